From an optimization exercise on the open Yosys and OpenROAD flow, aimed at a short achievable clock period and few clock cycles per item; shortcuts taken in it are not production practice.
Where RTL was checked, it was by simulation tests only, not by an equivalence proof against the original.
Runs are listed by start time; runs that overlapped did not see each other's results, and the first one shown may already differ from the original design.
Not every run is shown, and edits may drop behaviour that the tests do not exercise.
For runs 1 and 2, only the layout was checked, not whether the RTL still works.
Power is estimated from default activity; no workload was simulated.

--- flow/run.sh ---
#!/bin/bash
# synth_recipe.tcl (not shown) runs the flow's synth.tcl, then flattens the netlist and writes it again
# the make line also repeats each setting of config.mk as NAME=value (left out here)
make -C /OpenROAD-flow-scripts/flow DESIGN_CONFIG=/design/flow/config.mk WORK_HOME=/design/flow/orfs CLKGATE_MAP_FILE= SYNTH_SCRIPT=/design/flow/synth_recipe.tcl finish
--- flow/config.mk ---
export PLATFORM = sky130hd
export DESIGN_NAME = rv32_pipe_cpu
export DESIGN_NICKNAME = rv32_pipe_cpu
export VERILOG_FILES = /design/flow/design.v
export SDC_FILE = /design/flow/constraint.sdc
export NUM_CORES = 8
export LEC_CHECK = 0
export ABC_CLOCK_PERIOD_IN_PS = 2500
export CAP_MARGIN = 20
export CORE_MARGIN = 2
export CORE_UTILIZATION = 40
export GPL_TIMING_DRIVEN = 1
export SETUP_SLACK_MARGIN = 5
export SLEW_MARGIN = 20
--- flow/constraint.sdc ---
create_clock -name core_clock -period 10.0 [get_ports {clk}]
set_input_delay 2.0000 -clock core_clock [delete_from_list [all_inputs] [get_ports {clk}]]
set_output_delay 2.0000 -clock core_clock [all_outputs]
set_load 0.01 [all_outputs]
--- flow/design.v ---
module rv32_pipe_cpu(
    input clk,
    input rst_n,
    output [31:0] imem_addr,
    input  [31:0] imem_rdata,
    output [31:0] dmem_addr,
    output [31:0] dmem_wdata,
    output        dmem_we,
    input  [31:0] dmem_rdata,
    output        debug_wb_have_inst,
    output [31:0] debug_wb_pc,
    output        debug_wb_ena,
    output [4:0]  debug_wb_reg,
    output [31:0] debug_wb_value
);
    localparam OP_R    = 7'b0110011;
    localparam OP_I    = 7'b0010011;
    localparam OP_LW   = 7'b0000011;
    localparam OP_SW   = 7'b0100011;
    localparam OP_BR   = 7'b1100011;
    localparam OP_JAL  = 7'b1101111;
    localparam OP_JALR = 7'b1100111;
    localparam OP_LUI  = 7'b0110111;
    reg  [31:0] pc;
    reg         id_valid;
    reg  [31:0] id_pc;
    reg  [31:0] id_inst;
    reg         id_btb_hit;
    reg  [1:0]  id_btb_ctr;
    reg         ex_valid;
    reg  [31:0] ex_pc;
    reg  [31:0] ex_pc4;
    reg  [4:0]  ex_rd;
    reg         ex_rf_we;
    reg         ex_is_load;
    reg         ex_is_store;
    reg         ex_is_branch;
    reg         ex_is_jal;
    reg         ex_is_jalr;
    reg         ex_jal_far;          
    reg  [2:0]  ex_funct3;
    reg         ex_sub;
    reg         ex_sra;
    reg  [7:0]  ex_rsel;             
    reg  [31:0] ex_a;                
    reg  [31:0] ex_b;                
    reg  [31:0] ex_sd;               
    reg         ex_fa_mem, ex_fa_wb;
    reg         ex_fb_mem, ex_fb_wb;
    reg         ex_fs_mem, ex_fs_wb;
    reg  [31:0] ex_target;           
    reg         ex_p_seq;            
    reg         ex_p_tgt;            
    reg  [31:0] ex_jalr_cmp;         
    reg         ex_btb_hit;
    reg  [1:0]  ex_btb_ctr;
    reg         mem_valid;
    reg  [31:0] mem_pc;
    reg  [4:0]  mem_rd;
    reg         mem_rf_we;
    reg         mem_is_load;
    reg         mem_is_store;
    reg  [31:0] mem_alu;
    reg  [31:0] mem_sd;
    reg         mem_btb_upd;         
    reg         mem_btb_ins;         
    reg         mem_is_branch;
    reg  [31:0] mem_npc;
    reg         mem_btb_hit;
    reg  [1:0]  mem_btb_ctr;
    reg         wb_valid;
    reg  [31:0] wb_pc;
    reg  [4:0]  wb_rd;
    reg         wb_rf_we;
    reg  [31:0] wb_val;
    reg  [31:0] rf [1:31];
    reg         btb_v   [0:31];
    reg  [4:0]  btb_tag [0:31];
    reg  [29:0] btb_tgt [0:31];
    reg  [1:0]  btb_ctr [0:31];
    wire [4:0]  f_idx     = pc[6:2];
    wire        f_hit     = btb_v[f_idx] && (btb_tag[f_idx] == pc[11:7]);
    wire [1:0]  f_ctr     = btb_ctr[f_idx];
    wire        f_pred    = f_hit && f_ctr[1];
    wire [31:0] f_pc4     = pc + 32'd4;
    wire [31:0] f_npc     = f_pred ? {btb_tgt[f_idx], 2'b00} : f_pc4;
    assign imem_addr = pc;
    wire [6:0]  d_op  = id_inst[6:0];
    wire [4:0]  d_rd  = id_inst[11:7];
    wire [2:0]  d_f3  = id_inst[14:12];
    wire [4:0]  d_rs1 = id_inst[19:15];
    wire [4:0]  d_rs2 = id_inst[24:20];
    wire d_r    = (d_op == OP_R);
    wire d_i    = (d_op == OP_I);
    wire d_lw   = (d_op == OP_LW);
    wire d_sw   = (d_op == OP_SW);
    wire d_br   = (d_op == OP_BR);
    wire d_jal  = (d_op == OP_JAL);
    wire d_jalr = (d_op == OP_JALR);
    wire d_lui  = (d_op == OP_LUI);
    wire d_use1 = d_r | d_i | d_lw | d_sw | d_br | d_jalr;
    wire d_use2 = d_r | d_sw | d_br;
    wire d_wr   = (d_r | d_i | d_lw | d_jal | d_jalr | d_lui) && (d_rd != 5'd0);
    wire [31:0] d_immI = {{20{id_inst[31]}}, id_inst[31:20]};
    wire [31:0] d_immS = {{20{id_inst[31]}}, id_inst[31:25], id_inst[11:7]};
    wire [31:0] d_immB = {{20{id_inst[31]}}, id_inst[7], id_inst[30:25], id_inst[11:8], 1'b0};
    wire [31:0] d_immJ = {{12{id_inst[31]}}, id_inst[19:12], id_inst[20], id_inst[30:21], 1'b0};
    wire [31:0] d_immU = {id_inst[31:12], 12'h000};
    wire [31:0] d_imm = d_sw  ? d_immS :
                        d_lui ? d_immU : d_immI;
    wire [31:0] d_pc4    = id_pc + 32'd4;
    wire [31:0] d_target = id_pc + (d_jal ? d_immJ : d_immB);
    wire        d_jal_far = d_jal && (d_immJ != 32'd4);
    wire [31:0] d_rf1 = (d_rs1 == 5'd0) ? 32'd0 : rf[d_rs1];
    wire [31:0] d_rf2 = (d_rs2 == 5'd0) ? 32'd0 : rf[d_rs2];
    wire        d_wt1 = wb_valid && wb_rf_we && (wb_rd == d_rs1);
    wire        d_wt2 = wb_valid && wb_rf_we && (wb_rd == d_rs2);
    wire [31:0] d_v1  = d_wt1 ? wb_val : d_rf1;
    wire [31:0] d_v2  = d_wt2 ? wb_val : d_rf2;
    wire d_m1 = ex_valid && ex_rf_we && (ex_rd == d_rs1);
    wire d_m2 = ex_valid && ex_rf_we && (ex_rd == d_rs2);
    wire d_w1 = mem_valid && mem_rf_we && (mem_rd == d_rs1);
    wire d_w2 = mem_valid && mem_rf_we && (mem_rd == d_rs2);
    wire d_stall = id_valid && ex_valid && ex_is_load &&
                   ((d_use1 && d_m1) || (d_use2 && d_m2));
    wire d_pred     = id_btb_hit && id_btb_ctr[1];
    wire d_redirect = id_valid && !d_stall && !d_pred &&
                      (d_jal_far || (d_br && id_inst[31]));
    wire d_alu  = d_r | d_i;
    wire d_add  = (d_alu && d_f3 == 3'b000) | d_lw | d_sw;
    wire d_sub  = d_r && d_f3 == 3'b000 && id_inst[30];
    wire [7:0] d_rsel = {
        d_jal | d_jalr,                       
        d_lui,                                
        d_alu && d_f3 == 3'b101,              
        d_alu && d_f3 == 3'b001,              
        d_alu && d_f3 == 3'b100,              
        d_alu && d_f3 == 3'b110,              
        d_alu && d_f3 == 3'b111,              
        d_add                                 
    };
    wire d_use_imm = d_i | d_lw | d_sw | d_jalr | d_lui;
    wire d_p_seq = !d_redirect && (pc == d_pc4);
    wire d_p_tgt =  d_redirect || (pc == d_target);
    wire [31:0] wb_fwd = wb_val;
    wire [31:0] x_a  = ex_fa_mem ? mem_alu : ex_fa_wb ? wb_fwd : ex_a;
    wire [31:0] x_b  = ex_fb_mem ? mem_alu : ex_fb_wb ? wb_fwd : ex_b;
    wire [31:0] x_sd = ex_fs_mem ? mem_alu : ex_fs_wb ? wb_fwd : ex_sd;
    wire [31:0] x_sum = x_a + (ex_sub ? ~x_b : x_b) + {31'd0, ex_sub};
    wire [31:0] x_sll = x_a << x_b[4:0];
    wire [31:0] x_sr  = $signed({ex_sra & x_a[31], x_a}) >>> x_b[4:0];
    wire [31:0] x_res = ({32{ex_rsel[0]}} & x_sum)
                      | ({32{ex_rsel[1]}} & (x_a & x_b))
                      | ({32{ex_rsel[2]}} & (x_a | x_b))
                      | ({32{ex_rsel[3]}} & (x_a ^ x_b))
                      | ({32{ex_rsel[4]}} & x_sll)
                      | ({32{ex_rsel[5]}} & x_sr)
                      | ({32{ex_rsel[6]}} & ex_b)
                      | ({32{ex_rsel[7]}} & ex_pc4);
    wire x_eq = (x_a == x_b);
    wire x_lt = ($signed(x_a) < $signed(x_b));
    reg  x_cond;
    always @(*) begin
        case (ex_funct3)
            3'b000:  x_cond = x_eq;
            3'b001:  x_cond = !x_eq;
            3'b100:  x_cond = x_lt;
            3'b101:  x_cond = !x_lt;
            default: x_cond = 1'b0;
        endcase
    end
    wire x_taken = (ex_is_branch && x_cond) || ex_is_jal;
    wire x_jalr_ok = (x_a == ex_jalr_cmp);
    wire x_ok = ex_is_jalr ? x_jalr_ok :
                x_taken    ? ex_p_tgt  : ex_p_seq;
    wire x_mispredict = ex_valid && !x_ok;
    wire [31:0] x_npc = ex_is_jalr ? x_sum :
                        x_taken    ? ex_target : ex_pc4;
    assign dmem_addr  = mem_alu;
    assign dmem_wdata = mem_sd;
    assign dmem_we    = mem_valid && mem_is_store;
    wire [31:0] m_val = mem_is_load ? dmem_rdata : mem_alu;
    assign debug_wb_have_inst = wb_valid;
    assign debug_wb_pc        = wb_pc;
    assign debug_wb_ena       = wb_rf_we;
    assign debug_wb_reg       = wb_rd;
    assign debug_wb_value     = wb_val;
    always @(posedge clk or negedge rst_n) begin
        if (!rst_n)              pc <= 32'hffff_fffc;
        else if (x_mispredict)   pc <= x_npc;
        else if (d_stall)        pc <= pc;
        else if (d_redirect)     pc <= d_target;
        else                     pc <= f_npc;
    end
    always @(posedge clk or negedge rst_n) begin
        if (!rst_n)                           id_valid <= 1'b0;
        else if (x_mispredict || d_redirect)  id_valid <= 1'b0;
        else if (!d_stall)                    id_valid <= 1'b1;
    end
    always @(posedge clk) begin
        if (!d_stall) begin
            id_pc      <= pc;
            id_inst    <= imem_rdata;
            id_btb_hit <= f_hit;
            id_btb_ctr <= f_ctr;
        end
    end
    always @(posedge clk or negedge rst_n) begin
        if (!rst_n)                          ex_valid <= 1'b0;
        else if (x_mispredict || d_stall)    ex_valid <= 1'b0;
        else                                 ex_valid <= id_valid;
    end
    always @(posedge clk) begin
        ex_pc        <= id_pc;
        ex_pc4       <= d_pc4;
        ex_rd        <= d_rd;
        ex_rf_we     <= d_wr;
        ex_is_load   <= d_lw;
        ex_is_store  <= d_sw;
        ex_is_branch <= d_br;
        ex_is_jal    <= d_jal;
        ex_is_jalr   <= d_jalr;
        ex_jal_far   <= d_jal_far;
        ex_funct3    <= d_f3;
        ex_sub       <= d_sub;
        ex_sra       <= id_inst[30];
        ex_rsel      <= d_rsel;
        ex_a         <= d_v1;
        ex_b         <= d_use_imm ? d_imm : d_v2;
        ex_sd        <= d_v2;
        ex_fa_mem    <= d_m1 && (d_rs1 != 5'd0);
        ex_fa_wb     <= d_w1 && (d_rs1 != 5'd0);
        ex_fb_mem    <= d_m2 && (d_rs2 != 5'd0) && !d_use_imm;
        ex_fb_wb     <= d_w2 && (d_rs2 != 5'd0) && !d_use_imm;
        ex_fs_mem    <= d_m2 && (d_rs2 != 5'd0);
        ex_fs_wb     <= d_w2 && (d_rs2 != 5'd0);
        ex_target    <= d_target;
        ex_p_seq     <= d_p_seq;
        ex_p_tgt     <= d_p_tgt;
        ex_jalr_cmp  <= pc - d_immI;
        ex_btb_hit   <= id_btb_hit;
        ex_btb_ctr   <= id_btb_ctr;
    end
    always @(posedge clk or negedge rst_n) begin
        if (!rst_n)  mem_valid <= 1'b0;
        else         mem_valid <= ex_valid;
    end
    always @(posedge clk) begin
        mem_pc        <= ex_pc;
        mem_rd        <= ex_rd;
        mem_rf_we     <= ex_rf_we;
        mem_is_load   <= ex_is_load;
        mem_is_store  <= ex_is_store;
        mem_alu       <= x_res;
        mem_sd        <= x_sd;
        mem_btb_upd   <= ex_is_branch | ex_is_jal | ex_is_jalr;
        mem_btb_ins   <= (ex_is_branch && x_cond) || ex_jal_far || ex_is_jalr;
        mem_is_branch <= ex_is_branch;
        mem_npc       <= x_npc;
        mem_btb_hit   <= ex_btb_hit;
        mem_btb_ctr   <= ex_btb_ctr;
    end
    always @(posedge clk or negedge rst_n) begin
        if (!rst_n)  wb_valid <= 1'b0;
        else         wb_valid <= mem_valid;
    end
    always @(posedge clk) begin
        wb_pc    <= mem_pc;
        wb_rd    <= mem_rd;
        wb_rf_we <= mem_rf_we;
        wb_val   <= m_val;
    end
    genvar gi;
    generate
        for (gi = 1; gi < 32; gi = gi + 1) begin : g_rf
            always @(posedge clk or negedge rst_n) begin
                if (!rst_n)
                    rf[gi] <= 32'd0;
                else if (wb_valid && wb_rf_we && (wb_rd == gi))
                    rf[gi] <= wb_val;
            end
        end
    endgenerate
    wire [4:0] m_idx = mem_pc[6:2];
    wire [1:0] m_inc = (mem_btb_ctr == 2'b11) ? 2'b11 : mem_btb_ctr + 2'd1;
    wire [1:0] m_dec = (mem_btb_ctr == 2'b00) ? 2'b00 : mem_btb_ctr - 2'd1;
    wire m_btb_ins = mem_valid && mem_btb_upd && mem_btb_ins;
    wire m_btb_dec = mem_valid && mem_btb_upd && !mem_btb_ins && mem_is_branch && mem_btb_hit;
    generate
        for (gi = 0; gi < 32; gi = gi + 1) begin : g_btb
            always @(posedge clk or negedge rst_n) begin
                if (!rst_n)
                    btb_v[gi] <= 1'b0;
                else if (m_btb_ins && m_idx == gi)
                    btb_v[gi] <= 1'b1;
            end
            always @(posedge clk) begin
                if (m_btb_ins && m_idx == gi) begin
                    btb_tag[gi] <= mem_pc[11:7];
                    btb_tgt[gi] <= mem_npc[31:2];
                    btb_ctr[gi] <= mem_btb_hit ? m_inc : 2'b11;
                end else if (m_btb_dec && m_idx == gi) begin
                    btb_ctr[gi] <= m_dec;
                end
            end
        end
    endgenerate
endmodule
==> flow_metrics.py, run 1 <==
metrics = {
    "worst_setup_path": {
        "crit_arrival_ps": 5900,
        "crit_start": "id_inst[19]",
        "required_ps": 10710,
        "critPathMaxFanout": 20,
        "start_kind": "register",
        "cp-end-kind": "register",
        "worstSetupPathType": "reg -> reg",
        "crit-reg2reg-launch": "id_inst[19]",
    },
    "outcome": {
        "status": "finished clean",
    },
    "drt": {
        "postRouteAntennaNets": 0,
        "post_drt_wl_per_cell_um": 40.8,
        "drt_iter0_drc": 18204,
        "dr.pass1.iters": 10,
        "drt-total-wl_mm": 592,
        "routed_via_density": 6.93,
        "drcViolationCount": 0,
        "vias": 100653,
    },
    "logic_synthesis": {
        "seq_area_frac_synth": 0.586,
        "syn-cell-area_um2": 125000,
        "synthFlopType": "edfxtp_1",
        "syn_inst": 10000,
        "syn_nets": 10264,
        "synth_seq_cells": 2778,
        "avgSynthCellArea_um2": 12.5,
        "ys_types": 96,
        "yosysWarnings": 38,
        "async_reset_ff_frac": 0.382,
        "synth_edf_count": 1251,
    },
    "timing": {
        "max-slew-margin-rel": 0.118,
        "finalHoldViolCount": 0,
        "setup_tns_ps": 0,
        "skew_ps": 101,
        "slew_violations": 0,
        "setup_viol": 0,
        "worst_slack_ps": 4820,
        "max_freq_mhz": 193,
        "hold_slack_ps": 298,
        "tightest_slew_ps": 1310,
        "rsz0062_at_grt": "true",
        "post-route-min-period_ps": 5180,
        "post-route-period-util": 0.518,
    },
    "floorplanning": {
        "core_um2": 312000,
        "initial_core_util": 0.402,
        "row_count": 205,
        "fp.dieW_um": 564,
        "die_y_um": 564,
        "die_area_um2": 318000,
        "ios": 234,
    },
    "power_and_ir_drop": {
        "p_leak_nw": 57.3,
        "ir_drop_uv": 151,
        "p_per_area_nw_per_um2": 224,
    },
    "cts": {
        "cts-buffers-inserted": 306,
        "cts_tree": "built",
        "htreeDepth": 5,
        "ctsLongestPathBuffers": 4,
        "cts.sink_count": 2778,
        "root_buffer": "clkbuf_16",
        "postCtsHoldBufs": 0,
        "clkTransAtPathRegs_ps": 60,
        "clk-insertion-delay-late_ps": 960,
    },
    "finish": {
        "fillCellCount": 27848,
        "largest_reg_flops": 992,
        "layout_commonest_cell": "edfxtp_1",
        "final_cell_mix": "edfxtp_1, mux2_2, dfrtp_1",
        "syn2layout_area_growth_pct": 15.5,
        "reg_top3": "rf: 992 flops, btb_tgt: 960 flops, btb_tag: 160 flops",
        "drive_gt1_frac": 0.226,
        "largest-register": "rf",
        "nets": 10354,
    },
    "placement": {
        "pre_cts_slack_ps": 3890,
        "place.gp.congestion": 1.01,
        "portBuffers": 233,
        "hpwl_mm": 362,
    },
    "grt": {
        "grt_pass1_vias": 95649,
        "grt_use_total": 0.360,
        "grt_max_degree": 175,
        "antenna_found_initial": 57,
        "grt_overflow": 0,
        "grt_pass1_wl_mm": 799,
    },
    "hold_path": {
        "hp-start": "mem_pc[31]",
        "hp-class": "reg -> reg",
    },
    "flow_run": {
        "drv_cap": 0,
    },
}
## synthesized netlist by cell type (15+ instances only)
cell type	instances	area (um2)
nor4_1	37	231
or2_2	21	131
a22oi_1	725	5440
inv_1	182	683
o21ai_1	15	75.1
xor2_1	85	744
nor3_1	113	566
a22o_1	306	2680
dfstp_2	30	788
clkbuf_1	674	2530
a222oi_1	127	1270
a221o_1	20	200
a31oi_1	29	181
a21o_1	43	323
a221oi_1	310	2720
nor2_1	417	1570
and2_1	21	131
or4_1	53	398
mux2i_1	265	2650
edfxtp_1	1251	37600
o21ai_0	269	1350
o211ai_1	37	278
nand2_1	401	1510
buf_2	21	105
o2111ai_1	56	490
xnor2_1	207	1810
dfxtp_1	467	9350
nor2b_1	41	257
nand3_1	299	1500
ha_1	195	2440
nand4_1	205	1280
or3_1	15	93.8
mux2_2	1121	12600
and3_1	36	225
buf_1	123	462
a32oi_1	15	131
a211oi_1	39	293
o31ai_1	20	150
a21oi_1	366	1830
o21a_1	39	293
nand2b_1	58	363
dfrtp_1	1030	25800
## per-layer routing
| layer | part of all wire | routed length [um] | GRT usage |
|---|---|---|---|
| met1 | 0.37 | 218000 | 0.463 |
| met2 | 0.42 | 246000 | 0.518 |
| met3 | 0.14 | 80000 | 0.120 |
| met4 | 0.079 | 47000 | 0.233 |
| met5 | 0.00050 | 296 | 0.00104 |
## where the power goes
| group | switching [mW] | internal (mW) | leakage (nW) |
|---|---|---|---|
| clock | 4.92 | 6.63 | 4.95 |
| sequential | 1.07 | 13.0 | 30.1 |
| combinational | 4.58 | 2.16 | 22.2 |
## path summary, 6_finish.rpt
check | end | slack, ps | cells after the start
min in group asynchronous | rf[5][20] | 1050 | 1
worst min register to register | wb_pc[31] | 300 | 0
worst min-delay path | wb_pc[31] | 300 | 0
max in group asynchronous | rf[27][9] | 6660 | 3
worst max-delay path | ex_a[0] | 4820 | 9
worst max register to register | ex_a[0] | 4820 | 9
## layout make-up
| type | instances | area (um2) | share of cell area |
|---|---|---|---|
| Antenna cell | 49 | 123 | 0.000846 |
| Clock buffer | 412 | 8600 | 0.0593 |
| Clock inverter | 140 | 1490 | 0.0103 |
| Inverter | 190 | 737 | 0.00509 |
| Multi-Input combinational cell | 6197 | 49600 | 0.342 |
| Sequential cell | 2778 | 73500 | 0.508 |
| Tap cell | 4140 | 5180 | 0.0358 |
| Timing Repair Buffer | 617 | 5590 | 0.0386 |
## cell families (layout without fill, tap and decap cells)
family | count (synthesis) | after routing | share of synthesized area
flops | 2778 | 2778 | 0.586
mux | 1389 | 1389 | 0.122
compound gates | 2541 | 2541 | 0.150
buf+inv | 1025 | 1359 | 0.0317
fa+ha+maj | 198 | 198 | 0.0199
other cells | 0 | 49 | 0
simple gates | 1777 | 1777 | 0.0701
xor+xnor | 292 | 292 | 0.0204
## critical path, stage by stage (launching register included)
cell and delay [ps]:
edfxtp_1 1170, nand2b_1 770, nor2_4 940, buf_4 710, a22o_1 240, a221oi_1 50, nand3_1 120, or4_1 390
o2111ai_1 200, o21ai_0 320
## through the flow
stage / total power, mW / util / instance area (um2) / instances
after floorplan: 17.0 / - / 125000 / 10000
after global placement: 20.5 / 0.428 / 133000 / 13871
after detailed placement: 20.5 / 0.428 / 133000 / 13874
after CTS: 32.0 / 0.461 / 144000 / 14447
after global routing: 33.1 / 0.464 / 145000 / 14495
final: 32.4 / 0.464 / 145000 / 14523
## repair_timing
item | CTS | global route
gates resized for setup | 66 | 108
buffers inserted | 21 | 22
endpoints found under the setup margin | 85 | 53
cloned | 0 | 4
pin swaps | 11 | 26
==> run 2, diff against run 1 <==
==> flow/flow/run.sh (new file) <==
#!/bin/bash
set -euo pipefail
export SETUP_SLACK_MARGIN=7
bash standard.sh > standard.log 2>&1
==> flow/standard.sh (new file) <==
#!/bin/bash
# synth_recipe.tcl (not shown) runs the flow's synth.tcl, then flattens the netlist and writes it again
# the make line also repeats each setting of config.mk as NAME=value (left out here)
make -C /OpenROAD-flow-scripts/flow DESIGN_CONFIG=/design/flow/config.mk WORK_HOME=/design/flow/orfs CLKGATE_MAP_FILE= SYNTH_SCRIPT=/design/flow/synth_recipe.tcl "${@:-finish}"
--- a/flow/config.mk
+++ b/flow/config.mk
@@ -12,3 +12,2 @@
 export GPL_TIMING_DRIVEN = 1
-export SETUP_SLACK_MARGIN = 5
 export SLEW_MARGIN = 20
removed: flow/run.sh
==> flow_metrics.py, run 2 <==
metrics = {
    "cts": {
        "cts-buffers-inserted": 307,
        "postCtsHoldBufs": 0,
        "cts_tree": "built",
        "clkTransAtPathRegs_ps": 60,
        "cts.sink_count": 2778,
        "htreeDepth": 5,
        "clk-insertion-delay-late_ps": 990,
        "ctsLongestPathBuffers": 4,
        "root_buffer": "clkbuf_16",
    },
    "worst_setup_path": {
        "critPathMaxStageDelay_ps": 460,
        "path_buf_inv": 6,
        "required_ps": 10830,
        "cp_slowest_cell": "dfxtp_4",
        "cp-end-kind": "register",
        "worstSetupPathType": "reg -> reg",
        "path_common_cell": "buf_12",
        "crit_arrival_ps": 5510,
        "start_kind": "register",
        "path_cells": "clkbuf_16 -> buf_12 -> mux2i_1 -> o21a_1 -> inv_1 -> ha_1 -> o21bai_1 -> a21oi_2 -> o21ai_0 -> o211ai_1 -> mux2i_1 -> or3_4 -> a31o_4 -> buf_12 -> mux2i_4 -> o211a_4 -> buf_12 -> buf_16 -> mux2_4",
        "critPathMaxFanout": 14,
        "cp_top_family": "compound AO/OA/AOI/OAI gates",
    },
    "drt": {
        "drt-total-wl_mm": 681,
        "vias": 110935,
        "postRouteAntennaNets": 0,
        "dr.pass1.iters": 17,
        "drcViolationCount": 0,
        "post_drt_wl_per_cell_um": 43.7,
        "routed_via_density": 7.12,
        "drt_iter0_drc": 21716,
    },
    "timing": {
        "post-route-min-period_ps": 4680,
        "rsz0062_at_grt": "true",
        "hold_slack_ps": 308,
        "tightest_slew_ps": 1290,
        "skew_ps": 117,
        "setup_viol": 0,
        "max_freq_mhz": 214,
        "post-route-period-util": 0.468,
        "max-slew-margin-rel": 0.133,
        "setup_tns_ps": 0,
        "finalHoldViolCount": 0,
        "slew_violations": 0,
    },
    "floorplanning": {
        "row_count": 205,
        "die_y_um": 564,
        "die_area_um2": 318000,
        "ios": 234,
        "fp.dieW_um": 564,
        "initial_core_util": 0.402,
        "core_um2": 312000,
    },
    "logic_synthesis": {
        "synth_edf_count": 1251,
        "yosysWarnings": 38,
        "yosysTopAreaCell": "edfxtp_1",
        "async_reset_ff_frac": 0.382,
        "syn_inst": 10000,
        "ys_types": 96,
        "synth_common_cells": "edfxtp_1, mux2_2, dfrtp_1",
        "syn-cell-area_um2": 125000,
        "yosysMostFrequentCell": "edfxtp_1",
        "synth_top_area_frac": 0.299,
        "ys_top_cells_by_area": "edfxtp_1, dfrtp_1, mux2_2",
        "syn_nets": 10264,
        "synth_seq_cells": 2778,
        "avgSynthCellArea_um2": 12.5,
        "synthFlopType": "edfxtp_1",
        "seq_area_frac_synth": 0.586,
    },
    "finish": {
        "layout_commonest_cell": "edfxtp_1",
        "largest_reg_flops": 992,
        "fillCellCount": 25395,
        "largest-register": "rf",
        "final-seq-area_um2": 73900,
        "multiInputGateArea_um2": 55200,
        "syn2layout_area_growth_pct": 32.4,
        "nets": 11406,
        "drive_gt1_frac": 0.388,
        "reg_top3": "rf: 992 flops, btb_tgt: 960 flops, btb_tag: 160 flops",
        "final_cell_mix": "edfxtp_1, mux2_2, dfrtp_1",
    },
    "grt": {
        "grt_pass1_wl_mm": 888,
        "antenna_found_initial": 66,
        "busiest_layer": "met2",
        "grt_overflow": 0,
        "grt_max_degree": 188,
        "use_met1": 0.490,
        "grt_pass1_vias": 103115,
        "grt_util_met2": 0.560,
        "grt_use_met3": 0.191,
        "grt_use_total": 0.406,
    },
    "power_and_ir_drop": {
        "p_per_area_nw_per_um2": 207,
        "p_leak_nw": 66.8,
        "ir_drop_uv": 188,
    },
    "hold_path": {
        "hp-class": "reg -> reg",
    },
    "outcome": {
        "status": "finished clean",
    },
    "placement": {
        "hpwl_mm": 363,
        "portBuffers": 233,
        "place.gp.congestion": 1.02,
    },
    "flow_run": {
        "drv_cap": 0,
    },
}
[run 2: cell counts after synthesis]
Identical to the previous run, type by type.
[run 2: worst reg2reg max path, stage by stage (launching register included)]
cell	delay, ps
dfxtp_4	460
clkbuf_16	260
buf_12	140
mux2i_1	200
o21a_1	180
inv_1	190
ha_1	250
o21bai_1	240
a21oi_2	140
o21ai_0	360
o211ai_1	190
mux2i_1	180
or3_4	410
a31o_4	240
buf_12	130
mux2i_4	180
o211a_4	280
buf_12	150
buf_16	170
mux2_4	300
[run 2: timing repair]
action,CTS,global route
resized for setup,2615,649
pin swaps,342,352
setup endpoints to repair,2086,1283
buffers inserted,683,309
gates cloned,81,27
[run 2: stage by stage]
| step | util | setup slack [ps] | cell area (um2) | cells | total power, mW |
|---|---|---|---|---|---|
| 5_1_grt | 0.532 | 5270 | 166000 | 15549 | 34.9 |
| 3_3_place_gp | 0.429 | 3840 | 134000 | 13872 | 20.3 |
| 3_5_place_dp | 0.429 | 3740 | 134000 | 13873 | 20.4 |
| 4_1_cts | 0.512 | 5300 | 160000 | 15196 | 33.3 |
| 2_1_floorplan | - | 5720 | 126000 | 10000 | 17.1 |
| 6_report | 0.533 | 5320 | 166000 | 15579 | 34.4 |
[run 2: cell type report]
class                      instances  area share
clock buffer                     415      0.0517
clock inverter                   144     0.00911
timing repair buffer            1663       0.124
timing repair inverter             4    0.000218
sequential                      2778       0.445
tap                             4140      0.0312
antenna                           47    0.000708
inverter                         190     0.00493
multi-input combinational       6198       0.333
[run 2: path summary, 6_finish.rpt]
path | from | endpoint | slack (ps) | cells past startpoint
setup / recovery | ex_fa_wb | pc[16] | 5320 | 19
hold / removal | mem_pc[18] | wb_pc[18] | 310 | 0
setup reg to reg | ex_fa_wb | pc[16] | 5320 | 19
hold reg to reg | mem_pc[18] | wb_pc[18] | 310 | 0
max in group asynchronous | rst_n | pc[31] | 7140 | 3
min in group asynchronous | rst_n | rf[17][19] | 1000 | 1
[run 2: routing by layer]
metal / share of wire / up-vias
li1: - / 41103
met1: 0.34 / 54987
met2: 0.40 / 11278
met3: 0.17 / 3513
met4: 0.10 / 54
met5: 0.0020 / -
[run 2: logic make-up (layout without fill, tap and decap cells)]
group | after synthesis | count (layout) | synth area share
flip-flops | 2778 | 2778 | 0.586
AO/OA/AOI/OAI | 2541 | 2542 | 0.150
AND/OR/NAND/NOR | 1777 | 1777 | 0.0701
multiplexers | 1389 | 1389 | 0.122
buffers and inverters | 1025 | 2416 | 0.0317
XOR/XNOR | 292 | 292 | 0.0204
adder cells (fa/ha/maj) | 198 | 198 | 0.0199
other | 0 | 47 | 0
[run 2: where the power goes]
| group | total (mW) | switching [mW] | internal, mW | leakage [nW] |
|---|---|---|---|---|
| Combinational | 8.74 | 5.40 | 3.34 | 31.6 |
| Sequential | 14.0 | 0.966 | 13.1 | 30.2 |
| Clock | 11.6 | 5.00 | 6.64 | 4.96 |
| Total | 34.4 | 11.4 | 23.0 | 66.8 |
==> run 3, diff against run 2 <==
--- a/flow/design.v
+++ b/flow/design.v
@@ -24,2 +24,3 @@
     reg  [31:0] pc;
+    reg  [31:0] fetch_addr;          
     reg         id_valid;
@@ -27,4 +28,5 @@
     reg  [31:0] id_inst;
-    reg         id_btb_hit;
-    reg  [1:0]  id_btb_ctr;
+    reg  [31:0] id_rs1_oh;           
+    reg  [31:0] id_rs2_oh;
+    reg         id_pred;             
     reg         ex_valid;
@@ -47,5 +49,2 @@
     reg  [31:0] ex_sd;               
-    reg         ex_fa_mem, ex_fa_wb;
-    reg         ex_fb_mem, ex_fb_wb;
-    reg         ex_fs_mem, ex_fs_wb;
     reg  [31:0] ex_target;           
@@ -53,5 +52,3 @@
     reg         ex_p_tgt;            
-    reg  [31:0] ex_jalr_cmp;         
-    reg         ex_btb_hit;
-    reg  [1:0]  ex_btb_ctr;
+    reg  [31:0] ex_pnpc;             
     reg         mem_valid;
@@ -67,5 +64,5 @@
     reg         mem_is_branch;
-    reg  [31:0] mem_npc;
-    reg         mem_btb_hit;
-    reg  [1:0]  mem_btb_ctr;
+    reg  [31:0] mem_npc;             
+    reg         mem_jr_redirect;     
+    reg         mem_we;
     reg         wb_valid;
@@ -76,13 +73,63 @@
     reg  [31:0] rf [1:31];
-    reg         btb_v   [0:31];
-    reg  [4:0]  btb_tag [0:31];
-    reg  [29:0] btb_tgt [0:31];
-    reg  [1:0]  btb_ctr [0:31];
-    wire [4:0]  f_idx     = pc[6:2];
-    wire        f_hit     = btb_v[f_idx] && (btb_tag[f_idx] == pc[11:7]);
-    wire [1:0]  f_ctr     = btb_ctr[f_idx];
-    wire        f_pred    = f_hit && f_ctr[1];
-    wire [31:0] f_pc4     = pc + 32'd4;
-    wire [31:0] f_npc     = f_pred ? {btb_tgt[f_idx], 2'b00} : f_pc4;
-    assign imem_addr = pc;
+    reg  [7:0]  btb_v;
+    reg  [9:0]  btb_tag [0:7];
+    reg  [9:0]  btb_tgt [0:7];
+    reg  [1:0]  btb_ctr [0:7];
+    reg  [2:0]  btb_ptr;             
+    function [31:0] ks_add;
+        input [31:0] a;
+        input [31:0] b;
+        input        cin;
+        reg   [31:0] g, p, gn, pn;
+        integer      i, d;
+        begin
+            g = a & b;
+            p = a ^ b;
+            g[0] = g[0] | (p[0] & cin);
+            for (d = 1; d < 32; d = d * 2) begin
+                gn = g;
+                pn = p;
+                for (i = d; i < 32; i = i + 1) begin
+                    gn[i] = g[i] | (p[i] & g[i-d]);
+                    pn[i] = p[i] & p[i-d];
+                end
+                g = gn;
+                p = pn;
+            end
+            ks_add = (a ^ b) ^ {g[30:0], cin};
+        end
+    endfunction
+    function [31:0] inc4;
+        input [31:0] x;
+        reg   [31:0] c, cn;
+        integer      i, d;
+        begin
+            c = x;
+            for (d = 1; d < 32; d = d * 2) begin
+                cn = c;
+                for (i = 2 + d; i < 32; i = i + 1)
+                    cn[i] = c[i] & c[i-d];
+                c = cn;
+            end
+            inc4 = {x[31:3] ^ c[30:2], ~x[2], x[1:0]};
+        end
+    endfunction
+    reg         f_pred;
+    reg  [9:0]  f_tgt;
+    integer j;
+    always @(*) begin
+        f_pred = 1'b0;
+        f_tgt  = 10'd0;
+        for (j = 0; j < 8; j = j + 1) begin
+            if (btb_v[j] && btb_tag[j] == pc[11:2] && btb_ctr[j][1]) begin
+                f_pred = 1'b1;
+                f_tgt  = f_tgt | btb_tgt[j];
+            end
+        end
+    end
+    wire [31:0] f_pc4     = inc4(pc);
+    wire [31:0] f_npc     = f_pred ? {pc[31:12], f_tgt, 2'b00} : f_pc4;
+    assign imem_addr = fetch_addr;
+    wire [31:0] f_rs1_oh = 32'd1 << imem_rdata[19:15];
+    wire [31:0] f_rs2_oh = 32'd1 << imem_rdata[24:20];
     wire [6:0]  d_op  = id_inst[6:0];
@@ -110,19 +157,26 @@
                         d_lui ? d_immU : d_immI;
-    wire [31:0] d_pc4    = id_pc + 32'd4;
-    wire [31:0] d_target = id_pc + (d_jal ? d_immJ : d_immB);
+    wire [31:0] d_pc4    = inc4(id_pc);
+    wire [31:0] d_tgt_j  = ks_add(id_pc, d_immJ, 1'b0);
+    wire [31:0] d_tgt_b  = ks_add(id_pc, d_immB, 1'b0);
+    wire [31:0] d_target = d_jal ? d_tgt_j : d_tgt_b;
     wire        d_jal_far = d_jal && (d_immJ != 32'd4);
-    wire [31:0] d_rf1 = (d_rs1 == 5'd0) ? 32'd0 : rf[d_rs1];
-    wire [31:0] d_rf2 = (d_rs2 == 5'd0) ? 32'd0 : rf[d_rs2];
-    wire        d_wt1 = wb_valid && wb_rf_we && (wb_rd == d_rs1);
-    wire        d_wt2 = wb_valid && wb_rf_we && (wb_rd == d_rs2);
-    wire [31:0] d_v1  = d_wt1 ? wb_val : d_rf1;
-    wire [31:0] d_v2  = d_wt2 ? wb_val : d_rf2;
-    wire d_m1 = ex_valid && ex_rf_we && (ex_rd == d_rs1);
-    wire d_m2 = ex_valid && ex_rf_we && (ex_rd == d_rs2);
-    wire d_w1 = mem_valid && mem_rf_we && (mem_rd == d_rs1);
-    wire d_w2 = mem_valid && mem_rf_we && (mem_rd == d_rs2);
+    reg  [31:0] d_rf1, d_rf2;
+    integer k;
+    always @(*) begin
+        d_rf1 = 32'd0;
+        d_rf2 = 32'd0;
+        for (k = 1; k < 32; k = k + 1) begin
+            d_rf1 = d_rf1 | ({32{id_rs1_oh[k]}} & rf[k]);
+            d_rf2 = d_rf2 | ({32{id_rs2_oh[k]}} & rf[k]);
+        end
+    end
+    wire d_e1 = ex_valid  && ex_rf_we  && (ex_rd  == d_rs1);
+    wire d_e2 = ex_valid  && ex_rf_we  && (ex_rd  == d_rs2);
+    wire d_m1 = mem_valid && mem_rf_we && (mem_rd == d_rs1);
+    wire d_m2 = mem_valid && mem_rf_we && (mem_rd == d_rs2);
+    wire d_w1 = wb_valid  && wb_rf_we  && (wb_rd  == d_rs1);
+    wire d_w2 = wb_valid  && wb_rf_we  && (wb_rd  == d_rs2);
     wire d_stall = id_valid && ex_valid && ex_is_load &&
-                   ((d_use1 && d_m1) || (d_use2 && d_m2));
-    wire d_pred     = id_btb_hit && id_btb_ctr[1];
-    wire d_redirect = id_valid && !d_stall && !d_pred &&
+                   ((d_use1 && d_e1) || (d_use2 && d_e2));
+    wire d_redirect = id_valid && !d_stall && !id_pred &&
                       (d_jal_far || (d_br && id_inst[31]));
@@ -142,9 +196,11 @@
     wire d_use_imm = d_i | d_lw | d_sw | d_jalr | d_lui;
-    wire d_p_seq = !d_redirect && (pc == d_pc4);
-    wire d_p_tgt =  d_redirect || (pc == d_target);
-    wire [31:0] wb_fwd = wb_val;
-    wire [31:0] x_a  = ex_fa_mem ? mem_alu : ex_fa_wb ? wb_fwd : ex_a;
-    wire [31:0] x_b  = ex_fb_mem ? mem_alu : ex_fb_wb ? wb_fwd : ex_b;
-    wire [31:0] x_sd = ex_fs_mem ? mem_alu : ex_fs_wb ? wb_fwd : ex_sd;
-    wire [31:0] x_sum = x_a + (ex_sub ? ~x_b : x_b) + {31'd0, ex_sub};
+    wire [31:0] d_timm  = d_jal ? d_immJ : d_immB;
+    wire [31:0] d_cs_x  = id_pc ^ d_timm ^ pc;
+    wire [31:0] d_cs_c  = (id_pc & d_timm) | ((id_pc | d_timm) & ~pc);
+    wire        d_pc_is_tgt = (d_cs_x == {d_cs_c[30:0], 1'b0});
+    wire d_p_seq = !d_redirect && !id_pred;
+    wire d_p_tgt =  d_redirect || d_pc_is_tgt;
+    wire [31:0] x_a = ex_a;
+    wire [31:0] x_b = ex_b;
+    wire [31:0] x_sum = ks_add(x_a, x_b, ex_sub);
     wire [31:0] x_sll = x_a << x_b[4:0];
@@ -157,3 +213,3 @@
                       | ({32{ex_rsel[5]}} & x_sr)
-                      | ({32{ex_rsel[6]}} & ex_b)
+                      | ({32{ex_rsel[6]}} & x_b)
                       | ({32{ex_rsel[7]}} & ex_pc4);
@@ -172,12 +228,15 @@
     wire x_taken = (ex_is_branch && x_cond) || ex_is_jal;
-    wire x_jalr_ok = (x_a == ex_jalr_cmp);
-    wire x_ok = ex_is_jalr ? x_jalr_ok :
-                x_taken    ? ex_p_tgt  : ex_p_seq;
-    wire x_mispredict = ex_valid && !x_ok;
-    wire [31:0] x_npc = ex_is_jalr ? x_sum :
-                        x_taken    ? ex_target : ex_pc4;
+    wire [31:0] x_cs_x = x_a ^ x_b ^ ex_pnpc;
+    wire [31:0] x_cs_c = (x_a & x_b) | ((x_a | x_b) & ~ex_pnpc);
+    wire x_jalr_ok = (x_cs_x == {x_cs_c[30:0], 1'b0});
+    wire x_ok = x_taken ? ex_p_tgt : ex_p_seq;
+    wire x_mispredict = ex_valid && !ex_is_jalr && !x_ok;
+    wire x_jr_wrong   = ex_valid &&  ex_is_jalr && !x_jalr_ok;
+    wire [31:0] x_npc = x_taken ? ex_target : ex_pc4;
     assign dmem_addr  = mem_alu;
     assign dmem_wdata = mem_sd;
-    assign dmem_we    = mem_valid && mem_is_store;
+    assign dmem_we    = mem_we;
     wire [31:0] m_val = mem_is_load ? dmem_rdata : mem_alu;
+    wire [31:0] d_v1 = d_e1 ? x_res : d_m1 ? m_val : d_w1 ? wb_val : d_rf1;
+    wire [31:0] d_v2 = d_e2 ? x_res : d_m2 ? m_val : d_w2 ? wb_val : d_rf2;
     assign debug_wb_have_inst = wb_valid;
@@ -187,8 +246,12 @@
     assign debug_wb_value     = wb_val;
+    wire [31:0] pc_id = d_stall    ? pc :
+                        d_redirect ? d_target : f_npc;
+    wire [31:0] pc_n = mem_jr_redirect ? mem_npc :
+                       x_mispredict    ? x_npc   : pc_id;
     always @(posedge clk or negedge rst_n) begin
-        if (!rst_n)              pc <= 32'hffff_fffc;
-        else if (x_mispredict)   pc <= x_npc;
-        else if (d_stall)        pc <= pc;
-        else if (d_redirect)     pc <= d_target;
-        else                     pc <= f_npc;
+        if (!rst_n)  pc <= 32'hffff_fffc;
+        else         pc <= pc_n;
+    end
+    always @(posedge clk) begin
+        fetch_addr <= rst_n ? pc_n : 32'hffff_fffc;
     end
@@ -196,3 +259,4 @@
         if (!rst_n)                           id_valid <= 1'b0;
-        else if (x_mispredict || d_redirect)  id_valid <= 1'b0;
+        else if (mem_jr_redirect || x_mispredict || x_jr_wrong || d_redirect)
+                                              id_valid <= 1'b0;
         else if (!d_stall)                    id_valid <= 1'b1;
@@ -203,4 +267,5 @@
             id_inst    <= imem_rdata;
-            id_btb_hit <= f_hit;
-            id_btb_ctr <= f_ctr;
+            id_rs1_oh  <= f_rs1_oh;
+            id_rs2_oh  <= f_rs2_oh;
+            id_pred    <= f_pred;
         end
@@ -209,3 +274,4 @@
         if (!rst_n)                          ex_valid <= 1'b0;
-        else if (x_mispredict || d_stall)    ex_valid <= 1'b0;
+        else if (x_mispredict || x_jr_wrong || d_stall)
+                                             ex_valid <= 1'b0;
         else                                 ex_valid <= id_valid;
@@ -228,10 +294,4 @@
         ex_a         <= d_v1;
-        ex_b         <= d_use_imm ? d_imm : d_v2;
+        ex_b         <= d_use_imm ? d_imm : d_sub ? ~d_v2 : d_v2;
         ex_sd        <= d_v2;
-        ex_fa_mem    <= d_m1 && (d_rs1 != 5'd0);
-        ex_fa_wb     <= d_w1 && (d_rs1 != 5'd0);
-        ex_fb_mem    <= d_m2 && (d_rs2 != 5'd0) && !d_use_imm;
-        ex_fb_wb     <= d_w2 && (d_rs2 != 5'd0) && !d_use_imm;
-        ex_fs_mem    <= d_m2 && (d_rs2 != 5'd0);
-        ex_fs_wb     <= d_w2 && (d_rs2 != 5'd0);
         ex_target    <= d_target;
@@ -239,9 +299,14 @@
         ex_p_tgt     <= d_p_tgt;
-        ex_jalr_cmp  <= pc - d_immI;
-        ex_btb_hit   <= id_btb_hit;
-        ex_btb_ctr   <= id_btb_ctr;
+        ex_pnpc      <= pc;
     end
     always @(posedge clk or negedge rst_n) begin
-        if (!rst_n)  mem_valid <= 1'b0;
-        else         mem_valid <= ex_valid;
+        if (!rst_n) begin
+            mem_valid       <= 1'b0;
+            mem_we          <= 1'b0;
+            mem_jr_redirect <= 1'b0;
+        end else begin
+            mem_valid       <= ex_valid;
+            mem_we          <= ex_valid && ex_is_store;
+            mem_jr_redirect <= x_jr_wrong;
+        end
     end
@@ -254,3 +319,3 @@
         mem_alu       <= x_res;
-        mem_sd        <= x_sd;
+        mem_sd        <= ex_sd;
         mem_btb_upd   <= ex_is_branch | ex_is_jal | ex_is_jalr;
@@ -258,5 +323,3 @@
         mem_is_branch <= ex_is_branch;
-        mem_npc       <= x_npc;
-        mem_btb_hit   <= ex_btb_hit;
-        mem_btb_ctr   <= ex_btb_ctr;
+        mem_npc       <= ex_is_jalr ? x_sum : x_npc;
     end
@@ -283,9 +346,27 @@
     endgenerate
-    wire [4:0] m_idx = mem_pc[6:2];
-    wire [1:0] m_inc = (mem_btb_ctr == 2'b11) ? 2'b11 : mem_btb_ctr + 2'd1;
-    wire [1:0] m_dec = (mem_btb_ctr == 2'b00) ? 2'b00 : mem_btb_ctr - 2'd1;
+    reg        m_hit;
+    reg  [2:0] m_hidx;
+    integer    q;
+    always @(*) begin
+        m_hit  = 1'b0;
+        m_hidx = 3'd0;
+        for (q = 0; q < 8; q = q + 1) begin
+            if (btb_v[q] && btb_tag[q] == mem_pc[11:2]) begin
+                m_hit  = 1'b1;
+                m_hidx = q;
+            end
+        end
+    end
+    wire [1:0] m_ctr = btb_ctr[m_hidx];
+    wire [1:0] m_inc = (m_ctr == 2'b11) ? 2'b11 : m_ctr + 2'd1;
+    wire [1:0] m_dec = (m_ctr == 2'b00) ? 2'b00 : m_ctr - 2'd1;
     wire m_btb_ins = mem_valid && mem_btb_upd && mem_btb_ins;
-    wire m_btb_dec = mem_valid && mem_btb_upd && !mem_btb_ins && mem_is_branch && mem_btb_hit;
+    wire m_btb_dec = mem_valid && mem_btb_upd && !mem_btb_ins && mem_is_branch && m_hit;
+    wire [2:0] m_widx = m_hit ? m_hidx : btb_ptr;
+    always @(posedge clk or negedge rst_n) begin
+        if (!rst_n)                      btb_ptr <= 3'd0;
+        else if (m_btb_ins && !m_hit)    btb_ptr <= btb_ptr + 3'd1;
+    end
     generate
-        for (gi = 0; gi < 32; gi = gi + 1) begin : g_btb
+        for (gi = 0; gi < 8; gi = gi + 1) begin : g_btb
             always @(posedge clk or negedge rst_n) begin
@@ -293,3 +374,3 @@
                     btb_v[gi] <= 1'b0;
-                else if (m_btb_ins && m_idx == gi)
+                else if (m_btb_ins && m_widx == gi)
                     btb_v[gi] <= 1'b1;
@@ -297,7 +378,7 @@
             always @(posedge clk) begin
-                if (m_btb_ins && m_idx == gi) begin
-                    btb_tag[gi] <= mem_pc[11:7];
-                    btb_tgt[gi] <= mem_npc[31:2];
-                    btb_ctr[gi] <= mem_btb_hit ? m_inc : 2'b11;
-                end else if (m_btb_dec && m_idx == gi) begin
+                if (m_btb_ins && m_widx == gi) begin
+                    btb_tag[gi] <= mem_pc[11:2];
+                    btb_tgt[gi] <= mem_npc[11:2];
+                    btb_ctr[gi] <= m_hit ? m_inc : 2'b11;
+                end else if (m_btb_dec && m_widx == gi) begin
                     btb_ctr[gi] <= m_dec;
==> flow/flow/run.sh (replaced) <==
#!/bin/bash
# The standard layout (standard.sh) with the settings in env.sh:
# environment variables, and make variables in MAKE_ARGS.
set -euo pipefail
MAKE_ARGS=()
source flow/env.sh
bash standard.sh "${MAKE_ARGS[@]}" finish > standard.log 2>&1
==> flow/flow/env.sh (new file) <==
export SETUP_SLACK_MARGIN=7
# Port buffers: a strong buffer instead of the smallest one.
export BUFFER_PORTS_ARGS="-buffer_cell sky130_fd_sc_hd__buf_8"
export ADDER_MAP_FILE=
MAKE_ARGS=("DONT_USE_CELLS= sky130_fd_sc_hd__probe_p_8 sky130_fd_sc_hd__probec_p_8 sky130_fd_sc_hd__lpflow_bleeder_1 sky130_fd_sc_hd__lpflow_clkbufkapwr_1 sky130_fd_sc_hd__lpflow_clkbufkapwr_16 sky130_fd_sc_hd__lpflow_clkbufkapwr_2 sky130_fd_sc_hd__lpflow_clkbufkapwr_4 sky130_fd_sc_hd__lpflow_clkbufkapwr_8 sky130_fd_sc_hd__lpflow_clkinvkapwr_1 sky130_fd_sc_hd__lpflow_clkinvkapwr_16 sky130_fd_sc_hd__lpflow_clkinvkapwr_2 sky130_fd_sc_hd__lpflow_clkinvkapwr_4 sky130_fd_sc_hd__lpflow_clkinvkapwr_8 sky130_fd_sc_hd__lpflow_decapkapwr_12 sky130_fd_sc_hd__lpflow_decapkapwr_3 sky130_fd_sc_hd__lpflow_decapkapwr_4 sky130_fd_sc_hd__lpflow_decapkapwr_6 sky130_fd_sc_hd__lpflow_decapkapwr_8 sky130_fd_sc_hd__lpflow_inputiso0n_1 sky130_fd_sc_hd__lpflow_inputiso0p_1 sky130_fd_sc_hd__lpflow_inputiso1n_1 sky130_fd_sc_hd__lpflow_inputiso1p_1 sky130_fd_sc_hd__lpflow_inputisolatch_1 sky130_fd_sc_hd__lpflow_isobufsrc_1 sky130_fd_sc_hd__lpflow_isobufsrc_16 sky130_fd_sc_hd__lpflow_isobufsrc_2 sky130_fd_sc_hd__lpflow_isobufsrc_4 sky130_fd_sc_hd__lpflow_isobufsrc_8 sky130_fd_sc_hd__lpflow_isobufsrckapwr_16 sky130_fd_sc_hd__lpflow_lsbuf_lh_hl_isowell_tap_1 sky130_fd_sc_hd__lpflow_lsbuf_lh_hl_isowell_tap_2 sky130_fd_sc_hd__lpflow_lsbuf_lh_hl_isowell_tap_4 sky130_fd_sc_hd__lpflow_lsbuf_lh_isowell_4 sky130_fd_sc_hd__lpflow_lsbuf_lh_isowell_tap_1 sky130_fd_sc_hd__lpflow_lsbuf_lh_isowell_tap_2 sky130_fd_sc_hd__lpflow_lsbuf_lh_isowell_tap_4  sky130_fd_sc_hd__or3_* sky130_fd_sc_hd__or3b_* sky130_fd_sc_hd__or4_* sky130_fd_sc_hd__or4b_* sky130_fd_sc_hd__or4bb_* sky130_fd_sc_hd__nor3_* sky130_fd_sc_hd__nor3b_* sky130_fd_sc_hd__nor4_* sky130_fd_sc_hd__nor4b_* sky130_fd_sc_hd__nor4bb_* sky130_fd_sc_hd__o41a_* sky130_fd_sc_hd__o41ai_* sky130_fd_sc_hd__o311a_* sky130_fd_sc_hd__o311ai_* sky130_fd_sc_hd__a2111o_* sky130_fd_sc_hd__a2111oi_* sky130_fd_sc_hd__o32a_* sky130_fd_sc_hd__o32ai_* sky130_fd_sc_hd__maj3_* sky130_fd_sc_hd__fa_* sky130_fd_sc_hd__ha_* sky130_fd_sc_hd__xnor3_* sky130_fd_sc_hd__xor3_* sky130_fd_sc_hd__mux4_* sky130_fd_sc_hd__a211o_* sky130_fd_sc_hd__a211oi_* sky130_fd_sc_hd__o211a_* sky130_fd_sc_hd__o211ai_* sky130_fd_sc_hd__a311o_* sky130_fd_sc_hd__a311oi_* sky130_fd_sc_hd__o31a_* sky130_fd_sc_hd__o31ai_* sky130_fd_sc_hd__a31o_* sky130_fd_sc_hd__a31oi_* sky130_fd_sc_hd__a41o_* sky130_fd_sc_hd__a41oi_* sky130_fd_sc_hd__a32o_* sky130_fd_sc_hd__a32oi_* sky130_fd_sc_hd__o2111a_* sky130_fd_sc_hd__o2111ai_* sky130_fd_sc_hd__a222oi_*")
--- a/flow/config.mk
+++ b/flow/config.mk
@@ -10,3 +10,5 @@
 export CORE_MARGIN = 2
-export CORE_UTILIZATION = 40
+export CORE_UTILIZATION = 55
+export CTS_CLUSTER_DIAMETER = 80
+export CTS_CLUSTER_SIZE = 20
 export GPL_TIMING_DRIVEN = 1
==> flow_metrics.py, run 3 <==
metrics = {
    "grt": {
        "grt_pass1_wl_mm": 633,
        "antenna_found_initial": 30,
        "grt_use_total": 0.513,
        "grt_overflow": 0,
        "grt_pass1_vias": 82518,
        "grt_max_degree": 149,
    },
    "worst_setup_path": {
        "required_ps": 8000,
        "critPathMaxStageDelay_ps": 370,
        "worstSetupPathType": "reg -> out",
        "crit-reg2reg-launch": "id_pc[3]",
        "crit_arrival_ps": 1480,
        "cp_slowest_cell": "dfxtp_4",
        "critPathMaxFanout": 2,
        "cp-end-kind": "output port",
        "path_cells": "buf_12 -> buf_8",
        "r2r_end": "pc[12]",
        "cp.depth": 2,
        "path_buf_inv": 2,
        "r2r.worst_path.cells": 12,
        "cp_top_family": "flip-flops",
        "reg2reg_slack_ps": 6540,
        "start_kind": "register",
    },
    "cts": {
        "cts-buffers-inserted": 115,
        "postCtsHoldBufs": 0,
        "clk-insertion-delay-late_ps": 850,
        "root_buffer": "clkbuf_16",
        "clkTransAtPathRegs_ps": 90,
        "cts_tree": "built",
        "ctsLongestPathBuffers": 3,
        "cts.sink_count": 1832,
        "htreeDepth": 3,
    },
    "drt": {
        "drcViolationCount": 0,
        "drt-total-wl_mm": 467,
        "routed_via_density": 7.48,
        "postRouteAntennaNets": 0,
        "vias": 88413,
        "dr.pass1.iters": 17,
        "post_drt_wl_per_cell_um": 39.5,
        "drt_iter0_drc": 15829,
    },
    "placement": {
        "portBuffers": 233,
        "dpl-instance-area_um2": 99300,
        "dp.cells": 10924,
        "hpwl_mm": 272,
        "place.gp.congestion": 1.01,
    },
    "logic_synthesis": {
        "synth_common_cells": "mux2_2, dfrtp_1, a22oi_1",
        "yosysWarnings": 5,
        "synth-simple-area-share": 0.121,
        "synthMuxAreaShare": 0.158,
        "ys_types": 81,
        "synth_compound_area_frac": 0.157,
        "yosysTopAreaCell": "dfrtp_1",
        "yosysMostFrequentCell": "mux2_2",
        "synth_top_family_by_area": "multiplexers",
        "avgSynthCellArea_um2": 10.5,
        "synth-xor-area-share": 0.0467,
        "synth_edf_count": 303,
        "synth_seq_cells": 1832,
        "synth_fa_ha_area_frac": 0,
        "syn-cell-area_um2": 93800,
        "syn_nets": 9016,
        "synthFlopType": "dfrtp_1",
        "synth_top_area_frac": 0.270,
        "ys_top_cells_by_area": "dfrtp_1, mux2_2, dfxtp_1",
        "syn_inst": 8950,
        "seq_area_frac_synth": 0.479,
        "async_reset_ff_frac": 0.568,
    },
    "floorplanning": {
        "core_um2": 169000,
        "ios": 234,
        "initial_core_util": 0.554,
        "row_count": 151,
        "die_area_um2": 174000,
        "fp.dieW_um": 417,
        "die_y_um": 417,
    },
    "hold_path": {
        "hold_end": "wb_pc[24]",
        "hp-class": "reg -> reg",
        "hold_path_depth": 0,
        "hp-start": "mem_pc[24]",
    },
    "finish": {
        "layout_commonest_cell": "mux2_2",
        "reg_top3": "rf: 992 flops, btb_tag: 80 flops, btb_tgt: 80 flops",
        "largest-register": "rf",
        "syn2layout_area_growth_pct": 23.5,
        "fin_cells": 11823,
        "final_cell_mix": "mux2_2, dfrtp_1, a22oi_1",
        "largest_reg_flops": 992,
        "nets": 9554,
        "fin_area_um2": 116000,
        "drive_gt1_frac": 0.348,
        "utilization": 0.684,
    },
    "timing": {
        "skew_ps": 44.7,
        "finalHoldViolCount": 0,
        "hold_slack_ps": 319,
        "setup_tns_ps": 0,
        "rsz0062_at_grt": "true",
        "tightest_slew_ps": 1200,
        "max_freq_mhz": 287,
        "post-route-min-period_ps": 3480,
        "post-route-period-util": 0.348,
        "max-slew-margin-rel": 0.202,
        "slew_violations": 0,
        "setup_viol": 0,
    },
    "power_and_ir_drop": {
        "p_per_area_nw_per_um2": 174,
        "ir_drop_uv": 174,
        "p_leak_nw": 49.9,
    },
    "outcome": {
        "status": "finished clean",
    },
    "flow_run": {
        "drv_cap": 0,
    },
}
[run 3: cell types whose count changed after synthesis, sizes merged, moves of 97 or more]
cell / change
o21ai: +112
a221oi: -239
xnor2: +186
a22oi: +278
buf: +97
ha: -195
edfxtp: -948
a222oi: -127
clkbuf: -186
nand2: +133
nand4: +147
a22o: -283
nor2: +262
nor3: -113
[run 3: how the worst max path moves through the flow]
| stage | start | to | slack, ps |
|---|---|---|---|
| floorplan | mem_pc[11] | btb_ctr[6][1] | 6680 |
| global placement | id_inst[20] | fetch_addr[11] | 5310 |
| detailed placement | id_inst[20] | fetch_addr[11] | 5260 |
| CTS | wb_val[0] | debug_wb_value[0] | 6510 |
| global route | id_pc[3] | pc[12] | 6490 |
| finish | wb_val[0] | debug_wb_value[0] | 6520 |
[run 3: where the power goes]
group / switching (mW) / internal, mW
Combinational: 3.17 / 2.47
Sequential: 0.995 / 8.37
Clock: 2.85 / 2.36
[run 3: kinds of logic after synthesis]
family / count (synthesis)
AND/OR/NAND/NOR: 2273
multiplexers: 1342
XOR/XNOR: 479
AO/OA/AOI/OAI: 2138
flip-flops: 1832
buffers and inverters: 886
[run 3: routing by layer]
layer	up-vias	GRT usage	routed length (um)
met3	3131	0.205	66100
met4	34	0.460	56800
met5	-	0.00972	422
met1	42898	0.588	152000
li1	34129	-	-
met2	8221	0.736	192000
[run 3: cell type report]
type                            count  area, um2
Fill cell                       12729      53600
Multi-Input combinational cell   6237      49400
Sequential cell                  1832      45500
Timing Repair Buffer             1159      13800
Clock buffer                      178       3260
Tap cell                         2218       2780
Inverter                          140        584
Clock inverter                     33        420
Antenna cell                       23       57.6
Timing Repair inverter              3       25.0
[run 3: through the flow]
step                      total power, mW  setup WS (ps)
after CTS                            19.2           6510
after detailed placement             13.4           5260
after floorplan                      11.3           6680
after global placement               13.3           5310
after global routing                 20.6           6490
final                                20.2           6520
[run 3: repair_timing]
item,in CTS,in global routing
pin swaps,121,247
setup buffers,429,170
cloned,50,16
setup endpoints to repair,1128,1185
gates resized for setup,1034,512
Testbench counts for the RTL of run 3, summed over its fixed seeds: cycles 29,289, instrs 26,430.
==> run 4, diff against run 3 <==
--- a/flow/design.v
+++ b/flow/design.v
@@ -40,2 +40,3 @@
     reg         ex_is_jal;
+    reg         ex_is_addi;
     reg         ex_is_jalr;
@@ -66,3 +67,4 @@
     reg         mem_jr_redirect;     
-    reg         mem_we;
+    reg         mem_we;              
+    reg  [31:0] mem_addr_q;          
     reg         wb_valid;
@@ -72,2 +74,6 @@
     reg  [31:0] wb_val;
+    reg         dbg_have;
+    reg         dbg_ena;
+    reg  [4:0]  dbg_reg;
+    reg  [31:0] dbg_val;
     reg  [31:0] rf [1:31];
@@ -180,4 +186,10 @@
                    ((d_use1 && d_e1) || (d_use2 && d_e2));
-    wire d_redirect = id_valid && !d_stall && !id_pred &&
-                      (d_jal_far || (d_br && id_inst[31]));
+    wire x_addi_zero = ((ex_a ^ ex_b) == {ex_a[30:0] | ex_b[30:0], 1'b0});
+    wire d_fused     = d_br && (d_f3[2:1] == 2'b00) && (d_rs2 == 5'd0) &&
+                       ex_valid && ex_is_addi && ex_rf_we && (ex_rd == d_rs1);
+    wire d_fz_taken  = d_f3[0] ^ x_addi_zero;
+    wire d_redir_seq = d_fused && !d_fz_taken;       
+    wire d_br_redirect = id_valid && !d_stall &&
+                       (d_fused ? (d_fz_taken != id_pred)
+                                : (!id_pred && (d_jal_far || (d_br && id_inst[31]))));
     wire d_alu  = d_r | d_i;
@@ -200,4 +212,8 @@
     wire        d_pc_is_tgt = (d_cs_x == {d_cs_c[30:0], 1'b0});
-    wire d_p_seq = !d_redirect && !id_pred;
-    wire d_p_tgt =  d_redirect || d_pc_is_tgt;
+    wire        d_jr_fuse = d_jalr && ex_valid && ex_is_jal && ex_rf_we && (ex_rd == d_rs1);
+    wire [31:0] d_jr_tgt  = ks_add(ex_pc4, d_immI, 1'b0);
+    wire        d_jr_redirect = id_valid && d_jr_fuse && !id_pred;
+    wire        d_redirect    = d_br_redirect || d_jr_redirect;
+    wire d_p_seq = d_redirect ?  d_redir_seq : !id_pred;
+    wire d_p_tgt = d_redirect ? !d_redir_seq : d_pc_is_tgt;
     wire [31:0] x_a = ex_a;
@@ -235,3 +251,3 @@
     wire [31:0] x_npc = x_taken ? ex_target : ex_pc4;
-    assign dmem_addr  = mem_alu;
+    assign dmem_addr  = mem_addr_q;
     assign dmem_wdata = mem_sd;
@@ -241,9 +257,10 @@
     wire [31:0] d_v2 = d_e2 ? x_res : d_m2 ? m_val : d_w2 ? wb_val : d_rf2;
-    assign debug_wb_have_inst = wb_valid;
+    assign debug_wb_have_inst = dbg_have;
     assign debug_wb_pc        = wb_pc;
-    assign debug_wb_ena       = wb_rf_we;
-    assign debug_wb_reg       = wb_rd;
-    assign debug_wb_value     = wb_val;
+    assign debug_wb_ena       = dbg_ena;
+    assign debug_wb_reg       = dbg_reg;
+    assign debug_wb_value     = dbg_val;
     wire [31:0] pc_id = d_stall    ? pc :
-                        d_redirect ? d_target : f_npc;
+                        d_jr_redirect ? d_jr_tgt :
+                        d_br_redirect ? (d_redir_seq ? d_pc4 : d_target) : f_npc;
     wire [31:0] pc_n = mem_jr_redirect ? mem_npc :
@@ -287,2 +304,3 @@
         ex_is_jal    <= d_jal;
+        ex_is_addi   <= d_i && (d_f3 == 3'b000);
         ex_is_jalr   <= d_jalr;
@@ -299,3 +317,3 @@
         ex_p_tgt     <= d_p_tgt;
-        ex_pnpc      <= pc;
+        ex_pnpc      <= d_jr_redirect ? d_jr_tgt : pc;
     end
@@ -304,8 +322,8 @@
             mem_valid       <= 1'b0;
-            mem_we          <= 1'b0;
             mem_jr_redirect <= 1'b0;
+            mem_alu         <= 32'd0;
         end else begin
             mem_valid       <= ex_valid;
-            mem_we          <= ex_valid && ex_is_store;
             mem_jr_redirect <= x_jr_wrong;
+            mem_alu         <= x_res;
         end
@@ -313,2 +331,6 @@
     always @(posedge clk) begin
+        mem_we     <= rst_n && ex_valid && ex_is_store;
+        mem_addr_q <= x_res;
+    end
+    always @(posedge clk) begin
         mem_pc        <= ex_pc;
@@ -318,3 +340,2 @@
         mem_is_store  <= ex_is_store;
-        mem_alu       <= x_res;
         mem_sd        <= ex_sd;
@@ -326,4 +347,13 @@
     always @(posedge clk or negedge rst_n) begin
-        if (!rst_n)  wb_valid <= 1'b0;
-        else         wb_valid <= mem_valid;
+        if (!rst_n) begin
+            wb_valid <= 1'b0;
+            wb_rd    <= 5'd0;
+            wb_rf_we <= 1'b0;
+            wb_val   <= 32'd0;
+        end else begin
+            wb_valid <= mem_valid;
+            wb_rd    <= mem_rd;
+            wb_rf_we <= mem_rf_we;
+            wb_val   <= m_val;
+        end
     end
@@ -331,5 +361,6 @@
         wb_pc    <= mem_pc;
-        wb_rd    <= mem_rd;
-        wb_rf_we <= mem_rf_we;
-        wb_val   <= m_val;
+        dbg_have <= rst_n && mem_valid;
+        dbg_ena  <= mem_rf_we;
+        dbg_reg  <= mem_rd;
+        dbg_val  <= m_val;
     end
==> flow/flow/env.sh (replaced) <==
export SETUP_SLACK_MARGIN=7
# Port buffers: a strong buffer instead of the smallest one.
export BUFFER_PORTS_ARGS="-buffer_cell sky130_fd_sc_hd__buf_8"
# Leave adders to ABC (no fixed full/half-adder cells in the carry paths).
export ADDER_MAP_FILE=
# Make variables: the platform's don't-use cells plus slow cells ABC tends to
# chain (high-stack OR/NOR, majority, adder and 3-input XOR cells).
MAKE_ARGS=("DONT_USE_CELLS= sky130_fd_sc_hd__probe_p_8 sky130_fd_sc_hd__probec_p_8 sky130_fd_sc_hd__lpflow_bleeder_1 sky130_fd_sc_hd__lpflow_clkbufkapwr_1 sky130_fd_sc_hd__lpflow_clkbufkapwr_16 sky130_fd_sc_hd__lpflow_clkbufkapwr_2 sky130_fd_sc_hd__lpflow_clkbufkapwr_4 sky130_fd_sc_hd__lpflow_clkbufkapwr_8 sky130_fd_sc_hd__lpflow_clkinvkapwr_1 sky130_fd_sc_hd__lpflow_clkinvkapwr_16 sky130_fd_sc_hd__lpflow_clkinvkapwr_2 sky130_fd_sc_hd__lpflow_clkinvkapwr_4 sky130_fd_sc_hd__lpflow_clkinvkapwr_8 sky130_fd_sc_hd__lpflow_decapkapwr_12 sky130_fd_sc_hd__lpflow_decapkapwr_3 sky130_fd_sc_hd__lpflow_decapkapwr_4 sky130_fd_sc_hd__lpflow_decapkapwr_6 sky130_fd_sc_hd__lpflow_decapkapwr_8 sky130_fd_sc_hd__lpflow_inputiso0n_1 sky130_fd_sc_hd__lpflow_inputiso0p_1 sky130_fd_sc_hd__lpflow_inputiso1n_1 sky130_fd_sc_hd__lpflow_inputiso1p_1 sky130_fd_sc_hd__lpflow_inputisolatch_1 sky130_fd_sc_hd__lpflow_isobufsrc_1 sky130_fd_sc_hd__lpflow_isobufsrc_16 sky130_fd_sc_hd__lpflow_isobufsrc_2 sky130_fd_sc_hd__lpflow_isobufsrc_4 sky130_fd_sc_hd__lpflow_isobufsrc_8 sky130_fd_sc_hd__lpflow_isobufsrckapwr_16 sky130_fd_sc_hd__lpflow_lsbuf_lh_hl_isowell_tap_1 sky130_fd_sc_hd__lpflow_lsbuf_lh_hl_isowell_tap_2 sky130_fd_sc_hd__lpflow_lsbuf_lh_hl_isowell_tap_4 sky130_fd_sc_hd__lpflow_lsbuf_lh_isowell_4 sky130_fd_sc_hd__lpflow_lsbuf_lh_isowell_tap_1 sky130_fd_sc_hd__lpflow_lsbuf_lh_isowell_tap_2 sky130_fd_sc_hd__lpflow_lsbuf_lh_isowell_tap_4  sky130_fd_sc_hd__or3_* sky130_fd_sc_hd__or3b_* sky130_fd_sc_hd__or4_* sky130_fd_sc_hd__or4b_* sky130_fd_sc_hd__or4bb_* sky130_fd_sc_hd__nor3_* sky130_fd_sc_hd__nor3b_* sky130_fd_sc_hd__nor4_* sky130_fd_sc_hd__nor4b_* sky130_fd_sc_hd__nor4bb_* sky130_fd_sc_hd__o41a_* sky130_fd_sc_hd__o41ai_* sky130_fd_sc_hd__o311a_* sky130_fd_sc_hd__o311ai_* sky130_fd_sc_hd__a2111o_* sky130_fd_sc_hd__a2111oi_* sky130_fd_sc_hd__o32a_* sky130_fd_sc_hd__o32ai_* sky130_fd_sc_hd__maj3_* sky130_fd_sc_hd__fa_* sky130_fd_sc_hd__ha_* sky130_fd_sc_hd__xnor3_* sky130_fd_sc_hd__xor3_* sky130_fd_sc_hd__mux4_*")
==> flow_metrics.py, run 4 <==
metrics = {
    "logic_synthesis": {
        "seq_area_frac_synth": 0.483,
        "avgSynthCellArea_um2": 10.6,
        "synth_top_area_frac": 0.279,
        "syn-cell-area_um2": 96700,
        "async_reset_ff_frac": 0.583,
        "synthFlopType": "dfrtp_1",
        "synth_common_cells": "dfrtp_1, mux2_2, nand2_1",
        "yosysTopAreaCell": "dfrtp_1",
        "synth_edf_count": 303,
        "syn_nets": 9152,
        "yosysMostFrequentCell": "dfrtp_1",
        "ys_top_cells_by_area": "dfrtp_1, mux2_2, dfxtp_1",
        "synth_seq_cells": 1904,
        "yosysWarnings": 5,
        "syn_inst": 9086,
        "ys_types": 86,
    },
    "drt": {
        "dr.pass1.iters": 13,
        "drt_iter0_drc": 17858,
        "drt-total-wl_mm": 500,
        "drcViolationCount": 0,
        "postRouteAntennaNets": 0,
        "post_drt_wl_per_cell_um": 41.1,
        "vias": 93181,
        "routed_via_density": 7.67,
    },
    "timing": {
        "max_freq_mhz": 279,
        "worst_slack_ps": 6410,
        "max-slew-margin-rel": 0.105,
        "setup_tns_ps": 0,
        "slew_violations": 0,
        "post-route-min-period_ps": 3590,
        "setup_viol": 0,
        "tightest_slew_ps": 1330,
        "post-route-period-util": 0.359,
        "skew_ps": 55.2,
        "rsz0062_at_grt": "true",
        "finalHoldViolCount": 0,
    },
    "floorplanning": {
        "die_y_um": 423,
        "row_count": 153,
        "core_um2": 174000,
        "ios": 234,
        "initial_core_util": 0.555,
        "fp.dieW_um": 423,
        "die_area_um2": 179000,
    },
    "placement": {
        "portBuffers": 233,
        "pre_cts_slack_ps": 4620,
        "place.gp.congestion": 1.05,
        "hpwl_mm": 290,
        "dp.cells": 11039,
    },
    "worst_setup_path": {
        "start_kind": "register",
        "crit_arrival_ps": 4310,
        "critPathMaxStageDelay_ps": 410,
        "cp_slowest_cell": "dfxtp_4",
        "critPathMaxFanout": 9,
        "required_ps": 10720,
        "worstSetupPathType": "reg -> reg",
        "cp-end-kind": "register",
        "path_cells": "buf_4 -> xnor2_4 -> nand3_1 -> o221a_2 -> a211oi_4 -> nand3_4 -> o21ai_4 -> buf_6 -> nand3_4 -> a211oi_4 -> buf_12 -> buf_12 -> nand2_2 -> and3_4 -> a221o_1 -> a32oi_1",
    },
    "power_and_ir_drop": {
        "internal-power_mw": 13.8,
        "combPwrFrac": 0.286,
        "p_total_mw": 21.4,
        "seqPwrFrac": 0.458,
        "swShare": 0.356,
        "clkPwrFrac": 0.256,
        "p_leak_nw": 52.1,
        "netSwitchingPower_mw": 7.62,
        "ir_drop_uv": 213,
        "p_per_area_nw_per_um2": 175,
    },
    "finish": {
        "fin_cells": 12155,
        "largest_reg_flops": 992,
        "final_cell_mix": "dfrtp_1, mux2_2, buf_4",
        "layout_commonest_cell": "dfrtp_1",
        "utilization": 0.701,
        "nets": 9764,
        "reg_top3": "rf: 992 flops, btb_tag: 80 flops, btb_tgt: 80 flops",
        "syn2layout_area_growth_pct": 26.3,
        "drive_gt1_frac": 0.386,
        "largest-register": "rf",
    },
    "cts": {
        "ctsLongestPathBuffers": 3,
        "htreeDepth": 3,
        "root_buffer": "clkbuf_16",
        "cts.sink_count": 1904,
        "clk-insertion-delay-late_ps": 850,
        "clkTransAtPathRegs_ps": 90,
        "cts_tree": "built",
        "cts-buffers-inserted": 120,
        "postCtsHoldBufs": 0,
    },
    "grt": {
        "grt_use_total": 0.531,
        "antenna_found_initial": 32,
        "grt_max_degree": 161,
        "grt_pass1_vias": 86545,
        "grt_overflow": 0,
        "grt_pass1_wl_mm": 674,
    },
    "hold_path": {
        "hp-class": "reg -> reg",
    },
    "outcome": {
        "status": "finished clean",
    },
    "flow_run": {
        "drv_cap": 0,
    },
}
==> run 4: cell count changes after synthesis, sizes merged, moves of 61 or more <==
cell / previous run / this run
a22oi: 1003 / 157
a22o: 23 / 409
a221oi: 72 / 442
nand4: 352 / 217
nor2: 680 / 556
mux2i: 269 / 180
a31oi: 0 / 74
a211oi: 0 / 71
dfrtp: 1011 / 1080
a222oi: 0 / 67
nand3: 231 / 168
clkbuf: 489 / 550
==> run 4: repair_timing <==
action	CTS	global route
setup buffers	577	228
endpoints found under the setup margin	1188	893
pin swaps	225	294
gates cloned	49	8
resized for setup	1318	687
==> run 4: cells by family (layout without fill, tap and decap cells) <==
group | Yosys count | count (layout) | share of synthesized area
other | 0 | 26 | 0
flip-flops | 1904 | 1904 | 0.483
AND/OR/NAND/NOR | 1981 | 1983 | 0.100
buffers and inverters | 974 | 1690 | 0.0393
multiplexers | 1232 | 1232 | 0.141
AO/OA/AOI/OAI | 2425 | 2425 | 0.184
XOR/XNOR | 570 | 570 | 0.0520
==> run 4: worst max-delay path: cells and delay by family (launching register included) <==
| family | cells | cell delay (ps) |
|---|---|---|
| simple gates | 5 | 570 |
| compound gates | 6 | 1530 |
| xor+xnor | 1 | 260 |
| flops | 1 | 410 |
| buf+inv | 4 | 680 |
==> run 4: through the flow <==
step	hold WS, ps	instance area (um2)
2_1_floorplan	309	97300
3_3_place_gp	310	102000
3_5_place_dp	312	102000
4_1_cts	315	117000
5_1_grt	315	122000
6_report	308	122000
==> run 4: routing by layer <==
layer | routed length [um] | GRT usage | vias to the layer above
met3 | 75800 | 0.211 | 3457
li1 | - | - | 35334
met2 | 203000 | 0.754 | 9217
met1 | 160000 | 0.618 | 45137
met5 | 475 | 0.00753 | -
met4 | 60500 | 0.474 | 36
==> run 4: power groups by stage <==
stage	clock network [mW]	logic, mW	registers [mW]
floorplan	0	2.93	9.11
global placement	0	3.79	10.2
detailed placement	0	3.83	10.2
CTS	5.42	5.36	9.70
global route	5.71	6.27	9.80
finish	5.47	6.13	9.80
==> run 4: area by class of cell <==
| cell class | count | area (um2) |
|---|---|---|
| antenna | 26 | 65.1 |
| clock buffer | 193 | 3430 |
| clock inverter | 35 | 478 |
| fill | 12620 | 52200 |
| inverter | 175 | 796 |
| multi-input combinational | 6210 | 52800 |
| sequential | 1904 | 47300 |
| tap | 2325 | 2910 |
| timing repair buffer | 1276 | 14300 |
| timing repair inverter | 11 | 81.3 |
==> run 4: worst paths after layout <==
path                           from              to  slack [ps]  depth (start not counted)
max                        ex_b[15]  fetch_addr[30]        6410                         16
min                        ex_pc[8]       mem_pc[8]         310                          0
max reg2reg                ex_b[15]  fetch_addr[30]        6410                         16
min reg2reg                ex_pc[8]       mem_pc[8]         310                          0
max in group asynchronous     rst_n     mem_alu[10]        7280                          3
min in group asynchronous     rst_n      rf[19][28]        1100                          1
Testbench counts for the RTL of run 4, summed over its fixed seeds: cycles 28,528, instrs 26,430.
==> run 5, diff against run 4 <==
--- a/flow/design.v
+++ b/flow/design.v
@@ -43,3 +43,7 @@
     reg         ex_jal_far;          
-    reg  [2:0]  ex_funct3;
+    reg         ex_br_lt;            
+    reg         ex_br_inv;           
+    reg         ex_m_always;         
+    reg         ex_m_true;           
+    reg         ex_m_false;          
     reg         ex_sub;
@@ -122,2 +126,22 @@
     endfunction
+    function lt32;
+        input [31:0] a;
+        input [31:0] b;
+        reg   [31:0] l, e;
+        reg   [31:0] a2, b2;
+        integer      i, w;
+        begin
+            a2 = {~a[31], a[30:0]};      
+            b2 = {~b[31], b[30:0]};
+            l = ~a2 & b2;
+            e = ~(a2 ^ b2);
+            for (w = 1; w < 32; w = w * 2) begin
+                for (i = 0; i < 32; i = i + 2 * w) begin
+                    l[i] = l[i + w] | (e[i + w] & l[i]);
+                    e[i] = e[i + w] & e[i];
+                end
+            end
+            lt32 = l[0];
+        end
+    endfunction
     reg         f_pred;
@@ -136,3 +160,10 @@
     wire [31:0] f_pc4     = inc4(pc);
-    wire [31:0] f_npc     = f_pred ? {pc[31:12], f_tgt, 2'b00} : f_pc4;
+    wire [11:0] f_immB    = {imem_rdata[7], imem_rdata[30:25], imem_rdata[11:8], 1'b0};
+    wire [11:0] f_immJ    = {imem_rdata[20], imem_rdata[30:21], 1'b0};
+    wire        f_static  = imem_rdata[6] && (imem_rdata[3] || (!imem_rdata[2] && imem_rdata[31]));
+    wire [31:0] f_lo_b    = ks_add({20'd0, pc[11:0]}, {20'd0, f_immB}, 1'b0);
+    wire [31:0] f_lo_j    = ks_add({20'd0, pc[11:0]}, {20'd0, f_immJ}, 1'b0);
+    wire [31:0] f_tgt_b   = {pc[31:12], f_lo_b[11:0]};
+    wire [31:0] f_tgt_j   = {pc[31:12], f_lo_j[11:0]};
+    wire [31:0] f_tgt_s   = imem_rdata[3] ? f_tgt_j : f_tgt_b;
     assign imem_addr = fetch_addr;
@@ -191,5 +222,3 @@
     wire d_redir_seq = d_fused && !d_fz_taken;       
-    wire d_br_redirect = id_valid && !d_stall &&
-                       (d_fused ? (d_fz_taken != id_pred)
-                                : (!id_pred && (d_jal_far || (d_br && id_inst[31]))));
+    wire d_br_redirect = id_valid && d_fused && (d_fz_taken != id_pred);
     wire d_alu  = d_r | d_i;
@@ -232,14 +261,6 @@
     wire x_eq = (x_a == x_b);
-    wire x_lt = ($signed(x_a) < $signed(x_b));
-    reg  x_cond;
-    always @(*) begin
-        case (ex_funct3)
-            3'b000:  x_cond = x_eq;
-            3'b001:  x_cond = !x_eq;
-            3'b100:  x_cond = x_lt;
-            3'b101:  x_cond = !x_lt;
-            default: x_cond = 1'b0;
-        endcase
-    end
+    wire x_lt = lt32(x_a, x_b);
+    wire x_cond = (ex_br_lt ? x_lt : x_eq) ^ ex_br_inv;
     wire x_taken = (ex_is_branch && x_cond) || ex_is_jal;
+    wire x_mispredict = ex_valid && (ex_m_always || (x_cond ? ex_m_true : ex_m_false));
     wire [31:0] x_cs_x = x_a ^ x_b ^ ex_pnpc;
@@ -247,4 +268,2 @@
     wire x_jalr_ok = (x_cs_x == {x_cs_c[30:0], 1'b0});
-    wire x_ok = x_taken ? ex_p_tgt : ex_p_seq;
-    wire x_mispredict = ex_valid && !ex_is_jalr && !x_ok;
     wire x_jr_wrong   = ex_valid &&  ex_is_jalr && !x_jalr_ok;
@@ -262,7 +281,10 @@
     assign debug_wb_value     = dbg_val;
-    wire [31:0] pc_id = d_stall    ? pc :
-                        d_jr_redirect ? d_jr_tgt :
-                        d_br_redirect ? (d_redir_seq ? d_pc4 : d_target) : f_npc;
-    wire [31:0] pc_n = mem_jr_redirect ? mem_npc :
-                       x_mispredict    ? x_npc   : pc_id;
+    wire [31:0] pc_d = mem_jr_redirect ? mem_npc :
+                       d_stall         ? pc :
+                       d_jr_redirect   ? d_jr_tgt :
+                       f_pred          ? {pc[31:12], f_tgt, 2'b00} : f_pc4;
+    wire        use_static = f_static && !(mem_jr_redirect || d_stall || d_jr_redirect || f_pred);
+    wire [31:0] pc_c = use_static ? f_tgt_s : pc_d;
+    wire [31:0] pc_b = d_br_redirect ? (d_redir_seq ? d_pc4 : d_target) : pc_c;
+    wire [31:0] pc_n = x_mispredict ? x_npc : pc_b;
     always @(posedge clk or negedge rst_n) begin
@@ -286,3 +308,3 @@
             id_rs2_oh  <= f_rs2_oh;
-            id_pred    <= f_pred;
+            id_pred    <= f_pred || f_static;
         end
@@ -307,3 +329,7 @@
         ex_jal_far   <= d_jal_far;
-        ex_funct3    <= d_f3;
+        ex_br_lt     <= d_f3[2];
+        ex_br_inv    <= d_f3[0];
+        ex_m_always  <= !d_br && !d_jalr && (d_jal ? !d_p_tgt : !d_p_seq);
+        ex_m_true    <= d_br && !d_p_tgt;
+        ex_m_false   <= d_br && !d_p_seq;
         ex_sub       <= d_sub;
==> flow/flow/env.sh (replaced) <==
export SETUP_SLACK_MARGIN=7
# Port buffers: a strong buffer instead of the smallest one.
export BUFFER_PORTS_ARGS="-buffer_cell sky130_fd_sc_hd__buf_8"
# Leave adders to ABC (no fixed full/half-adder cells in the carry paths).
export ADDER_MAP_FILE=
# Make variables: the platform's don't-use cells plus slow cells ABC tends to
# chain (high-stack OR/NOR and complex AOI/OAI, majority, adder, 3-input XOR).
MAKE_ARGS=("DONT_USE_CELLS= sky130_fd_sc_hd__probe_p_8 sky130_fd_sc_hd__probec_p_8 sky130_fd_sc_hd__lpflow_bleeder_1 sky130_fd_sc_hd__lpflow_clkbufkapwr_1 sky130_fd_sc_hd__lpflow_clkbufkapwr_16 sky130_fd_sc_hd__lpflow_clkbufkapwr_2 sky130_fd_sc_hd__lpflow_clkbufkapwr_4 sky130_fd_sc_hd__lpflow_clkbufkapwr_8 sky130_fd_sc_hd__lpflow_clkinvkapwr_1 sky130_fd_sc_hd__lpflow_clkinvkapwr_16 sky130_fd_sc_hd__lpflow_clkinvkapwr_2 sky130_fd_sc_hd__lpflow_clkinvkapwr_4 sky130_fd_sc_hd__lpflow_clkinvkapwr_8 sky130_fd_sc_hd__lpflow_decapkapwr_12 sky130_fd_sc_hd__lpflow_decapkapwr_3 sky130_fd_sc_hd__lpflow_decapkapwr_4 sky130_fd_sc_hd__lpflow_decapkapwr_6 sky130_fd_sc_hd__lpflow_decapkapwr_8 sky130_fd_sc_hd__lpflow_inputiso0n_1 sky130_fd_sc_hd__lpflow_inputiso0p_1 sky130_fd_sc_hd__lpflow_inputiso1n_1 sky130_fd_sc_hd__lpflow_inputiso1p_1 sky130_fd_sc_hd__lpflow_inputisolatch_1 sky130_fd_sc_hd__lpflow_isobufsrc_1 sky130_fd_sc_hd__lpflow_isobufsrc_16 sky130_fd_sc_hd__lpflow_isobufsrc_2 sky130_fd_sc_hd__lpflow_isobufsrc_4 sky130_fd_sc_hd__lpflow_isobufsrc_8 sky130_fd_sc_hd__lpflow_isobufsrckapwr_16 sky130_fd_sc_hd__lpflow_lsbuf_lh_hl_isowell_tap_1 sky130_fd_sc_hd__lpflow_lsbuf_lh_hl_isowell_tap_2 sky130_fd_sc_hd__lpflow_lsbuf_lh_hl_isowell_tap_4 sky130_fd_sc_hd__lpflow_lsbuf_lh_isowell_4 sky130_fd_sc_hd__lpflow_lsbuf_lh_isowell_tap_1 sky130_fd_sc_hd__lpflow_lsbuf_lh_isowell_tap_2 sky130_fd_sc_hd__lpflow_lsbuf_lh_isowell_tap_4  sky130_fd_sc_hd__or3_* sky130_fd_sc_hd__or3b_* sky130_fd_sc_hd__or4_* sky130_fd_sc_hd__or4b_* sky130_fd_sc_hd__or4bb_* sky130_fd_sc_hd__nor3_* sky130_fd_sc_hd__nor3b_* sky130_fd_sc_hd__nor4_* sky130_fd_sc_hd__nor4b_* sky130_fd_sc_hd__nor4bb_* sky130_fd_sc_hd__o41a_* sky130_fd_sc_hd__o41ai_* sky130_fd_sc_hd__o311a_* sky130_fd_sc_hd__o311ai_* sky130_fd_sc_hd__a2111o_* sky130_fd_sc_hd__a2111oi_* sky130_fd_sc_hd__o32a_* sky130_fd_sc_hd__o32ai_* sky130_fd_sc_hd__maj3_* sky130_fd_sc_hd__fa_* sky130_fd_sc_hd__ha_* sky130_fd_sc_hd__xnor3_* sky130_fd_sc_hd__xor3_* sky130_fd_sc_hd__mux4_* sky130_fd_sc_hd__a211o_* sky130_fd_sc_hd__a211oi_* sky130_fd_sc_hd__o211a_* sky130_fd_sc_hd__o211ai_* sky130_fd_sc_hd__a311o_* sky130_fd_sc_hd__a311oi_* sky130_fd_sc_hd__o31a_* sky130_fd_sc_hd__o31ai_* sky130_fd_sc_hd__a31o_* sky130_fd_sc_hd__a31oi_* sky130_fd_sc_hd__a41o_* sky130_fd_sc_hd__a41oi_* sky130_fd_sc_hd__a32o_* sky130_fd_sc_hd__a32oi_* sky130_fd_sc_hd__o2111a_* sky130_fd_sc_hd__o2111ai_* sky130_fd_sc_hd__a222oi_*")
--- a/flow/config.mk
+++ b/flow/config.mk
@@ -10,3 +10,3 @@
 export CORE_MARGIN = 2
-export CORE_UTILIZATION = 55
+export CORE_UTILIZATION = 65
 export CTS_CLUSTER_DIAMETER = 80
==> flow_metrics.py, run 5 <==
metrics = {
    "drt": {
        "dr.pass1.iters": 12,
        "drcViolationCount": 0,
        "drt-total-wl_mm": 476,
        "routed_via_density": 7.99,
        "post_drt_wl_per_cell_um": 39.4,
        "postRouteAntennaNets": 0,
        "vias": 96465,
        "drt_iter0_drc": 19974,
    },
    "timing": {
        "skew_ps": 75.6,
        "max-slew-margin-rel": 0.177,
        "slew_violations": 0,
        "setup_viol": 0,
        "finalHoldViolCount": 0,
        "setup_tns_ps": 0,
        "max_freq_mhz": 264,
        "tightest_slew_ps": 1230,
        "post-route-period-util": 0.379,
        "post-route-min-period_ps": 3790,
        "rsz0062_at_grt": "true",
    },
    "hold_path": {
        "hold_path_depth": 0,
        "hp-class": "reg -> reg",
    },
    "finish": {
        "largest-register": "rf",
        "largest_reg_flops": 992,
        "final_cell_mix": "dfrtp_1, mux2_2, a22oi_1",
        "drive_gt1_frac": 0.355,
        "nets": 9991,
        "syn2layout_area_growth_pct": 22.6,
        "fin_cells": 12074,
        "layout_commonest_cell": "dfrtp_1",
        "reg_top3": "rf: 992 flops, btb_tag: 80 flops, btb_tgt: 80 flops",
    },
    "worst_setup_path": {
        "cp.depth": 14,
        "worstSetupPathType": "reg -> reg",
        "required_ps": 10740,
        "cp-end-kind": "register",
        "start_kind": "register",
        "critPathMaxFanout": 8,
        "path_buf_inv": 4,
        "critPathMaxStageDelay_ps": 790,
        "cp_top_family": "simple AND/OR/NAND/NOR gates",
        "path_cells": "buf_12 -> xnor2_2 -> and4_1 -> nand4_1 -> nand4_1 -> and4b_4 -> buf_6 -> nor2_4 -> nor2_4 -> buf_12 -> buf_6 -> a221oi_2 -> a221oi_2 -> nand3b_1",
        "r2r.worst_path.cells": 14,
        "cp_slowest_cell": "dfstp_4",
        "crit_arrival_ps": 4530,
    },
    "floorplanning": {
        "die_area_um2": 154000,
        "fp.dieW_um": 392,
        "core_um2": 150000,
        "initial_core_util": 0.654,
        "ios": 234,
        "die_y_um": 392,
        "row_count": 142,
    },
    "cts": {
        "root_buffer": "clkbuf_16",
        "cts.sink_count": 1904,
        "clk-insertion-delay-late_ps": 850,
        "clkTransAtPathRegs_ps": 90,
        "htreeDepth": 3,
        "postCtsHoldBufs": 0,
        "cts-buffers-inserted": 115,
        "ctsLongestPathBuffers": 3,
        "cts_tree": "built",
    },
    "power_and_ir_drop": {
        "ir_drop_uv": 252,
        "p_per_area_nw_per_um2": 175,
        "p_leak_nw": 51.3,
    },
    "grt": {
        "grt_pass1_wl_mm": 645,
        "antenna_found_initial": 51,
        "grt_overflow": 0,
        "grt_pass1_vias": 89169,
        "grt_max_degree": 167,
        "grt_use_total": 0.591,
    },
    "logic_synthesis": {
        "synthFlopType": "dfrtp_1",
        "synth_common_cells": "dfrtp_1, mux2_2, a22oi_1",
        "yosysMostFrequentCell": "dfrtp_1",
        "synth_top_area_frac": 0.276,
        "ys_types": 67,
        "syn_nets": 9536,
        "avgSynthCellArea_um2": 10.3,
        "yosysWarnings": 5,
        "yosysTopAreaCell": "dfrtp_1",
        "synth_seq_cells": 1904,
        "syn_inst": 9470,
        "synth_edf_count": 303,
        "ys_top_cells_by_area": "dfrtp_1, mux2_2, dfxtp_1",
        "seq_area_frac_synth": 0.477,
        "async_reset_ff_frac": 0.583,
        "syn-cell-area_um2": 97900,
    },
    "placement": {
        "place.gp.congestion": 1.12,
        "portBuffers": 233,
        "dp.cells": 11131,
        "hpwl_mm": 275,
    },
    "outcome": {
        "status": "finished clean",
    },
    "flow_run": {
        "drv_cap": 0,
    },
}
[run 5: path summary, 6_finish.rpt]
check                           from              to  slack (ps)
max                            pc[3]  fetch_addr[20]        6210
min                        ex_pc[10]      mem_pc[10]         310
max reg2reg                    pc[3]  fetch_addr[20]        6210
min reg2reg                ex_pc[10]      mem_pc[10]         310
max in group asynchronous      rst_n       rf[22][3]        7060
min in group asynchronous      rst_n       rf[5][19]        1100
[run 5: stage by stage]
| step | hold WS, ps | power (mW) | setup WS, ps | area [um2] | util |
|---|---|---|---|---|---|
| final | 311 | 21.0 | 6210 | 120000 | 0.801 |
| after CTS | 304 | 19.8 | 6590 | 115000 | 0.770 |
| after floorplan | 310 | 11.9 | 5920 | 98300 | - |
| after detailed placement | 312 | 13.8 | 4890 | 103000 | 0.686 |
| after global placement | 310 | 13.8 | 4830 | 103000 | 0.686 |
| after global routing | 329 | 21.3 | 6280 | 120000 | 0.801 |
[run 5: what timing repair did]
action / in CTS / in global routing
endpoints found under the setup margin: 1283 / 1122
endpoints found under the hold margin: 0 / 0
buffers inserted: 468 / 182
cloned: 32 / 9
gates resized for setup: 1240 / 666
pin swaps: 247 / 268
[run 5: area by class of cell]
cell class	instances	area [um2]
well taps	2016	2520
fillers	8871	29800
inverters	170	718
diodes	30	75.1
multi-input cells	6594	53200
clock buffers	195	3350
clock inverters	25	344
flip-flops and latches	1904	47200
repair inverters	16	116
repair buffers	1124	12400
[run 5: cell families after synthesis]
| logic type | share of synthesized area |
|---|---|
| AND/OR/NAND/NOR | 0.123 |
| XOR/XNOR | 0.0527 |
| flip-flops | 0.477 |
| AO/OA/AOI/OAI | 0.158 |
| multiplexers | 0.149 |
| buffers and inverters | 0.0395 |
[run 5: power breakdown]
part / internal, mW / switching, mW / total (mW) / leakage (nW)
sequential: 8.62 / 1.23 / 9.85 / 22.5
clock: 2.34 / 2.86 / 5.20 / 1.76
combinational: 2.60 / 3.37 / 5.97 / 27.0
total: 13.6 / 7.46 / 21.0 / 51.3
[run 5: worst register-to-register path: cells and delay by family (launching register included)]
family          cells  cell delay, ps
flops               1             790
compound gates      2             370
xor+xnor            1              90
buf+inv             4             570
simple gates        7            1920
[run 5: layer usage]
layer  wire (um)  GRT usage  part of all wire
met1      153000      0.726              0.32
met3      102000      0.383              0.21
met2      172000      0.734              0.36
met4       48200      0.409              0.10
met5        1580     0.0293            0.0033
Testbench counts for the RTL of run 5, summed over its fixed seeds: cycles 28,122, instrs 26,430.
==> run 6, diff against run 5 <==
--- a/flow/design.v
+++ b/flow/design.v
@@ -24,3 +24,3 @@
     reg  [31:0] pc;
-    reg  [31:0] fetch_addr;          
+    reg  [11:2] pc_tag;              
     reg         id_valid;
@@ -28,4 +28,6 @@
     reg  [31:0] id_inst;
-    reg  [31:0] id_rs1_oh;           
-    reg  [31:0] id_rs2_oh;
+    reg  [31:0] id_rv1;              
+    reg  [31:0] id_rv2;
+    reg         id_fe1, id_fe2;      
+    reg         id_fw1, id_fw2;      
     reg         id_pred;             
@@ -39,2 +41,4 @@
     reg         ex_is_branch;
+    reg         ex_lp, ex_ne;        
+    reg  [4:0]  ex_rs;
     reg         ex_is_jal;
@@ -58,17 +62,4 @@
     reg  [31:0] ex_pnpc;             
-    reg         mem_valid;
-    reg  [31:0] mem_pc;
-    reg  [4:0]  mem_rd;
-    reg         mem_rf_we;
-    reg         mem_is_load;
-    reg         mem_is_store;
-    reg  [31:0] mem_alu;
-    reg  [31:0] mem_sd;
-    reg         mem_btb_upd;         
-    reg         mem_btb_ins;         
-    reg         mem_is_branch;
-    reg  [31:0] mem_npc;             
-    reg         mem_jr_redirect;     
-    reg         mem_we;              
-    reg  [31:0] mem_addr_q;          
+    reg  [31:0] ex_addr;             
+    reg         ex_we;               
     reg         wb_valid;
@@ -78,2 +69,10 @@
     reg  [31:0] wb_val;
+    reg  [31:0] rf_wd;               
+    reg         wb_btb_upd;          
+    reg         wb_btb_ins;          
+    reg         wb_is_branch;
+    reg         wb_lp, wb_ne;        
+    reg  [4:0]  wb_rs;
+    reg  [31:0] wb_npc;              
+    reg         wb_jr_redirect;      
     reg         dbg_have;
@@ -87,2 +86,5 @@
     reg  [1:0]  btb_ctr [0:7];
+    reg  [7:0]  btb_lp;              
+    reg  [7:0]  btb_ne;              
+    reg  [4:0]  btb_rs  [0:7];       
     reg  [2:0]  btb_ptr;             
@@ -148,2 +150,4 @@
     reg  [9:0]  f_tgt;
+    reg         f_lp, f_ne;
+    reg  [4:0]  f_rs;
     integer j;
@@ -152,6 +156,12 @@
         f_tgt  = 10'd0;
+        f_lp   = 1'b0;
+        f_ne   = 1'b0;
+        f_rs   = 5'd0;
         for (j = 0; j < 8; j = j + 1) begin
-            if (btb_v[j] && btb_tag[j] == pc[11:2] && btb_ctr[j][1]) begin
+            if (btb_v[j] && btb_tag[j] == pc_tag && btb_ctr[j][1]) begin
                 f_pred = 1'b1;
                 f_tgt  = f_tgt | btb_tgt[j];
+                f_lp   = f_lp | btb_lp[j];
+                f_ne   = f_ne | btb_ne[j];
+                f_rs   = f_rs | btb_rs[j];
             end
@@ -163,10 +173,26 @@
     wire        f_static  = imem_rdata[6] && (imem_rdata[3] || (!imem_rdata[2] && imem_rdata[31]));
-    wire [31:0] f_lo_b    = ks_add({20'd0, pc[11:0]}, {20'd0, f_immB}, 1'b0);
-    wire [31:0] f_lo_j    = ks_add({20'd0, pc[11:0]}, {20'd0, f_immJ}, 1'b0);
-    wire [31:0] f_tgt_b   = {pc[31:12], f_lo_b[11:0]};
-    wire [31:0] f_tgt_j   = {pc[31:12], f_lo_j[11:0]};
+    wire [31:0] f_lo_b    = ks_add({22'd0, pc[11:2]}, {22'd0, f_immB[11:2]}, 1'b0);
+    wire [31:0] f_lo_j    = ks_add({22'd0, pc[11:2]}, {22'd0, f_immJ[11:2]}, 1'b0);
+    wire [31:0] f_tgt_b   = {pc[31:12], f_lo_b[9:0], pc[1:0]};
+    wire [31:0] f_tgt_j   = {pc[31:12], f_lo_j[9:0], pc[1:0]};
     wire [31:0] f_tgt_s   = imem_rdata[3] ? f_tgt_j : f_tgt_b;
-    assign imem_addr = fetch_addr;
-    wire [31:0] f_rs1_oh = 32'd1 << imem_rdata[19:15];
-    wire [31:0] f_rs2_oh = 32'd1 << imem_rdata[24:20];
+    assign imem_addr = pc;
+    wire [4:0]  f_rs1    = imem_rdata[19:15];
+    wire [4:0]  f_rs2    = imem_rdata[24:20];
+    wire [31:0] f_rs1_oh = 32'd1 << f_rs1;
+    wire [31:0] f_rs2_oh = 32'd1 << f_rs2;
+    reg  [31:0] f_rf1, f_rf2;
+    integer k;
+    always @(*) begin
+        f_rf1 = 32'd0;
+        f_rf2 = 32'd0;
+        for (k = 1; k < 32; k = k + 1) begin
+            f_rf1 = f_rf1 | ({32{f_rs1_oh[k]}} & rf[k]);
+            f_rf2 = f_rf2 | ({32{f_rs2_oh[k]}} & rf[k]);
+        end
+    end
+    wire        f_wt1 = wb_valid && wb_rf_we && (wb_rd == f_rs1);
+    wire        f_wt2 = wb_valid && wb_rf_we && (wb_rd == f_rs2);
+    wire [31:0] f_rv1 = f_wt1 ? wb_val : f_rf1;
+    wire [31:0] f_rv2 = f_wt2 ? wb_val : f_rf2;
     wire [6:0]  d_op  = id_inst[6:0];
@@ -199,20 +225,14 @@
     wire        d_jal_far = d_jal && (d_immJ != 32'd4);
-    reg  [31:0] d_rf1, d_rf2;
-    integer k;
-    always @(*) begin
-        d_rf1 = 32'd0;
-        d_rf2 = 32'd0;
-        for (k = 1; k < 32; k = k + 1) begin
-            d_rf1 = d_rf1 | ({32{id_rs1_oh[k]}} & rf[k]);
-            d_rf2 = d_rf2 | ({32{id_rs2_oh[k]}} & rf[k]);
-        end
-    end
-    wire d_e1 = ex_valid  && ex_rf_we  && (ex_rd  == d_rs1);
-    wire d_e2 = ex_valid  && ex_rf_we  && (ex_rd  == d_rs2);
-    wire d_m1 = mem_valid && mem_rf_we && (mem_rd == d_rs1);
-    wire d_m2 = mem_valid && mem_rf_we && (mem_rd == d_rs2);
-    wire d_w1 = wb_valid  && wb_rf_we  && (wb_rd  == d_rs1);
-    wire d_w2 = wb_valid  && wb_rf_we  && (wb_rd  == d_rs2);
-    wire d_stall = id_valid && ex_valid && ex_is_load &&
-                   ((d_use1 && d_e1) || (d_use2 && d_e2));
+    wire d_e1 = id_fe1;
+    wire d_e2 = id_fe2;
+    wire d_w1 = id_fw1;
+    wire d_w2 = id_fw2;
+    wire [31:0] d_rf1 = d_w1 ? wb_val : id_rv1;
+    wire [31:0] d_rf2 = d_w2 ? wb_val : id_rv2;
+    wire d_stall = id_valid && (d_lw || d_sw) && d_e1 && !ex_is_load;
+    wire [31:0] f_ai_x    = id_rv1 ^ d_immI;
+    wire        f_ai_zero = (f_ai_x == {id_rv1[30:0] | d_immI[30:0], 1'b0});
+    wire        f_ai_ok   = id_valid && d_i && (d_f3 == 3'b000) && d_wr && !id_fe1 && !id_fw1;
+    wire        f_exit    = f_lp && f_ai_ok && (f_rs == d_rd) && (f_ne == f_ai_zero);
+    wire        f_take    = f_pred && !f_exit;
     wire x_addi_zero = ((ex_a ^ ex_b) == {ex_a[30:0] | ex_b[30:0], 1'b0});
@@ -221,4 +241,8 @@
     wire d_fz_taken  = d_f3[0] ^ x_addi_zero;
-    wire d_redir_seq = d_fused && !d_fz_taken;       
-    wire d_br_redirect = id_valid && d_fused && (d_fz_taken != id_pred);
+    wire d_early     = d_br && !d_e1 && !d_e2 && !d_w1 && !d_w2;
+    wire d_early_taken = (d_f3[2] ? lt32(id_rv1, id_rv2) : (id_rv1 == id_rv2)) ^ d_f3[0];
+    wire d_resolved  = d_fused || d_early;
+    wire d_res_taken = d_fused ? d_fz_taken : d_early_taken;
+    wire d_redir_seq = d_resolved && !d_res_taken;   
+    wire d_br_redirect = id_valid && d_resolved && (d_res_taken != id_pred);
     wire d_alu  = d_r | d_i;
@@ -270,8 +294,10 @@
     wire [31:0] x_npc = x_taken ? ex_target : ex_pc4;
-    assign dmem_addr  = mem_addr_q;
-    assign dmem_wdata = mem_sd;
-    assign dmem_we    = mem_we;
-    wire [31:0] m_val = mem_is_load ? dmem_rdata : mem_alu;
-    wire [31:0] d_v1 = d_e1 ? x_res : d_m1 ? m_val : d_w1 ? wb_val : d_rf1;
-    wire [31:0] d_v2 = d_e2 ? x_res : d_m2 ? m_val : d_w2 ? wb_val : d_rf2;
+    assign dmem_addr  = ex_addr;
+    assign dmem_wdata = ex_sd;
+    assign dmem_we    = ex_we;
+    wire [31:0] x_val = ex_is_load ? dmem_rdata : x_res;
+    wire [31:0] d_v1 = d_e1 ? x_val : d_rf1;
+    wire [31:0] d_v2 = d_e2 ? x_val : d_rf2;
+    wire [31:0] d_base = d_e1 ? dmem_rdata : d_rf1;
+    wire [31:0] d_addr = ks_add(d_base, d_sw ? d_immS : d_immI, 1'b0);
     assign debug_wb_have_inst = dbg_have;
@@ -281,20 +307,18 @@
     assign debug_wb_value     = dbg_val;
-    wire [31:0] pc_d = mem_jr_redirect ? mem_npc :
+    wire [31:0] pc_d = wb_jr_redirect  ? wb_npc  :
                        d_stall         ? pc :
                        d_jr_redirect   ? d_jr_tgt :
-                       f_pred          ? {pc[31:12], f_tgt, 2'b00} : f_pc4;
-    wire        use_static = f_static && !(mem_jr_redirect || d_stall || d_jr_redirect || f_pred);
-    wire [31:0] pc_c = use_static ? f_tgt_s : pc_d;
-    wire [31:0] pc_b = d_br_redirect ? (d_redir_seq ? d_pc4 : d_target) : pc_c;
-    wire [31:0] pc_n = x_mispredict ? x_npc : pc_b;
-    always @(posedge clk or negedge rst_n) begin
-        if (!rst_n)  pc <= 32'hffff_fffc;
-        else         pc <= pc_n;
-    end
+                       f_take          ? {pc[31:12], f_tgt, 2'b00} : f_pc4;
+    wire [31:0] pc_b = d_br_redirect ? (d_redir_seq ? d_pc4 : d_target) : pc_d;
+    wire [31:0] pc_a = x_mispredict ? x_npc : pc_b;
+    wire        use_static = f_static && !(wb_jr_redirect || d_stall || d_jr_redirect || f_pred ||
+                                           d_br_redirect || x_mispredict);
+    wire [31:0] pc_n = use_static ? f_tgt_s : pc_a;
     always @(posedge clk) begin
-        fetch_addr <= rst_n ? pc_n : 32'hffff_fffc;
+        pc     <= rst_n ? pc_n : 32'hffff_fffc;
+        pc_tag <= pc_n[11:2];
     end
-    always @(posedge clk or negedge rst_n) begin
+    always @(posedge clk) begin
         if (!rst_n)                           id_valid <= 1'b0;
-        else if (mem_jr_redirect || x_mispredict || x_jr_wrong || d_redirect)
+        else if (wb_jr_redirect || x_mispredict || x_jr_wrong || d_redirect)
                                               id_valid <= 1'b0;
@@ -302,3 +326,17 @@
     end
+    wire f_fe1 = id_valid && d_wr && (d_rd == f_rs1);
+    wire f_fe2 = id_valid && d_wr && (d_rd == f_rs2);
+    wire f_fw1 = ex_valid && ex_rf_we && (ex_rd == f_rs1);
+    wire f_fw2 = ex_valid && ex_rf_we && (ex_rd == f_rs2);
+    always @(posedge clk) begin
+        id_fe1 <= d_stall ? 1'b0 : f_fe1;
+        id_fe2 <= d_stall ? 1'b0 : f_fe2;
+        id_fw1 <= d_stall ? d_e1 : f_fw1;
+        id_fw2 <= d_stall ? d_e2 : f_fw2;
+    end
     always @(posedge clk) begin
+        if (d_stall) begin
+            id_rv1     <= d_rf1;
+            id_rv2     <= d_rf2;
+        end
         if (!d_stall) begin
@@ -306,8 +344,8 @@
             id_inst    <= imem_rdata;
-            id_rs1_oh  <= f_rs1_oh;
-            id_rs2_oh  <= f_rs2_oh;
-            id_pred    <= f_pred || f_static;
+            id_rv1     <= f_rv1;
+            id_rv2     <= f_rv2;
+            id_pred    <= f_pred ? !f_exit : f_static;
         end
     end
-    always @(posedge clk or negedge rst_n) begin
+    always @(posedge clk) begin
         if (!rst_n)                          ex_valid <= 1'b0;
@@ -325,2 +363,5 @@
         ex_is_branch <= d_br;
+        ex_lp        <= (d_f3[2:1] == 2'b00) && (d_rs2 == 5'd0);
+        ex_ne        <= d_f3[0];
+        ex_rs        <= d_rs1;
         ex_is_jal    <= d_jal;
@@ -344,29 +385,7 @@
         ex_pnpc      <= d_jr_redirect ? d_jr_tgt : pc;
-    end
-    always @(posedge clk or negedge rst_n) begin
-        if (!rst_n) begin
-            mem_valid       <= 1'b0;
-            mem_jr_redirect <= 1'b0;
-            mem_alu         <= 32'd0;
-        end else begin
-            mem_valid       <= ex_valid;
-            mem_jr_redirect <= x_jr_wrong;
-            mem_alu         <= x_res;
-        end
-    end
-    always @(posedge clk) begin
-        mem_we     <= rst_n && ex_valid && ex_is_store;
-        mem_addr_q <= x_res;
+        ex_addr      <= d_addr;
     end
     always @(posedge clk) begin
-        mem_pc        <= ex_pc;
-        mem_rd        <= ex_rd;
-        mem_rf_we     <= ex_rf_we;
-        mem_is_load   <= ex_is_load;
-        mem_is_store  <= ex_is_store;
-        mem_sd        <= ex_sd;
-        mem_btb_upd   <= ex_is_branch | ex_is_jal | ex_is_jalr;
-        mem_btb_ins   <= (ex_is_branch && x_cond) || ex_jal_far || ex_is_jalr;
-        mem_is_branch <= ex_is_branch;
-        mem_npc       <= ex_is_jalr ? x_sum : x_npc;
+        ex_we        <= rst_n && id_valid && d_sw &&
+                        !(x_mispredict || x_jr_wrong || d_stall);
     end
@@ -374,11 +393,13 @@
         if (!rst_n) begin
-            wb_valid <= 1'b0;
-            wb_rd    <= 5'd0;
-            wb_rf_we <= 1'b0;
-            wb_val   <= 32'd0;
+            wb_valid       <= 1'b0;
+            wb_jr_redirect <= 1'b0;
+            wb_rd          <= 5'd0;
+            wb_rf_we       <= 1'b0;
+            wb_val         <= 32'd0;
         end else begin
-            wb_valid <= mem_valid;
-            wb_rd    <= mem_rd;
-            wb_rf_we <= mem_rf_we;
-            wb_val   <= m_val;
+            wb_valid       <= ex_valid;
+            wb_jr_redirect <= x_jr_wrong;
+            wb_rd          <= ex_rd;
+            wb_rf_we       <= ex_rf_we;
+            wb_val         <= x_val;
         end
@@ -386,7 +407,16 @@
     always @(posedge clk) begin
-        wb_pc    <= mem_pc;
-        dbg_have <= rst_n && mem_valid;
-        dbg_ena  <= mem_rf_we;
-        dbg_reg  <= mem_rd;
-        dbg_val  <= m_val;
+        wb_pc        <= ex_pc;
+        wb_btb_upd   <= ex_is_branch | ex_is_jal | ex_is_jalr;
+        wb_btb_ins   <= (ex_is_branch && x_cond) || ex_jal_far || ex_is_jalr;
+        wb_is_branch <= ex_is_branch;
+        wb_lp        <= ex_is_branch && ex_lp;
+        wb_ne        <= ex_ne;
+        wb_rs        <= ex_rs;
+        wb_npc       <= ex_is_jalr ? x_sum : x_npc;
+        dbg_have     <= rst_n && ex_valid;
+        dbg_ena      <= ex_rf_we;
+        dbg_reg      <= ex_rd;
+        dbg_val      <= x_val;
+        if (ex_valid && ex_rf_we)
+            rf_wd    <= x_val;
     end
@@ -399,3 +429,3 @@
                 else if (wb_valid && wb_rf_we && (wb_rd == gi))
-                    rf[gi] <= wb_val;
+                    rf[gi] <= rf_wd;
             end
@@ -410,3 +440,3 @@
         for (q = 0; q < 8; q = q + 1) begin
-            if (btb_v[q] && btb_tag[q] == mem_pc[11:2]) begin
+            if (btb_v[q] && btb_tag[q] == wb_pc[11:2]) begin
                 m_hit  = 1'b1;
@@ -416,7 +446,4 @@
     end
-    wire [1:0] m_ctr = btb_ctr[m_hidx];
-    wire [1:0] m_inc = (m_ctr == 2'b11) ? 2'b11 : m_ctr + 2'd1;
-    wire [1:0] m_dec = (m_ctr == 2'b00) ? 2'b00 : m_ctr - 2'd1;
-    wire m_btb_ins = mem_valid && mem_btb_upd && mem_btb_ins;
-    wire m_btb_dec = mem_valid && mem_btb_upd && !mem_btb_ins && mem_is_branch && m_hit;
+    wire m_btb_ins = wb_valid && wb_btb_upd && wb_btb_ins;
+    wire m_btb_dec = wb_valid && wb_btb_upd && !wb_btb_ins && wb_is_branch && m_hit;
     wire [2:0] m_widx = m_hit ? m_hidx : btb_ptr;
@@ -436,7 +463,10 @@
                 if (m_btb_ins && m_widx == gi) begin
-                    btb_tag[gi] <= mem_pc[11:2];
-                    btb_tgt[gi] <= mem_npc[11:2];
-                    btb_ctr[gi] <= m_hit ? m_inc : 2'b11;
+                    btb_tag[gi] <= wb_pc[11:2];
+                    btb_lp[gi]  <= wb_lp;
+                    btb_ne[gi]  <= wb_ne;
+                    btb_rs[gi]  <= wb_rs;
+                    btb_tgt[gi] <= wb_npc[11:2];
+                    btb_ctr[gi] <= (m_hit && btb_ctr[gi] != 2'b11) ? btb_ctr[gi] + 2'd1 : 2'b11;
                 end else if (m_btb_dec && m_widx == gi) begin
-                    btb_ctr[gi] <= m_dec;
+                    btb_ctr[gi] <= (btb_ctr[gi] == 2'b00) ? 2'b00 : btb_ctr[gi] - 2'd1;
                 end
--- a/flow/config.mk
+++ b/flow/config.mk
@@ -10,3 +10,3 @@
 export CORE_MARGIN = 2
-export CORE_UTILIZATION = 65
+export CORE_UTILIZATION = 55
 export CTS_CLUSTER_DIAMETER = 80
==> flow_metrics.py, run 6 <==
metrics = {
    "outcome": {
        "status": "finished clean",
    },
    "timing": {
        "finalHoldViolCount": 0,
        "max_freq_mhz": 259,
        "max-slew-margin-rel": 0.135,
        "post-route-min-period_ps": 3870,
        "post-route-period-util": 0.387,
        "setup_tns_ps": 0,
        "rsz0062_at_grt": "true",
        "hold_slack_ps": 325,
        "setup_viol": 0,
        "tightest_slew_ps": 1300,
        "skew_ps": 57.8,
        "slew_violations": 0,
    },
    "floorplanning": {
        "initial_core_util": 0.553,
        "ios": 234,
        "row_count": 157,
        "fp.dieW_um": 433,
        "core_um2": 183000,
        "die_area_um2": 187000,
        "die_y_um": 433,
    },
    "logic_synthesis": {
        "synthFlopType": "dfrtp_1",
        "synth_common_cells": "mux2_2, dfrtp_1, nor2_1",
        "syn_nets": 9931,
        "seq_area_frac_synth": 0.457,
        "yosysWarnings": 6,
        "async_reset_ff_frac": 0.554,
        "synth_top_area_frac": 0.258,
        "ys_types": 75,
        "synth_seq_cells": 1884,
        "avgSynthCellArea_um2": 10.3,
        "synth_edf_count": 329,
        "syn-cell-area_um2": 101000,
        "ys_top_cells_by_area": "dfrtp_1, mux2_2, dfxtp_1",
        "yosysTopAreaCell": "dfrtp_1",
        "syn_inst": 9865,
        "yosysMostFrequentCell": "mux2_2",
    },
    "finish": {
        "nets": 10848,
        "fin_area_um2": 137000,
        "final_cell_mix": "mux2_2, dfrtp_1, buf_4",
        "syn2layout_area_growth_pct": 35.1,
        "fin_cells": 13389,
        "reg_top3": "rf: 992 flops, btb_tag: 80 flops, btb_tgt: 80 flops",
        "largest-register": "rf",
        "fillCellCount": 11971,
        "drive_gt1_frac": 0.436,
        "largest_reg_flops": 992,
        "layout_commonest_cell": "mux2_2",
    },
    "power_and_ir_drop": {
        "p_per_area_nw_per_um2": 139,
        "p_leak_nw": 57.9,
        "ir_drop_uv": 184,
    },
    "placement": {
        "place.gp.congestion": 1.05,
        "dp.cells": 11961,
        "portBuffers": 233,
        "hpwl_mm": 314,
        "dpl-instance-area_um2": 108000,
    },
    "drt": {
        "drt_iter0_drc": 20297,
        "dr.pass1.iters": 17,
        "drcViolationCount": 0,
        "vias": 104772,
        "post_drt_wl_per_cell_um": 42.2,
        "routed_via_density": 7.83,
        "drt-total-wl_mm": 565,
        "postRouteAntennaNets": 0,
    },
    "worst_setup_path": {
        "required_ps": 10770,
        "r2r_end": "pc[26]",
        "cp-end-kind": "register",
        "critPathMaxFanout": 6,
        "crit-reg2reg-launch": "pc[2]",
        "path_cells": "buf_12 -> buf_4 -> and4_1 -> and3_1 -> and4_1 -> and3_1 -> nand2_1 -> xnor2_2 -> nand4_1 -> nand2_1 -> o21ai_0 -> and4_1 -> o21ai_1",
        "start_kind": "register",
        "worstSetupPathType": "reg -> reg",
        "reg2reg_slack_ps": 6130,
        "critPathMaxStageDelay_ps": 610,
        "crit_arrival_ps": 4640,
        "cp_slowest_cell": "xnor2_2",
        "r2r.worst_path.cells": 13,
        "path_common_cell": "and4_1",
    },
    "cts": {
        "cts.sink_count": 1884,
        "ctsLongestPathBuffers": 3,
        "cts-buffers-inserted": 118,
        "clkTransAtPathRegs_ps": 90,
        "cts_tree": "built",
        "clk-insertion-delay-late_ps": 870,
        "postCtsHoldBufs": 0,
        "htreeDepth": 3,
        "root_buffer": "clkbuf_16",
    },
    "flow_run": {
        "drv_cap": 0,
    },
    "grt": {
        "grt_overflow": 0,
        "grt_pass1_wl_mm": 739,
        "antenna_found_initial": 55,
        "grt_use_total": 0.563,
        "grt_max_degree": 157,
        "grt_pass1_vias": 94100,
    },
    "hold_path": {
        "hold_path_depth": 0,
        "hp-class": "reg -> reg",
        "hold_end": "wb_pc[8]",
        "hp-start": "ex_pc[8]",
    },
}
==> run 6: metal layers <==
layer | vias up | global-route usage | wire (um)
li1 | 38559 | - | -
met1 | 50125 | 0.626 | 176000
met2 | 11305 | 0.775 | 220000
met3 | 4714 | 0.268 | 91200
met4 | 69 | 0.548 | 77200
met5 | - | 0.0406 | 1670
==> run 6: layout make-up <==
| type | count | area (um2) | area share |
|---|---|---|---|
| Sequential cell | 1884 | 46800 | 0.342 |
| Antenna cell | 51 | 128 | 0.000933 |
| Timing Repair Buffer | 1609 | 20200 | 0.148 |
| Timing Repair inverter | 1 | 8.76 | 0.0000641 |
| Tap cell | 2464 | 3080 | 0.0225 |
| Clock inverter | 32 | 429 | 0.00314 |
| Inverter | 216 | 1000 | 0.00735 |
| Multi-Input combinational cell | 6952 | 61800 | 0.452 |
| Clock buffer | 180 | 3330 | 0.0244 |
==> run 6: timing repair <==
| item | 4_1_cts | 5_1_grt |
|---|---|---|
| gates cloned | 69 | 32 |
| endpoints found under the setup margin | 1196 | 1369 |
| pin swaps | 491 | 581 |
| setup buffers | 690 | 374 |
| gates resized for setup | 1915 | 1001 |
==> run 6: how the worst max path moves through the flow <==
stage	depth (start not counted)	slack [ps]	startpoint	to
detailed placement	14	4840	ex_b[1]	pc[10]
global placement	13	4850	ex_b[3]	pc[10]
floorplan	12	5970	imem_rdata[9]	pc[10]
global route	16	6220	id_inst[21]	pc[3]
CTS	14	6450	ex_a[27]	pc[20]
finish	13	6130	pc[2]	pc[26]
==> run 6: logic make-up (layout without fill, tap and decap cells) <==
| group | count (synthesis) | after routing | synth area share |
|---|---|---|---|
| multiplexers | 1334 | 1334 | 0.145 |
| XOR/XNOR | 667 | 667 | 0.0588 |
| AND/OR/NAND/NOR | 2385 | 2398 | 0.115 |
| buffers and inverters | 1044 | 2038 | 0.0417 |
| flip-flops | 1884 | 1884 | 0.457 |
| AO/OA/AOI/OAI | 2551 | 2553 | 0.182 |
| other | 0 | 51 | 0 |
==> run 6: per-stage QoR <==
step            util  total power, mW  setup WS [ps]
6_report       0.748             19.0           6130
5_1_grt        0.747             19.2           6220
4_1_cts        0.699             18.1           6450
3_5_place_dp   0.592             12.1           4840
3_3_place_gp   0.592             12.1           4850
2_1_floorplan      -             10.7           5970
==> run 6: power breakdown <==
part	switching [mW]	internal, mW
logic	2.65	2.02
registers	0.728	8.22
clock network	2.98	2.38
total	6.35	12.6
==> run 6: critical path, delay by kind of cell, from the launching register on <==
kind	cells	cell delay (ps)
buf+inv	2	220
flops	1	360
xor+xnor	1	610
simple gates	8	2390
compound gates	2	210
Testbench counts for the RTL of run 6, summed over its fixed seeds: cycles 27,131, instrs 26,430.
==> run 7, diff against run 6 <==
--- a/flow/config.mk
+++ b/flow/config.mk
@@ -10,3 +10,3 @@
 export CORE_MARGIN = 2
-export CORE_UTILIZATION = 55
+export CORE_UTILIZATION = 45
 export CTS_CLUSTER_DIAMETER = 80
==> flow_metrics.py, run 7 <==
metrics = {
    "timing": {
        "post-route-min-period_ps": 3840,
        "rsz0062_at_grt": "true",
        "skew_ps": 65.7,
        "finalHoldViolCount": 0,
        "hold_slack_ps": 327,
        "max_freq_mhz": 260,
        "setup_tns_ps": 0,
        "tightest_slew_ps": 1290,
        "setup_viol": 0,
        "post-route-period-util": 0.384,
        "slew_violations": 0,
        "max-slew-margin-rel": 0.143,
    },
    "finish": {
        "fin_area_um2": 137000,
        "final_cell_mix": "mux2_2, dfrtp_1, buf_4",
        "fin_cells": 13958,
        "syn2layout_area_growth_pct": 35.5,
        "layout_commonest_cell": "mux2_2",
        "largest-register": "rf",
        "reg_top3": "rf: 992 flops, btb_tag: 80 flops, btb_tgt: 80 flops",
        "largest_reg_flops": 992,
        "nets": 10885,
        "drive_gt1_frac": 0.425,
    },
    "logic_synthesis": {
        "yosysMostFrequentCell": "mux2_2",
        "syn_inst": 9865,
        "seq_area_frac_synth": 0.457,
        "syn-cell-area_um2": 101000,
        "synth_top_area_frac": 0.258,
        "avgSynthCellArea_um2": 10.3,
        "yosysTopAreaCell": "dfrtp_1",
        "synth_common_cells": "mux2_2, dfrtp_1, nor2_1",
        "ys_types": 75,
        "syn_nets": 9931,
        "synth_edf_count": 329,
        "async_reset_ff_frac": 0.554,
        "yosysWarnings": 6,
        "ys_top_cells_by_area": "dfrtp_1, mux2_2, dfxtp_1",
        "synth_seq_cells": 1884,
        "synthFlopType": "dfrtp_1",
    },
    "worst_setup_path": {
        "crit_arrival_ps": 4560,
        "cp_slowest_cell": "dfxtp_2",
        "critPathMaxStageDelay_ps": 500,
        "reg2reg_slack_ps": 6160,
        "critPathMaxFanout": 8,
        "cp_top_family": "simple AND/OR/NAND/NOR gates",
        "start_kind": "register",
        "cp-end-kind": "register",
        "required_ps": 10720,
        "worstSetupPathType": "reg -> reg",
        "path_buf_inv": 3,
        "path_cells": "nand2_1 -> nor2_1 -> and2_4 -> nand4_1 -> a221oi_4 -> o22a_4 -> nand4_1 -> and3_4 -> buf_12 -> a221oi_4 -> buf_4 -> buf_6 -> nand2b_4 -> and4_1 -> o21ai_1",
    },
    "power_and_ir_drop": {
        "ir_drop_uv": 147,
        "netSwitchingPower_mw": 6.20,
        "p_per_area_nw_per_um2": 140,
        "clkPwrFrac": 0.310,
        "combPwrFrac": 0.226,
        "seqPwrFrac": 0.465,
        "internal-power_mw": 12.9,
        "swShare": 0.324,
        "p_leak_nw": 58.2,
    },
    "grt": {
        "antenna_found_initial": 35,
        "grt_max_degree": 170,
        "grt_pass1_wl_mm": 749,
        "grt_pass1_vias": 93061,
        "grt_overflow": 0,
        "grt_use_total": 0.464,
    },
    "drt": {
        "routed_via_density": 7.19,
        "postRouteAntennaNets": 0,
        "vias": 100322,
        "drt-total-wl_mm": 564,
        "drcViolationCount": 0,
        "post_drt_wl_per_cell_um": 40.4,
        "drt_iter0_drc": 16659,
        "dr.pass1.iters": 17,
    },
    "hold_path": {
        "hp-class": "reg -> reg",
    },
    "placement": {
        "place.gp.congestion": 1.04,
        "dp.cells": 12521,
        "dpl-instance-area_um2": 109000,
        "portBuffers": 233,
        "hpwl_mm": 320,
    },
    "cts": {
        "ctsLongestPathBuffers": 3,
        "root_buffer": "clkbuf_16",
        "postCtsHoldBufs": 0,
        "clk-insertion-delay-late_ps": 860,
        "cts.sink_count": 1884,
        "htreeDepth": 4,
        "cts_tree": "built",
        "clkTransAtPathRegs_ps": 90,
        "cts-buffers-inserted": 132,
    },
    "floorplanning": {
        "ios": 234,
        "die_y_um": 478,
        "row_count": 174,
        "core_um2": 224000,
        "initial_core_util": 0.451,
        "fp.dieW_um": 478,
        "die_area_um2": 229000,
    },
    "outcome": {
        "status": "finished clean",
    },
    "flow_run": {
        "drv_cap": 0,
    },
}
-- run 7: cell types whose count changed in the layout (fill, tap and decap cells not counted), moves of 12 or more --
| cell | before | now |
|---|---|---|
| buf_6 | 266 | 253 |
| a221oi_2 | 321 | 286 |
| nand3_4 | 25 | 13 |
| a221oi_1 | 164 | 196 |
| nor2_1 | 534 | 557 |
| buf_16 | 60 | 72 |
| nand2_1 | 511 | 525 |
| a21oi_4 | 54 | 38 |
| nand2_2 | 71 | 54 |
| buf_4 | 728 | 758 |
| diode_2 | 51 | 39 |
| nor2_4 | 163 | 148 |
| a21oi_1 | 333 | 357 |
-- run 7: area by class of cell --
cell class                      instances  area, um2
Fill cell                           17883      87100
Clock buffer                          191       3690
Inverter                              216        957
Sequential cell                      1884      46800
Tap cell                             2992       3740
Antenna cell                           39       97.6
Clock inverter                         51        666
Timing Repair Buffer                 1639      20600
Multi-Input combinational cell       6946      60600
-- run 7: stage by stage --
| stage | power [mW] | utilization | setup slack (ps) |
|---|---|---|---|
| 2_1_floorplan | 10.7 | - | 5970 |
| 3_3_place_gp | 12.0 | 0.486 | 4710 |
| 3_5_place_dp | 12.0 | 0.487 | 4620 |
| 4_1_cts | 18.6 | 0.578 | 6340 |
| 5_1_grt | 19.6 | 0.611 | 6090 |
| 6_report | 19.1 | 0.611 | 6160 |
-- run 7: path summary, 6_finish.rpt --
| kind | startpoint | end | cells after the start |
|---|---|---|---|
| max | ex_valid | pc[26] | 15 |
| min | ex_pc[4] | wb_pc[4] | 0 |
| max reg2reg | ex_valid | pc[26] | 15 |
| min reg2reg | ex_pc[4] | wb_pc[4] | 0 |
| max in group asynchronous | rst_n | btb_v[2] | 3 |
| min in group asynchronous | rst_n | rf[8][14] | 1 |
-- run 7: kinds of logic (layout without fill, tap and decap cells) --
logic type,after synthesis,after routing,share of synthesized area
other cells,0,39,0
xor+xnor,667,667,0.0588
mux,1334,1334,0.145
flops,1884,1884,0.457
buf+inv,1044,2097,0.0417
simple gates,2385,2394,0.115
compound gates,2551,2551,0.182
-- run 7: power by group through the flow --
| stage | Combinational, mW | Sequential [mW] | Clock [mW] |
|---|---|---|---|
| 6_report | 4.32 | 8.90 | 5.93 |
| 5_1_grt | 4.48 | 8.91 | 6.19 |
| 4_1_cts | 3.83 | 8.85 | 5.90 |
| 3_5_place_dp | 2.93 | 9.12 | 0 |
| 3_3_place_gp | 2.92 | 9.12 | 0 |
| 2_1_floorplan | 2.12 | 8.58 | 0 |
-- run 7: routing by layer --
layer | share of wire | global-route usage
met2 | 0.41 | 0.666
met5 | 0.0037 | 0.0382
met3 | 0.14 | 0.194
met4 | 0.11 | 0.384
met1 | 0.34 | 0.534
-- run 7: repair_timing --
action,in CTS,in global routing
buffers inserted,729,338
setup endpoints to repair,1380,1244
pin swaps,457,488
cloned,66,21
gates resized for setup,1951,809
==> run 8, diff against run 7 <==
--- a/flow/flow/env.sh
+++ b/flow/flow/env.sh
@@ -1,2 +1,2 @@
-export SETUP_SLACK_MARGIN=7
+export SETUP_SLACK_MARGIN=6.5
 # Port buffers: a strong buffer instead of the smallest one.
--- a/flow/config.mk
+++ b/flow/config.mk
@@ -10,3 +10,3 @@
 export CORE_MARGIN = 2
-export CORE_UTILIZATION = 45
+export CORE_UTILIZATION = 55
 export CTS_CLUSTER_DIAMETER = 80
==> flow_metrics.py, run 8 <==
metrics = {
    "placement": {
        "portBuffers": 233,
        "hpwl_mm": 303,
        "place.gp.congestion": 1.07,
    },
    "timing": {
        "hold_slack_ps": 326,
        "post-route-period-util": 0.383,
        "max-slew-margin-rel": 0.186,
        "setup_tns_ps": 0,
        "rsz0062_at_grt": "true",
        "max_freq_mhz": 261,
        "skew_ps": 63.4,
        "setup_viol": 0,
        "tightest_slew_ps": 1220,
        "finalHoldViolCount": 0,
        "slew_violations": 0,
        "post-route-min-period_ps": 3830,
    },
    "grt": {
        "grt_max_degree": 195,
        "grt_pass1_vias": 89489,
        "grt_use_total": 0.519,
        "grt_pass1_wl_mm": 688,
        "grt_overflow": 0,
        "antenna_found_initial": 44,
    },
    "logic_synthesis": {
        "synth_top_area_frac": 0.258,
        "syn_inst": 9865,
        "yosysTopAreaCell": "dfrtp_1",
        "ys_top_cells_by_area": "dfrtp_1, mux2_2, dfxtp_1",
        "async_reset_ff_frac": 0.554,
        "synth_edf_count": 329,
        "ys_types": 75,
        "avgSynthCellArea_um2": 10.3,
        "synthFlopType": "dfrtp_1",
        "synth_seq_cells": 1884,
        "synth_common_cells": "mux2_2, dfrtp_1, nor2_1",
        "syn-cell-area_um2": 101000,
        "yosysMostFrequentCell": "mux2_2",
        "seq_area_frac_synth": 0.457,
        "syn_nets": 9931,
        "yosysWarnings": 6,
    },
    "drt": {
        "drt_iter0_drc": 16400,
        "dr.pass1.iters": 13,
        "vias": 95743,
        "post_drt_wl_per_cell_um": 39.7,
        "postRouteAntennaNets": 0,
        "routed_via_density": 7.53,
        "drt-total-wl_mm": 504,
        "drcViolationCount": 0,
    },
    "worst_setup_path": {
        "reg2reg_slack_ps": 6170,
        "critPathMaxFanout": 7,
        "r2r.worst_path.cells": 16,
        "cp_top_family": "simple AND/OR/NAND/NOR gates",
        "start_kind": "register",
        "cp.depth": 16,
        "critPathMaxStageDelay_ps": 530,
        "crit_arrival_ps": 4520,
        "worstSetupPathType": "reg -> reg",
        "path_buf_inv": 4,
        "path_cells": "buf_6 -> nor2_4 -> and3_4 -> and2_4 -> nand4_1 -> a221oi_2 -> o22a_2 -> nand4_1 -> and3_4 -> buf_12 -> a221oi_4 -> buf_12 -> nand2b_4 -> buf_6 -> and4_1 -> o21ai_1",
        "cp_slowest_cell": "edfxtp_1",
        "cp-end-kind": "register",
        "required_ps": 10690,
    },
    "floorplanning": {
        "fp.dieW_um": 433,
        "row_count": 157,
        "die_y_um": 433,
        "core_um2": 183000,
        "ios": 234,
        "initial_core_util": 0.553,
        "die_area_um2": 187000,
    },
    "finish": {
        "largest_reg_flops": 992,
        "drive_gt1_frac": 0.303,
        "syn2layout_area_growth_pct": 19.1,
        "reg_top3": "rf: 992 flops, btb_tag: 80 flops, btb_tgt: 80 flops",
        "final_cell_mix": "mux2_2, dfrtp_1, nor2_1",
        "layout_commonest_cell": "mux2_2",
        "largest-register": "rf",
        "nets": 10198,
    },
    "cts": {
        "clk-insertion-delay-late_ps": 880,
        "cts.sink_count": 1884,
        "htreeDepth": 3,
        "ctsLongestPathBuffers": 3,
        "cts-buffers-inserted": 117,
        "clkTransAtPathRegs_ps": 90,
        "cts_tree": "built",
        "root_buffer": "clkbuf_16",
    },
    "hold_path": {
        "hold_path_depth": 0,
        "hp-class": "reg -> reg",
    },
    "power_and_ir_drop": {
        "ir_drop_uv": 180,
        "p_leak_nw": 51.6,
        "p_per_area_nw_per_um2": 150,
    },
    "outcome": {
        "status": "finished clean",
    },
    "flow_run": {
        "drv_cap": 0,
    },
}
run 8: cell count changes in the layout (fill, tap and decap cells not counted), moves of 81 or more:
cell | previous run | this run
a221oi_1 | 196 | 466
a221oi_2 | 286 | 37
buf_4 | 758 | 518
buf_6 | 253 | 88
buf_12 | 238 | 86
dfxtp_1 | 264 | 381
a21oi_1 | 357 | 445
o21ai_0 | 239 | 320
run 8: area by class of cell:
cell class                      instances  area [um2]
Fill cell                           14310       62300
Clock inverter                         35         455
Antenna cell                           29        72.6
Clock buffer                          178        3300
Inverter                              216         905
Timing Repair Buffer                  968       11000
Sequential cell                      1884       46600
Tap cell                             2464        3080
Multi-Input combinational cell       6944       55100
Timing Repair inverter                  1        8.76
run 8: metal layers:
| layer | vias up | share of wire | global-route usage | routed length [um] |
|---|---|---|---|---|
| met5 | - | 0.0013 | 0.0234 | 648 |
| met4 | 47 | 0.12 | 0.461 | 61100 |
| li1 | 37167 | - | - | - |
| met1 | 46270 | 0.33 | 0.595 | 165000 |
| met3 | 3350 | 0.14 | 0.210 | 72100 |
| met2 | 8909 | 0.41 | 0.745 | 205000 |
run 8: where the power goes:
group	internal (mW)	leakage [nW]	switching [mW]
combinational	1.69	28.0	2.25
clock	2.40	1.82	2.91
sequential	8.20	21.8	0.659
run 8: repair_timing:
action                                  CTS  global route
buffers inserted                        282           208
pin swaps                               130           160
resized for setup                       751           427
endpoints found under the setup margin  974           767
hold buffers                              0             0
cloned                                   18             9
run 8: through the flow:
step | std cells | utilization | setup slack (ps) | total power, mW | area (um2)
final | 12719 | 0.659 | 6170 | 18.1 | 121000
after global routing | 12694 | 0.659 | 6160 | 18.5 | 121000
after floorplan | 9865 | - | 5970 | 10.6 | 102000
after CTS | 12470 | 0.639 | 6290 | 17.6 | 117000
after detailed placement | 11957 | 0.585 | 4390 | 12.0 | 107000
after global placement | 11956 | 0.585 | 4430 | 12.0 | 107000
run 8: logic make-up after synthesis:
group	synth area share
XOR/XNOR	0.0588
flip-flops	0.457
AO/OA/AOI/OAI	0.182
AND/OR/NAND/NOR	0.115
multiplexers	0.145
buffers and inverters	0.0417
run 8: final timing paths:
check                            start    endpoint
min in group asynchronous        rst_n   rf[17][8]
setup reg to reg           id_inst[23]      pc[26]
hold / removal               ex_pc[26]   wb_pc[26]
max in group asynchronous        rst_n  rf[29][19]
setup / recovery           id_inst[23]      pc[26]
hold reg to reg              ex_pc[26]   wb_pc[26]
run 8: worst reg2reg max path: stages, from the launching register on:
cell and delay [ps]:
edfxtp_1 530, buf_6 200, nor2_4 70, and3_4 180
and2_4 150, nand4_1 200, a221oi_2 390, o22a_2 310
nand4_1 210, and3_4 240, buf_12 140, a221oi_4 280
buf_12 190, nand2b_4 230, buf_6 120, and4_1 160
o21ai_1 50
==> run 9, diff against run 8 <==
--- a/flow/design.v
+++ b/flow/design.v
@@ -52,2 +52,3 @@
     reg         ex_m_false;          
+    reg         ex_jr_chk;           
     reg         ex_sub;
@@ -170,10 +171,2 @@
     wire [31:0] f_pc4     = inc4(pc);
-    wire [11:0] f_immB    = {imem_rdata[7], imem_rdata[30:25], imem_rdata[11:8], 1'b0};
-    wire [11:0] f_immJ    = {imem_rdata[20], imem_rdata[30:21], 1'b0};
-    wire        f_static  = imem_rdata[6] && (imem_rdata[3] || (!imem_rdata[2] && imem_rdata[31]));
-    wire [31:0] f_lo_b    = ks_add({22'd0, pc[11:2]}, {22'd0, f_immB[11:2]}, 1'b0);
-    wire [31:0] f_lo_j    = ks_add({22'd0, pc[11:2]}, {22'd0, f_immJ[11:2]}, 1'b0);
-    wire [31:0] f_tgt_b   = {pc[31:12], f_lo_b[9:0], pc[1:0]};
-    wire [31:0] f_tgt_j   = {pc[31:12], f_lo_j[9:0], pc[1:0]};
-    wire [31:0] f_tgt_s   = imem_rdata[3] ? f_tgt_j : f_tgt_b;
     assign imem_addr = pc;
@@ -246,3 +239,5 @@
     wire d_redir_seq = d_resolved && !d_res_taken;   
-    wire d_br_redirect = id_valid && d_resolved && (d_res_taken != id_pred);
+    wire d_br_redirect = id_valid &&
+                         (d_resolved ? (d_res_taken != id_pred)
+                                     : (!id_pred && (d_jal_far || (d_br && id_inst[31]))));
     wire d_alu  = d_r | d_i;
@@ -288,3 +283,3 @@
     wire x_taken = (ex_is_branch && x_cond) || ex_is_jal;
-    wire x_mispredict = ex_valid && (ex_m_always || (x_cond ? ex_m_true : ex_m_false));
+    wire x_mispredict = ex_m_always || (x_cond ? ex_m_true : ex_m_false);
     wire [31:0] x_cs_x = x_a ^ x_b ^ ex_pnpc;
@@ -292,3 +287,3 @@
     wire x_jalr_ok = (x_cs_x == {x_cs_c[30:0], 1'b0});
-    wire x_jr_wrong   = ex_valid &&  ex_is_jalr && !x_jalr_ok;
+    wire x_jr_wrong   = ex_jr_chk && !x_jalr_ok;
     wire [31:0] x_npc = x_taken ? ex_target : ex_pc4;
@@ -312,6 +307,3 @@
     wire [31:0] pc_b = d_br_redirect ? (d_redir_seq ? d_pc4 : d_target) : pc_d;
-    wire [31:0] pc_a = x_mispredict ? x_npc : pc_b;
-    wire        use_static = f_static && !(wb_jr_redirect || d_stall || d_jr_redirect || f_pred ||
-                                           d_br_redirect || x_mispredict);
-    wire [31:0] pc_n = use_static ? f_tgt_s : pc_a;
+    wire [31:0] pc_n = x_mispredict ? x_npc : pc_b;
     always @(posedge clk) begin
@@ -346,10 +338,12 @@
             id_rv2     <= f_rv2;
-            id_pred    <= f_pred ? !f_exit : f_static;
+            id_pred    <= f_take;
         end
     end
+    wire d_to_ex = rst_n && id_valid && !(x_mispredict || x_jr_wrong || d_stall);
     always @(posedge clk) begin
-        if (!rst_n)                          ex_valid <= 1'b0;
-        else if (x_mispredict || x_jr_wrong || d_stall)
-                                             ex_valid <= 1'b0;
-        else                                 ex_valid <= id_valid;
+        ex_valid     <= d_to_ex;
+        ex_m_always  <= d_to_ex && !d_br && !d_jalr && (d_jal ? !d_p_tgt : !d_p_seq);
+        ex_m_true    <= d_to_ex && d_br && !d_p_tgt;
+        ex_m_false   <= d_to_ex && d_br && !d_p_seq;
+        ex_jr_chk    <= d_to_ex && d_jalr;
     end
@@ -372,5 +366,2 @@
         ex_br_inv    <= d_f3[0];
-        ex_m_always  <= !d_br && !d_jalr && (d_jal ? !d_p_tgt : !d_p_seq);
-        ex_m_true    <= d_br && !d_p_tgt;
-        ex_m_false   <= d_br && !d_p_seq;
         ex_sub       <= d_sub;
==> flow_metrics.py, run 9 <==
metrics = {
    "outcome": {
        "status": "finished clean",
    },
    "drt": {
        "drt_iter0_drc": 15706,
        "routed_via_density": 7.52,
        "post_drt_wl_per_cell_um": 39.6,
        "drcViolationCount": 0,
        "drt-total-wl_mm": 493,
        "postRouteAntennaNets": 0,
        "vias": 93439,
        "dr.pass1.iters": 12,
    },
    "floorplanning": {
        "ios": 234,
        "fp.dieW_um": 431,
        "die_area_um2": 186000,
        "core_um2": 181000,
        "row_count": 156,
        "die_y_um": 431,
        "initial_core_util": 0.554,
    },
    "worst_setup_path": {
        "cp_slowest_cell": "o21ai_0",
        "path_common_cell": "o21ai_4",
        "crit_arrival_ps": 4510,
        "path_buf_inv": 3,
        "critPathMaxStageDelay_ps": 680,
        "required_ps": 10660,
        "path_cells": "buf_8 -> inv_1 -> nand2_1 -> o21ai_0 -> a21oi_1 -> a21oi_2 -> o21ai_4 -> buf_12 -> a221oi_4 -> o21ai_4 -> mux2i_1 -> xor2_1",
        "start_kind": "primary input",
        "worstSetupPathType": "in -> reg",
        "cp-end-kind": "register",
        "critPathMaxFanout": 3,
        "cp_top_family": "compound AO/OA/AOI/OAI gates",
    },
    "timing": {
        "slew_violations": 0,
        "max_freq_mhz": 260,
        "rsz0062_at_grt": "true",
        "setup_tns_ps": 0,
        "setup_viol": 0,
        "finalHoldViolCount": 0,
        "max-slew-margin-rel": 0.140,
        "post-route-period-util": 0.384,
        "tightest_slew_ps": 1290,
        "post-route-min-period_ps": 3840,
        "skew_ps": 115,
    },
    "logic_synthesis": {
        "async_reset_ff_frac": 0.553,
        "syn_nets": 9846,
        "avgSynthCellArea_um2": 10.3,
        "synthFlopType": "dfrtp_1",
        "ys_types": 77,
        "seq_area_frac_synth": 0.460,
        "synth_common_cells": "mux2_2, dfrtp_1, nor2_1",
        "syn-cell-area_um2": 100000,
        "syn_inst": 9780,
        "synth_seq_cells": 1885,
        "yosysTopAreaCell": "dfrtp_1",
        "ys_top_cells_by_area": "dfrtp_1, mux2_2, dfxtp_1",
        "yosysMostFrequentCell": "mux2_2",
        "yosysWarnings": 6,
        "synth_top_area_frac": 0.260,
        "synth_edf_count": 329,
    },
    "finish": {
        "final_cell_mix": "mux2_2, dfrtp_1, nor2_1",
        "multiInputGateArea_um2": 53500,
        "largest_reg_flops": 992,
        "reg_top3": "rf: 992 flops, btb_tag: 80 flops, btb_tgt: 80 flops",
        "layout_commonest_cell": "mux2_2",
        "final-seq-area_um2": 46600,
        "fillCellCount": 14461,
        "syn2layout_area_growth_pct": 17.1,
        "largest-register": "rf",
        "nets": 9994,
        "drive_gt1_frac": 0.284,
    },
    "grt": {
        "grt_max_degree": 175,
        "grt_overflow": 0,
        "grt_pass1_vias": 87893,
        "antenna_found_initial": 25,
        "grt_pass1_wl_mm": 675,
        "grt_use_total": 0.511,
    },
    "cts": {
        "postCtsHoldBufs": 0,
        "cts-buffers-inserted": 117,
        "cts.sink_count": 1885,
        "ctsLongestPathBuffers": 3,
        "cts_tree": "built",
        "clkTransAtPathRegs_ps": 80,
        "htreeDepth": 3,
        "clk-insertion-delay-late_ps": 890,
        "root_buffer": "clkbuf_16",
    },
    "placement": {
        "place.gp.congestion": 1.02,
        "hpwl_mm": 292,
        "portBuffers": 233,
    },
    "power_and_ir_drop": {
        "p_total_mw": 19.6,
        "ir_drop_uv": 165,
        "p_per_area_nw_per_um2": 167,
        "p_leak_nw": 49.8,
    },
    "flow_run": {
        "drv_cap": 0,
    },
    "hold_path": {
        "hp-class": "reg -> reg",
    },
}
## run 9: kinds of logic (layout without fill, tap and decap cells)
logic type,Yosys count,in the layout,share of synthesized area
simple gates,2458,2464,0.121
compound gates,2439,2441,0.172
flops,1885,1885,0.460
mux,1366,1366,0.150
buf+inv,981,1224,0.0389
xor+xnor,651,651,0.0577
other cells,0,28,0
## run 9: cell type report
cell class	instances	area share
Antenna cell	28	0.000596
Clock buffer	185	0.0280
Clock inverter	37	0.00434
Inverter	166	0.00579
Multi-Input combinational cell	6922	0.455
Sequential cell	1885	0.396
Tap cell	2370	0.0252
Timing Repair Buffer	836	0.0846
## run 9: path summary, 6_finish.rpt
path / cells past startpoint / from / end / slack (ps)
min in group asynchronous: 2 / rst_n / rf[2][6] / 1250
hold / removal: 0 / ex_rs[2] / wb_rs[2] / 320
hold reg to reg: 0 / ex_rs[2] / wb_rs[2] / 320
max in group asynchronous: 4 / rst_n / rf[18][19] / 6780
setup reg to reg: 17 / id_inst[31] / pc[24] / 6220
setup / recovery: 12 / dmem_rdata[14] / ex_addr[31] / 6160
## run 9: worst register-to-register path: stages (launching register included)
cell      delay, ps
edfxtp_1        450
buf_6           170
nor2b_4         150
nand2_2          90
o22ai_4         360
and4_1          260
nand4_1         280
xor2_2          280
nand4_1         110
buf_6           130
o21ai_4          70
buf_12          150
buf_16          150
and2_4          200
buf_6           140
a221oi_2        200
o21ai_1         130
a221o_1         330
## run 9: per-layer routing
| layer | track usage | routed length [um] |
|---|---|---|
| met1 | 0.589 | 163000 |
| met2 | 0.732 | 202000 |
| met3 | 0.207 | 70200 |
| met4 | 0.441 | 56400 |
| met5 | 0.0229 | 209 |
## run 9: repair_timing
action,4_1_cts,5_1_grt
resized for setup,599,329
cloned,26,14
setup buffers,210,120
endpoints found under the setup margin,1085,720
pin swaps,96,117
## run 9: metrics by stage
| stage | setup slack, ps | instances | area (um2) | util | hold WS (ps) |
|---|---|---|---|---|---|
| finish | 6160 | 12429 | 118000 | 0.649 | 324 |
| global placement | 4990 | 11806 | 106000 | 0.587 | 310 |
| CTS | 6270 | 12266 | 115000 | 0.634 | 325 |
| floorplan | 5920 | 9780 | 101000 | - | 310 |
| global route | 6180 | 12406 | 118000 | 0.649 | 324 |
| detailed placement | 5030 | 11808 | 106000 | 0.587 | 312 |
## run 9: power breakdown
part	leakage (nW)	total [mW]	switching [mW]	internal, mW
registers	21.8	9.34	0.954	8.39
clock network	1.83	5.37	2.97	2.40
logic	26.1	4.90	2.70	2.19
Testbench counts for the RTL of run 9, summed over its fixed seeds: cycles 27,534, instrs 26,430.
==> run 10, diff against run 9 <==
==> flow/design.v (replaced) <==
module rv32_pipe_cpu(
    input clk,
    input rst_n,
    output [31:0] imem_addr,
    input  [31:0] imem_rdata,
    output [31:0] dmem_addr,
    output [31:0] dmem_wdata,
    output        dmem_we,
    input  [31:0] dmem_rdata,
    output        debug_wb_have_inst,
    output [31:0] debug_wb_pc,
    output        debug_wb_ena,
    output [4:0]  debug_wb_reg,
    output [31:0] debug_wb_value
);
    localparam OP_R    = 7'b0110011;
    localparam OP_I    = 7'b0010011;
    localparam OP_LW   = 7'b0000011;
    localparam OP_SW   = 7'b0100011;
    localparam OP_BR   = 7'b1100011;
    localparam OP_JAL  = 7'b1101111;
    localparam OP_JALR = 7'b1100111;
    localparam OP_LUI  = 7'b0110111;
    reg  [31:0] pc;
    reg  [31:0] fetch_addr;          
    reg         id_valid;
    reg  [31:0] id_pc;
    reg  [31:0] id_inst;
    reg  [31:0] id_rs1_oh;           
    reg  [31:0] id_rs2_oh;
    reg         id_pred;             
    reg         ex_valid;
    reg  [31:0] ex_pc;
    reg  [31:0] ex_pc4;
    reg  [4:0]  ex_rd;
    reg         ex_rf_we;
    reg         ex_is_load;
    reg         ex_is_store;
    reg         ex_is_branch;
    reg         ex_is_jal;
    reg         ex_is_addi;
    reg         ex_is_jalr;
    reg         ex_jal_far;          
    reg  [2:0]  ex_funct3;
    reg         ex_sub;
    reg         ex_sra;
    reg  [7:0]  ex_rsel;             
    reg  [31:0] ex_a;                
    reg  [31:0] ex_b;                
    reg  [31:0] ex_sd;               
    reg  [31:0] ex_target;           
    reg         ex_p_seq;            
    reg         ex_p_tgt;            
    reg  [31:0] ex_pnpc;             
    reg         mem_valid;
    reg  [31:0] mem_pc;
    reg  [4:0]  mem_rd;
    reg         mem_rf_we;
    reg         mem_is_load;
    reg         mem_is_store;
    reg  [31:0] mem_alu;
    reg  [31:0] mem_sd;
    reg         mem_btb_upd;         
    reg         mem_btb_ins;         
    reg         mem_is_branch;
    reg  [31:0] mem_npc;             
    reg         mem_jr_redirect;     
    reg         mem_we;              
    reg  [31:0] mem_addr_q;          
    reg         wb_valid;
    reg  [31:0] wb_pc;
    reg  [4:0]  wb_rd;
    reg         wb_rf_we;
    reg  [31:0] wb_val;
    reg         dbg_have;
    reg         dbg_ena;
    reg  [4:0]  dbg_reg;
    reg  [31:0] dbg_val;
    reg  [31:0] rf [1:31];
    reg  [7:0]  btb_v;
    reg  [9:0]  btb_tag [0:7];
    reg  [9:0]  btb_tgt [0:7];
    reg  [1:0]  btb_ctr [0:7];
    reg  [2:0]  btb_ptr;             
    function [31:0] ks_add;
        input [31:0] a;
        input [31:0] b;
        input        cin;
        reg   [31:0] g, p, gn, pn;
        integer      i, d;
        begin
            g = a & b;
            p = a ^ b;
            g[0] = g[0] | (p[0] & cin);
            for (d = 1; d < 32; d = d * 2) begin
                gn = g;
                pn = p;
                for (i = d; i < 32; i = i + 1) begin
                    gn[i] = g[i] | (p[i] & g[i-d]);
                    pn[i] = p[i] & p[i-d];
                end
                g = gn;
                p = pn;
            end
            ks_add = (a ^ b) ^ {g[30:0], cin};
        end
    endfunction
    function [31:0] inc4;
        input [31:0] x;
        reg   [31:0] c, cn;
        integer      i, d;
        begin
            c = x;
            for (d = 1; d < 32; d = d * 2) begin
                cn = c;
                for (i = 2 + d; i < 32; i = i + 1)
                    cn[i] = c[i] & c[i-d];
                c = cn;
            end
            inc4 = {x[31:3] ^ c[30:2], ~x[2], x[1:0]};
        end
    endfunction
    function lt32;
        input [31:0] a;
        input [31:0] b;
        reg   [31:0] l, e;
        reg   [31:0] a2, b2;
        integer      i, w;
        begin
            a2 = {~a[31], a[30:0]};      
            b2 = {~b[31], b[30:0]};
            l = ~a2 & b2;
            e = ~(a2 ^ b2);
            for (w = 1; w < 32; w = w * 2) begin
                for (i = 0; i < 32; i = i + 2 * w) begin
                    l[i] = l[i + w] | (e[i + w] & l[i]);
                    e[i] = e[i + w] & e[i];
                end
            end
            lt32 = l[0];
        end
    endfunction
    reg         f_pred;
    reg  [9:0]  f_tgt;
    integer j;
    always @(*) begin
        f_pred = 1'b0;
        f_tgt  = 10'd0;
        for (j = 0; j < 8; j = j + 1) begin
            if (btb_v[j] && btb_tag[j] == pc[11:2] && btb_ctr[j][1]) begin
                f_pred = 1'b1;
                f_tgt  = f_tgt | btb_tgt[j];
            end
        end
    end
    wire [31:0] f_pc4     = inc4(pc);
    wire [31:0] f_npc     = f_pred ? {pc[31:12], f_tgt, 2'b00} : f_pc4;
    assign imem_addr = fetch_addr;
    wire [31:0] f_rs1_oh = 32'd1 << imem_rdata[19:15];
    wire [31:0] f_rs2_oh = 32'd1 << imem_rdata[24:20];
    wire [6:0]  d_op  = id_inst[6:0];
    wire [4:0]  d_rd  = id_inst[11:7];
    wire [2:0]  d_f3  = id_inst[14:12];
    wire [4:0]  d_rs1 = id_inst[19:15];
    wire [4:0]  d_rs2 = id_inst[24:20];
    wire d_r    = (d_op == OP_R);
    wire d_i    = (d_op == OP_I);
    wire d_lw   = (d_op == OP_LW);
    wire d_sw   = (d_op == OP_SW);
    wire d_br   = (d_op == OP_BR);
    wire d_jal  = (d_op == OP_JAL);
    wire d_jalr = (d_op == OP_JALR);
    wire d_lui  = (d_op == OP_LUI);
    wire d_use1 = d_r | d_i | d_lw | d_sw | d_br | d_jalr;
    wire d_use2 = d_r | d_sw | d_br;
    wire d_wr   = (d_r | d_i | d_lw | d_jal | d_jalr | d_lui) && (d_rd != 5'd0);
    wire [31:0] d_immI = {{20{id_inst[31]}}, id_inst[31:20]};
    wire [31:0] d_immS = {{20{id_inst[31]}}, id_inst[31:25], id_inst[11:7]};
    wire [31:0] d_immB = {{20{id_inst[31]}}, id_inst[7], id_inst[30:25], id_inst[11:8], 1'b0};
    wire [31:0] d_immJ = {{12{id_inst[31]}}, id_inst[19:12], id_inst[20], id_inst[30:21], 1'b0};
    wire [31:0] d_immU = {id_inst[31:12], 12'h000};
    wire [31:0] d_imm = d_sw  ? d_immS :
                        d_lui ? d_immU : d_immI;
    wire [31:0] d_pc4    = inc4(id_pc);
    wire [31:0] d_tgt_j  = ks_add(id_pc, d_immJ, 1'b0);
    wire [31:0] d_tgt_b  = ks_add(id_pc, d_immB, 1'b0);
    wire [31:0] d_target = d_jal ? d_tgt_j : d_tgt_b;
    wire        d_jal_far = d_jal && (d_immJ != 32'd4);
    reg  [31:0] d_rf1, d_rf2;
    integer k;
    always @(*) begin
        d_rf1 = 32'd0;
        d_rf2 = 32'd0;
        for (k = 1; k < 32; k = k + 1) begin
            d_rf1 = d_rf1 | ({32{id_rs1_oh[k]}} & rf[k]);
            d_rf2 = d_rf2 | ({32{id_rs2_oh[k]}} & rf[k]);
        end
    end
    wire d_e1 = ex_valid  && ex_rf_we  && (ex_rd  == d_rs1);
    wire d_e2 = ex_valid  && ex_rf_we  && (ex_rd  == d_rs2);
    wire d_m1 = mem_valid && mem_rf_we && (mem_rd == d_rs1);
    wire d_m2 = mem_valid && mem_rf_we && (mem_rd == d_rs2);
    wire d_w1 = wb_valid  && wb_rf_we  && (wb_rd  == d_rs1);
    wire d_w2 = wb_valid  && wb_rf_we  && (wb_rd  == d_rs2);
    wire d_stall = id_valid && ex_valid && ex_is_load &&
                   ((d_use1 && d_e1) || (d_use2 && d_e2));
    wire x_addi_zero = ((ex_a ^ ex_b) == {ex_a[30:0] | ex_b[30:0], 1'b0});
    wire d_fused     = d_br && (d_f3[2:1] == 2'b00) && (d_rs2 == 5'd0) &&
                       ex_valid && ex_is_addi && ex_rf_we && (ex_rd == d_rs1);
    wire d_fz_taken  = d_f3[0] ^ x_addi_zero;
    wire d_redir_seq = d_fused && !d_fz_taken;       
    wire d_redirect  = id_valid && !d_stall &&
                       (d_fused ? (d_fz_taken != id_pred)
                                : (!id_pred && (d_jal_far || (d_br && id_inst[31]))));
    wire d_alu  = d_r | d_i;
    wire d_add  = (d_alu && d_f3 == 3'b000) | d_lw | d_sw;
    wire d_sub  = d_r && d_f3 == 3'b000 && id_inst[30];
    wire [7:0] d_rsel = {
        d_jal | d_jalr,                       
        d_lui,                                
        d_alu && d_f3 == 3'b101,              
        d_alu && d_f3 == 3'b001,              
        d_alu && d_f3 == 3'b100,              
        d_alu && d_f3 == 3'b110,              
        d_alu && d_f3 == 3'b111,              
        d_add                                 
    };
    wire d_use_imm = d_i | d_lw | d_sw | d_jalr | d_lui;
    wire [31:0] d_timm  = d_jal ? d_immJ : d_immB;
    wire [31:0] d_cs_x  = id_pc ^ d_timm ^ pc;
    wire [31:0] d_cs_c  = (id_pc & d_timm) | ((id_pc | d_timm) & ~pc);
    wire        d_pc_is_tgt = (d_cs_x == {d_cs_c[30:0], 1'b0});
    wire d_p_seq = d_redirect ?  d_redir_seq : !id_pred;
    wire d_p_tgt = d_redirect ? !d_redir_seq : d_pc_is_tgt;
    wire [31:0] x_a = ex_a;
    wire [31:0] x_b = ex_b;
    wire [31:0] x_sum = ks_add(x_a, x_b, ex_sub);
    wire [31:0] x_sll = x_a << x_b[4:0];
    wire [31:0] x_sr  = $signed({ex_sra & x_a[31], x_a}) >>> x_b[4:0];
    wire [31:0] x_res = ({32{ex_rsel[0]}} & x_sum)
                      | ({32{ex_rsel[1]}} & (x_a & x_b))
                      | ({32{ex_rsel[2]}} & (x_a | x_b))
                      | ({32{ex_rsel[3]}} & (x_a ^ x_b))
                      | ({32{ex_rsel[4]}} & x_sll)
                      | ({32{ex_rsel[5]}} & x_sr)
                      | ({32{ex_rsel[6]}} & x_b)
                      | ({32{ex_rsel[7]}} & ex_pc4);
    wire x_eq = (x_a == x_b);
    wire x_lt = lt32(x_a, x_b);
    reg  x_cond;
    always @(*) begin
        case (ex_funct3)
            3'b000:  x_cond = x_eq;
            3'b001:  x_cond = !x_eq;
            3'b100:  x_cond = x_lt;
            3'b101:  x_cond = !x_lt;
            default: x_cond = 1'b0;
        endcase
    end
    wire x_taken = (ex_is_branch && x_cond) || ex_is_jal;
    wire [31:0] x_cs_x = x_a ^ x_b ^ ex_pnpc;
    wire [31:0] x_cs_c = (x_a & x_b) | ((x_a | x_b) & ~ex_pnpc);
    wire x_jalr_ok = (x_cs_x == {x_cs_c[30:0], 1'b0});
    wire x_ok = x_taken ? ex_p_tgt : ex_p_seq;
    wire x_mispredict = ex_valid && !ex_is_jalr && !x_ok;
    wire x_jr_wrong   = ex_valid &&  ex_is_jalr && !x_jalr_ok;
    wire [31:0] x_npc = x_taken ? ex_target : ex_pc4;
    assign dmem_addr  = mem_addr_q;
    assign dmem_wdata = mem_sd;
    assign dmem_we    = mem_we;
    wire [31:0] m_val = mem_is_load ? dmem_rdata : mem_alu;
    wire [31:0] d_v1 = d_e1 ? x_res : d_m1 ? m_val : d_w1 ? wb_val : d_rf1;
    wire [31:0] d_v2 = d_e2 ? x_res : d_m2 ? m_val : d_w2 ? wb_val : d_rf2;
    assign debug_wb_have_inst = dbg_have;
    assign debug_wb_pc        = wb_pc;
    assign debug_wb_ena       = dbg_ena;
    assign debug_wb_reg       = dbg_reg;
    assign debug_wb_value     = dbg_val;
    wire [31:0] pc_id = d_stall    ? pc :
                        d_redirect ? (d_redir_seq ? d_pc4 : d_target) : f_npc;
    wire [31:0] pc_n = mem_jr_redirect ? mem_npc :
                       x_mispredict    ? x_npc   : pc_id;
    always @(posedge clk or negedge rst_n) begin
        if (!rst_n)  pc <= 32'hffff_fffc;
        else         pc <= pc_n;
    end
    always @(posedge clk) begin
        fetch_addr <= rst_n ? pc_n : 32'hffff_fffc;
    end
    always @(posedge clk or negedge rst_n) begin
        if (!rst_n)                           id_valid <= 1'b0;
        else if (mem_jr_redirect || x_mispredict || x_jr_wrong || d_redirect)
                                              id_valid <= 1'b0;
        else if (!d_stall)                    id_valid <= 1'b1;
    end
    always @(posedge clk) begin
        if (!d_stall) begin
            id_pc      <= pc;
            id_inst    <= imem_rdata;
            id_rs1_oh  <= f_rs1_oh;
            id_rs2_oh  <= f_rs2_oh;
            id_pred    <= f_pred;
        end
    end
    always @(posedge clk or negedge rst_n) begin
        if (!rst_n)                          ex_valid <= 1'b0;
        else if (x_mispredict || x_jr_wrong || d_stall)
                                             ex_valid <= 1'b0;
        else                                 ex_valid <= id_valid;
    end
    always @(posedge clk) begin
        ex_pc        <= id_pc;
        ex_pc4       <= d_pc4;
        ex_rd        <= d_rd;
        ex_rf_we     <= d_wr;
        ex_is_load   <= d_lw;
        ex_is_store  <= d_sw;
        ex_is_branch <= d_br;
        ex_is_jal    <= d_jal;
        ex_is_addi   <= d_i && (d_f3 == 3'b000);
        ex_is_jalr   <= d_jalr;
        ex_jal_far   <= d_jal_far;
        ex_funct3    <= d_f3;
        ex_sub       <= d_sub;
        ex_sra       <= id_inst[30];
        ex_rsel      <= d_rsel;
        ex_a         <= d_v1;
        ex_b         <= d_use_imm ? d_imm : d_sub ? ~d_v2 : d_v2;
        ex_sd        <= d_v2;
        ex_target    <= d_target;
        ex_p_seq     <= d_p_seq;
        ex_p_tgt     <= d_p_tgt;
        ex_pnpc      <= pc;
    end
    always @(posedge clk or negedge rst_n) begin
        if (!rst_n) begin
            mem_valid       <= 1'b0;
            mem_jr_redirect <= 1'b0;
            mem_alu         <= 32'd0;
        end else begin
            mem_valid       <= ex_valid;
            mem_jr_redirect <= x_jr_wrong;
            mem_alu         <= x_res;
        end
    end
    always @(posedge clk) begin
        mem_we     <= rst_n && ex_valid && ex_is_store;
        mem_addr_q <= x_res;
    end
    always @(posedge clk) begin
        mem_pc        <= ex_pc;
        mem_rd        <= ex_rd;
        mem_rf_we     <= ex_rf_we;
        mem_is_load   <= ex_is_load;
        mem_is_store  <= ex_is_store;
        mem_sd        <= ex_sd;
        mem_btb_upd   <= ex_is_branch | ex_is_jal | ex_is_jalr;
        mem_btb_ins   <= (ex_is_branch && x_cond) || ex_jal_far || ex_is_jalr;
        mem_is_branch <= ex_is_branch;
        mem_npc       <= ex_is_jalr ? x_sum : x_npc;
    end
    always @(posedge clk or negedge rst_n) begin
        if (!rst_n) begin
            wb_valid <= 1'b0;
            wb_rd    <= 5'd0;
            wb_rf_we <= 1'b0;
            wb_val   <= 32'd0;
        end else begin
            wb_valid <= mem_valid;
            wb_rd    <= mem_rd;
            wb_rf_we <= mem_rf_we;
            wb_val   <= m_val;
        end
    end
    always @(posedge clk) begin
        wb_pc    <= mem_pc;
        dbg_have <= rst_n && mem_valid;
        dbg_ena  <= mem_rf_we;
        dbg_reg  <= mem_rd;
        dbg_val  <= m_val;
    end
    genvar gi;
    generate
        for (gi = 1; gi < 32; gi = gi + 1) begin : g_rf
            always @(posedge clk or negedge rst_n) begin
                if (!rst_n)
                    rf[gi] <= 32'd0;
                else if (wb_valid && wb_rf_we && (wb_rd == gi))
                    rf[gi] <= wb_val;
            end
        end
    endgenerate
    reg        m_hit;
    reg  [2:0] m_hidx;
    integer    q;
    always @(*) begin
        m_hit  = 1'b0;
        m_hidx = 3'd0;
        for (q = 0; q < 8; q = q + 1) begin
            if (btb_v[q] && btb_tag[q] == mem_pc[11:2]) begin
                m_hit  = 1'b1;
                m_hidx = q;
            end
        end
    end
    wire [1:0] m_ctr = btb_ctr[m_hidx];
    wire [1:0] m_inc = (m_ctr == 2'b11) ? 2'b11 : m_ctr + 2'd1;
    wire [1:0] m_dec = (m_ctr == 2'b00) ? 2'b00 : m_ctr - 2'd1;
    wire m_btb_ins = mem_valid && mem_btb_upd && mem_btb_ins;
    wire m_btb_dec = mem_valid && mem_btb_upd && !mem_btb_ins && mem_is_branch && m_hit;
    wire [2:0] m_widx = m_hit ? m_hidx : btb_ptr;
    always @(posedge clk or negedge rst_n) begin
        if (!rst_n)                      btb_ptr <= 3'd0;
        else if (m_btb_ins && !m_hit)    btb_ptr <= btb_ptr + 3'd1;
    end
    generate
        for (gi = 0; gi < 8; gi = gi + 1) begin : g_btb
            always @(posedge clk or negedge rst_n) begin
                if (!rst_n)
                    btb_v[gi] <= 1'b0;
                else if (m_btb_ins && m_widx == gi)
                    btb_v[gi] <= 1'b1;
            end
            always @(posedge clk) begin
                if (m_btb_ins && m_widx == gi) begin
                    btb_tag[gi] <= mem_pc[11:2];
                    btb_tgt[gi] <= mem_npc[11:2];
                    btb_ctr[gi] <= m_hit ? m_inc : 2'b11;
                end else if (m_btb_dec && m_widx == gi) begin
                    btb_ctr[gi] <= m_dec;
                end
            end
        end
    endgenerate
endmodule
--- a/flow/flow/env.sh
+++ b/flow/flow/env.sh
@@ -1,2 +1,2 @@
-export SETUP_SLACK_MARGIN=6.5
+export SETUP_SLACK_MARGIN=7
 # Port buffers: a strong buffer instead of the smallest one.
==> flow_metrics.py, run 10 <==
metrics = {
    "floorplanning": {
        "ios": 234,
        "initial_core_util": 0.553,
        "row_count": 153,
        "core_um2": 174000,
        "die_area_um2": 178000,
        "die_y_um": 422,
        "fp.dieW_um": 422,
    },
    "power_and_ir_drop": {
        "combPwrFrac": 0.246,
        "clkPwrFrac": 0.265,
        "netSwitchingPower_mw": 6.71,
        "swShare": 0.338,
        "seqPwrFrac": 0.489,
        "ir_drop_uv": 166,
        "p_per_area_nw_per_um2": 173,
        "internal-power_mw": 13.1,
        "p_leak_nw": 49.1,
        "p_total_mw": 19.8,
    },
    "drt": {
        "dr.pass1.iters": 9,
        "drcViolationCount": 0,
        "drt-total-wl_mm": 471,
        "drt_iter0_drc": 15998,
        "routed_via_density": 7.39,
        "post_drt_wl_per_cell_um": 39.4,
        "postRouteAntennaNets": 0,
        "vias": 88201,
    },
    "timing": {
        "hold_slack_ps": 328,
        "max-slew-margin-rel": 0.116,
        "tightest_slew_ps": 1320,
        "post-route-period-util": 0.350,
        "rsz0062_at_grt": "true",
        "setup_tns_ps": 0,
        "max_freq_mhz": 286,
        "skew_ps": 69.4,
        "finalHoldViolCount": 0,
        "slew_violations": 0,
        "setup_viol": 0,
        "post-route-min-period_ps": 3500,
    },
    "logic_synthesis": {
        "synth_top_area_frac": 0.281,
        "seq_area_frac_synth": 0.486,
        "syn_inst": 9198,
        "syn-cell-area_um2": 96200,
        "yosysWarnings": 5,
        "ys_types": 67,
        "synth_seq_cells": 1904,
        "yosysMostFrequentCell": "dfrtp_1",
        "synthFlopType": "dfrtp_1",
        "synth_compound_area_frac": 0.153,
        "synth-xor-area-share": 0.0459,
        "syn_nets": 9264,
        "async_reset_ff_frac": 0.583,
        "synth_fa_ha_area_frac": 0,
        "synth-simple-area-share": 0.120,
        "yosysTopAreaCell": "dfrtp_1",
        "synth_common_cells": "dfrtp_1, mux2_2, a22oi_1",
        "synth_edf_count": 303,
        "synth_top_family_by_area": "multiplexers",
        "synthMuxAreaShare": 0.156,
        "ys_top_cells_by_area": "dfrtp_1, mux2_2, dfxtp_1",
        "avgSynthCellArea_um2": 10.5,
    },
    "cts": {
        "cts_tree": "built",
        "htreeDepth": 3,
        "clk-insertion-delay-late_ps": 860,
        "cts.sink_count": 1904,
        "clkTransAtPathRegs_ps": 80,
        "ctsLongestPathBuffers": 3,
        "root_buffer": "clkbuf_16",
        "cts-buffers-inserted": 117,
    },
    "placement": {
        "hpwl_mm": 287,
        "dpl-instance-area_um2": 101000,
        "dp.cells": 11205,
        "place.gp.congestion": 1.07,
        "portBuffers": 233,
    },
    "finish": {
        "largest_reg_flops": 992,
        "largest-register": "rf",
        "final_cell_mix": "dfrtp_1, mux2_2, a22oi_1",
        "syn2layout_area_growth_pct": 19.2,
        "layout_commonest_cell": "dfrtp_1",
        "fin_area_um2": 115000,
        "fillCellCount": 13771,
        "drive_gt1_frac": 0.323,
        "reg_top3": "rf: 992 flops, btb_tag: 80 flops, btb_tgt: 80 flops",
        "fin_cells": 11929,
        "nets": 9562,
    },
    "worst_setup_path": {
        "path_buf_inv": 2,
        "critPathMaxFanout": 12,
        "cp-end-kind": "register",
        "cp_top_family": "compound AO/OA/AOI/OAI gates",
        "cp_slowest_cell": "dfxtp_4",
        "critPathMaxStageDelay_ps": 540,
        "start_kind": "register",
        "crit_arrival_ps": 4240,
        "required_ps": 10750,
        "path_cells": "xor2_4 -> nand2_1 -> o221ai_2 -> and3_1 -> and4_4 -> mux2_4 -> a21oi_4 -> buf_6 -> buf_8 -> o21ai_2 -> a22o_1 -> a221oi_2 -> nand2b_1",
        "worstSetupPathType": "reg -> reg",
        "reg2reg_slack_ps": 6500,
    },
    "grt": {
        "grt_max_degree": 131,
        "grt_pass1_wl_mm": 640,
        "grt_overflow": 0,
        "grt_use_total": 0.506,
        "grt_pass1_vias": 81703,
        "antenna_found_initial": 41,
    },
    "outcome": {
        "status": "finished clean",
    },
    "flow_run": {
        "drv_cap": 0,
    },
    "hold_path": {
        "hp-class": "reg -> reg",
    },
}
[run 10: repair_timing]
action / in CTS / in global routing
hold endpoints to repair: 0 / 0
gates cloned: 30 / 9
pin swaps: 110 / 139
hold buffers: 0 / 0
buffers inserted: 297 / 160
endpoints found under the setup margin: 1088 / 1002
resized for setup: 959 / 393
[run 10: kinds of logic (layout without fill, tap and decap cells)]
family,after synthesis,count (layout)
buffers and inverters,938,1315
DFF,1904,1904
xor gates and xnor gates,495,495
AOI/OAI and AO/OA,2165,2165
and+or+nand+nor,2332,2333
muxes,1364,1367
other,0,25
[run 10: metrics by stage]
stage                     utilization  worst slack [ps]
after floorplan                     -              6860
after global placement          0.583              4750
after detailed placement        0.584              4790
after CTS                       0.642              6580
after global routing            0.659              6470
final                           0.659              6500
[run 10: path summary, 6_finish.rpt]
kind / start / endpoint / cells after the start
worst max-delay path: ex_a[19] / fetch_addr[9] / 13
worst min-delay path: mem_pc[0] / wb_pc[0] / 0
worst max register to register: ex_a[19] / fetch_addr[9] / 13
worst min register to register: mem_pc[0] / wb_pc[0] / 0
max in group asynchronous: rst_n / wb_val[7] / 3
min in group asynchronous: rst_n / rf[21][17] / 1
[run 10: layer usage]
layer	track usage	vias up	wire (um)
li1	-	34438	-
met1	0.623	43130	162000
met2	0.706	8037	190000
met3	0.193	2560	69400
met4	0.409	36	49500
met5	0.00296	-	304
[run 10: final cells by class]
cell class / count / area, um2 / area share
multi-input cells: 6360 / 49300 / 0.430
flip-flops and latches: 1904 / 47300 / 0.413
repair buffers: 938 / 10600 / 0.0928
clock buffers: 168 / 3220 / 0.0281
well taps: 2325 / 2910 / 0.0254
inverters: 165 / 693 / 0.00605
clock inverters: 34 / 443 / 0.00386
repair inverters: 10 / 75.1 / 0.000655
diodes: 25 / 62.6 / 0.000546
[run 10: power by group through the flow]
| stage | clock network, mW | registers (mW) | logic (mW) |
|---|---|---|---|
| 5_1_grt | 5.50 | 9.72 | 5.08 |
| 2_1_floorplan | 0 | 9.14 | 2.46 |
| 4_1_cts | 5.22 | 9.69 | 4.26 |
| 3_3_place_gp | 0 | 10.0 | 3.49 |
| 6_report | 5.26 | 9.71 | 4.88 |
| 3_5_place_dp | 0 | 10.0 | 3.53 |
Testbench counts for the RTL of run 10, summed over its fixed seeds: cycles 28,776, instrs 26,430.
==> run 11, diff against run 10 <==
--- a/flow/design.v
+++ b/flow/design.v
@@ -43,3 +43,8 @@
     reg         ex_jal_far;          
-    reg  [2:0]  ex_funct3;
+    reg         ex_br_lt;            
+    reg         ex_br_inv;           
+    reg         ex_m_always;         
+    reg         ex_m_true;           
+    reg         ex_m_false;          
+    reg         ex_jr_chk;           
     reg         ex_sub;
@@ -51,4 +56,2 @@
     reg  [31:0] ex_target;           
-    reg         ex_p_seq;            
-    reg         ex_p_tgt;            
     reg  [31:0] ex_pnpc;             
@@ -66,2 +69,4 @@
     reg  [31:0] mem_npc;             
+    reg  [31:0] mem_jr_tgt;          
+    reg         mem_is_jalr;
     reg         mem_jr_redirect;     
@@ -249,12 +254,3 @@
     wire x_lt = lt32(x_a, x_b);
-    reg  x_cond;
-    always @(*) begin
-        case (ex_funct3)
-            3'b000:  x_cond = x_eq;
-            3'b001:  x_cond = !x_eq;
-            3'b100:  x_cond = x_lt;
-            3'b101:  x_cond = !x_lt;
-            default: x_cond = 1'b0;
-        endcase
-    end
+    wire x_cond = (ex_br_lt ? x_lt : x_eq) ^ ex_br_inv;
     wire x_taken = (ex_is_branch && x_cond) || ex_is_jal;
@@ -263,5 +259,4 @@
     wire x_jalr_ok = (x_cs_x == {x_cs_c[30:0], 1'b0});
-    wire x_ok = x_taken ? ex_p_tgt : ex_p_seq;
-    wire x_mispredict = ex_valid && !ex_is_jalr && !x_ok;
-    wire x_jr_wrong   = ex_valid &&  ex_is_jalr && !x_jalr_ok;
+    wire x_mispredict = ex_m_always || (x_cond ? ex_m_true : ex_m_false);
+    wire x_jr_wrong   = ex_jr_chk && !x_jalr_ok;
     wire [31:0] x_npc = x_taken ? ex_target : ex_pc4;
@@ -280,3 +275,3 @@
                         d_redirect ? (d_redir_seq ? d_pc4 : d_target) : f_npc;
-    wire [31:0] pc_n = mem_jr_redirect ? mem_npc :
+    wire [31:0] pc_n = mem_jr_redirect ? mem_jr_tgt :
                        x_mispredict    ? x_npc   : pc_id;
@@ -310,2 +305,9 @@
     end
+    wire d_to_ex = rst_n && id_valid && !(x_mispredict || x_jr_wrong || d_stall);
+    always @(posedge clk) begin
+        ex_m_always  <= d_to_ex && !d_br && !d_jalr && (d_jal ? !d_p_tgt : !d_p_seq);
+        ex_m_true    <= d_to_ex && d_br && !d_p_tgt;
+        ex_m_false   <= d_to_ex && d_br && !d_p_seq;
+        ex_jr_chk    <= d_to_ex && d_jalr;
+    end
     always @(posedge clk) begin
@@ -322,3 +324,4 @@
         ex_jal_far   <= d_jal_far;
-        ex_funct3    <= d_f3;
+        ex_br_lt     <= d_f3[2];
+        ex_br_inv    <= d_f3[0];
         ex_sub       <= d_sub;
@@ -330,4 +333,2 @@
         ex_target    <= d_target;
-        ex_p_seq     <= d_p_seq;
-        ex_p_tgt     <= d_p_tgt;
         ex_pnpc      <= pc;
@@ -359,3 +360,5 @@
         mem_is_branch <= ex_is_branch;
-        mem_npc       <= ex_is_jalr ? x_sum : x_npc;
+        mem_npc       <= x_npc;
+        mem_jr_tgt    <= x_sum;
+        mem_is_jalr   <= ex_is_jalr;
     end
@@ -405,5 +408,2 @@
     end
-    wire [1:0] m_ctr = btb_ctr[m_hidx];
-    wire [1:0] m_inc = (m_ctr == 2'b11) ? 2'b11 : m_ctr + 2'd1;
-    wire [1:0] m_dec = (m_ctr == 2'b00) ? 2'b00 : m_ctr - 2'd1;
     wire m_btb_ins = mem_valid && mem_btb_upd && mem_btb_ins;
@@ -426,6 +426,6 @@
                     btb_tag[gi] <= mem_pc[11:2];
-                    btb_tgt[gi] <= mem_npc[11:2];
-                    btb_ctr[gi] <= m_hit ? m_inc : 2'b11;
+                    btb_tgt[gi] <= mem_is_jalr ? mem_jr_tgt[11:2] : mem_npc[11:2];
+                    btb_ctr[gi] <= (m_hit && btb_ctr[gi] != 2'b11) ? btb_ctr[gi] + 2'd1 : 2'b11;
                 end else if (m_btb_dec && m_widx == gi) begin
-                    btb_ctr[gi] <= m_dec;
+                    btb_ctr[gi] <= (btb_ctr[gi] == 2'b00) ? 2'b00 : btb_ctr[gi] - 2'd1;
                 end
==> flow_metrics.py, run 11 <==
metrics = {
    "finish": {
        "drive_gt1_frac": 0.346,
        "syn2layout_area_growth_pct": 21.6,
        "reg_top3": "rf: 992 flops, btb_tag: 80 flops, btb_tgt: 80 flops",
        "nets": 9523,
        "largest_reg_flops": 992,
        "final_cell_mix": "dfrtp_1, mux2_2, a22oi_1",
        "fin_area_um2": 116000,
        "layout_commonest_cell": "dfrtp_1",
        "largest-register": "rf",
    },
    "timing": {
        "hold_slack_ps": 319,
        "slew_violations": 0,
        "setup_tns_ps": 0,
        "skew_ps": 46.3,
        "finalHoldViolCount": 0,
        "rsz0062_at_grt": "true",
        "tightest_slew_ps": 1430,
        "post-route-min-period_ps": 3640,
        "post-route-period-util": 0.364,
        "max-slew-margin-rel": 0.0435,
        "max_freq_mhz": 275,
        "setup_viol": 0,
    },
    "power_and_ir_drop": {
        "p_per_area_nw_per_um2": 166,
        "swShare": 0.329,
        "netSwitchingPower_mw": 6.36,
        "clkPwrFrac": 0.274,
        "combPwrFrac": 0.237,
        "internal-power_mw": 13.0,
        "p_total_mw": 19.3,
        "seqPwrFrac": 0.489,
        "p_leak_nw": 49.8,
        "ir_drop_uv": 143,
    },
    "drt": {
        "dr.pass1.iters": 7,
        "drt-total-wl_mm": 470,
        "post_drt_wl_per_cell_um": 39.5,
        "postRouteAntennaNets": 0,
        "drcViolationCount": 0,
        "vias": 87582,
        "drt_iter0_drc": 15846,
        "routed_via_density": 7.37,
    },
    "logic_synthesis": {
        "synth_edf_count": 303,
        "syn-cell-area_um2": 95700,
        "yosysMostFrequentCell": "mux2_2",
        "synth_seq_cells": 1916,
        "ys_types": 68,
        "ys_top_cells_by_area": "dfrtp_1, mux2_2, dfxtp_1",
        "avgSynthCellArea_um2": 10.6,
        "synth_common_cells": "mux2_2, dfrtp_1, a22oi_1",
        "yosysTopAreaCell": "dfrtp_1",
        "yosysWarnings": 5,
        "synthFlopType": "dfrtp_1",
        "syn_inst": 9063,
        "syn_nets": 9129,
        "seq_area_frac_synth": 0.491,
        "async_reset_ff_frac": 0.579,
        "synth_top_area_frac": 0.283,
    },
    "cts": {
        "cts.sink_count": 1916,
        "clk-insertion-delay-late_ps": 850,
        "postCtsHoldBufs": 0,
        "htreeDepth": 3,
        "cts_tree": "built",
        "clkTransAtPathRegs_ps": 90,
        "root_buffer": "clkbuf_16",
        "cts-buffers-inserted": 117,
        "ctsLongestPathBuffers": 3,
    },
    "worst_setup_path": {
        "cp_slowest_cell": "a221o_1",
        "cp-end-kind": "register",
        "path_cells": "buf_12 -> xnor2_4 -> and4b_1 -> and4_4 -> nand4_1 -> o21bai_4 -> nand4_1 -> buf_4 -> o21a_4 -> a21oi_1 -> nand4b_1 -> a221o_1 -> nand2b_1",
        "critPathMaxStageDelay_ps": 500,
        "crit_start": "ex_a[28]",
        "crit-reg2reg-launch": "ex_a[28]",
        "path_buf_inv": 2,
        "required_ps": 10700,
        "worstSetupPathType": "reg -> reg",
        "start_kind": "register",
        "critPathMaxFanout": 9,
        "cp_top_family": "simple AND/OR/NAND/NOR gates",
        "path_common_cell": "nand4_1",
        "crit_arrival_ps": 4350,
    },
    "placement": {
        "portBuffers": 233,
        "dpl-instance-area_um2": 101000,
        "place.gp.congestion": 1.02,
        "hpwl_mm": 275,
    },
    "floorplanning": {
        "initial_core_util": 0.552,
        "die_area_um2": 177000,
        "fp.dieW_um": 421,
        "ios": 234,
        "core_um2": 173000,
        "row_count": 153,
        "die_y_um": 421,
    },
    "grt": {
        "grt_pass1_vias": 81464,
        "antenna_found_initial": 33,
        "grt_overflow": 0,
        "grt_use_total": 0.506,
        "grt_max_degree": 142,
        "grt_pass1_wl_mm": 637,
    },
    "flow_run": {
        "drv_cap": 0,
    },
    "hold_path": {
        "hp-class": "reg -> reg",
        "hp-start": "mem_pc[0]",
    },
    "outcome": {
        "status": "finished clean",
    },
}
[run 11: power by group through the flow]
stage | Clock (mW) | Combinational [mW] | Sequential (mW)
6_report | 5.30 | 4.58 | 9.44
5_1_grt | 5.54 | 4.74 | 9.44
4_1_cts | 5.26 | 4.06 | 9.40
3_5_place_dp | 0 | 3.21 | 9.76
3_3_place_gp | 0 | 3.17 | 9.76
2_1_floorplan | 0 | 2.20 | 8.98
[run 11: final cells by class]
class	instances	area (um2)
fillers	13153	57000
multi-input cells	6226	49700
flip-flops and latches	1916	47500
repair buffers	1033	11700
clock buffers	168	3240
well taps	2325	2910
inverters	163	654
clock inverters	32	450
diodes	25	62.6
[run 11: path summary, 6_finish.rpt]
path	depth (start not counted)	slack (ps)	end
setup / recovery	13	6360	fetch_addr[8]
hold / removal	0	320	wb_pc[0]
setup reg to reg	13	6360	fetch_addr[8]
hold reg to reg	0	320	wb_pc[0]
max in group asynchronous	3	7340	rf[6][18]
min in group asynchronous	1	1030	rf[3][11]
[run 11: cell families (layout without fill, tap and decap cells)]
| kind of cell | after synthesis | after routing | synth area share |
|---|---|---|---|
| and+or+nand+nor | 2227 | 2237 | 0.116 |
| AOI/OAI and AO/OA | 2161 | 2161 | 0.155 |
| DFF | 1916 | 1916 | 0.491 |
| muxes | 1320 | 1320 | 0.152 |
| buffers and inverters | 931 | 1396 | 0.0382 |
| xor gates and xnor gates | 508 | 508 | 0.0482 |
| other | 0 | 25 | 0 |
[run 11: per-layer routing]
layer | vias to the layer above | part of all wire | GRT usage
met5 | - | 0.00069 | 0.00484
met4 | 38 | 0.11 | 0.414
met3 | 2513 | 0.14 | 0.185
met2 | 7941 | 0.41 | 0.714
met1 | 42881 | 0.34 | 0.620
li1 | 34209 | - | -
[run 11: timing repair]
action                                  4_1_cts  5_1_grt
cloned                                       37        7
endpoints found under the setup margin     1474      986
gates resized for setup                    1133      529
pin swaps                                   198      213
buffers inserted                            378      182
[run 11: stage by stage]
stage	setup slack [ps]	instances	utilization
final	6360	11888	0.671
after global routing	6410	11869	0.671
after CTS	6550	11673	0.649
after detailed placement	4850	11058	0.582
after global placement	4900	11055	0.582
after floorplan	6920	9063	-
Testbench counts for the RTL of run 11, summed over its fixed seeds: cycles 28,776, instrs 26,430.
==> run 12, diff against run 11 <==
--- a/flow/design.v
+++ b/flow/design.v
@@ -56,2 +56,4 @@
     reg  [31:0] ex_target;           
+    reg  [31:0] ex_redir;            
+    reg         ex_m_late;           
     reg  [31:0] ex_pnpc;             
@@ -260,3 +262,3 @@
     wire x_mispredict = ex_m_always || (x_cond ? ex_m_true : ex_m_false);
-    wire x_jr_wrong   = ex_jr_chk && !x_jalr_ok;
+    wire x_jr_wrong   = (ex_jr_chk && !x_jalr_ok) || ex_m_late;
     wire [31:0] x_npc = x_taken ? ex_target : ex_pc4;
@@ -275,4 +277,4 @@
                         d_redirect ? (d_redir_seq ? d_pc4 : d_target) : f_npc;
-    wire [31:0] pc_n = mem_jr_redirect ? mem_jr_tgt :
-                       x_mispredict    ? x_npc   : pc_id;
+    wire [31:0] pc_n = mem_jr_redirect ? (mem_is_jalr ? mem_jr_tgt : mem_npc) :
+                       x_mispredict    ? ex_redir : pc_id;
     always @(posedge clk or negedge rst_n) begin
@@ -308,4 +310,5 @@
         ex_m_always  <= d_to_ex && !d_br && !d_jalr && (d_jal ? !d_p_tgt : !d_p_seq);
-        ex_m_true    <= d_to_ex && d_br && !d_p_tgt;
-        ex_m_false   <= d_to_ex && d_br && !d_p_seq;
+        ex_m_true    <= d_to_ex && d_br && !d_p_tgt && d_p_seq;
+        ex_m_false   <= d_to_ex && d_br && !d_p_seq && d_p_tgt;
+        ex_m_late    <= d_to_ex && d_br && !d_p_seq && !d_p_tgt;
         ex_jr_chk    <= d_to_ex && d_jalr;
@@ -333,2 +336,3 @@
         ex_target    <= d_target;
+        ex_redir     <= (d_jal || (d_br && !d_p_tgt)) ? d_target : d_pc4;
         ex_pnpc      <= pc;
==> flow_metrics.py, run 12 <==
metrics = {
    "logic_synthesis": {
        "avgSynthCellArea_um2": 10.6,
        "yosysTopAreaCell": "dfrtp_1",
        "synthFlopType": "dfrtp_1",
        "syn_inst": 9132,
        "yosysWarnings": 5,
        "yosysMostFrequentCell": "mux2_2",
        "synth_common_cells": "mux2_2, dfrtp_1, a22oi_1",
        "ys_top_cells_by_area": "dfrtp_1, mux2_2, dfxtp_1",
        "syn_nets": 9198,
        "synth_edf_count": 303,
        "ys_types": 81,
        "syn-cell-area_um2": 96800,
        "synth_seq_cells": 1969,
        "async_reset_ff_frac": 0.564,
        "synth_top_area_frac": 0.279,
        "seq_area_frac_synth": 0.496,
    },
    "finish": {
        "largest-register": "rf",
        "layout_commonest_cell": "dfrtp_1",
        "multiInputGateArea_um2": 50000,
        "nets": 9696,
        "final-seq-area_um2": 48600,
        "reg_top3": "rf: 992 flops, btb_tag: 80 flops, btb_tgt: 80 flops",
        "fin_cells": 12052,
        "largest_reg_flops": 992,
        "syn2layout_area_growth_pct": 22.9,
        "drive_gt1_frac": 0.361,
        "final_cell_mix": "dfrtp_1, mux2_2, a22oi_1",
        "fillCellCount": 13229,
        "fin_area_um2": 119000,
    },
    "timing": {
        "skew_ps": 56.9,
        "max-slew-margin-rel": 0.209,
        "finalHoldViolCount": 0,
        "post-route-min-period_ps": 3910,
        "max_freq_mhz": 256,
        "tightest_slew_ps": 1190,
        "setup_viol": 0,
        "rsz0062_at_grt": "true",
        "slew_violations": 0,
        "setup_tns_ps": 0,
        "post-route-period-util": 0.391,
    },
    "cts": {
        "cts.sink_count": 1969,
        "ctsLongestPathBuffers": 3,
        "clk-insertion-delay-late_ps": 870,
        "root_buffer": "clkbuf_16",
        "postCtsHoldBufs": 0,
        "cts-buffers-inserted": 119,
        "clkTransAtPathRegs_ps": 90,
        "cts_tree": "built",
        "htreeDepth": 3,
    },
    "drt": {
        "post_drt_wl_per_cell_um": 39.3,
        "drt-total-wl_mm": 473,
        "drt_iter0_drc": 15699,
        "dr.pass1.iters": 13,
        "routed_via_density": 7.37,
        "postRouteAntennaNets": 0,
        "drcViolationCount": 0,
        "vias": 88869,
    },
    "floorplanning": {
        "initial_core_util": 0.555,
        "die_area_um2": 179000,
        "ios": 234,
        "fp.dieW_um": 423,
        "die_y_um": 423,
        "row_count": 153,
        "core_um2": 174000,
    },
    "worst_setup_path": {
        "crit_start": "id_inst[31]",
        "crit-reg2reg-launch": "id_inst[31]",
        "crit_arrival_ps": 4640,
        "worstSetupPathType": "reg -> reg",
        "critPathMaxFanout": 8,
        "start_kind": "register",
        "required_ps": 10730,
        "cp-end-kind": "register",
    },
    "grt": {
        "grt_overflow": 0,
        "grt_pass1_wl_mm": 637,
        "antenna_found_initial": 41,
        "grt_use_total": 0.502,
        "grt_pass1_vias": 82097,
        "grt_max_degree": 161,
    },
    "placement": {
        "hpwl_mm": 275,
        "dp.cells": 11150,
        "dpl-instance-area_um2": 102000,
        "place.gp.congestion": 1.07,
        "portBuffers": 233,
    },
    "power_and_ir_drop": {
        "p_per_area_nw_per_um2": 174,
        "p_leak_nw": 51.1,
        "ir_drop_uv": 167,
    },
    "flow_run": {
        "drv_cap": 0,
    },
    "hold_path": {
        "hp-start": "mem_pc[24]",
        "hp-class": "reg -> reg",
    },
    "outcome": {
        "status": "finished clean",
    },
}
## run 12: area by class of cell
cell class / instances / area share
multi-input combinational: 6224 / 0.420
inverter: 189 / 0.00642
tap: 2325 / 0.0245
clock buffer: 162 / 0.0274
antenna: 23 / 0.000484
clock inverter: 33 / 0.00341
timing repair buffer: 1127 / 0.109
sequential: 1969 / 0.408
## run 12: path summary, 6_finish.rpt
path	to	slack, ps	depth (start not counted)
setup / recovery	ex_redir[28]	6090	14
hold / removal	wb_pc[24]	320	0
setup reg to reg	ex_redir[28]	6090	14
min in group asynchronous	mem_alu[28]	1130	1
max in group asynchronous	rf[3][0]	7140	3
hold reg to reg	wb_pc[24]	320	0
## run 12: critical path: stages, from the launching register on
cell      delay, ps
edfxtp_1        470
buf_12          180
buf_16          120
nor2b_4         120
and2_4          160
a221o_1         170
nand4_1         350
a221oi_4        450
and4b_2         410
and4_1          210
nand4b_1        140
o21ai_2         180
o21a_4          280
buf_12          200
mux2_4          310
## run 12: repair_timing
action | CTS | global route
gates resized for setup | 1174 | 567
pin swaps | 196 | 261
setup endpoints to repair | 1147 | 992
buffers inserted | 427 | 197
gates cloned | 38 | 21
## run 12: cells by family (layout without fill, tap and decap cells)
group / Yosys count / in the layout / share of synthesized area
flops: 1969 / 1969 / 0.496
mux: 1341 / 1343 / 0.153
compound gates: 2137 / 2137 / 0.151
buf+inv: 951 / 1511 / 0.0397
xor+xnor: 521 / 521 / 0.0489
simple gates: 2213 / 2223 / 0.111
other cells: 0 / 23 / 0
## run 12: stage by stage
step	util	worst slack, ps	total power, mW	hold WS (ps)
final	0.682	6090	20.7	324
after detailed placement	0.585	4890	13.9	312
after CTS	0.656	6300	19.9	325
after floorplan	-	6850	11.9	310
after global routing	0.682	6080	21.2	329
after global placement	0.585	4970	13.8	312
## run 12: where the power goes
group | switching [mW] | leakage [nW] | internal [mW]
clock | 2.94 | 1.78 | 2.38
combinational | 3.18 | 26.2 | 2.44
sequential | 0.847 | 23.1 | 8.95
## run 12: routing by layer
| metal | track usage | vias to the layer above | routed length (um) |
|---|---|---|---|
| li1 | - | 34431 | - |
| met3 | 0.176 | 2716 | 69200 |
| met2 | 0.710 | 8277 | 192000 |
| met5 | 0.00914 | - | 631 |
| met1 | 0.618 | 43398 | 160000 |
| met4 | 0.407 | 47 | 51700 |
Testbench counts for the RTL of run 12, summed over its fixed seeds: cycles 28,776, instrs 26,430.
==> run 13, diff against run 12 <==
--- a/flow/design.v
+++ b/flow/design.v
@@ -218,5 +218,9 @@
     wire d_redir_seq = d_fused && !d_fz_taken;       
-    wire d_redirect  = id_valid && !d_stall &&
+    wire d_br_redirect = id_valid && !d_stall &&
                        (d_fused ? (d_fz_taken != id_pred)
                                 : (!id_pred && (d_jal_far || (d_br && id_inst[31]))));
+    wire        d_jr_fuse = d_jalr && ex_valid && ex_is_jal && ex_rf_we && (ex_rd == d_rs1);
+    wire [31:0] d_jr_tgt  = ks_add(ex_pc4, d_immI, 1'b0);
+    wire        d_jr_redirect = id_valid && d_jr_fuse && !id_pred;
+    wire        d_redirect    = d_br_redirect || d_jr_redirect;
     wire d_alu  = d_r | d_i;
@@ -275,4 +279,5 @@
     assign debug_wb_value     = dbg_val;
-    wire [31:0] pc_id = d_stall    ? pc :
-                        d_redirect ? (d_redir_seq ? d_pc4 : d_target) : f_npc;
+    wire [31:0] pc_id = d_stall       ? pc :
+                        d_jr_redirect ? d_jr_tgt :
+                        d_br_redirect ? (d_redir_seq ? d_pc4 : d_target) : f_npc;
     wire [31:0] pc_n = mem_jr_redirect ? (mem_is_jalr ? mem_jr_tgt : mem_npc) :
@@ -337,3 +342,3 @@
         ex_redir     <= (d_jal || (d_br && !d_p_tgt)) ? d_target : d_pc4;
-        ex_pnpc      <= pc;
+        ex_pnpc      <= d_jr_redirect ? d_jr_tgt : pc;
     end
==> flow_metrics.py, run 13 <==
metrics = {
    "cts": {
        "root_buffer": "clkbuf_16",
        "cts-buffers-inserted": 130,
        "cts.sink_count": 1969,
        "cts_tree": "built",
        "clk-insertion-delay-late_ps": 870,
        "htreeDepth": 4,
        "ctsLongestPathBuffers": 3,
        "clkTransAtPathRegs_ps": 90,
    },
    "grt": {
        "antenna_found_initial": 39,
        "busiest_layer": "met2",
        "grt_pass1_wl_mm": 666,
        "use_met1": 0.632,
        "grt_overflow": 0,
        "grt_use_met3": 0.209,
        "grt_util_met2": 0.729,
        "grt_max_degree": 154,
        "grt_pass1_vias": 85041,
        "grt_use_total": 0.527,
    },
    "drt": {
        "dr.pass1.iters": 10,
        "routed_via_density": 7.38,
        "vias": 91071,
        "drt_iter0_drc": 16695,
        "drcViolationCount": 0,
        "postRouteAntennaNets": 0,
        "drt-total-wl_mm": 491,
        "post_drt_wl_per_cell_um": 39.8,
    },
    "power_and_ir_drop": {
        "p_leak_nw": 51.9,
        "p_total_mw": 21.6,
        "p_per_area_nw_per_um2": 180,
        "ir_drop_uv": 181,
    },
    "timing": {
        "setup_viol": 0,
        "tightest_slew_ps": 1230,
        "post-route-min-period_ps": 3870,
        "slew_violations": 0,
        "worst_slack_ps": 6130,
        "rsz0062_at_grt": "true",
        "finalHoldViolCount": 0,
        "post-route-period-util": 0.387,
        "skew_ps": 51.1,
        "max-slew-margin-rel": 0.173,
        "setup_tns_ps": 0,
        "max_freq_mhz": 259,
    },
    "worst_setup_path": {
        "reg2reg_slack_ps": 6130,
        "cp-end-kind": "register",
        "r2r_end": "ex_b[23]",
        "r2r.worst_path.cells": 15,
        "crit-reg2reg-launch": "ex_b[4]",
        "worstSetupPathType": "reg -> reg",
        "critPathMaxFanout": 4,
        "crit_arrival_ps": 4510,
        "required_ps": 10650,
        "start_kind": "register",
    },
    "finish": {
        "final_cell_mix": "dfrtp_1, mux2_2, a22oi_1",
        "largest-register": "rf",
        "fin_cells": 12344,
        "largest_reg_flops": 992,
        "syn2layout_area_growth_pct": 24.1,
        "drive_gt1_frac": 0.363,
        "reg_top3": "rf: 992 flops, btb_tag: 80 flops, btb_tgt: 80 flops",
        "fin_area_um2": 120000,
        "nets": 9958,
        "layout_commonest_cell": "dfrtp_1",
        "fillCellCount": 13362,
    },
    "logic_synthesis": {
        "yosysTopAreaCell": "dfrtp_1",
        "ys_types": 66,
        "syn-cell-area_um2": 96900,
        "synth_seq_cells": 1969,
        "synth_edf_count": 303,
        "syn_nets": 9392,
        "async_reset_ff_frac": 0.564,
        "synth_top_area_frac": 0.279,
        "yosysMostFrequentCell": "mux2_2",
        "syn_inst": 9326,
        "seq_area_frac_synth": 0.496,
        "avgSynthCellArea_um2": 10.4,
        "synthFlopType": "dfrtp_1",
        "ys_top_cells_by_area": "dfrtp_1, mux2_2, dfxtp_1",
        "yosysWarnings": 5,
        "synth_common_cells": "mux2_2, dfrtp_1, a22oi_1",
    },
    "floorplanning": {
        "row_count": 154,
        "fp.dieW_um": 424,
        "die_area_um2": 180000,
        "die_y_um": 424,
        "initial_core_util": 0.552,
        "ios": 234,
        "core_um2": 176000,
    },
    "placement": {
        "portBuffers": 233,
        "dpl-instance-area_um2": 103000,
        "pre_cts_slack_ps": 5070,
        "dp.cells": 11348,
        "hpwl_mm": 296,
        "place.gp.congestion": 1.04,
    },
    "hold_path": {
        "hp-start": "mem_pc[1]",
        "hp-class": "reg -> reg",
        "hold_path_depth": 0,
        "hold_end": "wb_pc[1]",
    },
    "outcome": {
        "status": "finished clean",
    },
    "flow_run": {
        "drv_cap": 0,
    },
}
run 13: worst max-delay path, cell delays in order, from the launching register on:
cell	delay [ps]
dfxtp_4	360
buf_12	150
xor2_4	160
and3_1	160
a221o_1	390
o22ai_4	280
o21ai_4	140
a221o_1	370
buf_4	150
buf_6	120
xnor2_4	120
a221o_2	490
nand2_2	100
o21ai_2	80
xnor2_1	150
a221o_1	430
run 13: routing by layer:
layer,vias to the layer above,routed length (um)
met2,8764,196000
met4,34,57200
met3,3019,73400
met5,-,668
met1,44124,164000
li1,35130,-
run 13: kinds of logic (layout without fill, tap and decap cells):
| kind of cell | after synthesis | after routing | synth area share |
|---|---|---|---|
| muxes | 1265 | 1265 | 0.145 |
| AOI/OAI and AO/OA | 2228 | 2228 | 0.154 |
| buffers and inverters | 929 | 1569 | 0.0370 |
| DFF | 1969 | 1969 | 0.496 |
| and+or+nand+nor | 2354 | 2367 | 0.116 |
| xor gates and xnor gates | 581 | 581 | 0.0529 |
| other | 0 | 25 | 0 |
run 13: cell type report:
cell class | count | area (um2) | area share
sequential | 1969 | 48700 | 0.404
timing repair buffer | 1189 | 13200 | 0.110
clock buffer | 179 | 3660 | 0.0304
multi-input combinational | 6441 | 50500 | 0.420
inverter | 158 | 674 | 0.00561
tap | 2340 | 2930 | 0.0243
clock inverter | 40 | 567 | 0.00471
timing repair inverter | 3 | 25.0 | 0.000208
antenna | 25 | 62.6 | 0.000520
run 13: per-stage QoR:
stage          hold WS [ps]   util
2_1_floorplan           310      -
3_3_place_gp            309  0.585
3_5_place_dp            312  0.585
4_1_cts                 326  0.666
5_1_grt                 330  0.684
6_report                323  0.685
run 13: worst max-delay path by stage:
stage          startpoint        to  slack [ps]  cells after the start
2_1_floorplan     ex_b[3]  ex_b[27]        6630                     14
3_3_place_gp      ex_b[3]  ex_b[18]        5020                     13
3_5_place_dp      ex_b[3]  ex_b[18]        5070                     13
4_1_cts           ex_b[4]  ex_b[27]        6220                     14
5_1_grt           ex_b[4]  ex_b[23]        6120                     15
6_report          ex_b[4]  ex_b[23]        6130                     15
run 13: what timing repair did:
item | CTS | global route
resized for setup | 1328 | 423
setup endpoints to repair | 1374 | 1274
hold buffers | 0 | 0
setup buffers | 539 | 167
gates cloned | 39 | 5
pin swaps | 258 | 221
run 13: power breakdown:
part / internal, mW / leakage [nW] / switching [mW]
combinational: 2.68 / 26.7 / 3.23
sequential: 8.90 / 23.1 / 0.996
clock: 2.79 / 2.05 / 3.05
Testbench counts for the RTL of run 13, summed over its fixed seeds: cycles 28,528, instrs 26,430.
==> run 14, diff against run 13 <==
--- a/flow/design.v
+++ b/flow/design.v
@@ -56,3 +56,3 @@
     reg  [31:0] ex_target;           
-    reg  [31:0] ex_redir;            
+    reg         ex_redir_t;          
     reg         ex_m_late;           
@@ -218,9 +218,5 @@
     wire d_redir_seq = d_fused && !d_fz_taken;       
-    wire d_br_redirect = id_valid && !d_stall &&
+    wire d_redirect  = id_valid && !d_stall &&
                        (d_fused ? (d_fz_taken != id_pred)
                                 : (!id_pred && (d_jal_far || (d_br && id_inst[31]))));
-    wire        d_jr_fuse = d_jalr && ex_valid && ex_is_jal && ex_rf_we && (ex_rd == d_rs1);
-    wire [31:0] d_jr_tgt  = ks_add(ex_pc4, d_immI, 1'b0);
-    wire        d_jr_redirect = id_valid && d_jr_fuse && !id_pred;
-    wire        d_redirect    = d_br_redirect || d_jr_redirect;
     wire d_alu  = d_r | d_i;
@@ -279,7 +275,6 @@
     assign debug_wb_value     = dbg_val;
-    wire [31:0] pc_id = d_stall       ? pc :
-                        d_jr_redirect ? d_jr_tgt :
-                        d_br_redirect ? (d_redir_seq ? d_pc4 : d_target) : f_npc;
+    wire [31:0] pc_id = d_stall    ? pc :
+                        d_redirect ? (d_redir_seq ? d_pc4 : d_target) : f_npc;
     wire [31:0] pc_n = mem_jr_redirect ? (mem_is_jalr ? mem_jr_tgt : mem_npc) :
-                       x_mispredict    ? ex_redir : pc_id;
+                       x_mispredict    ? (ex_redir_t ? ex_target : ex_pc4) : pc_id;
     always @(posedge clk or negedge rst_n) begin
@@ -341,4 +336,4 @@
         ex_target    <= d_target;
-        ex_redir     <= (d_jal || (d_br && !d_p_tgt)) ? d_target : d_pc4;
-        ex_pnpc      <= d_jr_redirect ? d_jr_tgt : pc;
+        ex_redir_t   <= d_jal || (d_br && !(d_redirect ? !d_redir_seq : id_pred));
+        ex_pnpc      <= pc;
     end
==> flow_metrics.py, run 14 <==
metrics = {
    "outcome": {
        "status": "finished clean",
    },
    "worst_setup_path": {
        "cp-end-kind": "output port",
        "cp_slowest_cell": "dfxtp_4",
        "start_kind": "register",
        "cp_top_family": "flip-flops",
        "critPathMaxFanout": 1,
        "worstSetupPathType": "reg -> out",
        "path_cells": "buf_8",
        "path_buf_inv": 1,
        "crit-reg2reg-launch": "ex_a[9]",
        "required_ps": 8000,
        "critPathMaxStageDelay_ps": 460,
        "crit_start": "dbg_val[30]",
        "crit_arrival_ps": 1460,
    },
    "power_and_ir_drop": {
        "seqPwrFrac": 0.478,
        "p_leak_nw": 51.2,
        "netSwitchingPower_mw": 6.66,
        "ir_drop_uv": 184,
        "combPwrFrac": 0.255,
        "p_per_area_nw_per_um2": 169,
        "clkPwrFrac": 0.267,
        "p_total_mw": 20.1,
        "swShare": 0.331,
        "internal-power_mw": 13.4,
    },
    "logic_synthesis": {
        "syn_inst": 8994,
        "syn-cell-area_um2": 96400,
        "synth_top_area_frac": 0.280,
        "async_reset_ff_frac": 0.572,
        "seq_area_frac_synth": 0.492,
        "ys_types": 67,
        "avgSynthCellArea_um2": 10.7,
        "synth_common_cells": "mux2_2, dfrtp_1, a22oi_1",
        "synth_seq_cells": 1939,
        "syn_nets": 9060,
        "yosysMostFrequentCell": "mux2_2",
        "ys_top_cells_by_area": "dfrtp_1, mux2_2, dfxtp_1",
        "synth_edf_count": 303,
        "synthFlopType": "dfrtp_1",
        "yosysWarnings": 5,
        "yosysTopAreaCell": "dfrtp_1",
    },
    "drt": {
        "drcViolationCount": 0,
        "post_drt_wl_per_cell_um": 40.2,
        "drt_iter0_drc": 16441,
        "vias": 89099,
        "dr.pass1.iters": 11,
        "routed_via_density": 7.46,
        "postRouteAntennaNets": 0,
        "drt-total-wl_mm": 479,
    },
    "grt": {
        "grt_overflow": 0,
        "grt_max_degree": 159,
        "grt_use_total": 0.514,
        "antenna_found_initial": 53,
        "grt_pass1_vias": 82675,
        "grt_pass1_wl_mm": 649,
    },
    "finish": {
        "final-seq-area_um2": 48000,
        "layout_commonest_cell": "dfrtp_1",
        "multiInputGateArea_um2": 50900,
        "syn2layout_area_growth_pct": 23.5,
        "fillCellCount": 12982,
        "final_cell_mix": "dfrtp_1, mux2_2, a22oi_1",
        "largest-register": "rf",
        "reg_top3": "rf: 992 flops, btb_tag: 80 flops, btb_tgt: 80 flops",
        "largest_reg_flops": 992,
        "nets": 9557,
        "drive_gt1_frac": 0.369,
    },
    "placement": {
        "portBuffers": 233,
        "hpwl_mm": 291,
        "place.gp.congestion": 1.06,
    },
    "hold_path": {
        "hp-start": "mem_pc[30]",
        "hp-class": "reg -> reg",
    },
    "cts": {
        "htreeDepth": 3,
        "cts.sink_count": 1939,
        "cts-buffers-inserted": 119,
        "cts_tree": "built",
        "clkTransAtPathRegs_ps": 80,
        "ctsLongestPathBuffers": 3,
        "clk-insertion-delay-late_ps": 890,
        "root_buffer": "clkbuf_16",
    },
    "timing": {
        "max-slew-margin-rel": 0.0487,
        "tightest_slew_ps": 1420,
        "setup_tns_ps": 0,
        "max_freq_mhz": 289,
        "post-route-period-util": 0.346,
        "skew_ps": 79.9,
        "post-route-min-period_ps": 3460,
        "setup_viol": 0,
        "finalHoldViolCount": 0,
        "slew_violations": 0,
        "rsz0062_at_grt": "true",
    },
    "floorplanning": {
        "fp.dieW_um": 423,
        "ios": 234,
        "row_count": 153,
        "die_area_um2": 179000,
        "die_y_um": 423,
        "initial_core_util": 0.554,
        "core_um2": 174000,
    },
    "flow_run": {
        "drv_cap": 0,
    },
}
run 14: cell count changes after synthesis, sizes merged, moves of 29 or more:
cell	delta
nand4	-29
a22o	+117
nor2	-132
a22oi	-203
a21oi	-48
xor2	-57
mux2	+32
and4	+36
mux2i	+83
o21ai	-122
a221oi	+119
nand2	-146
dfxtp	-30
o221ai	+35
run 14: cell type report:
class,count,area share
clock inverters,36,0.00390
inverters,164,0.00590
repair inverters,1,0.0000420
well taps,2325,0.0244
flip-flops and latches,1939,0.403
clock buffers,165,0.0276
diodes,41,0.000862
multi-input cells,6147,0.428
repair buffers,1119,0.106
run 14: metal layers:
metal	track usage	share of wire	wire (um)	vias up
met4	0.443	0.12	55300	42
met5	0.0116	0.00092	439	-
met1	0.612	0.33	159000	43498
met3	0.209	0.15	70300	2972
li1	-	-	-	34299
met2	0.717	0.40	194000	8288
run 14: power by group through the flow:
stage          Sequential, mW  Clock, mW  Combinational, mW
6_report                 9.61       5.37               5.12
5_1_grt                  9.61       5.63               5.27
4_1_cts                  9.58       5.33               4.34
3_5_place_dp             9.93          0               3.33
3_3_place_gp             9.92          0               3.30
2_1_floorplan            9.09          0               2.34
run 14: worst paths after layout:
check	slack [ps]	end	depth (start not counted)
hold / removal	320	wb_pc[30]	0
min in group asynchronous	1080	pc[0]	1
setup / recovery	6540	debug_wb_value[30]	1
hold reg to reg	320	wb_pc[30]	0
setup reg to reg	6570	fetch_addr[28]	16
max in group asynchronous	7220	rf[31][7]	4
run 14: cells by family (layout without fill, tap and decap cells):
kind of cell           count (synthesis)  in the layout  share of synthesized area
other                                  0             41                          0
AO/OA/AOI/OAI                       2133           2133                      0.155
flip-flops                          1939           1939                      0.492
multiplexers                        1380           1380                      0.158
AND/OR/NAND/NOR                     2119           2126                      0.111
buffers and inverters                916           1485                     0.0369
XOR/XNOR                             507            508                     0.0474
run 14: stage by stage:
step	util	hold slack, ps	instances	area [um2]	setup WS (ps)
after floorplan	-	310	8994	96500	6830
after global routing	0.684	326	11905	119000	6510
after detailed placement	0.585	312	11022	102000	5000
final	0.684	324	11937	119000	6540
after CTS	0.653	327	11621	114000	6590
after global placement	0.585	310	11021	102000	5050
run 14: what timing repair did:
action,4_1_cts,5_1_grt
endpoints found under the setup margin,1581,1196
hold buffers,0,0
pin swaps,157,263
cloned,36,9
gates resized for setup,1096,685
buffers inserted,362,265
Testbench counts for the RTL of run 14, summed over its fixed seeds: cycles 28,776, instrs 26,430.
==> run 15, diff against run 14 <==
--- a/flow/design.v
+++ b/flow/design.v
@@ -218,5 +218,9 @@
     wire d_redir_seq = d_fused && !d_fz_taken;       
-    wire d_redirect  = id_valid && !d_stall &&
+    wire d_br_redirect = id_valid && !d_stall &&
                        (d_fused ? (d_fz_taken != id_pred)
                                 : (!id_pred && (d_jal_far || (d_br && id_inst[31]))));
+    wire        d_jr_fuse = d_jalr && ex_valid && ex_is_jal && ex_rf_we && (ex_rd == d_rs1);
+    wire [31:0] d_jr_tgt  = ks_add(ex_pc4, d_immI, 1'b0);
+    wire        d_jr_redirect = id_valid && d_jr_fuse && !id_pred;
+    wire        d_redirect    = d_br_redirect || d_jr_redirect;
     wire d_alu  = d_r | d_i;
@@ -275,4 +279,5 @@
     assign debug_wb_value     = dbg_val;
-    wire [31:0] pc_id = d_stall    ? pc :
-                        d_redirect ? (d_redir_seq ? d_pc4 : d_target) : f_npc;
+    wire [31:0] pc_id = d_stall       ? pc :
+                        d_jr_redirect ? d_jr_tgt :
+                        d_br_redirect ? (d_redir_seq ? d_pc4 : d_target) : f_npc;
     wire [31:0] pc_n = mem_jr_redirect ? (mem_is_jalr ? mem_jr_tgt : mem_npc) :
@@ -337,3 +342,3 @@
         ex_redir_t   <= d_jal || (d_br && !(d_redirect ? !d_redir_seq : id_pred));
-        ex_pnpc      <= pc;
+        ex_pnpc      <= d_jr_redirect ? d_jr_tgt : pc;
     end
==> flow_metrics.py, run 15 <==
metrics = {
    "outcome": {
        "status": "finished clean",
    },
    "timing": {
        "finalHoldViolCount": 0,
        "setup_viol": 0,
        "post-route-period-util": 0.349,
        "post-route-min-period_ps": 3490,
        "tightest_slew_ps": 1340,
        "skew_ps": 77.8,
        "max-slew-margin-rel": 0.0835,
        "setup_tns_ps": 0,
        "max_freq_mhz": 287,
        "slew_violations": 0,
        "rsz0062_at_grt": "true",
    },
    "power_and_ir_drop": {
        "swShare": 0.340,
        "seqPwrFrac": 0.461,
        "clkPwrFrac": 0.258,
        "p_leak_nw": 51.9,
        "p_per_area_nw_per_um2": 170,
        "netSwitchingPower_mw": 7.03,
        "ir_drop_uv": 173,
        "internal-power_mw": 13.6,
        "combPwrFrac": 0.281,
    },
    "finish": {
        "fin_cells": 12410,
        "syn2layout_area_growth_pct": 22.9,
        "final_cell_mix": "dfrtp_1, mux2_2, a22oi_1",
        "utilization": 0.680,
        "final-seq-area_um2": 48000,
        "nets": 10018,
        "multiInputGateArea_um2": 52500,
        "largest_reg_flops": 992,
        "layout_commonest_cell": "dfrtp_1",
        "reg_top3": "rf: 992 flops, btb_tag: 80 flops, btb_tgt: 80 flops",
        "drive_gt1_frac": 0.349,
        "fillCellCount": 13425,
        "largest-register": "rf",
    },
    "logic_synthesis": {
        "synth_top_area_frac": 0.274,
        "ys_top_cells_by_area": "dfrtp_1, mux2_2, dfxtp_1",
        "syn_nets": 9569,
        "syn-cell-area_um2": 98600,
        "seq_area_frac_synth": 0.481,
        "avgSynthCellArea_um2": 10.4,
        "synth_edf_count": 303,
        "synthFlopType": "dfrtp_1",
        "yosysWarnings": 5,
        "ys_types": 61,
        "synth_seq_cells": 1939,
        "async_reset_ff_frac": 0.572,
        "yosysTopAreaCell": "dfrtp_1",
        "yosysMostFrequentCell": "mux2_2",
        "syn_inst": 9503,
        "synth_common_cells": "mux2_2, dfrtp_1, a22oi_1",
    },
    "worst_setup_path": {
        "critPathMaxFanout": 14,
        "crit_arrival_ps": 4160,
        "start_kind": "register",
        "worstSetupPathType": "reg -> reg",
        "cp-end-kind": "register",
        "required_ps": 10670,
    },
    "cts": {
        "cts_tree": "built",
        "postCtsHoldBufs": 0,
        "htreeDepth": 3,
        "ctsLongestPathBuffers": 3,
        "clkTransAtPathRegs_ps": 90,
        "cts.sink_count": 1939,
        "clk-insertion-delay-late_ps": 860,
        "root_buffer": "clkbuf_16",
        "cts-buffers-inserted": 120,
    },
    "floorplanning": {
        "fp.dieW_um": 427,
        "die_y_um": 427,
        "core_um2": 178000,
        "ios": 234,
        "die_area_um2": 183000,
        "row_count": 155,
        "initial_core_util": 0.553,
    },
    "drt": {
        "vias": 91626,
        "dr.pass1.iters": 7,
        "drt_iter0_drc": 17045,
        "drt-total-wl_mm": 487,
        "postRouteAntennaNets": 0,
        "routed_via_density": 7.38,
        "drcViolationCount": 0,
        "post_drt_wl_per_cell_um": 39.3,
    },
    "placement": {
        "portBuffers": 233,
        "hpwl_mm": 289,
        "dp.cells": 11513,
        "place.gp.congestion": 1.03,
    },
    "flow_run": {
        "drv_cap": 0,
    },
    "grt": {
        "grt_pass1_vias": 85224,
        "grt_use_total": 0.515,
        "grt_overflow": 0,
        "grt_max_degree": 155,
        "grt_pass1_wl_mm": 661,
        "antenna_found_initial": 38,
    },
    "hold_path": {
        "hp-class": "reg -> reg",
    },
}
==> run 15: cell count changes after synthesis, moves of 58 or more <==
cell	before	now
a22o_1	133	21
a21oi_1	391	333
a22oi_1	807	1029
nand2_1	504	661
a221oi_1	170	75
o21ai_0	285	407
==> run 15: area by class of cell <==
| cell class | count | share of cell area |
|---|---|---|
| timing repair buffer | 1124 | 0.109 |
| timing repair inverter | 3 | 0.000186 |
| antenna | 18 | 0.000372 |
| clock inverter | 32 | 0.00300 |
| tap | 2355 | 0.0243 |
| multi-input combinational | 6595 | 0.433 |
| inverter | 169 | 0.00603 |
| sequential | 1939 | 0.396 |
| clock buffer | 175 | 0.0277 |
==> run 15: metrics by stage <==
stage / area, um2 / hold WS, ps / power, mW / setup slack (ps)
detailed placement: 104000 / 312 / 13.6 / 4720
global placement: 104000 / 311 / 13.6 / 4830
global route: 121000 / 332 / 21.1 / 6510
CTS: 117000 / 317 / 19.9 / 6580
finish: 121000 / 328 / 20.6 / 6510
floorplan: 98700 / 310 / 11.6 / 6930
==> run 15: metal layers <==
metal	wire (um)	GRT usage	up-vias
met3	69800	0.189	2881
met1	165000	0.625	44410
met2	197000	0.718	8598
li1	-	-	35705
met5	291	0.00291	-
met4	55900	0.447	32
==> run 15: timing repair <==
item,CTS,global route
endpoints found under the setup margin,1565,1324
setup buffers,436,182
resized for setup,1292,520
gates cloned,45,9
pin swaps,223,204
==> run 15: worst paths after layout <==
| path | from | to | slack [ps] | cells past startpoint |
|---|---|---|---|---|
| max in group asynchronous | rst_n | rf[27][2] | 7170 | 3 |
| hold / removal | ex_pc[6] | mem_pc[6] | 330 | 0 |
| setup / recovery | ex_b[4] | ex_b[29] | 6510 | 13 |
| setup reg to reg | ex_b[4] | ex_b[29] | 6510 | 13 |
| hold reg to reg | ex_pc[6] | mem_pc[6] | 330 | 0 |
| min in group asynchronous | rst_n | mem_alu[4] | 1150 | 1 |
==> run 15: worst max-delay path, cell delays in order (launching register included) <==
cell,delay (ps)
dfxtp_2,450
buf_12,230
xnor2_4,170
nor2_1,100
nand4_1,140
nand4b_1,270
a22o_1,340
buf_6,150
o21ai_4,160
nand2_2,100
mux2i_2,170
a221o_2,490
o21a_1,260
o221a_4,290
==> run 15: cell families after synthesis <==
group                     Yosys count  share of synthesized area
buffers and inverters             973                     0.0388
and+or+nand+nor                  2459                      0.123
AOI/OAI and AO/OA                2171                      0.150
DFF                              1939                      0.481
muxes                            1391                      0.155
xor gates and xnor gates          570                     0.0514
==> run 15: power groups by stage <==
stage	combinational [mW]	sequential (mW)	clock, mW
global route	5.98	9.54	5.58
floorplan	2.59	9.06	0
detailed placement	3.69	9.90	0
CTS	5.13	9.47	5.29
finish	5.80	9.52	5.32
global placement	3.66	9.89	0
Testbench counts for the RTL of run 15, summed over its fixed seeds: cycles 28,528, instrs 26,430.
==> run 16, diff against run 15 <==
--- a/flow/design.v
+++ b/flow/design.v
@@ -30,2 +30,3 @@
     reg  [31:0] id_rs2_oh;
+    reg         id_rs1_one;          
     reg         id_pred;             
@@ -39,2 +40,4 @@
     reg         ex_is_branch;
+    reg         ex_lp;               
+    reg  [4:0]  ex_rs;
     reg         ex_is_jal;
@@ -70,3 +73,7 @@
     reg         mem_is_branch;
-    reg  [31:0] mem_npc;             
+    reg  [31:0] mem_target;          
+    reg  [31:0] mem_pc4;
+    reg         mem_taken;
+    reg         mem_lp;              
+    reg  [4:0]  mem_rs;
     reg  [31:0] mem_jr_tgt;          
@@ -90,2 +97,6 @@
     reg  [1:0]  btb_ctr [0:7];
+    reg  [7:0]  btb_lp;              
+    reg  [4:0]  btb_rs  [0:7];       
+    reg  [31:1] rf_is_one;
+    reg         wb_is_one;
     reg  [2:0]  btb_ptr;             
@@ -149,19 +160,6 @@
     endfunction
-    reg         f_pred;
-    reg  [9:0]  f_tgt;
-    integer j;
-    always @(*) begin
-        f_pred = 1'b0;
-        f_tgt  = 10'd0;
-        for (j = 0; j < 8; j = j + 1) begin
-            if (btb_v[j] && btb_tag[j] == pc[11:2] && btb_ctr[j][1]) begin
-                f_pred = 1'b1;
-                f_tgt  = f_tgt | btb_tgt[j];
-            end
-        end
-    end
-    wire [31:0] f_pc4     = inc4(pc);
-    wire [31:0] f_npc     = f_pred ? {pc[31:12], f_tgt, 2'b00} : f_pc4;
     assign imem_addr = fetch_addr;
     wire [31:0] f_rs1_oh = 32'd1 << imem_rdata[19:15];
+    wire        f_rs1_one = (wb_valid && wb_rf_we && wb_rd == imem_rdata[19:15]) ?
+                            wb_is_one : |(f_rs1_oh[31:1] & rf_is_one);
     wire [31:0] f_rs2_oh = 32'd1 << imem_rdata[24:20];
@@ -213,2 +211,25 @@
                    ((d_use1 && d_e1) || (d_use2 && d_e2));
+    wire d_rs1_one = d_m1 ? (!mem_is_load && mem_alu == 32'd1) :
+                     d_w1 ? wb_is_one : id_rs1_one;
+    wire d_exit    = id_valid && d_i && (d_f3 == 3'b000) && d_wr &&
+                     (id_inst[31:20] == 12'hfff) && !d_e1 && d_rs1_one;
+    reg         f_pred;
+    reg         f_take;
+    reg  [9:0]  f_tgt;
+    integer j;
+    always @(*) begin
+        f_pred = 1'b0;
+        f_take = 1'b0;
+        f_tgt  = 10'd0;
+        for (j = 0; j < 8; j = j + 1) begin
+            if (btb_v[j] && btb_tag[j] == pc[11:2] && btb_ctr[j][1]) begin
+                f_pred = 1'b1;
+                f_tgt  = f_tgt | btb_tgt[j];
+                if (!(btb_lp[j] && btb_rs[j] == d_rd && d_exit))
+                    f_take = 1'b1;
+            end
+        end
+    end
+    wire [31:0] f_pc4     = inc4(pc);
+    wire [31:0] f_npc     = f_take ? {pc[31:12], f_tgt, 2'b00} : f_pc4;
     wire x_addi_zero = ((ex_a ^ ex_b) == {ex_a[30:0] | ex_b[30:0], 1'b0});
@@ -267,3 +288,2 @@
     wire x_jr_wrong   = (ex_jr_chk && !x_jalr_ok) || ex_m_late;
-    wire [31:0] x_npc = x_taken ? ex_target : ex_pc4;
     assign dmem_addr  = mem_addr_q;
@@ -282,3 +302,4 @@
                         d_br_redirect ? (d_redir_seq ? d_pc4 : d_target) : f_npc;
-    wire [31:0] pc_n = mem_jr_redirect ? (mem_is_jalr ? mem_jr_tgt : mem_npc) :
+    wire [31:0] pc_n = mem_jr_redirect ? (mem_is_jalr ? mem_jr_tgt :
+                                          mem_taken   ? mem_target : mem_pc4) :
                        x_mispredict    ? (ex_redir_t ? ex_target : ex_pc4) : pc_id;
@@ -298,2 +319,5 @@
     always @(posedge clk) begin
+        if (d_stall) begin
+            if (d_w1) id_rs1_one <= wb_is_one;
+        end
         if (!d_stall) begin
@@ -302,4 +326,5 @@
             id_rs1_oh  <= f_rs1_oh;
+            id_rs1_one <= f_rs1_one;
             id_rs2_oh  <= f_rs2_oh;
-            id_pred    <= f_pred;
+            id_pred    <= f_take;
         end
@@ -328,2 +353,4 @@
         ex_is_branch <= d_br;
+        ex_lp        <= (d_f3 == 3'b001) && (d_rs2 == 5'd0);
+        ex_rs        <= d_rs1;
         ex_is_jal    <= d_jal;
@@ -369,3 +396,7 @@
         mem_is_branch <= ex_is_branch;
-        mem_npc       <= x_npc;
+        mem_target    <= ex_target;
+        mem_pc4       <= ex_pc4;
+        mem_taken     <= x_taken;
+        mem_lp        <= ex_is_branch && ex_lp;
+        mem_rs        <= ex_rs;
         mem_jr_tgt    <= x_sum;
@@ -379,2 +410,3 @@
             wb_val   <= 32'd0;
+            wb_is_one <= 1'b0;
         end else begin
@@ -384,2 +416,3 @@
             wb_val   <= m_val;
+            wb_is_one <= (m_val == 32'd1);
         end
@@ -402,2 +435,8 @@
             end
+            always @(posedge clk or negedge rst_n) begin
+                if (!rst_n)
+                    rf_is_one[gi] <= 1'b0;
+                else if (wb_valid && wb_rf_we && (wb_rd == gi))
+                    rf_is_one[gi] <= wb_is_one;
+            end
         end
@@ -435,3 +474,5 @@
                     btb_tag[gi] <= mem_pc[11:2];
-                    btb_tgt[gi] <= mem_is_jalr ? mem_jr_tgt[11:2] : mem_npc[11:2];
+                    btb_tgt[gi] <= mem_is_jalr ? mem_jr_tgt[11:2] : mem_target[11:2];
+                    btb_lp[gi]  <= mem_lp;
+                    btb_rs[gi]  <= mem_rs;
                     btb_ctr[gi] <= (m_hit && btb_ctr[gi] != 2'b11) ? btb_ctr[gi] + 2'd1 : 2'b11;
==> flow_metrics.py, run 16 <==
metrics = {
    "worst_setup_path": {
        "r2r_end": "fetch_addr[20]",
        "cp_slowest_cell": "dfxtp_4",
        "crit-reg2reg-launch": "ex_a[28]",
        "path_buf_inv": 4,
        "path_cells": "xnor2_4 -> nand4_1 -> nor2_4 -> and4b_2 -> mux2_4 -> nand2_2 -> o221ai_4 -> buf_12 -> mux2i_4 -> buf_6 -> buf_16 -> buf_8 -> a221o_1 -> a22oi_2 -> nand3_1",
        "cp.depth": 15,
        "critPathMaxFanout": 5,
        "critPathMaxStageDelay_ps": 420,
        "crit_arrival_ps": 4250,
        "reg2reg_slack_ps": 6440,
        "start_kind": "register",
        "cp_top_family": "simple AND/OR/NAND/NOR gates",
        "crit_end": "fetch_addr[20]",
        "cp-end-kind": "register",
        "crit_start": "ex_a[28]",
        "worstSetupPathType": "reg -> reg",
        "required_ps": 10690,
        "r2r.worst_path.cells": 15,
    },
    "drt": {
        "vias": 97487,
        "post_drt_wl_per_cell_um": 40.2,
        "drt-total-wl_mm": 523,
        "postRouteAntennaNets": 0,
        "drcViolationCount": 0,
        "dr.pass1.iters": 14,
        "routed_via_density": 7.49,
        "drt_iter0_drc": 18238,
    },
    "placement": {
        "dpl-instance-area_um2": 110000,
        "portBuffers": 233,
        "hpwl_mm": 315,
        "dp.cells": 11992,
        "place.gp.congestion": 1.05,
        "pre_cts_slack_ps": 4460,
    },
    "timing": {
        "setup_tns_ps": 0,
        "setup_viol": 0,
        "worst_slack_ps": 6440,
        "finalHoldViolCount": 0,
        "tightest_slew_ps": 1320,
        "slew_violations": 0,
        "post-route-period-util": 0.356,
        "max_freq_mhz": 281,
        "rsz0062_at_grt": "true",
        "skew_ps": 54.2,
        "max-slew-margin-rel": 0.123,
        "post-route-min-period_ps": 3560,
    },
    "finish": {
        "final_cell_mix": "dfrtp_1, mux2_2, a22oi_1",
        "largest-register": "rf",
        "largest_reg_flops": 992,
        "layout_commonest_cell": "dfrtp_1",
        "fin_area_um2": 129000,
        "reg_top3": "rf: 992 flops, btb_tag: 80 flops, btb_tgt: 80 flops",
        "syn2layout_area_growth_pct": 24.0,
        "drive_gt1_frac": 0.357,
        "nets": 10466,
        "fin_cells": 13010,
    },
    "logic_synthesis": {
        "ys_types": 74,
        "ys_top_cells_by_area": "dfrtp_1, mux2_2, dfxtp_1",
        "yosysMostFrequentCell": "dfrtp_1",
        "yosysTopAreaCell": "dfrtp_1",
        "synth_edf_count": 351,
        "syn-cell-area_um2": 104000,
        "synth_seq_cells": 2063,
        "syn_nets": 9905,
        "synth_top_area_frac": 0.268,
        "yosysWarnings": 6,
        "async_reset_ff_frac": 0.554,
        "avgSynthCellArea_um2": 10.5,
        "syn_inst": 9839,
        "seq_area_frac_synth": 0.487,
        "synth_common_cells": "dfrtp_1, mux2_2, a22oi_1",
        "synthFlopType": "dfrtp_1",
    },
    "floorplanning": {
        "core_um2": 188000,
        "ios": 234,
        "die_y_um": 438,
        "fp.dieW_um": 438,
        "row_count": 159,
        "die_area_um2": 192000,
        "initial_core_util": 0.553,
    },
    "cts": {
        "root_buffer": "clkbuf_16",
        "cts_tree": "built",
        "cts-buffers-inserted": 134,
        "ctsLongestPathBuffers": 3,
        "clk-insertion-delay-late_ps": 870,
        "postCtsHoldBufs": 0,
        "htreeDepth": 4,
        "clkTransAtPathRegs_ps": 90,
        "cts.sink_count": 2063,
    },
    "power_and_ir_drop": {
        "p_leak_nw": 55.0,
        "ir_drop_uv": 214,
        "p_per_area_nw_per_um2": 168,
    },
    "grt": {
        "grt_use_total": 0.526,
        "grt_max_degree": 162,
        "grt_pass1_vias": 90734,
        "grt_pass1_wl_mm": 710,
        "antenna_found_initial": 38,
        "grt_overflow": 0,
    },
    "outcome": {
        "status": "finished clean",
    },
    "flow_run": {
        "drv_cap": 0,
    },
    "hold_path": {
        "hp-class": "reg -> reg",
    },
}
run 16: area by class of cell:
| type | instances | area (um2) |
|---|---|---|
| antenna | 28 | 70.1 |
| clock buffer | 187 | 3690 |
| clock inverter | 36 | 445 |
| fill | 14030 | 59000 |
| inverter | 146 | 609 |
| multi-input combinational | 6822 | 55400 |
| sequential | 2063 | 51200 |
| tap | 2495 | 3120 |
| timing repair buffer | 1232 | 14100 |
| timing repair inverter | 1 | 8.76 |
run 16: stage by stage:
step	utilization	hold WS [ps]	total power [mW]
finish	0.685	324	21.6
global route	0.685	329	22.1
CTS	0.665	328	21.0
detailed placement	0.584	312	14.5
global placement	0.583	310	14.5
floorplan	-	310	12.5
run 16: worst register-to-register path: cells and delay by family, from the launching register on:
kind | cells | cell delay, ps
buf+inv | 4 | 640
xor+xnor | 1 | 250
compound gates | 3 | 530
flops | 1 | 420
mux | 2 | 560
simple gates | 5 | 1010
run 16: worst min-delay path by stage:
stage                   start    endpoint  slack [ps]  cells after the start
floorplan           ex_pc[10]  mem_pc[10]         310                      0
global placement    ex_sd[21]  mem_sd[21]         310                      0
detailed placement  ex_pc[19]  mem_pc[19]         310                      0
CTS                 ex_sd[28]  mem_sd[28]         330                      0
global route        ex_pc[12]  mem_pc[12]         330                      0
finish              ex_pc[15]  mem_pc[15]         320                      0
run 16: cells by family (layout without fill, tap and decap cells):
logic type | count (synthesis) | in the layout | share of synthesized area
XOR/XNOR | 581 | 581 | 0.0501
multiplexers | 1410 | 1412 | 0.150
flip-flops | 2063 | 2063 | 0.487
other | 0 | 28 | 0
buffers and inverters | 969 | 1602 | 0.0367
AND/OR/NAND/NOR | 2560 | 2573 | 0.125
AO/OA/AOI/OAI | 2256 | 2256 | 0.151
run 16: per-layer routing:
metal / part of all wire / global-route usage
met1: 0.33 / 0.627
met2: 0.40 / 0.730
met3: 0.15 / 0.215
met4: 0.12 / 0.454
met5: 0.00089 / 0.0203
run 16: where the power goes:
part	total, mW	leakage (nW)	switching (mW)	internal (mW)
logic	5.43	28.9	3.09	2.34
clock network	5.87	2.00	3.15	2.72
registers	10.3	24.1	0.989	9.33
total	21.6	55.0	7.23	14.4
run 16: repair_timing:
item,4_1_cts,5_1_grt
gates resized for setup,1424,545
pin swaps,277,237
cloned,45,5
buffers inserted,556,160
setup endpoints to repair,1810,1378
Testbench counts for the RTL of run 16, summed over its fixed seeds: cycles 28,017, instrs 26,430.
==> run 17, diff against run 16 <==
--- a/flow/design.v
+++ b/flow/design.v
@@ -239,9 +239,5 @@
     wire d_redir_seq = d_fused && !d_fz_taken;       
-    wire d_br_redirect = id_valid && !d_stall &&
+    wire d_redirect  = id_valid && !d_stall &&
                        (d_fused ? (d_fz_taken != id_pred)
                                 : (!id_pred && (d_jal_far || (d_br && id_inst[31]))));
-    wire        d_jr_fuse = d_jalr && ex_valid && ex_is_jal && ex_rf_we && (ex_rd == d_rs1);
-    wire [31:0] d_jr_tgt  = ks_add(ex_pc4, d_immI, 1'b0);
-    wire        d_jr_redirect = id_valid && d_jr_fuse && !id_pred;
-    wire        d_redirect    = d_br_redirect || d_jr_redirect;
     wire d_alu  = d_r | d_i;
@@ -299,5 +295,4 @@
     assign debug_wb_value     = dbg_val;
-    wire [31:0] pc_id = d_stall       ? pc :
-                        d_jr_redirect ? d_jr_tgt :
-                        d_br_redirect ? (d_redir_seq ? d_pc4 : d_target) : f_npc;
+    wire [31:0] pc_id = d_stall    ? pc :
+                        d_redirect ? (d_redir_seq ? d_pc4 : d_target) : f_npc;
     wire [31:0] pc_n = mem_jr_redirect ? (mem_is_jalr ? mem_jr_tgt :
@@ -369,3 +364,3 @@
         ex_redir_t   <= d_jal || (d_br && !(d_redirect ? !d_redir_seq : id_pred));
-        ex_pnpc      <= d_jr_redirect ? d_jr_tgt : pc;
+        ex_pnpc      <= pc;
     end
==> flow_metrics.py, run 17 <==
metrics = {
    "power_and_ir_drop": {
        "p_total_mw": 21.4,
        "combPwrFrac": 0.236,
        "swShare": 0.322,
        "ir_drop_uv": 140,
        "internal-power_mw": 14.5,
        "p_leak_nw": 52.1,
        "p_per_area_nw_per_um2": 175,
        "seqPwrFrac": 0.484,
        "clkPwrFrac": 0.280,
        "netSwitchingPower_mw": 6.87,
    },
    "finish": {
        "fin_area_um2": 122000,
        "drive_gt1_frac": 0.342,
        "final_cell_mix": "dfrtp_1, mux2_2, a22oi_1",
        "largest-register": "rf",
        "nets": 9932,
        "syn2layout_area_growth_pct": 22.4,
        "reg_top3": "rf: 992 flops, btb_tag: 80 flops, btb_tgt: 80 flops",
        "layout_commonest_cell": "dfrtp_1",
        "largest_reg_flops": 992,
    },
    "logic_synthesis": {
        "syn_nets": 9433,
        "synth_compound_area_frac": 0.151,
        "synthFlopType": "dfrtp_1",
        "ys_types": 67,
        "ys_top_cells_by_area": "dfrtp_1, mux2_2, dfxtp_1",
        "yosysTopAreaCell": "dfrtp_1",
        "avgSynthCellArea_um2": 10.6,
        "yosysMostFrequentCell": "dfrtp_1",
        "synth_edf_count": 351,
        "synth_fa_ha_area_frac": 0,
        "yosysWarnings": 6,
        "synth_top_family_by_area": "compound AO/OA/AOI/OAI gates",
        "syn-cell-area_um2": 99700,
        "synth_top_area_frac": 0.279,
        "synthMuxAreaShare": 0.146,
        "async_reset_ff_frac": 0.554,
        "syn_inst": 9367,
        "seq_area_frac_synth": 0.507,
        "synth_seq_cells": 2063,
        "synth-xor-area-share": 0.0485,
        "synth_common_cells": "dfrtp_1, mux2_2, a22oi_1",
        "synth-simple-area-share": 0.111,
    },
    "worst_setup_path": {
        "worstSetupPathType": "reg -> reg",
        "critPathMaxFanout": 7,
        "crit_arrival_ps": 4410,
        "cp-end-kind": "register",
        "required_ps": 10720,
        "start_kind": "register",
    },
    "timing": {
        "rsz0062_at_grt": "true",
        "max-slew-margin-rel": 0.170,
        "finalHoldViolCount": 0,
        "max_freq_mhz": 271,
        "tightest_slew_ps": 1240,
        "post-route-min-period_ps": 3680,
        "setup_viol": 0,
        "setup_tns_ps": 0,
        "skew_ps": 53.1,
        "slew_violations": 0,
        "post-route-period-util": 0.368,
    },
    "drt": {
        "routed_via_density": 7.36,
        "vias": 90998,
        "drt-total-wl_mm": 482,
        "postRouteAntennaNets": 0,
        "drcViolationCount": 0,
        "drt_iter0_drc": 16019,
        "post_drt_wl_per_cell_um": 39.0,
        "dr.pass1.iters": 10,
    },
    "grt": {
        "grt_pass1_vias": 84896,
        "antenna_found_initial": 39,
        "grt_max_degree": 169,
        "grt_use_total": 0.504,
        "grt_pass1_wl_mm": 658,
        "grt_overflow": 0,
    },
    "floorplanning": {
        "die_y_um": 430,
        "row_count": 156,
        "ios": 234,
        "core_um2": 180000,
        "fp.dieW_um": 430,
        "die_area_um2": 185000,
        "initial_core_util": 0.553,
    },
    "placement": {
        "portBuffers": 233,
        "hpwl_mm": 283,
        "dpl-instance-area_um2": 105000,
        "place.gp.congestion": 1.05,
    },
    "cts": {
        "ctsLongestPathBuffers": 3,
        "clk-insertion-delay-late_ps": 840,
        "cts-buffers-inserted": 132,
        "htreeDepth": 4,
        "root_buffer": "clkbuf_16",
        "clkTransAtPathRegs_ps": 90,
        "cts_tree": "built",
        "cts.sink_count": 2063,
    },
    "flow_run": {
        "drv_cap": 0,
    },
    "hold_path": {
        "hp-class": "reg -> reg",
    },
    "outcome": {
        "status": "finished clean",
    },
}
run 17: changes by cell type after synthesis, sizes merged, moves of 42 or more:
cell    previous run  this run
mux2i            297       253
a221oi           177        94
and3             139        94
a22o             149        28
nor2b             83        27
o221ai            91        49
nand2b           120        57
a22oi            814      1021
and2              99        55
buf              237       168
mux2            1113      1064
run 17: final cells by class:
cell class              count  area (um2)
clock buffers             188        3700
fillers                 13716       58300
inverters                 149         654
repair inverters            1        8.76
clock inverters            39         572
diodes                     40         100
multi-input cells        6388       50200
repair buffers           1131       12700
well taps                2370        2970
flip-flops and latches   2063       51200
run 17: repair_timing:
| item | CTS | global route |
|---|---|---|
| setup endpoints to repair | 1418 | 824 |
| hold buffers | 0 | 0 |
| cloned | 43 | 4 |
| pin swaps | 229 | 191 |
| resized for setup | 1100 | 453 |
| setup buffers | 485 | 160 |
run 17: kinds of logic (layout without fill, tap and decap cells):
group,Yosys count,in the layout
muxes,1317,1317
other,0,40
AOI/OAI and AO/OA,2223,2223
DFF,2063,2063
xor gates and xnor gates,544,544
buffers and inverters,932,1508
and+or+nand+nor,2288,2304
run 17: path summary, 6_finish.rpt:
kind                            from       endpoint  cells past startpoint  slack (ps)
setup reg to reg           mem_rd[0]  fetch_addr[6]                     15        6320
setup / recovery           mem_rd[0]  fetch_addr[6]                     15        6320
max in group asynchronous      rst_n       wb_rd[3]                      2        7350
min in group asynchronous      rst_n      rf[14][4]                      1        1120
hold reg to reg             ex_rs[4]      mem_rs[4]                      0         330
hold / removal              ex_rs[4]      mem_rs[4]                      0         330
run 17: power groups by stage:
stage	Combinational [mW]	Sequential (mW)	Clock (mW)
floorplan	2.50	9.83	0
global placement	3.38	10.8	0
detailed placement	3.41	10.8	0
global route	5.24	10.4	6.24
CTS	4.62	10.3	5.95
finish	5.05	10.3	5.97
run 17: critical path, cell delays in order (launching register included):
cell and delay [ps]:
dfxtp_1 700, xnor2_2 180, nand4_1 210, nor2_4 300
o21ai_4 150, nand4_1 330, a21oi_4 120, buf_6 140
buf_12 130, buf_16 150, nand4b_1 190, and4_1 210
a221oi_2 230, a21oi_1 110, o221a_2 290, nand2b_4 140
run 17: routing by layer:
metal  global-route usage  up-vias  part of all wire
li1                     -    35364                 -
met1                0.605    44604              0.34
met2                0.711     8278              0.41
met3                0.196     2720              0.14
met4                0.424       32              0.11
met5              0.00442        -           0.00052
run 17: stage by stage:
stage | worst slack (ps) | hold slack (ps) | instances | utilization
final | 6320 | 327 | 12369 | 0.677
after global routing | 6300 | 331 | 12332 | 0.676
after CTS | 6450 | 324 | 12163 | 0.657
after detailed placement | 4900 | 312 | 11408 | 0.584
after global placement | 4990 | 310 | 11405 | 0.584
after floorplan | 6800 | 310 | 9367 | -
Testbench counts for the RTL of run 17, summed over its fixed seeds: cycles 28,265, instrs 26,430.
==> run 18, diff against run 17 <==
--- a/flow/design.v
+++ b/flow/design.v
@@ -29,4 +29,5 @@
     reg  [31:0] id_rs1_oh;           
-    reg  [31:0] id_rs2_oh;
-    reg         id_rs1_one;          
+    reg  [31:0] id_rs2_oh;           
+    reg  [31:0] id_rs1_ohn;          
+    reg  [31:0] id_rs2_ohn;          
     reg         id_pred;             
@@ -40,4 +41,2 @@
     reg         ex_is_branch;
-    reg         ex_lp;               
-    reg  [4:0]  ex_rs;
     reg         ex_is_jal;
@@ -73,7 +72,3 @@
     reg         mem_is_branch;
-    reg  [31:0] mem_target;          
-    reg  [31:0] mem_pc4;
-    reg         mem_taken;
-    reg         mem_lp;              
-    reg  [4:0]  mem_rs;
+    reg  [31:0] mem_npc;             
     reg  [31:0] mem_jr_tgt;          
@@ -97,6 +92,2 @@
     reg  [1:0]  btb_ctr [0:7];
-    reg  [7:0]  btb_lp;              
-    reg  [4:0]  btb_rs  [0:7];       
-    reg  [31:1] rf_is_one;
-    reg         wb_is_one;
     reg  [2:0]  btb_ptr;             
@@ -160,6 +151,19 @@
     endfunction
+    reg         f_pred;
+    reg  [9:0]  f_tgt;
+    integer j;
+    always @(*) begin
+        f_pred = 1'b0;
+        f_tgt  = 10'd0;
+        for (j = 0; j < 8; j = j + 1) begin
+            if (btb_v[j] && btb_tag[j] == pc[11:2] && btb_ctr[j][1]) begin
+                f_pred = 1'b1;
+                f_tgt  = f_tgt | btb_tgt[j];
+            end
+        end
+    end
+    wire [31:0] f_pc4     = inc4(pc);
+    wire [31:0] f_npc     = f_pred ? {pc[31:12], f_tgt, 2'b00} : f_pc4;
     assign imem_addr = fetch_addr;
     wire [31:0] f_rs1_oh = 32'd1 << imem_rdata[19:15];
-    wire        f_rs1_one = (wb_valid && wb_rf_we && wb_rd == imem_rdata[19:15]) ?
-                            wb_is_one : |(f_rs1_oh[31:1] & rf_is_one);
     wire [31:0] f_rs2_oh = 32'd1 << imem_rdata[24:20];
@@ -199,4 +203,4 @@
         for (k = 1; k < 32; k = k + 1) begin
-            d_rf1 = d_rf1 | ({32{id_rs1_oh[k]}} & rf[k]);
-            d_rf2 = d_rf2 | ({32{id_rs2_oh[k]}} & rf[k]);
+            d_rf1 = d_rf1 | ({{16{!id_rs1_ohn[k]}}, {16{id_rs1_oh[k]}}} & rf[k]);
+            d_rf2 = d_rf2 | ({{16{!id_rs2_ohn[k]}}, {16{id_rs2_oh[k]}}} & rf[k]);
         end
@@ -211,25 +215,2 @@
                    ((d_use1 && d_e1) || (d_use2 && d_e2));
-    wire d_rs1_one = d_m1 ? (!mem_is_load && mem_alu == 32'd1) :
-                     d_w1 ? wb_is_one : id_rs1_one;
-    wire d_exit    = id_valid && d_i && (d_f3 == 3'b000) && d_wr &&
-                     (id_inst[31:20] == 12'hfff) && !d_e1 && d_rs1_one;
-    reg         f_pred;
-    reg         f_take;
-    reg  [9:0]  f_tgt;
-    integer j;
-    always @(*) begin
-        f_pred = 1'b0;
-        f_take = 1'b0;
-        f_tgt  = 10'd0;
-        for (j = 0; j < 8; j = j + 1) begin
-            if (btb_v[j] && btb_tag[j] == pc[11:2] && btb_ctr[j][1]) begin
-                f_pred = 1'b1;
-                f_tgt  = f_tgt | btb_tgt[j];
-                if (!(btb_lp[j] && btb_rs[j] == d_rd && d_exit))
-                    f_take = 1'b1;
-            end
-        end
-    end
-    wire [31:0] f_pc4     = inc4(pc);
-    wire [31:0] f_npc     = f_take ? {pc[31:12], f_tgt, 2'b00} : f_pc4;
     wire x_addi_zero = ((ex_a ^ ex_b) == {ex_a[30:0] | ex_b[30:0], 1'b0});
@@ -284,2 +265,3 @@
     wire x_jr_wrong   = (ex_jr_chk && !x_jalr_ok) || ex_m_late;
+    wire [31:0] x_npc = x_taken ? ex_target : ex_pc4;
     assign dmem_addr  = mem_addr_q;
@@ -297,4 +279,3 @@
                         d_redirect ? (d_redir_seq ? d_pc4 : d_target) : f_npc;
-    wire [31:0] pc_n = mem_jr_redirect ? (mem_is_jalr ? mem_jr_tgt :
-                                          mem_taken   ? mem_target : mem_pc4) :
+    wire [31:0] pc_n = mem_jr_redirect ? (mem_is_jalr ? mem_jr_tgt : mem_npc) :
                        x_mispredict    ? (ex_redir_t ? ex_target : ex_pc4) : pc_id;
@@ -314,5 +295,2 @@
     always @(posedge clk) begin
-        if (d_stall) begin
-            if (d_w1) id_rs1_one <= wb_is_one;
-        end
         if (!d_stall) begin
@@ -321,5 +299,6 @@
             id_rs1_oh  <= f_rs1_oh;
-            id_rs1_one <= f_rs1_one;
             id_rs2_oh  <= f_rs2_oh;
-            id_pred    <= f_take;
+            id_rs1_ohn <= ~f_rs1_oh;
+            id_rs2_ohn <= ~f_rs2_oh;
+            id_pred    <= f_pred;
         end
@@ -348,4 +327,2 @@
         ex_is_branch <= d_br;
-        ex_lp        <= (d_f3 == 3'b001) && (d_rs2 == 5'd0);
-        ex_rs        <= d_rs1;
         ex_is_jal    <= d_jal;
@@ -391,7 +368,3 @@
         mem_is_branch <= ex_is_branch;
-        mem_target    <= ex_target;
-        mem_pc4       <= ex_pc4;
-        mem_taken     <= x_taken;
-        mem_lp        <= ex_is_branch && ex_lp;
-        mem_rs        <= ex_rs;
+        mem_npc       <= x_npc;
         mem_jr_tgt    <= x_sum;
@@ -405,3 +378,2 @@
             wb_val   <= 32'd0;
-            wb_is_one <= 1'b0;
         end else begin
@@ -411,3 +383,2 @@
             wb_val   <= m_val;
-            wb_is_one <= (m_val == 32'd1);
         end
@@ -430,8 +401,2 @@
             end
-            always @(posedge clk or negedge rst_n) begin
-                if (!rst_n)
-                    rf_is_one[gi] <= 1'b0;
-                else if (wb_valid && wb_rf_we && (wb_rd == gi))
-                    rf_is_one[gi] <= wb_is_one;
-            end
         end
@@ -469,5 +434,3 @@
                     btb_tag[gi] <= mem_pc[11:2];
-                    btb_tgt[gi] <= mem_is_jalr ? mem_jr_tgt[11:2] : mem_target[11:2];
-                    btb_lp[gi]  <= mem_lp;
-                    btb_rs[gi]  <= mem_rs;
+                    btb_tgt[gi] <= mem_is_jalr ? mem_jr_tgt[11:2] : mem_npc[11:2];
                     btb_ctr[gi] <= (m_hit && btb_ctr[gi] != 2'b11) ? btb_ctr[gi] + 2'd1 : 2'b11;
==> flow_metrics.py, run 18 <==
metrics = {
    "grt": {
        "grt_pass1_vias": 80832,
        "grt_overflow": 0,
        "grt_max_degree": 173,
        "antenna_found_initial": 40,
        "grt_use_total": 0.506,
        "grt_pass1_wl_mm": 637,
    },
    "cts": {
        "clk-insertion-delay-late_ps": 850,
        "htreeDepth": 4,
        "ctsLongestPathBuffers": 3,
        "cts-buffers-inserted": 130,
        "root_buffer": "clkbuf_16",
        "cts_tree": "built",
        "cts.sink_count": 2002,
        "postCtsHoldBufs": 0,
        "clkTransAtPathRegs_ps": 90,
    },
    "power_and_ir_drop": {
        "p_per_area_nw_per_um2": 144,
        "p_total_mw": 17.2,
        "p_leak_nw": 52.0,
        "ir_drop_uv": 201,
    },
    "logic_synthesis": {
        "yosysMostFrequentCell": "mux2_2",
        "yosysTopAreaCell": "dfrtp_1",
        "synth_common_cells": "mux2_2, dfrtp_1, nand2_1",
        "synth_seq_cells": 2002,
        "syn-cell-area_um2": 97100,
        "synth_top_area_frac": 0.278,
        "synth_edf_count": 365,
        "synth_top_family_by_area": "compound AO/OA/AOI/OAI gates",
        "syn_nets": 8960,
        "synthFlopType": "dfrtp_1",
        "seq_area_frac_synth": 0.508,
        "syn_inst": 8894,
        "ys_top_cells_by_area": "dfrtp_1, mux2_2, edfxtp_1",
        "synthMuxAreaShare": 0.146,
        "yosysWarnings": 5,
        "avgSynthCellArea_um2": 10.9,
        "synth-simple-area-share": 0.0949,
        "synth_fa_ha_area_frac": 0,
        "async_reset_ff_frac": 0.554,
        "ys_types": 74,
        "synth_compound_area_frac": 0.162,
        "synth-xor-area-share": 0.0468,
    },
    "timing": {
        "finalHoldViolCount": 0,
        "setup_viol": 0,
        "worst_slack_ps": 6210,
        "tightest_slew_ps": 1270,
        "rsz0062_at_grt": "true",
        "skew_ps": 38.2,
        "post-route-min-period_ps": 3790,
        "post-route-period-util": 0.379,
        "max-slew-margin-rel": 0.154,
        "hold_slack_ps": 322,
        "max_freq_mhz": 264,
        "setup_tns_ps": 0,
        "slew_violations": 0,
    },
    "floorplanning": {
        "die_y_um": 424,
        "die_area_um2": 180000,
        "core_um2": 176000,
        "fp.dieW_um": 424,
        "row_count": 154,
        "initial_core_util": 0.552,
        "ios": 234,
    },
    "drt": {
        "routed_via_density": 7.36,
        "drt-total-wl_mm": 475,
        "vias": 87596,
        "postRouteAntennaNets": 0,
        "post_drt_wl_per_cell_um": 39.9,
        "drcViolationCount": 0,
        "dr.pass1.iters": 8,
        "drt_iter0_drc": 16085,
    },
    "worst_setup_path": {
        "path_cells": "inv_1 -> buf_4 -> a22o_1 -> a221oi_1 -> and4_1 -> nand2_1 -> o22ai_1 -> nor2_1 -> a21oi_1 -> a22oi_2 -> buf_4 -> o21ai_2",
        "required_ps": 10720,
        "critPathMaxFanout": 12,
        "start_kind": "register",
        "cp-end-kind": "register",
        "cp_slowest_cell": "edfxtp_1",
        "critPathMaxStageDelay_ps": 760,
        "worstSetupPathType": "reg -> reg",
        "crit_arrival_ps": 4510,
        "path_common_cell": "buf_4",
    },
    "placement": {
        "place.gp.congestion": 1.05,
        "hpwl_mm": 287,
        "portBuffers": 233,
        "dpl-instance-area_um2": 103000,
        "pre_cts_slack_ps": 4900,
    },
    "finish": {
        "largest-register": "rf",
        "reg_top3": "rf: 992 flops, btb_tag: 80 flops, btb_tgt: 80 flops",
        "drive_gt1_frac": 0.360,
        "fin_area_um2": 119000,
        "nets": 9521,
        "largest_reg_flops": 992,
        "final_cell_mix": "mux2_2, dfrtp_1, buf_4",
        "syn2layout_area_growth_pct": 22.4,
    },
    "outcome": {
        "status": "finished clean",
    },
    "hold_path": {
        "hp-class": "reg -> reg",
    },
    "flow_run": {
        "drv_cap": 0,
    },
}
run 18: what timing repair did:
action	4_1_cts	5_1_grt
pin swaps	130	181
endpoints found under the setup margin	1326	1261
cloned	27	13
setup buffers	375	252
resized for setup	967	536
run 18: path summary, 6_finish.rpt:
| check | startpoint | endpoint | slack [ps] | cells past startpoint |
|---|---|---|---|---|
| max | id_rs2_ohn[8] | ex_b[29] | 6210 | 12 |
| min reg2reg | ex_pc[22] | mem_pc[22] | 320 | 0 |
| max reg2reg | id_rs2_ohn[8] | ex_b[29] | 6210 | 12 |
| max in group asynchronous | rst_n | rf[26][6] | 7100 | 3 |
| min in group asynchronous | rst_n | rf[30][16] | 1080 | 1 |
| min | ex_pc[22] | mem_pc[22] | 320 | 0 |
run 18: final cells by class:
cell class | instances | area (um2)
diodes | 22 | 55.1
flip-flops and latches | 2002 | 49900
repair inverters | 1 | 8.76
well taps | 2340 | 2930
fillers | 13328 | 57000
multi-input cells | 5890 | 48100
clock buffers | 182 | 3650
repair buffers | 1146 | 12400
clock inverters | 41 | 524
inverters | 284 | 1170
run 18: stage by stage:
step                      cells   util
after floorplan            8894      -
after global placement    10996  0.586
after detailed placement  10996  0.586
after CTS                 11621  0.650
after global routing      11892  0.676
final                     11908  0.676
run 18: critical path: cells and delay by family (launching register included):
kind            cells  cell delay, ps
compound gates      6            1740
flops               1             760
buf+inv             3             640
simple gates        3             470
run 18: power breakdown:
group          switching (mW)  leakage (nW)  internal [mW]
logic                    1.49          26.7           1.04
clock network            3.04          2.03           2.74
registers               0.313          23.3           8.53
run 18: routing by layer:
layer  global-route usage  vias up  wire (um)
met5              0.00714        -        618
met4                0.419       32      51500
met3                0.199     2598      71400
met2                0.702     8302     191000
met1                0.618    42768     160000
li1                     -    33896          -
run 18: cells by family after synthesis:
family / count (synthesis)
AO/OA/AOI/OAI: 2181
flip-flops: 2002
XOR/XNOR: 508
AND/OR/NAND/NOR: 1907
multiplexers: 1281
buffers and inverters: 1015
Testbench counts for the RTL of run 18, summed over its fixed seeds: cycles 28,776, instrs 26,430.
==> run 19, diff against run 18 <==
--- a/flow/design.v
+++ b/flow/design.v
@@ -32,2 +32,3 @@
     reg  [31:0] id_rs2_ohn;          
+    reg         id_rs1_one;          
     reg         id_pred;             
@@ -41,2 +42,4 @@
     reg         ex_is_branch;
+    reg         ex_lp;               
+    reg  [4:0]  ex_rs;
     reg         ex_is_jal;
@@ -72,3 +75,7 @@
     reg         mem_is_branch;
-    reg  [31:0] mem_npc;             
+    reg  [31:0] mem_target;          
+    reg  [31:0] mem_pc4;
+    reg         mem_taken;
+    reg         mem_lp;              
+    reg  [4:0]  mem_rs;
     reg  [31:0] mem_jr_tgt;          
@@ -92,2 +99,6 @@
     reg  [1:0]  btb_ctr [0:7];
+    reg  [7:0]  btb_lp;              
+    reg  [4:0]  btb_rs  [0:7];       
+    reg  [31:1] rf_is_one;
+    reg         wb_is_one;
     reg  [2:0]  btb_ptr;             
@@ -151,19 +162,6 @@
     endfunction
-    reg         f_pred;
-    reg  [9:0]  f_tgt;
-    integer j;
-    always @(*) begin
-        f_pred = 1'b0;
-        f_tgt  = 10'd0;
-        for (j = 0; j < 8; j = j + 1) begin
-            if (btb_v[j] && btb_tag[j] == pc[11:2] && btb_ctr[j][1]) begin
-                f_pred = 1'b1;
-                f_tgt  = f_tgt | btb_tgt[j];
-            end
-        end
-    end
-    wire [31:0] f_pc4     = inc4(pc);
-    wire [31:0] f_npc     = f_pred ? {pc[31:12], f_tgt, 2'b00} : f_pc4;
     assign imem_addr = fetch_addr;
     wire [31:0] f_rs1_oh = 32'd1 << imem_rdata[19:15];
+    wire        f_rs1_one = (wb_valid && wb_rf_we && wb_rd == imem_rdata[19:15]) ?
+                            wb_is_one : |(f_rs1_oh[31:1] & rf_is_one);
     wire [31:0] f_rs2_oh = 32'd1 << imem_rdata[24:20];
@@ -215,2 +213,25 @@
                    ((d_use1 && d_e1) || (d_use2 && d_e2));
+    wire d_rs1_one = d_m1 ? (!mem_is_load && mem_alu == 32'd1) :
+                     d_w1 ? wb_is_one : id_rs1_one;
+    wire d_exit    = id_valid && d_i && (d_f3 == 3'b000) && d_wr &&
+                     (id_inst[31:20] == 12'hfff) && !d_e1 && d_rs1_one;
+    reg         f_pred;
+    reg         f_take;
+    reg  [9:0]  f_tgt;
+    integer j;
+    always @(*) begin
+        f_pred = 1'b0;
+        f_take = 1'b0;
+        f_tgt  = 10'd0;
+        for (j = 0; j < 8; j = j + 1) begin
+            if (btb_v[j] && btb_tag[j] == pc[11:2] && btb_ctr[j][1]) begin
+                f_pred = 1'b1;
+                f_tgt  = f_tgt | btb_tgt[j];
+                if (!(btb_lp[j] && btb_rs[j] == d_rd && d_exit))
+                    f_take = 1'b1;
+            end
+        end
+    end
+    wire [31:0] f_pc4     = inc4(pc);
+    wire [31:0] f_npc     = f_take ? {pc[31:12], f_tgt, 2'b00} : f_pc4;
     wire x_addi_zero = ((ex_a ^ ex_b) == {ex_a[30:0] | ex_b[30:0], 1'b0});
@@ -220,5 +241,9 @@
     wire d_redir_seq = d_fused && !d_fz_taken;       
-    wire d_redirect  = id_valid && !d_stall &&
+    wire d_br_redirect = id_valid && !d_stall &&
                        (d_fused ? (d_fz_taken != id_pred)
                                 : (!id_pred && (d_jal_far || (d_br && id_inst[31]))));
+    wire        d_jr_fuse = d_jalr && ex_valid && ex_is_jal && ex_rf_we && (ex_rd == d_rs1);
+    wire [31:0] d_jr_tgt  = ks_add(ex_pc4, d_immI, 1'b0);
+    wire        d_jr_redirect = id_valid && d_jr_fuse && !id_pred;
+    wire        d_redirect    = d_br_redirect || d_jr_redirect;
     wire d_alu  = d_r | d_i;
@@ -265,3 +290,2 @@
     wire x_jr_wrong   = (ex_jr_chk && !x_jalr_ok) || ex_m_late;
-    wire [31:0] x_npc = x_taken ? ex_target : ex_pc4;
     assign dmem_addr  = mem_addr_q;
@@ -277,5 +301,7 @@
     assign debug_wb_value     = dbg_val;
-    wire [31:0] pc_id = d_stall    ? pc :
-                        d_redirect ? (d_redir_seq ? d_pc4 : d_target) : f_npc;
-    wire [31:0] pc_n = mem_jr_redirect ? (mem_is_jalr ? mem_jr_tgt : mem_npc) :
+    wire [31:0] pc_id = d_stall       ? pc :
+                        d_jr_redirect ? d_jr_tgt :
+                        d_br_redirect ? (d_redir_seq ? d_pc4 : d_target) : f_npc;
+    wire [31:0] pc_n = mem_jr_redirect ? (mem_is_jalr ? mem_jr_tgt :
+                                          mem_taken   ? mem_target : mem_pc4) :
                        x_mispredict    ? (ex_redir_t ? ex_target : ex_pc4) : pc_id;
@@ -295,2 +321,5 @@
     always @(posedge clk) begin
+        if (d_stall) begin
+            if (d_w1) id_rs1_one <= wb_is_one;
+        end
         if (!d_stall) begin
@@ -299,2 +328,3 @@
             id_rs1_oh  <= f_rs1_oh;
+            id_rs1_one <= f_rs1_one;
             id_rs2_oh  <= f_rs2_oh;
@@ -302,3 +332,3 @@
             id_rs2_ohn <= ~f_rs2_oh;
-            id_pred    <= f_pred;
+            id_pred    <= f_take;
         end
@@ -327,2 +357,4 @@
         ex_is_branch <= d_br;
+        ex_lp        <= (d_f3 == 3'b001) && (d_rs2 == 5'd0);
+        ex_rs        <= d_rs1;
         ex_is_jal    <= d_jal;
@@ -341,3 +373,3 @@
         ex_redir_t   <= d_jal || (d_br && !(d_redirect ? !d_redir_seq : id_pred));
-        ex_pnpc      <= pc;
+        ex_pnpc      <= d_jr_redirect ? d_jr_tgt : pc;
     end
@@ -368,3 +400,7 @@
         mem_is_branch <= ex_is_branch;
-        mem_npc       <= x_npc;
+        mem_target    <= ex_target;
+        mem_pc4       <= ex_pc4;
+        mem_taken     <= x_taken;
+        mem_lp        <= ex_is_branch && ex_lp;
+        mem_rs        <= ex_rs;
         mem_jr_tgt    <= x_sum;
@@ -378,2 +414,3 @@
             wb_val   <= 32'd0;
+            wb_is_one <= 1'b0;
         end else begin
@@ -383,2 +420,3 @@
             wb_val   <= m_val;
+            wb_is_one <= (m_val == 32'd1);
         end
@@ -401,2 +439,8 @@
             end
+            always @(posedge clk or negedge rst_n) begin
+                if (!rst_n)
+                    rf_is_one[gi] <= 1'b0;
+                else if (wb_valid && wb_rf_we && (wb_rd == gi))
+                    rf_is_one[gi] <= wb_is_one;
+            end
         end
@@ -434,3 +478,5 @@
                     btb_tag[gi] <= mem_pc[11:2];
-                    btb_tgt[gi] <= mem_is_jalr ? mem_jr_tgt[11:2] : mem_npc[11:2];
+                    btb_tgt[gi] <= mem_is_jalr ? mem_jr_tgt[11:2] : mem_target[11:2];
+                    btb_lp[gi]  <= mem_lp;
+                    btb_rs[gi]  <= mem_rs;
                     btb_ctr[gi] <= (m_hit && btb_ctr[gi] != 2'b11) ? btb_ctr[gi] + 2'd1 : 2'b11;
==> flow_metrics.py, run 19 <==
metrics = {
    "hold_path": {
        "hold_end": "mem_sd[9]",
        "hp-class": "reg -> reg",
        "hold_path_depth": 0,
        "hp-start": "ex_sd[9]",
    },
    "cts": {
        "postCtsHoldBufs": 0,
        "clk-insertion-delay-late_ps": 900,
        "cts_tree": "built",
        "clkTransAtPathRegs_ps": 90,
        "cts-buffers-inserted": 138,
        "htreeDepth": 4,
        "cts.sink_count": 2125,
        "root_buffer": "clkbuf_16",
        "ctsLongestPathBuffers": 3,
    },
    "finish": {
        "reg_top3": "rf: 992 flops, btb_tag: 80 flops, btb_tgt: 80 flops",
        "final_cell_mix": "dfrtp_1, mux2_2, buf_4",
        "final-seq-area_um2": 53000,
        "largest-register": "rf",
        "fin_area_um2": 130000,
        "fillCellCount": 14210,
        "layout_commonest_cell": "dfrtp_1",
        "drive_gt1_frac": 0.350,
        "multiInputGateArea_um2": 54700,
        "nets": 10532,
        "syn2layout_area_growth_pct": 23.3,
        "largest_reg_flops": 992,
    },
    "drt": {
        "postRouteAntennaNets": 0,
        "vias": 96806,
        "drt_iter0_drc": 17850,
        "drcViolationCount": 0,
        "drt-total-wl_mm": 517,
        "dr.pass1.iters": 12,
        "routed_via_density": 7.39,
        "post_drt_wl_per_cell_um": 39.4,
    },
    "timing": {
        "hold_slack_ps": 310,
        "rsz0062_at_grt": "true",
        "setup_viol": 0,
        "max-slew-margin-rel": 0.162,
        "post-route-min-period_ps": 3600,
        "post-route-period-util": 0.360,
        "tightest_slew_ps": 1260,
        "max_freq_mhz": 278,
        "finalHoldViolCount": 0,
        "setup_tns_ps": 0,
        "slew_violations": 0,
        "skew_ps": 57.0,
    },
    "logic_synthesis": {
        "syn_inst": 9924,
        "yosysMostFrequentCell": "dfrtp_1",
        "avgSynthCellArea_um2": 10.6,
        "synth_common_cells": "dfrtp_1, mux2_2, nand2_1",
        "ys_types": 76,
        "yosysWarnings": 6,
        "ys_top_cells_by_area": "dfrtp_1, edfxtp_1, mux2_2",
        "syn_nets": 9990,
        "syn-cell-area_um2": 106000,
        "synth_edf_count": 413,
        "async_reset_ff_frac": 0.537,
        "synth_seq_cells": 2125,
        "synthFlopType": "dfrtp_1",
        "synth_top_area_frac": 0.264,
        "yosysTopAreaCell": "dfrtp_1",
        "seq_area_frac_synth": 0.497,
    },
    "grt": {
        "grt_use_total": 0.504,
        "antenna_found_initial": 64,
        "grt_pass1_vias": 89844,
        "grt_overflow": 0,
        "grt_max_degree": 152,
        "grt_pass1_wl_mm": 697,
    },
    "worst_setup_path": {
        "crit-reg2reg-launch": "ex_b[0]",
        "crit_arrival_ps": 4290,
        "r2r_end": "ex_b[22]",
        "r2r.worst_path.cells": 15,
        "cp-end-kind": "register",
        "worstSetupPathType": "reg -> reg",
        "start_kind": "register",
        "reg2reg_slack_ps": 6400,
        "required_ps": 10690,
        "critPathMaxFanout": 7,
    },
    "floorplanning": {
        "core_um2": 190000,
        "fp.dieW_um": 442,
        "initial_core_util": 0.554,
        "die_y_um": 442,
        "row_count": 160,
        "ios": 234,
        "die_area_um2": 195000,
    },
    "outcome": {
        "status": "finished clean",
    },
    "flow_run": {
        "drv_cap": 0,
    },
    "placement": {
        "place.gp.congestion": 1.09,
        "hpwl_mm": 312,
        "dpl-instance-area_um2": 111000,
        "portBuffers": 233,
    },
    "power_and_ir_drop": {
        "p_leak_nw": 56.5,
        "ir_drop_uv": 154,
        "p_per_area_nw_per_um2": 168,
    },
}
==> run 19: kinds of logic after synthesis <==
kind of cell	Yosys count	share of synthesized area
flops	2125	0.497
mux	1313	0.137
simple gates	2362	0.112
xor+xnor	611	0.0513
compound gates	2374	0.161
buf+inv	1139	0.0419
==> run 19: how the worst max path moves through the flow <==
stage | cells past startpoint | from | end
after floorplan | 12 | imem_rdata[15] | id_rs1_one
after global placement | 10 | id_inst[15] | fetch_addr[20]
after detailed placement | 12 | ex_b[0] | fetch_addr[20]
after CTS | 13 | ex_b[0] | fetch_addr[20]
after global routing | 12 | id_inst[16] | ex_m_always
final | 15 | ex_b[0] | ex_b[22]
==> run 19: power breakdown <==
part           switching, mW  internal, mW
clock network           3.29          2.82
logic                   3.01          2.24
registers              0.965          9.53
==> run 19: area by class of cell <==
| class | count | area share |
|---|---|---|
| Multi-Input combinational cell | 6674 | 0.420 |
| Inverter | 301 | 0.00933 |
| Sequential cell | 2125 | 0.407 |
| Timing Repair inverter | 2 | 0.000154 |
| Timing Repair Buffer | 1224 | 0.105 |
| Tap cell | 2511 | 0.0241 |
| Clock buffer | 197 | 0.0293 |
| Antenna cell | 32 | 0.000615 |
| Clock inverter | 42 | 0.00430 |
==> run 19: metrics by stage <==
step,power (mW),cells,worst slack (ps),utilization
floorplan,12.5,9924,6630,-
global placement,14.4,12098,4770,0.584
detailed placement,14.4,12099,4950,0.585
CTS,21.1,12784,6510,0.656
global route,22.3,13095,6420,0.683
finish,21.9,13108,6400,0.684
==> run 19: critical path, cell delays in order (launching register included) <==
cell and delay, ps:
dfxtp_4 440, buf_6 120, buf_6 80, buf_6 110
buf_6 120, mux2i_4 400, mux2_2 270, mux2_2 180
nor2_1 50, a21oi_1 110, o22ai_1 90, a221o_1 400
a21oi_4 290, mux2i_4 150, xnor2_1 170, a221o_1 430
==> run 19: what timing repair did <==
| item | 4_1_cts | 5_1_grt |
|---|---|---|
| pin swaps | 210 | 318 |
| buffers inserted | 407 | 272 |
| endpoints found under the setup margin | 1499 | 1206 |
| cloned | 39 | 20 |
| resized for setup | 1220 | 580 |
| hold endpoints to repair | 0 | 0 |
==> run 19: layer usage <==
| layer | GRT usage | wire length (um) | vias up |
|---|---|---|---|
| met4 | 0.436 | 58200 | 62 |
| met5 | 0.00952 | 750 | - |
| met2 | 0.705 | 208000 | 9040 |
| li1 | - | - | 37595 |
| met3 | 0.196 | 77400 | 2984 |
| met1 | 0.604 | 173000 | 47125 |
Testbench counts for the RTL of run 19, summed over its fixed seeds: cycles 28,017, instrs 26,430.
==> run 20, diff against run 19 <==
--- a/flow/design.v
+++ b/flow/design.v
@@ -28,2 +28,4 @@
     reg  [31:0] id_inst;
+    reg  [31:0] id_pc_n;
+    reg  [31:0] id_inst_n;
     reg  [31:0] id_rs1_oh;           
@@ -53,2 +55,5 @@
     reg         ex_m_false;          
+    reg         ex_m_always_n;       
+    reg         ex_m_true_n;         
+    reg         ex_m_false_n;        
     reg         ex_jr_chk;           
@@ -289,2 +294,3 @@
     wire x_mispredict = ex_m_always || (x_cond ? ex_m_true : ex_m_false);
+    wire x_mispredict_f = !(ex_m_always_n && (x_cond ? ex_m_true_n : ex_m_false_n));
     wire x_jr_wrong   = (ex_jr_chk && !x_jalr_ok) || ex_m_late;
@@ -304,5 +310,6 @@
                         d_br_redirect ? (d_redir_seq ? d_pc4 : d_target) : f_npc;
-    wire [31:0] pc_n = mem_jr_redirect ? (mem_is_jalr ? mem_jr_tgt :
-                                          mem_taken   ? mem_target : mem_pc4) :
-                       x_mispredict    ? (ex_redir_t ? ex_target : ex_pc4) : pc_id;
+    wire [31:0] pc_m = mem_is_jalr ? mem_jr_tgt : mem_taken ? mem_target : mem_pc4;
+    wire [31:0] pc_x = ex_redir_t ? ex_target : ex_pc4;
+    wire [31:0] pc_n  = mem_jr_redirect ? pc_m : x_mispredict   ? pc_x : pc_id;
+    wire [31:0] pc_nf = mem_jr_redirect ? pc_m : x_mispredict_f ? pc_x : pc_id;
     always @(posedge clk or negedge rst_n) begin
@@ -312,3 +319,3 @@
     always @(posedge clk) begin
-        fetch_addr <= rst_n ? pc_n : 32'hffff_fffc;
+        fetch_addr <= rst_n ? pc_nf : 32'hffff_fffc;
     end
@@ -325,9 +332,3 @@
         if (!d_stall) begin
-            id_pc      <= pc;
-            id_inst    <= imem_rdata;
-            id_rs1_oh  <= f_rs1_oh;
             id_rs1_one <= f_rs1_one;
-            id_rs2_oh  <= f_rs2_oh;
-            id_rs1_ohn <= ~f_rs1_oh;
-            id_rs2_ohn <= ~f_rs2_oh;
             id_pred    <= f_take;
@@ -335,2 +336,12 @@
     end
+    always @(posedge clk) begin
+        id_pc      <= d_stall ? ~id_pc_n   : pc;
+        id_pc_n    <= d_stall ? ~id_pc     : ~pc;
+        id_inst    <= d_stall ? ~id_inst_n : imem_rdata;
+        id_inst_n  <= d_stall ? ~id_inst   : ~imem_rdata;
+        id_rs1_oh  <= d_stall ?  (32'd1 << d_rs1) :  f_rs1_oh;
+        id_rs2_oh  <= d_stall ?  (32'd1 << d_rs2) :  f_rs2_oh;
+        id_rs1_ohn <= d_stall ? ~(32'd1 << d_rs1) : ~f_rs1_oh;
+        id_rs2_ohn <= d_stall ? ~(32'd1 << d_rs2) : ~f_rs2_oh;
+    end
     always @(posedge clk or negedge rst_n) begin
@@ -346,2 +357,5 @@
         ex_m_false   <= d_to_ex && d_br && !d_p_seq && d_p_tgt;
+        ex_m_always_n <= !(d_to_ex && !d_br && !d_jalr && (d_jal ? !d_p_tgt : !d_p_seq));
+        ex_m_true_n   <= !(d_to_ex && d_br && !d_p_tgt && d_p_seq);
+        ex_m_false_n  <= !(d_to_ex && d_br && !d_p_seq && d_p_tgt);
         ex_m_late    <= d_to_ex && d_br && !d_p_seq && !d_p_tgt;
==> flow_metrics.py, run 20 <==
metrics = {
    "logic_synthesis": {
        "async_reset_ff_frac": 0.521,
        "synth_top_area_frac": 0.261,
        "avgSynthCellArea_um2": 10.4,
        "yosysTopAreaCell": "dfrtp_1",
        "ys_top_cells_by_area": "dfrtp_1, dfxtp_1, mux2_2",
        "ys_types": 66,
        "synth_edf_count": 225,
        "synth_common_cells": "mux2_2, dfrtp_1, dfxtp_1",
        "syn_inst": 10239,
        "syn-cell-area_um2": 107000,
        "yosysWarnings": 6,
        "synth_seq_cells": 2192,
        "syn_nets": 10305,
        "synthFlopType": "dfrtp_1",
        "seq_area_frac_synth": 0.487,
        "yosysMostFrequentCell": "mux2_2",
    },
    "power_and_ir_drop": {
        "ir_drop_uv": 169,
        "p_per_area_nw_per_um2": 174,
        "p_leak_nw": 56.1,
    },
    "floorplanning": {
        "die_area_um2": 197000,
        "fp.dieW_um": 444,
        "die_y_um": 444,
        "row_count": 161,
        "core_um2": 193000,
        "ios": 234,
        "initial_core_util": 0.553,
    },
    "finish": {
        "final_cell_mix": "dfrtp_1, mux2_2, nand2_1",
        "drive_gt1_frac": 0.345,
        "fin_cells": 13331,
        "nets": 10721,
        "largest-register": "rf",
        "largest_reg_flops": 992,
        "reg_top3": "rf: 992 flops, btb_tag: 80 flops, btb_tgt: 80 flops",
        "layout_commonest_cell": "dfrtp_1",
        "syn2layout_area_growth_pct": 22.2,
    },
    "timing": {
        "post-route-min-period_ps": 3870,
        "finalHoldViolCount": 0,
        "setup_viol": 0,
        "post-route-period-util": 0.387,
        "setup_tns_ps": 0,
        "slew_violations": 0,
        "max_freq_mhz": 258,
        "skew_ps": 41.4,
        "max-slew-margin-rel": 0.156,
        "tightest_slew_ps": 1270,
        "rsz0062_at_grt": "true",
    },
    "flow_run": {
        "drv_cap": 0,
    },
    "grt": {
        "grt_overflow": 0,
        "antenna_found_initial": 51,
        "grt_max_degree": 134,
        "grt_pass1_vias": 91675,
        "grt_use_total": 0.510,
        "grt_pass1_wl_mm": 711,
    },
    "worst_setup_path": {
        "cp_slowest_cell": "dfstp_4",
        "start_kind": "register",
        "path_common_cell": "a221o_1",
        "critPathMaxStageDelay_ps": 710,
        "required_ps": 10720,
        "worstSetupPathType": "reg -> reg",
        "cp-end-kind": "register",
        "crit_arrival_ps": 4600,
        "critPathMaxFanout": 5,
        "path_cells": "buf_12 -> xor2_1 -> nor2_1 -> and4b_1 -> buf_6 -> a22oi_2 -> nand4_1 -> a21oi_4 -> buf_12 -> and4_4 -> nand2_2 -> xnor2_1 -> a221o_1 -> a221o_1 -> a221o_1",
    },
    "cts": {
        "postCtsHoldBufs": 0,
        "clkTransAtPathRegs_ps": 90,
        "ctsLongestPathBuffers": 3,
        "cts_tree": "built",
        "clk-insertion-delay-late_ps": 870,
        "htreeDepth": 4,
        "cts-buffers-inserted": 140,
        "cts.sink_count": 2192,
        "root_buffer": "clkbuf_16",
    },
    "placement": {
        "dp.cells": 12388,
        "place.gp.congestion": 1.08,
        "portBuffers": 233,
        "hpwl_mm": 316,
    },
    "drt": {
        "routed_via_density": 7.38,
        "vias": 98428,
        "dr.pass1.iters": 10,
        "post_drt_wl_per_cell_um": 39.2,
        "drcViolationCount": 0,
        "postRouteAntennaNets": 0,
        "drt-total-wl_mm": 523,
        "drt_iter0_drc": 17756,
    },
    "outcome": {
        "status": "finished clean",
    },
    "hold_path": {
        "hp-class": "reg -> reg",
    },
}
## run 20: cell types whose count changed after synthesis, sizes merged, moves of 72 or more
cell | before | now
mux2i | 236 | 308
a22oi | 461 | 380
dfxtp | 570 | 825
o21ai | 391 | 509
edfxtp | 413 | 225
buf | 162 | 248
## run 20: layer usage
layer / part of all wire / GRT usage
met5: 0.00098 / 0.00708
met4: 0.11 / 0.436
met3: 0.15 / 0.215
met2: 0.40 / 0.707
met1: 0.34 / 0.607
## run 20: worst paths after layout
| check | startpoint | end | slack, ps | cells past startpoint |
|---|---|---|---|---|
| worst max-delay path | pc[2] | fetch_addr[30] | 6130 | 15 |
| worst min-delay path | mem_pc[19] | wb_pc[19] | 320 | 0 |
| worst max register to register | pc[2] | fetch_addr[30] | 6130 | 15 |
| worst min register to register | mem_pc[19] | wb_pc[19] | 320 | 0 |
| max in group asynchronous | rst_n | rf[15][22] | 7170 | 4 |
| min in group asynchronous | rst_n | rf[11][9] | 1280 | 2 |
## run 20: what timing repair did
item | CTS | global route
pin swaps | 207 | 240
hold endpoints to repair | 0 | 0
cloned | 40 | 7
gates resized for setup | 1388 | 521
setup endpoints to repair | 1287 | 1101
buffers inserted | 433 | 170
## run 20: cells by family (layout without fill, tap and decap cells)
family,Yosys count,count (layout),share of synthesized area
multiplexers,1429,1429,0.147
AND/OR/NAND/NOR,2365,2376,0.108
XOR/XNOR,595,595,0.0500
AO/OA/AOI/OAI,2488,2488,0.165
buffers and inverters,1170,1680,0.0423
other,0,45,0
flip-flops,2192,2192,0.487
## run 20: final cells by class
class	count	area, um2
fillers	14534	62400
flip-flops and latches	2192	52600
diodes	45	113
inverters	285	1180
well taps	2526	3160
clock inverters	34	447
repair buffers	1146	13000
repair inverters	2	22.5
clock buffers	213	4010
multi-input cells	6888	55600
## run 20: power by group
part / internal (mW) / total [mW] / switching (mW)
clock: 2.93 / 6.27 / 3.34
combinational: 2.30 / 5.37 / 3.07
sequential: 9.86 / 11.1 / 1.22
total: 15.1 / 22.7 / 7.63
## run 20: critical path, delay by kind of cell (launching register included)
kind | cells | cell delay, ps
AOI/OAI and AO/OA | 5 | 1400
xor gates and xnor gates | 2 | 300
buffers and inverters | 3 | 410
DFF | 1 | 710
and+or+nand+nor | 5 | 880
## run 20: per-stage QoR
stage / utilization / worst slack, ps / power, mW / cell area, um2 / hold WS, ps
floorplan: - / 6730 / 13.3 / 107000 / 310
global placement: 0.584 / 5050 / 15.3 / 112000 / 310
detailed placement: 0.584 / 5000 / 15.4 / 113000 / 312
CTS: 0.656 / 6170 / 22.1 / 126000 / 321
global route: 0.676 / 6070 / 23.3 / 130000 / 326
finish: 0.676 / 6130 / 22.7 / 130000 / 322
Testbench counts for the RTL of run 20, summed over its fixed seeds: cycles 28,017, instrs 26,430.
==> run 21, diff against run 20 <==
--- a/flow/design.v
+++ b/flow/design.v
@@ -34,3 +34,2 @@
     reg  [31:0] id_rs2_ohn;          
-    reg         id_rs1_one;          
     reg         id_pred;             
@@ -44,4 +43,2 @@
     reg         ex_is_branch;
-    reg         ex_lp;               
-    reg  [4:0]  ex_rs;
     reg         ex_is_jal;
@@ -80,7 +77,3 @@
     reg         mem_is_branch;
-    reg  [31:0] mem_target;          
-    reg  [31:0] mem_pc4;
-    reg         mem_taken;
-    reg         mem_lp;              
-    reg  [4:0]  mem_rs;
+    reg  [31:0] mem_npc;             
     reg  [31:0] mem_jr_tgt;          
@@ -104,6 +97,2 @@
     reg  [1:0]  btb_ctr [0:7];
-    reg  [7:0]  btb_lp;              
-    reg  [4:0]  btb_rs  [0:7];       
-    reg  [31:1] rf_is_one;
-    reg         wb_is_one;
     reg  [2:0]  btb_ptr;             
@@ -167,6 +156,19 @@
     endfunction
+    reg         f_pred;
+    reg  [9:0]  f_tgt;
+    integer j;
+    always @(*) begin
+        f_pred = 1'b0;
+        f_tgt  = 10'd0;
+        for (j = 0; j < 8; j = j + 1) begin
+            if (btb_v[j] && btb_tag[j] == pc[11:2] && btb_ctr[j][1]) begin
+                f_pred = 1'b1;
+                f_tgt  = f_tgt | btb_tgt[j];
+            end
+        end
+    end
+    wire [31:0] f_pc4     = inc4(pc);
+    wire [31:0] f_npc     = f_pred ? {pc[31:12], f_tgt, 2'b00} : f_pc4;
     assign imem_addr = fetch_addr;
     wire [31:0] f_rs1_oh = 32'd1 << imem_rdata[19:15];
-    wire        f_rs1_one = (wb_valid && wb_rf_we && wb_rd == imem_rdata[19:15]) ?
-                            wb_is_one : |(f_rs1_oh[31:1] & rf_is_one);
     wire [31:0] f_rs2_oh = 32'd1 << imem_rdata[24:20];
@@ -218,25 +220,2 @@
                    ((d_use1 && d_e1) || (d_use2 && d_e2));
-    wire d_rs1_one = d_m1 ? (!mem_is_load && mem_alu == 32'd1) :
-                     d_w1 ? wb_is_one : id_rs1_one;
-    wire d_exit    = id_valid && d_i && (d_f3 == 3'b000) && d_wr &&
-                     (id_inst[31:20] == 12'hfff) && !d_e1 && d_rs1_one;
-    reg         f_pred;
-    reg         f_take;
-    reg  [9:0]  f_tgt;
-    integer j;
-    always @(*) begin
-        f_pred = 1'b0;
-        f_take = 1'b0;
-        f_tgt  = 10'd0;
-        for (j = 0; j < 8; j = j + 1) begin
-            if (btb_v[j] && btb_tag[j] == pc[11:2] && btb_ctr[j][1]) begin
-                f_pred = 1'b1;
-                f_tgt  = f_tgt | btb_tgt[j];
-                if (!(btb_lp[j] && btb_rs[j] == d_rd && d_exit))
-                    f_take = 1'b1;
-            end
-        end
-    end
-    wire [31:0] f_pc4     = inc4(pc);
-    wire [31:0] f_npc     = f_take ? {pc[31:12], f_tgt, 2'b00} : f_pc4;
     wire x_addi_zero = ((ex_a ^ ex_b) == {ex_a[30:0] | ex_b[30:0], 1'b0});
@@ -246,9 +225,5 @@
     wire d_redir_seq = d_fused && !d_fz_taken;       
-    wire d_br_redirect = id_valid && !d_stall &&
+    wire d_redirect  = id_valid && !d_stall &&
                        (d_fused ? (d_fz_taken != id_pred)
                                 : (!id_pred && (d_jal_far || (d_br && id_inst[31]))));
-    wire        d_jr_fuse = d_jalr && ex_valid && ex_is_jal && ex_rf_we && (ex_rd == d_rs1);
-    wire [31:0] d_jr_tgt  = ks_add(ex_pc4, d_immI, 1'b0);
-    wire        d_jr_redirect = id_valid && d_jr_fuse && !id_pred;
-    wire        d_redirect    = d_br_redirect || d_jr_redirect;
     wire d_alu  = d_r | d_i;
@@ -296,2 +271,3 @@
     wire x_jr_wrong   = (ex_jr_chk && !x_jalr_ok) || ex_m_late;
+    wire [31:0] x_npc = x_taken ? ex_target : ex_pc4;
     assign dmem_addr  = mem_addr_q;
@@ -307,6 +283,5 @@
     assign debug_wb_value     = dbg_val;
-    wire [31:0] pc_id = d_stall       ? pc :
-                        d_jr_redirect ? d_jr_tgt :
-                        d_br_redirect ? (d_redir_seq ? d_pc4 : d_target) : f_npc;
-    wire [31:0] pc_m = mem_is_jalr ? mem_jr_tgt : mem_taken ? mem_target : mem_pc4;
+    wire [31:0] pc_id = d_stall    ? pc :
+                        d_redirect ? (d_redir_seq ? d_pc4 : d_target) : f_npc;
+    wire [31:0] pc_m = mem_is_jalr ? mem_jr_tgt : mem_npc;
     wire [31:0] pc_x = ex_redir_t ? ex_target : ex_pc4;
@@ -328,8 +303,4 @@
     always @(posedge clk) begin
-        if (d_stall) begin
-            if (d_w1) id_rs1_one <= wb_is_one;
-        end
         if (!d_stall) begin
-            id_rs1_one <= f_rs1_one;
-            id_pred    <= f_take;
+            id_pred    <= f_pred;
         end
@@ -371,4 +342,2 @@
         ex_is_branch <= d_br;
-        ex_lp        <= (d_f3 == 3'b001) && (d_rs2 == 5'd0);
-        ex_rs        <= d_rs1;
         ex_is_jal    <= d_jal;
@@ -387,3 +356,3 @@
         ex_redir_t   <= d_jal || (d_br && !(d_redirect ? !d_redir_seq : id_pred));
-        ex_pnpc      <= d_jr_redirect ? d_jr_tgt : pc;
+        ex_pnpc      <= pc;
     end
@@ -414,7 +383,3 @@
         mem_is_branch <= ex_is_branch;
-        mem_target    <= ex_target;
-        mem_pc4       <= ex_pc4;
-        mem_taken     <= x_taken;
-        mem_lp        <= ex_is_branch && ex_lp;
-        mem_rs        <= ex_rs;
+        mem_npc       <= x_npc;
         mem_jr_tgt    <= x_sum;
@@ -428,3 +393,2 @@
             wb_val   <= 32'd0;
-            wb_is_one <= 1'b0;
         end else begin
@@ -434,3 +398,2 @@
             wb_val   <= m_val;
-            wb_is_one <= (m_val == 32'd1);
         end
@@ -453,8 +416,2 @@
             end
-            always @(posedge clk or negedge rst_n) begin
-                if (!rst_n)
-                    rf_is_one[gi] <= 1'b0;
-                else if (wb_valid && wb_rf_we && (wb_rd == gi))
-                    rf_is_one[gi] <= wb_is_one;
-            end
         end
@@ -492,5 +449,3 @@
                     btb_tag[gi] <= mem_pc[11:2];
-                    btb_tgt[gi] <= mem_is_jalr ? mem_jr_tgt[11:2] : mem_target[11:2];
-                    btb_lp[gi]  <= mem_lp;
-                    btb_rs[gi]  <= mem_rs;
+                    btb_tgt[gi] <= mem_is_jalr ? mem_jr_tgt[11:2] : mem_npc[11:2];
                     btb_ctr[gi] <= (m_hit && btb_ctr[gi] != 2'b11) ? btb_ctr[gi] + 2'd1 : 2'b11;
==> flow_metrics.py, run 21 <==
metrics = {
    "outcome": {
        "status": "finished clean",
    },
    "logic_synthesis": {
        "yosysTopAreaCell": "dfrtp_1",
        "ys_types": 64,
        "synth_seq_cells": 2069,
        "synth_common_cells": "mux2_2, dfrtp_1, dfxtp_1",
        "synth_top_area_frac": 0.271,
        "avgSynthCellArea_um2": 10.4,
        "syn_inst": 9604,
        "yosysWarnings": 5,
        "syn_nets": 9670,
        "synthFlopType": "dfrtp_1",
        "async_reset_ff_frac": 0.536,
        "yosysMostFrequentCell": "mux2_2",
        "synth_edf_count": 177,
        "seq_area_frac_synth": 0.489,
        "ys_top_cells_by_area": "dfrtp_1, dfxtp_1, mux2_2",
        "syn-cell-area_um2": 99800,
    },
    "cts": {
        "htreeDepth": 4,
        "cts_tree": "built",
        "clkTransAtPathRegs_ps": 100,
        "ctsLongestPathBuffers": 3,
        "cts-buffers-inserted": 134,
        "root_buffer": "clkbuf_16",
        "postCtsHoldBufs": 0,
        "clk-insertion-delay-late_ps": 860,
        "cts.sink_count": 2069,
    },
    "grt": {
        "use_met1": 0.652,
        "grt_use_total": 0.519,
        "grt_overflow": 0,
        "busiest_layer": "met2",
        "grt_util_met2": 0.683,
        "grt_pass1_vias": 85484,
        "grt_pass1_wl_mm": 675,
        "grt_use_met3": 0.251,
        "grt_max_degree": 173,
        "antenna_found_initial": 52,
    },
    "power_and_ir_drop": {
        "ir_drop_uv": 197,
        "p_per_area_nw_per_um2": 173,
        "p_total_mw": 20.8,
        "p_leak_nw": 52.0,
    },
    "worst_setup_path": {
        "start_kind": "register",
        "worstSetupPathType": "reg -> reg",
        "cp-end-kind": "register",
        "critPathMaxFanout": 6,
        "required_ps": 10750,
        "crit_arrival_ps": 4580,
    },
    "floorplanning": {
        "die_y_um": 430,
        "die_area_um2": 185000,
        "core_um2": 181000,
        "initial_core_util": 0.553,
        "row_count": 156,
        "ios": 234,
        "fp.dieW_um": 430,
    },
    "drt": {
        "drt_iter0_drc": 18000,
        "postRouteAntennaNets": 0,
        "vias": 92457,
        "drcViolationCount": 0,
        "post_drt_wl_per_cell_um": 40.2,
        "routed_via_density": 7.46,
        "drt-total-wl_mm": 498,
        "dr.pass1.iters": 13,
    },
    "finish": {
        "layout_commonest_cell": "dfrtp_1",
        "largest_reg_flops": 992,
        "syn2layout_area_growth_pct": 20.8,
        "fin_cells": 12389,
        "final_cell_mix": "dfrtp_1, mux2_2, nand2_1",
        "nets": 9953,
        "largest-register": "rf",
        "reg_top3": "rf: 992 flops, btb_tag: 80 flops, btb_tgt: 80 flops",
        "drive_gt1_frac": 0.335,
        "fin_area_um2": 121000,
    },
    "timing": {
        "post-route-period-util": 0.383,
        "skew_ps": 41.5,
        "setup_viol": 0,
        "max_freq_mhz": 261,
        "finalHoldViolCount": 0,
        "setup_tns_ps": 0,
        "rsz0062_at_grt": "true",
        "tightest_slew_ps": 1350,
        "slew_violations": 0,
        "post-route-min-period_ps": 3830,
        "max-slew-margin-rel": 0.0954,
    },
    "placement": {
        "hpwl_mm": 305,
        "portBuffers": 233,
        "dpl-instance-area_um2": 106000,
        "place.gp.congestion": 1.07,
        "dp.cells": 11654,
    },
    "flow_run": {
        "drv_cap": 0,
    },
    "hold_path": {
        "hp-class": "reg -> reg",
    },
}
## run 21: cell types whose count changed in the layout (fill, tap and decap cells not counted), sizes merged, moves of 43 or more
cell / previous run / this run
a22o: 349 / 298
a22oi: 380 / 433
buf: 1123 / 915
dfxtp: 825 / 782
edfxtp: 225 / 177
mux2i: 308 / 190
nand2: 743 / 682
nor2: 623 / 578
o21ai: 509 / 439
xnor2: 466 / 417
xor2: 129 / 85
## run 21: area by class of cell
cell class              instances  area, um2
fillers                     13959      59900
multi-input cells            6462      51500
flip-flops and latches       2069      49500
repair buffers                941      11200
clock buffers                 195       3800
well taps                    2370       2970
inverters                     276       1110
clock inverters                37        505
diodes                         36       90.1
repair inverters                3       26.3
## run 21: path summary, 6_finish.rpt
| path | start | to | slack, ps | depth (start not counted) |
|---|---|---|---|---|
| setup / recovery | ex_b[1] | fetch_addr[21] | 6170 | 15 |
| hold / removal | mem_pc[24] | wb_pc[24] | 310 | 0 |
| setup reg to reg | ex_b[1] | fetch_addr[21] | 6170 | 15 |
| hold reg to reg | mem_pc[24] | wb_pc[24] | 310 | 0 |
| max in group asynchronous | rst_n | wb_rd[2] | 7310 | 3 |
| min in group asynchronous | rst_n | rf[10][19] | 1110 | 1 |
## run 21: per-layer routing
layer / share of wire / wire length, um
met4: 0.10 / 49600
met2: 0.38 / 189000
met5: 0.00084 / 420
met1: 0.35 / 174000
met3: 0.17 / 84800
## run 21: timing repair
item	CTS	global route
setup endpoints to repair	1521	1216
pin swaps	158	221
buffers inserted	263	152
resized for setup	1177	466
cloned	42	10
## run 21: power by group
group          switching (mW)  internal [mW]  leakage, nW
clock network            3.16           2.83         2.09
logic                    2.65           1.91         26.4
registers                1.08           9.18         23.5
## run 21: stage by stage
step	setup slack [ps]	hold WS, ps	utilization
detailed placement	4780	313	0.585
global route	6160	313	0.668
global placement	4800	310	0.585
floorplan	6790	310	-
CTS	6340	315	0.648
finish	6170	313	0.668
## run 21: kinds of logic after synthesis
| logic type | share of synthesized area |
|---|---|
| xor+xnor | 0.0443 |
| mux | 0.146 |
| buf+inv | 0.0421 |
| flops | 0.489 |
| simple gates | 0.113 |
| compound gates | 0.166 |
## run 21: critical path, stage by stage (launching register included)
cell,delay [ps]
dfxtp_4,350
buf_12,130
xnor2_4,220
mux2i_4,350
nand4_1,110
and4b_1,310
nand4_1,370
xor2_4,320
buf_6,160
a21bo_4,270
buf_12,160
nand2_8,120
a2bb2oi_2,160
nor2_1,90
a221o_1,300
a221o_1,290
Testbench counts for the RTL of run 21, summed over its fixed seeds: cycles 28,776, instrs 26,430.
==> run 22, diff against run 21 <==
--- a/flow/design.v
+++ b/flow/design.v
@@ -25,2 +25,3 @@
     reg  [31:0] fetch_addr;          
+    reg  [11:2] pc_tag;              
     reg         id_valid;
@@ -28,4 +29,2 @@
     reg  [31:0] id_inst;
-    reg  [31:0] id_pc_n;
-    reg  [31:0] id_inst_n;
     reg  [31:0] id_rs1_oh;           
@@ -34,2 +33,3 @@
     reg  [31:0] id_rs2_ohn;          
+    reg         id_rs1_one;          
     reg         id_pred;             
@@ -43,2 +43,4 @@
     reg         ex_is_branch;
+    reg         ex_lp;               
+    reg  [4:0]  ex_rs;
     reg         ex_is_jal;
@@ -52,5 +54,2 @@
     reg         ex_m_false;          
-    reg         ex_m_always_n;       
-    reg         ex_m_true_n;         
-    reg         ex_m_false_n;        
     reg         ex_jr_chk;           
@@ -77,3 +76,7 @@
     reg         mem_is_branch;
-    reg  [31:0] mem_npc;             
+    reg  [31:0] mem_target;          
+    reg  [31:0] mem_pc4;
+    reg         mem_taken;
+    reg         mem_lp;              
+    reg  [4:0]  mem_rs;
     reg  [31:0] mem_jr_tgt;          
@@ -97,2 +100,6 @@
     reg  [1:0]  btb_ctr [0:7];
+    reg  [7:0]  btb_lp;              
+    reg  [4:0]  btb_rs  [0:7];       
+    reg  [31:1] rf_is_one;
+    reg         wb_is_one;
     reg  [2:0]  btb_ptr;             
@@ -156,19 +163,6 @@
     endfunction
-    reg         f_pred;
-    reg  [9:0]  f_tgt;
-    integer j;
-    always @(*) begin
-        f_pred = 1'b0;
-        f_tgt  = 10'd0;
-        for (j = 0; j < 8; j = j + 1) begin
-            if (btb_v[j] && btb_tag[j] == pc[11:2] && btb_ctr[j][1]) begin
-                f_pred = 1'b1;
-                f_tgt  = f_tgt | btb_tgt[j];
-            end
-        end
-    end
-    wire [31:0] f_pc4     = inc4(pc);
-    wire [31:0] f_npc     = f_pred ? {pc[31:12], f_tgt, 2'b00} : f_pc4;
     assign imem_addr = fetch_addr;
     wire [31:0] f_rs1_oh = 32'd1 << imem_rdata[19:15];
+    wire        f_rs1_one = (wb_valid && wb_rf_we && wb_rd == imem_rdata[19:15]) ?
+                            wb_is_one : |(f_rs1_oh[31:1] & rf_is_one);
     wire [31:0] f_rs2_oh = 32'd1 << imem_rdata[24:20];
@@ -220,2 +214,25 @@
                    ((d_use1 && d_e1) || (d_use2 && d_e2));
+    wire d_rs1_one = d_m1 ? (!mem_is_load && mem_alu == 32'd1) :
+                     d_w1 ? wb_is_one : id_rs1_one;
+    wire d_exit    = id_valid && d_i && (d_f3 == 3'b000) && d_wr &&
+                     (id_inst[31:20] == 12'hfff) && !d_e1 && d_rs1_one;
+    reg         f_pred;
+    reg         f_take;
+    reg  [9:0]  f_tgt;
+    integer j;
+    always @(*) begin
+        f_pred = 1'b0;
+        f_take = 1'b0;
+        f_tgt  = 10'd0;
+        for (j = 0; j < 8; j = j + 1) begin
+            if (btb_v[j] && btb_tag[j] == pc_tag && btb_ctr[j][1]) begin
+                f_pred = 1'b1;
+                f_tgt  = f_tgt | btb_tgt[j];
+                if (!(btb_lp[j] && btb_rs[j] == d_rd && d_exit))
+                    f_take = 1'b1;
+            end
+        end
+    end
+    wire [31:0] f_pc4     = inc4(pc);
+    wire [31:0] f_npc     = f_take ? {pc[31:12], f_tgt, 2'b00} : f_pc4;
     wire x_addi_zero = ((ex_a ^ ex_b) == {ex_a[30:0] | ex_b[30:0], 1'b0});
@@ -225,5 +242,9 @@
     wire d_redir_seq = d_fused && !d_fz_taken;       
-    wire d_redirect  = id_valid && !d_stall &&
+    wire d_br_redirect = id_valid && !d_stall &&
                        (d_fused ? (d_fz_taken != id_pred)
                                 : (!id_pred && (d_jal_far || (d_br && id_inst[31]))));
+    wire        d_jr_fuse = d_jalr && ex_valid && ex_is_jal && ex_rf_we && (ex_rd == d_rs1);
+    wire [31:0] d_jr_tgt  = ks_add(ex_pc4, d_immI, 1'b0);
+    wire        d_jr_redirect = id_valid && d_jr_fuse && !id_pred;
+    wire        d_redirect    = d_br_redirect || d_jr_redirect;
     wire d_alu  = d_r | d_i;
@@ -269,5 +290,3 @@
     wire x_mispredict = ex_m_always || (x_cond ? ex_m_true : ex_m_false);
-    wire x_mispredict_f = !(ex_m_always_n && (x_cond ? ex_m_true_n : ex_m_false_n));
     wire x_jr_wrong   = (ex_jr_chk && !x_jalr_ok) || ex_m_late;
-    wire [31:0] x_npc = x_taken ? ex_target : ex_pc4;
     assign dmem_addr  = mem_addr_q;
@@ -283,8 +302,8 @@
     assign debug_wb_value     = dbg_val;
-    wire [31:0] pc_id = d_stall    ? pc :
-                        d_redirect ? (d_redir_seq ? d_pc4 : d_target) : f_npc;
-    wire [31:0] pc_m = mem_is_jalr ? mem_jr_tgt : mem_npc;
-    wire [31:0] pc_x = ex_redir_t ? ex_target : ex_pc4;
-    wire [31:0] pc_n  = mem_jr_redirect ? pc_m : x_mispredict   ? pc_x : pc_id;
-    wire [31:0] pc_nf = mem_jr_redirect ? pc_m : x_mispredict_f ? pc_x : pc_id;
+    wire [31:0] pc_id = d_stall       ? pc :
+                        d_jr_redirect ? d_jr_tgt :
+                        d_br_redirect ? (d_redir_seq ? d_pc4 : d_target) : f_npc;
+    wire [31:0] pc_n = mem_jr_redirect ? (mem_is_jalr ? mem_jr_tgt :
+                                          mem_taken   ? mem_target : mem_pc4) :
+                       x_mispredict    ? (ex_redir_t ? ex_target : ex_pc4) : pc_id;
     always @(posedge clk or negedge rst_n) begin
@@ -294,3 +313,10 @@
     always @(posedge clk) begin
-        fetch_addr <= rst_n ? pc_nf : 32'hffff_fffc;
+        fetch_addr <= rst_n ? pc_n : 32'hffff_fffc;
+        pc_tag     <= pc_n[11:2];
+    end
+    always @(posedge clk) begin
+        id_rs1_oh  <= d_stall ?  (32'd1 << d_rs1) :  f_rs1_oh;
+        id_rs2_oh  <= d_stall ?  (32'd1 << d_rs2) :  f_rs2_oh;
+        id_rs1_ohn <= d_stall ? ~(32'd1 << d_rs1) : ~f_rs1_oh;
+        id_rs2_ohn <= d_stall ? ~(32'd1 << d_rs2) : ~f_rs2_oh;
     end
@@ -303,16 +329,12 @@
     always @(posedge clk) begin
+        if (d_stall) begin
+            if (d_w1) id_rs1_one <= wb_is_one;
+        end
         if (!d_stall) begin
-            id_pred    <= f_pred;
+            id_pc      <= pc;
+            id_inst    <= imem_rdata;
+            id_rs1_one <= f_rs1_one;
+            id_pred    <= f_take;
         end
     end
-    always @(posedge clk) begin
-        id_pc      <= d_stall ? ~id_pc_n   : pc;
-        id_pc_n    <= d_stall ? ~id_pc     : ~pc;
-        id_inst    <= d_stall ? ~id_inst_n : imem_rdata;
-        id_inst_n  <= d_stall ? ~id_inst   : ~imem_rdata;
-        id_rs1_oh  <= d_stall ?  (32'd1 << d_rs1) :  f_rs1_oh;
-        id_rs2_oh  <= d_stall ?  (32'd1 << d_rs2) :  f_rs2_oh;
-        id_rs1_ohn <= d_stall ? ~(32'd1 << d_rs1) : ~f_rs1_oh;
-        id_rs2_ohn <= d_stall ? ~(32'd1 << d_rs2) : ~f_rs2_oh;
-    end
     always @(posedge clk or negedge rst_n) begin
@@ -328,5 +350,2 @@
         ex_m_false   <= d_to_ex && d_br && !d_p_seq && d_p_tgt;
-        ex_m_always_n <= !(d_to_ex && !d_br && !d_jalr && (d_jal ? !d_p_tgt : !d_p_seq));
-        ex_m_true_n   <= !(d_to_ex && d_br && !d_p_tgt && d_p_seq);
-        ex_m_false_n  <= !(d_to_ex && d_br && !d_p_seq && d_p_tgt);
         ex_m_late    <= d_to_ex && d_br && !d_p_seq && !d_p_tgt;
@@ -342,2 +361,4 @@
         ex_is_branch <= d_br;
+        ex_lp        <= (d_f3 == 3'b001) && (d_rs2 == 5'd0);
+        ex_rs        <= d_rs1;
         ex_is_jal    <= d_jal;
@@ -356,3 +377,3 @@
         ex_redir_t   <= d_jal || (d_br && !(d_redirect ? !d_redir_seq : id_pred));
-        ex_pnpc      <= pc;
+        ex_pnpc      <= d_jr_redirect ? d_jr_tgt : pc;
     end
@@ -383,3 +404,7 @@
         mem_is_branch <= ex_is_branch;
-        mem_npc       <= x_npc;
+        mem_target    <= ex_target;
+        mem_pc4       <= ex_pc4;
+        mem_taken     <= x_taken;
+        mem_lp        <= ex_is_branch && ex_lp;
+        mem_rs        <= ex_rs;
         mem_jr_tgt    <= x_sum;
@@ -393,2 +418,3 @@
             wb_val   <= 32'd0;
+            wb_is_one <= 1'b0;
         end else begin
@@ -398,2 +424,3 @@
             wb_val   <= m_val;
+            wb_is_one <= (m_val == 32'd1);
         end
@@ -416,2 +443,8 @@
             end
+            always @(posedge clk or negedge rst_n) begin
+                if (!rst_n)
+                    rf_is_one[gi] <= 1'b0;
+                else if (wb_valid && wb_rf_we && (wb_rd == gi))
+                    rf_is_one[gi] <= wb_is_one;
+            end
         end
@@ -449,3 +482,5 @@
                     btb_tag[gi] <= mem_pc[11:2];
-                    btb_tgt[gi] <= mem_is_jalr ? mem_jr_tgt[11:2] : mem_npc[11:2];
+                    btb_tgt[gi] <= mem_is_jalr ? mem_jr_tgt[11:2] : mem_target[11:2];
+                    btb_lp[gi]  <= mem_lp;
+                    btb_rs[gi]  <= mem_rs;
                     btb_ctr[gi] <= (m_hit && btb_ctr[gi] != 2'b11) ? btb_ctr[gi] + 2'd1 : 2'b11;
==> flow_metrics.py, run 22 <==
metrics = {
    "outcome": {
        "status": "finished clean",
    },
    "logic_synthesis": {
        "yosysMostFrequentCell": "dfrtp_1",
        "syn-cell-area_um2": 105000,
        "async_reset_ff_frac": 0.535,
        "synth_seq_cells": 2135,
        "ys_types": 73,
        "synthFlopType": "dfrtp_1",
        "synth_common_cells": "dfrtp_1, mux2_2, nand2_1",
        "yosysTopAreaCell": "dfrtp_1",
        "synth_edf_count": 289,
        "avgSynthCellArea_um2": 10.4,
        "syn_inst": 10122,
        "seq_area_frac_synth": 0.488,
        "syn_nets": 10188,
        "synth_top_area_frac": 0.264,
        "ys_top_cells_by_area": "dfrtp_1, dfxtp_1, mux2_2",
        "yosysWarnings": 6,
    },
    "drt": {
        "drcViolationCount": 0,
        "post_drt_wl_per_cell_um": 40.0,
        "met3_wirelength_mm": 77.5,
        "drt_iter0_drc": 16856,
        "wl_met1_mm": 178,
        "routed_via_density": 7.42,
        "vias": 98221,
        "wl_met2_mm": 211,
        "dr.pass1.iters": 10,
        "drt-total-wl_mm": 529,
        "postRouteAntennaNets": 0,
        "top_layer": "met5",
    },
    "timing": {
        "hold_slack_ps": 318,
        "max-slew-margin-rel": 0.159,
        "skew_ps": 71.0,
        "slew_violations": 0,
        "rsz0062_at_grt": "true",
        "post-route-period-util": 0.363,
        "tightest_slew_ps": 1260,
        "max_freq_mhz": 276,
        "finalHoldViolCount": 0,
        "setup_viol": 0,
        "post-route-min-period_ps": 3630,
        "setup_tns_ps": 0,
    },
    "worst_setup_path": {
        "path_common_cell": "nand4_4",
        "cp_slowest_cell": "dfxtp_4",
        "cp-end-kind": "register",
        "required_ps": 10740,
        "crit_arrival_ps": 4370,
        "start_kind": "register",
        "path_cells": "xnor2_1 -> buf_4 -> o22ai_1 -> and3_1 -> and4b_4 -> nand4_4 -> xor2_4 -> nand4_4 -> and3_4 -> a21o_1 -> a221oi_2 -> o221ai_2 -> or2_1",
        "critPathMaxStageDelay_ps": 410,
        "critPathMaxFanout": 14,
        "worstSetupPathType": "reg -> reg",
    },
    "power_and_ir_drop": {
        "swShare": 0.337,
        "p_per_area_nw_per_um2": 170,
        "ir_drop_uv": 129,
        "seqPwrFrac": 0.488,
        "clkPwrFrac": 0.274,
        "p_leak_nw": 55.1,
        "combPwrFrac": 0.238,
        "netSwitchingPower_mw": 7.35,
        "internal-power_mw": 14.5,
    },
    "finish": {
        "largest-register": "rf",
        "syn2layout_area_growth_pct": 22.2,
        "reg_top3": "rf: 992 flops, btb_tag: 80 flops, btb_tgt: 80 flops",
        "final_cell_mix": "dfrtp_1, mux2_2, nand2_1",
        "fillCellCount": 14466,
        "nets": 10651,
        "largest_reg_flops": 992,
        "drive_gt1_frac": 0.340,
        "layout_commonest_cell": "dfrtp_1",
    },
    "placement": {
        "portBuffers": 233,
        "hpwl_mm": 321,
        "place.gp.congestion": 1.06,
    },
    "grt": {
        "grt_pass1_vias": 91283,
        "grt_max_degree": 162,
        "grt_use_total": 0.522,
        "antenna_found_initial": 46,
        "grt_pass1_wl_mm": 713,
        "grt_overflow": 0,
    },
    "cts": {
        "htreeDepth": 4,
        "ctsLongestPathBuffers": 3,
        "cts-buffers-inserted": 137,
        "postCtsHoldBufs": 0,
        "cts.sink_count": 2135,
        "cts_tree": "built",
        "clkTransAtPathRegs_ps": 80,
        "clk-insertion-delay-late_ps": 890,
        "root_buffer": "clkbuf_16",
    },
    "hold_path": {
        "hp-class": "reg -> reg",
    },
    "floorplanning": {
        "die_y_um": 441,
        "die_area_um2": 195000,
        "fp.dieW_um": 441,
        "row_count": 160,
        "core_um2": 190000,
        "initial_core_util": 0.553,
        "ios": 234,
    },
    "flow_run": {
        "drv_cap": 0,
    },
}
==> run 22: cell types whose count changed in the layout (fill, tap and decap cells not counted), moves of 69 or more <==
cell,before,now
nand2_1,595,700
buf_6,96,204
dfxtp_1,481,405
buf_4,475,584
a21boi_0,72,3
edfxtp_1,177,289
==> run 22: cell families (layout without fill, tap and decap cells) <==
logic type	after synthesis	after routing	share of synthesized area
AND/OR/NAND/NOR	2480	2495	0.116
AO/OA/AOI/OAI	2407	2408	0.162
flip-flops	2135	2135	0.488
multiplexers	1312	1312	0.138
buffers and inverters	1186	1734	0.0445
XOR/XNOR	602	602	0.0518
other	0	34	0
==> run 22: final cells by class <==
| cell class | instances | area, um2 | share of cell area |
|---|---|---|---|
| tap | 2511 | 3140 | 0.0244 |
| sequential | 2135 | 52000 | 0.404 |
| timing repair inverter | 1 | 7.51 | 0.0000583 |
| inverter | 330 | 1320 | 0.0102 |
| multi-input combinational | 6817 | 54600 | 0.424 |
| clock inverter | 38 | 399 | 0.00310 |
| clock buffer | 202 | 3790 | 0.0294 |
| timing repair buffer | 1163 | 13300 | 0.104 |
| antenna | 34 | 85.1 | 0.000661 |
==> run 22: through the flow <==
step | std cells | power (mW) | cell area, um2 | utilization | worst slack, ps
2_1_floorplan | 10122 | 12.7 | 106000 | - | 6790
3_3_place_gp | 12276 | 14.6 | 111000 | 0.584 | 4330
3_5_place_dp | 12280 | 14.6 | 111000 | 0.584 | 4840
4_1_cts | 13044 | 21.2 | 125000 | 0.657 | 6490
5_1_grt | 13206 | 22.3 | 129000 | 0.676 | 6370
6_report | 13231 | 21.9 | 129000 | 0.677 | 6370
==> run 22: timing repair <==
action / CTS / global route
setup endpoints to repair: 1771 / 1474
gates resized for setup: 1304 / 506
setup buffers: 481 / 140
cloned: 43 / 13
pin swaps: 277 / 222
==> run 22: power groups by stage <==
stage | combinational [mW] | sequential [mW] | clock (mW)
floorplan | 2.69 | 10.0 | 0
detailed placement | 3.79 | 10.8 | 0
finish | 5.20 | 10.7 | 5.99
CTS | 4.69 | 10.6 | 5.93
global placement | 3.75 | 10.8 | 0
global route | 5.38 | 10.7 | 6.26
==> run 22: critical path: cells and delay by family, from the launching register on <==
kind	cells	cell delay [ps]
and+or+nand+nor	6	1490
AOI/OAI and AO/OA	4	790
xor gates and xnor gates	2	610
DFF	1	410
buffers and inverters	1	200
==> run 22: worst paths after layout <==
check	start	endpoint	slack (ps)	cells past startpoint
max	ex_a[22]	fetch_addr[24]	6370	13
min	ex_pc[11]	mem_pc[11]	320	0
max reg2reg	ex_a[22]	fetch_addr[24]	6370	13
min reg2reg	ex_pc[11]	mem_pc[11]	320	0
max in group asynchronous	rst_n	rf[6][25]	6820	3
min in group asynchronous	rst_n	pc[0]	1160	1
==> run 22: metal layers <==
metal / vias up / GRT usage
li1: 37937 / -
met3: 3223 / 0.213
met2: 9253 / 0.727
met1: 47761 / 0.622
met5: - / 0.0276
met4: 47 / 0.447
Testbench counts for the RTL of run 22, summed over its fixed seeds: cycles 28,017, instrs 26,430.
==> run 23, diff against run 22 <==
--- a/flow/design.v
+++ b/flow/design.v
@@ -33,3 +33,2 @@
     reg  [31:0] id_rs2_ohn;          
-    reg         id_rs1_one;          
     reg         id_pred;             
@@ -43,4 +42,2 @@
     reg         ex_is_branch;
-    reg         ex_lp;               
-    reg  [4:0]  ex_rs;
     reg         ex_is_jal;
@@ -76,7 +73,3 @@
     reg         mem_is_branch;
-    reg  [31:0] mem_target;          
-    reg  [31:0] mem_pc4;
-    reg         mem_taken;
-    reg         mem_lp;              
-    reg  [4:0]  mem_rs;
+    reg  [31:0] mem_npc;             
     reg  [31:0] mem_jr_tgt;          
@@ -100,6 +93,2 @@
     reg  [1:0]  btb_ctr [0:7];
-    reg  [7:0]  btb_lp;              
-    reg  [4:0]  btb_rs  [0:7];       
-    reg  [31:1] rf_is_one;
-    reg         wb_is_one;
     reg  [2:0]  btb_ptr;             
@@ -163,6 +152,19 @@
     endfunction
+    reg         f_pred;
+    reg  [9:0]  f_tgt;
+    integer j;
+    always @(*) begin
+        f_pred = 1'b0;
+        f_tgt  = 10'd0;
+        for (j = 0; j < 8; j = j + 1) begin
+            if (btb_v[j] && btb_tag[j] == pc_tag && btb_ctr[j][1]) begin
+                f_pred = 1'b1;
+                f_tgt  = f_tgt | btb_tgt[j];
+            end
+        end
+    end
+    wire [31:0] f_pc4     = inc4(pc);
+    wire [31:0] f_npc     = f_pred ? {pc[31:12], f_tgt, 2'b00} : f_pc4;
     assign imem_addr = fetch_addr;
     wire [31:0] f_rs1_oh = 32'd1 << imem_rdata[19:15];
-    wire        f_rs1_one = (wb_valid && wb_rf_we && wb_rd == imem_rdata[19:15]) ?
-                            wb_is_one : |(f_rs1_oh[31:1] & rf_is_one);
     wire [31:0] f_rs2_oh = 32'd1 << imem_rdata[24:20];
@@ -214,25 +216,2 @@
                    ((d_use1 && d_e1) || (d_use2 && d_e2));
-    wire d_rs1_one = d_m1 ? (!mem_is_load && mem_alu == 32'd1) :
-                     d_w1 ? wb_is_one : id_rs1_one;
-    wire d_exit    = id_valid && d_i && (d_f3 == 3'b000) && d_wr &&
-                     (id_inst[31:20] == 12'hfff) && !d_e1 && d_rs1_one;
-    reg         f_pred;
-    reg         f_take;
-    reg  [9:0]  f_tgt;
-    integer j;
-    always @(*) begin
-        f_pred = 1'b0;
-        f_take = 1'b0;
-        f_tgt  = 10'd0;
-        for (j = 0; j < 8; j = j + 1) begin
-            if (btb_v[j] && btb_tag[j] == pc_tag && btb_ctr[j][1]) begin
-                f_pred = 1'b1;
-                f_tgt  = f_tgt | btb_tgt[j];
-                if (!(btb_lp[j] && btb_rs[j] == d_rd && d_exit))
-                    f_take = 1'b1;
-            end
-        end
-    end
-    wire [31:0] f_pc4     = inc4(pc);
-    wire [31:0] f_npc     = f_take ? {pc[31:12], f_tgt, 2'b00} : f_pc4;
     wire x_addi_zero = ((ex_a ^ ex_b) == {ex_a[30:0] | ex_b[30:0], 1'b0});
@@ -242,9 +221,5 @@
     wire d_redir_seq = d_fused && !d_fz_taken;       
-    wire d_br_redirect = id_valid && !d_stall &&
+    wire d_redirect  = id_valid && !d_stall &&
                        (d_fused ? (d_fz_taken != id_pred)
                                 : (!id_pred && (d_jal_far || (d_br && id_inst[31]))));
-    wire        d_jr_fuse = d_jalr && ex_valid && ex_is_jal && ex_rf_we && (ex_rd == d_rs1);
-    wire [31:0] d_jr_tgt  = ks_add(ex_pc4, d_immI, 1'b0);
-    wire        d_jr_redirect = id_valid && d_jr_fuse && !id_pred;
-    wire        d_redirect    = d_br_redirect || d_jr_redirect;
     wire d_alu  = d_r | d_i;
@@ -291,2 +266,3 @@
     wire x_jr_wrong   = (ex_jr_chk && !x_jalr_ok) || ex_m_late;
+    wire [31:0] x_npc = x_taken ? ex_target : ex_pc4;
     assign dmem_addr  = mem_addr_q;
@@ -302,7 +278,5 @@
     assign debug_wb_value     = dbg_val;
-    wire [31:0] pc_id = d_stall       ? pc :
-                        d_jr_redirect ? d_jr_tgt :
-                        d_br_redirect ? (d_redir_seq ? d_pc4 : d_target) : f_npc;
-    wire [31:0] pc_n = mem_jr_redirect ? (mem_is_jalr ? mem_jr_tgt :
-                                          mem_taken   ? mem_target : mem_pc4) :
+    wire [31:0] pc_id = d_stall    ? pc :
+                        d_redirect ? (d_redir_seq ? d_pc4 : d_target) : f_npc;
+    wire [31:0] pc_n = mem_jr_redirect ? (mem_is_jalr ? mem_jr_tgt : mem_npc) :
                        x_mispredict    ? (ex_redir_t ? ex_target : ex_pc4) : pc_id;
@@ -329,5 +303,2 @@
     always @(posedge clk) begin
-        if (d_stall) begin
-            if (d_w1) id_rs1_one <= wb_is_one;
-        end
         if (!d_stall) begin
@@ -335,4 +306,3 @@
             id_inst    <= imem_rdata;
-            id_rs1_one <= f_rs1_one;
-            id_pred    <= f_take;
+            id_pred    <= f_pred;
         end
@@ -361,4 +331,2 @@
         ex_is_branch <= d_br;
-        ex_lp        <= (d_f3 == 3'b001) && (d_rs2 == 5'd0);
-        ex_rs        <= d_rs1;
         ex_is_jal    <= d_jal;
@@ -377,3 +345,3 @@
         ex_redir_t   <= d_jal || (d_br && !(d_redirect ? !d_redir_seq : id_pred));
-        ex_pnpc      <= d_jr_redirect ? d_jr_tgt : pc;
+        ex_pnpc      <= pc;
     end
@@ -404,7 +372,3 @@
         mem_is_branch <= ex_is_branch;
-        mem_target    <= ex_target;
-        mem_pc4       <= ex_pc4;
-        mem_taken     <= x_taken;
-        mem_lp        <= ex_is_branch && ex_lp;
-        mem_rs        <= ex_rs;
+        mem_npc       <= x_npc;
         mem_jr_tgt    <= x_sum;
@@ -418,3 +382,2 @@
             wb_val   <= 32'd0;
-            wb_is_one <= 1'b0;
         end else begin
@@ -424,3 +387,2 @@
             wb_val   <= m_val;
-            wb_is_one <= (m_val == 32'd1);
         end
@@ -443,8 +405,2 @@
             end
-            always @(posedge clk or negedge rst_n) begin
-                if (!rst_n)
-                    rf_is_one[gi] <= 1'b0;
-                else if (wb_valid && wb_rf_we && (wb_rd == gi))
-                    rf_is_one[gi] <= wb_is_one;
-            end
         end
@@ -482,5 +438,3 @@
                     btb_tag[gi] <= mem_pc[11:2];
-                    btb_tgt[gi] <= mem_is_jalr ? mem_jr_tgt[11:2] : mem_target[11:2];
-                    btb_lp[gi]  <= mem_lp;
-                    btb_rs[gi]  <= mem_rs;
+                    btb_tgt[gi] <= mem_is_jalr ? mem_jr_tgt[11:2] : mem_npc[11:2];
                     btb_ctr[gi] <= (m_hit && btb_ctr[gi] != 2'b11) ? btb_ctr[gi] + 2'd1 : 2'b11;
==> flow_metrics.py, run 23 <==
metrics = {
    "worst_setup_path": {
        "crit_arrival_ps": 4510,
        "required_ps": 10730,
        "r2r.worst_path.cells": 12,
        "worstSetupPathType": "in -> reg",
        "cp-end-kind": "register",
        "crit_end": "ex_a[10]",
        "crit_start": "dmem_rdata[10]",
        "reg2reg_slack_ps": 6450,
        "critPathMaxFanout": 3,
        "crit-reg2reg-launch": "ex_b[1]",
        "r2r_end": "ex_b[23]",
        "start_kind": "primary input",
    },
    "power_and_ir_drop": {
        "combPwrFrac": 0.230,
        "p_total_mw": 20.5,
        "swShare": 0.327,
        "p_per_area_nw_per_um2": 171,
        "ir_drop_uv": 174,
        "netSwitchingPower_mw": 6.71,
        "clkPwrFrac": 0.285,
        "p_leak_nw": 51.7,
        "internal-power_mw": 13.8,
        "seqPwrFrac": 0.485,
    },
    "timing": {
        "tightest_slew_ps": 1510,
        "max-slew-margin-rel": -0.0387,
        "slew_violations": 4,
        "finalHoldViolCount": 0,
        "setup_tns_ps": 0,
        "max_freq_mhz": 265,
        "setup_viol": 0,
        "rsz0062_at_grt": "true",
        "skew_ps": 43.8,
        "post-route-period-util": 0.378,
        "post-route-min-period_ps": 3780,
    },
    "logic_synthesis": {
        "yosysMostFrequentCell": "mux2_2",
        "async_reset_ff_frac": 0.552,
        "synth_seq_cells": 2012,
        "yosysWarnings": 5,
        "synth_fa_ha_area_frac": 0,
        "synthMuxAreaShare": 0.155,
        "ys_top_cells_by_area": "dfrtp_1, dfxtp_1, mux2_2",
        "synth-xor-area-share": 0.0454,
        "yosysTopAreaCell": "dfrtp_1",
        "synth_top_family_by_area": "compound AO/OA/AOI/OAI gates",
        "synth-simple-area-share": 0.108,
        "syn_inst": 9207,
        "synth_edf_count": 241,
        "syn_nets": 9273,
        "synth_compound_area_frac": 0.156,
        "synth_common_cells": "mux2_2, dfrtp_1, dfxtp_1",
        "ys_types": 74,
        "synthFlopType": "dfrtp_1",
        "seq_area_frac_synth": 0.492,
        "avgSynthCellArea_um2": 10.7,
        "synth_top_area_frac": 0.275,
        "syn-cell-area_um2": 98200,
    },
    "finish": {
        "largest_reg_flops": 992,
        "fillCellCount": 13348,
        "reg_top3": "rf: 992 flops, btb_tag: 80 flops, btb_tgt: 80 flops",
        "final_cell_mix": "dfrtp_1, mux2_2, buf_4",
        "layout_commonest_cell": "dfrtp_1",
        "largest-register": "rf",
        "syn2layout_area_growth_pct": 22.7,
        "drive_gt1_frac": 0.366,
        "nets": 9715,
    },
    "floorplanning": {
        "row_count": 155,
        "die_area_um2": 182000,
        "initial_core_util": 0.552,
        "core_um2": 178000,
        "die_y_um": 427,
        "fp.dieW_um": 427,
        "ios": 234,
    },
    "grt": {
        "antenna_found_initial": 40,
        "grt_use_total": 0.509,
        "grt_pass1_vias": 82499,
        "grt_pass1_wl_mm": 648,
        "grt_overflow": 0,
        "grt_max_degree": 152,
    },
    "cts": {
        "htreeDepth": 4,
        "ctsLongestPathBuffers": 3,
        "root_buffer": "clkbuf_16",
        "cts.sink_count": 2012,
        "cts_tree": "built",
        "clkTransAtPathRegs_ps": 80,
        "postCtsHoldBufs": 0,
        "cts-buffers-inserted": 130,
        "clk-insertion-delay-late_ps": 870,
    },
    "placement": {
        "portBuffers": 233,
        "hpwl_mm": 290,
        "place.gp.congestion": 1.06,
    },
    "outcome": {
        "violations": "max-capacitance violations",
        "status": "complete, but fails checks",
    },
    "drt": {
        "dr.pass1.iters": 11,
        "vias": 90069,
        "drt_iter0_drc": 16729,
        "postRouteAntennaNets": 0,
        "drt-total-wl_mm": 483,
        "routed_via_density": 7.42,
        "drcViolationCount": 0,
        "post_drt_wl_per_cell_um": 39.8,
    },
    "flow_run": {
        "drv_cap": 1,
    },
    "hold_path": {
        "hp-class": "reg -> reg",
    },
}
-- run 23: area by class of cell --
cell class                 count  area (um2)  share of cell area
multi-input combinational   6138       51100               0.425
tap                         2355        2950              0.0245
timing repair inverter         3        25.0            0.000208
sequential                  2012       48800               0.406
clock buffer                 195        3820              0.0317
antenna                       31        77.6            0.000644
inverter                     297        1190             0.00991
clock inverter                34         373             0.00310
timing repair buffer        1067       12000              0.0998
-- run 23: logic make-up (layout without fill, tap and decap cells) --
family | Yosys count | after routing
buffers and inverters | 1063 | 1596
muxes | 1383 | 1383
xor gates and xnor gates | 506 | 506
AOI/OAI and AO/OA | 2145 | 2145
DFF | 2012 | 2012
and+or+nand+nor | 2098 | 2104
other | 0 | 31
-- run 23: worst max-delay path, cell delays in order --
cell and delay [ps]:
buf_8 120, mux2i_1 1160, o21ai_0 720, mux2_4 490
-- run 23: through the flow --
step	worst slack (ps)	utilization	hold WS [ps]	area, um2	std cells
after CTS	6600	0.652	314	116000	11877
after global routing	6270	0.677	325	120000	12102
after global placement	5260	0.582	310	104000	11263
final	6220	0.677	318	120000	12132
after floorplan	6800	-	310	98300	9207
after detailed placement	5100	0.582	312	104000	11264
-- run 23: worst min-delay path by stage --
stage                 endpoint  startpoint  cells past startpoint  slack, ps
finish              mem_sd[13]   ex_sd[13]                      0        320
global route        mem_sd[31]   ex_sd[31]                      0        330
CTS                 mem_sd[31]   ex_sd[31]                      0        310
detailed placement  mem_pc[22]   ex_pc[22]                      0        310
global placement      wb_pc[1]   mem_pc[1]                      0        310
floorplan           mem_pc[10]   ex_pc[10]                      0        310
-- run 23: what timing repair did --
item,CTS,global route
hold endpoints to repair,0,0
gates resized for setup,1179,589
cloned,37,11
setup endpoints to repair,1291,771
buffers inserted,347,213
pin swaps,172,227
-- run 23: power groups by stage --
stage	combinational, mW	sequential, mW	clock, mW
after CTS	4.25	9.89	5.83
after floorplan	2.35	9.42	0
after global placement	3.46	10.1	0
after detailed placement	3.50	10.1	0
after global routing	4.91	9.96	6.13
final	4.73	9.96	5.85
-- run 23: per-layer routing --
| metal | global-route usage | share of wire |
|---|---|---|
| met1 | 0.617 | 0.34 |
| met2 | 0.710 | 0.40 |
| met3 | 0.202 | 0.15 |
| met4 | 0.419 | 0.11 |
| met5 | 0.00317 | 0.0012 |
Testbench counts for the RTL of run 23, summed over its fixed seeds: cycles 28,776, instrs 26,430.
==> run 24, diff against run 23 <==
--- a/flow/config.mk
+++ b/flow/config.mk
@@ -8,3 +8,3 @@
 export ABC_CLOCK_PERIOD_IN_PS = 2500
-export CAP_MARGIN = 20
+export CAP_MARGIN = 30
 export CORE_MARGIN = 2
@@ -14,2 +14,2 @@
 export GPL_TIMING_DRIVEN = 1
-export SLEW_MARGIN = 20
+export SLEW_MARGIN = 30
==> flow_metrics.py, run 24 <==
metrics = {
    "outcome": {
        "status": "finished clean",
    },
    "drt": {
        "drt_iter0_drc": 16044,
        "routed_via_density": 7.41,
        "top_layer": "met5",
        "wl_met1_mm": 163,
        "met3_wirelength_mm": 70.4,
        "dr.pass1.iters": 21,
        "vias": 89818,
        "drt-total-wl_mm": 481,
        "post_drt_wl_per_cell_um": 39.7,
        "drcViolationCount": 0,
        "postRouteAntennaNets": 0,
        "wl_met2_mm": 192,
    },
    "finish": {
        "nets": 9718,
        "layout_commonest_cell": "mux2_2",
        "utilization": 0.677,
        "largest-register": "rf",
        "syn2layout_area_growth_pct": 22.6,
        "largest_reg_flops": 992,
        "drive_gt1_frac": 0.370,
        "final_cell_mix": "mux2_2, dfrtp_1, buf_4",
        "reg_top3": "rf: 992 flops, btb_tag: 80 flops, btb_tgt: 80 flops",
    },
    "cts": {
        "postCtsHoldBufs": 0,
        "ctsLongestPathBuffers": 3,
        "cts-buffers-inserted": 130,
        "htreeDepth": 4,
        "clkTransAtPathRegs_ps": 90,
        "clk-insertion-delay-late_ps": 850,
        "cts.sink_count": 2012,
        "cts_tree": "built",
        "root_buffer": "clkbuf_16",
    },
    "logic_synthesis": {
        "yosysMostFrequentCell": "mux2_2",
        "syn_nets": 9273,
        "ys_types": 74,
        "synth_common_cells": "mux2_2, dfrtp_1, dfxtp_1",
        "syn_inst": 9207,
        "synth_compound_area_frac": 0.156,
        "seq_area_frac_synth": 0.492,
        "yosysWarnings": 5,
        "synth-simple-area-share": 0.108,
        "synthMuxAreaShare": 0.155,
        "synth_fa_ha_area_frac": 0,
        "synth_edf_count": 241,
        "syn-cell-area_um2": 98200,
        "synth_top_area_frac": 0.275,
        "synth-xor-area-share": 0.0454,
        "avgSynthCellArea_um2": 10.7,
        "synth_top_family_by_area": "compound AO/OA/AOI/OAI gates",
        "async_reset_ff_frac": 0.552,
        "yosysTopAreaCell": "dfrtp_1",
        "synthFlopType": "dfrtp_1",
        "ys_top_cells_by_area": "dfrtp_1, dfxtp_1, mux2_2",
        "synth_seq_cells": 2012,
    },
    "worst_setup_path": {
        "required_ps": 10500,
        "path_cells": "buf_6 -> and2_2 -> a21oi_1 -> o221ai_1 -> nor2_1 -> a21oi_2 -> and2_2 -> a21oi_4 -> xnor2_4 -> a221oi_2 -> buf_6 -> nand3b_1 -> nand4_1",
        "cp_top_family": "simple AND/OR/NAND/NOR gates",
        "critPathMaxFanout": 18,
        "cp.depth": 13,
        "crit_start": "ex_a[17]",
        "crit-reg2reg-launch": "ex_a[17]",
        "crit_end": "ex_b[23]",
        "cp-end-kind": "register",
        "worstSetupPathType": "reg -> reg",
        "crit_arrival_ps": 4010,
        "r2r_end": "ex_b[23]",
        "critPathMaxStageDelay_ps": 440,
        "cp_slowest_cell": "nand4_1",
        "path_buf_inv": 2,
        "r2r.worst_path.cells": 13,
        "start_kind": "register",
        "reg2reg_slack_ps": 6500,
    },
    "timing": {
        "rsz0062_at_grt": "true",
        "max-slew-margin-rel": 0.177,
        "setup_viol": 0,
        "hold_slack_ps": 324,
        "post-route-period-util": 0.350,
        "setup_tns_ps": 0,
        "slew_violations": 0,
        "finalHoldViolCount": 0,
        "max_freq_mhz": 285,
        "skew_ps": 44.5,
        "tightest_slew_ps": 1230,
        "post-route-min-period_ps": 3500,
    },
    "placement": {
        "hpwl_mm": 290,
        "portBuffers": 233,
        "place.gp.congestion": 1.06,
    },
    "power_and_ir_drop": {
        "p_per_area_nw_per_um2": 170,
        "ir_drop_uv": 181,
        "p_leak_nw": 51.7,
    },
    "grt": {
        "grt_overflow": 0,
        "grt_pass1_wl_mm": 651,
        "grt_max_degree": 183,
        "grt_use_total": 0.511,
        "grt_pass1_vias": 82952,
        "antenna_found_initial": 38,
    },
    "floorplanning": {
        "core_um2": 178000,
        "initial_core_util": 0.552,
        "ios": 234,
        "die_y_um": 427,
        "die_area_um2": 182000,
        "fp.dieW_um": 427,
        "row_count": 155,
    },
    "hold_path": {
        "hp-class": "reg -> reg",
    },
    "flow_run": {
        "drv_cap": 0,
    },
}
==> run 24: cell counts after synthesis <==
Identical to the previous run, type by type.
==> run 24: routing by layer <==
layer / global-route usage / up-vias
met5: 0.00661 / -
met4: 0.430 / 36
met3: 0.204 / 2922
met2: 0.706 / 8424
met1: 0.620 / 43672
li1: - / 34764
==> run 24: final cells by class <==
cell class	instances	area, um2
well taps	2355	2950
repair inverters	3	22.5
flip-flops and latches	2012	48900
fillers	13238	57400
multi-input cells	6139	51200
clock inverters	36	335
clock buffers	188	3710
inverters	297	1180
diodes	23	57.6
repair buffers	1069	12100
==> run 24: cells by family after synthesis <==
family,Yosys count
and+or+nand+nor,2098
xor gates and xnor gates,506
DFF,2012
muxes,1383
buffers and inverters,1063
AOI/OAI and AO/OA,2145
==> run 24: stage by stage <==
| step | total power [mW] | cells | worst slack [ps] | area [um2] |
|---|---|---|---|---|
| after floorplan | 11.8 | 9207 | 6800 | 98300 |
| after CTS | 19.8 | 11865 | 6620 | 116000 |
| after global routing | 20.9 | 12100 | 6440 | 120000 |
| final | 20.5 | 12122 | 6500 | 120000 |
| after global placement | 13.6 | 11263 | 5260 | 104000 |
| after detailed placement | 13.6 | 11264 | 5060 | 104000 |
==> run 24: power breakdown <==
part           switching [mW]  total (mW)  internal (mW)
Combinational            2.70        4.79           2.08
Clock                    3.04        5.71           2.66
Sequential              0.975        9.96           8.99
Total                    6.72        20.5           13.7
==> run 24: how the worst min path moves through the flow <==
stage	start	end	cells after the start
CTS	mem_pc[23]	wb_pc[23]	0
detailed placement	ex_pc[22]	mem_pc[22]	0
global route	ex_pc[22]	mem_pc[22]	0
global placement	mem_pc[1]	wb_pc[1]	0
floorplan	ex_pc[10]	mem_pc[10]	0
finish	ex_sd[7]	mem_sd[7]	0
==> run 24: timing repair <==
item                       4_1_cts  5_1_grt
resized for setup             1168      602
pin swaps                      163      249
gates cloned                    40        5
setup endpoints to repair     1294      644
hold endpoints to repair         0        0
buffers inserted               337      226
==> run 25, diff against run 24 <==
--- a/flow/design.v
+++ b/flow/design.v
@@ -221,5 +221,9 @@
     wire d_redir_seq = d_fused && !d_fz_taken;       
-    wire d_redirect  = id_valid && !d_stall &&
+    wire d_br_redirect = id_valid && !d_stall &&
                        (d_fused ? (d_fz_taken != id_pred)
                                 : (!id_pred && (d_jal_far || (d_br && id_inst[31]))));
+    wire        d_jr_fuse = d_jalr && ex_valid && ex_is_jal && ex_rf_we && (ex_rd == d_rs1);
+    wire [31:0] d_jr_tgt  = ks_add(ex_pc4, d_immI, 1'b0);
+    wire        d_jr_redirect = id_valid && d_jr_fuse && !id_pred;
+    wire        d_redirect    = d_br_redirect || d_jr_redirect;
     wire d_alu  = d_r | d_i;
@@ -278,4 +282,5 @@
     assign debug_wb_value     = dbg_val;
-    wire [31:0] pc_id = d_stall    ? pc :
-                        d_redirect ? (d_redir_seq ? d_pc4 : d_target) : f_npc;
+    wire [31:0] pc_id = d_stall       ? pc :
+                        d_jr_redirect ? d_jr_tgt :
+                        d_br_redirect ? (d_redir_seq ? d_pc4 : d_target) : f_npc;
     wire [31:0] pc_n = mem_jr_redirect ? (mem_is_jalr ? mem_jr_tgt : mem_npc) :
@@ -345,3 +350,3 @@
         ex_redir_t   <= d_jal || (d_br && !(d_redirect ? !d_redir_seq : id_pred));
-        ex_pnpc      <= pc;
+        ex_pnpc      <= d_jr_redirect ? d_jr_tgt : pc;
     end
==> flow_metrics.py, run 25 <==
metrics = {
    "worst_setup_path": {
        "crit_arrival_ps": 4310,
        "cp-end-kind": "register",
        "required_ps": 10680,
        "start_kind": "register",
        "critPathMaxFanout": 8,
        "r2r.worst_path.cells": 11,
        "worstSetupPathType": "reg -> reg",
    },
    "drt": {
        "routed_via_density": 7.49,
        "postRouteAntennaNets": 0,
        "vias": 93802,
        "dr.pass1.iters": 9,
        "drt_iter0_drc": 17275,
        "drcViolationCount": 0,
        "post_drt_wl_per_cell_um": 40.3,
        "drt-total-wl_mm": 505,
    },
    "timing": {
        "setup_viol": 0,
        "skew_ps": 78.5,
        "setup_tns_ps": 0,
        "hold_slack_ps": 324,
        "slew_violations": 0,
        "tightest_slew_ps": 1180,
        "rsz0062_at_grt": "true",
        "max_freq_mhz": 275,
        "worst_slack_ps": 6360,
        "max-slew-margin-rel": 0.212,
        "post-route-period-util": 0.364,
        "finalHoldViolCount": 0,
        "post-route-min-period_ps": 3640,
    },
    "placement": {
        "pre_cts_slack_ps": 5050,
        "hpwl_mm": 309,
        "portBuffers": 233,
        "place.gp.congestion": 1.07,
        "dpl-instance-area_um2": 106000,
        "dp.cells": 11671,
    },
    "power_and_ir_drop": {
        "p_per_area_nw_per_um2": 178,
        "p_leak_nw": 53.4,
        "ir_drop_uv": 208,
        "p_total_mw": 21.9,
    },
    "floorplanning": {
        "ios": 234,
        "row_count": 157,
        "core_um2": 182000,
        "initial_core_util": 0.552,
        "die_y_um": 432,
        "fp.dieW_um": 432,
        "die_area_um2": 186000,
    },
    "grt": {
        "grt_max_degree": 166,
        "grt_overflow": 0,
        "antenna_found_initial": 46,
        "grt_pass1_vias": 86410,
        "grt_pass1_wl_mm": 677,
        "grt_use_total": 0.518,
    },
    "logic_synthesis": {
        "synth_common_cells": "mux2_2, dfrtp_1, dfxtp_1",
        "syn_inst": 9609,
        "synth_edf_count": 241,
        "synth_seq_cells": 2012,
        "ys_types": 74,
        "seq_area_frac_synth": 0.480,
        "ys_top_cells_by_area": "dfrtp_1, dfxtp_1, mux2_2",
        "syn-cell-area_um2": 101000,
        "yosysTopAreaCell": "dfrtp_1",
        "avgSynthCellArea_um2": 10.5,
        "async_reset_ff_frac": 0.552,
        "synthFlopType": "dfrtp_1",
        "synth_top_area_frac": 0.268,
        "yosysWarnings": 5,
        "syn_nets": 9675,
        "yosysMostFrequentCell": "mux2_2",
    },
    "cts": {
        "root_buffer": "clkbuf_16",
        "postCtsHoldBufs": 0,
        "clkTransAtPathRegs_ps": 90,
        "cts.sink_count": 2012,
        "cts-buffers-inserted": 137,
        "clk-insertion-delay-late_ps": 900,
        "htreeDepth": 4,
        "cts_tree": "built",
        "ctsLongestPathBuffers": 3,
    },
    "hold_path": {
        "hp-class": "reg -> reg",
        "hold_path_depth": 0,
    },
    "finish": {
        "reg_top3": "rf: 992 flops, btb_tag: 80 flops, btb_tgt: 80 flops",
        "fillCellCount": 13789,
        "fin_cells": 12530,
        "final_cell_mix": "dfrtp_1, mux2_2, buf_4",
        "syn2layout_area_growth_pct": 22.2,
        "nets": 10079,
        "fin_area_um2": 123000,
        "largest_reg_flops": 992,
        "utilization": 0.674,
        "layout_commonest_cell": "dfrtp_1",
        "largest-register": "rf",
        "drive_gt1_frac": 0.350,
    },
    "flow_run": {
        "drv_cap": 0,
    },
    "outcome": {
        "status": "finished clean",
    },
}
## run 25: worst max-delay path: stages (launching register included)
cell and delay [ps]:
edfxtp_1 660, inv_1 280, o221ai_1 230, nand4_1 190, a22o_2 330, nand3_1 100, o21ai_0 160, nand4b_1 450
mux2i_1 340, mux2_4 360, o221ai_4 200, nand3_1 130
## run 25: final timing paths
kind / endpoint / from / slack (ps)
setup / recovery: fetch_addr[18] / id_inst[11] / 6360
max in group asynchronous: wb_val[3] / rst_n / 7160
min in group asynchronous: wb_val[30] / rst_n / 1030
hold / removal: mem_sd[30] / ex_sd[30] / 320
setup reg to reg: fetch_addr[18] / id_inst[11] / 6360
hold reg to reg: mem_sd[30] / ex_sd[30] / 320
## run 25: what timing repair did
| item | in CTS | in global routing |
|---|---|---|
| setup endpoints to repair | 1186 | 1209 |
| gates cloned | 38 | 14 |
| resized for setup | 1155 | 568 |
| buffers inserted | 384 | 150 |
| pin swaps | 207 | 217 |
## run 25: report_power, final
part | switching (mW) | total, mW | internal, mW
combinational | 3.22 | 5.66 | 2.44
clock | 3.18 | 6.05 | 2.87
sequential | 1.16 | 10.2 | 9.05
total | 7.55 | 21.9 | 14.4
## run 25: kinds of logic (layout without fill, tap and decap cells)
kind of cell | count (synthesis) | in the layout | synth area share
flops | 2012 | 2012 | 0.480
simple gates | 2281 | 2290 | 0.115
compound gates | 2287 | 2287 | 0.162
xor+xnor | 554 | 554 | 0.0491
other cells | 0 | 30 | 0
mux | 1397 | 1397 | 0.153
buf+inv | 1078 | 1575 | 0.0419
## run 25: cell type report
type / count / area [um2] / share of cell area
Timing Repair inverter: 4 / 35.0 / 0.000285
Antenna cell: 30 / 75.1 / 0.000610
Clock buffer: 198 / 3930 / 0.0320
Tap cell: 2385 / 2980 / 0.0243
Sequential cell: 2012 / 48900 / 0.397
Clock inverter: 43 / 499 / 0.00406
Timing Repair Buffer: 1064 / 12200 / 0.0992
Multi-Input combinational cell: 6528 / 53400 / 0.434
Inverter: 266 / 1070 / 0.00868
## run 25: metal layers
metal,up-vias,global-route usage,share of wire
met5,-,0.0159,0.0013
met4,54,0.430,0.11
met3,2926,0.215,0.15
met2,8743,0.715,0.40
met1,45877,0.626,0.34
li1,36202,-,-
Testbench counts for the RTL of run 25, summed over its fixed seeds: cycles 28,528, instrs 26,430.
==> run 26, diff against run 25 <==
--- a/flow/design.v
+++ b/flow/design.v
@@ -33,2 +33,3 @@
     reg  [31:0] id_rs2_ohn;          
+    reg         id_rs1_one;          
     reg         id_pred;             
@@ -42,2 +43,4 @@
     reg         ex_is_branch;
+    reg         ex_lp;               
+    reg  [4:0]  ex_rs;
     reg         ex_is_jal;
@@ -59,3 +62,2 @@
     reg  [31:0] ex_target;           
-    reg         ex_redir_t;          
     reg         ex_m_late;           
@@ -73,3 +75,7 @@
     reg         mem_is_branch;
-    reg  [31:0] mem_npc;             
+    reg  [31:0] mem_target;          
+    reg  [31:0] mem_pc4;
+    reg         mem_taken;
+    reg         mem_lp;              
+    reg  [4:0]  mem_rs;
     reg  [31:0] mem_jr_tgt;          
@@ -93,2 +99,6 @@
     reg  [1:0]  btb_ctr [0:7];
+    reg  [7:0]  btb_lp;              
+    reg  [4:0]  btb_rs  [0:7];       
+    reg  [31:1] rf_is_one;
+    reg         wb_is_one;
     reg  [2:0]  btb_ptr;             
@@ -152,19 +162,6 @@
     endfunction
-    reg         f_pred;
-    reg  [9:0]  f_tgt;
-    integer j;
-    always @(*) begin
-        f_pred = 1'b0;
-        f_tgt  = 10'd0;
-        for (j = 0; j < 8; j = j + 1) begin
-            if (btb_v[j] && btb_tag[j] == pc_tag && btb_ctr[j][1]) begin
-                f_pred = 1'b1;
-                f_tgt  = f_tgt | btb_tgt[j];
-            end
-        end
-    end
-    wire [31:0] f_pc4     = inc4(pc);
-    wire [31:0] f_npc     = f_pred ? {pc[31:12], f_tgt, 2'b00} : f_pc4;
     assign imem_addr = fetch_addr;
     wire [31:0] f_rs1_oh = 32'd1 << imem_rdata[19:15];
+    wire        f_rs1_one = (wb_valid && wb_rf_we && wb_rd == imem_rdata[19:15]) ?
+                            wb_is_one : |(f_rs1_oh[31:1] & rf_is_one);
     wire [31:0] f_rs2_oh = 32'd1 << imem_rdata[24:20];
@@ -216,2 +213,25 @@
                    ((d_use1 && d_e1) || (d_use2 && d_e2));
+    wire d_rs1_one = d_m1 ? (!mem_is_load && mem_alu == 32'd1) :
+                     d_w1 ? wb_is_one : id_rs1_one;
+    wire d_exit    = id_valid && d_i && (d_f3 == 3'b000) && d_wr &&
+                     (id_inst[31:20] == 12'hfff) && !d_e1 && d_rs1_one;
+    reg         f_pred;
+    reg         f_take;
+    reg  [9:0]  f_tgt;
+    integer j;
+    always @(*) begin
+        f_pred = 1'b0;
+        f_take = 1'b0;
+        f_tgt  = 10'd0;
+        for (j = 0; j < 8; j = j + 1) begin
+            if (btb_v[j] && btb_tag[j] == pc_tag && btb_ctr[j][1]) begin
+                f_pred = 1'b1;
+                f_tgt  = f_tgt | btb_tgt[j];
+                if (!(btb_lp[j] && btb_rs[j] == d_rd && d_exit))
+                    f_take = 1'b1;
+            end
+        end
+    end
+    wire [31:0] f_pc4     = inc4(pc);
+    wire [31:0] f_npc     = f_take ? {pc[31:12], f_tgt, 2'b00} : f_pc4;
     wire x_addi_zero = ((ex_a ^ ex_b) == {ex_a[30:0] | ex_b[30:0], 1'b0});
@@ -270,3 +290,2 @@
     wire x_jr_wrong   = (ex_jr_chk && !x_jalr_ok) || ex_m_late;
-    wire [31:0] x_npc = x_taken ? ex_target : ex_pc4;
     assign dmem_addr  = mem_addr_q;
@@ -285,4 +304,4 @@
                         d_br_redirect ? (d_redir_seq ? d_pc4 : d_target) : f_npc;
-    wire [31:0] pc_n = mem_jr_redirect ? (mem_is_jalr ? mem_jr_tgt : mem_npc) :
-                       x_mispredict    ? (ex_redir_t ? ex_target : ex_pc4) : pc_id;
+    wire [31:0] pc_n = mem_jr_redirect ? (mem_is_jalr ? mem_jr_tgt :
+                                          mem_taken   ? mem_target : mem_pc4) : pc_id;
     always @(posedge clk or negedge rst_n) begin
@@ -308,2 +327,5 @@
     always @(posedge clk) begin
+        if (d_stall) begin
+            if (d_w1) id_rs1_one <= wb_is_one;
+        end
         if (!d_stall) begin
@@ -311,3 +333,4 @@
             id_inst    <= imem_rdata;
-            id_pred    <= f_pred;
+            id_rs1_one <= f_rs1_one;
+            id_pred    <= f_take;
         end
@@ -336,2 +359,4 @@
         ex_is_branch <= d_br;
+        ex_lp        <= (d_f3 == 3'b001) && (d_rs2 == 5'd0);
+        ex_rs        <= d_rs1;
         ex_is_jal    <= d_jal;
@@ -349,3 +374,2 @@
         ex_target    <= d_target;
-        ex_redir_t   <= d_jal || (d_br && !(d_redirect ? !d_redir_seq : id_pred));
         ex_pnpc      <= d_jr_redirect ? d_jr_tgt : pc;
@@ -359,3 +383,3 @@
             mem_valid       <= ex_valid;
-            mem_jr_redirect <= x_jr_wrong;
+            mem_jr_redirect <= x_jr_wrong || x_mispredict;
             mem_alu         <= x_res;
@@ -377,3 +401,7 @@
         mem_is_branch <= ex_is_branch;
-        mem_npc       <= x_npc;
+        mem_target    <= ex_target;
+        mem_pc4       <= ex_pc4;
+        mem_taken     <= x_taken;
+        mem_lp        <= ex_is_branch && ex_lp;
+        mem_rs        <= ex_rs;
         mem_jr_tgt    <= x_sum;
@@ -387,2 +415,3 @@
             wb_val   <= 32'd0;
+            wb_is_one <= 1'b0;
         end else begin
@@ -392,2 +421,3 @@
             wb_val   <= m_val;
+            wb_is_one <= (m_val == 32'd1);
         end
@@ -410,2 +440,8 @@
             end
+            always @(posedge clk or negedge rst_n) begin
+                if (!rst_n)
+                    rf_is_one[gi] <= 1'b0;
+                else if (wb_valid && wb_rf_we && (wb_rd == gi))
+                    rf_is_one[gi] <= wb_is_one;
+            end
         end
@@ -443,3 +479,5 @@
                     btb_tag[gi] <= mem_pc[11:2];
-                    btb_tgt[gi] <= mem_is_jalr ? mem_jr_tgt[11:2] : mem_npc[11:2];
+                    btb_tgt[gi] <= mem_is_jalr ? mem_jr_tgt[11:2] : mem_target[11:2];
+                    btb_lp[gi]  <= mem_lp;
+                    btb_rs[gi]  <= mem_rs;
                     btb_ctr[gi] <= (m_hit && btb_ctr[gi] != 2'b11) ? btb_ctr[gi] + 2'd1 : 2'b11;
==> flow_metrics.py, run 26 <==
metrics = {
    "drt": {
        "drcViolationCount": 0,
        "drt-total-wl_mm": 506,
        "dr.pass1.iters": 10,
        "postRouteAntennaNets": 0,
        "vias": 95242,
        "drt_iter0_drc": 17082,
        "post_drt_wl_per_cell_um": 39.2,
        "routed_via_density": 7.38,
    },
    "timing": {
        "hold_slack_ps": 312,
        "rsz0062_at_grt": "true",
        "max-slew-margin-rel": 0.201,
        "max_freq_mhz": 284,
        "finalHoldViolCount": 0,
        "skew_ps": 51.0,
        "tightest_slew_ps": 1200,
        "slew_violations": 0,
        "post-route-period-util": 0.353,
        "setup_tns_ps": 0,
        "post-route-min-period_ps": 3530,
        "setup_viol": 0,
    },
    "finish": {
        "layout_commonest_cell": "dfrtp_1",
        "syn2layout_area_growth_pct": 20.3,
        "fillCellCount": 14655,
        "largest-register": "rf",
        "final_cell_mix": "dfrtp_1, mux2_2, nand2_1",
        "largest_reg_flops": 992,
        "reg_top3": "rf: 992 flops, btb_tag: 80 flops, btb_tgt: 80 flops",
        "drive_gt1_frac": 0.327,
        "nets": 10342,
    },
    "logic_synthesis": {
        "ys_types": 61,
        "seq_area_frac_synth": 0.491,
        "yosysMostFrequentCell": "dfrtp_1",
        "ys_top_cells_by_area": "dfrtp_1, dfxtp_1, mux2_2",
        "syn_nets": 10033,
        "synth-xor-area-share": 0.0504,
        "syn-cell-area_um2": 105000,
        "synthFlopType": "dfrtp_1",
        "synth_edf_count": 289,
        "synth-simple-area-share": 0.112,
        "synth_common_cells": "dfrtp_1, mux2_2, clkbuf_1",
        "async_reset_ff_frac": 0.535,
        "syn_inst": 9967,
        "synth_fa_ha_area_frac": 0,
        "synthMuxAreaShare": 0.143,
        "yosysWarnings": 6,
        "synth_compound_area_frac": 0.162,
        "yosysTopAreaCell": "dfrtp_1",
        "synth_top_area_frac": 0.266,
        "synth_top_family_by_area": "compound AO/OA/AOI/OAI gates",
        "synth_seq_cells": 2134,
        "avgSynthCellArea_um2": 10.5,
    },
    "floorplanning": {
        "die_area_um2": 194000,
        "fp.dieW_um": 440,
        "row_count": 160,
        "die_y_um": 440,
        "ios": 234,
        "initial_core_util": 0.552,
        "core_um2": 190000,
    },
    "power_and_ir_drop": {
        "p_per_area_nw_per_um2": 178,
        "netSwitchingPower_mw": 7.55,
        "combPwrFrac": 0.241,
        "p_leak_nw": 53.7,
        "seqPwrFrac": 0.491,
        "ir_drop_uv": 195,
        "internal-power_mw": 14.8,
        "swShare": 0.338,
        "clkPwrFrac": 0.268,
    },
    "worst_setup_path": {
        "cp-end-kind": "register",
        "path_cells": "xor2_2 -> xnor2_1 -> o221a_2 -> and4b_1 -> nand4_4 -> mux2_4 -> buf_6 -> mux2i_4 -> buf_6 -> nand3_2 -> nand4_1 -> a221oi_2 -> nor2_1",
        "critPathMaxStageDelay_ps": 560,
        "worstSetupPathType": "reg -> reg",
        "required_ps": 10720,
        "crit-reg2reg-launch": "ex_b[27]",
        "critPathMaxFanout": 9,
        "cp_slowest_cell": "dfxtp_2",
        "path_buf_inv": 2,
        "r2r_end": "pc_tag[2]",
        "crit_arrival_ps": 4250,
        "start_kind": "register",
        "reg2reg_slack_ps": 6470,
        "path_common_cell": "buf_6",
        "cp_top_family": "simple AND/OR/NAND/NOR gates",
        "r2r.worst_path.cells": 13,
    },
    "grt": {
        "grt_pass1_vias": 87968,
        "grt_max_degree": 137,
        "antenna_found_initial": 53,
        "grt_use_total": 0.504,
        "grt_pass1_wl_mm": 685,
        "grt_overflow": 0,
    },
    "placement": {
        "place.gp.congestion": 1.05,
        "portBuffers": 233,
        "hpwl_mm": 310,
    },
    "hold_path": {
        "hold_path_depth": 0,
        "hold_end": "mem_pc[9]",
        "hp-start": "ex_pc[9]",
        "hp-class": "reg -> reg",
    },
    "cts": {
        "cts_tree": "built",
        "htreeDepth": 4,
        "clk-insertion-delay-late_ps": 880,
        "clkTransAtPathRegs_ps": 90,
        "cts.sink_count": 2134,
        "postCtsHoldBufs": 0,
        "root_buffer": "clkbuf_16",
        "ctsLongestPathBuffers": 3,
        "cts-buffers-inserted": 136,
    },
    "flow_run": {
        "drv_cap": 0,
    },
    "outcome": {
        "status": "finished clean",
    },
}
[run 26: timing repair]
action                                  in CTS  in global routing
endpoints found under the setup margin    1658                721
gates cloned                                31                  7
pin swaps                                  144                180
buffers inserted                           316                163
resized for setup                          967                586
[run 26: worst reg2reg max path: stages, from the launching register on]
cell,delay [ps]
dfxtp_2,560
xor2_2,330
xnor2_1,190
o221a_2,260
and4b_1,250
nand4_4,210
mux2_4,390
buf_6,140
mux2i_4,180
buf_6,170
nand3_2,70
nand4_1,130
a221oi_2,360
nor2_1,140
[run 26: layout make-up]
type | count | area [um2] | share of cell area
diodes | 28 | 70.1 | 0.000557
clock inverters | 36 | 417 | 0.00331
well taps | 2511 | 3140 | 0.0250
repair inverters | 1 | 5.00 | 0.0000398
inverters | 301 | 1200 | 0.00955
flip-flops and latches | 2134 | 52000 | 0.413
repair buffers | 1011 | 11400 | 0.0910
clock buffers | 197 | 3770 | 0.0300
multi-input cells | 6691 | 53800 | 0.427
[run 26: kinds of logic (layout without fill, tap and decap cells)]
group                  after synthesis  after routing
flip-flops                        2134           2134
other                                0             28
XOR/XNOR                           596            596
multiplexers                      1354           1354
AND/OR/NAND/NOR                   2328           2337
AO/OA/AOI/OAI                     2403           2404
buffers and inverters             1152           1546
[run 26: worst max-delay path by stage]
stage,startpoint,to,cells after the start
global placement,id_inst[18],fetch_addr[3],12
floorplan,imem_rdata[18],id_rs1_one,9
global route,ex_b[22],pc_tag[2],13
finish,ex_b[27],pc_tag[2],13
CTS,ex_b[22],fetch_addr[7],14
detailed placement,id_inst[18],fetch_addr[3],12
[run 26: per-layer routing]
metal,part of all wire,GRT usage
met5,0.0010,0.00893
met4,0.11,0.438
met3,0.15,0.205
met2,0.40,0.700
met1,0.34,0.602
[run 26: stage by stage]
step,setup slack [ps],power (mW),utilization,cells,instance area (um2)
after global placement,5210,15.2,0.582,12120,110000
final,6470,22.3,0.664,12910,126000
after global routing,6470,22.9,0.663,12885,126000
after detailed placement,5160,15.2,0.584,12129,111000
after CTS,6570,21.7,0.641,12709,122000
after floorplan,6770,13.1,-,9967,105000
[run 26: power groups by stage]
| stage | registers (mW) | clock network (mW) | logic (mW) |
|---|---|---|---|
| 2_1_floorplan | 10.2 | 0 | 2.89 |
| 3_3_place_gp | 11.3 | 0 | 3.88 |
| 3_5_place_dp | 11.3 | 0 | 3.92 |
| 4_1_cts | 11.0 | 5.96 | 4.83 |
| 5_1_grt | 11.0 | 6.27 | 5.65 |
| 6_report | 11.0 | 5.98 | 5.39 |
Testbench counts for the RTL of run 26, summed over its fixed seeds: cycles 28,257, instrs 26,430.
==> run 27, diff against run 26 <==
--- a/flow/design.v
+++ b/flow/design.v
@@ -33,3 +33,2 @@
     reg  [31:0] id_rs2_ohn;          
-    reg         id_rs1_one;          
     reg         id_pred;             
@@ -43,4 +42,2 @@
     reg         ex_is_branch;
-    reg         ex_lp;               
-    reg  [4:0]  ex_rs;
     reg         ex_is_jal;
@@ -78,4 +75,2 @@
     reg         mem_taken;
-    reg         mem_lp;              
-    reg  [4:0]  mem_rs;
     reg  [31:0] mem_jr_tgt;          
@@ -99,6 +94,2 @@
     reg  [1:0]  btb_ctr [0:7];
-    reg  [7:0]  btb_lp;              
-    reg  [4:0]  btb_rs  [0:7];       
-    reg  [31:1] rf_is_one;
-    reg         wb_is_one;
     reg  [2:0]  btb_ptr;             
@@ -162,6 +153,19 @@
     endfunction
+    reg         f_pred;
+    reg  [9:0]  f_tgt;
+    integer j;
+    always @(*) begin
+        f_pred = 1'b0;
+        f_tgt  = 10'd0;
+        for (j = 0; j < 8; j = j + 1) begin
+            if (btb_v[j] && btb_tag[j] == pc_tag && btb_ctr[j][1]) begin
+                f_pred = 1'b1;
+                f_tgt  = f_tgt | btb_tgt[j];
+            end
+        end
+    end
+    wire [31:0] f_pc4     = inc4(pc);
+    wire [31:0] f_npc     = f_pred ? {pc[31:12], f_tgt, 2'b00} : f_pc4;
     assign imem_addr = fetch_addr;
     wire [31:0] f_rs1_oh = 32'd1 << imem_rdata[19:15];
-    wire        f_rs1_one = (wb_valid && wb_rf_we && wb_rd == imem_rdata[19:15]) ?
-                            wb_is_one : |(f_rs1_oh[31:1] & rf_is_one);
     wire [31:0] f_rs2_oh = 32'd1 << imem_rdata[24:20];
@@ -213,25 +217,2 @@
                    ((d_use1 && d_e1) || (d_use2 && d_e2));
-    wire d_rs1_one = d_m1 ? (!mem_is_load && mem_alu == 32'd1) :
-                     d_w1 ? wb_is_one : id_rs1_one;
-    wire d_exit    = id_valid && d_i && (d_f3 == 3'b000) && d_wr &&
-                     (id_inst[31:20] == 12'hfff) && !d_e1 && d_rs1_one;
-    reg         f_pred;
-    reg         f_take;
-    reg  [9:0]  f_tgt;
-    integer j;
-    always @(*) begin
-        f_pred = 1'b0;
-        f_take = 1'b0;
-        f_tgt  = 10'd0;
-        for (j = 0; j < 8; j = j + 1) begin
-            if (btb_v[j] && btb_tag[j] == pc_tag && btb_ctr[j][1]) begin
-                f_pred = 1'b1;
-                f_tgt  = f_tgt | btb_tgt[j];
-                if (!(btb_lp[j] && btb_rs[j] == d_rd && d_exit))
-                    f_take = 1'b1;
-            end
-        end
-    end
-    wire [31:0] f_pc4     = inc4(pc);
-    wire [31:0] f_npc     = f_take ? {pc[31:12], f_tgt, 2'b00} : f_pc4;
     wire x_addi_zero = ((ex_a ^ ex_b) == {ex_a[30:0] | ex_b[30:0], 1'b0});
@@ -241,9 +222,5 @@
     wire d_redir_seq = d_fused && !d_fz_taken;       
-    wire d_br_redirect = id_valid && !d_stall &&
+    wire d_redirect  = id_valid && !d_stall &&
                        (d_fused ? (d_fz_taken != id_pred)
                                 : (!id_pred && (d_jal_far || (d_br && id_inst[31]))));
-    wire        d_jr_fuse = d_jalr && ex_valid && ex_is_jal && ex_rf_we && (ex_rd == d_rs1);
-    wire [31:0] d_jr_tgt  = ks_add(ex_pc4, d_immI, 1'b0);
-    wire        d_jr_redirect = id_valid && d_jr_fuse && !id_pred;
-    wire        d_redirect    = d_br_redirect || d_jr_redirect;
     wire d_alu  = d_r | d_i;
@@ -301,5 +278,4 @@
     assign debug_wb_value     = dbg_val;
-    wire [31:0] pc_id = d_stall       ? pc :
-                        d_jr_redirect ? d_jr_tgt :
-                        d_br_redirect ? (d_redir_seq ? d_pc4 : d_target) : f_npc;
+    wire [31:0] pc_id = d_stall    ? pc :
+                        d_redirect ? (d_redir_seq ? d_pc4 : d_target) : f_npc;
     wire [31:0] pc_n = mem_jr_redirect ? (mem_is_jalr ? mem_jr_tgt :
@@ -327,5 +303,2 @@
     always @(posedge clk) begin
-        if (d_stall) begin
-            if (d_w1) id_rs1_one <= wb_is_one;
-        end
         if (!d_stall) begin
@@ -333,4 +306,3 @@
             id_inst    <= imem_rdata;
-            id_rs1_one <= f_rs1_one;
-            id_pred    <= f_take;
+            id_pred    <= f_pred;
         end
@@ -359,4 +331,2 @@
         ex_is_branch <= d_br;
-        ex_lp        <= (d_f3 == 3'b001) && (d_rs2 == 5'd0);
-        ex_rs        <= d_rs1;
         ex_is_jal    <= d_jal;
@@ -374,3 +344,3 @@
         ex_target    <= d_target;
-        ex_pnpc      <= d_jr_redirect ? d_jr_tgt : pc;
+        ex_pnpc      <= pc;
     end
@@ -404,4 +374,2 @@
         mem_taken     <= x_taken;
-        mem_lp        <= ex_is_branch && ex_lp;
-        mem_rs        <= ex_rs;
         mem_jr_tgt    <= x_sum;
@@ -415,3 +383,2 @@
             wb_val   <= 32'd0;
-            wb_is_one <= 1'b0;
         end else begin
@@ -421,3 +388,2 @@
             wb_val   <= m_val;
-            wb_is_one <= (m_val == 32'd1);
         end
@@ -440,8 +406,2 @@
             end
-            always @(posedge clk or negedge rst_n) begin
-                if (!rst_n)
-                    rf_is_one[gi] <= 1'b0;
-                else if (wb_valid && wb_rf_we && (wb_rd == gi))
-                    rf_is_one[gi] <= wb_is_one;
-            end
         end
@@ -480,4 +440,2 @@
                     btb_tgt[gi] <= mem_is_jalr ? mem_jr_tgt[11:2] : mem_target[11:2];
-                    btb_lp[gi]  <= mem_lp;
-                    btb_rs[gi]  <= mem_rs;
                     btb_ctr[gi] <= (m_hit && btb_ctr[gi] != 2'b11) ? btb_ctr[gi] + 2'd1 : 2'b11;
==> flow_metrics.py, run 27 <==
metrics = {
    "drt": {
        "drcViolationCount": 0,
        "routed_via_density": 7.39,
        "dr.pass1.iters": 8,
        "drt-total-wl_mm": 479,
        "postRouteAntennaNets": 0,
        "vias": 88663,
        "post_drt_wl_per_cell_um": 39.9,
        "drt_iter0_drc": 16323,
    },
    "timing": {
        "hold_slack_ps": 315,
        "finalHoldViolCount": 0,
        "setup_tns_ps": 0,
        "slew_violations": 0,
        "setup_viol": 0,
        "post-route-period-util": 0.339,
        "post-route-min-period_ps": 3390,
        "tightest_slew_ps": 1190,
        "max-slew-margin-rel": 0.208,
        "skew_ps": 37.0,
        "rsz0062_at_grt": "true",
        "max_freq_mhz": 295,
    },
    "logic_synthesis": {
        "yosysTopAreaCell": "dfrtp_1",
        "ys_types": 78,
        "syn-cell-area_um2": 98500,
        "synth_common_cells": "mux2_2, dfrtp_1, dfxtp_1",
        "synth_seq_cells": 2041,
        "avgSynthCellArea_um2": 10.8,
        "synth_edf_count": 241,
        "async_reset_ff_frac": 0.544,
        "yosysWarnings": 5,
        "ys_top_cells_by_area": "dfrtp_1, dfxtp_1, mux2_2",
        "seq_area_frac_synth": 0.496,
        "synth_top_area_frac": 0.274,
        "yosysMostFrequentCell": "mux2_2",
        "synthFlopType": "dfrtp_1",
        "syn_inst": 9118,
        "syn_nets": 9184,
    },
    "worst_setup_path": {
        "path_cells": "buf_8",
        "crit_start": "mem_addr_q[18]",
        "r2r.worst_path.cells": 14,
        "start_kind": "register",
        "path_buf_inv": 1,
        "cp_slowest_cell": "dfxtp_4",
        "crit_end": "dmem_addr[18]",
        "critPathMaxStageDelay_ps": 420,
        "cp_top_family": "flip-flops",
        "cp.depth": 1,
        "cp-end-kind": "output port",
        "required_ps": 8000,
        "crit_arrival_ps": 1390,
        "critPathMaxFanout": 1,
        "r2r_end": "ex_b[26]",
        "reg2reg_slack_ps": 6730,
        "worstSetupPathType": "reg -> out",
        "crit-reg2reg-launch": "ex_b[0]",
    },
    "grt": {
        "antenna_found_initial": 36,
        "grt_pass1_vias": 81881,
        "grt_max_degree": 160,
        "grt_use_total": 0.506,
        "grt_pass1_wl_mm": 646,
        "grt_overflow": 0,
    },
    "cts": {
        "cts_tree": "built",
        "cts.sink_count": 2041,
        "root_buffer": "clkbuf_16",
        "clkTransAtPathRegs_ps": 90,
        "clk-insertion-delay-late_ps": 860,
        "ctsLongestPathBuffers": 3,
        "htreeDepth": 3,
        "postCtsHoldBufs": 0,
        "cts-buffers-inserted": 121,
    },
    "floorplanning": {
        "initial_core_util": 0.552,
        "ios": 234,
        "fp.dieW_um": 427,
        "row_count": 155,
        "die_area_um2": 182000,
        "die_y_um": 427,
        "core_um2": 178000,
    },
    "outcome": {
        "status": "finished clean",
    },
    "finish": {
        "largest-register": "rf",
        "layout_commonest_cell": "mux2_2",
        "syn2layout_area_growth_pct": 21.0,
        "fin_cells": 12004,
        "nets": 9598,
        "final_cell_mix": "mux2_2, dfrtp_1, buf_4",
        "fin_area_um2": 119000,
        "largest_reg_flops": 992,
        "reg_top3": "rf: 992 flops, btb_tag: 80 flops, btb_tgt: 80 flops",
        "drive_gt1_frac": 0.352,
    },
    "power_and_ir_drop": {
        "ir_drop_uv": 202,
        "p_per_area_nw_per_um2": 178,
        "p_leak_nw": 51.2,
    },
    "hold_path": {
        "hp-class": "reg -> reg",
    },
    "flow_run": {
        "drv_cap": 0,
    },
    "placement": {
        "dpl-instance-area_um2": 104000,
        "portBuffers": 233,
        "hpwl_mm": 290,
        "place.gp.congestion": 1.06,
        "dp.cells": 11173,
    },
}
-- run 27: area by class of cell --
type                    instances  area, um2
fillers                     13560      59100
diodes                         18       45.0
well taps                    2355       2950
clock buffers                 203       3540
repair inverters                3       26.3
flip-flops and latches       2041      49500
repair buffers               1038      11700
inverters                     258       1060
multi-input cells            6069      50100
clock inverters                19        229
-- run 27: cell families (layout without fill, tap and decap cells) --
family,after synthesis,count (layout),synth area share
multiplexers,1328,1328,0.149
other,0,18,0
AND/OR/NAND/NOR,2052,2061,0.106
AO/OA/AOI/OAI,2166,2166,0.160
buffers and inverters,1017,1521,0.0409
flip-flops,2041,2041,0.496
XOR/XNOR,514,514,0.0474
-- run 27: how the worst min path moves through the flow --
stage / to / from / cells past startpoint / slack (ps)
final: mem_pc[29] / ex_pc[29] / 0 / 310
after global routing: mem_target[21] / ex_target[21] / 0 / 320
after CTS: mem_target[21] / ex_target[21] / 0 / 320
after detailed placement: mem_pc[26] / ex_pc[26] / 0 / 310
after global placement: mem_sd[8] / ex_sd[8] / 0 / 310
after floorplan: mem_pc[10] / ex_pc[10] / 0 / 310
-- run 27: power by group --
part / switching, mW / leakage (nW) / internal (mW) / total (mW)
logic: 2.86 / 26.0 / 2.46 / 5.32
registers: 1.15 / 23.4 / 9.30 / 10.4
clock network: 3.01 / 1.81 / 2.45 / 5.46
-- run 27: metal layers --
layer  global-route usage  part of all wire  wire length (um)
met4                0.416              0.11             52100
met3                0.189              0.14             69100
met1                0.629              0.35            166000
met2                0.698              0.40            191000
met5               0.0124            0.0017               803
-- run 27: what timing repair did --
action                     4_1_cts  5_1_grt
cloned                          40        8
pin swaps                      164      238
setup endpoints to repair     1440      896
setup buffers                  334      206
resized for setup              975      482
-- run 27: through the flow --
stage	utilization	worst slack, ps	power (mW)
2_1_floorplan	-	6810	12.4
3_3_place_gp	0.582	5470	14.4
3_5_place_dp	0.583	5380	14.4
4_1_cts	0.645	6580	20.5
5_1_grt	0.668	6600	21.7
6_report	0.669	6610	21.2
Testbench counts for the RTL of run 27, summed over its fixed seeds: cycles 29,016, instrs 26,430.
==> run 28, diff against run 27 <==
--- a/flow/config.mk
+++ b/flow/config.mk
@@ -14,2 +14,3 @@
 export GPL_TIMING_DRIVEN = 1
+export PLACE_DENSITY = 0.75
 export SLEW_MARGIN = 30
==> flow_metrics.py, run 28 <==
metrics = {
    "timing": {
        "max-slew-margin-rel": 0.218,
        "max_freq_mhz": 294,
        "slew_violations": 0,
        "finalHoldViolCount": 0,
        "setup_tns_ps": 0,
        "setup_viol": 0,
        "post-route-period-util": 0.340,
        "tightest_slew_ps": 1170,
        "worst_slack_ps": 6600,
        "rsz0062_at_grt": "true",
        "skew_ps": 47.1,
        "post-route-min-period_ps": 3400,
    },
    "finish": {
        "fin_cells": 11972,
        "nets": 9550,
        "largest_reg_flops": 992,
        "utilization": 0.671,
        "reg_top3": "rf: 992 flops, btb_tag: 80 flops, btb_tgt: 80 flops",
        "largest-register": "rf",
        "syn2layout_area_growth_pct": 21.4,
        "layout_commonest_cell": "mux2_2",
        "fillCellCount": 13005,
        "drive_gt1_frac": 0.348,
        "final_cell_mix": "mux2_2, dfrtp_1, buf_4",
    },
    "worst_setup_path": {
        "cp_slowest_cell": "edfxtp_1",
        "start_kind": "register",
        "cp-end-kind": "register",
        "reg2reg_slack_ps": 6600,
        "crit_arrival_ps": 4120,
        "r2r_end": "fetch_addr[30]",
        "path_buf_inv": 2,
        "critPathMaxStageDelay_ps": 610,
        "required_ps": 10720,
        "path_cells": "buf_6 -> and3_4 -> a221oi_4 -> o21bai_4 -> and2_4 -> o221ai_4 -> a22o_4 -> a221oi_4 -> mux2i_1 -> xor2_1 -> buf_4 -> a21boi_2 -> o21ai_1",
        "path_common_cell": "a221oi_4",
        "r2r.worst_path.cells": 13,
        "worstSetupPathType": "reg -> reg",
        "critPathMaxFanout": 5,
        "crit-reg2reg-launch": "id_pc[1]",
        "cp_top_family": "compound AO/OA/AOI/OAI gates",
    },
    "placement": {
        "dp.cells": 11179,
        "portBuffers": 233,
        "place.gp.congestion": 1.03,
        "pre_cts_slack_ps": 5500,
        "hpwl_mm": 281,
    },
    "grt": {
        "grt_max_degree": 161,
        "grt_overflow": 0,
        "grt_use_total": 0.490,
        "antenna_found_initial": 42,
        "grt_pass1_vias": 83803,
        "grt_pass1_wl_mm": 631,
    },
    "drt": {
        "post_drt_wl_per_cell_um": 38.9,
        "postRouteAntennaNets": 0,
        "drt_iter0_drc": 17777,
        "drt-total-wl_mm": 465,
        "routed_via_density": 7.49,
        "vias": 89686,
        "drcViolationCount": 0,
        "dr.pass1.iters": 11,
    },
    "floorplanning": {
        "ios": 234,
        "initial_core_util": 0.552,
        "die_area_um2": 182000,
        "core_um2": 178000,
        "row_count": 155,
        "die_y_um": 427,
        "fp.dieW_um": 427,
    },
    "logic_synthesis": {
        "seq_area_frac_synth": 0.496,
        "async_reset_ff_frac": 0.544,
        "yosysWarnings": 5,
        "synthFlopType": "dfrtp_1",
        "ys_types": 78,
        "synth_top_area_frac": 0.274,
        "synth_common_cells": "mux2_2, dfrtp_1, dfxtp_1",
        "ys_top_cells_by_area": "dfrtp_1, dfxtp_1, mux2_2",
        "syn-cell-area_um2": 98500,
        "yosysMostFrequentCell": "mux2_2",
        "syn_inst": 9118,
        "synth_edf_count": 241,
        "syn_nets": 9184,
        "avgSynthCellArea_um2": 10.8,
        "yosysTopAreaCell": "dfrtp_1",
        "synth_seq_cells": 2041,
    },
    "power_and_ir_drop": {
        "ir_drop_uv": 195,
        "p_leak_nw": 51.4,
        "p_total_mw": 21.7,
        "p_per_area_nw_per_um2": 182,
    },
    "cts": {
        "cts-buffers-inserted": 133,
        "cts_tree": "built",
        "clk-insertion-delay-late_ps": 870,
        "htreeDepth": 4,
        "cts.sink_count": 2041,
        "ctsLongestPathBuffers": 3,
        "clkTransAtPathRegs_ps": 90,
        "postCtsHoldBufs": 0,
        "root_buffer": "clkbuf_16",
    },
    "hold_path": {
        "hold_path_depth": 0,
        "hp-start": "ex_pc[9]",
        "hp-class": "reg -> reg",
        "hold_end": "mem_pc[9]",
    },
    "outcome": {
        "status": "finished clean",
    },
    "flow_run": {
        "drv_cap": 0,
    },
}
## run 28: kinds of logic after synthesis
group | Yosys count | synth area share
buffers and inverters | 1017 | 0.0409
flip-flops | 2041 | 0.496
AND/OR/NAND/NOR | 2052 | 0.106
multiplexers | 1328 | 0.149
XOR/XNOR | 514 | 0.0474
AO/OA/AOI/OAI | 2166 | 0.160
## run 28: worst max path at each step
stage                   startpoint              to  slack (ps)  depth (start not counted)
finish                    id_pc[1]  fetch_addr[30]        6600                         13
global route              id_pc[1]  fetch_addr[30]        6600                         13
CTS                 mem_addr_q[22]   dmem_addr[22]        6610                          1
detailed placement           rst_n       rf[8][13]        5500                          3
global placement           ex_b[3]        ex_b[17]        5370                         12
floorplan               mem_pc[10]   btb_ctr[4][1]        6810                         13
## run 28: layout make-up
type | count | area, um2 | area share
Timing Repair inverter | 2 | 17.5 | 0.000147
Sequential cell | 2041 | 49400 | 0.413
Timing Repair Buffer | 980 | 11200 | 0.0941
Tap cell | 2355 | 2950 | 0.0247
Clock buffer | 195 | 3700 | 0.0310
Clock inverter | 36 | 477 | 0.00399
Antenna cell | 37 | 92.6 | 0.000775
Inverter | 258 | 1050 | 0.00877
Multi-Input combinational cell | 6068 | 50600 | 0.423
## run 28: worst register-to-register path, cell delays in order (launching register included)
cell	delay, ps
edfxtp_1	610
buf_6	160
and3_4	220
a221oi_4	50
o21bai_4	300
and2_4	210
o221ai_4	170
a22o_4	330
a221oi_4	350
mux2i_1	360
xor2_1	110
buf_4	170
a21boi_2	170
o21ai_1	80
## run 28: metrics by stage
stage / cell area, um2 / hold slack (ps)
6_report: 120000 / 319
5_1_grt: 119000 / 323
4_1_cts: 115000 / 323
3_5_place_dp: 104000 / 312
3_3_place_gp: 104000 / 310
2_1_floorplan: 98500 / 310
## run 28: repair_timing
item,in CTS,in global routing
cloned,35,10
endpoints found under the setup margin,1671,864
gates resized for setup,992,482
pin swaps,147,244
buffers inserted,303,176
## run 28: report_power, final
group / switching [mW] / total, mW / internal, mW
Clock: 3.13 / 5.84 / 2.71
Combinational: 2.93 / 5.37 / 2.44
Sequential: 1.18 / 10.5 / 9.31
## run 28: per-layer routing
| layer | part of all wire | GRT usage | wire length [um] |
|---|---|---|---|
| met1 | 0.33 | 0.565 | 152000 |
| met2 | 0.39 | 0.670 | 184000 |
| met3 | 0.16 | 0.244 | 75000 |
| met4 | 0.12 | 0.419 | 54300 |
| met5 | 0.0015 | 0.0267 | 699 |
==> run 29, diff against run 28 <==
--- a/flow/config.mk
+++ b/flow/config.mk
@@ -10,3 +10,3 @@
 export CORE_MARGIN = 2
-export CORE_UTILIZATION = 55
+export CORE_UTILIZATION = 62
 export CTS_CLUSTER_DIAMETER = 80
@@ -14,3 +14,3 @@
 export GPL_TIMING_DRIVEN = 1
-export PLACE_DENSITY = 0.75
+export PLACE_DENSITY = 0.7
 export SLEW_MARGIN = 30
==> flow_metrics.py, run 29 <==
metrics = {
    "logic_synthesis": {
        "syn-cell-area_um2": 98500,
        "synth_top_area_frac": 0.274,
        "synth_common_cells": "mux2_2, dfrtp_1, dfxtp_1",
        "avgSynthCellArea_um2": 10.8,
        "syn_inst": 9118,
        "yosysMostFrequentCell": "mux2_2",
        "seq_area_frac_synth": 0.496,
        "synth_edf_count": 241,
        "synth_seq_cells": 2041,
        "async_reset_ff_frac": 0.544,
        "yosysTopAreaCell": "dfrtp_1",
        "syn_nets": 9184,
        "yosysWarnings": 5,
        "ys_top_cells_by_area": "dfrtp_1, dfxtp_1, mux2_2",
        "synthFlopType": "dfrtp_1",
        "ys_types": 78,
    },
    "floorplanning": {
        "row_count": 146,
        "fp.dieW_um": 403,
        "core_um2": 158000,
        "initial_core_util": 0.623,
        "die_area_um2": 162000,
        "die_y_um": 403,
        "ios": 234,
    },
    "placement": {
        "dpl-instance-area_um2": 104000,
        "dp.cells": 10903,
        "hpwl_mm": 282,
        "pre_cts_slack_ps": 5260,
        "portBuffers": 233,
        "place.gp.congestion": 1.06,
    },
    "finish": {
        "reg_top3": "rf: 992 flops, btb_tag: 80 flops, btb_tgt: 80 flops",
        "largest_reg_flops": 992,
        "drive_gt1_frac": 0.354,
        "nets": 9609,
        "fin_area_um2": 119000,
        "largest-register": "rf",
        "fillCellCount": 10220,
        "layout_commonest_cell": "mux2_2",
        "syn2layout_area_growth_pct": 20.9,
        "fin_cells": 11769,
        "final_cell_mix": "mux2_2, dfrtp_1, buf_4",
    },
    "cts": {
        "cts.sink_count": 2041,
        "clk-insertion-delay-late_ps": 870,
        "ctsLongestPathBuffers": 3,
        "clkTransAtPathRegs_ps": 90,
        "cts-buffers-inserted": 120,
        "cts_tree": "built",
        "htreeDepth": 3,
        "postCtsHoldBufs": 0,
        "root_buffer": "clkbuf_16",
    },
    "timing": {
        "rsz0062_at_grt": "true",
        "worst_slack_ps": 6600,
        "setup_viol": 0,
        "slew_violations": 0,
        "tightest_slew_ps": 1170,
        "max_freq_mhz": 294,
        "max-slew-margin-rel": 0.217,
        "finalHoldViolCount": 0,
        "setup_tns_ps": 0,
        "post-route-period-util": 0.340,
        "post-route-min-period_ps": 3400,
        "skew_ps": 75.3,
    },
    "power_and_ir_drop": {
        "p_total_mw": 21.3,
        "ir_drop_uv": 235,
        "p_leak_nw": 51.4,
        "p_per_area_nw_per_um2": 179,
    },
    "worst_setup_path": {
        "path_buf_inv": 1,
        "r2r.worst_path.cells": 14,
        "r2r_end": "ex_b[19]",
        "start_kind": "register",
        "critPathMaxStageDelay_ps": 430,
        "worstSetupPathType": "reg -> out",
        "required_ps": 8000,
        "cp-end-kind": "output port",
        "reg2reg_slack_ps": 6670,
        "crit-reg2reg-launch": "ex_b[0]",
        "path_cells": "buf_8",
        "cp_top_family": "flip-flops",
        "crit_arrival_ps": 1400,
        "critPathMaxFanout": 1,
        "cp_slowest_cell": "dfxtp_4",
    },
    "drt": {
        "drt-total-wl_mm": 470,
        "vias": 91120,
        "dr.pass1.iters": 17,
        "routed_via_density": 7.74,
        "post_drt_wl_per_cell_um": 39.9,
        "drt_iter0_drc": 17073,
        "drcViolationCount": 0,
        "postRouteAntennaNets": 0,
    },
    "flow_run": {
        "drv_cap": 0,
    },
    "outcome": {
        "status": "finished clean",
    },
    "grt": {
        "grt_use_total": 0.552,
        "grt_pass1_vias": 83129,
        "grt_max_degree": 143,
        "grt_overflow": 0,
        "grt_pass1_wl_mm": 633,
        "antenna_found_initial": 54,
    },
    "hold_path": {
        "hp-start": "ex_target[12]",
        "hp-class": "reg -> reg",
        "hold_path_depth": 0,
        "hold_end": "mem_target[12]",
    },
}
-- run 29: area by class of cell --
| class | instances | area [um2] | share of cell area |
|---|---|---|---|
| clock buffers | 202 | 3440 | 0.0289 |
| clock inverters | 27 | 369 | 0.00310 |
| inverters | 258 | 1080 | 0.00905 |
| multi-input cells | 6067 | 50300 | 0.422 |
| flip-flops and latches | 2041 | 49500 | 0.416 |
| repair buffers | 1053 | 11700 | 0.0981 |
| diodes | 47 | 118 | 0.000988 |
| repair inverters | 2 | 17.5 | 0.000147 |
| well taps | 2072 | 2590 | 0.0218 |
-- run 29: logic make-up after synthesis --
| kind of cell | count (synthesis) | share of synthesized area |
|---|---|---|
| and+or+nand+nor | 2052 | 0.106 |
| AOI/OAI and AO/OA | 2166 | 0.160 |
| xor gates and xnor gates | 514 | 0.0474 |
| buffers and inverters | 1017 | 0.0409 |
| DFF | 2041 | 0.496 |
| muxes | 1328 | 0.149 |
-- run 29: worst max path at each step --
stage,slack [ps],end,cells past startpoint,from
2_1_floorplan,6810,btb_ctr[4][1],13,mem_pc[10]
5_1_grt,6620,debug_wb_value[13],1,dbg_val[13]
4_1_cts,6620,debug_wb_value[13],1,dbg_val[13]
3_5_place_dp,5260,id_rs1_ohn[29],12,id_inst[19]
6_report,6600,debug_wb_value[13],1,dbg_val[13]
3_3_place_gp,5370,id_rs2_oh[21],12,id_inst[19]
-- run 29: through the flow --
stage               hold WS [ps]  utilization
floorplan                    310            -
global placement             310        0.655
detailed placement           312        0.656
CTS                          295        0.723
global route                 313        0.753
finish                       281        0.753
-- run 29: power by group --
group,internal (mW),switching [mW],leakage [nW]
clock network,2.45,2.99,1.82
registers,9.31,1.24,23.4
logic,2.43,2.90,26.1
-- run 29: what timing repair did --
action,in CTS,in global routing
pin swaps,122,245
resized for setup,925,580
endpoints found under the setup margin,1727,980
gates cloned,36,9
setup buffers,319,225
-- run 29: metal layers --
layer | track usage | part of all wire | vias to the layer above
li1 | - | - | 34438
met1 | 0.664 | 0.33 | 43740
met2 | 0.732 | 0.38 | 9625
met3 | 0.281 | 0.17 | 3267
met4 | 0.454 | 0.11 | 50
met5 | 0.0199 | 0.0014 | -
==> run 30, diff against run 29 <==
--- a/flow/design.v
+++ b/flow/design.v
@@ -33,2 +33,3 @@
     reg  [31:0] id_rs2_ohn;          
+    reg         id_rs1_one;          
     reg         id_pred;             
@@ -42,2 +43,4 @@
     reg         ex_is_branch;
+    reg         ex_lp;               
+    reg  [4:0]  ex_rs;
     reg         ex_is_jal;
@@ -75,2 +78,4 @@
     reg         mem_taken;
+    reg         mem_lp;              
+    reg  [4:0]  mem_rs;
     reg  [31:0] mem_jr_tgt;          
@@ -94,2 +99,6 @@
     reg  [1:0]  btb_ctr [0:7];
+    reg  [7:0]  btb_lp;              
+    reg  [4:0]  btb_rs  [0:7];       
+    reg  [31:1] rf_is_one;
+    reg         wb_is_one;
     reg  [2:0]  btb_ptr;             
@@ -153,19 +162,6 @@
     endfunction
-    reg         f_pred;
-    reg  [9:0]  f_tgt;
-    integer j;
-    always @(*) begin
-        f_pred = 1'b0;
-        f_tgt  = 10'd0;
-        for (j = 0; j < 8; j = j + 1) begin
-            if (btb_v[j] && btb_tag[j] == pc_tag && btb_ctr[j][1]) begin
-                f_pred = 1'b1;
-                f_tgt  = f_tgt | btb_tgt[j];
-            end
-        end
-    end
-    wire [31:0] f_pc4     = inc4(pc);
-    wire [31:0] f_npc     = f_pred ? {pc[31:12], f_tgt, 2'b00} : f_pc4;
     assign imem_addr = fetch_addr;
     wire [31:0] f_rs1_oh = 32'd1 << imem_rdata[19:15];
+    wire        f_rs1_one = (wb_valid && wb_rf_we && wb_rd == imem_rdata[19:15]) ?
+                            wb_is_one : |(f_rs1_oh[31:1] & rf_is_one);
     wire [31:0] f_rs2_oh = 32'd1 << imem_rdata[24:20];
@@ -217,2 +213,25 @@
                    ((d_use1 && d_e1) || (d_use2 && d_e2));
+    wire d_rs1_one = d_m1 ? (!mem_is_load && mem_alu == 32'd1) :
+                     d_w1 ? wb_is_one : id_rs1_one;
+    wire d_exit    = id_valid && d_i && (d_f3 == 3'b000) && d_wr &&
+                     (id_inst[31:20] == 12'hfff) && !d_e1 && d_rs1_one;
+    reg         f_pred;
+    reg         f_take;
+    reg  [9:0]  f_tgt;
+    integer j;
+    always @(*) begin
+        f_pred = 1'b0;
+        f_take = 1'b0;
+        f_tgt  = 10'd0;
+        for (j = 0; j < 8; j = j + 1) begin
+            if (btb_v[j] && btb_tag[j] == pc_tag && btb_ctr[j][1]) begin
+                f_pred = 1'b1;
+                f_tgt  = f_tgt | btb_tgt[j];
+                if (!(btb_lp[j] && btb_rs[j] == d_rd && d_exit))
+                    f_take = 1'b1;
+            end
+        end
+    end
+    wire [31:0] f_pc4     = inc4(pc);
+    wire [31:0] f_npc     = f_take ? {pc[31:12], f_tgt, 2'b00} : f_pc4;
     wire x_addi_zero = ((ex_a ^ ex_b) == {ex_a[30:0] | ex_b[30:0], 1'b0});
@@ -303,2 +322,5 @@
     always @(posedge clk) begin
+        if (d_stall) begin
+            if (d_w1) id_rs1_one <= wb_is_one;
+        end
         if (!d_stall) begin
@@ -306,3 +328,4 @@
             id_inst    <= imem_rdata;
-            id_pred    <= f_pred;
+            id_rs1_one <= f_rs1_one;
+            id_pred    <= f_take;
         end
@@ -331,2 +354,4 @@
         ex_is_branch <= d_br;
+        ex_lp        <= (d_f3 == 3'b001) && (d_rs2 == 5'd0);
+        ex_rs        <= d_rs1;
         ex_is_jal    <= d_jal;
@@ -374,2 +399,4 @@
         mem_taken     <= x_taken;
+        mem_lp        <= ex_is_branch && ex_lp;
+        mem_rs        <= ex_rs;
         mem_jr_tgt    <= x_sum;
@@ -383,2 +410,3 @@
             wb_val   <= 32'd0;
+            wb_is_one <= 1'b0;
         end else begin
@@ -388,2 +416,3 @@
             wb_val   <= m_val;
+            wb_is_one <= (m_val == 32'd1);
         end
@@ -406,2 +435,8 @@
             end
+            always @(posedge clk or negedge rst_n) begin
+                if (!rst_n)
+                    rf_is_one[gi] <= 1'b0;
+                else if (wb_valid && wb_rf_we && (wb_rd == gi))
+                    rf_is_one[gi] <= wb_is_one;
+            end
         end
@@ -440,2 +475,4 @@
                     btb_tgt[gi] <= mem_is_jalr ? mem_jr_tgt[11:2] : mem_target[11:2];
+                    btb_lp[gi]  <= mem_lp;
+                    btb_rs[gi]  <= mem_rs;
                     btb_ctr[gi] <= (m_hit && btb_ctr[gi] != 2'b11) ? btb_ctr[gi] + 2'd1 : 2'b11;
--- a/flow/config.mk
+++ b/flow/config.mk
@@ -10,3 +10,3 @@
 export CORE_MARGIN = 2
-export CORE_UTILIZATION = 62
+export CORE_UTILIZATION = 55
 export CTS_CLUSTER_DIAMETER = 80
@@ -14,3 +14,2 @@
 export GPL_TIMING_DRIVEN = 1
-export PLACE_DENSITY = 0.7
 export SLEW_MARGIN = 30
==> flow_metrics.py, run 30 <==
metrics = {
    "drt": {
        "drt-total-wl_mm": 505,
        "postRouteAntennaNets": 0,
        "post_drt_wl_per_cell_um": 40.3,
        "met3_wirelength_mm": 77.6,
        "wl_met2_mm": 201,
        "wl_met1_mm": 166,
        "routed_via_density": 7.50,
        "drt_iter0_drc": 17087,
        "dr.pass1.iters": 11,
        "vias": 93971,
        "top_layer": "met5",
        "drcViolationCount": 0,
    },
    "worst_setup_path": {
        "cp-end-kind": "register",
        "reg2reg_slack_ps": 5620,
        "worstSetupPathType": "reg -> reg",
        "r2r_end": "ex_b[25]",
        "required_ps": 10600,
        "r2r.worst_path.cells": 8,
        "cp_slowest_cell": "a21oi_1",
        "crit-reg2reg-launch": "id_inst[6]",
        "crit_arrival_ps": 4980,
        "path_cells": "and3b_2 -> and2_1 -> nand2b_1 -> o22a_1 -> buf_4 -> and3_2 -> a21oi_1 -> o221ai_2",
        "start_kind": "register",
        "critPathMaxFanout": 17,
        "path_buf_inv": 1,
        "critPathMaxStageDelay_ps": 1840,
        "cp_top_family": "compound AO/OA/AOI/OAI gates",
    },
    "power_and_ir_drop": {
        "p_per_area_nw_per_um2": 173,
        "seqPwrFrac": 0.491,
        "netSwitchingPower_mw": 7.05,
        "ir_drop_uv": 176,
        "internal-power_mw": 14.7,
        "p_total_mw": 21.8,
        "combPwrFrac": 0.238,
        "clkPwrFrac": 0.271,
        "swShare": 0.324,
        "p_leak_nw": 54.2,
    },
    "timing": {
        "max-slew-margin-rel": -0.623,
        "max_freq_mhz": 228,
        "hold_slack_ps": 304,
        "setup_viol": 0,
        "finalHoldViolCount": 0,
        "tightest_slew_ps": 2430,
        "setup_tns_ps": 0,
        "skew_ps": 42.6,
        "worst_slack_ps": 5620,
        "post-route-min-period_ps": 4380,
        "post-route-period-util": 0.438,
        "slew_violations": 2,
        "rsz0062_at_grt": "true",
    },
    "grt": {
        "grt_overflow": 0,
        "grt_pass1_vias": 88213,
        "grt_use_total": 0.517,
        "grt_pass1_wl_mm": 684,
        "antenna_found_initial": 44,
        "grt_max_degree": 165,
    },
    "hold_path": {
        "hold_end": "mem_rs[0]",
        "hp-start": "ex_rs[0]",
        "hold_path_depth": 0,
        "hp-class": "reg -> reg",
    },
    "logic_synthesis": {
        "synth_common_cells": "mux2_2, dfrtp_1, dfxtp_1",
        "ys_top_cells_by_area": "dfrtp_1, dfxtp_1, mux2_2",
        "synth_top_area_frac": 0.273,
        "syn_inst": 9385,
        "syn-cell-area_um2": 102000,
        "yosysWarnings": 6,
        "async_reset_ff_frac": 0.535,
        "syn_nets": 9451,
        "yosysMostFrequentCell": "mux2_2",
        "synthFlopType": "dfrtp_1",
        "yosysTopAreaCell": "dfrtp_1",
        "seq_area_frac_synth": 0.504,
        "ys_types": 71,
        "synth_edf_count": 289,
        "avgSynthCellArea_um2": 10.9,
        "synth_seq_cells": 2134,
    },
    "finish": {
        "nets": 10023,
        "fillCellCount": 13601,
        "layout_commonest_cell": "dfrtp_1",
        "reg_top3": "rf: 992 flops, btb_tag: 80 flops, btb_tgt: 80 flops",
        "utilization": 0.684,
        "largest_reg_flops": 992,
        "final_cell_mix": "dfrtp_1, mux2_2, buf_4",
        "drive_gt1_frac": 0.360,
        "fin_cells": 12534,
        "syn2layout_area_growth_pct": 23.3,
        "fin_area_um2": 126000,
        "final-seq-area_um2": 52000,
        "largest-register": "rf",
        "multiInputGateArea_um2": 51400,
    },
    "placement": {
        "pre_cts_slack_ps": 4370,
        "dp.cells": 11567,
        "dpl-instance-area_um2": 108000,
        "place.gp.congestion": 1.06,
        "portBuffers": 233,
        "hpwl_mm": 294,
    },
    "cts": {
        "ctsLongestPathBuffers": 3,
        "htreeDepth": 4,
        "cts.sink_count": 2134,
        "clkTransAtPathRegs_ps": 90,
        "cts-buffers-inserted": 133,
        "postCtsHoldBufs": 0,
        "root_buffer": "clkbuf_16",
        "clk-insertion-delay-late_ps": 870,
        "cts_tree": "built",
    },
    "outcome": {
        "status": "complete, but fails checks",
        "violations": "max-capacitance violations, max-slew violations",
    },
    "floorplanning": {
        "ios": 234,
        "die_y_um": 434,
        "die_area_um2": 189000,
        "initial_core_util": 0.555,
        "row_count": 157,
        "fp.dieW_um": 434,
        "core_um2": 184000,
    },
    "flow_run": {
        "drv_cap": 1,
    },
}
[run 30: how the worst max path moves through the flow]
stage | startpoint | slack [ps] | cells after the start | end
after global routing | id_inst[0] | 5900 | 8 | ex_b[25]
after CTS | mem_addr_q[1] | 6570 | 1 | dmem_addr[1]
after floorplan | imem_rdata[16] | 6810 | 9 | id_rs1_one
final | id_inst[6] | 5620 | 8 | ex_b[25]
after global placement | ex_a[8] | 4350 | 10 | ex_b[21]
after detailed placement | ex_a[8] | 4370 | 10 | ex_b[21]
[run 30: kinds of logic after synthesis]
family,synth area share
AOI/OAI and AO/OA,0.157
xor gates and xnor gates,0.0477
buffers and inverters,0.0411
DFF,0.504
muxes,0.149
and+or+nand+nor,0.101
[run 30: cell type report]
cell class | count | area share
Antenna cell | 20 | 0.000398
Timing Repair inverter | 3 | 0.000249
Clock inverter | 23 | 0.00225
Tap cell | 2464 | 0.0245
Sequential cell | 2134 | 0.413
Clock buffer | 205 | 0.0306
Multi-Input combinational cell | 6179 | 0.409
Timing Repair Buffer | 1205 | 0.110
Inverter | 301 | 0.00956
[run 30: worst reg2reg max path: stages (launching register included)]
cell      delay [ps]
edfxtp_1         400
and3b_2          280
and2_1           270
nand2b_1         220
o22a_1           190
buf_4            230
and3_2           360
a21oi_1         1840
o221ai_2         360
[run 30: power by group through the flow]
stage,sequential [mW],combinational [mW],clock (mW)
after floorplan,10.1,2.38,0
after global placement,10.9,3.36,0
after detailed placement,10.9,3.40,0
after CTS,10.6,4.60,5.88
after global routing,10.7,5.33,6.20
final,10.7,5.17,5.90
[run 30: repair_timing]
action                                 in CTS  in global routing
setup endpoints to repair                1218               1219
resized for setup                        1237                504
buffers inserted                          497                165
pin swaps                                 233                195
cloned                                     49                  8
endpoints found under the hold margin       0                  0
[run 30: per-layer routing]
metal | track usage | up-vias
li1 | - | 35682
met1 | 0.606 | 45694
met2 | 0.717 | 9178
met3 | 0.226 | 3367
met4 | 0.455 | 50
met5 | 0.0141 | -
Testbench counts for the RTL of run 30, summed over its fixed seeds: cycles 28,505, instrs 26,430.
==> run 31, diff against run 30 <==
--- a/flow/design.v
+++ b/flow/design.v
@@ -33,3 +33,2 @@
     reg  [31:0] id_rs2_ohn;          
-    reg         id_rs1_one;          
     reg         id_pred;             
@@ -43,4 +42,2 @@
     reg         ex_is_branch;
-    reg         ex_lp;               
-    reg  [4:0]  ex_rs;
     reg         ex_is_jal;
@@ -78,4 +75,2 @@
     reg         mem_taken;
-    reg         mem_lp;              
-    reg  [4:0]  mem_rs;
     reg  [31:0] mem_jr_tgt;          
@@ -99,6 +94,2 @@
     reg  [1:0]  btb_ctr [0:7];
-    reg  [7:0]  btb_lp;              
-    reg  [4:0]  btb_rs  [0:7];       
-    reg  [31:1] rf_is_one;
-    reg         wb_is_one;
     reg  [2:0]  btb_ptr;             
@@ -162,6 +153,19 @@
     endfunction
+    reg         f_pred;
+    reg  [9:0]  f_tgt;
+    integer j;
+    always @(*) begin
+        f_pred = 1'b0;
+        f_tgt  = 10'd0;
+        for (j = 0; j < 8; j = j + 1) begin
+            if (btb_v[j] && btb_tag[j] == pc_tag && btb_ctr[j][1]) begin
+                f_pred = 1'b1;
+                f_tgt  = f_tgt | btb_tgt[j];
+            end
+        end
+    end
+    wire [31:0] f_pc4     = inc4(pc);
+    wire [31:0] f_npc     = f_pred ? {pc[31:12], f_tgt, 2'b00} : f_pc4;
     assign imem_addr = fetch_addr;
     wire [31:0] f_rs1_oh = 32'd1 << imem_rdata[19:15];
-    wire        f_rs1_one = (wb_valid && wb_rf_we && wb_rd == imem_rdata[19:15]) ?
-                            wb_is_one : |(f_rs1_oh[31:1] & rf_is_one);
     wire [31:0] f_rs2_oh = 32'd1 << imem_rdata[24:20];
@@ -213,25 +217,2 @@
                    ((d_use1 && d_e1) || (d_use2 && d_e2));
-    wire d_rs1_one = d_m1 ? (!mem_is_load && mem_alu == 32'd1) :
-                     d_w1 ? wb_is_one : id_rs1_one;
-    wire d_exit    = id_valid && d_i && (d_f3 == 3'b000) && d_wr &&
-                     (id_inst[31:20] == 12'hfff) && !d_e1 && d_rs1_one;
-    reg         f_pred;
-    reg         f_take;
-    reg  [9:0]  f_tgt;
-    integer j;
-    always @(*) begin
-        f_pred = 1'b0;
-        f_take = 1'b0;
-        f_tgt  = 10'd0;
-        for (j = 0; j < 8; j = j + 1) begin
-            if (btb_v[j] && btb_tag[j] == pc_tag && btb_ctr[j][1]) begin
-                f_pred = 1'b1;
-                f_tgt  = f_tgt | btb_tgt[j];
-                if (!(btb_lp[j] && btb_rs[j] == d_rd && d_exit))
-                    f_take = 1'b1;
-            end
-        end
-    end
-    wire [31:0] f_pc4     = inc4(pc);
-    wire [31:0] f_npc     = f_take ? {pc[31:12], f_tgt, 2'b00} : f_pc4;
     wire x_addi_zero = ((ex_a ^ ex_b) == {ex_a[30:0] | ex_b[30:0], 1'b0});
@@ -241,5 +222,9 @@
     wire d_redir_seq = d_fused && !d_fz_taken;       
-    wire d_redirect  = id_valid && !d_stall &&
+    wire d_br_redirect = id_valid && !d_stall &&
                        (d_fused ? (d_fz_taken != id_pred)
                                 : (!id_pred && (d_jal_far || (d_br && id_inst[31]))));
+    wire        d_jr_fuse = d_jalr && ex_valid && ex_is_jal && ex_rf_we && (ex_rd == d_rs1);
+    wire [31:0] d_jr_tgt  = ks_add(ex_pc4, d_immI, 1'b0);
+    wire        d_jr_redirect = id_valid && d_jr_fuse && !id_pred;
+    wire        d_redirect    = d_br_redirect || d_jr_redirect;
     wire d_alu  = d_r | d_i;
@@ -297,4 +282,5 @@
     assign debug_wb_value     = dbg_val;
-    wire [31:0] pc_id = d_stall    ? pc :
-                        d_redirect ? (d_redir_seq ? d_pc4 : d_target) : f_npc;
+    wire [31:0] pc_id = d_stall       ? pc :
+                        d_jr_redirect ? d_jr_tgt :
+                        d_br_redirect ? (d_redir_seq ? d_pc4 : d_target) : f_npc;
     wire [31:0] pc_n = mem_jr_redirect ? (mem_is_jalr ? mem_jr_tgt :
@@ -322,5 +308,2 @@
     always @(posedge clk) begin
-        if (d_stall) begin
-            if (d_w1) id_rs1_one <= wb_is_one;
-        end
         if (!d_stall) begin
@@ -328,4 +311,3 @@
             id_inst    <= imem_rdata;
-            id_rs1_one <= f_rs1_one;
-            id_pred    <= f_take;
+            id_pred    <= f_pred;
         end
@@ -354,4 +336,2 @@
         ex_is_branch <= d_br;
-        ex_lp        <= (d_f3 == 3'b001) && (d_rs2 == 5'd0);
-        ex_rs        <= d_rs1;
         ex_is_jal    <= d_jal;
@@ -369,3 +349,3 @@
         ex_target    <= d_target;
-        ex_pnpc      <= pc;
+        ex_pnpc      <= d_jr_redirect ? d_jr_tgt : pc;
     end
@@ -399,4 +379,2 @@
         mem_taken     <= x_taken;
-        mem_lp        <= ex_is_branch && ex_lp;
-        mem_rs        <= ex_rs;
         mem_jr_tgt    <= x_sum;
@@ -410,3 +388,2 @@
             wb_val   <= 32'd0;
-            wb_is_one <= 1'b0;
         end else begin
@@ -416,3 +393,2 @@
             wb_val   <= m_val;
-            wb_is_one <= (m_val == 32'd1);
         end
@@ -435,8 +411,2 @@
             end
-            always @(posedge clk or negedge rst_n) begin
-                if (!rst_n)
-                    rf_is_one[gi] <= 1'b0;
-                else if (wb_valid && wb_rf_we && (wb_rd == gi))
-                    rf_is_one[gi] <= wb_is_one;
-            end
         end
@@ -475,4 +445,2 @@
                     btb_tgt[gi] <= mem_is_jalr ? mem_jr_tgt[11:2] : mem_target[11:2];
-                    btb_lp[gi]  <= mem_lp;
-                    btb_rs[gi]  <= mem_rs;
                     btb_ctr[gi] <= (m_hit && btb_ctr[gi] != 2'b11) ? btb_ctr[gi] + 2'd1 : 2'b11;
==> flow_metrics.py, run 31 <==
metrics = {
    "outcome": {
        "status": "finished clean",
    },
    "finish": {
        "drive_gt1_frac": 0.373,
        "largest-register": "rf",
        "final_cell_mix": "dfrtp_1, mux2_2, buf_4",
        "layout_commonest_cell": "dfrtp_1",
        "syn2layout_area_growth_pct": 24.6,
        "utilization": 0.687,
        "nets": 10228,
        "largest_reg_flops": 992,
        "reg_top3": "rf: 992 flops, btb_tag: 80 flops, btb_tgt: 80 flops",
    },
    "worst_setup_path": {
        "path_cells": "buf_8",
        "path_buf_inv": 1,
        "critPathMaxFanout": 1,
        "cp.depth": 1,
        "r2r.worst_path.cells": 13,
        "critPathMaxStageDelay_ps": 430,
        "start_kind": "register",
        "crit-reg2reg-launch": "id_inst[21]",
        "cp-end-kind": "output port",
        "crit_arrival_ps": 1420,
        "reg2reg_slack_ps": 6590,
        "cp_slowest_cell": "dfxtp_4",
        "r2r_end": "ex_b[25]",
        "cp_top_family": "flip-flops",
        "worstSetupPathType": "reg -> out",
        "required_ps": 8000,
    },
    "timing": {
        "max-slew-margin-rel": 0.175,
        "skew_ps": 67.4,
        "slew_violations": 0,
        "tightest_slew_ps": 1230,
        "worst_slack_ps": 6580,
        "rsz0062_at_grt": "true",
        "setup_viol": 0,
        "post-route-period-util": 0.342,
        "setup_tns_ps": 0,
        "finalHoldViolCount": 0,
        "max_freq_mhz": 293,
        "post-route-min-period_ps": 3420,
    },
    "floorplanning": {
        "core_um2": 182000,
        "initial_core_util": 0.552,
        "die_y_um": 432,
        "die_area_um2": 186000,
        "ios": 234,
        "row_count": 157,
        "fp.dieW_um": 432,
    },
    "power_and_ir_drop": {
        "ir_drop_uv": 181,
        "clkPwrFrac": 0.262,
        "combPwrFrac": 0.265,
        "internal-power_mw": 14.4,
        "p_per_area_nw_per_um2": 174,
        "p_leak_nw": 53.9,
        "swShare": 0.341,
        "netSwitchingPower_mw": 7.47,
        "seqPwrFrac": 0.474,
    },
    "logic_synthesis": {
        "seq_area_frac_synth": 0.485,
        "synth_common_cells": "mux2_2, dfrtp_1, dfxtp_1",
        "ys_top_cells_by_area": "dfrtp_1, dfxtp_1, mux2_2",
        "yosysMostFrequentCell": "mux2_2",
        "synth_edf_count": 241,
        "syn-cell-area_um2": 101000,
        "synth_seq_cells": 2041,
        "synthFlopType": "dfrtp_1",
        "yosysWarnings": 5,
        "yosysTopAreaCell": "dfrtp_1",
        "avgSynthCellArea_um2": 10.5,
        "async_reset_ff_frac": 0.544,
        "syn_inst": 9614,
        "synth_top_area_frac": 0.268,
        "ys_types": 66,
        "syn_nets": 9680,
    },
    "hold_path": {
        "hold_end": "mem_pc[24]",
        "hp-class": "reg -> reg",
        "hp-start": "ex_pc[24]",
        "hold_path_depth": 0,
    },
    "cts": {
        "root_buffer": "clkbuf_16",
        "ctsLongestPathBuffers": 3,
        "clk-insertion-delay-late_ps": 890,
        "cts.sink_count": 2041,
        "cts_tree": "built",
        "htreeDepth": 4,
        "cts-buffers-inserted": 131,
        "clkTransAtPathRegs_ps": 90,
    },
    "placement": {
        "hpwl_mm": 306,
        "place.gp.congestion": 1.07,
        "portBuffers": 233,
        "pre_cts_slack_ps": 4770,
    },
    "drt": {
        "vias": 94373,
        "drt_iter0_drc": 17566,
        "routed_via_density": 7.45,
        "postRouteAntennaNets": 0,
        "drt-total-wl_mm": 509,
        "post_drt_wl_per_cell_um": 40.2,
        "drcViolationCount": 0,
        "dr.pass1.iters": 10,
    },
    "grt": {
        "grt_use_total": 0.522,
        "antenna_found_initial": 45,
        "grt_max_degree": 167,
        "grt_pass1_vias": 87094,
        "grt_pass1_wl_mm": 683,
        "grt_overflow": 0,
    },
    "flow_run": {
        "drv_cap": 0,
    },
}
## run 31: changes by cell type in the layout (fill, tap and decap cells not counted), moves of 35 or more
cell,delta
buf_4,+35
a221oi_1,-46
nand2_1,+110
edfxtp_1,-48
a22oi_1,+76
o22ai_1,+44
a22o_1,-55
o21ai_0,-35
mux2i_1,-46
## run 31: what timing repair did
item	4_1_cts	5_1_grt
hold buffers	0	0
cloned	42	8
setup endpoints to repair	1149	865
setup buffers	437	252
gates resized for setup	1276	716
pin swaps	234	310
## run 31: worst max path at each step
| stage | startpoint | endpoint | slack [ps] |
|---|---|---|---|
| floorplan | dmem_rdata[31] | ex_b[31] | 6800 |
| global route | id_inst[12] | fetch_addr[30] | 6570 |
| detailed placement | id_inst[20] | fetch_addr[7] | 4770 |
| CTS | fetch_addr[17] | imem_addr[17] | 6590 |
| finish | fetch_addr[15] | imem_addr[15] | 6580 |
| global placement | id_inst[20] | fetch_addr[7] | 4960 |
## run 31: logic make-up after synthesis
family	synth area share
buf+inv	0.0409
mux	0.147
xor+xnor	0.0504
simple gates	0.114
compound gates	0.162
flops	0.485
## run 31: final cells by class
cell class	count	area [um2]
fill	13468	57000
clock inverter	38	432
timing repair inverter	5	41.3
tap	2385	2980
sequential	2041	49500
inverter	277	1200
antenna	27	67.6
timing repair buffer	1208	13600
clock buffer	185	3590
multi-input combinational	6498	54000
## run 31: power groups by stage
stage	sequential, mW	clock, mW	combinational [mW]
floorplan	9.67	0	2.79
global placement	10.5	0	4.00
detailed placement	10.5	0	4.04
CTS	10.3	5.70	5.04
global route	10.4	6.00	6.00
finish	10.4	5.73	5.79
## run 31: routing by layer
metal,vias to the layer above,global-route usage,part of all wire
met5,-,0.0141,0.0017
met4,56,0.447,0.11
met3,3148,0.232,0.15
met2,8892,0.718,0.40
met1,45897,0.618,0.33
li1,36380,-,-
## run 31: stage by stage
stage	power, mW	instances	instance area, um2	hold WS [ps]
after floorplan	12.5	9614	101000	310
after global placement	14.5	11670	106000	310
after detailed placement	14.6	11672	106000	312
after CTS	21.0	12374	120000	323
after global routing	22.4	12642	125000	329
final	21.9	12664	125000	316
Testbench counts for the RTL of run 31, summed over its fixed seeds: cycles 28,768, instrs 26,430.
==> run 32, diff against run 31 <==
--- a/flow/design.v
+++ b/flow/design.v
@@ -222,9 +222,9 @@
     wire d_redir_seq = d_fused && !d_fz_taken;       
-    wire d_br_redirect = id_valid && !d_stall &&
+    wire d_same      = (d_rs1 == d_rs2);
+    wire d_fwd_take  = (d_f3 == 3'b000) ?  d_same :
+                       (d_f3 == 3'b001) ? !d_same :
+                       (d_f3 == 3'b101) ?  d_same : 1'b0;
+    wire d_redirect  = id_valid && !d_stall &&
                        (d_fused ? (d_fz_taken != id_pred)
-                                : (!id_pred && (d_jal_far || (d_br && id_inst[31]))));
-    wire        d_jr_fuse = d_jalr && ex_valid && ex_is_jal && ex_rf_we && (ex_rd == d_rs1);
-    wire [31:0] d_jr_tgt  = ks_add(ex_pc4, d_immI, 1'b0);
-    wire        d_jr_redirect = id_valid && d_jr_fuse && !id_pred;
-    wire        d_redirect    = d_br_redirect || d_jr_redirect;
+                                : (!id_pred && (d_jal_far || (d_br && (id_inst[31] || d_fwd_take)))));
     wire d_alu  = d_r | d_i;
@@ -282,5 +282,4 @@
     assign debug_wb_value     = dbg_val;
-    wire [31:0] pc_id = d_stall       ? pc :
-                        d_jr_redirect ? d_jr_tgt :
-                        d_br_redirect ? (d_redir_seq ? d_pc4 : d_target) : f_npc;
+    wire [31:0] pc_id = d_stall    ? pc :
+                        d_redirect ? (d_redir_seq ? d_pc4 : d_target) : f_npc;
     wire [31:0] pc_n = mem_jr_redirect ? (mem_is_jalr ? mem_jr_tgt :
@@ -349,3 +348,3 @@
         ex_target    <= d_target;
-        ex_pnpc      <= d_jr_redirect ? d_jr_tgt : pc;
+        ex_pnpc      <= pc;
     end
==> flow_metrics.py, run 32 <==
metrics = {
    "logic_synthesis": {
        "ys_types": 70,
        "syn_inst": 9058,
        "synth_edf_count": 241,
        "yosysWarnings": 5,
        "yosysMostFrequentCell": "mux2_2",
        "async_reset_ff_frac": 0.544,
        "synth_seq_cells": 2041,
        "syn_nets": 9124,
        "ys_top_cells_by_area": "dfrtp_1, dfxtp_1, mux2_2",
        "yosysTopAreaCell": "dfrtp_1",
        "synth_common_cells": "mux2_2, dfrtp_1, dfxtp_1",
        "synthFlopType": "dfrtp_1",
        "avgSynthCellArea_um2": 10.8,
        "syn-cell-area_um2": 97500,
        "seq_area_frac_synth": 0.501,
        "synth_top_area_frac": 0.277,
    },
    "cts": {
        "cts_tree": "built",
        "htreeDepth": 4,
        "cts.sink_count": 2041,
        "ctsLongestPathBuffers": 3,
        "cts-buffers-inserted": 132,
        "clk-insertion-delay-late_ps": 870,
        "root_buffer": "clkbuf_16",
        "clkTransAtPathRegs_ps": 90,
    },
    "placement": {
        "pre_cts_slack_ps": 5060,
        "hpwl_mm": 290,
        "portBuffers": 233,
        "place.gp.congestion": 1.05,
        "dp.cells": 11098,
    },
    "timing": {
        "finalHoldViolCount": 0,
        "setup_tns_ps": 0,
        "post-route-min-period_ps": 3480,
        "max_freq_mhz": 287,
        "post-route-period-util": 0.348,
        "worst_slack_ps": 6520,
        "slew_violations": 0,
        "max-slew-margin-rel": 0.214,
        "skew_ps": 46.9,
        "rsz0062_at_grt": "true",
        "tightest_slew_ps": 1180,
        "setup_viol": 0,
    },
    "outcome": {
        "status": "finished clean",
    },
    "drt": {
        "routed_via_density": 7.41,
        "vias": 88934,
        "drcViolationCount": 0,
        "drt_iter0_drc": 16223,
        "postRouteAntennaNets": 0,
        "post_drt_wl_per_cell_um": 39.8,
        "drt-total-wl_mm": 477,
        "dr.pass1.iters": 12,
    },
    "worst_setup_path": {
        "crit_arrival_ps": 4220,
        "critPathMaxFanout": 7,
        "reg2reg_slack_ps": 6520,
        "cp_slowest_cell": "dfxtp_4",
        "r2r_end": "fetch_addr[10]",
        "path_common_cell": "xnor2_4",
        "critPathMaxStageDelay_ps": 410,
        "cp-end-kind": "register",
        "crit_end": "fetch_addr[10]",
        "crit-reg2reg-launch": "ex_b[21]",
        "start_kind": "register",
        "worstSetupPathType": "reg -> reg",
        "required_ps": 10730,
        "cp.depth": 13,
        "r2r.worst_path.cells": 13,
        "path_buf_inv": 1,
        "path_cells": "xnor2_4 -> or2_1 -> mux2i_2 -> and4bb_2 -> nand4_4 -> xnor2_4 -> nand3_4 -> buf_12 -> nand2_8 -> mux2_4 -> a21oi_2 -> o21ai_2 -> or2_4",
        "crit_start": "ex_b[21]",
        "cp_top_family": "simple AND/OR/NAND/NOR gates",
    },
    "grt": {
        "grt_pass1_wl_mm": 646,
        "grt_use_total": 0.509,
        "antenna_found_initial": 35,
        "grt_max_degree": 153,
        "grt_overflow": 0,
        "grt_pass1_vias": 82827,
    },
    "finish": {
        "largest-register": "rf",
        "syn2layout_area_growth_pct": 22.9,
        "final_cell_mix": "dfrtp_1, mux2_2, buf_4",
        "fillCellCount": 13305,
        "drive_gt1_frac": 0.367,
        "largest_reg_flops": 992,
        "fin_cells": 12000,
        "layout_commonest_cell": "dfrtp_1",
        "nets": 9599,
        "reg_top3": "rf: 992 flops, btb_tag: 80 flops, btb_tgt: 80 flops",
    },
    "floorplanning": {
        "core_um2": 176000,
        "die_area_um2": 181000,
        "ios": 234,
        "row_count": 154,
        "die_y_um": 425,
        "initial_core_util": 0.554,
        "fp.dieW_um": 425,
    },
    "hold_path": {
        "hold_path_depth": 0,
        "hp-class": "reg -> reg",
    },
    "power_and_ir_drop": {
        "p_leak_nw": 51.7,
        "ir_drop_uv": 170,
        "p_per_area_nw_per_um2": 176,
    },
    "flow_run": {
        "drv_cap": 0,
    },
}
[run 32: per-layer routing]
| metal | track usage | wire, um | up-vias |
|---|---|---|---|
| li1 | - | - | 34306 |
| met5 | 0.0143 | 455 | - |
| met3 | 0.211 | 70100 | 2814 |
| met2 | 0.702 | 190000 | 8407 |
| met1 | 0.610 | 161000 | 43373 |
| met4 | 0.443 | 55100 | 34 |
[run 32: worst reg2reg max path, cell delays in order, from the launching register on]
cell	delay, ps
dfxtp_4	410
xnor2_4	180
or2_1	280
mux2i_2	290
and4bb_2	330
nand4_4	220
xnor2_4	380
nand3_4	210
buf_12	190
nand2_8	80
mux2_4	310
a21oi_2	160
o21ai_2	80
or2_4	260
[run 32: layout make-up]
type	count	area, um2	area share
Timing Repair inverter	2	13.8	0.000115
Sequential cell	2041	49600	0.413
Inverter	304	1280	0.0107
Tap cell	2340	2930	0.0244
Multi-Input combinational cell	5971	49800	0.415
Clock buffer	197	3770	0.0314
Timing Repair Buffer	1081	12000	0.0999
Clock inverter	38	519	0.00433
Antenna cell	26	65.1	0.000543
[run 32: report_power, final]
part	leakage, nW	switching (mW)	internal [mW]
registers	23.4	1.09	9.27
logic	26.2	2.70	2.14
clock network	2.07	3.13	2.80
[run 32: worst min path at each step]
stage                              from              to  slack [ps]
final                      ex_target[5]   mem_target[5]         320
after global routing         mem_pc[12]       wb_pc[12]         330
after CTS                 ex_target[26]  mem_target[26]         320
after detailed placement      ex_pc[11]      mem_pc[11]         310
after global placement     ex_target[7]   mem_target[7]         310
after floorplan               ex_pc[10]      mem_pc[10]         310
[run 32: logic make-up after synthesis]
family,count (synthesis),share of synthesized area
buffers and inverters,1056,0.0424
and+or+nand+nor,1920,0.0974
muxes,1307,0.148
AOI/OAI and AO/OA,2205,0.162
xor gates and xnor gates,529,0.0489
DFF,2041,0.501
[run 32: through the flow]
stage	utilization	hold WS [ps]	cell area [um2]	total power, mW
floorplan	-	310	97700	12.2
global route	0.680	332	120000	21.6
CTS	0.657	320	116000	20.6
finish	0.681	323	120000	21.1
detailed placement	0.585	312	103000	14.1
global placement	0.584	310	103000	14.1
[run 32: what timing repair did]
| action | CTS | global route |
|---|---|---|
| hold buffers | 0 | 0 |
| gates resized for setup | 1219 | 477 |
| pin swaps | 204 | 220 |
| buffers inserted | 417 | 184 |
| cloned | 30 | 9 |
| endpoints found under the setup margin | 1388 | 1185 |
Testbench counts for the RTL of run 32, summed over its fixed seeds: cycles 28,810, instrs 26,430.
==> run 33, diff against run 32 <==
--- a/flow/design.v
+++ b/flow/design.v
@@ -226,5 +226,9 @@
                        (d_f3 == 3'b101) ?  d_same : 1'b0;
-    wire d_redirect  = id_valid && !d_stall &&
+    wire d_br_redirect = id_valid && !d_stall &&
                        (d_fused ? (d_fz_taken != id_pred)
                                 : (!id_pred && (d_jal_far || (d_br && (id_inst[31] || d_fwd_take)))));
+    wire        d_jr_fuse = d_jalr && ex_valid && ex_is_jal && ex_rf_we && (ex_rd == d_rs1);
+    wire [31:0] d_jr_tgt  = ks_add(ex_pc4, d_immI, 1'b0);
+    wire        d_jr_redirect = id_valid && d_jr_fuse && !id_pred;
+    wire        d_redirect    = d_br_redirect || d_jr_redirect;
     wire d_alu  = d_r | d_i;
@@ -282,4 +286,5 @@
     assign debug_wb_value     = dbg_val;
-    wire [31:0] pc_id = d_stall    ? pc :
-                        d_redirect ? (d_redir_seq ? d_pc4 : d_target) : f_npc;
+    wire [31:0] pc_id = d_stall       ? pc :
+                        d_jr_redirect ? d_jr_tgt :
+                        d_br_redirect ? (d_redir_seq ? d_pc4 : d_target) : f_npc;
     wire [31:0] pc_n = mem_jr_redirect ? (mem_is_jalr ? mem_jr_tgt :
@@ -348,3 +353,3 @@
         ex_target    <= d_target;
-        ex_pnpc      <= pc;
+        ex_pnpc      <= d_jr_redirect ? d_jr_tgt : pc;
     end
==> flow_metrics.py, run 33 <==
metrics = {
    "floorplanning": {
        "die_y_um": 430,
        "initial_core_util": 0.554,
        "ios": 234,
        "die_area_um2": 185000,
        "core_um2": 181000,
        "row_count": 156,
        "fp.dieW_um": 430,
    },
    "power_and_ir_drop": {
        "ir_drop_uv": 193,
        "p_per_area_nw_per_um2": 179,
        "p_leak_nw": 53.2,
        "p_total_mw": 22.1,
    },
    "worst_setup_path": {
        "crit-reg2reg-launch": "ex_b[1]",
        "path_cells": "buf_8",
        "cp_slowest_cell": "dfxtp_4",
        "crit_arrival_ps": 1450,
        "cp-end-kind": "output port",
        "critPathMaxFanout": 1,
        "worstSetupPathType": "reg -> out",
        "start_kind": "register",
        "crit_start": "fetch_addr[12]",
        "crit_end": "imem_addr[12]",
        "reg2reg_slack_ps": 6650,
        "required_ps": 8000,
        "cp_top_family": "flip-flops",
        "critPathMaxStageDelay_ps": 430,
        "path_buf_inv": 1,
        "r2r.worst_path.cells": 16,
        "cp.depth": 1,
        "r2r_end": "ex_b[12]",
    },
    "cts": {
        "cts_tree": "built",
        "ctsLongestPathBuffers": 3,
        "htreeDepth": 4,
        "cts.sink_count": 2041,
        "postCtsHoldBufs": 0,
        "root_buffer": "clkbuf_16",
        "clkTransAtPathRegs_ps": 90,
        "clk-insertion-delay-late_ps": 910,
        "cts-buffers-inserted": 133,
    },
    "drt": {
        "dr.pass1.iters": 11,
        "drt-total-wl_mm": 505,
        "drcViolationCount": 0,
        "postRouteAntennaNets": 0,
        "post_drt_wl_per_cell_um": 40.5,
        "drt_iter0_drc": 17710,
        "routed_via_density": 7.48,
        "vias": 93211,
    },
    "grt": {
        "grt_use_total": 0.520,
        "grt_max_degree": 83,
        "grt_overflow": 0,
        "grt_pass1_vias": 86089,
        "antenna_found_initial": 43,
        "grt_pass1_wl_mm": 677,
    },
    "timing": {
        "setup_tns_ps": 0,
        "worst_slack_ps": 6550,
        "rsz0062_at_grt": "true",
        "tightest_slew_ps": 1200,
        "skew_ps": 43.5,
        "finalHoldViolCount": 0,
        "post-route-min-period_ps": 3450,
        "max_freq_mhz": 290,
        "post-route-period-util": 0.345,
        "setup_viol": 0,
        "max-slew-margin-rel": 0.199,
        "slew_violations": 0,
    },
    "logic_synthesis": {
        "ys_top_cells_by_area": "dfrtp_1, dfxtp_1, mux2_2",
        "yosysWarnings": 5,
        "synth_common_cells": "mux2_2, dfrtp_1, dfxtp_1",
        "synthFlopType": "dfrtp_1",
        "seq_area_frac_synth": 0.488,
        "ys_types": 66,
        "avgSynthCellArea_um2": 10.5,
        "synth_seq_cells": 2041,
        "syn-cell-area_um2": 100000,
        "yosysTopAreaCell": "dfrtp_1",
        "synth_top_area_frac": 0.270,
        "async_reset_ff_frac": 0.544,
        "syn_nets": 9564,
        "yosysMostFrequentCell": "mux2_2",
        "synth_edf_count": 241,
        "syn_inst": 9498,
    },
    "finish": {
        "fin_area_um2": 124000,
        "syn2layout_area_growth_pct": 23.6,
        "layout_commonest_cell": "dfrtp_1",
        "nets": 10036,
        "fillCellCount": 13654,
        "multiInputGateArea_um2": 53000,
        "largest-register": "rf",
        "drive_gt1_frac": 0.363,
        "reg_top3": "rf: 992 flops, btb_tag: 80 flops, btb_tgt: 80 flops",
        "largest_reg_flops": 992,
        "final_cell_mix": "dfrtp_1, mux2_2, buf_4",
        "final-seq-area_um2": 49500,
    },
    "hold_path": {
        "hp-class": "reg -> reg",
    },
    "placement": {
        "place.gp.congestion": 1.07,
        "dpl-instance-area_um2": 106000,
        "hpwl_mm": 304,
        "portBuffers": 233,
        "pre_cts_slack_ps": 5090,
    },
    "outcome": {
        "status": "finished clean",
    },
    "flow_run": {
        "drv_cap": 0,
    },
}
run 33: through the flow:
| stage | util | std cells | hold slack [ps] |
|---|---|---|---|
| after floorplan | - | 9498 | 310 |
| after global routing | 0.684 | 12443 | 315 |
| after CTS | 0.654 | 12180 | 314 |
| after global placement | 0.584 | 11542 | 310 |
| after detailed placement | 0.584 | 11549 | 312 |
| final | 0.684 | 12468 | 311 |
run 33: power by group:
group	total (mW)	internal [mW]	switching, mW	leakage (nW)
Sequential	10.5	9.27	1.20	23.4
Clock	5.89	2.71	3.18	2.03
Combinational	5.76	2.49	3.27	27.8
Total	22.1	14.5	7.64	53.2
run 33: how the worst min path moves through the flow:
stage                   from              to  slack, ps  cells after the start
2_1_floorplan      ex_pc[10]      mem_pc[10]        310                      0
6_report           ex_sd[27]      mem_sd[27]        310                      0
5_1_grt            ex_sd[27]      mem_sd[27]        320                      0
3_5_place_dp        ex_sd[0]       mem_sd[0]        310                      0
4_1_cts            ex_sd[27]      mem_sd[27]        310                      0
3_3_place_gp   ex_target[17]  mem_target[17]        310                      0
run 33: metal layers:
metal / wire length (um) / track usage / up-vias
li1: - / - / 35851
met1: 170000 / 0.625 / 45356
met2: 200000 / 0.715 / 8849
met3: 76600 / 0.220 / 3111
met4: 57300 / 0.442 / 44
met5: 423 / 0.00208 / -
run 33: layout make-up:
cell class              count  share of cell area
inverters                 270             0.00878
diodes                     27            0.000546
repair buffers           1122               0.104
flip-flops and latches   2041               0.400
well taps                2370              0.0240
clock inverters            42             0.00401
repair inverters            1           0.0000708
multi-input cells        6401               0.429
clock buffers             194              0.0299
run 33: cell families (layout without fill, tap and decap cells):
family | after synthesis | after routing | share of synthesized area
and+or+nand+nor | 2233 | 2244 | 0.112
xor gates and xnor gates | 569 | 569 | 0.0505
AOI/OAI and AO/OA | 2249 | 2249 | 0.160
other | 0 | 27 | 0
DFF | 2041 | 2041 | 0.488
muxes | 1339 | 1339 | 0.148
buffers and inverters | 1067 | 1629 | 0.0413
run 33: repair_timing:
action                                  4_1_cts  5_1_grt
buffers inserted                            352      243
resized for setup                          1171      658
gates cloned                                 43       14
endpoints found under the setup margin     1239      636
pin swaps                                   206      275
Testbench counts for the RTL of run 33, summed over its fixed seeds: cycles 28,562, instrs 26,430.
==> run 34, diff against run 33 <==
--- a/flow/design.v
+++ b/flow/design.v
@@ -33,2 +33,3 @@
     reg  [31:0] id_rs2_ohn;          
+    reg         id_rs1_one;          
     reg         id_pred;             
@@ -42,4 +43,7 @@
     reg         ex_is_branch;
+    reg         ex_lp;               
+    reg  [4:0]  ex_rs;
     reg         ex_is_jal;
-    reg         ex_is_addi;
+    reg         ex_ai_known;         
+    reg         ex_ai_zero;          
     reg         ex_is_jalr;
@@ -75,2 +79,4 @@
     reg         mem_taken;
+    reg         mem_lp;              
+    reg  [4:0]  mem_rs;
     reg  [31:0] mem_jr_tgt;          
@@ -94,2 +100,6 @@
     reg  [1:0]  btb_ctr [0:7];
+    reg  [7:0]  btb_lp;              
+    reg  [4:0]  btb_rs  [0:7];       
+    reg  [31:1] rf_is_one;
+    reg         wb_is_one;
     reg  [2:0]  btb_ptr;             
@@ -153,19 +163,6 @@
     endfunction
-    reg         f_pred;
-    reg  [9:0]  f_tgt;
-    integer j;
-    always @(*) begin
-        f_pred = 1'b0;
-        f_tgt  = 10'd0;
-        for (j = 0; j < 8; j = j + 1) begin
-            if (btb_v[j] && btb_tag[j] == pc_tag && btb_ctr[j][1]) begin
-                f_pred = 1'b1;
-                f_tgt  = f_tgt | btb_tgt[j];
-            end
-        end
-    end
-    wire [31:0] f_pc4     = inc4(pc);
-    wire [31:0] f_npc     = f_pred ? {pc[31:12], f_tgt, 2'b00} : f_pc4;
     assign imem_addr = fetch_addr;
     wire [31:0] f_rs1_oh = 32'd1 << imem_rdata[19:15];
+    wire        f_rs1_one = (wb_valid && wb_rf_we && wb_rd == imem_rdata[19:15]) ?
+                            wb_is_one : |(f_rs1_oh[31:1] & rf_is_one);
     wire [31:0] f_rs2_oh = 32'd1 << imem_rdata[24:20];
@@ -217,7 +214,29 @@
                    ((d_use1 && d_e1) || (d_use2 && d_e2));
-    wire x_addi_zero = ((ex_a ^ ex_b) == {ex_a[30:0] | ex_b[30:0], 1'b0});
+    wire d_rs1_one = d_m1 ? (!mem_is_load && mem_alu == 32'd1) :
+                     d_w1 ? wb_is_one : id_rs1_one;
+    wire d_ai_known = d_i && (d_f3 == 3'b000) && d_wr && (id_inst[31:20] == 12'hfff) &&
+                      !d_e1 && !(d_m1 && mem_is_load);
+    wire d_exit    = id_valid && d_ai_known && d_rs1_one;
+    reg         f_pred;
+    reg         f_take;
+    reg  [9:0]  f_tgt;
+    integer j;
+    always @(*) begin
+        f_pred = 1'b0;
+        f_take = 1'b0;
+        f_tgt  = 10'd0;
+        for (j = 0; j < 8; j = j + 1) begin
+            if (btb_v[j] && btb_tag[j] == pc_tag && btb_ctr[j][1]) begin
+                f_pred = 1'b1;
+                f_tgt  = f_tgt | btb_tgt[j];
+                if (!(btb_lp[j] && btb_rs[j] == d_rd && d_exit))
+                    f_take = 1'b1;
+            end
+        end
+    end
+    wire [31:0] f_pc4     = inc4(pc);
+    wire [31:0] f_npc     = f_take ? {pc[31:12], f_tgt, 2'b00} : f_pc4;
     wire d_fused     = d_br && (d_f3[2:1] == 2'b00) && (d_rs2 == 5'd0) &&
-                       ex_valid && ex_is_addi && ex_rf_we && (ex_rd == d_rs1);
-    wire d_fz_taken  = d_f3[0] ^ x_addi_zero;
-    wire d_redir_seq = d_fused && !d_fz_taken;       
+                       ex_valid && ex_ai_known && (ex_rd == d_rs1);
+    wire d_fz_taken  = d_f3[0] ^ ex_ai_zero;
     wire d_same      = (d_rs1 == d_rs2);
@@ -226,2 +245,3 @@
                        (d_f3 == 3'b101) ?  d_same : 1'b0;
+    wire d_redir_seq = d_fused && !d_fz_taken;       
     wire d_br_redirect = id_valid && !d_stall &&
@@ -312,2 +332,5 @@
     always @(posedge clk) begin
+        if (d_stall) begin
+            if (d_w1) id_rs1_one <= wb_is_one;
+        end
         if (!d_stall) begin
@@ -315,3 +338,4 @@
             id_inst    <= imem_rdata;
-            id_pred    <= f_pred;
+            id_rs1_one <= f_rs1_one;
+            id_pred    <= f_take;
         end
@@ -340,4 +364,7 @@
         ex_is_branch <= d_br;
+        ex_lp        <= (d_f3 == 3'b001) && (d_rs2 == 5'd0);
+        ex_rs        <= d_rs1;
         ex_is_jal    <= d_jal;
-        ex_is_addi   <= d_i && (d_f3 == 3'b000);
+        ex_ai_known  <= d_ai_known;
+        ex_ai_zero   <= d_rs1_one;
         ex_is_jalr   <= d_jalr;
@@ -383,2 +410,4 @@
         mem_taken     <= x_taken;
+        mem_lp        <= ex_is_branch && ex_lp;
+        mem_rs        <= ex_rs;
         mem_jr_tgt    <= x_sum;
@@ -392,2 +421,3 @@
             wb_val   <= 32'd0;
+            wb_is_one <= 1'b0;
         end else begin
@@ -397,2 +427,3 @@
             wb_val   <= m_val;
+            wb_is_one <= (m_val == 32'd1);
         end
@@ -415,2 +446,8 @@
             end
+            always @(posedge clk or negedge rst_n) begin
+                if (!rst_n)
+                    rf_is_one[gi] <= 1'b0;
+                else if (wb_valid && wb_rf_we && (wb_rd == gi))
+                    rf_is_one[gi] <= wb_is_one;
+            end
         end
@@ -449,2 +486,4 @@
                     btb_tgt[gi] <= mem_is_jalr ? mem_jr_tgt[11:2] : mem_target[11:2];
+                    btb_lp[gi]  <= mem_lp;
+                    btb_rs[gi]  <= mem_rs;
                     btb_ctr[gi] <= (m_hit && btb_ctr[gi] != 2'b11) ? btb_ctr[gi] + 2'd1 : 2'b11;
==> flow_metrics.py, run 34 <==
metrics = {
    "outcome": {
        "status": "finished clean",
    },
    "finish": {
        "largest_reg_flops": 992,
        "largest-register": "rf",
        "reg_top3": "rf: 992 flops, btb_tag: 80 flops, btb_tgt: 80 flops",
        "nets": 10422,
        "syn2layout_area_growth_pct": 21.8,
        "drive_gt1_frac": 0.343,
        "layout_commonest_cell": "dfrtp_1",
        "final_cell_mix": "dfrtp_1, mux2_2, buf_4",
        "fin_cells": 12983,
    },
    "worst_setup_path": {
        "cp-end-kind": "output port",
        "required_ps": 8000,
        "cp_slowest_cell": "dfxtp_4",
        "worstSetupPathType": "reg -> out",
        "critPathMaxStageDelay_ps": 440,
        "path_buf_inv": 1,
        "crit_arrival_ps": 1430,
        "cp_top_family": "flip-flops",
        "path_cells": "buf_8",
        "critPathMaxFanout": 1,
        "start_kind": "register",
    },
    "floorplanning": {
        "die_y_um": 440,
        "row_count": 159,
        "initial_core_util": 0.555,
        "die_area_um2": 193000,
        "core_um2": 188000,
        "ios": 234,
        "fp.dieW_um": 440,
    },
    "power_and_ir_drop": {
        "ir_drop_uv": 154,
        "p_per_area_nw_per_um2": 177,
        "p_leak_nw": 55.0,
    },
    "placement": {
        "place.gp.congestion": 1.05,
        "hpwl_mm": 307,
        "portBuffers": 233,
        "dp.cells": 12045,
    },
    "grt": {
        "antenna_found_initial": 39,
        "grt_pass1_vias": 89395,
        "grt_use_total": 0.510,
        "grt_max_degree": 141,
        "grt_pass1_wl_mm": 694,
        "grt_overflow": 0,
    },
    "timing": {
        "setup_viol": 0,
        "rsz0062_at_grt": "true",
        "post-route-period-util": 0.343,
        "max-slew-margin-rel": 0.184,
        "max_freq_mhz": 292,
        "hold_slack_ps": 322,
        "slew_violations": 0,
        "post-route-min-period_ps": 3430,
        "finalHoldViolCount": 0,
        "setup_tns_ps": 0,
        "skew_ps": 44.0,
        "tightest_slew_ps": 1220,
    },
    "logic_synthesis": {
        "synth_edf_count": 289,
        "synth_top_area_frac": 0.267,
        "syn_inst": 9866,
        "async_reset_ff_frac": 0.535,
        "yosysTopAreaCell": "dfrtp_1",
        "synth_common_cells": "dfrtp_1, mux2_2, dfxtp_1",
        "yosysWarnings": 6,
        "ys_types": 79,
        "syn_nets": 9932,
        "synth_seq_cells": 2135,
        "avgSynthCellArea_um2": 10.6,
        "yosysMostFrequentCell": "dfrtp_1",
        "ys_top_cells_by_area": "dfrtp_1, dfxtp_1, mux2_2",
        "synthFlopType": "dfrtp_1",
        "seq_area_frac_synth": 0.492,
        "syn-cell-area_um2": 104000,
    },
    "drt": {
        "drcViolationCount": 0,
        "routed_via_density": 7.39,
        "drt-total-wl_mm": 512,
        "postRouteAntennaNets": 0,
        "dr.pass1.iters": 9,
        "drt_iter0_drc": 18017,
        "vias": 95995,
        "post_drt_wl_per_cell_um": 39.4,
    },
    "hold_path": {
        "hp-class": "reg -> reg",
    },
    "cts": {
        "root_buffer": "clkbuf_16",
        "cts.sink_count": 2135,
        "htreeDepth": 4,
        "postCtsHoldBufs": 0,
        "ctsLongestPathBuffers": 3,
        "clkTransAtPathRegs_ps": 90,
        "cts_tree": "built",
        "cts-buffers-inserted": 136,
        "clk-insertion-delay-late_ps": 880,
    },
    "flow_run": {
        "drv_cap": 0,
    },
}
## run 34: final cells by class
cell class / count / area [um2]
timing repair buffer: 1165 / 13000
tap: 2495 / 3120
clock buffer: 204 / 3780
inverter: 319 / 1270
timing repair inverter: 2 / 12.5
multi-input combinational: 6597 / 53400
antenna: 29 / 72.6
clock inverter: 37 / 526
fill: 14327 / 61000
sequential: 2135 / 52000
## run 34: worst paths after layout
kind                                from           end  slack [ps]  cells after the start
setup / recovery           fetch_addr[0]  imem_addr[0]        6570                      1
min in group asynchronous          rst_n    rf[23][19]        1040                      1
hold reg to reg                ex_pc[26]    mem_pc[26]         320                      0
max in group asynchronous          rst_n     wb_val[4]        7190                      3
hold / removal                 ex_pc[26]    mem_pc[26]         320                      0
setup reg to reg             id_inst[27]        pc[29]        6640                     15
## run 34: repair_timing
action	in CTS	in global routing
pin swaps	215	226
buffers inserted	427	186
endpoints found under the hold margin	0	0
gates cloned	42	10
gates resized for setup	1045	517
endpoints found under the setup margin	1592	1167
## run 34: kinds of logic after synthesis
kind of cell,count (synthesis),synth area share
flip-flops,2135,0.492
AND/OR/NAND/NOR,2313,0.110
AO/OA/AOI/OAI,2319,0.160
XOR/XNOR,596,0.0506
buffers and inverters,1151,0.0442
multiplexers,1352,0.143
## run 34: through the flow
| step | area [um2] | power, mW | util | setup slack (ps) |
|---|---|---|---|---|
| 2_1_floorplan | 105000 | 13.0 | - | 6580 |
| 3_3_place_gp | 110000 | 15.0 | 0.585 | 5180 |
| 3_5_place_dp | 110000 | 15.1 | 0.586 | 5330 |
| 4_1_cts | 123000 | 21.8 | 0.653 | 6560 |
| 5_1_grt | 127000 | 23.1 | 0.675 | 6560 |
| 6_report | 127000 | 22.5 | 0.676 | 6570 |
## run 34: power breakdown
group | switching (mW) | leakage, nW | internal [mW] | total, mW
clock network | 3.26 | 2.08 | 2.79 | 6.05
registers | 1.18 | 24.4 | 9.69 | 10.9
logic | 3.14 | 28.5 | 2.49 | 5.64
## run 34: metal layers
layer  vias to the layer above  track usage  part of all wire
li1                      37123            -                 -
met1                     46733        0.611              0.34
met2                      9016        0.710              0.40
met3                      3089        0.213              0.15
met4                        34        0.424              0.11
met5                         -       0.0107            0.0012
Testbench counts for the RTL of run 34, summed over its fixed seeds: cycles 28,051, instrs 26,430.
==> run 35, diff against run 34 <==
--- a/flow/design.v
+++ b/flow/design.v
@@ -246,9 +246,5 @@
     wire d_redir_seq = d_fused && !d_fz_taken;       
-    wire d_br_redirect = id_valid && !d_stall &&
+    wire d_redirect  = id_valid && !d_stall &&
                        (d_fused ? (d_fz_taken != id_pred)
                                 : (!id_pred && (d_jal_far || (d_br && (id_inst[31] || d_fwd_take)))));
-    wire        d_jr_fuse = d_jalr && ex_valid && ex_is_jal && ex_rf_we && (ex_rd == d_rs1);
-    wire [31:0] d_jr_tgt  = ks_add(ex_pc4, d_immI, 1'b0);
-    wire        d_jr_redirect = id_valid && d_jr_fuse && !id_pred;
-    wire        d_redirect    = d_br_redirect || d_jr_redirect;
     wire d_alu  = d_r | d_i;
@@ -306,5 +302,4 @@
     assign debug_wb_value     = dbg_val;
-    wire [31:0] pc_id = d_stall       ? pc :
-                        d_jr_redirect ? d_jr_tgt :
-                        d_br_redirect ? (d_redir_seq ? d_pc4 : d_target) : f_npc;
+    wire [31:0] pc_id = d_stall    ? pc :
+                        d_redirect ? (d_redir_seq ? d_pc4 : d_target) : f_npc;
     wire [31:0] pc_n = mem_jr_redirect ? (mem_is_jalr ? mem_jr_tgt :
@@ -380,3 +375,3 @@
         ex_target    <= d_target;
-        ex_pnpc      <= d_jr_redirect ? d_jr_tgt : pc;
+        ex_pnpc      <= pc;
     end
==> flow_metrics.py, run 35 <==
metrics = {
    "worst_setup_path": {
        "crit-reg2reg-launch": "mem_alu[31]",
        "start_kind": "register",
        "r2r.worst_path.cells": 14,
        "r2r_end": "fetch_addr[21]",
        "critPathMaxFanout": 6,
        "critPathMaxStageDelay_ps": 500,
        "worstSetupPathType": "reg -> reg",
        "crit_start": "mem_alu[31]",
        "crit_arrival_ps": 4520,
        "crit_end": "fetch_addr[21]",
        "cp-end-kind": "register",
        "cp_slowest_cell": "nand4_1",
        "required_ps": 10690,
        "reg2reg_slack_ps": 6180,
        "path_cells": "nor2_1 -> and4_4 -> nand4_1 -> o21ai_2 -> nand4_1 -> a21oi_4 -> buf_12 -> and2_4 -> buf_4 -> nand2_1 -> xnor2_2 -> a221oi_2 -> a221oi_2 -> nand2b_1",
    },
    "logic_synthesis": {
        "synth_top_area_frac": 0.276,
        "seq_area_frac_synth": 0.510,
        "avgSynthCellArea_um2": 10.8,
        "syn_inst": 9307,
        "yosysTopAreaCell": "dfrtp_1",
        "yosysWarnings": 6,
        "ys_top_cells_by_area": "dfrtp_1, dfxtp_1, mux2_2",
        "syn_nets": 9373,
        "ys_types": 60,
        "synth_seq_cells": 2135,
        "yosysMostFrequentCell": "dfrtp_1",
        "syn-cell-area_um2": 101000,
        "synthFlopType": "dfrtp_1",
        "synth_common_cells": "dfrtp_1, mux2_2, dfxtp_1",
        "async_reset_ff_frac": 0.535,
        "synth_edf_count": 289,
    },
    "flow_run": {
        "drv_cap": 0,
    },
    "power_and_ir_drop": {
        "seqPwrFrac": 0.484,
        "swShare": 0.321,
        "netSwitchingPower_mw": 7.09,
        "internal-power_mw": 15.0,
        "combPwrFrac": 0.232,
        "ir_drop_uv": 173,
        "clkPwrFrac": 0.284,
        "p_leak_nw": 53.9,
        "p_per_area_nw_per_um2": 178,
    },
    "finish": {
        "multiInputGateArea_um2": 49800,
        "layout_commonest_cell": "dfrtp_1",
        "final_cell_mix": "dfrtp_1, mux2_2, buf_4",
        "reg_top3": "rf: 992 flops, btb_tag: 80 flops, btb_tgt: 80 flops",
        "largest-register": "rf",
        "nets": 9936,
        "syn2layout_area_growth_pct": 23.1,
        "drive_gt1_frac": 0.358,
        "fillCellCount": 13653,
        "final-seq-area_um2": 52000,
        "largest_reg_flops": 992,
    },
    "cts": {
        "clkTransAtPathRegs_ps": 90,
        "clk-insertion-delay-late_ps": 860,
        "root_buffer": "clkbuf_16",
        "htreeDepth": 4,
        "ctsLongestPathBuffers": 3,
        "cts_tree": "built",
        "cts-buffers-inserted": 139,
        "postCtsHoldBufs": 0,
        "cts.sink_count": 2135,
    },
    "grt": {
        "grt_overflow": 0,
        "antenna_found_initial": 49,
        "grt_max_degree": 156,
        "grt_use_total": 0.501,
        "grt_pass1_wl_mm": 657,
        "grt_pass1_vias": 84817,
    },
    "timing": {
        "max-slew-margin-rel": 0.226,
        "skew_ps": 39.0,
        "max_freq_mhz": 262,
        "finalHoldViolCount": 0,
        "post-route-period-util": 0.382,
        "setup_tns_ps": 0,
        "post-route-min-period_ps": 3820,
        "hold_slack_ps": 321,
        "tightest_slew_ps": 1160,
        "slew_violations": 0,
        "setup_viol": 0,
        "rsz0062_at_grt": "true",
    },
    "floorplanning": {
        "fp.dieW_um": 432,
        "row_count": 157,
        "initial_core_util": 0.552,
        "die_y_um": 432,
        "core_um2": 182000,
        "die_area_um2": 187000,
        "ios": 234,
    },
    "placement": {
        "place.gp.congestion": 1.03,
        "hpwl_mm": 283,
        "portBuffers": 233,
    },
    "drt": {
        "drt_iter0_drc": 15924,
        "dr.pass1.iters": 8,
        "routed_via_density": 7.35,
        "post_drt_wl_per_cell_um": 39.4,
        "drt-total-wl_mm": 488,
        "vias": 91099,
        "postRouteAntennaNets": 0,
        "drcViolationCount": 0,
    },
    "outcome": {
        "status": "finished clean",
    },
    "hold_path": {
        "hp-class": "reg -> reg",
    },
}
[run 35: cell count changes after synthesis, moves of 23 or more]
cell	before	now
mux2i_1	243	220
buf_1	151	63
nand4_1	250	225
nand3_1	254	176
a21oi_1	435	389
o21ai_0	376	433
and3_1	106	80
clkbuf_1	547	652
nand2_1	688	562
buf_2	97	72
mux2_2	1108	1079
inv_1	317	269
a22oi_1	336	312
[run 35: metal layers]
| metal | part of all wire | global-route usage | routed length (um) |
|---|---|---|---|
| met5 | 0.00092 | 0.0130 | 448 |
| met3 | 0.14 | 0.199 | 69400 |
| met2 | 0.41 | 0.711 | 200000 |
| met4 | 0.11 | 0.423 | 54200 |
| met1 | 0.34 | 0.593 | 163000 |
[run 35: how the worst min path moves through the flow]
stage                       start              to  slack (ps)  cells past startpoint
floorplan               ex_pc[10]      mem_pc[10]         310                      0
global placement     ex_target[9]   mem_target[9]         310                      0
detailed placement  ex_target[13]  mem_target[13]         310                      0
CTS                    mem_pc[19]       wb_pc[19]         320                      0
global route         ex_target[4]   mem_target[4]         330                      0
finish                 mem_pc[19]       wb_pc[19]         320                      0
[run 35: power by group through the flow]
stage	registers, mW	clock network, mW	logic (mW)
4_1_cts	10.7	6.25	4.49
3_5_place_dp	11.1	0	3.41
6_report	10.7	6.27	5.13
3_3_place_gp	11.0	0	3.37
2_1_floorplan	10.2	0	2.46
5_1_grt	10.7	6.56	5.34
[run 35: layout make-up]
cell class | instances | area share
Sequential cell | 2135 | 0.419
Multi-Input combinational cell | 6121 | 0.402
Timing Repair Buffer | 1198 | 0.109
Clock buffer | 210 | 0.0328
Tap cell | 2385 | 0.0241
Inverter | 273 | 0.00881
Clock inverter | 37 | 0.00404
Antenna cell | 26 | 0.000525
Timing Repair inverter | 2 | 0.000141
[run 35: metrics by stage]
step                cells   util  area [um2]  setup slack [ps]  power (mW)
global route        12365  0.679      124000              6290        22.6
global placement    11378  0.583      106000              4720        14.4
floorplan            9307      -      101000              6710        12.6
detailed placement  11386  0.583      106000              4550        14.5
finish              12387  0.679      124000              6180        22.1
CTS                 12101  0.651      119000              6570        21.4
[run 35: what timing repair did]
| item | 4_1_cts | 5_1_grt |
|---|---|---|
| setup buffers | 424 | 246 |
| resized for setup | 939 | 621 |
| gates cloned | 44 | 14 |
| pin swaps | 165 | 219 |
| endpoints found under the setup margin | 1652 | 981 |
[run 35: kinds of logic after synthesis]
group | after synthesis | share of synthesized area
AOI/OAI and AO/OA | 2264 | 0.160
DFF | 2135 | 0.510
and+or+nand+nor | 1996 | 0.0984
muxes | 1300 | 0.143
buffers and inverters | 1063 | 0.0406
xor gates and xnor gates | 549 | 0.0478
[run 35: worst max-delay path: cells and delay by family (launching register included)]
kind	cells	cell delay (ps)
flops	1	410
compound gates	4	1100
buf+inv	2	300
simple gates	7	1700
xor+xnor	1	150
Testbench counts for the RTL of run 35, summed over its fixed seeds: cycles 28,299, instrs 26,430.
==> run 36, diff against run 35 <==
--- a/flow/design.v
+++ b/flow/design.v
@@ -28,2 +28,5 @@
     reg  [31:0] id_pc;
+    reg  [31:0] id_tgt_b;            
+    reg  [31:0] id_tgt_j;            
+    reg  [31:0] id_jr_tgt;           
     reg  [31:0] id_inst;
@@ -192,5 +195,3 @@
     wire [31:0] d_pc4    = inc4(id_pc);
-    wire [31:0] d_tgt_j  = ks_add(id_pc, d_immJ, 1'b0);
-    wire [31:0] d_tgt_b  = ks_add(id_pc, d_immB, 1'b0);
-    wire [31:0] d_target = d_jal ? d_tgt_j : d_tgt_b;
+    wire [31:0] d_target = d_jal ? id_tgt_j : id_tgt_b;
     wire        d_jal_far = d_jal && (d_immJ != 32'd4);
@@ -246,5 +247,9 @@
     wire d_redir_seq = d_fused && !d_fz_taken;       
-    wire d_redirect  = id_valid && !d_stall &&
+    wire d_br_redirect = id_valid && !d_stall &&
                        (d_fused ? (d_fz_taken != id_pred)
                                 : (!id_pred && (d_jal_far || (d_br && (id_inst[31] || d_fwd_take)))));
+    wire        d_jr_fuse = d_jalr && ex_valid && ex_is_jal && ex_rf_we && (ex_rd == d_rs1);
+    wire [31:0] d_jr_tgt  = id_jr_tgt;
+    wire        d_jr_redirect = id_valid && d_jr_fuse && !id_pred;
+    wire        d_redirect    = d_br_redirect || d_jr_redirect;
     wire d_alu  = d_r | d_i;
@@ -263,6 +268,3 @@
     wire d_use_imm = d_i | d_lw | d_sw | d_jalr | d_lui;
-    wire [31:0] d_timm  = d_jal ? d_immJ : d_immB;
-    wire [31:0] d_cs_x  = id_pc ^ d_timm ^ pc;
-    wire [31:0] d_cs_c  = (id_pc & d_timm) | ((id_pc | d_timm) & ~pc);
-    wire        d_pc_is_tgt = (d_cs_x == {d_cs_c[30:0], 1'b0});
+    wire        d_pc_is_tgt = (pc == d_target);
     wire d_p_seq = d_redirect ?  d_redir_seq : !id_pred;
@@ -302,4 +304,5 @@
     assign debug_wb_value     = dbg_val;
-    wire [31:0] pc_id = d_stall    ? pc :
-                        d_redirect ? (d_redir_seq ? d_pc4 : d_target) : f_npc;
+    wire [31:0] pc_id = d_stall       ? pc :
+                        d_jr_redirect ? d_jr_tgt :
+                        d_br_redirect ? (d_redir_seq ? d_pc4 : d_target) : f_npc;
     wire [31:0] pc_n = mem_jr_redirect ? (mem_is_jalr ? mem_jr_tgt :
@@ -337,2 +340,10 @@
     end
+    wire [31:0] f_immB_x = {{20{imem_rdata[31]}}, imem_rdata[7], imem_rdata[30:25], imem_rdata[11:8], 1'b0};
+    wire [31:0] f_immJ_x = {{12{imem_rdata[31]}}, imem_rdata[19:12], imem_rdata[20], imem_rdata[30:21], 1'b0};
+    wire [31:0] f_immI_x = {{20{imem_rdata[31]}}, imem_rdata[31:20]};
+    always @(posedge clk) begin
+        id_tgt_b  <= d_stall ? ks_add(id_pc, d_immB, 1'b0) : ks_add(pc, f_immB_x, 1'b0);
+        id_tgt_j  <= d_stall ? ks_add(id_pc, d_immJ, 1'b0) : ks_add(pc, f_immJ_x, 1'b0);
+        id_jr_tgt <= ks_add(d_pc4, f_immI_x, 1'b0);
+    end
     always @(posedge clk or negedge rst_n) begin
@@ -375,3 +386,3 @@
         ex_target    <= d_target;
-        ex_pnpc      <= pc;
+        ex_pnpc      <= d_jr_redirect ? d_jr_tgt : pc;
     end
==> flow_metrics.py, run 36 <==
metrics = {
    "cts": {
        "clkTransAtPathRegs_ps": 80,
        "ctsLongestPathBuffers": 3,
        "htreeDepth": 4,
        "root_buffer": "clkbuf_16",
        "cts.sink_count": 2232,
        "cts-buffers-inserted": 143,
        "cts_tree": "built",
        "clk-insertion-delay-late_ps": 870,
    },
    "finish": {
        "nets": 10761,
        "fin_cells": 13370,
        "syn2layout_area_growth_pct": 22.0,
        "largest_reg_flops": 992,
        "layout_commonest_cell": "mux2_2",
        "fin_area_um2": 131000,
        "reg_top3": "rf: 992 flops, btb_tag: 80 flops, btb_tgt: 80 flops",
        "utilization": 0.674,
        "final-seq-area_um2": 53900,
        "final_cell_mix": "mux2_2, dfrtp_1, nand2_1",
        "largest-register": "rf",
        "fillCellCount": 14712,
        "drive_gt1_frac": 0.342,
        "multiInputGateArea_um2": 55400,
    },
    "hold_path": {
        "hp-start": "ex_target[3]",
        "hp-class": "reg -> reg",
    },
    "placement": {
        "portBuffers": 233,
        "dp.cells": 12432,
        "pre_cts_slack_ps": 3960,
        "place.gp.congestion": 1.04,
        "hpwl_mm": 309,
        "dpl-instance-area_um2": 113000,
    },
    "logic_synthesis": {
        "synth_seq_cells": 2232,
        "async_reset_ff_frac": 0.512,
        "synth_top_area_frac": 0.259,
        "yosysWarnings": 6,
        "syn_inst": 10264,
        "synth_common_cells": "mux2_2, dfrtp_1, dfxtp_1",
        "yosysTopAreaCell": "dfrtp_1",
        "ys_top_cells_by_area": "dfrtp_1, dfxtp_1, mux2_2",
        "seq_area_frac_synth": 0.496,
        "syn-cell-area_um2": 107000,
        "synthFlopType": "dfrtp_1",
        "syn_nets": 10330,
        "ys_types": 80,
        "avgSynthCellArea_um2": 10.5,
        "synth_edf_count": 289,
        "yosysMostFrequentCell": "mux2_2",
    },
    "worst_setup_path": {
        "critPathMaxStageDelay_ps": 530,
        "crit_arrival_ps": 4670,
        "start_kind": "primary input",
        "path_cells": "buf_16 -> a21o_1 -> a221oi_4 -> o221ai_4 -> a21boi_2 -> nand2_2 -> a221o_2 -> nand2_4 -> a21o_4 -> mux2i_2 -> xor2_1 -> nand2_1 -> o21ai_1",
        "crit_start": "imem_rdata[21]",
        "cp-end-kind": "register",
        "reg2reg_slack_ps": 6270,
        "required_ps": 10780,
        "worstSetupPathType": "in -> reg",
        "cp_slowest_cell": "a221o_2",
        "crit-reg2reg-launch": "id_inst[9]",
        "cp_top_family": "compound AO/OA/AOI/OAI gates",
        "path_buf_inv": 1,
        "critPathMaxFanout": 4,
    },
    "flow_run": {
        "drv_cap": 0,
    },
    "timing": {
        "post-route-min-period_ps": 3880,
        "max-slew-margin-rel": 0.203,
        "max_freq_mhz": 257,
        "setup_tns_ps": 0,
        "tightest_slew_ps": 1200,
        "setup_viol": 0,
        "post-route-period-util": 0.388,
        "worst_slack_ps": 6120,
        "hold_slack_ps": 311,
        "skew_ps": 57.0,
        "finalHoldViolCount": 0,
        "slew_violations": 0,
        "rsz0062_at_grt": "true",
    },
    "grt": {
        "grt_overflow": 0,
        "antenna_found_initial": 46,
        "grt_use_total": 0.496,
        "grt_pass1_wl_mm": 693,
        "grt_max_degree": 153,
        "grt_pass1_vias": 89697,
    },
    "drt": {
        "wl_met2_mm": 200,
        "post_drt_wl_per_cell_um": 38.4,
        "postRouteAntennaNets": 0,
        "wl_met1_mm": 186,
        "top_layer": "met5",
        "vias": 97317,
        "routed_via_density": 7.28,
        "met3_wirelength_mm": 82.6,
        "drt-total-wl_mm": 513,
        "drcViolationCount": 0,
        "dr.pass1.iters": 11,
        "drt_iter0_drc": 17778,
    },
    "power_and_ir_drop": {
        "p_leak_nw": 56.4,
        "ir_drop_uv": 194,
        "p_total_mw": 24.3,
        "p_per_area_nw_per_um2": 186,
    },
    "floorplanning": {
        "die_area_um2": 199000,
        "core_um2": 195000,
        "fp.dieW_um": 446,
        "die_y_um": 446,
        "initial_core_util": 0.552,
        "row_count": 162,
        "ios": 234,
    },
    "outcome": {
        "status": "finished clean",
    },
}
run 36: cell types whose count changed after synthesis, sizes merged, moves of 97 or more:
| cell | change |
|---|---|
| a22oi | +137 |
| nor2 | +123 |
| buf | +143 |
| dfxtp | +97 |
| nand2 | +228 |
run 36: what timing repair did:
item | in CTS | in global routing
hold buffers | 0 | 0
cloned | 43 | 6
endpoints found under the setup margin | 1291 | 946
pin swaps | 263 | 291
setup buffers | 438 | 170
gates resized for setup | 1210 | 567
run 36: final timing paths:
kind | endpoint | cells after the start
worst max-delay path | id_tgt_j[26] | 13
worst min-delay path | mem_target[3] | 0
worst max register to register | id_tgt_b[28] | 13
worst min register to register | mem_target[3] | 0
max in group asynchronous | mem_alu[4] | 3
min in group asynchronous | rf[10][2] | 1
run 36: logic make-up (layout without fill, tap and decap cells):
family | count (synthesis) | after routing | synth area share
AO/OA/AOI/OAI | 2413 | 2414 | 0.157
XOR/XNOR | 684 | 684 | 0.0566
buffers and inverters | 1163 | 1690 | 0.0431
multiplexers | 1341 | 1341 | 0.138
flip-flops | 2232 | 2232 | 0.496
AND/OR/NAND/NOR | 2431 | 2444 | 0.110
other | 0 | 23 | 0
run 36: final cells by class:
cell class | instances | area share
multi-input combinational | 6883 | 0.422
inverter | 319 | 0.00981
tap | 2542 | 0.0243
timing repair inverter | 2 | 0.000134
sequential | 2232 | 0.411
clock buffer | 218 | 0.0306
timing repair buffer | 1114 | 0.0980
antenna | 23 | 0.000439
clock inverter | 37 | 0.00329
run 36: report_power, final:
part	switching, mW	internal, mW
clock	3.38	2.87
combinational	3.62	2.88
sequential	1.32	10.3
total	8.32	16.0
run 36: per-layer routing:
layer,global-route usage,vias to the layer above
li1,-,38019
met1,0.644,47640
met2,0.667,9013
met3,0.216,2613
met4,0.317,32
met5,0.00904,-
Testbench counts for the RTL of run 36, summed over its fixed seeds: cycles 28,051, instrs 26,430.

[re-timing with driven ports]
How much do the figures lean on ideal ports? The routed layouts below were timed once more, with nothing changed but the port constraints.
Step 1, drivers: a clkbuf_16 drives clk and a buf_2 each remaining input, both assumed.
Step 2 also shifts input and output timing later by t, the mid clock arrival at the registers, as if the neighbouring blocks saw the same clock.
Slacks: ideal / step 1 / step 2; pairs: ideal / step 1.
run	t (ns)	setup WS [ns]	latest minus earliest clock arrival (ns)	pins driven straight from the clock port
run 1	1.018	4.815 / 4.815 / 4.815	0.104 / 0.105	1
run 2	1.028	5.321 / 5.321 / 5.321	0.118 / 0.117	1
run 3	0.923	6.518 / 6.427 / 5.956	0.054 / 0.054	1
run 4	0.914	6.410 / 6.410 / 5.735	0.056 / 0.056	1
run 5	0.901	6.207 / 6.207 / 5.518	0.078 / 0.078	1
run 6	0.941	6.135 / 6.135 / 5.392	0.058 / 0.058	1
run 7	0.933	6.156 / 6.156 / 5.407	0.078 / 0.078	1
run 8	0.955	6.168 / 6.169 / 5.399	0.066 / 0.066	1
run 9	0.932	6.160 / 6.214 / 5.282	0.119 / 0.119	1
run 10	0.922	6.503 / 6.479 / 6.131	0.070 / 0.069	1
run 11	0.914	6.357 / 6.357 / 5.935	0.048 / 0.047	1
run 12	0.935	6.090 / 6.090 / 6.090	0.060 / 0.059	1
run 13	0.929	6.133 / 6.133 / 6.133	0.054 / 0.054	1
run 14	0.943	6.541 / 6.448 / 6.167	0.081 / 0.081	1
run 15	0.914	6.510 / 6.510 / 5.854	0.079 / 0.078	1
run 16	0.928	6.440 / 6.440 / 5.781	0.062 / 0.061	1
run 17	0.907	6.316 / 6.316 / 5.924	0.059 / 0.059	1
run 18	0.918	6.213 / 6.213 / 5.934	0.043 / 0.043	1
run 19	0.949	6.400 / 6.364 / 5.786	0.068 / 0.068	1
run 20	0.934	6.126 / 6.126 / 5.911	0.042 / 0.042	1
run 21	0.946	6.173 / 6.173 / 5.705	0.043 / 0.043	1
run 22	0.947	6.371 / 6.371 / 5.916	0.071 / 0.071	1
run 23	0.932	6.220 / 6.267 / 5.335	0.044 / 0.044	1
run 24	0.917	6.496 / 6.496 / 6.099	0.048 / 0.048	1
run 25	0.952	6.364 / 6.364 / 5.941	0.079 / 0.079	1
run 26	0.938	6.474 / 6.474 / 5.922	0.051 / 0.052	1
run 27	0.933	6.608 / 6.522 / 6.222	0.045 / 0.044	1
run 28	0.925	6.596 / 6.549 / 5.930	0.055 / 0.055	1
run 29	0.920	6.599 / 6.508 / 6.154	0.076 / 0.076	1
run 30	0.940	5.616 / 5.616 / 5.616	0.048 / 0.048	1
run 31	0.942	6.584 / 6.495 / 5.925	0.070 / 0.070	1
run 32	0.946	6.516 / 6.436 / 6.068	0.051 / 0.051	1
run 33	0.974	6.549 / 6.460 / 5.852	0.045 / 0.045	1
run 34	0.950	6.570 / 6.481 / 6.082	0.046 / 0.046	1
run 35	0.935	6.176 / 6.176 / 5.928	0.048 / 0.049	1
run 36	0.944	6.116 / 6.068 / 5.125	0.061 / 0.061	1
For run 36, which loses most, drivers alone change the setup slack by -0.048 ns; drivers and shift together by -0.991 ns. The worst setup slack also covers recovery checks on asynchronous resets.
